Source: an optimization exercise on an open RTL-to-GDS flow (aim: small area and a short achievable clock period). Production flows keep margins and buffers that such runs may drop.
At most, simulation tests tie the RTL to the original design; equivalence was not proved.
Order is by start time. A run may have started before the one above it ended, and the first run may already hold edits.
Some runs may be left out. An edit can pass the tests and still lose a function that they never use.
Only the layout flow was run in runs 2 to 17, 19 to 21, 23 and 28; the RTL was not checked for function there.
No activity file was given, so power comes from the tool's default toggle rates.

==> flow/design.v <==
module cpreg
#(
    parameter WIDTH = 4
)
(
    input wire i_CLK,
    input wire i_RSTn,
    input wire i_READY, i_VALID,
    output reg o_READY, o_VALID,
    input wire [WIDTH-1 : 0] i_D,
    output reg [WIDTH-1 : 0] o_Q   
);
    reg s_LATCH, s_VALID;
    reg [1:0] s_state;
    localparam [1:0] 
        S0 = 2'b00, 
        S1 = 2'b01,
        S2 = 2'b11;
    always @(posedge i_CLK or negedge i_RSTn)
        if (i_RSTn == 1'b0)
            s_VALID <= 1'b0;
        else
            s_VALID <= i_VALID;
    always @(posedge i_CLK)
        if (s_LATCH == 1'b1)
            o_Q <= i_D;
    always @(posedge i_CLK or negedge i_RSTn)
        if(i_RSTn == 1'b0)
            s_state <= S0;
        else
            case(s_state)
                S0: if(i_VALID == 1'b1)
                        s_state <= S1;
                S1: if(i_READY == 1'b0)
                        s_state <= S2;
                    else
                        if(i_VALID == 1'b0)
                            s_state <= S0;
                S2: if(i_READY == 1'b1)
                        if(s_VALID)
                            s_state <= S1;
                        else
                            s_state <= S0;
                default:
                        s_state <= S0;
            endcase
    always @(*) 
    begin
        s_LATCH = 1'b1;
        o_READY = 1'b1;
        o_VALID = 1'b1;
        case (s_state)
            S0: begin
                    o_VALID = 1'b0;
                end
            S1: begin
                    if (i_READY == 1'b0)
                        s_LATCH = 1'b0;
                end
            S2: begin
                    s_LATCH = 1'b0;
                    o_READY = 1'b0;
                end
        endcase
    end
endmodule
module ALU #(
    parameter WIDTH = 8
)
(
    input wire signed [WIDTH-1:0] i_arg0,
    input wire signed [WIDTH-1:0] i_arg1,
    input wire [1:0] i_oper,
    output wire [WIDTH+2:0] o_Y, 
    input wire i_CLK,
    input wire i_RSTn,
    input wire i_VALID,
    output wire o_READY,
    output wire o_VALID,
    input wire i_READY
);
    reg signed [WIDTH-1:0] o_result;
    reg [2:0] o_flag;  
    reg [WIDTH:0] temp_add_sub;
    reg [2*WIDTH-1:0] temp_vec;
    integer i;
    always @(*) begin
        o_result = {WIDTH{1'b0}};
        o_flag = {3{1'b0}};
        temp_add_sub = {(WIDTH+1){1'b0}};
        case(i_oper)
           2'b00: begin
                temp_add_sub = i_arg0 + i_arg1; 
                o_result = temp_add_sub[WIDTH-1:0];
                o_flag[1] = temp_add_sub[WIDTH];
                o_flag[0] = (i_arg0[WIDTH-1] == i_arg1[WIDTH-1]) && (o_result[WIDTH-1] != i_arg0[WIDTH-1]);
            end
            2'b01: begin
                {o_flag[1], o_result} = $unsigned(i_arg0) - $unsigned(i_arg1);
                o_flag[0] = (i_arg0[WIDTH-1] != i_arg1[WIDTH-1]) && (o_result[WIDTH-1] != i_arg0[WIDTH-1]);
            end
            2'b10: begin
                o_result = i_arg0 & i_arg1;
                o_flag[1] = 1'b0;
                o_flag[0] = 1'b0;
            end
            2'b11: begin
                temp_vec = {i_arg1, i_arg0};
                o_result = 0;
                for(i = 0; i < 2*WIDTH; i = i + 1) begin
                    o_result = o_result + temp_vec[i];
                end
            end
        endcase
        o_flag[2] = (o_result == {WIDTH{1'b0}});
    end
    cpreg #(
        .WIDTH(WIDTH + 3)
    ) u_preg (
        .i_CLK(i_CLK),
        .i_RSTn(i_RSTn),
        .i_VALID(i_VALID),
        .o_READY(o_READY),
        .o_VALID(o_VALID),
        .i_READY(i_READY),
        .i_D({o_result, o_flag}),
        .o_Q(o_Y)
    );
endmodule
module REGS #(
    parameter DATA_WIDTH = 8,
    parameter ADDR_WIDTH = 5,
    parameter REG_COUNT  = 32
)
(
    input wire i_CLK,
    input wire i_RSTn,
    input wire [ADDR_WIDTH-1:0] i_reg0,
    input wire [ADDR_WIDTH-1:0] i_reg1,
    input wire [ADDR_WIDTH-1:0] i_reg2,
    input wire [DATA_WIDTH-1:0] i_data2,
    output reg [DATA_WIDTH-1:0] o_data0,
    output reg [DATA_WIDTH-1:0] o_data1
);
    reg [DATA_WIDTH-1:0] registers [1:REG_COUNT-1];
    integer i;
    always @(*) begin
        if (i_reg0 == 0 || i_reg0 >= REG_COUNT)
            o_data0 = {DATA_WIDTH{1'b0}};
        else
            o_data0 = registers[i_reg0];
        if (i_reg1 == 0 || i_reg1 >= REG_COUNT)
            o_data1 = {DATA_WIDTH{1'b0}};
        else
            o_data1 = registers[i_reg1];
    end
    always @(posedge i_CLK or negedge i_RSTn) begin
        if (!i_RSTn) begin
            for (i = 1; i < REG_COUNT; i = i + 1) begin
                registers[i] <= {DATA_WIDTH{1'b0}};
            end
            registers[1] <= 8'd10;
            registers[2] <= 8'd5;
        end
        else
            if (i_reg2 != 0 && i_reg2 < REG_COUNT)
                registers[i_reg2] <= i_data2;
    end
endmodule
module CONTROL #(
    parameter INSTR_WIDTH = 32,
    parameter ADDR_WIDTH = 5
)
(
    input wire i_CLK,
    input wire i_RSTn,
    input wire [INSTR_WIDTH-1:0] i_instr,
    input wire i_valid,
    output reg o_ready,
    output wire [ADDR_WIDTH-1:0] o_reg0_addr,
    output wire [ADDR_WIDTH-1:0] o_reg1_addr,
    output reg [ADDR_WIDTH-1:0] o_reg2_addr,
    output reg [1:0] o_alu_oper,
    input wire i_alu_ready,
    output reg o_alu_valid
);
    wire [1:0] curr_oper = i_instr[31:30];
    wire [ADDR_WIDTH-1:0] curr_reg2 = i_instr[29:25];
    wire [ADDR_WIDTH-1:0] curr_reg0 = i_instr[24:20];
    wire [ADDR_WIDTH-1:0] curr_reg1 = i_instr[19:15];
    reg [ADDR_WIDTH-1:0] pending_dest_reg;
    reg pending_valid;
    wire hazard_detected;
    assign hazard_detected = pending_valid && (pending_dest_reg != 0) && ((curr_reg0 == pending_dest_reg) || (curr_reg1 == pending_dest_reg));
    assign o_reg0_addr = curr_reg0;
    assign o_reg1_addr = curr_reg1;
    always @(posedge i_CLK or negedge i_RSTn) begin
        if (!i_RSTn) begin
            o_ready <= 0;
            o_alu_valid <= 0;
            o_alu_oper <= 0;
            o_reg2_addr <= 0;
            pending_dest_reg <= 0;
            pending_valid <= 0;
        end
        else begin
            o_ready <= 1; 
            if (i_valid && !hazard_detected && i_alu_ready) begin
                o_alu_oper <= curr_oper;
                o_alu_valid <= 1;
                pending_dest_reg <= curr_reg2; 
                pending_valid <= 1;
                o_reg2_addr <= curr_reg2; 
            end
            else if (hazard_detected) begin
                o_alu_valid <= 0;
                o_ready <= 0; 
                pending_valid <= 0;
            end
            else begin
                o_alu_valid <= 0;
                pending_valid <= 0;
            end
        end
    end
endmodule
module CORE #(
    parameter DATA_WIDTH = 8
)
(
    input wire i_CLK,
    input wire i_RSTn,
    input wire [31:0] i_instr,
    input wire i_valid,
    input wire i_ready1,
    output wire o_ready,
    output wire [DATA_WIDTH-1:0] o_data1,
    output wire o_valid1
);
    wire [4:0] s_reg0_addr, s_reg1_addr, s_reg2_addr;
    wire [1:0] s_alu_oper;
    wire s_alu_start_valid;
    wire [4:0] s_wb_reg_addr;
    wire [DATA_WIDTH-1:0] s_op_a, s_op_b;
    wire s_alu_out_ready;
    wire [DATA_WIDTH+2:0] s_alu_result_packet;
    wire s_alu_done_valid;
    wire [DATA_WIDTH-1:0] s_result_data;
    reg [4:0] r_reg2_addr_delayed;
    assign s_wb_reg_addr = (s_alu_done_valid && i_ready1) ? r_reg2_addr_delayed : 5'd0;
    always @(posedge i_CLK or negedge i_RSTn) begin
        if(!i_RSTn) 
            r_reg2_addr_delayed <= 0;
        else if(s_alu_start_valid && s_alu_out_ready)
            r_reg2_addr_delayed <= s_reg2_addr;
    end
    CONTROL U_CTRL (
        .i_CLK(i_CLK), .i_RSTn(i_RSTn),
        .i_instr(i_instr),
        .i_valid(i_valid),
        .o_ready(o_ready),
        .o_reg0_addr(s_reg0_addr),
        .o_reg1_addr(s_reg1_addr),
        .o_reg2_addr(s_reg2_addr),
        .o_alu_oper(s_alu_oper),
        .i_alu_ready(s_alu_out_ready),
        .o_alu_valid(s_alu_start_valid)
    );
    REGS #(.DATA_WIDTH(DATA_WIDTH)) U_REGS (
        .i_CLK(i_CLK), .i_RSTn(i_RSTn),
        .i_reg0(s_reg0_addr),
        .i_reg1(s_reg1_addr),
        .i_reg2(s_wb_reg_addr), 
        .i_data2(s_result_data),
        .o_data0(s_op_a),
        .o_data1(s_op_b)
    );
    ALU #(.WIDTH(DATA_WIDTH)) U_ALU (
        .i_CLK(i_CLK), .i_RSTn(i_RSTn),
        .i_arg0(s_op_a),
        .i_arg1(s_op_b),
        .i_oper(s_alu_oper),
        .i_VALID(s_alu_start_valid),
        .o_READY(s_alu_out_ready),
        .o_VALID(s_alu_done_valid),
        .i_READY(i_ready1),
        .o_Y(s_alu_result_packet)
    );
    assign s_result_data = s_alu_result_packet[DATA_WIDTH+2 : 3];
    assign o_data1 = s_result_data;
    assign o_valid1 = s_alu_done_valid;
endmodule
==> flow/run.sh <==
#!/bin/bash
# synth_recipe.tcl (not shown) runs the flow's synth.tcl, then flattens the netlist and writes it again
# the make line also repeats each setting of config.mk as NAME=value (left out here)
make -C /OpenROAD-flow-scripts/flow DESIGN_CONFIG=/design/flow/config.mk WORK_HOME=/design/flow/orfs CLKGATE_MAP_FILE= SYNTH_SCRIPT=/design/flow/synth_recipe.tcl finish
==> flow/config.mk <==
export PLATFORM = sky130hd
export DESIGN_NAME = CORE
export DESIGN_NICKNAME = CORE
export VERILOG_FILES = /design/flow/design.v
export SDC_FILE = /design/flow/constraint.sdc
export NUM_CORES = 4
export LEC_CHECK = 0
export CAP_MARGIN = 20
export CORE_MARGIN = 2
export CORE_UTILIZATION = 40
export SETUP_SLACK_MARGIN = 0.3
export SLEW_MARGIN = 20
==> flow/constraint.sdc <==
create_clock -name core_clock -period 7.5 [get_ports {i_CLK}]
set_input_delay 1.5000 -clock core_clock [delete_from_list [all_inputs] [get_ports {i_CLK}]]
set_output_delay 1.5000 -clock core_clock [all_outputs]
set_load 0.01 [all_outputs]
==> impl_metrics.json, run 1 <==
{
  "status": "no timing/DRC/antenna violations",
  "layout-drive-gt1-share_pct": 37.95,
  "die_h_um": 202.9,
  "final_antenna_net_count": 0,
  "drc_errors": 0,
  "synth_area_leader_cell": "dfrtp_1",
  "fin_area_um2": 19690,
  "setup_ws_ns": 0.4806,
  "fin_util_pct": 50.70,
  "wirelength_um": 84250,
  "ir_drop_uv": 193.7,
  "grt_max_degree": 167,
  "fillers": 3582,
  "stdcell_count": 2195,
  "num_rows": 72,
  "min_period_ns": 7.019,
  "worst_skew_pair.late_latency_ns": 0.56,
  "crit_slowest_cell": "fa_1",
  "cap_viol_max_count": 0,
  "numCtsBuffers": 34,
  "worstHoldPathCells": 0,
  "hold_violations": 0,
  "cp_top_family": "adder cells",
  "syn_to_final_growth_pct": 24.36,
  "grt_overflow": 0,
  "maxSlewHeadroom_pct": 20.30,
  "cts_tree": "built",
  "synthTopCellsByArea": "dfrtp_1 41%, mux2_2 20%, a22oi_1 4.3%",
  "start_kind": "primary input",
  "ctsHtreeMaxLevel": 2,
  "die_w_um": 202.9,
  "rsz0062_at_grt": "no",
  "wl_per_cell_um": 38.38,
  "grt_pass1_vias": 14110,
  "dp_cells": 2134,
  "dr.pass1.iters": 6,
  "cp.required_ns": 7.80,
  "synthArstFlopShare_pct": 97.07,
  "crit_buf_inv": 7,
  "pre_cts_ws_ns": -0.4009,
  "pin_count": 46,
  "end_kind": "register",
  "critical_path_class": "primary input to register",
  "worst_slew_pin_slew_ns": 1.194,
  "synthCells": 1445,
  "globalplace.congestion": 1.069,
  "ys_ff_latch": 273,
  "grt_pass1_wl_um": 115300,
  "cp_common_cell": "fa_1",
  "crit_cells": 20,
  "synth_ff_type": "dfrtp_1",
  "clockBufferDepth": 3,
  "layout_common_cells": "276 x mux2_2, 261 x dfrtp_1, 228 x buf_4",
  "skew_ns": 0.01667,
  "drv_slew": 0,
  "dieArea_um2": 41180,
  "synth-seq-area-share_pct": 43.44,
  "powerDensity_nw_per_um2": 333.2,
  "drt_iter0_drc": 1950,
  "leakage_nw": 8.873,
  "slowest_delay_ns": 0.54,
  "critPathArrivalTime_ns": 7.32,
  "hold_path.class": "register to register",
  "synth_warnings": 6,
  "initial_core_util_pct": 40.77,
  "io_buffers": 30,
  "timing.fmax_mhz": 142.5,
  "clkTransAtPathRegs_ns": 0.06,
  "syn-cell-area_um2": 15830,
  "numClockSinks": 273,
  "cts_root_buffer": "clkbuf_16",
  "r2r_cells": 16,
  "coreArea_um2": 38830,
  "regArea_um2": 6877,
  "cp_max_fo": 7,
  "synth_top_area_share_pct": 41.26,
  "ys_types": 73,
  "vias_per_cell": 6.635,
  "setup_viol": 0,
  "track_usage_pct": 41.02,
  "vias": 14560,
  "nNetsFinal": 1723,
  "hpwl_um": 62620,
  "antenna_found_initial": 2,
  "min_period_over_period_pct": 93.59,
  "layout_commonest_cell": "mux2_2",
  "place_area_um2": 18450,
  "multi_input_area_um2": 8568,
  "synth_edf_count": 8,
  "syn_avg_cell_area_um2": 10.96,
  "cp_cell_sequence": "clkdlybuf4s50_1, buf_4, nand2b_1, buf_4, nor4_1, buf_4, nand2_1, nand4_1, a221oi_2, and3_1, fa_1, inv_1, fa_1, inv_1, fa_1, fa_1, fa_2, fa_1, inv_1, mux4_2",
  "total_power_mw": 6.560
}
[Yosys cell counts (13+ instances only)]
| library cell | count |
|---|---|
| ha_1 | 20 |
| a22o_1 | 27 |
| clkbuf_1 | 79 |
| nand3_1 | 50 |
| a22oi_1 | 91 |
| a32oi_1 | 23 |
| inv_1 | 21 |
| dfrtp_1 | 261 |
| nand4_1 | 21 |
| mux2_2 | 276 |
| buf_1 | 13 |
| nor2_1 | 85 |
| nor2b_1 | 30 |
| nor3_1 | 29 |
| mux2i_1 | 32 |
| nand2b_1 | 13 |
| and2_1 | 14 |
| nand2_1 | 59 |
| nand3b_1 | 16 |
| o21ai_0 | 32 |
| a21oi_1 | 28 |
[path summary, 6_finish.rpt]
check                      slack [ns]                      end                     from
max                              0.48      U_ALU.u_preg.o_Q[4]              i_instr[20]
min                              0.41     U_ALU.u_preg.s_VALID     U_CTRL.pending_valid
max reg2reg                      1.78      U_ALU.u_preg.o_Q[4]  U_REGS.registers[13][4]
min reg2reg                      0.41     U_ALU.u_preg.s_VALID     U_CTRL.pending_valid
max in group asynchronous        5.09  U_REGS.registers[18][5]                   i_RSTn
min in group asynchronous        0.95    U_CTRL.o_reg2_addr[2]                   i_RSTn
[what timing repair did]
action	4_1_cts	5_1_grt
hold buffers	0	0
pin swaps	1	6
setup endpoints to repair	3	4
setup buffers	1	0
resized for setup	2	12
[per-layer routing]
layer	vias to the layer above	routed length [µm]	share of wire, %	GRT usage [%]
met5	-	13	0.015	0
met4	2	6370	7.6	25.55
met3	284	8978	11	11.11
met2	950	35090	42	59.99
met1	7410	33810	40	53.90
li1	5917	-	-	-
[kinds of logic after synthesis]
kind of cell	share of synthesized area, %
compound gates	13.86
mux	22.37
buf+inv	3.122
fa+ha+maj	3.098
xor+xnor	0.9405
flops	43.44
simple gates	13.17
[final cells by class]
type / instances / area share, %
sequential: 273 / 34.93
antenna: 1 / 0.01271
clock buffer: 47 / 5.154
multi-input combinational: 1046 / 43.52
tap: 518 / 3.292
timing repair buffer: 278 / 11.99
clock inverter: 10 / 0.6801
inverter: 22 / 0.4195
[report_power, final]
part | switching (mW) | internal [mW]
clock | 0.678 | 1.05
sequential | 0.650 | 2.00
combinational | 1.15 | 1.04
total | 2.47 | 4.09
[state kept, by name, summed over array words and instances (netlist names)]
signal                count
U_REGS.registers        248
U_ALU.u_preg.o_Q          8
U_CTRL.o_reg2_addr        5
r_reg2_addr_delayed       5
U_ALU.u_preg.s_state      2
U_CTRL.o_alu_oper         2
U_ALU.u_preg.s_VALID      1
U_CTRL.o_ready            1
U_CTRL.pending_valid      1
[metrics by stage]
stage                     setup TNS [ns]  hold slack [ns]
after floorplan                        0           0.3729
after global placement           -0.9462           0.3946
after detailed placement          -1.127           0.3947
after CTS                              0           0.4108
after global routing                   0           0.4204
final                                  0           0.4125
==> inputs of run 2 (changes only) <==
==> flow/design.v (replaced) <==
module O22AI (
    input  wire a1, a2, b1, b2,
    output wire y
);
    assign y = ~((a1 | a2) & (b1 | b2));
endmodule
module NOR2 (
    input  wire a, b,
    output wire y
);
    assign y = ~(a | b);
endmodule
module OR16 (
    input  wire [15:0] x,
    output wire        y
);
    assign y = |x;
endmodule
module DEC5N (
    input  wire [4:0]  a,
    output wire [31:1] n
);
    genvar k;
    generate
        for (k = 1; k < 32; k = k + 1) begin : g_dec
            assign n[k] = (a != k);
        end
    endgenerate
endmodule
module ALU (
    input  wire [1:0] i_op,
    input  wire [7:0] i_a,
    input  wire [7:0] i_b,
    output reg  [7:0] o_y
);
    wire [8:0] s = {i_a, 1'b1} + {i_b ^ {8{i_op[0]}}, i_op[0]};
    reg  [4:0] cnt;
    integer i;
    always @(*) begin
        cnt = 5'd0;
        for (i = 0; i < 8; i = i + 1)
            cnt = cnt + i_a[i] + i_b[i];
    end
    always @(*)
        case (i_op)
            2'b10:   o_y = i_a & i_b;
            2'b11:   o_y = {3'd0, cnt};
            default: o_y = s[8:1];
        endcase
endmodule
module RDBIT (
    input  wire [31:1] nsel,
    input  wire [31:1] nd,
    output wire        y
);
    wire [15:0] t;
    genvar k;
    generate
        for (k = 0; k < 15; k = k + 1) begin : g_pair
            O22AI u_p (.a1(nsel[2*k+1]), .a2(nd[2*k+1]),
                       .b1(nsel[2*k+2]), .b2(nd[2*k+2]), .y(t[k]));
        end
    endgenerate
    NOR2 u_last (.a(nsel[31]), .b(nd[31]), .y(t[15]));
    OR16 u_or (.x(t), .y(y));
endmodule
module RDPORT (
    input  wire [4:0]   i_addr,
    input  wire [247:0] i_nd,       
    output wire [7:0]   o_data
);
    wire [31:1] nsel;
    DEC5N u_dec (.a(i_addr), .n(nsel));
    genvar b, k;
    generate
        for (b = 0; b < 8; b = b + 1) begin : g_bit
            wire [31:1] col;
            for (k = 1; k < 32; k = k + 1) begin : g_col
                assign col[k] = i_nd[8*(k-1)+b];
            end
            RDBIT u_bit (.nsel(nsel), .nd(col), .y(o_data[b]));
        end
    endgenerate
endmodule
module CORE #(
    parameter DATA_WIDTH = 8
)
(
    input wire i_CLK,
    input wire i_RSTn,
    input wire [31:0] i_instr,
    input wire i_valid,
    input wire i_ready1,
    output reg o_ready,
    output wire [DATA_WIDTH-1:0] o_data1,
    output wire o_valid1
);
    wire [1:0] op  = i_instr[31:30];
    wire [4:0] rd  = i_instr[29:25];
    wire [4:0] rs0 = i_instr[24:20];
    wire [4:0] rs1 = i_instr[19:15];
    reg       alu_valid;         
    reg [4:0] pend_dest;         
    reg [1:0] alu_oper;
    reg [4:0] wb_dest;
    reg       last_alu_valid;
    reg       st_show;           
    reg       st_hold;           
    wire hazard = alu_valid && (pend_dest != 5'd0) &&
                  ((rs0 == pend_dest) || (rs1 == pend_dest));
    wire alu_ready = !st_hold;
    wire load = !st_show || (!st_hold && i_ready1);
    wire wen  = st_show && i_ready1;
    assign o_valid1 = st_show;
    always @(posedge i_CLK) begin
        pend_dest <= rd;
        alu_oper  <= op;
    end
    always @(posedge i_CLK)
        if (alu_valid && alu_ready)
            wb_dest <= pend_dest;
    always @(posedge i_CLK or negedge i_RSTn)
        if (!i_RSTn) begin
            o_ready        <= 1'b0;
            alu_valid      <= 1'b0;
            last_alu_valid <= 1'b0;
            st_show        <= 1'b0;
            st_hold        <= 1'b0;
        end else begin
            o_ready        <= !hazard;
            alu_valid      <= i_valid && !hazard && alu_ready;
            last_alu_valid <= alu_valid;
            if (!st_show) begin
                st_show <= alu_valid;
            end else if (!st_hold) begin
                if (!i_ready1)
                    st_hold <= 1'b1;
                else if (!alu_valid)
                    st_show <= 1'b0;
            end else if (i_ready1) begin
                st_hold <= 1'b0;
                st_show <= last_alu_valid;
            end
        end
    reg  [247:0] rfn;            
    wire [7:0]   rd0, rd1;
    wire         rst = !i_RSTn;
    genvar k;
    generate
        for (k = 1; k < 32; k = k + 1) begin : g_row
            localparam [7:0] INIT = (k == 1) ? 8'd10 : (k == 2) ? 8'd5 : 8'd0;
            wire we = rst || (wen && wb_dest == k);
            always @(posedge i_CLK)
                if (we)
                    rfn[8*(k-1) +: 8] <= rst ? ~INIT : ~o_data1;
        end
    endgenerate
    RDPORT u_rd0 (.i_addr(rs0), .i_nd(rfn), .o_data(rd0));
    RDPORT u_rd1 (.i_addr(rs1), .i_nd(rfn), .o_data(rd1));
    reg [1:0] res_op;
    reg [7:0] res_a, res_b;
    always @(posedge i_CLK)
        if (load) begin
            res_op <= alu_oper;
            res_a  <= rd0;
            res_b  <= rd1;
        end
    ALU u_alu (.i_op(res_op), .i_a(res_a), .i_b(res_b), .o_y(o_data1));
endmodule
--- a/flow/config.mk
+++ b/flow/config.mk
@@ -10,3 +10,4 @@
 export CORE_UTILIZATION = 40
-export SETUP_SLACK_MARGIN = 0.3
+export SETUP_SLACK_MARGIN = 4.2
 export SLEW_MARGIN = 20
+export SYNTH_HIERARCHICAL = 1
==> impl_metrics.json, run 2 <==
{
  "status": "no timing/DRC/antenna violations",
  "synth_warnings": 8,
  "vias": 9600,
  "largest_reg_flops": 248,
  "synth_top_area_share_pct": 65.09,
  "syn_avg_cell_area_um2": 13.15,
  "setup_ws_ns": 1.753,
  "r2r-start": "res_b[1]",
  "regMostFlops": "rfn",
  "dp_cells": 1368,
  "cp_common_cell": "fa_1",
  "cts_hold_buf": 0,
  "synth_ff_type": "edfxtp_1",
  "ys_ff_latch": 283,
  "worst_slew_pin_slew_ns": 1.114,
  "r2r_cells": 15,
  "syn-cell-area_um2": 12500,
  "synthArstFlopShare_pct": 1.767,
  "wirelength_um": 40960,
  "cp_max_fo": 2,
  "worstReg2RegEnd": "rfn[105]",
  "hold_path.class": "register to register",
  "ir_drop_uv": 505.4,
  "track_usage_pct": 24.10,
  "dieArea_um2": 32690,
  "timing.fmax_mhz": 174.0,
  "hold_violations": 0,
  "setup_viol": 0,
  "yosysMostFrequentCell": "edfxtp_1",
  "critPathArrivalTime_ns": 4.25,
  "drt_iter0_drc": 1116,
  "clkTransAtPathRegs_ns": 0.06,
  "grt_pass1_wl_um": 59270,
  "die_h_um": 180.8,
  "powerDensity_nw_per_um2": 582.6,
  "coreArea_um2": 30670,
  "end_kind": "output port",
  "start_kind": "register",
  "hpwl_um": 26700,
  "synth-seq-area-share_pct": 67.21,
  "min_period_over_period_pct": 76.63,
  "stdcell_count": 1463,
  "final_antenna_net_count": 0,
  "nNetsFinal": 1100,
  "cp_cell_sequence": "inv_2, fa_1, fa_1, fa_2, fa_1, inv_2, ha_4, fa_2, nand2_2, o31ai_4, nand2_1, o21ai_4, buf_6",
  "ctsHtreeMaxLevel": 1,
  "die_w_um": 180.8,
  "numCtsBuffers": 30,
  "initial_core_util_pct": 40.77,
  "pre_cts_ws_ns": 1.696,
  "hold_path_startpoint": "alu_valid",
  "globalplace.congestion": 0.9808,
  "layout-drive-gt1-share_pct": 22.70,
  "layout_common_cells": "271 x edfxtp_1, 241 x o22ai_1, 49 x nand2_1",
  "setup-tns-final_ns": 0,
  "top_regs": "rfn: 248 flops, res_a: 8 flops, res_b: 8 flops",
  "total_power_mw": 9.095,
  "grt_pass1_vias": 9303,
  "cp.required_ns": 6.00,
  "ys_types": 52,
  "crit_buf_inv": 3,
  "drc_errors": 0,
  "num_rows": 64,
  "cts_tree": "built",
  "synth_area_leader_cell": "edfxtp_1",
  "crit_slowest_cell": "fa_1",
  "synthTopCellsByArea": "edfxtp_1 65%, o22ai_1 12%, nor4_1 3.2%",
  "maxSlewHeadroom_pct": 25.70,
  "drv_slew": 0,
  "min_period_ns": 5.747,
  "clockBufferDepth": 3,
  "pin_count": 46,
  "fillers": 2578,
  "synthTopCellsByCount": "271 x edfxtp_1, 241 x o22ai_1, 96 x nand2_1",
  "vias_per_cell": 6.562,
  "slowest_delay_ns": 0.54,
  "syn_to_final_growth_pct": 24.85,
  "fin_area_um2": 15610,
  "critical_path_class": "register to output port",
  "worstHoldPathCells": 0,
  "cp_top_family": "adder cells",
  "dr.pass1.iters": 5,
  "grt_overflow": 0,
  "cap_viol_max_count": 0,
  "synthCells": 951,
  "antenna_found_initial": 0,
  "layout_commonest_cell": "edfxtp_1",
  "reg2reg_slack_ns": 3.19,
  "place_area_um2": 13370,
  "wl_per_cell_um": 28.00,
  "leakage_nw": 4.696,
  "rsz0062_at_grt": "yes",
  "synth_edf_count": 271,
  "cts_root_buffer": "clkbuf_16",
  "numClockSinks": 283,
  "worst_skew_pair.late_latency_ns": 0.55,
  "min_to": "last_alu_valid",
  "skew_ns": 0.008179,
  "io_buffers": 30,
  "grt_max_degree": 67
}
==> run 2: cell types whose count changed in the layout (fill, tap and decap cells not counted), sizes merged, moves of 27 or more <==
cell / delta
mux2: -276
edfxtp: +263
dfrtp: -256
o22ai: +235
buf: -217
a22oi: -91
nor2: -60
nor4: +53
nand2: +51
nand3: -44
mux2i: -31
a22o: -27
==> run 2: metal layers <==
layer	track usage (%)	wire [µm]	vias to the layer above
met5	0	0	-
met4	12.13	2501	0
met3	6.108	4486	144
met2	36.91	18130	669
met1	31.92	15840	4660
li1	-	-	4127
==> run 2: how the worst max path moves through the flow <==
stage	start	to	slack [ns]	depth (start not counted)
2_1_floorplan	res_b[5]	o_data1[1]	2.61	12
3_3_place_gp	res_a[0]	o_data1[2]	1.72	14
3_5_place_dp	res_b[3]	o_data1[2]	1.70	14
4_1_cts	res_b[3]	o_data1[4]	1.73	13
5_1_grt	res_b[1]	o_data1[2]	1.63	14
6_report	res_b[1]	o_data1[1]	1.75	13
==> run 2: worst register-to-register path: cells and delay by family, from the launching register on <==
kind / cells / cell delay (ns)
and+or+nand+nor: 3 / 0.32
buffers and inverters: 4 / 0.44
DFF: 1 / 0.43
adders and majority gates: 6 / 2.59
AOI/OAI and AO/OA: 2 / 0.19
==> run 2: area by class of cell <==
cell class                      count  area, µm²  area share [%]
Antenna cell                        1      2.502         0.01603
Clock buffer                       42      847.1           5.426
Clock inverter                     14      168.9           1.082
Inverter                           30      112.6          0.7214
Multi-Input combinational cell    636       4982           31.92
Sequential cell                   283       8403           53.83
Tap cell                          396      495.5           3.174
Timing Repair Buffer               61      598.1           3.831
==> run 2: power breakdown <==
part	total, mW	internal [mW]	leakage (nW)	switching [mW]
clock network	1.51	0.920	0.498	0.591
logic	4.36	1.73	1.77	2.63
registers	3.22	2.84	2.43	0.378
==> run 2: modules after synthesis, one instance, submodules excluded, excerpt <==
module  flip-flops and latches  area (µm²)
ALU                          0        1013
CORE                       283        8977
DEC5N                        0       225.2
NOR2                         0       3.754
O22AI                        0       6.256
OR16                         0       31.28
==> run 2: repair_timing <==
item,in CTS,in global routing
cloned,10,3
pin swaps,13,10
setup buffers,18,7
resized for setup,138,73
hold endpoints to repair,0,0
endpoints found under the setup margin,237,267
==> run 2: kinds of logic after synthesis <==
| logic type | Yosys count | share of synthesized area [%] |
|---|---|---|
| multiplexers | 1 | 0.1101 |
| AND/OR/NAND/NOR | 263 | 11.33 |
| adder cells (fa/ha/maj) | 22 | 2.802 |
| AO/OA/AOI/OAI | 312 | 15.37 |
| buffers and inverters | 45 | 1.431 |
| XOR/XNOR | 25 | 1.751 |
| flip-flops | 283 | 67.21 |
==> run 2: stage by stage <==
| stage | hold slack, ns | utilization, % |
|---|---|---|
| floorplan | 0.3537 | - |
| global placement | 0.3609 | 43.58 |
| detailed placement | 0.3632 | 43.58 |
| CTS | 0.3761 | 49.46 |
| global route | 0.3916 | 50.89 |
| finish | 0.3743 | 50.90 |
==> inputs of run 3 (changes only) <==
--- a/flow/config.mk
+++ b/flow/config.mk
@@ -10,3 +10,3 @@
 export CORE_UTILIZATION = 40
-export SETUP_SLACK_MARGIN = 4.2
+export SETUP_SLACK_MARGIN = 0.3
 export SLEW_MARGIN = 20
==> impl_metrics.json, run 3 <==
{
  "largest_reg_flops": 248,
  "hpwl_um": 26800,
  "antenna_found_initial": 0,
  "cts_hold_buf": 0,
  "worstReg2RegEnd": "rfn[236]",
  "regMostFlops": "rfn",
  "diodes": 0,
  "maxSlewHeadroom_pct": 22.70,
  "top_regs": "rfn: 248 flops, res_a: 8 flops, res_b: 8 flops",
  "min_period_over_period_pct": 87.24,
  "grt_max_degree": 57,
  "ctsHtreeMaxLevel": 1,
  "status": "no timing/DRC/antenna violations",
  "synthTopCellsByArea": "edfxtp_1 65%, o22ai_1 12%, nor4_1 3.2%",
  "synth_ff_type": "edfxtp_1",
  "cp-startpoint": "res_a[0]",
  "drv_slew": 0,
  "dieArea_um2": 32690,
  "grt_pass1_wl_um": 55770,
  "layout_common_cells": "271 x edfxtp_1, 241 x o22ai_1, 91 x nand2_1",
  "ir_drop_uv": 495.1,
  "worstSetupEndpoint": "o_data1[2]",
  "critPathArrivalTime_ns": 5.04,
  "cts_setup_buffers": 0,
  "synthArstFlopShare_pct": 1.767,
  "cts_tree": "built",
  "vias_per_cell": 6.475,
  "syn-cell-area_um2": 12500,
  "hold_violations": 0,
  "worst_slew_pin_slew_ns": 1.149,
  "r2r-start": "res_a[0]",
  "powerDensity_nw_per_um2": 496.5,
  "clockBufferDepth": 3,
  "die_h_um": 180.8,
  "drt_iter0_drc": 1177,
  "ys_ff_latch": 283,
  "synth_top_area_share_pct": 65.09,
  "vias": 9195,
  "ys_types": 52,
  "io_buffers": 30,
  "syn_avg_cell_area_um2": 13.15,
  "hold_path_startpoint": "alu_valid",
  "skew_ns": 0.01163,
  "globalplace.congestion": 0.9722,
  "yosysMostFrequentCell": "edfxtp_1",
  "layout_commonest_cell": "edfxtp_1",
  "clkTransAtPathRegs_ns": 0.06,
  "synthTopCellsByCount": "271 x edfxtp_1, 241 x o22ai_1, 96 x nand2_1",
  "synthCells": 951,
  "layout-drive-gt1-share_pct": 6.445,
  "num_rows": 64,
  "grt_pass1_vias": 8741,
  "grt_overflow": 0,
  "total_power_mw": 7.052,
  "syn_to_final_growth_pct": 13.60,
  "cts_root_buffer": "clkbuf_16",
  "synth_edf_count": 271,
  "rsz0062_at_grt": "no",
  "cp.required_ns": 6.00,
  "die_w_um": 180.8,
  "cp_max_fo": 4,
  "setup-tns-final_ns": 0,
  "dr.pass1.iters": 6,
  "pin_count": 46,
  "coreArea_um2": 30670,
  "track_usage_pct": 22.66,
  "reg2reg_slack_ns": 2.51,
  "synth_warnings": 8,
  "cap_viol_max_count": 0,
  "worst_skew_pair.late_latency_ns": 0.55,
  "end_kind": "output port",
  "wirelength_um": 37910,
  "timing.fmax_mhz": 152.8,
  "cts_resized": 0,
  "min_period_ns": 6.543,
  "setup_viol": 0,
  "synth-seq-area-share_pct": 67.21,
  "synth_area_leader_cell": "edfxtp_1",
  "numCtsBuffers": 29,
  "numClockSinks": 283,
  "wl_per_cell_um": 26.70,
  "leakage_nw": 4.180,
  "hold_path.class": "register to register",
  "critical_path_class": "register to output port",
  "drc_errors": 0,
  "r2r_cells": 13,
  "initial_core_util_pct": 40.77,
  "nNetsFinal": 1059,
  "final_antenna_net_count": 0,
  "start_kind": "register"
}
-- run 3: cell families (layout without fill, tap and decap cells) --
family / Yosys count / in the layout / share of synthesized area [%]
muxes: 1 / 1 / 0.1101
and+or+nand+nor: 263 / 263 / 11.33
buffers and inverters: 45 / 118 / 1.431
adders and majority gates: 22 / 22 / 2.802
DFF: 283 / 283 / 67.21
AOI/OAI and AO/OA: 312 / 312 / 15.37
xor gates and xnor gates: 25 / 25 / 1.751
-- run 3: area by class of cell --
class	count	area [µm²]
Tap cell	396	495.5
Sequential cell	283	8403
Multi-Input combinational cell	623	3958
Inverter	30	112.6
Clock inverter	21	168.9
Clock buffer	33	740.7
Fill cell	2699	16470
Timing Repair Buffer	34	325.3
-- run 3: worst min-delay path by stage --
stage	endpoint	cells past startpoint
final	last_alu_valid	0
after global routing	last_alu_valid	0
after CTS	last_alu_valid	0
after detailed placement	last_alu_valid	0
after global placement	last_alu_valid	0
after floorplan	last_alu_valid	0
-- run 3: power by group --
group / switching [mW] / internal [mW]
sequential: 0.373 / 2.86
combinational: 1.57 / 0.862
clock: 0.579 / 0.805
-- run 3: Yosys stat by module, one instance, submodules excluded, excerpt --
| module | flip-flops and latches | copies in the design | area [µm²] | cells inside |
|---|---|---|---|---|
| CORE | 283 | 1 | 8977 | 385 |
| ALU | 0 | 1 | 1013 | 138 |
| DEC5N | 0 | 2 | 225.2 | 46 |
| OR16 | 0 | 16 | 31.28 | 5 |
| O22AI | 0 | 240 | 6.256 | 1 |
| NOR2 | 0 | 16 | 3.754 | 1 |
-- run 3: metrics by stage --
step | hold slack (ns) | std cells | instance area, µm² | setup WS [ns] | util [%]
finish | 0.3798 | 1420 | 14200 | 0.9569 | 46.31
global route | 0.3929 | 1420 | 14200 | 0.6346 | 46.31
CTS | 0.3852 | 1420 | 14180 | 0.9313 | 46.25
detailed placement | 0.3724 | 1366 | 13270 | 1.521 | 43.28
global placement | 0.3585 | 1366 | 13260 | 1.551 | 43.24
floorplan | 0.3537 | 951 | 12500 | 2.446 | -
-- run 3: routing by layer --
layer	global-route usage [%]	routed length (µm)	vias up
met5	0	0	-
met4	6.194	1074	0
met3	3.830	3820	82
met2	35.94	17450	556
met1	32.36	15570	4539
li1	-	-	4018
-- run 3: critical path, cell delays in order, from the launching register on --
cell and delay [ns]:
edfxtp_1 0.42, inv_1 0.09, fa_1 0.59, fa_1 0.45
fa_1 0.48, fa_1 0.49, inv_1 0.05, ha_1 0.20
fa_1 0.40, xor2_1 0.15, nand2_1 0.06, o21ai_0 0.11
nand2_1 0.07, o21ai_0 0.28, clkdlybuf4s50_1 0.66
==> inputs of run 4 (changes only) <==
--- a/flow/design.v
+++ b/flow/design.v
@@ -29,3 +29,3 @@
 endmodule
-module ALU (
+module ALU_PRE (
     input  wire [1:0] i_op,
@@ -33,18 +33,67 @@
     input  wire [7:0] i_b,
-    output reg  [7:0] o_y
-);
-    wire [8:0] s = {i_a, 1'b1} + {i_b ^ {8{i_op[0]}}, i_op[0]};
-    reg  [4:0] cnt;
-    integer i;
+    output wire [7:0] o_x,
+    output wire [7:0] o_y
+);
+    wire sub   = (i_op == 2'b01);
+    wire andop = (i_op == 2'b10);
+    wire cntop = (i_op == 2'b11);
+    wire [7:0] bb = i_b ^ {8{sub}};
+    wire [7:0] p  = i_a ^ bb;
+    wire [7:0] g  = i_a & bb;
+    wire [7:0] g0 = {g[7:1], g[0] | (p[0] & sub)};
+    wire [7:0] p0 = p;
+    wire [7:0] g1, p1, g2, p2, g3;
+    genvar i;
+    generate
+        for (i = 0; i < 8; i = i + 1) begin : g_ks
+            if (i >= 1) begin : l1
+                assign g1[i] = g0[i] | (p0[i] & g0[i-1]);
+                assign p1[i] = p0[i] & p0[i-1];
+            end else begin : l1n
+                assign g1[i] = g0[i];
+                assign p1[i] = p0[i];
+            end
+            if (i >= 2) begin : l2
+                assign g2[i] = g1[i] | (p1[i] & g1[i-2]);
+                assign p2[i] = p1[i] & p1[i-2];
+            end else begin : l2n
+                assign g2[i] = g1[i];
+                assign p2[i] = p1[i];
+            end
+            if (i >= 4) begin : l3
+                assign g3[i] = g2[i] | (p2[i] & g2[i-4]);
+            end else begin : l3n
+                assign g3[i] = g2[i];
+            end
+        end
+    endgenerate
+    wire [7:0] c = {g3[6:0], sub};       
+    reg [3:0] ca, cb;
+    integer k;
     always @(*) begin
-        cnt = 5'd0;
-        for (i = 0; i < 8; i = i + 1)
-            cnt = cnt + i_a[i] + i_b[i];
+        ca = 4'd0;
+        cb = 4'd0;
+        for (k = 0; k < 8; k = k + 1) begin
+            ca = ca + i_a[k];
+            cb = cb + i_b[k];
+        end
     end
-    always @(*)
-        case (i_op)
-            2'b10:   o_y = i_a & i_b;
-            2'b11:   o_y = {3'd0, cnt};
-            default: o_y = s[8:1];
-        endcase
+    assign o_x = cntop ? {4'd0, ca} : andop ? g : p;
+    assign o_y = cntop ? {4'd0, cb} : andop ? 8'd0 : c;
+endmodule
+module ALU_POST (
+    input  wire       i_cnt,
+    input  wire [7:0] i_x,
+    input  wire [7:0] i_y,
+    output wire [7:0] o_r
+);
+    wire [4:0] c;
+    assign c[0] = 1'b0;
+    genvar i;
+    generate
+        for (i = 0; i < 4; i = i + 1) begin : g_c
+            assign c[i+1] = (i_x[i] & i_y[i]) | ((i_x[i] | i_y[i]) & c[i]);
+        end
+    endgenerate
+    assign o_r = i_x ^ i_y ^ {3'd0, {5{i_cnt}} & c};
 endmodule
@@ -159,11 +208,13 @@
     RDPORT u_rd1 (.i_addr(rs1), .i_nd(rfn), .o_data(rd1));
-    reg [1:0] res_op;
-    reg [7:0] res_a, res_b;
+    wire [7:0] pre_x, pre_y;
+    ALU_PRE u_pre (.i_op(alu_oper), .i_a(rd0), .i_b(rd1), .o_x(pre_x), .o_y(pre_y));
+    reg       res_cnt;
+    reg [7:0] res_x, res_y;
     always @(posedge i_CLK)
         if (load) begin
-            res_op <= alu_oper;
-            res_a  <= rd0;
-            res_b  <= rd1;
-        end
-    ALU u_alu (.i_op(res_op), .i_a(res_a), .i_b(res_b), .o_y(o_data1));
-endmodule
+            res_cnt <= (alu_oper == 2'b11);
+            res_x   <= pre_x;
+            res_y   <= pre_y;
+        end
+    ALU_POST u_post (.i_cnt(res_cnt), .i_x(res_x), .i_y(res_y), .o_r(o_data1));
+endmodule
--- a/flow/config.mk
+++ b/flow/config.mk
@@ -10,3 +10,3 @@
 export CORE_UTILIZATION = 40
-export SETUP_SLACK_MARGIN = 0.3
+export SETUP_SLACK_MARGIN = 4.0
 export SLEW_MARGIN = 20
==> impl_metrics.json, run 4 <==
{
  "status": "no timing/DRC/antenna violations",
  "synth_area_leader_cell": "edfxtp_1",
  "multi_input_area_um2": 5689,
  "cts_tree": "built",
  "syn_avg_cell_area_um2": 13.26,
  "track_usage_pct": 24.03,
  "hpwl_um": 27200,
  "cts_root_buffer": "clkbuf_16",
  "critPathArrivalTime_ns": 5.47,
  "fillers": 2389,
  "synthCells": 948,
  "drt_iter0_drc": 1242,
  "ctsHtreeMaxLevel": 1,
  "worst_slew_pin_slew_ns": 1.099,
  "reg2reg_slack_ns": 3.40,
  "synth_top_family_by_area": "compound AO/OA/AOI/OAI gates",
  "setup-tns-final_ns": 0,
  "synthArstFlopShare_pct": 1.773,
  "min_period_ns": 5.173,
  "rsz0062_at_grt": "yes",
  "syn-cell-area_um2": 12570,
  "dieArea_um2": 32860,
  "synth_fa_ha_area_share_pct": 3.364,
  "pin_count": 46,
  "synth_edf_count": 270,
  "antenna_found_initial": 0,
  "synthTopCellsByArea": "edfxtp_1 64%, o22ai_1 12%, nor4_1 3.2%",
  "synth_top_area_share_pct": 64.50,
  "drv_slew": 0,
  "synth_mux_area_share_pct": 0.3683,
  "top_regs": "rfn: 248 flops, res_x: 8 flops, res_y: 8 flops",
  "clockBufferDepth": 3,
  "largest_reg_flops": 248,
  "worstReg2RegEnd": "res_x[1]",
  "routed.top_layer": "met4",
  "initial_core_util_pct": 40.88,
  "maxSlewHeadroom_pct": 26.55,
  "worst_skew_pair.late_latency_ns": 0.56,
  "start_kind": "primary input",
  "min_to": "last_alu_valid",
  "layout-drive-gt1-share_pct": 35.98,
  "wl_met2_um": 19830,
  "cp-startpoint": "i_instr[23]",
  "ys_ff_latch": 282,
  "setup_viol": 0,
  "powerDensity_nw_per_um2": 350.1,
  "hold_violations": 0,
  "globalplace.congestion": 0.9466,
  "cp.required_ns": 7.80,
  "numClockSinks": 282,
  "synth-seq-area-share_pct": 66.61,
  "worstHoldPathCells": 0,
  "timing.fmax_mhz": 193.3,
  "clkTransAtPathRegs_ns": 0.06,
  "synth_ff_type": "edfxtp_1",
  "hold_path.class": "register to register",
  "grt_pass1_vias": 9728,
  "wl_per_cell_um": 26.45,
  "die_h_um": 181.3,
  "grt_max_degree": 57,
  "coreArea_um2": 30750,
  "diodes": 0,
  "ir_drop_uv": 206.3,
  "final_antenna_net_count": 0,
  "hold_path_startpoint": "alu_valid",
  "numCtsBuffers": 29,
  "cp_max_fo": 5,
  "wirelength_um": 41120,
  "regArea_um2": 8373,
  "layout_common_cells": "270 x edfxtp_1, 199 x o22ai_1, 96 x buf_4",
  "synth_xor_area_share_pct": 1.951,
  "yosys.area_share.simple_pct": 10.86,
  "layout_commonest_cell": "edfxtp_1",
  "yosysMostFrequentCell": "edfxtp_1",
  "synthTopCellsByCount": "270 x edfxtp_1, 244 x o22ai_1, 91 x nand2_1",
  "vias_per_cell": 6.425,
  "die_w_um": 181.3,
  "hold_slack_ns": 0.3854,
  "end_kind": "register",
  "syn_to_final_growth_pct": 39.10,
  "min_period_over_period_pct": 68.98,
  "r2r-start": "rfn[160]",
  "skew_ns": 0.01244,
  "synth_warnings": 8,
  "leakage_nw": 6.028,
  "drc_errors": 0,
  "grt_pass1_wl_um": 59710,
  "r2r_cells": 14,
  "nNetsFinal": 1201,
  "cap_viol_max_count": 0,
  "ys_types": 52,
  "grt_overflow": 0,
  "dr.pass1.iters": 5,
  "wl_met1_um": 16310,
  "regMostFlops": "rfn",
  "critical_path_class": "primary input to register",
  "vias": 9991,
  "num_rows": 64,
  "io_buffers": 30,
  "wl_met3_um": 3491,
  "synth_compound_area_share_pct": 15.37
}
run 4: changes by cell type in the layout (fill, tap and decap cells not counted), moves of 23 or more:
cell,before,now
buf_12,0,23
buf_4,4,96
buf_6,0,29
nand2_1,91,28
nand2_4,0,40
nor4_1,62,21
o22ai_1,241,199
o22ai_2,0,32
run 4: critical path, cell delays in order:
cell	delay (ns)
buf_12	0.11
and3b_2	0.29
buf_12	0.16
nand2_8	0.09
o22ai_2	0.11
nor4_4	0.35
nand4_1	0.22
fa_1	0.60
inv_2	0.04
fa_1	0.49
fa_1	0.44
inv_2	0.08
ha_4	0.13
inv_1	0.05
fa_1	0.47
a21oi_1	0.06
mux2_4	0.28
run 4: worst max path at each step:
stage | slack, ns | depth (start not counted) | endpoint
after global routing | 2.25 | 18 | res_x[2]
final | 2.33 | 17 | res_x[1]
after CTS | 2.24 | 18 | res_x[1]
after detailed placement | 0.57 | 16 | res_x[1]
after floorplan | 2.35 | 16 | res_x[1]
after global placement | 0.69 | 16 | res_x[1]
run 4: logic make-up (layout without fill, tap and decap cells):
family | count (synthesis) | count (layout)
compound gates | 309 | 309
xor+xnor | 28 | 28
fa+ha+maj | 29 | 29
buf+inv | 45 | 256
flops | 282 | 282
mux | 4 | 4
simple gates | 251 | 251
run 4: power breakdown:
| group | internal [mW] | switching (mW) | leakage (nW) |
|---|---|---|---|
| combinational | 0.753 | 1.00 | 3.01 |
| sequential | 2.52 | 0.320 | 2.53 |
| clock | 0.908 | 0.612 | 0.492 |
| total | 4.19 | 1.94 | 6.03 |
run 4: final cells by class:
class / instances / area share, %
Clock inverter: 12 / 0.8658
Inverter: 31 / 0.6655
Multi-Input combinational cell: 621 / 32.54
Tap cell: 396 / 2.834
Timing Repair Buffer: 171 / 10.25
Sequential cell: 282 / 47.89
Clock buffer: 42 / 4.959
run 4: routing by layer:
layer,global-route usage (%),up-vias
met5,0,-
met4,7.317,0
met3,3.346,112
met2,40.21,557
met1,32.64,5031
li1,-,4291
run 4: metrics by stage:
stage	cell area, µm²	cells	utilization, %	setup slack (ns)	power (mW)
floorplan	13170	948	-	2.354	3.570
detailed placement	13940	1382	45.35	0.5704	4.180
global placement	13940	1382	45.34	0.6852	4.129
finish	17490	1555	56.86	2.327	6.121
global route	17490	1555	56.86	2.251	6.402
CTS	16710	1520	54.34	2.245	5.988
run 4: timing repair:
| action | in CTS | in global routing |
|---|---|---|
| setup buffers | 81 | 34 |
| endpoints found under the hold margin | 0 | 0 |
| endpoints found under the setup margin | 20 | 21 |
| resized for setup | 245 | 69 |
| hold buffers | 0 | 0 |
| cloned | 3 | 1 |
| pin swaps | 68 | 52 |
run 4: modules after synthesis, one instance, submodules excluded, a selection:
module | flip-flops and latches | cells | copies in the design | cell area, µm²
O22AI | 0 | 1 | 240 | 6.256
ALU_PRE | 0 | 106 | 1 | 865.8
ALU_POST | 0 | 29 | 1 | 239.0
NOR2 | 0 | 1 | 16 | 3.754
OR16 | 0 | 5 | 16 | 31.28
CORE | 282 | 385 | 1 | 8954
DEC5N | 0 | 46 | 2 | 225.2
==> inputs of run 5 (changes only) <==
--- a/flow/config.mk
+++ b/flow/config.mk
@@ -10,3 +10,3 @@
 export CORE_UTILIZATION = 40
-export SETUP_SLACK_MARGIN = 4.0
+export SETUP_SLACK_MARGIN = 4.4
 export SLEW_MARGIN = 20
==> impl_metrics.json, run 5 <==
{
  "setup_ws_ns": 2.171,
  "synth_xor_area_share_pct": 1.951,
  "cap_viol_max_count": 0,
  "internal_power_mw": 4.375,
  "wl_per_cell_um": 27.18,
  "syn_avg_cell_area_um2": 13.26,
  "wirelength_um": 43190,
  "synthTopCellsByArea": "edfxtp_1 64%, o22ai_1 12%, nor4_1 3.2%",
  "synth_ff_type": "edfxtp_1",
  "clkTransAtPathRegs_ns": 0.06,
  "grt_overflow": 0,
  "powerDensity_nw_per_um2": 360.4,
  "track_usage_pct": 25.85,
  "synth_warnings": 8,
  "yosysMostFrequentCell": "edfxtp_1",
  "numCtsBuffers": 31,
  "synthTopCellsByCount": "270 x edfxtp_1, 244 x o22ai_1, 91 x nand2_1",
  "vias": 10200,
  "skew_ns": 0.03059,
  "synth_mux_area_share_pct": 0.3683,
  "place_area_um2": 13970,
  "initial_core_util_pct": 40.88,
  "coreArea_um2": 30750,
  "slowest_delay_ns": 0.56,
  "grt_max_degree": 57,
  "worst_skew_pair.late_latency_ns": 0.57,
  "min_period_ns": 5.329,
  "worst_slew_pin_slew_ns": 1.005,
  "ys_ff_latch": 282,
  "cp.required_ns": 7.83,
  "vias_per_cell": 6.419,
  "die_w_um": 181.3,
  "top_regs": "rfn: 248 flops, res_x: 8 flops, res_y: 8 flops",
  "setup_viol": 0,
  "cp_max_fo": 7,
  "synth-seq-area-share_pct": 66.61,
  "hpwl_um": 27300,
  "synth_edf_count": 270,
  "pwr-share-clk_pct": 23.9,
  "syn_to_final_growth_pct": 43.11,
  "rsz0062_at_grt": "yes",
  "fin_util_pct": 58.50,
  "num_rows": 64,
  "maxSlewHeadroom_pct": 32.39,
  "critical_path_class": "primary input to register",
  "pre_cts_ws_ns": 0.6816,
  "synthCells": 948,
  "final_antenna_net_count": 0,
  "antenna_found_initial": 0,
  "start_kind": "primary input",
  "crit_slowest_cell": "fa_1",
  "pwr-share-comb_pct": 31.9,
  "synth_top_area_share_pct": 64.50,
  "setup-tns-final_ns": 0,
  "synth_compound_area_share_pct": 15.37,
  "cts_root_buffer": "clkbuf_16",
  "drv_slew": 0,
  "min_period_over_period_pct": 71.05,
  "drc_errors": 0,
  "cts_tree": "built",
  "synth_area_leader_cell": "edfxtp_1",
  "timing.fmax_mhz": 187.7,
  "p_sw_mw": 2.108,
  "largest_reg_flops": 248,
  "cp_common_cell": "inv_2",
  "cp_top_family": "adder cells",
  "numClockSinks": 282,
  "die_h_um": 181.3,
  "synthArstFlopShare_pct": 1.773,
  "nNetsFinal": 1233,
  "dr.pass1.iters": 5,
  "grt_pass1_wl_um": 63230,
  "syn-cell-area_um2": 12570,
  "layout_commonest_cell": "edfxtp_1",
  "end_kind": "register",
  "ir_drop_uv": 176.5,
  "cp_cell_sequence": "buf_4, and2_4, buf_12, nand2_8, o22ai_1, nor4_1, nand4_1, buf_4, fa_1, inv_2, fa_1, fa_2, inv_2, ha_4, inv_2, fa_2, a21oi_1, mux2_4",
  "critPathArrivalTime_ns": 5.66,
  "yosys.area_share.simple_pct": 10.86,
  "io_buffers": 30,
  "diodes": 0,
  "status": "no timing/DRC/antenna violations",
  "layout-drive-gt1-share_pct": 41.16,
  "crit_buf_inv": 6,
  "ys_types": 52,
  "fillers": 2320,
  "seqPwrFrac_pct": 44.2,
  "fin_area_um2": 17990,
  "leakage_nw": 6.341,
  "synth_top_family_by_area": "compound AO/OA/AOI/OAI gates",
  "pin_count": 46,
  "hold_path.class": "register to register",
  "hold_violations": 0,
  "synth_fa_ha_area_share_pct": 3.364,
  "ctsHtreeMaxLevel": 1,
  "layout_common_cells": "270 x edfxtp_1, 190 x o22ai_1, 115 x buf_4",
  "drt_iter0_drc": 1170,
  "clockBufferDepth": 3,
  "globalplace.congestion": 0.9328,
  "dieArea_um2": 32860,
  "regMostFlops": "rfn",
  "grt_pass1_vias": 10030,
  "swShare_pct": 32.52,
  "total_power_mw": 6.483
}
==> run 5: cell counts after synthesis <==
No cell type changed its count.
==> run 5: routing by layer <==
| metal | up-vias | track usage [%] | part of all wire (%) |
|---|---|---|---|
| li1 | 4362 | - | - |
| met2 | 595 | 40.89 | 46 |
| met3 | 145 | 5.342 | 8.9 |
| met1 | 5097 | 34.26 | 40 |
| met5 | - | 0 | 0 |
| met4 | 0 | 12.16 | 5.5 |
==> run 5: path summary, 6_finish.rpt <==
kind,from,to,slack (ns),cells after the start
min in group asynchronous,i_RSTn,o_ready,1.06,2
max in group asynchronous,i_RSTn,st_show,5.89,2
worst min-delay path,alu_valid,last_alu_valid,0.40,0
worst max-delay path,i_instr[21],res_x[1],2.17,18
worst max register to register,rfn[35],res_x[1],3.22,14
worst min register to register,alu_valid,last_alu_valid,0.40,0
==> run 5: what timing repair did <==
action                                  CTS  global route
pin swaps                                83            57
setup buffers                           126            21
hold buffers                              0             0
resized for setup                       317            79
gates cloned                              3             1
endpoints found under the setup margin  188            86
==> run 5: per-module statistics from Yosys, one instance, submodules excluded, excerpt <==
module	flops+latches	cell area, µm²	times used
NOR2	0	3.754	16
O22AI	0	6.256	240
DEC5N	0	225.2	2
ALU_PRE	0	865.8	1
ALU_POST	0	239.0	1
CORE	282	8954	1
OR16	0	31.28	16
==> run 5: power by group through the flow <==
stage | sequential, mW | combinational [mW] | clock, mW
5_1_grt | 2.92 | 2.21 | 1.64
3_3_place_gp | 2.80 | 1.36 | 0
4_1_cts | 2.84 | 1.81 | 1.57
3_5_place_dp | 2.82 | 1.41 | 0
2_1_floorplan | 2.73 | 0.841 | 0
6_report | 2.86 | 2.07 | 1.55
==> run 5: area by class of cell <==
class | count | area, µm² | area share, %
flip-flops and latches | 282 | 8374 | 46.55
multi-input cells | 621 | 5966 | 33.16
repair buffers | 201 | 1996 | 11.09
clock buffers | 35 | 790.8 | 4.396
well taps | 396 | 495.5 | 2.754
clock inverters | 23 | 251.5 | 1.398
inverters | 31 | 116.4 | 0.6468
==> run 5: cells by family (layout without fill, tap and decap cells) <==
| group | after synthesis | in the layout |
|---|---|---|
| XOR/XNOR | 28 | 28 |
| multiplexers | 4 | 4 |
| flip-flops | 282 | 282 |
| buffers and inverters | 45 | 290 |
| AND/OR/NAND/NOR | 251 | 251 |
| adder cells (fa/ha/maj) | 29 | 29 |
| AO/OA/AOI/OAI | 309 | 309 |
==> run 5: stage by stage <==
| step | hold slack, ns | instances |
|---|---|---|
| global placement | 0.3561 | 1378 |
| floorplan | 0.3537 | 948 |
| finish | 0.4001 | 1589 |
| CTS | 0.4151 | 1566 |
| global route | 0.4217 | 1589 |
| detailed placement | 0.3676 | 1379 |
==> inputs of run 6 (changes only) <==
--- a/flow/design.v
+++ b/flow/design.v
@@ -28,2 +28,72 @@
     endgenerate
+endmodule
+module XOR2 (
+    input  wire a, b,
+    output wire y
+);
+    assign y = a ^ b;
+endmodule
+module PC4 (
+    input  wire [3:0] x,
+    output wire [2:0] c
+);
+    wire h0, k0, h1, k1, hk;
+    XOR2 u_h (.a(x[0]), .b(x[1]), .y(h0));
+    XOR2 u_k (.a(x[2]), .b(x[3]), .y(k0));
+    assign h1 = x[0] & x[1];
+    assign k1 = x[2] & x[3];
+    XOR2 u_c0 (.a(h0), .b(k0), .y(c[0]));
+    XOR2 u_hk (.a(h1), .b(k1), .y(hk));
+    assign c[1] = hk | (h0 & k0);
+    assign c[2] = h1 & k1;
+endmodule
+module PC8 (
+    input  wire [7:0] x,
+    output wire [3:0] c
+);
+    wire [2:0] u, v;
+    PC4 u_lo (.x(x[3:0]), .c(u));
+    PC4 u_hi (.x(x[7:4]), .c(v));
+    wire c1 = u[0] & v[0];
+    wire uv1;
+    XOR2 u_0 (.a(u[0]), .b(v[0]), .y(c[0]));
+    XOR2 u_1 (.a(u[1]), .b(v[1]), .y(uv1));
+    XOR2 u_2 (.a(uv1), .b(c1), .y(c[1]));
+    wire c2 = (u[1] & v[1]) | ((u[1] | v[1]) & c1);
+    assign c[2] = (u[2] ^ v[2]) | c2;
+    assign c[3] = u[2] & v[2];
+endmodule
+module CARRY8 (
+    input  wire [7:0] g,
+    input  wire [7:0] t,
+    input  wire       cin,
+    output wire [7:0] o_c
+);
+    wire [7:0] g0 = {g[7:1], g[0] | (t[0] & cin)};
+    wire [7:0] g1, p1, g2, p2, g3;
+    genvar i;
+    generate
+        for (i = 0; i < 8; i = i + 1) begin : g_ks
+            if (i >= 1) begin : l1
+                assign g1[i] = g0[i] | (t[i] & g0[i-1]);
+                assign p1[i] = t[i] & t[i-1];
+            end else begin : l1n
+                assign g1[i] = g0[i];
+                assign p1[i] = t[i];
+            end
+            if (i >= 2) begin : l2
+                assign g2[i] = g1[i] | (p1[i] & g1[i-2]);
+                assign p2[i] = p1[i] & p1[i-2];
+            end else begin : l2n
+                assign g2[i] = g1[i];
+                assign p2[i] = p1[i];
+            end
+            if (i >= 4) begin : l3
+                assign g3[i] = g2[i] | (p2[i] & g2[i-4]);
+            end else begin : l3n
+                assign g3[i] = g2[i];
+            end
+        end
+    endgenerate
+    assign o_c = {g3[6:0], cin};
 endmodule
@@ -39,45 +109,19 @@
     wire cntop = (i_op == 2'b11);
-    wire [7:0] bb = i_b ^ {8{sub}};
-    wire [7:0] p  = i_a ^ bb;
-    wire [7:0] g  = i_a & bb;
-    wire [7:0] g0 = {g[7:1], g[0] | (p[0] & sub)};
-    wire [7:0] p0 = p;
-    wire [7:0] g1, p1, g2, p2, g3;
+    wire asop  = !i_op[1];
+    wire [7:0] bb, p, c;
+    wire [3:0] ca, cb;
     genvar i;
     generate
-        for (i = 0; i < 8; i = i + 1) begin : g_ks
-            if (i >= 1) begin : l1
-                assign g1[i] = g0[i] | (p0[i] & g0[i-1]);
-                assign p1[i] = p0[i] & p0[i-1];
-            end else begin : l1n
-                assign g1[i] = g0[i];
-                assign p1[i] = p0[i];
-            end
-            if (i >= 2) begin : l2
-                assign g2[i] = g1[i] | (p1[i] & g1[i-2]);
-                assign p2[i] = p1[i] & p1[i-2];
-            end else begin : l2n
-                assign g2[i] = g1[i];
-                assign p2[i] = p1[i];
-            end
-            if (i >= 4) begin : l3
-                assign g3[i] = g2[i] | (p2[i] & g2[i-4]);
-            end else begin : l3n
-                assign g3[i] = g2[i];
-            end
-        end
-    endgenerate
-    wire [7:0] c = {g3[6:0], sub};       
-    reg [3:0] ca, cb;
-    integer k;
-    always @(*) begin
-        ca = 4'd0;
-        cb = 4'd0;
-        for (k = 0; k < 8; k = k + 1) begin
-            ca = ca + i_a[k];
-            cb = cb + i_b[k];
-        end
-    end
-    assign o_x = cntop ? {4'd0, ca} : andop ? g : p;
-    assign o_y = cntop ? {4'd0, cb} : andop ? 8'd0 : c;
+        for (i = 0; i < 8; i = i + 1) begin : g_bit
+            XOR2 u_bb (.a(i_b[i]), .b(sub), .y(bb[i]));
+            XOR2 u_p  (.a(i_a[i]), .b(bb[i]), .y(p[i]));
+        end
+    endgenerate
+    wire [7:0] g = i_a & bb;
+    wire [7:0] t = i_a | bb;
+    CARRY8 u_carry (.g(g), .t(t), .cin(sub), .o_c(c));
+    PC8 u_ca (.x(i_a), .c(ca));
+    PC8 u_cb (.x(i_b), .c(cb));
+    assign o_x = ({8{cntop}} & {4'd0, ca}) | ({8{andop}} & g) | ({8{asop}} & p);
+    assign o_y = ({8{cntop}} & {4'd0, cb}) | ({8{asop}} & c);
 endmodule
@@ -89,11 +133,21 @@
 );
-    wire [4:0] c;
-    assign c[0] = 1'b0;
+    wire [3:0] gg = i_x[3:0] & i_y[3:0];
+    wire [3:0] tt = i_x[3:0] | i_y[3:0];
+    wire [4:1] c;
+    assign c[1] = i_cnt & gg[0];
+    assign c[2] = i_cnt & (gg[1] | (tt[1] & gg[0]));
+    assign c[3] = i_cnt & (gg[2] | (tt[2] & gg[1]) | (tt[2] & tt[1] & gg[0]));
+    assign c[4] = i_cnt & gg[3];
+    wire [7:0] pp;
+    wire [4:1] s;
     genvar i;
     generate
-        for (i = 0; i < 4; i = i + 1) begin : g_c
-            assign c[i+1] = (i_x[i] & i_y[i]) | ((i_x[i] | i_y[i]) & c[i]);
-        end
-    endgenerate
-    assign o_r = i_x ^ i_y ^ {3'd0, {5{i_cnt}} & c};
+        for (i = 0; i < 8; i = i + 1) begin : g_pp
+            XOR2 u_pp (.a(i_x[i]), .b(i_y[i]), .y(pp[i]));
+        end
+        for (i = 1; i < 5; i = i + 1) begin : g_s
+            XOR2 u_s (.a(pp[i]), .b(c[i]), .y(s[i]));
+        end
+    endgenerate
+    assign o_r = {pp[7:5], s[4:1], pp[0]};
 endmodule
--- a/flow/config.mk
+++ b/flow/config.mk
@@ -10,3 +10,3 @@
 export CORE_UTILIZATION = 40
-export SETUP_SLACK_MARGIN = 4.4
+export SETUP_SLACK_MARGIN = 3.8
 export SLEW_MARGIN = 20
==> impl_metrics.json, run 6 <==
{
  "status": "no timing/DRC/antenna violations",
  "die_h_um": 182.0,
  "num_rows": 65,
  "die_w_um": 182.0,
  "diodes": 0,
  "cp_max_fo": 7,
  "grt_max_degree": 57,
  "skew_ns": 0.01401,
  "cts_root_buffer": "clkbuf_16",
  "setup-tns-final_ns": 0,
  "io_buffers": 30,
  "numCtsBuffers": 30,
  "rsz0062_at_grt": "yes",
  "timing.fmax_mhz": 257.3,
  "worst_skew_pair.late_latency_ns": 0.57,
  "syn-cell-area_um2": 12670,
  "cp_cell_sequence": "buf_12, and3b_4, nand2_4, o22ai_4, nor4_4, nand4_1, xor2_2, or2_4, a21o_4, a21o_1, a31o_1, and2b_1",
  "setup_viol": 0,
  "grt_pass1_vias": 9583,
  "regMostFlops": "rfn",
  "hold_violations": 0,
  "cp.required_ns": 7.82,
  "wirelength_um": 42200,
  "layout_common_cells": "270 x edfxtp_1, 194 x o22ai_1, 108 x buf_4",
  "powerDensity_nw_per_um2": 333.5,
  "vias_per_cell": 6.468,
  "grt_overflow": 0,
  "clkTransAtPathRegs_ns": 0.06,
  "worst_slew_pin_slew_ns": 1.083,
  "drt_iter0_drc": 1479,
  "min_period_ns": 3.887,
  "crit_slowest_cell": "nor4_4",
  "maxSlewHeadroom_pct": 27.34,
  "pin_count": 46,
  "layout_commonest_cell": "edfxtp_1",
  "wl_per_cell_um": 26.53,
  "initial_core_util_pct": 40.35,
  "min_period_over_period_pct": 51.82,
  "syn_avg_cell_area_um2": 12.90,
  "critPathArrivalTime_ns": 4.21,
  "fin_util_pct": 56.66,
  "cts_tree": "built",
  "critical_path_class": "primary input to register",
  "dieArea_um2": 33110,
  "numClockSinks": 282,
  "coreArea_um2": 31390,
  "top_regs": "rfn: 248 flops, res_x: 8 flops, res_y: 8 flops",
  "syn_to_final_growth_pct": 40.41,
  "fillers": 2432,
  "ir_drop_uv": 212.6,
  "r2r-start": "alu_oper[1]",
  "end_kind": "register",
  "clockBufferDepth": 3,
  "cp-startpoint": "i_instr[17]",
  "grt_pass1_wl_um": 59860,
  "synthCells": 982,
  "synth_warnings": 7,
  "leakage_nw": 6.080,
  "largest_reg_flops": 248,
  "globalplace.congestion": 0.8886,
  "slowest_delay_ns": 0.53,
  "hold_path_startpoint": "alu_valid",
  "layout-drive-gt1-share_pct": 36.67,
  "hold_path.class": "register to register",
  "vias": 10290,
  "cap_viol_max_count": 0,
  "antenna_found_initial": 0,
  "ctsHtreeMaxLevel": 1,
  "dr.pass1.iters": 5,
  "track_usage_pct": 24.04,
  "final_antenna_net_count": 0,
  "start_kind": "primary input",
  "nNetsFinal": 1205,
  "drc_errors": 0,
  "hpwl_um": 26610,
  "drv_slew": 0
}
[run 6: worst paths after layout]
| check | endpoint | slack (ns) | cells after the start |
|---|---|---|---|
| min in group asynchronous | o_ready | 1.01 | 2 |
| max | res_y[4] | 3.61 | 12 |
| max reg2reg | res_y[4] | 4.49 | 7 |
| max in group asynchronous | last_alu_valid | 6.10 | 2 |
| min | last_alu_valid | 0.39 | 0 |
| min reg2reg | last_alu_valid | 0.39 | 0 |
[run 6: critical path, delay by kind of cell]
family / cells / cell delay [ns]
and+or+nand+nor: 6 / 1.63
AOI/OAI and AO/OA: 4 / 0.72
xor gates and xnor gates: 1 / 0.25
buffers and inverters: 1 / 0.11
[run 6: area by class of cell]
cell class,instances,area (µm²),area share (%)
Tap cell,402,503.0,2.828
Multi-Input combinational cell,666,6190,34.80
Sequential cell,282,8373,47.08
Inverter,15,56.30,0.3166
Clock inverter,22,195.2,1.097
Clock buffer,32,779.5,4.383
Timing Repair Buffer,172,1689,9.497
[run 6: per-layer routing]
layer	vias up	global-route usage, %	wire length (µm)	share of wire (%)
met5	-	0	0	0
met4	0	9.065	1787	4.2
met3	129	5.134	4287	10
met2	633	37.07	19340	46
met1	5132	33.59	16790	40
li1	4396	-	-	-
[run 6: stage by stage]
stage | power, mW | hold slack (ns) | std cells | setup WS [ns] | instance area, µm²
finish | 5.931 | 0.3932 | 1591 | 3.613 | 17790
global route | 6.184 | 0.4051 | 1591 | 3.565 | 17790
CTS | 5.717 | 0.4081 | 1523 | 3.672 | 16250
detailed placement | 4.037 | 0.3714 | 1409 | 1.646 | 13920
global placement | 4.000 | 0.3581 | 1409 | 1.708 | 13920
floorplan | 3.508 | 0.3537 | 982 | 3.631 | 13220
[run 6: timing repair]
action,CTS,global route
endpoints found under the setup margin,19,13
resized for setup,205,156
pin swaps,65,81
hold buffers,0,0
cloned,0,3
buffers inserted,60,65
[run 6: power breakdown]
group / total (mW) / switching, mW / internal [mW]
logic: 1.64 / 0.953 / 0.683
clock network: 1.47 / 0.619 / 0.852
registers: 2.82 / 0.328 / 2.50
total: 5.93 / 1.90 / 4.03
==> inputs of run 7 (changes only) <==
--- a/flow/config.mk
+++ b/flow/config.mk
@@ -10,3 +10,3 @@
 export CORE_UTILIZATION = 40
-export SETUP_SLACK_MARGIN = 3.8
+export SETUP_SLACK_MARGIN = 4.3
 export SLEW_MARGIN = 20
==> impl_metrics.json, run 7 <==
{
  "status": "no timing/DRC/antenna violations",
  "setup_viol": 0,
  "cp.required_ns": 7.80,
  "hold_path.class": "register to register",
  "syn_avg_cell_area_um2": 12.90,
  "fillers": 2374,
  "maxSlewHeadroom_pct": 25.41,
  "vias": 10170,
  "cp_max_fo": 8,
  "grt_max_degree": 57,
  "pin_count": 46,
  "skew_ns": 0.009049,
  "powerDensity_nw_per_um2": 335.6,
  "hold_violations": 0,
  "final_antenna_net_count": 0,
  "rsz0062_at_grt": "yes",
  "ctsHtreeMaxLevel": 1,
  "start_kind": "primary input",
  "r2r_cells": 12,
  "wl_per_cell_um": 26.41,
  "die_w_um": 182.0,
  "timing.fmax_mhz": 254.6,
  "leakage_nw": 6.242,
  "coreArea_um2": 31390,
  "regMostFlops": "rfn",
  "setup-tns-final_ns": 0,
  "layout-drive-gt1-share_pct": 39.53,
  "cts_tree": "built",
  "critPathArrivalTime_ns": 4.22,
  "initial_core_util_pct": 40.35,
  "num_rows": 65,
  "cts_root_buffer": "clkbuf_16",
  "globalplace.congestion": 0.9082,
  "worstReg2RegEnd": "res_y[1]",
  "io_buffers": 30,
  "ir_drop_uv": 202.3,
  "synthCells": 982,
  "worst_skew_pair.late_latency_ns": 0.56,
  "largest_reg_flops": 248,
  "synth_warnings": 7,
  "hold_path_startpoint": "alu_valid",
  "clockBufferDepth": 3,
  "track_usage_pct": 24.54,
  "r2r-start": "rfn[41]",
  "nNetsFinal": 1198,
  "syn_to_final_growth_pct": 42.19,
  "drc_errors": 0,
  "end_kind": "register",
  "min_to": "last_alu_valid",
  "clkTransAtPathRegs_ns": 0.06,
  "reg2reg_slack_ns": 4.63,
  "place_area_um2": 13940,
  "min_period_ns": 3.928,
  "vias_per_cell": 6.414,
  "grt_overflow": 0,
  "hpwl_um": 26470,
  "min_period_over_period_pct": 52.37,
  "grt_pass1_wl_um": 61300,
  "critical_path_class": "primary input to register",
  "worst_slew_pin_slew_ns": 1.116,
  "diodes": 0,
  "drt_iter0_drc": 1226,
  "numClockSinks": 282,
  "die_h_um": 182.0,
  "dr.pass1.iters": 6,
  "numCtsBuffers": 30,
  "syn-cell-area_um2": 12670,
  "grt_pass1_vias": 9766,
  "fin_area_um2": 18010,
  "antenna_found_initial": 0,
  "drv_slew": 0,
  "top_regs": "rfn: 248 flops, res_x: 8 flops, res_y: 8 flops",
  "dieArea_um2": 33110,
  "wirelength_um": 41890,
  "layout_common_cells": "270 x edfxtp_1, 192 x o22ai_1, 88 x buf_4",
  "layout_commonest_cell": "edfxtp_1",
  "worstHoldPathCells": 0,
  "cap_viol_max_count": 0
}
[run 7: cell count changes in the layout (fill, tap and decap cells not counted), sizes merged]
cell,change
dlygate4sd2,+3
buf,-2
inv,-3
clkbuf,+1
clkinvlp,-3
clkinv,+7
bufinv,-1
clkdlybuf4s50,-7
[run 7: area by class of cell]
class,count,area [µm²],area share (%)
Sequential cell,282,8373,46.49
Multi-Input combinational cell,666,6405,35.56
Timing Repair Buffer,165,1729,9.601
Clock buffer,34,787.0,4.370
Tap cell,402,503.0,2.793
Clock inverter,22,157.7,0.8753
Inverter,15,56.30,0.3126
[run 7: per-stage QoR]
step / setup slack [ns] / hold WS [ns] / total power, mW / utilization (%) / instances
global placement: 1.628 / 0.3642 / 3.981 / 44.39 / 1404
global route: 3.535 / 0.3917 / 6.315 / 57.37 / 1586
CTS: 3.688 / 0.3817 / 5.851 / 55.22 / 1557
finish: 3.572 / 0.3780 / 6.045 / 57.37 / 1586
detailed placement: 1.597 / 0.3685 / 4.019 / 44.42 / 1405
floorplan: 3.631 / 0.3537 / 3.512 / - / 982
[run 7: how the worst max path moves through the flow]
stage | endpoint | from | cells past startpoint
after global routing | res_y[1] | i_instr[17] | 15
after floorplan | res_y[4] | i_instr[16] | 12
after detailed placement | res_y[7] | i_instr[18] | 12
after global placement | res_y[7] | i_instr[18] | 12
final | res_y[1] | i_instr[17] | 15
after CTS | res_y[7] | i_instr[17] | 13
[run 7: per-layer routing]
layer / wire length (µm) / vias to the layer above / share of wire, % / global-route usage [%]
met3: 4325 / 153 / 10 / 4.693
met1: 16330 / 5037 / 39 / 33.66
met4: 2096 / 0 / 5.0 / 9.548
met2: 19140 / 622 / 46 / 38.87
li1: - / 4360 / - / -
met5: 0 / - / 0 / 0
[run 7: critical path, cell delays in order]
cell	delay, ns
buf_12	0.11
and3b_2	0.31
nand2_4	0.16
o22ai_4	0.09
nor4_4	0.52
nand4_1	0.14
buf_4	0.18
buf_4	0.14
and2_1	0.15
xor2_1	0.16
a21o_1	0.23
xor2_2	0.22
xor2_1	0.17
nand3_1	0.06
o21ai_1	0.07
[run 7: repair_timing]
| action | 4_1_cts | 5_1_grt |
|---|---|---|
| endpoints found under the setup margin | 80 | 76 |
| setup buffers | 92 | 26 |
| pin swaps | 102 | 40 |
| resized for setup | 347 | 60 |
| hold buffers | 0 | 0 |
| cloned | 4 | 2 |
[run 7: report_power, final]
| group | switching [mW] | internal [mW] |
|---|---|---|
| Combinational | 1.02 | 0.779 |
| Clock | 0.604 | 0.817 |
| Sequential | 0.335 | 2.49 |
| Total | 1.96 | 4.09 |
==> inputs of run 8 (changes only) <==
--- a/flow/config.mk
+++ b/flow/config.mk
@@ -10,3 +10,4 @@
 export CORE_UTILIZATION = 40
-export SETUP_SLACK_MARGIN = 4.3
+export CTS_BUF_LIST = sky130_fd_sc_hd__clkbuf_4 sky130_fd_sc_hd__clkbuf_8
+export SETUP_SLACK_MARGIN = 3.8
 export SLEW_MARGIN = 20
==> impl_metrics.json, run 8 <==
{
  "synthCells": 982,
  "leakage_nw": 6.041,
  "pre_cts_ws_ns": 1.646,
  "wirelength_um": 42300,
  "cp_common_cell": "buf_4",
  "hold_slack_ns": 0.3913,
  "syn-cell-area_um2": 12670,
  "wl_per_cell_um": 26.27,
  "wl_met1_um": 17150,
  "cts_tree": "built",
  "cp.required_ns": 7.84,
  "drt_iter0_drc": 1279,
  "place_area_um2": 13920,
  "globalplace.congestion": 0.8886,
  "reg2reg_slack_ns": 4.48,
  "grt_pass1_wl_um": 60040,
  "die_h_um": 182.0,
  "io_buffers": 30,
  "track_usage_pct": 24.23,
  "fin_area_um2": 17660,
  "setup_ws_ns": 3.644,
  "powerDensity_nw_per_um2": 336.5,
  "grt_overflow": 0,
  "layout_common_cells": "270 x edfxtp_1, 207 x o22ai_1, 96 x buf_4",
  "die_w_um": 182.0,
  "top_regs": "rfn: 248 flops, res_x: 8 flops, res_y: 8 flops",
  "routed.top_layer": "met4",
  "skew_ns": 0.01388,
  "pin_count": 46,
  "min_period_over_period_pct": 51.42,
  "cp_cell_sequence": "buf_12, nor3b_4, buf_4, nand2_8, o22ai_1, nor4_2, nand4_1, buf_4, xor2_2, or2_4, a21o_4, a21o_1, a31o_1, and2b_1",
  "wl_met2_um": 19330,
  "setup_viol": 0,
  "crit_slowest_cell": "nor4_2",
  "diodes": 0,
  "antenna_found_initial": 0,
  "layout-drive-gt1-share_pct": 36.18,
  "hold_path.class": "register to register",
  "synth_warnings": 7,
  "cap_viol_max_count": 0,
  "status": "no timing/DRC/antenna violations",
  "largest_reg_flops": 248,
  "cp_max_fo": 8,
  "regArea_um2": 8373,
  "dieArea_um2": 33110,
  "num_rows": 65,
  "timing.fmax_mhz": 259.3,
  "critPathArrivalTime_ns": 4.19,
  "ir_drop_uv": 173.8,
  "cts_root_buffer": "clkbuf_8",
  "dr.pass1.iters": 6,
  "grt_max_degree": 57,
  "numClockSinks": 282,
  "syn_avg_cell_area_um2": 12.90,
  "drc_errors": 0,
  "final_antenna_net_count": 0,
  "drv_slew": 0,
  "regMostFlops": "rfn",
  "ctsHtreeMaxLevel": 2,
  "worst_skew_pair.late_latency_ns": 0.58,
  "numCtsBuffers": 47,
  "hpwl_um": 26610,
  "slowest_delay_ns": 0.46,
  "hold_violations": 0,
  "multi_input_area_um2": 6102,
  "layout_commonest_cell": "edfxtp_1",
  "syn_to_final_growth_pct": 39.40,
  "maxSlewHeadroom_pct": 24.00,
  "end_kind": "register",
  "coreArea_um2": 31390,
  "rsz0062_at_grt": "yes",
  "start_kind": "primary input",
  "min_period_ns": 3.856,
  "wl_met3_um": 4049,
  "vias_per_cell": 6.443,
  "setup-tns-final_ns": 0,
  "clkTransAtPathRegs_ns": 0.07,
  "initial_core_util_pct": 40.35,
  "vias": 10370,
  "clockBufferDepth": 3,
  "fillers": 2448,
  "cts_hold_buf": 0,
  "grt_pass1_vias": 9689,
  "worst_slew_pin_slew_ns": 1.132,
  "nNetsFinal": 1207,
  "critical_path_class": "primary input to register"
}
-- run 8: final timing paths --
check / startpoint / end / cells after the start
min in group asynchronous: i_RSTn / st_hold / 2
setup reg to reg: alu_oper[1] / res_y[4] / 7
hold reg to reg: alu_valid / last_alu_valid / 0
hold / removal: alu_valid / last_alu_valid / 0
max in group asynchronous: i_RSTn / last_alu_valid / 2
setup / recovery: i_instr[18] / res_y[4] / 14
-- run 8: final cells by class --
type                            instances  area share [%]
Clock buffer                           65           4.499
Timing Repair Buffer                  157           8.992
Inverter                               15          0.3189
Multi-Input combinational cell        666           34.56
Tap cell                              402           2.848
Sequential cell                       282           47.42
Clock inverter                         23           1.368
-- run 8: repair_timing --
item	4_1_cts	5_1_grt
setup buffers	60	48
endpoints found under the setup margin	19	13
pin swaps	63	68
cloned	0	5
gates resized for setup	219	115
-- run 8: power breakdown --
| part | internal [mW] | total (mW) | switching, mW |
|---|---|---|---|
| logic | 0.687 | 1.65 | 0.958 |
| clock network | 0.865 | 1.49 | 0.623 |
| registers | 2.50 | 2.81 | 0.315 |
| total | 4.05 | 5.94 | 1.90 |
-- run 8: stage by stage --
step                      power, mW  cells  util (%)
after floorplan               3.508    982         -
after global placement        4.000   1409     44.35
after detailed placement      4.037   1409     44.35
after CTS                     5.749   1557     52.43
after global routing          6.212   1610     56.25
final                         5.943   1610     56.25
-- run 8: routing by layer --
layer / vias to the layer above / GRT usage (%)
li1: 4411 / -
met1: 5158 / 33.77
met2: 683 / 37.59
met3: 121 / 4.934
met4: 0 / 9.226
met5: - / 0
-- run 8: critical path, delay by kind of cell --
family	cells	cell delay (ns)
XOR/XNOR	1	0.15
buffers and inverters	3	0.49
AND/OR/NAND/NOR	6	1.30
AO/OA/AOI/OAI	4	0.74
==> inputs of run 9 (changes only) <==
--- a/flow/config.mk
+++ b/flow/config.mk
@@ -9,4 +9,3 @@
 export CORE_MARGIN = 2
-export CORE_UTILIZATION = 40
-export CTS_BUF_LIST = sky130_fd_sc_hd__clkbuf_4 sky130_fd_sc_hd__clkbuf_8
+export CORE_UTILIZATION = 60
 export SETUP_SLACK_MARGIN = 3.8
==> impl_metrics.json, run 9 <==
{
  "critPathArrivalTime_ns": 4.45,
  "ctsHtreeMaxLevel": 1,
  "synthCells": 982,
  "layout-drive-gt1-share_pct": 35.14,
  "top_regs": "rfn: 248 flops, res_x: 8 flops, res_y: 8 flops",
  "powerDensity_nw_per_um2": 345.3,
  "worst_skew_pair.late_latency_ns": 0.55,
  "regMostFlops": "rfn",
  "pin_count": 46,
  "skew_ns": 0.01321,
  "worst_slew_pin_slew_ns": 1.159,
  "timing.fmax_mhz": 241.8,
  "clockBufferDepth": 3,
  "hold_slack_ns": 0.3818,
  "numClockSinks": 282,
  "place_area_um2": 13770,
  "dieArea_um2": 22290,
  "critical_path_class": "primary input to register",
  "final_antenna_net_count": 0,
  "track_usage_pct": 39.26,
  "fillers": 1002,
  "io_buffers": 30,
  "start_kind": "primary input",
  "clkTransAtPathRegs_ns": 0.06,
  "min_period_ns": 4.135,
  "hold_violations": 0,
  "diodes": 0,
  "cp.required_ns": 7.81,
  "hold_path_startpoint": "alu_valid",
  "die_h_um": 149.3,
  "end_kind": "register",
  "cp-startpoint": "i_instr[17]",
  "dp_cells": 1282,
  "seqPwrFrac_pct": 46.8,
  "pwr-share-clk_pct": 24.9,
  "p_sw_mw": 1.991,
  "syn-cell-area_um2": 12670,
  "largest_reg_flops": 248,
  "fin_area_um2": 17540,
  "syn_to_final_growth_pct": 38.47,
  "cap_viol_max_count": 0,
  "setup_viol": 0,
  "cp_max_fo": 6,
  "r2r-start": "alu_oper[1]",
  "syn_avg_cell_area_um2": 12.90,
  "synth_warnings": 7,
  "hold_path.class": "register to register",
  "antenna_found_initial": 2,
  "vias_per_cell": 7.516,
  "coreArea_um2": 20890,
  "setup_ws_ns": 3.365,
  "hpwl_um": 27570,
  "cts_root_buffer": "clkbuf_16",
  "drt_iter0_drc": 1638,
  "grt_pass1_wl_um": 63490,
  "swShare_pct": 32.86,
  "layout_commonest_cell": "edfxtp_1",
  "total_power_mw": 6.057,
  "cts_tree": "built",
  "num_rows": 53,
  "wl_per_cell_um": 31.93,
  "pre_cts_ws_ns": 1.603,
  "stdcell_count": 1456,
  "internal_power_mw": 4.067,
  "maxSlewHeadroom_pct": 22.22,
  "drv_slew": 0,
  "ir_drop_uv": 265.7,
  "initial_core_util_pct": 60.64,
  "min_period_over_period_pct": 55.13,
  "numCtsBuffers": 28,
  "vias": 10940,
  "die_w_um": 149.3,
  "globalplace.congestion": 0.9856,
  "dr.pass1.iters": 6,
  "leakage_nw": 6.124,
  "drc_errors": 0,
  "fin_util_pct": 83.97,
  "grt_max_degree": 57,
  "grt_pass1_vias": 10270,
  "nNetsFinal": 1198,
  "wirelength_um": 46480,
  "pwr-share-comb_pct": 28.3,
  "rsz0062_at_grt": "yes",
  "setup-tns-final_ns": 0,
  "status": "no timing/DRC/antenna violations",
  "cts_hold_buf": 0,
  "grt_overflow": 0,
  "layout_common_cells": "270 x edfxtp_1, 213 x o22ai_1, 104 x buf_4"
}
run 9: per-layer routing:
layer	wire length (µm)	share of wire, %	vias to the layer above	global-route usage, %
met2	21150	46	971	61.87
met4	3294	7.1	4	20.38
met1	15690	34	5354	50.93
met5	27	0.058	-	0
met3	6318	14	227	9.725
li1	-	-	4387	-
run 9: power groups by stage:
| stage | Sequential, mW | Clock [mW] | Combinational (mW) |
|---|---|---|---|
| 6_report | 2.83 | 1.51 | 1.72 |
| 5_1_grt | 2.88 | 1.57 | 1.80 |
| 4_1_cts | 2.79 | 1.51 | 1.47 |
| 3_5_place_dp | 2.80 | 0 | 1.24 |
| 3_3_place_gp | 2.76 | 0 | 1.20 |
| 2_1_floorplan | 2.70 | 0 | 0.812 |
run 9: final timing paths:
| kind | depth (start not counted) | slack [ns] | to |
|---|---|---|---|
| max | 15 | 3.37 | res_y[0] |
| min reg2reg | 0 | 0.38 | last_alu_valid |
| min | 0 | 0.38 | last_alu_valid |
| max in group asynchronous | 2 | 6.04 | st_show |
| max reg2reg | 7 | 4.32 | res_y[7] |
| min in group asynchronous | 2 | 1.05 | o_ready |
run 9: critical path: stages:
cell and delay, ns:
buf_12 0.11, and3b_2 0.29, nand2_4 0.16, buf_6 0.13
o22ai_1 0.09, nor4_2 0.46, nand4_1 0.15, buf_4 0.19
buf_4 0.14, xor2_2 0.18, xor2_1 0.25, buf_4 0.16
xor2_1 0.25, nand3_1 0.14, o21ai_0 0.23
run 9: what timing repair did:
action	4_1_cts	5_1_grt
setup endpoints to repair	19	13
resized for setup	262	64
buffers inserted	76	44
endpoints found under the hold margin	0	0
pin swaps	76	58
cloned	1	2
run 9: final cells by class:
class / count / area (µm²) / share of cell area [%]
clock buffer: 30 / 729.5 / 4.159
clock inverter: 21 / 266.5 / 1.519
inverter: 15 / 56.30 / 0.3210
multi-input combinational: 666 / 6071 / 34.61
sequential: 282 / 8373 / 47.74
tap: 275 / 344.1 / 1.962
timing repair buffer: 167 / 1700 / 9.694
==> inputs of run 10 (changes only) <==
--- a/flow/config.mk
+++ b/flow/config.mk
@@ -9,4 +9,4 @@
 export CORE_MARGIN = 2
-export CORE_UTILIZATION = 60
-export SETUP_SLACK_MARGIN = 3.8
+export CORE_UTILIZATION = 40
+export SETUP_SLACK_MARGIN = 0.3
 export SLEW_MARGIN = 20
==> impl_metrics.json, run 10 <==
{
  "worst_slew_pin_slew_ns": 1.083,
  "drv_slew": 0,
  "r2r-start": "rfn[199]",
  "diodes": 0,
  "hold_slack_ns": 0.3847,
  "numClockSinks": 282,
  "min_to": "last_alu_valid",
  "coreArea_um2": 31390,
  "status": "no timing/DRC/antenna violations",
  "antenna_found_initial": 0,
  "start_kind": "primary input",
  "die_w_um": 182.0,
  "drc_errors": 0,
  "cp_max_fo": 9,
  "fin_util_pct": 45.86,
  "dieArea_um2": 33110,
  "cp.required_ns": 7.82,
  "min_period_over_period_pct": 71.63,
  "final_antenna_net_count": 0,
  "dp_cells": 1409,
  "vias_per_cell": 6.413,
  "rsz0062_at_grt": "no",
  "timing.fmax_mhz": 186.1,
  "pin_count": 46,
  "fillers": 2788,
  "grt_overflow": 0,
  "reg2reg_slack_ns": 4.09,
  "ir_drop_uv": 201.9,
  "worstReg2RegEnd": "res_y[2]",
  "setup_viol": 0,
  "clockBufferDepth": 3,
  "track_usage_pct": 22.86,
  "setup_ws_ns": 2.128,
  "powerDensity_nw_per_um2": 375.4,
  "largest_reg_flops": 248,
  "vias": 9389,
  "io_buffers": 30,
  "grt_max_degree": 57,
  "ctsHtreeMaxLevel": 1,
  "die_h_um": 182.0,
  "cap_viol_max_count": 0,
  "hold_path_startpoint": "alu_valid",
  "r2r_cells": 9,
  "hold_path.class": "register to register",
  "synth_warnings": 7,
  "layout-drive-gt1-share_pct": 8.286,
  "wirelength_um": 38280,
  "initial_core_util_pct": 40.35,
  "cts_tree": "built",
  "cts_root_buffer": "clkbuf_16",
  "grt_pass1_wl_um": 56120,
  "clkTransAtPathRegs_ns": 0.06,
  "setup-tns-final_ns": 0,
  "skew_ns": 0.01794,
  "dr.pass1.iters": 5,
  "grt_pass1_vias": 8865,
  "worst_skew_pair.late_latency_ns": 0.57,
  "syn_avg_cell_area_um2": 12.90,
  "regMostFlops": "rfn",
  "leakage_nw": 4.567,
  "num_rows": 65,
  "top_regs": "rfn: 248 flops, res_x: 8 flops, res_y: 8 flops",
  "cts_hold_buf": 0,
  "min_period_ns": 5.372,
  "cts_resized": 0,
  "layout_common_cells": "270 x edfxtp_1, 245 x o22ai_1, 91 x nand2_1",
  "wl_per_cell_um": 26.15,
  "hpwl_um": 27040,
  "synthCells": 982,
  "globalplace.congestion": 0.9462,
  "drt_iter0_drc": 1197,
  "critical_path_class": "primary input to register",
  "worstHoldPathCells": 0,
  "syn_to_final_growth_pct": 13.65,
  "layout_commonest_cell": "edfxtp_1",
  "stdcell_count": 1464,
  "maxSlewHeadroom_pct": 27.12,
  "pre_cts_ws_ns": 1.652,
  "numCtsBuffers": 30,
  "end_kind": "register",
  "cts_setup_buffers": 0,
  "nNetsFinal": 1077,
  "critPathArrivalTime_ns": 5.69,
  "hold_violations": 0,
  "syn-cell-area_um2": 12670,
  "cp-startpoint": "i_instr[24]"
}
-- run 10: power breakdown --
| group | switching, mW | internal [mW] |
|---|---|---|
| logic | 0.831 | 0.413 |
| registers | 0.257 | 2.49 |
| clock network | 0.610 | 0.804 |
-- run 10: cell type report --
cell class | instances | area (µm²) | area share (%)
clock inverters | 19 | 163.9 | 1.139
clock buffers | 36 | 773.2 | 5.371
inverters | 15 | 56.30 | 0.3911
multi-input cells | 666 | 4126 | 28.66
well taps | 402 | 503.0 | 3.494
flip-flops and latches | 282 | 8373 | 58.16
repair buffers | 44 | 400.4 | 2.781
-- run 10: how the worst max path moves through the flow --
stage | end | depth (start not counted) | slack [ns]
floorplan | res_y[4] | 12 | 3.48
global placement | res_y[7] | 11 | 1.71
detailed placement | res_x[1] | 12 | 1.65
CTS | res_x[1] | 12 | 2.22
global route | res_x[2] | 12 | 2.02
finish | res_y[7] | 11 | 2.13
-- run 10: critical path, cell delays in order --
cell and delay (ns):
clkdlybuf4s50_1 0.72, and3b_1 0.40, nand2_1 0.27, o22ai_1 0.15, nor4_1 0.87, nand4_1 0.52, or2_2 0.43, a21o_1 0.21
a31oi_1 0.27, a32oi_1 0.16, and2b_1 0.18
-- run 10: per-stage QoR --
stage	area (µm²)	total power, mW
4_1_cts	14390	5.425
5_1_grt	14400	5.660
2_1_floorplan	12670	3.471
3_3_place_gp	13450	3.980
6_report	14400	5.404
3_5_place_dp	13450	4.018
-- run 10: metal layers --
layer  up-vias  GRT usage (%)  routed length [µm]
met1      4653          30.60               15520
met2       495          38.41               18300
met3        98          3.630                3026
met5         -              0                   0
li1       4143              -                   -
met4         0          7.161                1431
==> inputs of run 11 (changes only) <==
--- a/flow/config.mk
+++ b/flow/config.mk
@@ -10,3 +10,6 @@
 export CORE_UTILIZATION = 40
-export SETUP_SLACK_MARGIN = 0.3
+export CTS_BUF_LIST = sky130_fd_sc_hd__clkbuf_16
+export CTS_CLUSTER_DIAMETER = 100
+export CTS_CLUSTER_SIZE = 30
+export SETUP_SLACK_MARGIN = 3.8
 export SLEW_MARGIN = 20
==> impl_metrics.json, run 11 <==
{
  "antenna_found_initial": 0,
  "pre_cts_ws_ns": 1.646,
  "die_h_um": 182.0,
  "syn_avg_cell_area_um2": 12.90,
  "vias_per_cell": 6.504,
  "regMostFlops": "rfn",
  "hpwl_um": 26610,
  "hold_violations": 0,
  "grt_max_degree": 57,
  "layout_common_cells": "270 x edfxtp_1, 204 x o22ai_1, 78 x buf_4",
  "worstReg2RegEnd": "res_y[4]",
  "wl_per_cell_um": 26.75,
  "fin_area_um2": 17010,
  "slowest_delay_ns": 0.46,
  "rsz0062_at_grt": "yes",
  "vias": 9919,
  "end_kind": "register",
  "critPathArrivalTime_ns": 4.14,
  "final_antenna_net_count": 0,
  "wirelength_um": 40800,
  "synth_warnings": 7,
  "largest_reg_flops": 248,
  "dieArea_um2": 33110,
  "worstSetupEndpoint": "res_y[4]",
  "setup_viol": 0,
  "leakage_nw": 5.656,
  "clkTransAtPathRegs_ns": 0.11,
  "drc_errors": 0,
  "cp_max_fo": 7,
  "place_area_um2": 13920,
  "dr.pass1.iters": 5,
  "worst_slew_pin_slew_ns": 1.184,
  "ctsHtreeMaxLevel": 1,
  "hold_path.class": "register to register",
  "grt_overflow": 0,
  "layout-drive-gt1-share_pct": 32.59,
  "num_rows": 65,
  "hold_slack_ns": 0.4224,
  "cp_cell_sequence": "buf_12, and3b_2, buf_12, nand2_8, o22ai_4, nor4_4, nand4_1, buf_4, xor2_2, or2_4, a21o_4, a21o_1, a31o_1, and2b_1",
  "status": "no timing/DRC/antenna violations",
  "cts_tree": "built",
  "synthCells": 982,
  "cp.required_ns": 7.78,
  "cap_viol_max_count": 0,
  "syn_to_final_growth_pct": 34.29,
  "numCtsBuffers": 14,
  "reg2reg_slack_ns": 4.54,
  "drv_slew": 0,
  "skew_ns": 0.03476,
  "syn-cell-area_um2": 12670,
  "critical_path_class": "primary input to register",
  "maxSlewHeadroom_pct": 20.53,
  "r2r_cells": 7,
  "diodes": 0,
  "cts_hold_buf": 0,
  "io_buffers": 30,
  "top_regs": "rfn: 248 flops, res_x: 8 flops, res_y: 8 flops",
  "drt_iter0_drc": 1326,
  "grt_pass1_vias": 9557,
  "setup-tns-final_ns": 0,
  "min_period_ns": 3.852,
  "cp_common_cell": "buf_12",
  "cp-startpoint": "i_instr[18]",
  "grt_pass1_wl_um": 60050,
  "ir_drop_uv": 251.5,
  "start_kind": "primary input",
  "powerDensity_nw_per_um2": 314.9,
  "globalplace.congestion": 0.8886,
  "pin_count": 46,
  "timing.fmax_mhz": 259.6,
  "worst_skew_pair.late_latency_ns": 0.52,
  "r2r-start": "alu_oper[1]",
  "crit_slowest_cell": "nor4_4",
  "initial_core_util_pct": 40.35,
  "die_w_um": 182.0,
  "nNetsFinal": 1156,
  "numClockSinks": 282,
  "coreArea_um2": 31390,
  "setup_ws_ns": 3.648,
  "cts_root_buffer": "clkbuf_16",
  "min_period_over_period_pct": 51.36,
  "layout_commonest_cell": "edfxtp_1",
  "track_usage_pct": 24.09,
  "clockBufferDepth": 3
}
## run 11: through the flow
stage / power (mW) / utilization [%] / instances
5_1_grt: 5.611 / 54.18 / 1525
2_1_floorplan: 3.508 / - / 982
3_3_place_gp: 4.000 / 44.35 / 1409
6_report: 5.356 / 54.18 / 1525
4_1_cts: 5.185 / 51.49 / 1499
3_5_place_dp: 4.037 / 44.35 / 1409
## run 11: timing repair
| action | 4_1_cts | 5_1_grt |
|---|---|---|
| endpoints found under the setup margin | 19 | 14 |
| pin swaps | 77 | 56 |
| gates resized for setup | 254 | 94 |
| cloned | 1 | 0 |
| setup buffers | 68 | 25 |
| hold endpoints to repair | 0 | 0 |
## run 11: area by class of cell
cell class / instances / area (µm²)
clock buffer: 15 / 375.4
clock inverter: 6 / 82.58
fill: 2503 / 14380
inverter: 15 / 56.30
multi-input combinational: 666 / 6183
sequential: 282 / 8373
tap: 402 / 503.0
timing repair buffer: 139 / 1436
## run 11: metal layers
metal | global-route usage [%] | vias up | share of wire, %
li1 | - | 4273 | -
met1 | 33.89 | 4898 | 40
met2 | 38.13 | 642 | 46
met3 | 4.553 | 106 | 10
met4 | 7.387 | 0 | 3.6
met5 | 0 | - | 0
## run 11: report_power, final
part	internal, mW	switching [mW]
registers	2.49	0.320
logic	0.675	0.952
clock network	0.414	0.509
## run 11: how the worst min path moves through the flow
stage / start / slack, ns / cells after the start / to
final: alu_valid / 0.42 / 0 / last_alu_valid
after CTS: alu_valid / 0.41 / 0 / last_alu_valid
after detailed placement: alu_valid / 0.37 / 0 / last_alu_valid
after floorplan: alu_valid / 0.35 / 0 / last_alu_valid
after global routing: alu_valid / 0.42 / 0 / last_alu_valid
after global placement: alu_valid / 0.36 / 0 / last_alu_valid
## run 11: worst max-delay path: cells and delay by family
kind / cells / cell delay (ns)
buffers and inverters: 3 / 0.46
AO/OA/AOI/OAI: 4 / 0.68
XOR/XNOR: 1 / 0.15
AND/OR/NAND/NOR: 6 / 1.33
==> inputs of run 12 (changes only) <==
--- a/flow/config.mk
+++ b/flow/config.mk
@@ -13,3 +13,3 @@
 export CTS_CLUSTER_SIZE = 30
-export SETUP_SLACK_MARGIN = 3.8
+export SETUP_SLACK_MARGIN = 4.1
 export SLEW_MARGIN = 20
==> impl_metrics.json, run 12 <==
{
  "powerDensity_nw_per_um2": 311.4,
  "coreArea_um2": 31390,
  "numCtsBuffers": 13,
  "fillers": 2537,
  "top_regs": "rfn: 248 flops, res_x: 8 flops, res_y: 8 flops",
  "grt_pass1_vias": 9531,
  "slowest_delay_ns": 0.39,
  "cp_max_fo": 8,
  "num_rows": 65,
  "wl_per_cell_um": 25.56,
  "maxSlewHeadroom_pct": 30.79,
  "layout-drive-gt1-share_pct": 34.21,
  "cts_root_buffer": "clkbuf_16",
  "synth_warnings": 7,
  "fin_util_pct": 53.87,
  "worst_slew_pin_slew_ns": 1.031,
  "worstReg2RegEnd": "res_y[7]",
  "cap_viol_max_count": 0,
  "cp_top_family": "simple AND/OR/NAND/NOR gates",
  "hold_path_startpoint": "alu_valid",
  "drc_errors": 0,
  "syn_to_final_growth_pct": 33.49,
  "r2r-start": "alu_oper[1]",
  "leakage_nw": 5.820,
  "ctsHtreeMaxLevel": 1,
  "regMostFlops": "rfn",
  "die_h_um": 182.0,
  "syn-cell-area_um2": 12670,
  "clockBufferDepth": 3,
  "wirelength_um": 39410,
  "r2r_cells": 7,
  "setup-tns-final_ns": 0,
  "min_period_ns": 3.921,
  "grt_max_degree": 57,
  "min_to": "last_alu_valid",
  "vias_per_cell": 6.377,
  "ir_drop_uv": 307.4,
  "synthCells": 982,
  "crit_buf_inv": 3,
  "critical_path_class": "primary input to register",
  "clkTransAtPathRegs_ns": 0.12,
  "layout_common_cells": "270 x edfxtp_1, 198 x o22ai_1, 96 x buf_4",
  "worst_skew_pair.late_latency_ns": 0.50,
  "dieArea_um2": 33110,
  "place_area_um2": 13970,
  "fin_area_um2": 16910,
  "die_w_um": 182.0,
  "hpwl_um": 26620,
  "antenna_found_initial": 0,
  "cp_common_cell": "buf_12",
  "cts_hold_buf": 0,
  "cp.required_ns": 7.75,
  "hold_slack_ns": 0.4050,
  "critPathArrivalTime_ns": 4.18,
  "drv_slew": 0,
  "largest_reg_flops": 248,
  "diodes": 0,
  "dr.pass1.iters": 5,
  "nNetsFinal": 1172,
  "syn_avg_cell_area_um2": 12.90,
  "reg2reg_slack_ns": 4.42,
  "pin_count": 46,
  "timing.fmax_mhz": 255.0,
  "start_kind": "primary input",
  "setup_viol": 0,
  "skew_ns": 0.02698,
  "io_buffers": 30,
  "layout_commonest_cell": "edfxtp_1",
  "hold_violations": 0,
  "numClockSinks": 282,
  "min_period_over_period_pct": 52.28,
  "vias": 9833,
  "rsz0062_at_grt": "yes",
  "end_kind": "register",
  "final_antenna_net_count": 0,
  "globalplace.congestion": 0.9041,
  "grt_overflow": 0,
  "drt_iter0_drc": 1166,
  "cts_tree": "built",
  "hold_path.class": "register to register",
  "crit_slowest_cell": "nor4_2",
  "cp_cell_sequence": "buf_12, and2_4, buf_12, nand2_4, nor2_1, nor4_2, nand4_1, buf_6, xor2_4, or2_4, a211o_1, o211ai_1, a32oi_1, and2b_1",
  "worstHoldPathCells": 0,
  "grt_pass1_wl_um": 57640,
  "status": "no timing/DRC/antenna violations",
  "initial_core_util_pct": 40.35,
  "track_usage_pct": 22.98
}
[run 12: metrics by stage]
step	instances	worst slack [ns]	power [mW]
after floorplan	982	3.631	3.512
after global placement	1405	1.602	3.985
after detailed placement	1406	1.534	4.046
after CTS	1508	3.613	5.146
after global routing	1542	3.523	5.521
final	1542	3.579	5.266
[run 12: power by group]
group	internal (mW)	switching, mW	leakage, nW
clock network	0.326	0.482	0.201
registers	2.49	0.331	2.53
logic	0.702	0.938	3.09
[run 12: cell type report]
type,instances,area (µm²),area share (%)
Inverter,15,56.30,0.3330
Timing Repair Buffer,156,1544,9.131
Multi-Input combinational cell,666,6068,35.89
Sequential cell,282,8373,49.52
Clock buffer,13,325.3,1.924
Clock inverter,8,40.04,0.2368
Tap cell,402,503.0,2.974
[run 12: worst max-delay path by stage]
stage                 from       end  slack [ns]  cells after the start
5_1_grt        i_instr[18]  res_y[7]        3.52                     13
6_report       i_instr[15]  res_y[7]        3.58                     14
4_1_cts        i_instr[15]  res_y[7]        3.61                     13
2_1_floorplan  i_instr[16]  res_y[4]        3.63                     12
3_3_place_gp   i_instr[18]  res_y[7]        1.60                     12
3_5_place_dp   i_instr[18]  res_y[7]        1.53                     12
[run 12: repair_timing]
item                                   CTS  global route
setup endpoints to repair               21            27
gates cloned                             0             2
gates resized for setup                279            52
buffers inserted                        81            32
pin swaps                               65            35
endpoints found under the hold margin    0             0
[run 12: layer usage]
metal	global-route usage (%)	share of wire [%]	up-vias	wire length (µm)
met3	3.911	9.1	95	3570
met5	0	0	-	0
met4	7.161	3.5	0	1379
li1	-	-	4302	-
met1	31.51	41	4897	16230
met2	37.61	46	539	18230
==> inputs of run 13 (changes only) <==
--- a/flow/config.mk
+++ b/flow/config.mk
@@ -13,4 +13,5 @@
 export CTS_CLUSTER_SIZE = 30
-export SETUP_SLACK_MARGIN = 4.1
+export SETUP_SLACK_MARGIN = 3.8
 export SLEW_MARGIN = 20
 export SYNTH_HIERARCHICAL = 1
+export TNS_END_PERCENT = 20
==> impl_metrics.json, run 13 <==
{
  "syn_to_final_growth_pct": 27.34,
  "routed.top_layer": "met4",
  "cap_viol_max_count": 0,
  "grt_pass1_vias": 9305,
  "setup-tns-final_ns": 0,
  "vias_per_cell": 6.406,
  "die_w_um": 182.0,
  "skew_ns": 0.01992,
  "fin_area_um2": 16130,
  "wl_per_cell_um": 25.99,
  "track_usage_pct": 23.34,
  "vias": 9680,
  "coreArea_um2": 31390,
  "worst_slew_pin_slew_ns": 1.117,
  "place_area_um2": 13690,
  "syn-cell-area_um2": 12670,
  "io_buffers": 30,
  "wirelength_um": 39270,
  "swShare_pct": 32.53,
  "clkTransAtPathRegs_ns": 0.11,
  "pwr-share-clk_pct": 16.3,
  "syn_avg_cell_area_um2": 12.90,
  "dieArea_um2": 33110,
  "rsz0062_at_grt": "yes",
  "largest_reg_flops": 248,
  "final_antenna_net_count": 0,
  "fin_util_pct": 51.38,
  "wl_met1_um": 15990,
  "cp.required_ns": 7.76,
  "grt_pass1_wl_um": 57840,
  "pwr-share-comb_pct": 29.5,
  "synthCells": 982,
  "hpwl_um": 26120,
  "ir_drop_uv": 238.5,
  "pin_count": 46,
  "start_kind": "primary input",
  "critical_path_class": "primary input to register",
  "initial_core_util_pct": 40.35,
  "drt_iter0_drc": 1393,
  "drv_slew": 0,
  "worst_skew_pair.late_latency_ns": 0.50,
  "num_rows": 65,
  "grt_max_degree": 57,
  "critPathArrivalTime_ns": 4.20,
  "setup_viol": 0,
  "total_power_mw": 5.120,
  "regMostFlops": "rfn",
  "status": "no timing/DRC/antenna violations",
  "powerDensity_nw_per_um2": 317.4,
  "numCtsBuffers": 13,
  "hold_path.class": "register to register",
  "clockBufferDepth": 3,
  "numClockSinks": 282,
  "top_regs": "rfn: 248 flops, res_x: 8 flops, res_y: 8 flops",
  "dr.pass1.iters": 6,
  "p_sw_mw": 1.666,
  "layout-drive-gt1-share_pct": 28.58,
  "min_period_over_period_pct": 52.60,
  "hold_violations": 0,
  "internal_power_mw": 3.454,
  "cts_root_buffer": "clkbuf_16",
  "nNetsFinal": 1141,
  "leakage_nw": 5.504,
  "ctsHtreeMaxLevel": 1,
  "cts_tree": "built",
  "synth_warnings": 7,
  "seqPwrFrac_pct": 54.1,
  "cp_max_fo": 8,
  "maxSlewHeadroom_pct": 25.07,
  "timing.fmax_mhz": 253.5,
  "layout_commonest_cell": "edfxtp_1",
  "min_period_ns": 3.945,
  "wl_met2_um": 17830,
  "die_h_um": 182.0,
  "layout_common_cells": "270 x edfxtp_1, 225 x o22ai_1, 74 x buf_4",
  "drc_errors": 0,
  "antenna_found_initial": 0,
  "cts_hold_buf": 0,
  "wl_met3_um": 3634,
  "end_kind": "register",
  "globalplace.congestion": 0.9194,
  "grt_overflow": 0,
  "diodes": 0
}
==> run 13: final timing paths <==
check	start	to	slack (ns)	cells past startpoint
max	i_instr[19]	res_y[7]	3.55	14
min	alu_valid	last_alu_valid	0.40	0
max reg2reg	alu_oper[1]	res_y[3]	4.46	8
min reg2reg	alu_valid	last_alu_valid	0.40	0
max in group asynchronous	i_RSTn	o_ready	6.07	2
min in group asynchronous	i_RSTn	last_alu_valid	1.05	2
==> run 13: repair_timing <==
action | in CTS | in global routing
pin swaps | 72 | 35
cloned | 1 | 0
setup buffers | 63 | 16
resized for setup | 269 | 35
setup endpoints to repair | 19 | 15
==> run 13: area by class of cell <==
cell class,count,area [µm²]
clock buffer,13,325.3
clock inverter,8,70.07
fill,2598,15260
inverter,15,56.30
multi-input combinational,666,5603
sequential,282,8373
tap,402,503.0
timing repair buffer,125,1200
==> run 13: metal layers <==
metal | up-vias | GRT usage (%)
met5 | - | 0
met4 | 0 | 9.677
met3 | 97 | 3.951
met2 | 560 | 36.84
met1 | 4787 | 32.18
li1 | 4236 | -
==> run 13: power groups by stage <==
stage,registers (mW),clock network [mW],logic (mW)
finish,2.77,0.836,1.51
CTS,2.76,0.849,1.43
global placement,2.76,0,1.21
floorplan,2.70,0,0.798
detailed placement,2.78,0,1.23
global route,2.83,0.905,1.65
==> run 13: per-stage QoR <==
| step | hold WS (ns) | setup slack (ns) | std cells |
|---|---|---|---|
| 2_1_floorplan | 0.3537 | 3.631 | 982 |
| 3_3_place_gp | 0.3570 | 1.810 | 1409 |
| 3_5_place_dp | 0.3686 | 1.745 | 1409 |
| 4_1_cts | 0.3945 | 3.587 | 1494 |
| 5_1_grt | 0.4197 | 3.493 | 1511 |
| 6_report | 0.3955 | 3.555 | 1511 |
==> run 13: critical path: stages <==
cell and delay (ns):
buf_12 0.11, and3b_2 0.30, buf_12 0.16, nand2_8 0.09, o22ai_1 0.09, nor4_2 0.47
nand4_1 0.21, buf_6 0.19, xor2_4 0.15, and2_4 0.19, a211o_1 0.28, o211ai_1 0.13
a32oi_1 0.14, and2b_1 0.17
==> inputs of run 14 (changes only) <==
--- a/flow/design.v
+++ b/flow/design.v
@@ -35,31 +35,43 @@
 endmodule
-module PC4 (
-    input  wire [3:0] x,
-    output wire [2:0] c
-);
-    wire h0, k0, h1, k1, hk;
-    XOR2 u_h (.a(x[0]), .b(x[1]), .y(h0));
-    XOR2 u_k (.a(x[2]), .b(x[3]), .y(k0));
-    assign h1 = x[0] & x[1];
-    assign k1 = x[2] & x[3];
-    XOR2 u_c0 (.a(h0), .b(k0), .y(c[0]));
-    XOR2 u_hk (.a(h1), .b(k1), .y(hk));
-    assign c[1] = hk | (h0 & k0);
-    assign c[2] = h1 & k1;
-endmodule
-module PC8 (
+module PAR8 (
     input  wire [7:0] x,
-    output wire [3:0] c
-);
-    wire [2:0] u, v;
-    PC4 u_lo (.x(x[3:0]), .c(u));
-    PC4 u_hi (.x(x[7:4]), .c(v));
-    wire c1 = u[0] & v[0];
-    wire uv1;
-    XOR2 u_0 (.a(u[0]), .b(v[0]), .y(c[0]));
-    XOR2 u_1 (.a(u[1]), .b(v[1]), .y(uv1));
-    XOR2 u_2 (.a(uv1), .b(c1), .y(c[1]));
-    wire c2 = (u[1] & v[1]) | ((u[1] | v[1]) & c1);
-    assign c[2] = (u[2] ^ v[2]) | c2;
-    assign c[3] = u[2] & v[2];
+    output wire       y
+);
+    wire [3:0] l1;
+    wire [1:0] l2;
+    genvar i;
+    generate
+        for (i = 0; i < 4; i = i + 1) begin : g_l1
+            XOR2 u_x (.a(x[2*i]), .b(x[2*i+1]), .y(l1[i]));
+        end
+    endgenerate
+    XOR2 u_x20 (.a(l1[0]), .b(l1[1]), .y(l2[0]));
+    XOR2 u_x21 (.a(l1[2]), .b(l1[3]), .y(l2[1]));
+    XOR2 u_x3  (.a(l2[0]), .b(l2[1]), .y(y));
+endmodule
+module PC8HI (
+    input  wire [7:0] x,
+    output wire [3:1] c
+);
+    wire [3:0] lo = x[3:0];
+    wire [3:0] hi = x[7:4];
+    wire l1 = |lo;
+    wire l2 = (lo[0] & lo[1]) | (lo[0] & lo[2]) | (lo[0] & lo[3]) |
+              (lo[1] & lo[2]) | (lo[1] & lo[3]) | (lo[2] & lo[3]);
+    wire l3 = (lo[0] & lo[1] & lo[2]) | (lo[0] & lo[1] & lo[3]) |
+              (lo[0] & lo[2] & lo[3]) | (lo[1] & lo[2] & lo[3]);
+    wire l4 = &lo;
+    wire h1 = |hi;
+    wire h2 = (hi[0] & hi[1]) | (hi[0] & hi[2]) | (hi[0] & hi[3]) |
+              (hi[1] & hi[2]) | (hi[1] & hi[3]) | (hi[2] & hi[3]);
+    wire h3 = (hi[0] & hi[1] & hi[2]) | (hi[0] & hi[1] & hi[3]) |
+              (hi[0] & hi[2] & hi[3]) | (hi[1] & hi[2] & hi[3]);
+    wire h4 = &hi;
+    wire ge2 = l2 | h2 | (l1 & h1);
+    wire ge4 = l4 | h4 | (l3 & h1) | (l2 & h2) | (l1 & h3);
+    wire ge6 = (l4 & h2) | (l3 & h3) | (l2 & h4);
+    wire ge8 = l4 & h4;
+    assign c[3] = ge8;
+    assign c[2] = ge4 & !ge8;
+    assign c[1] = (ge2 & !ge4) | (ge6 & !ge8);
 endmodule
@@ -106,2 +118,3 @@
 );
+    wire addop = (i_op == 2'b00);
     wire sub   = (i_op == 2'b01);
@@ -109,5 +122,3 @@
     wire cntop = (i_op == 2'b11);
-    wire asop  = !i_op[1];
-    wire [7:0] bb, p, c;
-    wire [3:0] ca, cb;
+    wire [7:0] h;
     genvar i;
@@ -115,13 +126,18 @@
         for (i = 0; i < 8; i = i + 1) begin : g_bit
-            XOR2 u_bb (.a(i_b[i]), .b(sub), .y(bb[i]));
-            XOR2 u_p  (.a(i_a[i]), .b(bb[i]), .y(p[i]));
-        end
-    endgenerate
-    wire [7:0] g = i_a & bb;
-    wire [7:0] t = i_a | bb;
-    CARRY8 u_carry (.g(g), .t(t), .cin(sub), .o_c(c));
-    PC8 u_ca (.x(i_a), .c(ca));
-    PC8 u_cb (.x(i_b), .c(cb));
-    assign o_x = ({8{cntop}} & {4'd0, ca}) | ({8{andop}} & g) | ({8{asop}} & p);
-    assign o_y = ({8{cntop}} & {4'd0, cb}) | ({8{asop}} & c);
+            XOR2 u_h (.a(i_a[i]), .b(i_b[i]), .y(h[i]));
+        end
+    endgenerate
+    wire [7:0] g = i_a & i_b;
+    wire [7:0] ca, cs;
+    CARRY8 u_cadd (.g(g), .t(i_a | i_b), .cin(1'b0), .o_c(ca));
+    CARRY8 u_csub (.g(i_a & ~i_b), .t(i_a | ~i_b), .cin(1'b1), .o_c(cs));
+    wire [3:0] na, nb;
+    PAR8  u_pa (.x(i_a), .y(na[0]));
+    PAR8  u_pb (.x(i_b), .y(nb[0]));
+    PC8HI u_ha (.x(i_a), .c(na[3:1]));
+    PC8HI u_hb (.x(i_b), .c(nb[3:1]));
+    assign o_x = ({8{cntop}} & {4'd0, na}) | ({8{andop}} & g) |
+                 ({8{addop}} & h) | ({8{sub}} & ~h);
+    assign o_y = ({8{cntop}} & {4'd0, nb}) | ({8{addop}} & ca) |
+                 ({8{sub}} & cs);
 endmodule
--- a/flow/config.mk
+++ b/flow/config.mk
@@ -16,2 +16 @@
 export SYNTH_HIERARCHICAL = 1
-export TNS_END_PERCENT = 20
==> impl_metrics.json, run 14 <==
{
  "hpwl_um": 29560,
  "diodes": 0,
  "hold_path.class": "register to register",
  "cap_viol_max_count": 0,
  "place_area_um2": 14670,
  "cts_hold_buf": 0,
  "regMostFlops": "rfn",
  "drt_iter0_drc": 1244,
  "setup_ws_ns": 3.263,
  "maxSlewHeadroom_pct": 25.76,
  "ir_drop_uv": 233.0,
  "skew_ns": 0.02466,
  "fin_area_um2": 18160,
  "total_power_mw": 5.697,
  "wirelength_um": 44890,
  "numClockSinks": 282,
  "die_h_um": 186.4,
  "initial_core_util_pct": 40.82,
  "worst_skew_pair.late_latency_ns": 0.52,
  "min_period_over_period_pct": 56.49,
  "cp_cell_sequence": "buf_6, nor2b_4, buf_4, nand2_4, o22ai_1, nor4_2, nand4_1, buf_6, or4_4, a2111oi_4, nor2_1, a31oi_1, o41ai_1, nand3_1, o21ai_2",
  "status": "no timing/DRC/antenna violations",
  "grt_overflow": 0,
  "numCtsBuffers": 14,
  "track_usage_pct": 24.67,
  "p_sw_mw": 2.008,
  "grt_max_degree": 57,
  "layout_common_cells": "270 x edfxtp_1, 170 x o22ai_1, 109 x buf_4",
  "regArea_um2": 8373,
  "grt_pass1_wl_um": 65020,
  "hold_slack_ns": 0.3842,
  "cts_root_buffer": "clkbuf_16",
  "coreArea_um2": 32620,
  "nNetsFinal": 1281,
  "internal_power_mw": 3.689,
  "num_rows": 66,
  "dp_cells": 1551,
  "drv_slew": 0,
  "pre_cts_ws_ns": 1.288,
  "min_period_ns": 4.237,
  "syn-cell-area_um2": 13310,
  "multi_input_area_um2": 6958,
  "die_w_um": 186.4,
  "cts_tree": "built",
  "largest_reg_flops": 248,
  "final_antenna_net_count": 0,
  "crit_slowest_cell": "or4_4",
  "layout_commonest_cell": "edfxtp_1",
  "end_kind": "register",
  "setup-tns-final_ns": 0,
  "fillers": 2535,
  "leakage_nw": 6.185,
  "cp_max_fo": 8,
  "timing.fmax_mhz": 236.0,
  "stdcell_count": 1692,
  "vias_per_cell": 6.396,
  "dieArea_um2": 34760,
  "setup_viol": 0,
  "antenna_found_initial": 1,
  "vias": 10820,
  "synthCells": 1077,
  "critPathArrivalTime_ns": 4.48,
  "ctsHtreeMaxLevel": 1,
  "critical_path_class": "primary input to register",
  "fin_util_pct": 55.68,
  "dr.pass1.iters": 8,
  "pin_count": 46,
  "worst_slew_pin_slew_ns": 1.102,
  "pwr-share-clk_pct": 15.5,
  "cp.required_ns": 7.74,
  "synth_warnings": 7,
  "top_regs": "rfn: 248 flops, res_x: 8 flops, res_y: 8 flops",
  "hold_violations": 0,
  "rsz0062_at_grt": "yes",
  "seqPwrFrac_pct": 50.4,
  "drc_errors": 0,
  "syn_to_final_growth_pct": 36.41,
  "wl_per_cell_um": 26.53,
  "pwr-share-comb_pct": 34.1,
  "cp_common_cell": "buf_6",
  "swShare_pct": 35.25,
  "globalplace.congestion": 0.9740,
  "crit_buf_inv": 3,
  "cp_top_family": "simple AND/OR/NAND/NOR gates",
  "powerDensity_nw_per_um2": 313.7,
  "io_buffers": 30,
  "grt_pass1_vias": 10320,
  "clockBufferDepth": 3,
  "clkTransAtPathRegs_ns": 0.11,
  "start_kind": "primary input",
  "slowest_delay_ns": 0.55,
  "syn_avg_cell_area_um2": 12.36,
  "layout-drive-gt1-share_pct": 36.24
}
## run 14: worst register-to-register path: stages (launching register included)
cell and delay [ns]:
edfxtp_1 0.43, o22ai_2 0.15, nor4_4 0.39, nand4_1 0.20
buf_6 0.18, or4_4 0.55, a2111oi_4 0.37, nor2_1 0.09
a31oi_1 0.22, o41ai_1 0.10, nand3_1 0.10, o21ai_2 0.08
## run 14: layout make-up
cell class	instances	share of cell area (%)
Clock inverter	6	0.3996
Clock buffer	15	2.067
Tap cell	442	3.045
Inverter	9	0.1860
Sequential cell	282	46.10
Timing Repair Buffer	180	9.886
Multi-Input combinational cell	758	38.31
## run 14: repair_timing
item / 4_1_cts / 5_1_grt
endpoints found under the hold margin: 0 / 0
setup endpoints to repair: 18 / 15
resized for setup: 320 / 78
buffers inserted: 79 / 38
pin swaps: 77 / 35
cloned: 1 / 2
## run 14: layer usage
| layer | vias to the layer above | share of wire (%) | track usage, % |
|---|---|---|---|
| li1 | 4715 | - | - |
| met1 | 5405 | 39 | 32.21 |
| met2 | 564 | 47 | 40.46 |
| met3 | 138 | 8.6 | 4.758 |
| met4 | 0 | 5.1 | 10.22 |
| met5 | - | 0 | 0 |
## run 14: power groups by stage
stage / registers, mW / clock network, mW / logic [mW]
2_1_floorplan: 2.73 / 0 / 0.985
3_3_place_gp: 2.81 / 0 / 1.51
3_5_place_dp: 2.82 / 0 / 1.55
4_1_cts: 2.83 / 0.900 / 1.79
5_1_grt: 2.93 / 0.959 / 2.06
6_report: 2.87 / 0.884 / 1.94
## run 14: final timing paths
| path | endpoint | depth (start not counted) | slack, ns | startpoint |
|---|---|---|---|---|
| worst max-delay path | res_y[1] | 15 | 3.26 | i_instr[15] |
| worst min-delay path | last_alu_valid | 0 | 0.38 | alu_valid |
| worst max register to register | res_y[1] | 11 | 4.35 | rfn[181] |
| worst min register to register | last_alu_valid | 0 | 0.38 | alu_valid |
| max in group asynchronous | st_show | 1 | 5.80 | i_RSTn |
| min in group asynchronous | st_hold | 1 | 1.13 | i_RSTn |
==> inputs of run 15 (changes only) <==
==> flow/design.v: back to that of run 6 <==
--- a/flow/config.mk
+++ b/flow/config.mk
@@ -12,3 +12,3 @@
 export CTS_CLUSTER_DIAMETER = 100
-export CTS_CLUSTER_SIZE = 30
+export CTS_CLUSTER_SIZE = 24
 export SETUP_SLACK_MARGIN = 3.8
@@ -16 +16,2 @@
 export SYNTH_HIERARCHICAL = 1
+export TNS_END_PERCENT = 5
==> impl_metrics.json, run 15 <==
{
  "antenna_found_initial": 0,
  "clkTransAtPathRegs_ns": 0.09,
  "syn_to_final_growth_pct": 26.71,
  "cp_max_fo": 9,
  "cts_root_buffer": "clkbuf_16",
  "maxSlewHeadroom_pct": 17.56,
  "track_usage_pct": 23.03,
  "num_rows": 65,
  "internal_power_mw": 3.429,
  "multi_input_area_um2": 5684,
  "worst_skew_pair.late_latency_ns": 0.52,
  "critical_path_class": "primary input to register",
  "top_regs": "rfn: 248 flops, res_x: 8 flops, res_y: 8 flops",
  "dp_cells": 1409,
  "diodes": 0,
  "vias_per_cell": 6.402,
  "cts_tree": "built",
  "synth_warnings": 7,
  "place_area_um2": 13690,
  "pin_count": 46,
  "syn_avg_cell_area_um2": 12.90,
  "cp.required_ns": 7.78,
  "vias": 9577,
  "setup-tns-final_ns": 0,
  "stdcell_count": 1496,
  "clockBufferDepth": 3,
  "drt_iter0_drc": 1199,
  "initial_core_util_pct": 40.35,
  "dieArea_um2": 33110,
  "r2r_cells": 7,
  "busiest_layer": "met2",
  "start_kind": "primary input",
  "nNetsFinal": 1125,
  "skew_ns": 0.02359,
  "leakage_nw": 5.318,
  "status": "no timing/DRC/antenna violations",
  "io_buffers": 30,
  "pre_cts_ws_ns": 1.745,
  "grtUsageMet1_pct": 31.95,
  "synthCells": 982,
  "regArea_um2": 8373,
  "hold_slack_ns": 0.3902,
  "hold_violations": 0,
  "grt_max_degree": 57,
  "syn-cell-area_um2": 12670,
  "setup_ws_ns": 3.592,
  "fillers": 2621,
  "worstHoldPathCells": 0,
  "crit_cells": 14,
  "p_sw_mw": 1.671,
  "layout_common_cells": "270 x edfxtp_1, 224 x o22ai_1, 60 x buf_4",
  "cap_viol_max_count": 0,
  "die_h_um": 182.0,
  "worst_slew_pin_slew_ns": 1.228,
  "min_period_over_period_pct": 52.11,
  "drv_slew": 0,
  "grt_overflow": 0,
  "numClockSinks": 282,
  "ir_drop_uv": 193.7,
  "use_met3_pct": 4.011,
  "critPathArrivalTime_ns": 4.19,
  "crit_slowest_cell": "nor4_4",
  "wl_per_cell_um": 25.99,
  "reg2reg_slack_ns": 4.51,
  "hold_path.class": "register to register",
  "final_antenna_net_count": 0,
  "cp_cell_sequence": "buf_8, and3b_2, buf_4, nand2_8, o22ai_2, nor4_4, nand4_1, buf_6, xor2_4, or2_4, a21o_4, a21o_1, a31o_1, and2b_1",
  "pwr-share-comb_pct": 28.8,
  "swShare_pct": 32.77,
  "rsz0062_at_grt": "yes",
  "seqPwrFrac_pct": 54.3,
  "dr.pass1.iters": 5,
  "layout_commonest_cell": "edfxtp_1",
  "globalplace.congestion": 0.9194,
  "timing.fmax_mhz": 255.9,
  "hpwl_um": 26120,
  "wirelength_um": 38890,
  "met2_usage_pct": 36.35,
  "min_period_ns": 3.908,
  "total_power_mw": 5.100,
  "powerDensity_nw_per_um2": 317.8,
  "regMostFlops": "rfn",
  "cp_top_family": "simple AND/OR/NAND/NOR gates",
  "setup_viol": 0,
  "layout-drive-gt1-share_pct": 27.61,
  "numCtsBuffers": 15,
  "pwr-share-clk_pct": 16.8,
  "cts_hold_buf": 0,
  "slowest_delay_ns": 0.36,
  "largest_reg_flops": 248,
  "end_kind": "register",
  "grt_pass1_wl_um": 57100,
  "crit_buf_inv": 3,
  "drc_errors": 0,
  "fin_util_pct": 51.13,
  "coreArea_um2": 31390,
  "grt_pass1_vias": 9127,
  "die_w_um": 182.0,
  "fin_area_um2": 16050,
  "ctsHtreeMaxLevel": 1
}
## run 15: layout make-up
| class | count | area share, % |
|---|---|---|
| clock buffers | 15 | 2.339 |
| flip-flops and latches | 282 | 52.17 |
| repair buffers | 107 | 6.346 |
| well taps | 402 | 3.134 |
| multi-input cells | 666 | 35.41 |
| clock inverters | 9 | 0.2495 |
| inverters | 15 | 0.3508 |
## run 15: power groups by stage
| stage | combinational (mW) | sequential [mW] | clock [mW] |
|---|---|---|---|
| after global routing | 1.60 | 2.83 | 0.925 |
| final | 1.47 | 2.77 | 0.859 |
| after detailed placement | 1.23 | 2.78 | 0 |
| after CTS | 1.37 | 2.76 | 0.869 |
| after global placement | 1.21 | 2.76 | 0 |
| after floorplan | 0.798 | 2.70 | 0 |
## run 15: what timing repair did
action | in CTS | in global routing
setup buffers | 41 | 22
endpoints found under the setup margin | 19 | 15
resized for setup | 218 | 89
pin swaps | 59 | 58
## run 15: final timing paths
check,end,from
setup / recovery,res_y[4],i_instr[19]
hold / removal,last_alu_valid,alu_valid
setup reg to reg,res_y[4],alu_oper[1]
hold reg to reg,last_alu_valid,alu_valid
max in group asynchronous,st_hold,i_RSTn
min in group asynchronous,o_ready,i_RSTn
## run 15: per-layer routing
layer  vias to the layer above  part of all wire, %
li1                       4203                    -
met4                         0                  4.6
met1                      4753                   40
met5                         -                    0
met2                       523                   46
met3                        98                  9.5
==> inputs of run 16 (changes only) <==
--- a/flow/design.v
+++ b/flow/design.v
@@ -12,3 +12,9 @@
 endmodule
-module OR16 (
+module NAND4 (
+    input  wire a, b, c, d,
+    output wire y
+);
+    assign y = ~(a & b & c & d);
+endmodule
+module NOR16 (
     input  wire [15:0] x,
@@ -16,3 +22,13 @@
 );
-    assign y = |x;
+    wire [7:0] n;
+    wire [1:0] m;
+    genvar i;
+    generate
+        for (i = 0; i < 8; i = i + 1) begin : g_n
+            NOR2 u_n (.a(x[2*i]), .b(x[2*i+1]), .y(n[i]));
+        end
+    endgenerate
+    NAND4 u_m0 (.a(n[0]), .b(n[1]), .c(n[2]), .d(n[3]), .y(m[0]));
+    NAND4 u_m1 (.a(n[4]), .b(n[5]), .c(n[6]), .d(n[7]), .y(m[1]));
+    NOR2  u_y  (.a(m[0]), .b(m[1]), .y(y));
 endmodule
@@ -167,3 +183,5 @@
     NOR2 u_last (.a(nsel[31]), .b(nd[31]), .y(t[15]));
-    OR16 u_or (.x(t), .y(y));
+    wire yn;
+    NOR16 u_or (.x(t), .y(yn));
+    assign y = ~yn;
 endmodule
==> impl_metrics.json, run 16 <==
{
  "numCtsBuffers": 15,
  "cap_viol_max_count": 0,
  "track_usage_pct": 22.96,
  "pin_count": 46,
  "regMostFlops": "rfn",
  "final_antenna_net_count": 0,
  "timing.fmax_mhz": 252.8,
  "synth_warnings": 7,
  "initial_core_util_pct": 40.88,
  "io_buffers": 30,
  "clkTransAtPathRegs_ns": 0.09,
  "rsz0062_at_grt": "yes",
  "drv_slew": 0,
  "cp_cell_sequence": "buf_6, nor2b_4, buf_12, buf_6, nand2_8, o22ai_1, nor2_1, nand4_1, nor2_2, inv_2, buf_6, and2_1, xor2_1, a21o_1, xor2_1, xor2_1, nand3_1, o21ai_1",
  "clockBufferDepth": 3,
  "syn_to_final_growth_pct": 20.48,
  "hpwl_um": 27500,
  "wirelength_um": 39990,
  "hold_violations": 0,
  "synthCells": 1094,
  "syn-cell-area_um2": 12970,
  "worst_skew_pair.late_latency_ns": 0.51,
  "min_period_over_period_pct": 52.73,
  "end_kind": "register",
  "vias": 9950,
  "die_h_um": 184.1,
  "min_period_ns": 3.955,
  "layout_common_cells": "270 x edfxtp_1, 237 x o22ai_1, 137 x nor2_1",
  "layout-drive-gt1-share_pct": 22.90,
  "ir_drop_uv": 208.3,
  "grt_pass1_wl_um": 57790,
  "setup_viol": 0,
  "grt_pass1_vias": 9305,
  "leakage_nw": 5.466,
  "globalplace.congestion": 0.9304,
  "regArea_um2": 8373,
  "worst_slew_pin_slew_ns": 0.9818,
  "hold_slack_ns": 0.3858,
  "wl_per_cell_um": 25.09,
  "ctsHtreeMaxLevel": 1,
  "antenna_found_initial": 0,
  "cts_tree": "built",
  "nNetsFinal": 1222,
  "dieArea_um2": 33870,
  "drc_errors": 0,
  "setup-tns-final_ns": 0,
  "critPathArrivalTime_ns": 4.19,
  "numClockSinks": 282,
  "status": "no timing/DRC/antenna violations",
  "multi_input_area_um2": 5273,
  "powerDensity_nw_per_um2": 326.6,
  "syn_avg_cell_area_um2": 11.85,
  "largest_reg_flops": 248,
  "layout_commonest_cell": "edfxtp_1",
  "coreArea_um2": 31720,
  "vias_per_cell": 6.242,
  "critical_path_class": "primary input to register",
  "slowest_delay_ns": 0.23,
  "grt_max_degree": 57,
  "top_regs": "rfn: 248 flops, res_x: 8 flops, res_y: 8 flops",
  "crit_slowest_cell": "nor2_1",
  "drt_iter0_drc": 1057,
  "start_kind": "primary input",
  "total_power_mw": 5.102,
  "skew_ns": 0.02260,
  "maxSlewHeadroom_pct": 34.11,
  "cp_max_fo": 8,
  "reg2reg_slack_ns": 4.44,
  "dr.pass1.iters": 6,
  "hold_path.class": "register to register",
  "diodes": 0,
  "num_rows": 65,
  "die_w_um": 184.1,
  "grt_overflow": 0,
  "cp.required_ns": 7.73,
  "fillers": 2779,
  "cts_root_buffer": "clkbuf_16"
}
run 16: worst paths after layout:
check | startpoint | endpoint | depth (start not counted)
worst max-delay path | i_instr[16] | res_y[1] | 18
worst min register to register | alu_valid | last_alu_valid | 0
worst min-delay path | alu_valid | last_alu_valid | 0
max in group asynchronous | i_RSTn | st_show | 2
worst max register to register | alu_oper[1] | res_y[3] | 8
min in group asynchronous | i_RSTn | last_alu_valid | 2
run 16: area by class of cell:
| type | instances | area share (%) |
|---|---|---|
| flip-flops and latches | 282 | 53.59 |
| repair buffers | 92 | 6.046 |
| clock inverters | 10 | 0.2483 |
| clock buffers | 15 | 2.403 |
| multi-input cells | 762 | 33.75 |
| well taps | 402 | 3.219 |
| inverters | 31 | 0.7448 |
run 16: power by group:
group / internal, mW / leakage [nW] / switching, mW / total [mW]
Clock: 0.368 / 0.237 / 0.482 / 0.850
Combinational: 0.562 / 2.70 / 0.942 / 1.50
Sequential: 2.47 / 2.53 / 0.274 / 2.75
run 16: worst max-delay path: cells and delay by family:
kind	cells	cell delay, ns
compound gates	3	0.35
xor+xnor	3	0.50
buf+inv	5	0.66
simple gates	7	1.17
run 16: per-stage QoR:
| stage | utilization [%] | instance area [µm²] | instances | setup WS, ns |
|---|---|---|---|---|
| 3_3_place_gp | 44.25 | 14040 | 1523 | 1.972 |
| 4_1_cts | 47.55 | 15080 | 1576 | 3.637 |
| 2_1_floorplan | - | 13260 | 1094 | 3.797 |
| 3_5_place_dp | 44.27 | 14040 | 1524 | 1.886 |
| 6_report | 49.26 | 15620 | 1594 | 3.545 |
| 5_1_grt | 49.26 | 15620 | 1594 | 3.551 |
run 16: per-layer routing:
layer / part of all wire (%) / GRT usage, % / up-vias / wire [µm]
met5: 0 / 0 / - / 0
met4: 3.3 / 7.808 / 0 / 1304
met3: 8.3 / 2.793 / 65 / 3301
met2: 45 / 35.37 / 510 / 18120
met1: 43 / 33.71 / 4966 / 17260
li1: - / - / 4409 / -
run 16: timing repair:
| action | 4_1_cts | 5_1_grt |
|---|---|---|
| buffers inserted | 27 | 15 |
| pin swaps | 38 | 79 |
| hold buffers | 0 | 0 |
| cloned | 0 | 3 |
| setup endpoints to repair | 18 | 14 |
| resized for setup | 159 | 87 |
==> inputs of run 17 (changes only) <==
--- a/flow/design.v
+++ b/flow/design.v
@@ -12,9 +12,3 @@
 endmodule
-module NAND4 (
-    input  wire a, b, c, d,
-    output wire y
-);
-    assign y = ~(a & b & c & d);
-endmodule
-module NOR16 (
+module OR16 (
     input  wire [15:0] x,
@@ -22,13 +16,3 @@
 );
-    wire [7:0] n;
-    wire [1:0] m;
-    genvar i;
-    generate
-        for (i = 0; i < 8; i = i + 1) begin : g_n
-            NOR2 u_n (.a(x[2*i]), .b(x[2*i+1]), .y(n[i]));
-        end
-    endgenerate
-    NAND4 u_m0 (.a(n[0]), .b(n[1]), .c(n[2]), .d(n[3]), .y(m[0]));
-    NAND4 u_m1 (.a(n[4]), .b(n[5]), .c(n[6]), .d(n[7]), .y(m[1]));
-    NOR2  u_y  (.a(m[0]), .b(m[1]), .y(y));
+    assign y = |x;
 endmodule
@@ -183,5 +167,3 @@
     NOR2 u_last (.a(nsel[31]), .b(nd[31]), .y(t[15]));
-    wire yn;
-    NOR16 u_or (.x(t), .y(yn));
-    assign y = ~yn;
+    OR16 u_or (.x(t), .y(y));
 endmodule
--- a/flow/config.mk
+++ b/flow/config.mk
@@ -9,3 +9,3 @@
 export CORE_MARGIN = 2
-export CORE_UTILIZATION = 40
+export CORE_UTILIZATION = 55
 export CTS_BUF_LIST = sky130_fd_sc_hd__clkbuf_16
@@ -13,2 +13,3 @@
 export CTS_CLUSTER_SIZE = 24
+export PLACE_DENSITY = 0.7
 export SETUP_SLACK_MARGIN = 3.8
==> impl_metrics.json, run 17 <==
{
  "layout_common_cells": "270 x edfxtp_1, 227 x o22ai_1, 54 x buf_4",
  "slowest_delay_ns": 0.43,
  "track_usage_pct": 31.19,
  "layout-drive-gt1-share_pct": 25.37,
  "hold_slack_ns": 0.3862,
  "min_period_ns": 3.957,
  "powerDensity_nw_per_um2": 327.6,
  "crit_slowest_cell": "nor4_4",
  "vias_per_cell": 7.229,
  "fin_area_um2": 15670,
  "setup_viol": 0,
  "final_antenna_net_count": 0,
  "initial_core_util_pct": 55.95,
  "io_buffers": 30,
  "grt_pass1_wl_um": 56190,
  "syn_to_final_growth_pct": 23.69,
  "r2r_cells": 7,
  "globalplace.congestion": 0.9580,
  "cp_top_family": "simple AND/OR/NAND/NOR gates",
  "crit_buf_inv": 3,
  "ctsHtreeMaxLevel": 1,
  "dr.pass1.iters": 6,
  "maxSlewHeadroom_pct": 23.97,
  "swShare_pct": 32.62,
  "worstHoldPathCells": 0,
  "multi_input_area_um2": 5595,
  "pwr-share-clk_pct": 17.3,
  "cap_viol_max_count": 0,
  "hold_violations": 0,
  "cts_hold_buf": 0,
  "skew_ns": 0.01987,
  "syn-cell-area_um2": 12670,
  "cts_root_buffer": "clkbuf_16",
  "grt_max_degree": 57,
  "total_power_mw": 5.132,
  "end_kind": "register",
  "die_w_um": 155.8,
  "hold_path.class": "register to register",
  "die_h_um": 155.8,
  "largest_reg_flops": 248,
  "start_kind": "primary input",
  "status": "no timing/DRC/antenna violations",
  "top_regs": "rfn: 248 flops, res_x: 8 flops, res_y: 8 flops",
  "crit_cells": 14,
  "critical_path_class": "primary input to register",
  "synth_warnings": 7,
  "cp_cell_sequence": "buf_8, nor3b_4, buf_4, nand2_4, o22ai_1, nor4_4, nand4_1, buf_6, xor2_4, or2_4, a211o_1, o211ai_1, a32oi_1, and2b_1",
  "vias": 9868,
  "place_area_um2": 13500,
  "clockBufferDepth": 3,
  "grt_pass1_vias": 9213,
  "wirelength_um": 38570,
  "regMostFlops": "rfn",
  "synthCells": 982,
  "internal_power_mw": 3.458,
  "numClockSinks": 282,
  "num_rows": 55,
  "p_sw_mw": 1.674,
  "syn_avg_cell_area_um2": 12.90,
  "dieArea_um2": 24260,
  "setup-tns-final_ns": 0,
  "rsz0062_at_grt": "yes",
  "clkTransAtPathRegs_ns": 0.09,
  "seqPwrFrac_pct": 54.3,
  "ir_drop_uv": 246.9,
  "wl_per_cell_um": 28.25,
  "diodes": 0,
  "min_period_over_period_pct": 52.76,
  "cp.required_ns": 7.77,
  "worst_skew_pair.late_latency_ns": 0.51,
  "grt_overflow": 0,
  "numCtsBuffers": 15,
  "drt_iter0_drc": 1638,
  "pwr-share-comb_pct": 28.3,
  "pin_count": 46,
  "cts_tree": "built",
  "nNetsFinal": 1110,
  "fillers": 1523,
  "cp_max_fo": 9,
  "coreArea_um2": 22640,
  "hpwl_um": 25590,
  "drc_errors": 0,
  "drv_slew": 0,
  "timing.fmax_mhz": 252.7,
  "worst_slew_pin_slew_ns": 1.133,
  "leakage_nw": 5.304,
  "layout_commonest_cell": "edfxtp_1",
  "critPathArrivalTime_ns": 4.22,
  "regArea_um2": 8373,
  "antenna_found_initial": 0
}
## run 17: worst paths after layout
| check | slack, ns | startpoint | to |
|---|---|---|---|
| setup / recovery | 3.54 | i_instr[17] | res_y[7] |
| hold / removal | 0.39 | alu_valid | last_alu_valid |
| setup reg to reg | 4.47 | alu_oper[1] | res_y[4] |
| hold reg to reg | 0.39 | alu_valid | last_alu_valid |
| max in group asynchronous | 6.05 | i_RSTn | o_ready |
| min in group asynchronous | 1.07 | i_RSTn | st_show |
## run 17: metrics by stage
step | worst slack (ns) | instances | util (%)
after CTS | 3.583 | 1349 | 66.90
final | 3.543 | 1365 | 69.20
after detailed placement | 1.772 | 1286 | 59.64
after global placement | 1.836 | 1286 | 59.64
after floorplan | 3.631 | 982 | -
after global routing | 3.496 | 1365 | 69.20
## run 17: repair_timing
action / in CTS / in global routing
setup buffers: 38 / 15
setup endpoints to repair: 19 / 15
pin swaps: 42 / 35
gates resized for setup: 217 / 72
## run 17: power groups by stage
| stage | combinational [mW] | sequential (mW) | clock, mW |
|---|---|---|---|
| after global routing | 1.57 | 2.84 | 0.945 |
| after CTS | 1.36 | 2.77 | 0.893 |
| after detailed placement | 1.21 | 2.79 | 0 |
| after global placement | 1.18 | 2.77 | 0 |
| final | 1.45 | 2.79 | 0.889 |
| after floorplan | 0.798 | 2.70 | 0 |
## run 17: worst register-to-register path: stages, from the launching register on
cell     delay (ns)
dfxtp_1        0.91
and2b_1        0.55
xor2_4         0.29
or2_4          0.30
a21o_4         0.24
a21o_1         0.20
a31o_1         0.18
and2b_1        0.15
## run 17: layout make-up
| class | count | area share (%) |
|---|---|---|
| clock buffers | 15 | 2.396 |
| clock inverters | 10 | 0.4073 |
| inverters | 15 | 0.3594 |
| multi-input cells | 666 | 35.71 |
| flip-flops and latches | 282 | 53.44 |
| well taps | 285 | 2.276 |
| repair buffers | 92 | 5.406 |
## run 17: layer usage
metal	vias up	wire (µm)	track usage, %
met3	133	4308	6.083
met1	4800	14480	42.78
met5	-	0	0
li1	4173	-	-
met2	762	17930	49.56
met4	0	1852	12.63
==> inputs of run 18 (changes only) <==
--- a/flow/design.v
+++ b/flow/design.v
@@ -12,3 +12,9 @@
 endmodule
-module OR16 (
+module NAND4 (
+    input  wire a, b, c, d,
+    output wire y
+);
+    assign y = ~(a & b & c & d);
+endmodule
+module NOR16 (
     input  wire [15:0] x,
@@ -16,3 +22,13 @@
 );
-    assign y = |x;
+    wire [7:0] n;
+    wire [1:0] m;
+    genvar i;
+    generate
+        for (i = 0; i < 8; i = i + 1) begin : g_n
+            NOR2 u_n (.a(x[2*i]), .b(x[2*i+1]), .y(n[i]));
+        end
+    endgenerate
+    NAND4 u_m0 (.a(n[0]), .b(n[1]), .c(n[2]), .d(n[3]), .y(m[0]));
+    NAND4 u_m1 (.a(n[4]), .b(n[5]), .c(n[6]), .d(n[7]), .y(m[1]));
+    NOR2  u_y  (.a(m[0]), .b(m[1]), .y(y));
 endmodule
@@ -103,2 +119,5 @@
     input  wire [7:0] i_b,
+    input  wire       i_load,       
+    input  wire [7:0] i_xq,
+    input  wire [7:0] i_yq,
     output wire [7:0] o_x,
@@ -124,4 +143,8 @@
     PC8 u_cb (.x(i_b), .c(cb));
-    assign o_x = ({8{cntop}} & {4'd0, ca}) | ({8{andop}} & g) | ({8{asop}} & p);
-    assign o_y = ({8{cntop}} & {4'd0, cb}) | ({8{asop}} & c);
+    wire [7:0] hold = {8{!i_load}};
+    wire [7:0] ld   = {8{i_load}};
+    assign o_x = (hold & i_xq) |
+                 (ld & (({8{cntop}} & {4'd0, ca}) | ({8{andop}} & g) | ({8{asop}} & p)));
+    assign o_y = (hold & i_yq) |
+                 (ld & (({8{cntop}} & {4'd0, cb}) | ({8{asop}} & c)));
 endmodule
@@ -167,3 +190,5 @@
     NOR2 u_last (.a(nsel[31]), .b(nd[31]), .y(t[15]));
-    OR16 u_or (.x(t), .y(y));
+    wire yn;
+    NOR16 u_or (.x(t), .y(yn));
+    assign y = ~yn;
 endmodule
@@ -262,12 +287,13 @@
     RDPORT u_rd1 (.i_addr(rs1), .i_nd(rfn), .o_data(rd1));
+    reg        res_cnt;
+    reg  [7:0] res_x, res_y;
     wire [7:0] pre_x, pre_y;
-    ALU_PRE u_pre (.i_op(alu_oper), .i_a(rd0), .i_b(rd1), .o_x(pre_x), .o_y(pre_y));
-    reg       res_cnt;
-    reg [7:0] res_x, res_y;
-    always @(posedge i_CLK)
-        if (load) begin
+    ALU_PRE u_pre (.i_op(alu_oper), .i_a(rd0), .i_b(rd1), .i_load(load),
+                   .i_xq(res_x), .i_yq(res_y), .o_x(pre_x), .o_y(pre_y));
+    always @(posedge i_CLK) begin
+        res_x <= pre_x;
+        res_y <= pre_y;
+        if (load)
             res_cnt <= (alu_oper == 2'b11);
-            res_x   <= pre_x;
-            res_y   <= pre_y;
-        end
+    end
     ALU_POST u_post (.i_cnt(res_cnt), .i_x(res_x), .i_y(res_y), .o_r(o_data1));
--- a/flow/config.mk
+++ b/flow/config.mk
@@ -9,3 +9,3 @@
 export CORE_MARGIN = 2
-export CORE_UTILIZATION = 55
+export CORE_UTILIZATION = 40
 export CTS_BUF_LIST = sky130_fd_sc_hd__clkbuf_16
@@ -13,3 +13,2 @@
 export CTS_CLUSTER_SIZE = 24
-export PLACE_DENSITY = 0.7
 export SETUP_SLACK_MARGIN = 3.8
==> impl_metrics.json, run 18 <==
{
  "status": "no timing/DRC/antenna violations",
  "min_period_over_period_pct": 51.49,
  "seqPwrFrac_pct": 53.0,
  "regArea_um2": 8214,
  "cap_viol_max_count": 0,
  "cp.required_ns": 7.90,
  "syn-cell-area_um2": 12990,
  "grt_overflow": 0,
  "num_rows": 65,
  "initial_core_util_pct": 40.84,
  "place_area_um2": 14000,
  "layout-drive-gt1-share_pct": 24.63,
  "skew_ns": 0.03360,
  "internal_power_mw": 3.422,
  "leakage_nw": 5.341,
  "die_h_um": 184.2,
  "cts_hold_buf": 0,
  "clkTransAtPathRegs_ns": 0.10,
  "setup-tns-final_ns": 0,
  "die_w_um": 184.2,
  "numClockSinks": 282,
  "grt_max_degree": 57,
  "pwr-share-comb_pct": 30.3,
  "cts_tree": "built",
  "min_period_ns": 3.862,
  "layout_commonest_cell": "edfxtp_1",
  "timing.fmax_mhz": 259.0,
  "fillers": 2821,
  "maxSlewHeadroom_pct": 29.58,
  "worst_skew_pair.late_latency_ns": 0.52,
  "fin_util_pct": 48.92,
  "numCtsBuffers": 15,
  "top_regs": "rfn: 248 flops, res_x: 8 flops, res_y: 8 flops",
  "swShare_pct": 34.00,
  "drc_errors": 0,
  "wl_per_cell_um": 24.70,
  "io_buffers": 30,
  "syn_avg_cell_area_um2": 11.69,
  "layout_common_cells": "254 x edfxtp_1, 221 x o22ai_1, 137 x nor2_1",
  "vias_per_cell": 6.155,
  "total_power_mw": 5.186,
  "start_kind": "primary input",
  "hold_violations": 0,
  "clockBufferDepth": 3,
  "largest_reg_flops": 248,
  "antenna_found_initial": 0,
  "diodes": 0,
  "dieArea_um2": 33920,
  "pwr-share-clk_pct": 16.7,
  "nNetsFinal": 1235,
  "critPathArrivalTime_ns": 4.26,
  "setup_ws_ns": 3.638,
  "final_antenna_net_count": 0,
  "end_kind": "register",
  "syn_to_final_growth_pct": 19.78,
  "powerDensity_nw_per_um2": 333.4,
  "hold_path.class": "register to register",
  "drv_slew": 0,
  "coreArea_um2": 31800,
  "hpwl_um": 27420,
  "setup_viol": 0,
  "synth_warnings": 7,
  "grt_pass1_vias": 9492,
  "ir_drop_uv": 197.7,
  "regMostFlops": "rfn",
  "track_usage_pct": 23.28,
  "drt_iter0_drc": 1473,
  "globalplace.congestion": 0.9199,
  "vias": 10100,
  "synthCells": 1111,
  "pin_count": 46,
  "fin_area_um2": 15550,
  "critical_path_class": "primary input to register",
  "p_sw_mw": 1.763,
  "worst_slew_pin_slew_ns": 1.049,
  "wirelength_um": 40530,
  "pre_cts_ws_ns": 1.790,
  "cp_max_fo": 8,
  "ctsHtreeMaxLevel": 1,
  "multi_input_area_um2": 5434,
  "dr.pass1.iters": 5,
  "cts_root_buffer": "clkbuf_16",
  "rsz0062_at_grt": "yes",
  "grt_pass1_wl_um": 58200
}
## run 18: cell types whose count changed in the layout (fill, tap and decap cells not counted), moves of 13 or more
cell      previous run  this run
nand4_1             16        32
nand2_1             34        21
nand2_8             17         3
nand2_2             15        28
nor4_1              16         0
edfxtp_1           270       254
nor4_2              19         0
nor2_2               0        41
nor4_4              29         0
inv_2                0        14
nor2_1              26       137
dfxtp_1              7        22
## run 18: worst paths after layout
kind / start / slack [ns] / cells after the start / endpoint
max in group asynchronous: i_RSTn / 5.72 / 1 / last_alu_valid
worst max register to register: alu_oper[1] / 4.47 / 7 / res_y[7]
worst max-delay path: i_instr[16] / 3.64 / 15 / res_y[7]
worst min register to register: alu_valid / 0.39 / 0 / last_alu_valid
worst min-delay path: alu_valid / 0.39 / 0 / last_alu_valid
min in group asynchronous: i_RSTn / 1.17 / 1 / st_show
## run 18: stage by stage
| stage | hold WS (ns) | cells |
|---|---|---|
| 6_report | 0.3869 | 1641 |
| 5_1_grt | 0.3954 | 1641 |
| 4_1_cts | 0.3885 | 1614 |
| 3_5_place_dp | 0.3669 | 1565 |
| 3_3_place_gp | 0.3581 | 1564 |
| 2_1_floorplan | 0.3537 | 1111 |
## run 18: area by class of cell
| cell class | count | share of cell area [%] |
|---|---|---|
| tap | 435 | 3.499 |
| inverter | 21 | 0.5228 |
| multi-input combinational | 785 | 34.93 |
| clock inverter | 11 | 0.3218 |
| sequential | 282 | 52.81 |
| timing repair buffer | 92 | 5.502 |
| clock buffer | 15 | 2.413 |
## run 18: worst max-delay path, cell delays in order
cell and delay (ns):
clkbuf_4 0.16, nor2b_4 0.15, buf_12 0.16, nand2_8 0.10
o22ai_1 0.10, nor2_2 0.17, nand4_1 0.34, nor2_2 0.29
inv_2 0.10, buf_4 0.15, xor2_1 0.18, or2_2 0.36
o21ai_0 0.17, a32oi_1 0.09, a22o_1 0.22
## run 18: power groups by stage
| stage | Combinational [mW] | Clock, mW | Sequential, mW |
|---|---|---|---|
| after global routing | 1.69 | 0.932 | 2.81 |
| final | 1.57 | 0.864 | 2.75 |
| after CTS | 1.43 | 0.881 | 2.74 |
| after floorplan | 0.860 | 0 | 2.68 |
| after detailed placement | 1.34 | 0 | 2.77 |
| after global placement | 1.32 | 0 | 2.76 |
## run 18: per-layer routing
layer  up-vias  routed length (µm)  GRT usage (%)
met5         -                   0              0
met4         0                1750          7.648
met3        87                3575          2.727
met2       534               18640          37.84
met1      5018               16560          32.63
li1       4461                   -              -
## run 18: repair_timing
| action | in CTS | in global routing |
|---|---|---|
| buffers inserted | 23 | 26 |
| endpoints found under the setup margin | 19 | 15 |
| hold endpoints to repair | 0 | 0 |
| gates cloned | 0 | 1 |
| pin swaps | 25 | 81 |
| resized for setup | 145 | 108 |
==> inputs of run 19 (changes only) <==
--- a/flow/design.v
+++ b/flow/design.v
@@ -125,2 +125,3 @@
 );
+    wire addop = (i_op == 2'b00);
     wire sub   = (i_op == 2'b01);
@@ -128,5 +129,3 @@
     wire cntop = (i_op == 2'b11);
-    wire asop  = !i_op[1];
-    wire [7:0] bb, p, c;
-    wire [3:0] ca, cb;
+    wire [7:0] h;
     genvar i;
@@ -134,11 +133,12 @@
         for (i = 0; i < 8; i = i + 1) begin : g_bit
-            XOR2 u_bb (.a(i_b[i]), .b(sub), .y(bb[i]));
-            XOR2 u_p  (.a(i_a[i]), .b(bb[i]), .y(p[i]));
+            XOR2 u_h (.a(i_a[i]), .b(i_b[i]), .y(h[i]));
         end
     endgenerate
-    wire [7:0] g = i_a & bb;
-    wire [7:0] t = i_a | bb;
-    CARRY8 u_carry (.g(g), .t(t), .cin(sub), .o_c(c));
-    PC8 u_ca (.x(i_a), .c(ca));
-    PC8 u_cb (.x(i_b), .c(cb));
+    wire [7:0] g = i_a & i_b;
+    wire [7:0] ca, cs;
+    CARRY8 u_cadd (.g(g), .t(i_a | i_b), .cin(1'b0), .o_c(ca));
+    CARRY8 u_csub (.g(i_a & ~i_b), .t(i_a | ~i_b), .cin(1'b1), .o_c(cs));
+    wire [3:0] na, nb;
+    PC8 u_ca (.x(i_a), .c(na));
+    PC8 u_cb (.x(i_b), .c(nb));
     wire [7:0] hold = {8{!i_load}};
@@ -146,5 +146,7 @@
     assign o_x = (hold & i_xq) |
-                 (ld & (({8{cntop}} & {4'd0, ca}) | ({8{andop}} & g) | ({8{asop}} & p)));
+                 (ld & (({8{cntop}} & {4'd0, na}) | ({8{andop}} & g) |
+                        ({8{addop}} & h) | ({8{sub}} & ~h)));
     assign o_y = (hold & i_yq) |
-                 (ld & (({8{cntop}} & {4'd0, cb}) | ({8{asop}} & c)));
+                 (ld & (({8{cntop}} & {4'd0, nb}) | ({8{addop}} & ca) |
+                        ({8{sub}} & cs)));
 endmodule
==> impl_metrics.json, run 19 <==
{
  "critPathArrivalTime_ns": 4.30,
  "dieArea_um2": 34460,
  "min_period_over_period_pct": 51.25,
  "die_h_um": 185.6,
  "status": "no timing/DRC/antenna violations",
  "nNetsFinal": 1290,
  "leakage_nw": 5.434,
  "layout_common_cells": "254 x edfxtp_1, 232 x o22ai_1, 128 x nor2_1",
  "fillers": 2898,
  "num_rows": 66,
  "setup-tns-final_ns": 0,
  "clockBufferDepth": 3,
  "cp_max_fo": 8,
  "hold_violations": 0,
  "largest_reg_flops": 248,
  "synthCells": 1146,
  "coreArea_um2": 32540,
  "syn_to_final_growth_pct": 20.92,
  "synth_warnings": 7,
  "grt_overflow": 0,
  "grt_pass1_wl_um": 60380,
  "setup_viol": 0,
  "antenna_found_initial": 0,
  "cts_hold_buf": 0,
  "cts_tree": "built",
  "critical_path_class": "primary input to register",
  "worst_skew_pair.late_latency_ns": 0.52,
  "syn-cell-area_um2": 13200,
  "total_power_mw": 5.207,
  "layout-drive-gt1-share_pct": 23.39,
  "initial_core_util_pct": 40.56,
  "numCtsBuffers": 15,
  "vias_per_cell": 6.135,
  "dr.pass1.iters": 5,
  "wirelength_um": 41450,
  "hpwl_um": 28350,
  "cp.required_ns": 7.96,
  "drt_iter0_drc": 1459,
  "end_kind": "register",
  "powerDensity_nw_per_um2": 326.3,
  "numClockSinks": 282,
  "layout_commonest_cell": "edfxtp_1",
  "drv_slew": 0,
  "maxSlewHeadroom_pct": 41.31,
  "die_w_um": 185.6,
  "ctsHtreeMaxLevel": 1,
  "pin_count": 46,
  "vias": 10450,
  "start_kind": "primary input",
  "final_antenna_net_count": 0,
  "syn_avg_cell_area_um2": 11.52,
  "track_usage_pct": 23.63,
  "grt_pass1_vias": 9635,
  "io_buffers": 30,
  "multi_input_area_um2": 5569,
  "regArea_um2": 8213,
  "worst_slew_pin_slew_ns": 0.8745,
  "cts_root_buffer": "clkbuf_16",
  "cap_viol_max_count": 0,
  "globalplace.congestion": 0.9552,
  "diodes": 0,
  "wl_per_cell_um": 24.34,
  "ir_drop_uv": 177.7,
  "rsz0062_at_grt": "yes",
  "grt_max_degree": 57,
  "clkTransAtPathRegs_ns": 0.09,
  "drc_errors": 0,
  "skew_ns": 0.01998,
  "top_regs": "rfn: 248 flops, res_x: 8 flops, res_y: 8 flops",
  "regMostFlops": "rfn",
  "hold_path.class": "register to register",
  "min_period_ns": 3.844,
  "timing.fmax_mhz": 260.2
}
## run 19: per-stage QoR
stage | hold WS (ns) | std cells | setup slack, ns | instance area [µm²] | util, %
after global routing | 0.3873 | 1703 | 3.628 | 15960 | 49.05
after global placement | 0.3549 | 1616 | 1.840 | 14050 | 43.19
final | 0.3806 | 1703 | 3.656 | 15960 | 49.05
after detailed placement | 0.3621 | 1617 | 1.788 | 14060 | 43.21
after floorplan | 0.3537 | 1148 | 3.832 | 13210 | -
after CTS | 0.3847 | 1664 | 3.741 | 15220 | 46.79
## run 19: critical path, stage by stage
cell	delay [ns]
buf_12	0.12
and3_2	0.29
nand2_4	0.14
o22ai_1	0.09
nor2_1	0.20
nand4_1	0.31
nor2_4	0.28
inv_4	0.09
and2_4	0.16
xor2_1	0.13
a21o_1	0.19
xor2_1	0.19
xor2_1	0.18
nand3_1	0.09
o211ai_1	0.17
o21a_1	0.15
## run 19: worst paths after layout
| path | from | end | slack (ns) | cells past startpoint |
|---|---|---|---|---|
| max | i_instr[18] | res_y[1] | 3.66 | 16 |
| min | alu_valid | last_alu_valid | 0.38 | 0 |
| max reg2reg | rfn[197] | res_y[1] | 4.78 | 13 |
| min reg2reg | alu_valid | last_alu_valid | 0.38 | 0 |
| max in group asynchronous | i_RSTn | o_ready | 6.04 | 2 |
| min in group asynchronous | i_RSTn | st_show | 1.09 | 2 |
## run 19: final cells by class
| type | count | area share [%] |
|---|---|---|
| Multi-Input combinational cell | 813 | 34.90 |
| Timing Repair Buffer | 111 | 6.805 |
| Inverter | 29 | 0.6978 |
| Tap cell | 442 | 3.465 |
| Clock buffer | 15 | 2.352 |
| Clock inverter | 11 | 0.3214 |
| Sequential cell | 282 | 51.46 |
## run 19: power by group
| group | switching [mW] | internal [mW] |
|---|---|---|
| logic | 0.999 | 0.630 |
| registers | 0.288 | 2.42 |
| clock network | 0.500 | 0.372 |
| total | 1.79 | 3.42 |
## run 19: timing repair
action / 4_1_cts / 5_1_grt
hold endpoints to repair: 0 / 0
cloned: 2 / 0
pin swaps: 60 / 65
setup buffers: 19 / 39
resized for setup: 225 / 94
setup endpoints to repair: 18 / 12
## run 19: routing by layer
metal	track usage (%)	share of wire [%]
met5	0	0
met4	6.835	3.0
met3	3.952	9.3
met2	36.28	45
met1	34.52	43
==> inputs of run 20 (changes only) <==
--- a/flow/design.v
+++ b/flow/design.v
@@ -140,5 +140,7 @@
     CARRY8 u_csub (.g(i_a & ~i_b), .t(i_a | ~i_b), .cin(1'b1), .o_c(cs));
-    wire [3:0] na, nb;
-    PC8 u_ca (.x(i_a), .c(na));
-    PC8 u_cb (.x(i_b), .c(nb));
+    wire [2:0] ua, va, ub, vb;
+    PC4 u_ua (.x(i_a[3:0]), .c(ua));
+    PC4 u_va (.x(i_a[7:4]), .c(va));
+    PC4 u_ub (.x(i_b[3:0]), .c(ub));
+    PC4 u_vb (.x(i_b[7:4]), .c(vb));
     wire [7:0] hold = {8{!i_load}};
@@ -146,6 +148,6 @@
     assign o_x = (hold & i_xq) |
-                 (ld & (({8{cntop}} & {4'd0, na}) | ({8{andop}} & g) |
+                 (ld & (({8{cntop}} & {1'b0, va, 1'b0, ua}) | ({8{andop}} & g) |
                         ({8{addop}} & h) | ({8{sub}} & ~h)));
     assign o_y = (hold & i_yq) |
-                 (ld & (({8{cntop}} & {4'd0, nb}) | ({8{addop}} & ca) |
+                 (ld & (({8{cntop}} & {1'b0, vb, 1'b0, ub}) | ({8{addop}} & ca) |
                         ({8{sub}} & cs)));
@@ -158,11 +160,3 @@
 );
-    wire [3:0] gg = i_x[3:0] & i_y[3:0];
-    wire [3:0] tt = i_x[3:0] | i_y[3:0];
-    wire [4:1] c;
-    assign c[1] = i_cnt & gg[0];
-    assign c[2] = i_cnt & (gg[1] | (tt[1] & gg[0]));
-    assign c[3] = i_cnt & (gg[2] | (tt[2] & gg[1]) | (tt[2] & tt[1] & gg[0]));
-    assign c[4] = i_cnt & gg[3];
     wire [7:0] pp;
-    wire [4:1] s;
     genvar i;
@@ -172,7 +166,28 @@
         end
-        for (i = 1; i < 5; i = i + 1) begin : g_s
-            XOR2 u_s (.a(pp[i]), .b(c[i]), .y(s[i]));
-        end
     endgenerate
-    assign o_r = {pp[7:5], s[4:1], pp[0]};
+    wire [3:0] l, h;
+    wire gl0 = i_x[0] & i_y[0];
+    wire gh0 = i_x[4] & i_y[4];
+    assign l[0] = pp[0];
+    assign h[0] = pp[4];
+    XOR2 u_l1 (.a(pp[1]), .b(gl0), .y(l[1]));
+    XOR2 u_h1 (.a(pp[5]), .b(gh0), .y(h[1]));
+    assign l[2] = pp[2] | (i_x[1] & i_y[1]) | ((i_x[1] | i_y[1]) & gl0);
+    assign h[2] = pp[6] | (i_x[5] & i_y[5]) | ((i_x[5] | i_y[5]) & gh0);
+    assign l[3] = i_x[2] & i_y[2];
+    assign h[3] = i_x[6] & i_y[6];
+    wire [4:0] s;
+    wire k0 = l[0] & h[0];
+    wire k1 = (l[1] & h[1]) | ((l[1] | h[1]) & k0);
+    wire k2 = (l[2] & h[2]) | ((l[2] | h[2]) & k1);
+    wire lh1, lh2, lh3;
+    XOR2 u_s0  (.a(l[0]), .b(h[0]), .y(s[0]));
+    XOR2 u_lh1 (.a(l[1]), .b(h[1]), .y(lh1));
+    XOR2 u_s1  (.a(lh1),  .b(k0),   .y(s[1]));
+    XOR2 u_lh2 (.a(l[2]), .b(h[2]), .y(lh2));
+    XOR2 u_s2  (.a(lh2),  .b(k1),   .y(s[2]));
+    XOR2 u_lh3 (.a(l[3]), .b(h[3]), .y(lh3));
+    XOR2 u_s3  (.a(lh3),  .b(k2),   .y(s[3]));
+    assign s[4] = l[3] & h[3];
+    assign o_r = i_cnt ? {3'd0, s} : pp;
 endmodule
==> flow/flow/run.sh (new file) <==
#!/bin/bash
# The standard layout, except that the input and output port buffers are
# sky130_fd_sc_hd__buf_2 cells (buffer_ports otherwise picks a slow delay cell);
# timing repair resizes them like any other cell.
set -euo pipefail
export BUFFER_PORTS_ARGS="-buffer_cell sky130_fd_sc_hd__buf_2"
bash standard.sh > standard.log 2>&1
==> flow/standard.sh (new file) <==
#!/bin/bash
# synth_recipe.tcl (not shown) runs the flow's synth.tcl, then flattens the netlist and writes it again
# the make line also repeats each setting of config.mk as NAME=value (left out here)
make -C /OpenROAD-flow-scripts/flow DESIGN_CONFIG=/design/flow/config.mk WORK_HOME=/design/flow/orfs CLKGATE_MAP_FILE= SYNTH_SCRIPT=/design/flow/synth_recipe.tcl "${@:-finish}"
removed: flow/run.sh
==> impl_metrics.json, run 20 <==
{
  "worst_slew_pin_slew_ns": 1.094,
  "min_period_over_period_pct": 52.70,
  "layout_commonest_cell": "edfxtp_1",
  "num_rows": 66,
  "initial_core_util_pct": 40.63,
  "status": "no timing/DRC/antenna violations",
  "syn_avg_cell_area_um2": 11.54,
  "vias": 10090,
  "numCtsBuffers": 15,
  "die_h_um": 185.8,
  "r2r_cells": 10,
  "powerDensity_nw_per_um2": 354.1,
  "antenna_found_initial": 0,
  "fin_area_um2": 15260,
  "end_kind": "register",
  "critPathArrivalTime_ns": 4.36,
  "synth_warnings": 7,
  "cts_hold_buf": 0,
  "start_kind": "primary input",
  "place_area_um2": 13960,
  "regArea_um2": 8233,
  "grt_pass1_vias": 9272,
  "layout_common_cells": "254 x edfxtp_1, 243 x o22ai_1, 139 x nor2_1",
  "setup_ws_ns": 3.548,
  "worstReg2RegEnd": "rfn[195]",
  "largest_reg_flops": 248,
  "clockBufferDepth": 3,
  "top_regs": "rfn: 248 flops, res_x: 8 flops, res_y: 8 flops",
  "grt_pass1_wl_um": 57430,
  "maxSlewHeadroom_pct": 26.57,
  "min_to": "last_alu_valid",
  "cp_cell_sequence": "buf_2, and3b_2, nand2_4, o22ai_1, nor2_1, nand4_1, nor2_2, inv_2, and2_1, a21o_1, a21o_1, a31o_1, mux2i_1, o211ai_1, o21a_1",
  "pre_cts_ws_ns": 2.429,
  "reg2reg_slack_ns": 4.66,
  "ir_drop_uv": 222.7,
  "stdcell_count": 1674,
  "cp_top_family": "simple AND/OR/NAND/NOR gates",
  "critical_path_class": "primary input to register",
  "dr.pass1.iters": 5,
  "drc_errors": 0,
  "syn-cell-area_um2": 13220,
  "drv_slew": 0,
  "total_power_mw": 5.406,
  "setup-tns-final_ns": 0,
  "layout-drive-gt1-share_pct": 20.45,
  "hpwl_um": 26920,
  "track_usage_pct": 22.44,
  "crit_slowest_cell": "and3b_2",
  "timing.fmax_mhz": 253.0,
  "cp_max_fo": 9,
  "rsz0062_at_grt": "yes",
  "wirelength_um": 39350,
  "cts_tree": "built",
  "slowest_delay_ns": 0.33,
  "drt_iter0_drc": 1274,
  "cap_viol_max_count": 0,
  "die_w_um": 185.8,
  "multi_input_area_um2": 5339,
  "skew_ns": 0.02015,
  "clkTransAtPathRegs_ns": 0.10,
  "dieArea_um2": 34520,
  "globalplace.congestion": 0.9249,
  "leakage_nw": 5.203,
  "worst_skew_pair.late_latency_ns": 0.51,
  "min_period_ns": 3.952,
  "grt_overflow": 0,
  "numClockSinks": 282,
  "diodes": 0,
  "setup_viol": 0,
  "cp_common_cell": "a21o_1",
  "crit_buf_inv": 2,
  "hold_violations": 0,
  "hold_path_startpoint": "alu_valid",
  "io_buffers": 30,
  "syn_to_final_growth_pct": 15.48,
  "cts_root_buffer": "clkbuf_16",
  "fillers": 3022,
  "vias_per_cell": 6.027,
  "coreArea_um2": 32540,
  "worstHoldPathCells": 0,
  "pin_count": 46,
  "wl_per_cell_um": 23.51,
  "regMostFlops": "rfn",
  "nNetsFinal": 1260,
  "cp.required_ns": 7.91,
  "dp_cells": 1610,
  "final_antenna_net_count": 0,
  "synthCells": 1145,
  "hold_path.class": "register to register",
  "ctsHtreeMaxLevel": 1,
  "grt_max_degree": 57,
  "r2r-start": "res_y[0]"
}
-- run 20: stage by stage --
stage / utilization (%) / hold WS, ns
floorplan: - / 0.3537
global placement: 42.89 / 0.3576
detailed placement: 42.89 / 0.3705
CTS: 45.67 / 0.3911
global route: 46.92 / 0.3993
finish: 46.92 / 0.3890
-- run 20: area by class of cell --
cell class              instances  area share, %
clock buffers                  16          2.623
clock inverters                 9         0.2213
inverters                      25         0.6148
multi-input cells             817          34.98
flip-flops and latches        282          53.93
well taps                     442          3.623
repair buffers                 83          4.008
-- run 20: worst max-delay path by stage --
| stage | cells past startpoint | end | slack, ns | start |
|---|---|---|---|---|
| after floorplan | 15 | res_y[6] | 3.81 | i_instr[21] |
| after global placement | 15 | res_y[6] | 2.50 | i_instr[15] |
| after detailed placement | 15 | res_y[6] | 2.43 | i_instr[15] |
| after CTS | 7 | o_data1[3] | 3.55 | res_y[0] |
| after global routing | 7 | o_data1[3] | 3.50 | res_x[1] |
| final | 15 | res_y[4] | 3.55 | i_instr[24] |
-- run 20: per-layer routing --
metal,part of all wire (%),global-route usage (%),vias to the layer above
met5,0,0,-
met4,3.5,6.488,0
met3,8.7,3.444,67
met2,44,34.44,498
met1,43,32.98,4952
li1,-,-,4572
-- run 20: timing repair --
item,CTS,global route
endpoints found under the setup margin,19,11
pin swaps,13,34
setup buffers,18,20
resized for setup,97,70
-- run 20: report_power, final --
group | internal (mW) | total, mW | leakage [nW] | switching [mW]
clock network | 0.389 | 0.874 | 0.241 | 0.485
registers | 2.53 | 2.83 | 2.43 | 0.303
logic | 0.642 | 1.70 | 2.54 | 1.06
-- run 20: worst register-to-register path, stage by stage, from the launching register on --
cell,delay (ns)
dfxtp_4,0.37
xor2_2,0.19
and2_4,0.17
maj3_2,0.32
maj3_2,0.31
xor2_1,0.17
mux2_4,0.29
buf_4,0.14
buf_4,0.14
nand2_1,0.33
buf_8,0.23
==> inputs of run 21 (changes only) <==
--- a/flow/design.v
+++ b/flow/design.v
@@ -51,65 +51,10 @@
 endmodule
-module PC4 (
+module PC4X (
     input  wire [3:0] x,
-    output wire [2:0] c
+    output wire       c0
 );
-    wire h0, k0, h1, k1, hk;
+    wire h0, k0;
     XOR2 u_h (.a(x[0]), .b(x[1]), .y(h0));
     XOR2 u_k (.a(x[2]), .b(x[3]), .y(k0));
-    assign h1 = x[0] & x[1];
-    assign k1 = x[2] & x[3];
-    XOR2 u_c0 (.a(h0), .b(k0), .y(c[0]));
-    XOR2 u_hk (.a(h1), .b(k1), .y(hk));
-    assign c[1] = hk | (h0 & k0);
-    assign c[2] = h1 & k1;
-endmodule
-module PC8 (
-    input  wire [7:0] x,
-    output wire [3:0] c
-);
-    wire [2:0] u, v;
-    PC4 u_lo (.x(x[3:0]), .c(u));
-    PC4 u_hi (.x(x[7:4]), .c(v));
-    wire c1 = u[0] & v[0];
-    wire uv1;
-    XOR2 u_0 (.a(u[0]), .b(v[0]), .y(c[0]));
-    XOR2 u_1 (.a(u[1]), .b(v[1]), .y(uv1));
-    XOR2 u_2 (.a(uv1), .b(c1), .y(c[1]));
-    wire c2 = (u[1] & v[1]) | ((u[1] | v[1]) & c1);
-    assign c[2] = (u[2] ^ v[2]) | c2;
-    assign c[3] = u[2] & v[2];
-endmodule
-module CARRY8 (
-    input  wire [7:0] g,
-    input  wire [7:0] t,
-    input  wire       cin,
-    output wire [7:0] o_c
-);
-    wire [7:0] g0 = {g[7:1], g[0] | (t[0] & cin)};
-    wire [7:0] g1, p1, g2, p2, g3;
-    genvar i;
-    generate
-        for (i = 0; i < 8; i = i + 1) begin : g_ks
-            if (i >= 1) begin : l1
-                assign g1[i] = g0[i] | (t[i] & g0[i-1]);
-                assign p1[i] = t[i] & t[i-1];
-            end else begin : l1n
-                assign g1[i] = g0[i];
-                assign p1[i] = t[i];
-            end
-            if (i >= 2) begin : l2
-                assign g2[i] = g1[i] | (p1[i] & g1[i-2]);
-                assign p2[i] = p1[i] & p1[i-2];
-            end else begin : l2n
-                assign g2[i] = g1[i];
-                assign p2[i] = p1[i];
-            end
-            if (i >= 4) begin : l3
-                assign g3[i] = g2[i] | (p2[i] & g2[i-4]);
-            end else begin : l3n
-                assign g3[i] = g2[i];
-            end
-        end
-    endgenerate
-    assign o_c = {g3[6:0], cin};
+    XOR2 u_c (.a(h0), .b(k0), .y(c0));
 endmodule
@@ -125,2 +70,20 @@
 );
+    function [7:0] carries(input [7:0] g, input [7:0] t, input cin);
+        reg [7:0] g0, g1, p1, g2, p2, g3;
+        integer i;
+        begin
+            g0 = {g[7:1], g[0] | (t[0] & cin)};
+            for (i = 0; i < 8; i = i + 1) begin
+                g1[i] = (i >= 1) ? (g0[i] | (t[i] & g0[i-1])) : g0[i];
+                p1[i] = (i >= 1) ? (t[i] & t[i-1]) : t[i];
+            end
+            for (i = 0; i < 8; i = i + 1) begin
+                g2[i] = (i >= 2) ? (g1[i] | (p1[i] & g1[i-2])) : g1[i];
+                p2[i] = (i >= 2) ? (p1[i] & p1[i-2]) : p1[i];
+            end
+            for (i = 0; i < 8; i = i + 1)
+                g3[i] = (i >= 4) ? (g2[i] | (p2[i] & g2[i-4])) : g2[i];
+            carries = {g3[6:0], cin};
+        end
+    endfunction
     wire addop = (i_op == 2'b00);
@@ -137,10 +100,17 @@
     wire [7:0] g = i_a & i_b;
-    wire [7:0] ca, cs;
-    CARRY8 u_cadd (.g(g), .t(i_a | i_b), .cin(1'b0), .o_c(ca));
-    CARRY8 u_csub (.g(i_a & ~i_b), .t(i_a | ~i_b), .cin(1'b1), .o_c(cs));
-    wire [2:0] ua, va, ub, vb;
-    PC4 u_ua (.x(i_a[3:0]), .c(ua));
-    PC4 u_va (.x(i_a[7:4]), .c(va));
-    PC4 u_ub (.x(i_b[3:0]), .c(ub));
-    PC4 u_vb (.x(i_b[7:4]), .c(vb));
+    wire [7:0] ca = carries(g, i_a | i_b, 1'b0);
+    wire [7:0] cs = carries(i_a & ~i_b, i_a | ~i_b, 1'b1);
+    wire [15:0] nib = {i_b, i_a};
+    wire [2:0]  nc [0:3];
+    genvar n;
+    generate
+        for (n = 0; n < 4; n = n + 1) begin : g_nib
+            wire [3:0] x = nib[4*n +: 4];
+            PC4X u_x (.x(x), .c0(nc[n][0]));
+            assign nc[n][1] = ((x[0] & x[1]) | (x[0] & x[2]) | (x[0] & x[3]) |
+                               (x[1] & x[2]) | (x[1] & x[3]) | (x[2] & x[3])) & !(&x);
+            assign nc[n][2] = &x;
+        end
+    endgenerate
+    wire [2:0] ua = nc[0], va = nc[1], ub = nc[2], vb = nc[3];
     wire [7:0] hold = {8{!i_load}};
==> impl_metrics.json, run 21 <==
{
  "wl_per_cell_um": 24.62,
  "synth_fa_ha_area_share_pct": 0.7077,
  "r2r_cells": 9,
  "pin_count": 46,
  "powerDensity_nw_per_um2": 373.1,
  "cts_hold_buf": 0,
  "hold_path.class": "register to register",
  "worst_slew_pin_slew_ns": 0.9763,
  "end_kind": "register",
  "yosysMostFrequentCell": "edfxtp_1",
  "initial_core_util_pct": 40.65,
  "critPathArrivalTime_ns": 4.40,
  "critical_path_class": "primary input to register",
  "vias": 10420,
  "io_buffers": 30,
  "cap_viol_max_count": 0,
  "yosys.area_share.simple_pct": 14.00,
  "synth_top_area_share_pct": 57.52,
  "ctsHtreeMaxLevel": 1,
  "nNetsFinal": 1256,
  "hold_slack_ns": 0.3841,
  "cts_tree": "built",
  "grt_max_degree": 57,
  "drc_errors": 0,
  "synth_compound_area_share_pct": 17.07,
  "setup_viol": 0,
  "numClockSinks": 282,
  "cp_max_fo": 12,
  "regMostFlops": "rfn",
  "synthTopCellsByArea": "edfxtp_1 58%, o22ai_1 12%, nor2_1 5.2%",
  "track_usage_pct": 23.50,
  "ys_ff_latch": 282,
  "synth_mux_area_share_pct": 0.6605,
  "rsz0062_at_grt": "yes",
  "numCtsBuffers": 16,
  "synth_ff_type": "edfxtp_1",
  "hold_path_startpoint": "alu_valid",
  "min_period_over_period_pct": 53.45,
  "ys_types": 67,
  "hold_violations": 0,
  "antenna_found_initial": 0,
  "die_h_um": 186.1,
  "min_to": "last_alu_valid",
  "worstHoldPathCells": 0,
  "cp.required_ns": 7.89,
  "drt_iter0_drc": 1511,
  "cts_root_buffer": "clkbuf_16",
  "layout_common_cells": "254 x edfxtp_1, 244 x o22ai_1, 171 x nor2_1",
  "wirelength_um": 41170,
  "synthTopCellsByCount": "254 x edfxtp_1, 244 x o22ai_1, 182 x nor2_1",
  "hpwl_um": 27970,
  "leakage_nw": 4.630,
  "maxSlewHeadroom_pct": 34.47,
  "diodes": 0,
  "synthCells": 1167,
  "r2r-start": "res_x[0]",
  "grt_overflow": 0,
  "synth_edf_count": 254,
  "synth_top_family_by_area": "compound AO/OA/AOI/OAI gates",
  "syn_to_final_growth_pct": 11.97,
  "grt_pass1_vias": 9710,
  "clkTransAtPathRegs_ns": 0.09,
  "die_w_um": 186.1,
  "synth_warnings": 8,
  "layout-drive-gt1-share_pct": 14.55,
  "timing.fmax_mhz": 249.5,
  "setup-tns-final_ns": 0,
  "skew_ns": 0.03139,
  "final_antenna_net_count": 0,
  "synth_xor_area_share_pct": 3.633,
  "worst_skew_pair.late_latency_ns": 0.52,
  "ir_drop_uv": 242.8,
  "clockBufferDepth": 3,
  "grt_pass1_wl_um": 60190,
  "syn_avg_cell_area_um2": 11.36,
  "reg2reg_slack_ns": 4.78,
  "largest_reg_flops": 248,
  "synth_area_leader_cell": "edfxtp_1",
  "vias_per_cell": 6.231,
  "layout_commonest_cell": "edfxtp_1",
  "dr.pass1.iters": 6,
  "worstReg2RegEnd": "rfn[211]",
  "min_period_ns": 4.009,
  "globalplace.congestion": 1.000,
  "drv_slew": 0,
  "status": "no timing/DRC/antenna violations",
  "coreArea_um2": 32620,
  "synth-seq-area-share_pct": 61.94,
  "dieArea_um2": 34620,
  "syn-cell-area_um2": 13260,
  "start_kind": "primary input",
  "top_regs": "rfn: 248 flops, res_x: 8 flops, res_y: 8 flops",
  "synthArstFlopShare_pct": 1.773,
  "num_rows": 66
}
## run 21: area by class of cell
class,count,area (µm²)
fill,2968,17770
sequential,282,8233
multi-input combinational,825,5032
tap,442,553.0
clock buffer,17,425.4
timing repair buffer,64,414.1
inverter,31,123.9
clock inverter,11,66.31
## run 21: logic make-up after synthesis
group | after synthesis
muxes | 8
xor gates and xnor gates | 55
buffers and inverters | 60
and+or+nand+nor | 398
adders and majority gates | 9
DFF | 282
AOI/OAI and AO/OA | 355
## run 21: report_power, final
| group | internal, mW | switching (mW) |
|---|---|---|
| Combinational | 0.612 | 1.14 |
| Clock | 0.423 | 0.515 |
| Sequential | 2.53 | 0.323 |
## run 21: layer usage
| metal | wire (µm) | track usage (%) | part of all wire (%) |
|---|---|---|---|
| met1 | 17590 | 33.96 | 43 |
| met2 | 18580 | 36.49 | 45 |
| met3 | 3549 | 3.052 | 8.6 |
| met4 | 1451 | 8.063 | 3.5 |
| met5 | 0 | 0 | 0 |
## run 21: critical path, stage by stage
cell and delay (ns):
buf_2 0.26, and3b_2 0.32, nand2_2 0.20, o22ai_1 0.11, nor2_1 0.17, nand4_1 0.26
nor2_2 0.27, inv_2 0.16, a31o_1 0.26, a31oi_2 0.30, nor2_1 0.09, o311ai_2 0.34
o221ai_2 0.14
## run 21: how the worst max path moves through the flow
| stage | start | end | slack [ns] |
|---|---|---|---|
| 3_3_place_gp | i_instr[15] | res_y[7] | 2.32 |
| 4_1_cts | res_y[5] | o_data1[3] | 3.52 |
| 2_1_floorplan | i_instr[21] | res_y[7] | 3.85 |
| 5_1_grt | res_x[0] | o_data1[3] | 3.47 |
| 3_5_place_dp | i_instr[15] | res_y[6] | 2.29 |
| 6_report | i_instr[23] | res_y[7] | 3.49 |
## run 21: Yosys stat by module, one instance, submodules excluded, excerpt
module | flops+latches | copies in the design | cells inside
ALU_POST | 0 | 1 | 24
XOR2 | 0 | 37 | 1
CORE | 282 | 1 | 385
O22AI | 0 | 240 | 1
RDBIT | 0 | 16 | 1
NAND4 | 0 | 32 | 1
## run 21: stage by stage
stage | power (mW) | std cells | cell area [µm²] | setup WS [ns] | util, %
floorplan | 3.780 | 1167 | 13260 | 3.847 | -
global placement | 4.399 | 1624 | 13920 | 2.317 | 42.69
detailed placement | 4.441 | 1624 | 13920 | 2.287 | 42.69
CTS | 5.453 | 1658 | 14600 | 3.518 | 44.74
global route | 5.801 | 1672 | 14850 | 3.469 | 45.52
finish | 5.540 | 1672 | 14850 | 3.491 | 45.52
## run 21: repair_timing
item	4_1_cts	5_1_grt
setup endpoints to repair	19	18
gates resized for setup	43	45
setup buffers	6	14
pin swaps	2	5
==> inputs of run 22 (changes only) <==
--- a/flow/design.v
+++ b/flow/design.v
@@ -51,2 +51,38 @@
 endmodule
+module XNOR2 (
+    input  wire a, b,
+    output wire y
+);
+    assign y = ~(a ^ b);
+endmodule
+module NAND2 (
+    input  wire a, b,
+    output wire y
+);
+    assign y = ~(a & b);
+endmodule
+module OAI21 (
+    input  wire a1, a2, b,
+    output wire y
+);
+    assign y = ~((a1 | a2) & b);
+endmodule
+module MUXN (
+    input  wire a, b, s, sn,
+    output wire y
+);
+    wire ta, tb;
+    NAND2 u_a (.a(a), .b(sn), .y(ta));
+    NAND2 u_b (.a(b), .b(s),  .y(tb));
+    NAND2 u_y (.a(ta), .b(tb), .y(y));
+endmodule
+module MAJN (
+    input  wire a, b, c,
+    output wire y
+);
+    wire t, u;
+    NAND2 u_t (.a(a), .b(b), .y(t));
+    OAI21 u_u (.a1(a), .a2(b), .b(c), .y(u));
+    NAND2 u_y (.a(t), .b(u), .y(y));
+endmodule
 module PC4X (
@@ -150,4 +186,5 @@
     wire k0 = l[0] & h[0];
-    wire k1 = (l[1] & h[1]) | ((l[1] | h[1]) & k0);
-    wire k2 = (l[2] & h[2]) | ((l[2] | h[2]) & k1);
+    wire k1, k2;
+    MAJN u_k1 (.a(l[1]), .b(h[1]), .c(k0), .y(k1));
+    MAJN u_k2 (.a(l[2]), .b(h[2]), .c(k1), .y(k2));
     wire lh1, lh2, lh3;
@@ -161,3 +198,10 @@
     assign s[4] = l[3] & h[3];
-    assign o_r = i_cnt ? {3'd0, s} : pp;
+    wire cntn = !i_cnt;
+    genvar j;
+    generate
+        for (j = 0; j < 5; j = j + 1) begin : g_mux
+            MUXN u_m (.a(pp[j]), .b(s[j]), .s(i_cnt), .sn(cntn), .y(o_r[j]));
+        end
+    endgenerate
+    assign o_r[7:5] = pp[7:5] & {3{cntn}};
 endmodule
==> impl_metrics.json, run 22 <==
{
  "wirelength_um": 41610,
  "clkTransAtPathRegs_ns": 0.10,
  "cts_root_buffer": "clkbuf_16",
  "cp.required_ns": 7.88,
  "synth_top_area_share_pct": 57.47,
  "hpwl_um": 28410,
  "dr.pass1.iters": 7,
  "cap_viol_max_count": 0,
  "final_antenna_net_count": 0,
  "drv_slew": 0,
  "die_h_um": 186.2,
  "syn_avg_cell_area_um2": 11.25,
  "layout_common_cells": "254 x edfxtp_1, 242 x o22ai_1, 161 x nor2_1",
  "synthTopCellsByArea": "edfxtp_1 57%, o22ai_1 12%, nor2_1 5.2%",
  "numClockSinks": 282,
  "initial_core_util_pct": 40.69,
  "grt_pass1_wl_um": 60310,
  "syn_to_final_growth_pct": 15.38,
  "cts_hold_buf": 0,
  "numCtsBuffers": 15,
  "ys_ff_latch": 282,
  "coreArea_um2": 32620,
  "synthCells": 1180,
  "synth_warnings": 8,
  "reg2reg_slack_ns": 4.76,
  "regMostFlops": "rfn",
  "ctsHtreeMaxLevel": 1,
  "nNetsFinal": 1286,
  "dieArea_um2": 34650,
  "synthArstFlopShare_pct": 1.773,
  "drc_errors": 0,
  "setup_ws_ns": 3.780,
  "end_kind": "register",
  "synth-seq-area-share_pct": 61.88,
  "skew_ns": 0.03432,
  "layout-drive-gt1-share_pct": 20.02,
  "grt_max_degree": 57,
  "globalplace.congestion": 0.9557,
  "fillers": 2904,
  "powerDensity_nw_per_um2": 347.5,
  "start_kind": "primary input",
  "cts_tree": "built",
  "min_period_ns": 3.720,
  "rsz0062_at_grt": "yes",
  "yosysMostFrequentCell": "edfxtp_1",
  "synth_ff_type": "edfxtp_1",
  "pin_count": 46,
  "ir_drop_uv": 183.2,
  "total_power_mw": 5.322,
  "largest_reg_flops": 248,
  "dp_cells": 1642,
  "vias_per_cell": 6.236,
  "status": "no timing/DRC/antenna violations",
  "hold_violations": 0,
  "setup-tns-final_ns": 0,
  "track_usage_pct": 23.60,
  "layout_commonest_cell": "edfxtp_1",
  "hold_path.class": "register to register",
  "worst_skew_pair.late_latency_ns": 0.53,
  "io_buffers": 30,
  "cp_max_fo": 11,
  "die_w_um": 186.2,
  "critical_path_class": "primary input to register",
  "vias": 10610,
  "leakage_nw": 4.948,
  "synth_area_leader_cell": "edfxtp_1",
  "syn-cell-area_um2": 13270,
  "hold_slack_ns": 0.3887,
  "worst_slew_pin_slew_ns": 1.054,
  "critPathArrivalTime_ns": 4.10,
  "drt_iter0_drc": 1653,
  "stdcell_count": 1702,
  "maxSlewHeadroom_pct": 29.54,
  "antenna_found_initial": 2,
  "min_period_over_period_pct": 49.60,
  "ys_types": 67,
  "grt_pass1_vias": 9863,
  "num_rows": 66,
  "timing.fmax_mhz": 268.8,
  "setup_viol": 0,
  "wl_per_cell_um": 24.45,
  "clockBufferDepth": 3,
  "pre_cts_ws_ns": 2.332,
  "grt_overflow": 0,
  "synthTopCellsByCount": "254 x edfxtp_1, 244 x o22ai_1, 184 x nor2_1",
  "synth_edf_count": 254,
  "top_regs": "rfn: 248 flops, res_x: 8 flops, res_y: 8 flops"
}
-- run 22: routing by layer --
metal | vias up | GRT usage [%] | routed length (µm)
met1 | 5213 | 33.37 | 16860
met4 | 0 | 8.756 | 1709
met2 | 612 | 36.27 | 18650
met3 | 96 | 4.556 | 4388
li1 | 4692 | - | -
met5 | - | 0 | 0
-- run 22: per-stage QoR --
stage                     util (%)  cell area (µm²)
after floorplan                  -            13270
after global placement       42.80            13960
after detailed placement     42.85            13980
after CTS                    45.50            14840
after global routing         46.94            15310
final                        46.94            15310
-- run 22: worst paths after layout --
path	cells after the start	end	start
min in group asynchronous	1	alu_valid	i_RSTn
hold / removal	0	last_alu_valid	alu_valid
max in group asynchronous	1	o_ready	i_RSTn
setup / recovery	13	res_y[7]	i_instr[17]
hold reg to reg	0	last_alu_valid	alu_valid
setup reg to reg	13	rfn[179]	res_y[5]
-- run 22: critical path: stages --
cell and delay [ns]:
buf_8 0.16, and3b_2 0.33, nand2_4 0.16, o22ai_1 0.11
nor2_2 0.19, nand4_1 0.27, nor2_2 0.23, inv_2 0.14
a21o_4 0.23, a2111oi_4 0.36, o221ai_2 0.16, o311ai_2 0.11
o221ai_2 0.13
-- run 22: power breakdown --
group	switching [mW]	internal, mW	total, mW
sequential	0.305	2.48	2.78
clock	0.505	0.372	0.876
combinational	1.08	0.587	1.66
-- run 22: cell families (layout without fill, tap and decap cells) --
group	Yosys count	after routing	synth area share, %
multiplexers	4	4	0.3205
AND/OR/NAND/NOR	419	419	14.63
flip-flops	282	282	61.88
AO/OA/AOI/OAI	354	354	17.04
other	0	1	0
adder cells (fa/ha/maj)	7	7	0.5374
XOR/XNOR	55	55	3.630
buffers and inverters	59	138	1.961
-- run 22: area by class of cell --
type	instances	area (µm²)	area share (%)
clock inverter	11	50.05	0.3269
tap	442	553.0	3.612
sequential	282	8233	53.77
timing repair buffer	81	634.4	4.143
inverter	31	135.1	0.8825
clock buffer	15	375.4	2.451
antenna	1	2.502	0.01634
multi-input combinational	839	5329	34.80
-- run 22: timing repair --
| action | in CTS | in global routing |
|---|---|---|
| resized for setup | 116 | 76 |
| pin swaps | 9 | 32 |
| endpoints found under the setup margin | 19 | 13 |
| buffers inserted | 11 | 22 |
-- run 22: per-module statistics from Yosys, one instance, submodules excluded, excerpt --
module / cell area [µm²] / cells / times used
ALU_POST: 105.1 / 16 / 1
ALU_PRE: 1152 / 181 / 1
CORE: 8796 / 385 / 1
DEC5N: 225.2 / 46 / 2
NAND2: 3.754 / 1 / 19
NAND4: 6.256 / 1 / 32
NOR2: 3.754 / 1 / 160
O22AI: 6.256 / 1 / 240
OAI21: 5.005 / 1 / 2
RDBIT: 3.754 / 1 / 16
XOR2: 8.758 / 1 / 37
==> inputs of run 23 (changes only) <==
--- a/flow/design.v
+++ b/flow/design.v
@@ -20,3 +20,4 @@
     input  wire [15:0] x,
-    output wire        y
+    output wire        y,
+    output wire        yo        
 );
@@ -33,2 +34,9 @@
     NOR2  u_y  (.a(m[0]), .b(m[1]), .y(y));
+    OR2   u_yo (.a(m[0]), .b(m[1]), .y(yo));
+endmodule
+module OR2 (
+    input  wire a, b,
+    output wire y
+);
+    assign y = a | b;
 endmodule
@@ -87,16 +95,91 @@
 endmodule
-module PC4X (
+module NAND3 (
+    input  wire a, b, c,
+    output wire y
+);
+    assign y = ~(a & b & c);
+endmodule
+module INV (
+    input  wire a,
+    output wire y
+);
+    assign y = ~a;
+endmodule
+module AND2 (
+    input  wire a, b,
+    output wire y
+);
+    assign y = a & b;
+endmodule
+module AOI21 (
+    input  wire a1, a2, b,
+    output wire y
+);
+    assign y = ~((a1 & a2) | b);
+endmodule
+module PC4N (
+    input  wire       lc,
     input  wire [3:0] x,
-    output wire       c0
+    output wire       y0n, y1n, y2n
 );
-    wire h0, k0;
-    XOR2 u_h (.a(x[0]), .b(x[1]), .y(h0));
-    XOR2 u_k (.a(x[2]), .b(x[3]), .y(k0));
-    XOR2 u_c (.a(h0), .b(k0), .y(c0));
+    wire h0, k0, par, n1, n2, m, ge2, ne4, all4;
+    XOR2  u_h  (.a(x[0]), .b(x[1]), .y(h0));
+    XOR2  u_k  (.a(x[2]), .b(x[3]), .y(k0));
+    XOR2  u_c  (.a(h0), .b(k0), .y(par));
+    NAND2 u_0  (.a(par), .b(lc), .y(y0n));
+    NAND2 u_n1 (.a(x[0]), .b(x[1]), .y(n1));
+    NAND2 u_n2 (.a(x[2]), .b(x[3]), .y(n2));
+    NAND2 u_m  (.a(h0), .b(k0), .y(m));
+    NAND3 u_g2 (.a(n1), .b(n2), .c(m), .y(ge2));      
+    NAND4 u_n4 (.a(x[0]), .b(x[1]), .c(x[2]), .d(x[3]), .y(ne4));
+    NAND3 u_1  (.a(lc), .b(ge2), .c(ne4), .y(y1n));
+    NOR2  u_a4 (.a(n1), .b(n2), .y(all4));
+    NAND2 u_2  (.a(all4), .b(lc), .y(y2n));
+endmodule
+module CARRYKS (
+    input  wire [7:0] ng,
+    input  wire [7:0] nt,
+    input  wire       c0,
+    output wire [7:0] c
+);
+    wire [7:0] g1, t1, ng2, nt2;
+    INV u_g10 (.a(ng[0]), .y(g1[0]));
+    genvar i;
+    generate
+        for (i = 1; i < 8; i = i + 1) begin : g_l1
+            OAI21 u_g (.a1(nt[i]), .a2(ng[i-1]), .b(ng[i]), .y(g1[i]));
+            NOR2  u_t (.a(nt[i]), .b(nt[i-1]), .y(t1[i]));
+        end
+        for (i = 2; i < 7; i = i + 1) begin : g_l2
+            AOI21 u_g (.a1(t1[i]), .a2(g1[i-2]), .b(g1[i]), .y(ng2[i]));
+        end
+        for (i = 4; i < 7; i = i + 1) begin : g_l2t
+            NAND2 u_t (.a(t1[i]), .b(t1[i-2]), .y(nt2[i]));
+        end
+    endgenerate
+    INV u_g21 (.a(g1[1]), .y(ng2[1]));
+    INV u_g20 (.a(g1[0]), .y(ng2[0]));
+    assign c[0] = c0;
+    assign c[1] = g1[0];
+    assign c[2] = g1[1];
+    INV u_c3 (.a(ng2[2]), .y(c[3]));
+    INV u_c4 (.a(ng2[3]), .y(c[4]));
+    generate
+        for (i = 4; i < 7; i = i + 1) begin : g_l3
+            OAI21 u_g (.a1(nt2[i]), .a2(ng2[i-4]), .b(ng2[i]), .y(c[i+1]));
+        end
+    endgenerate
 endmodule
 module ALU_PRE (
-    input  wire [1:0] i_op,
     input  wire [7:0] i_a,
+    input  wire [7:0] i_a2,         
+    input  wire [7:0] i_an,
     input  wire [7:0] i_b,
-    input  wire       i_load,       
+    input  wire [7:0] i_b2,
+    input  wire [7:0] i_bn,
+    input  wire       i_hold,
+    input  wire       i_la,
+    input  wire       i_ladd,
+    input  wire       i_ls,
+    input  wire       i_lc,
     input  wire [7:0] i_xq,
@@ -106,55 +189,45 @@
 );
-    function [7:0] carries(input [7:0] g, input [7:0] t, input cin);
-        reg [7:0] g0, g1, p1, g2, p2, g3;
-        integer i;
-        begin
-            g0 = {g[7:1], g[0] | (t[0] & cin)};
-            for (i = 0; i < 8; i = i + 1) begin
-                g1[i] = (i >= 1) ? (g0[i] | (t[i] & g0[i-1])) : g0[i];
-                p1[i] = (i >= 1) ? (t[i] & t[i-1]) : t[i];
-            end
-            for (i = 0; i < 8; i = i + 1) begin
-                g2[i] = (i >= 2) ? (g1[i] | (p1[i] & g1[i-2])) : g1[i];
-                p2[i] = (i >= 2) ? (p1[i] & p1[i-2]) : p1[i];
-            end
-            for (i = 0; i < 8; i = i + 1)
-                g3[i] = (i >= 4) ? (g2[i] | (p2[i] & g2[i-4])) : g2[i];
-            carries = {g3[6:0], cin};
-        end
-    endfunction
-    wire addop = (i_op == 2'b00);
-    wire sub   = (i_op == 2'b01);
-    wire andop = (i_op == 2'b10);
-    wire cntop = (i_op == 2'b11);
-    wire [7:0] h;
     genvar i;
+    wire [7:0] ngA, ntA, ngS, ntS;
+    generate
+        for (i = 0; i < 8; i = i + 1) begin : g_l0
+            NAND2 u_nga (.a(i_a[i]),  .b(i_b[i]),  .y(ngA[i]));
+            NOR2  u_nta (.a(i_a[i]), .b(i_b[i]), .y(ntA[i]));
+            NOR2  u_nts (.a(i_a[i]), .b(i_bn[i]), .y(ntS[i]));
+            if (i > 0) begin : g_s
+                NAND2 u_ngs (.a(i_a[i]), .b(i_bn[i]), .y(ngS[i]));
+            end
+        end
+    endgenerate
+    assign ngS[0] = ntS[0];
+    wire [7:0] ca, cs;
+    CARRYKS u_ka (.ng(ngA), .nt(ntA), .c0(1'b0), .c(ca));
+    CARRYKS u_ks (.ng(ngS), .nt(ntS), .c0(1'b1), .c(cs));
+    wire [15:0] nib = {i_b2, i_a2};
+    wire [3:0]  nc0n, nc1n, nc2n;
+    generate
+        for (i = 0; i < 4; i = i + 1) begin : g_nib
+            PC4N u_pc (.lc(i_lc), .x(nib[4*i +: 4]),
+                       .y0n(nc0n[i]), .y1n(nc1n[i]), .y2n(nc2n[i]));
+        end
+    endgenerate
+    wire [7:0] cxn = {1'b1, nc2n[1], nc1n[1], nc0n[1], 1'b1, nc2n[0], nc1n[0], nc0n[0]};
+    wire [7:0] cyn = {1'b1, nc2n[3], nc1n[3], nc0n[3], 1'b1, nc2n[2], nc1n[2], nc0n[2]};
     generate
-        for (i = 0; i < 8; i = i + 1) begin : g_bit
-            XOR2 u_h (.a(i_a[i]), .b(i_b[i]), .y(h[i]));
+        for (i = 0; i < 8; i = i + 1) begin : g_out
+            wire h, hn, n_g, n_h, n_hn, n_e, t, n_ca, n_cs, n_ey;
+            XOR2  u_h   (.a(i_a[i]), .b(i_b[i]), .y(h));
+            XNOR2 u_hn  (.a(i_a[i]), .b(i_b[i]), .y(hn));
+            NAND3 u_ng  (.a(i_la), .b(i_a[i]), .c(i_b[i]), .y(n_g));
+            NAND2 u_nh  (.a(i_ladd), .b(h), .y(n_h));
+            NAND2 u_nhn (.a(i_ls), .b(hn), .y(n_hn));
+            NAND2 u_ne  (.a(i_hold), .b(i_xq[i]), .y(n_e));
+            AND2  u_t   (.a(n_g), .b(n_e), .y(t));
+            NAND4 u_x   (.a(n_h), .b(n_hn), .c(cxn[i]), .d(t), .y(o_x[i]));
+            NAND2 u_nca (.a(i_ladd), .b(ca[i]), .y(n_ca));
+            NAND2 u_ncs (.a(i_ls), .b(cs[i]), .y(n_cs));
+            NAND2 u_ney (.a(i_hold), .b(i_yq[i]), .y(n_ey));
+            NAND4 u_y   (.a(n_ca), .b(n_cs), .c(cyn[i]), .d(n_ey), .y(o_y[i]));
         end
     endgenerate
-    wire [7:0] g = i_a & i_b;
-    wire [7:0] ca = carries(g, i_a | i_b, 1'b0);
-    wire [7:0] cs = carries(i_a & ~i_b, i_a | ~i_b, 1'b1);
-    wire [15:0] nib = {i_b, i_a};
-    wire [2:0]  nc [0:3];
-    genvar n;
-    generate
-        for (n = 0; n < 4; n = n + 1) begin : g_nib
-            wire [3:0] x = nib[4*n +: 4];
-            PC4X u_x (.x(x), .c0(nc[n][0]));
-            assign nc[n][1] = ((x[0] & x[1]) | (x[0] & x[2]) | (x[0] & x[3]) |
-                               (x[1] & x[2]) | (x[1] & x[3]) | (x[2] & x[3])) & !(&x);
-            assign nc[n][2] = &x;
-        end
-    endgenerate
-    wire [2:0] ua = nc[0], va = nc[1], ub = nc[2], vb = nc[3];
-    wire [7:0] hold = {8{!i_load}};
-    wire [7:0] ld   = {8{i_load}};
-    assign o_x = (hold & i_xq) |
-                 (ld & (({8{cntop}} & {1'b0, va, 1'b0, ua}) | ({8{andop}} & g) |
-                        ({8{addop}} & h) | ({8{sub}} & ~h)));
-    assign o_y = (hold & i_yq) |
-                 (ld & (({8{cntop}} & {1'b0, vb, 1'b0, ub}) | ({8{addop}} & ca) |
-                        ({8{sub}} & cs)));
 endmodule
@@ -210,3 +283,5 @@
     input  wire [31:1] nd,
-    output wire        y
+    output wire        y,
+    output wire        y2,       
+    output wire        yn
 );
@@ -221,5 +296,4 @@
     NOR2 u_last (.a(nsel[31]), .b(nd[31]), .y(t[15]));
-    wire yn;
-    NOR16 u_or (.x(t), .y(yn));
-    assign y = ~yn;
+    NOR16 u_or (.x(t), .y(yn), .yo(y2));
+    INV u_inv  (.a(yn), .y(y));
 endmodule
@@ -228,3 +302,5 @@
     input  wire [247:0] i_nd,       
-    output wire [7:0]   o_data
+    output wire [7:0]   o_data,
+    output wire [7:0]   o_data2,
+    output wire [7:0]   o_datan
 );
@@ -239,3 +315,3 @@
             end
-            RDBIT u_bit (.nsel(nsel), .nd(col), .y(o_data[b]));
+            RDBIT u_bit (.nsel(nsel), .nd(col), .y(o_data[b]), .y2(o_data2[b]), .yn(o_datan[b]));
         end
@@ -304,3 +380,3 @@
     reg  [247:0] rfn;            
-    wire [7:0]   rd0, rd1;
+    wire [7:0]   rd0, rd1, rd0n, rd1n, rd0c, rd1c;
     wire         rst = !i_RSTn;
@@ -316,4 +392,4 @@
     endgenerate
-    RDPORT u_rd0 (.i_addr(rs0), .i_nd(rfn), .o_data(rd0));
-    RDPORT u_rd1 (.i_addr(rs1), .i_nd(rfn), .o_data(rd1));
+    RDPORT u_rd0 (.i_addr(rs0), .i_nd(rfn), .o_data(rd0), .o_data2(rd0c), .o_datan(rd0n));
+    RDPORT u_rd1 (.i_addr(rs1), .i_nd(rfn), .o_data(rd1), .o_data2(rd1c), .o_datan(rd1n));
     reg        res_cnt;
@@ -321,3 +397,9 @@
     wire [7:0] pre_x, pre_y;
-    ALU_PRE u_pre (.i_op(alu_oper), .i_a(rd0), .i_b(rd1), .i_load(load),
+    ALU_PRE u_pre (.i_a(rd0), .i_a2(rd0c), .i_an(rd0n),
+                   .i_b(rd1), .i_b2(rd1c), .i_bn(rd1n),
+                   .i_hold(!load),
+                   .i_la(load && alu_oper == 2'b10),
+                   .i_ladd(load && alu_oper == 2'b00),
+                   .i_ls(load && alu_oper == 2'b01),
+                   .i_lc(load && alu_oper == 2'b11),
                    .i_xq(res_x), .i_yq(res_y), .o_x(pre_x), .o_y(pre_y));
==> impl_metrics.json, run 23 <==
{
  "status": "no timing/DRC/antenna violations",
  "worstReg2RegEnd": "rfn[75]",
  "crit_slowest_cell": "buf_2",
  "numClockSinks": 282,
  "syn_avg_cell_area_um2": 10.75,
  "layout_common_cells": "254 x edfxtp_1, 241 x o22ai_1, 179 x nor2_1",
  "nNetsFinal": 1338,
  "synth_warnings": 7,
  "end_kind": "register",
  "rsz0062_at_grt": "yes",
  "grt_overflow": 0,
  "layout_commonest_cell": "edfxtp_1",
  "wl_per_cell_um": 23.20,
  "globalplace.congestion": 0.9458,
  "critPathArrivalTime_ns": 4.10,
  "clockBufferDepth": 3,
  "place_area_um2": 14070,
  "pin_count": 46,
  "min_period_ns": 3.682,
  "hold_path.class": "register to register",
  "r2r_cells": 12,
  "grt_pass1_wl_um": 59150,
  "drc_errors": 0,
  "r2r-start": "res_y[5]",
  "clkTransAtPathRegs_ns": 0.09,
  "start_kind": "primary input",
  "dr.pass1.iters": 6,
  "grt_pass1_vias": 9718,
  "cp_max_fo": 9,
  "hold_violations": 0,
  "ctsHtreeMaxLevel": 1,
  "numCtsBuffers": 16,
  "slowest_delay_ns": 0.31,
  "cp_common_cell": "nor2_1",
  "cts_hold_buf": 0,
  "top_regs": "rfn: 248 flops, res_x: 8 flops, res_y: 8 flops",
  "cts_tree": "built",
  "worstHoldPathCells": 0,
  "diodes": 0,
  "hold_path_startpoint": "alu_valid",
  "timing.fmax_mhz": 271.6,
  "drv_slew": 0,
  "drt_iter0_drc": 1190,
  "worst_skew_pair.late_latency_ns": 0.52,
  "cp_top_family": "simple AND/OR/NAND/NOR gates",
  "hpwl_um": 28500,
  "final_antenna_net_count": 0,
  "critical_path_class": "primary input to register",
  "maxSlewHeadroom_pct": 26.93,
  "wirelength_um": 40690,
  "layout-drive-gt1-share_pct": 14.18,
  "cp_cell_sequence": "buf_2, and3b_2, nand2_2, o22ai_1, nor2_1, nand4_1, nor2_1, inv_1, nor2_1, nor2_1, a21oi_2, o21ai_1, nand2_1, nand4_1",
  "setup_viol": 0,
  "crit_cells": 14,
  "pre_cts_ws_ns": 2.954,
  "min_to": "last_alu_valid",
  "regMostFlops": "rfn",
  "setup_ws_ns": 3.818,
  "die_h_um": 185.8,
  "io_buffers": 30,
  "worst_slew_pin_slew_ns": 1.085,
  "cap_viol_max_count": 0,
  "coreArea_um2": 32540,
  "fin_area_um2": 15000,
  "cts_root_buffer": "clkbuf_16",
  "syn_to_final_growth_pct": 13.54,
  "track_usage_pct": 23.37,
  "largest_reg_flops": 248,
  "reg2reg_slack_ns": 5.04,
  "cp.required_ns": 7.91,
  "dieArea_um2": 34510,
  "min_period_over_period_pct": 49.09,
  "vias_per_cell": 6.038,
  "die_w_um": 185.8,
  "grt_max_degree": 57,
  "num_rows": 66,
  "synthCells": 1229,
  "vias": 10590,
  "crit_buf_inv": 2,
  "setup-tns-final_ns": 0,
  "syn-cell-area_um2": 13220,
  "leakage_nw": 4.735,
  "powerDensity_nw_per_um2": 332.7,
  "ir_drop_uv": 267.9,
  "skew_ns": 0.02972,
  "initial_core_util_pct": 40.62,
  "antenna_found_initial": 0
}
## run 23: how the worst max path moves through the flow
stage | startpoint | to | slack [ns]
6_report | i_instr[23] | res_y[7] | 3.82
2_1_floorplan | i_instr[16] | res_y[7] | 4.21
3_5_place_dp | i_instr[20] | res_y[7] | 2.95
4_1_cts | i_instr[15] | res_y[6] | 3.74
3_3_place_gp | i_instr[20] | res_y[7] | 2.95
5_1_grt | res_y[0] | o_data1[3] | 3.77
## run 23: what timing repair did
item                                    4_1_cts  5_1_grt
endpoints found under the setup margin       15       14
pin swaps                                     5       10
gates resized for setup                      11       80
setup buffers                                 2       12
## run 23: layout make-up
| class | count | area [µm²] |
|---|---|---|
| Fill cell | 3016 | 17530 |
| Sequential cell | 282 | 8227 |
| Multi-Input combinational cell | 905 | 5115 |
| Tap cell | 442 | 553.0 |
| Timing Repair Buffer | 68 | 504.2 |
| Clock buffer | 17 | 425.4 |
| Inverter | 29 | 108.9 |
| Clock inverter | 11 | 71.32 |
## run 23: report_power, final
part	internal (mW)	switching [mW]	total (mW)
registers	2.37	0.255	2.63
logic	0.459	0.956	1.41
clock network	0.423	0.525	0.947
## run 23: stage by stage
step | instances | power (mW) | hold slack (ns) | util, %
2_1_floorplan | 1233 | 3.425 | 0.3883 | -
3_3_place_gp | 1710 | 3.911 | 0.4286 | 43.11
3_5_place_dp | 1711 | 3.974 | 0.4344 | 43.24
4_1_cts | 1741 | 4.930 | 0.4666 | 44.92
5_1_grt | 1754 | 5.241 | 0.4900 | 46.12
6_report | 1754 | 4.992 | 0.4772 | 46.12
## run 23: layer usage
layer	up-vias	global-route usage, %	wire [µm]
met1	5158	33.00	17220
met3	62	5.987	4262
met4	0	7.748	972
met2	608	35.14	18240
li1	4762	-	-
met5	-	0	0
==> inputs of run 24 (changes only) <==
--- a/flow/design.v
+++ b/flow/design.v
@@ -20,4 +20,3 @@
     input  wire [15:0] x,
-    output wire        y,
-    output wire        yo        
+    output wire        y
 );
@@ -34,9 +33,2 @@
     NOR2  u_y  (.a(m[0]), .b(m[1]), .y(y));
-    OR2   u_yo (.a(m[0]), .b(m[1]), .y(yo));
-endmodule
-module OR2 (
-    input  wire a, b,
-    output wire y
-);
-    assign y = a | b;
 endmodule
@@ -119,20 +111,26 @@
 endmodule
-module PC4N (
+module PC4X (
+    input  wire [3:0] x,
+    output wire       c0
+);
+    wire h0, k0;
+    XOR2 u_h (.a(x[0]), .b(x[1]), .y(h0));
+    XOR2 u_k (.a(x[2]), .b(x[3]), .y(k0));
+    XOR2 u_c (.a(h0), .b(k0), .y(c0));
+endmodule
+module NC1N (
+    input  wire       lc,
+    input  wire [3:0] x,
+    output wire       y
+);
+    wire ge2 = (x[0] & x[1]) | (x[0] & x[2]) | (x[0] & x[3]) |
+               (x[1] & x[2]) | (x[1] & x[3]) | (x[2] & x[3]);
+    assign y = !(lc & ge2 & !(&x));
+endmodule
+module NC2N (
     input  wire       lc,
     input  wire [3:0] x,
-    output wire       y0n, y1n, y2n
+    output wire       y
 );
-    wire h0, k0, par, n1, n2, m, ge2, ne4, all4;
-    XOR2  u_h  (.a(x[0]), .b(x[1]), .y(h0));
-    XOR2  u_k  (.a(x[2]), .b(x[3]), .y(k0));
-    XOR2  u_c  (.a(h0), .b(k0), .y(par));
-    NAND2 u_0  (.a(par), .b(lc), .y(y0n));
-    NAND2 u_n1 (.a(x[0]), .b(x[1]), .y(n1));
-    NAND2 u_n2 (.a(x[2]), .b(x[3]), .y(n2));
-    NAND2 u_m  (.a(h0), .b(k0), .y(m));
-    NAND3 u_g2 (.a(n1), .b(n2), .c(m), .y(ge2));      
-    NAND4 u_n4 (.a(x[0]), .b(x[1]), .c(x[2]), .d(x[3]), .y(ne4));
-    NAND3 u_1  (.a(lc), .b(ge2), .c(ne4), .y(y1n));
-    NOR2  u_a4 (.a(n1), .b(n2), .y(all4));
-    NAND2 u_2  (.a(all4), .b(lc), .y(y2n));
+    assign y = !(lc & (&x));
 endmodule
@@ -174,6 +172,4 @@
     input  wire [7:0] i_a,
-    input  wire [7:0] i_a2,         
     input  wire [7:0] i_an,
     input  wire [7:0] i_b,
-    input  wire [7:0] i_b2,
     input  wire [7:0] i_bn,
@@ -205,3 +201,3 @@
     CARRYKS u_ks (.ng(ngS), .nt(ntS), .c0(1'b1), .c(cs));
-    wire [15:0] nib = {i_b2, i_a2};
+    wire [15:0] nib = {i_b, i_a};
     wire [3:0]  nc0n, nc1n, nc2n;
@@ -209,4 +205,8 @@
         for (i = 0; i < 4; i = i + 1) begin : g_nib
-            PC4N u_pc (.lc(i_lc), .x(nib[4*i +: 4]),
-                       .y0n(nc0n[i]), .y1n(nc1n[i]), .y2n(nc2n[i]));
+            wire [3:0] x = nib[4*i +: 4];
+            wire par;
+            PC4X  u_par (.x(x), .c0(par));
+            NAND2 u_n0  (.a(par), .b(i_lc), .y(nc0n[i]));
+            NC1N  u_n1  (.lc(i_lc), .x(x), .y(nc1n[i]));
+            NC2N  u_n2  (.lc(i_lc), .x(x), .y(nc2n[i]));
         end
@@ -284,3 +284,2 @@
     output wire        y,
-    output wire        y2,       
     output wire        yn
@@ -296,4 +295,4 @@
     NOR2 u_last (.a(nsel[31]), .b(nd[31]), .y(t[15]));
-    NOR16 u_or (.x(t), .y(yn), .yo(y2));
-    INV u_inv  (.a(yn), .y(y));
+    NOR16 u_or (.x(t), .y(yn));
+    INV u_inv (.a(yn), .y(y));
 endmodule
@@ -303,3 +302,2 @@
     output wire [7:0]   o_data,
-    output wire [7:0]   o_data2,
     output wire [7:0]   o_datan
@@ -315,3 +313,3 @@
             end
-            RDBIT u_bit (.nsel(nsel), .nd(col), .y(o_data[b]), .y2(o_data2[b]), .yn(o_datan[b]));
+            RDBIT u_bit (.nsel(nsel), .nd(col), .y(o_data[b]), .yn(o_datan[b]));
         end
@@ -380,3 +378,3 @@
     reg  [247:0] rfn;            
-    wire [7:0]   rd0, rd1, rd0n, rd1n, rd0c, rd1c;
+    wire [7:0]   rd0, rd1, rd0n, rd1n;
     wire         rst = !i_RSTn;
@@ -392,4 +390,4 @@
     endgenerate
-    RDPORT u_rd0 (.i_addr(rs0), .i_nd(rfn), .o_data(rd0), .o_data2(rd0c), .o_datan(rd0n));
-    RDPORT u_rd1 (.i_addr(rs1), .i_nd(rfn), .o_data(rd1), .o_data2(rd1c), .o_datan(rd1n));
+    RDPORT u_rd0 (.i_addr(rs0), .i_nd(rfn), .o_data(rd0), .o_datan(rd0n));
+    RDPORT u_rd1 (.i_addr(rs1), .i_nd(rfn), .o_data(rd1), .o_datan(rd1n));
     reg        res_cnt;
@@ -397,4 +395,3 @@
     wire [7:0] pre_x, pre_y;
-    ALU_PRE u_pre (.i_a(rd0), .i_a2(rd0c), .i_an(rd0n),
-                   .i_b(rd1), .i_b2(rd1c), .i_bn(rd1n),
+    ALU_PRE u_pre (.i_a(rd0), .i_an(rd0n), .i_b(rd1), .i_bn(rd1n),
                    .i_hold(!load),
==> impl_metrics.json, run 24 <==
{
  "status": "no timing/DRC/antenna violations",
  "clkTransAtPathRegs_ns": 0.10,
  "cp_max_fo": 8,
  "hpwl_um": 29090,
  "dr.pass1.iters": 8,
  "die_w_um": 185.5,
  "skew_ns": 0.01875,
  "numClockSinks": 282,
  "use_met3_pct": 3.659,
  "powerDensity_nw_per_um2": 335.2,
  "critPathArrivalTime_ns": 4.04,
  "critical_path_class": "primary input to register",
  "syn-cell-area_um2": 13180,
  "synthCells": 1205,
  "timing.fmax_mhz": 273.6,
  "min_period_ns": 3.655,
  "ir_drop_uv": 222.8,
  "regMostFlops": "rfn",
  "maxSlewHeadroom_pct": 25.18,
  "final_antenna_net_count": 0,
  "grt_pass1_wl_um": 61470,
  "grt_overflow": 0,
  "drv_slew": 0,
  "setup-tns-final_ns": 0,
  "cts_tree": "built",
  "num_rows": 66,
  "grt_max_degree": 57,
  "track_usage_pct": 24.30,
  "grtUsageMet1_pct": 34.39,
  "drc_errors": 0,
  "leakage_nw": 4.659,
  "drt_iter0_drc": 1260,
  "vias_per_cell": 6.054,
  "synth_warnings": 7,
  "nNetsFinal": 1313,
  "cap_viol_max_count": 0,
  "crit_slowest_cell": "or3_1",
  "pin_count": 46,
  "end_kind": "register",
  "worst_skew_pair.late_latency_ns": 0.52,
  "largest_reg_flops": 248,
  "met2_usage_pct": 37.96,
  "worst_slew_pin_slew_ns": 1.122,
  "hold_violations": 0,
  "cts_root_buffer": "clkbuf_16",
  "busiest_layer": "met2",
  "setup_viol": 0,
  "slowest_delay_ns": 0.32,
  "clockBufferDepth": 3,
  "rsz0062_at_grt": "yes",
  "numCtsBuffers": 15,
  "grt_pass1_vias": 9868,
  "antenna_found_initial": 1,
  "dieArea_um2": 34400,
  "ctsHtreeMaxLevel": 1,
  "layout-drive-gt1-share_pct": 15.01,
  "syn_avg_cell_area_um2": 10.93,
  "coreArea_um2": 32450,
  "wirelength_um": 41940,
  "cp_cell_sequence": "buf_2, nor2b_4, buf_12, buf_4, nand2_2, o22ai_1, nor2_2, nand4_1, nor2_4, clkinvlp_4, buf_4, or3_1, o2111ai_2, nand4_1",
  "fin_util_pct": 45.94,
  "initial_core_util_pct": 40.60,
  "syn_to_final_growth_pct": 13.15,
  "io_buffers": 30,
  "vias": 10470,
  "globalplace.congestion": 0.9507,
  "cts_hold_buf": 0,
  "cp.required_ns": 7.89,
  "layout_common_cells": "254 x edfxtp_1, 241 x o22ai_1, 177 x nor2_1",
  "min_period_over_period_pct": 48.73,
  "wl_per_cell_um": 24.26,
  "die_h_um": 185.5,
  "hold_path.class": "register to register",
  "top_regs": "rfn: 248 flops, res_x: 8 flops, res_y: 8 flops",
  "layout_commonest_cell": "edfxtp_1",
  "start_kind": "primary input"
}
[run 24: final cells by class]
cell class / count / area [µm²]
diodes: 1 / 2.502
clock buffers: 15 / 375.4
clock inverters: 11 / 47.55
fillers: 2999 / 17550
inverters: 29 / 112.6
multi-input cells: 881 / 5082
flip-flops and latches: 282 / 8233
well taps: 442 / 553.0
repair buffers: 68 / 501.7
[run 24: report_power, final]
| group | total [mW] | internal, mW | switching (mW) |
|---|---|---|---|
| Combinational | 1.46 | 0.484 | 0.975 |
| Clock | 0.874 | 0.371 | 0.503 |
| Sequential | 2.67 | 2.39 | 0.278 |
| Total | 5.00 | 3.24 | 1.76 |
[run 24: per-stage QoR]
stage	area, µm²	power (mW)	hold slack, ns	instances	setup slack [ns]
final	14910	4.998	0.4424	1729	3.845
after global routing	14910	5.251	0.4646	1729	3.781
after CTS	14520	4.894	0.4430	1713	3.787
after detailed placement	13970	4.005	0.4201	1686	2.609
after global placement	13970	3.956	0.4129	1685	2.676
after floorplan	13190	3.447	0.3883	1209	4.162
[run 24: routing by layer]
metal / wire, µm / vias to the layer above
met5: 0 / -
met4: 1606 / 0
met3: 3829 / 85
met2: 18890 / 538
met1: 17620 / 5120
li1: - / 4725
[run 24: critical path: cells and delay by family]
family | cells | cell delay (ns)
AOI/OAI and AO/OA | 2 | 0.20
and+or+nand+nor | 7 | 1.46
buffers and inverters | 5 | 0.86
[run 24: path summary, 6_finish.rpt]
kind / to / slack, ns / depth (start not counted) / start
setup reg to reg: rfn[201] / 4.88 / 10 / res_y[5]
min in group asynchronous: st_hold / 1.19 / 1 / i_RSTn
setup / recovery: res_y[1] / 3.85 / 14 / i_instr[16]
max in group asynchronous: o_ready / 5.65 / 1 / i_RSTn
hold reg to reg: last_alu_valid / 0.44 / 0 / alu_valid
hold / removal: last_alu_valid / 0.44 / 0 / alu_valid
[run 24: repair_timing]
action | CTS | global route
setup buffers | 1 | 15
resized for setup | 37 | 70
endpoints found under the setup margin | 19 | 15
pin swaps | 2 | 8
==> inputs of run 25 (changes only) <==
--- a/flow/config.mk
+++ b/flow/config.mk
@@ -13,3 +13,3 @@
 export CTS_CLUSTER_SIZE = 24
-export SETUP_SLACK_MARGIN = 3.8
+export SETUP_SLACK_MARGIN = 4.0
 export SLEW_MARGIN = 20
==> impl_metrics.json, run 25 <==
{
  "cp-startpoint": "i_instr[16]",
  "powerDensity_nw_per_um2": 336.0,
  "synthCells": 1205,
  "pwr-share-comb_pct": 29.0,
  "antenna_found_initial": 2,
  "worst_skew_pair.late_latency_ns": 0.51,
  "numClockSinks": 282,
  "ir_drop_uv": 221.7,
  "syn_to_final_growth_pct": 12.51,
  "min_period_ns": 3.694,
  "r2r_cells": 10,
  "fin_area_um2": 14820,
  "swShare_pct": 35.03,
  "end_kind": "register",
  "maxSlewHeadroom_pct": 26.14,
  "leakage_nw": 4.585,
  "place_area_um2": 13970,
  "seqPwrFrac_pct": 53.5,
  "layout_commonest_cell": "edfxtp_1",
  "largest_reg_flops": 248,
  "layout_common_cells": "254 x edfxtp_1, 241 x o22ai_1, 180 x nor2_1",
  "p_sw_mw": 1.745,
  "setup_ws_ns": 3.806,
  "track_usage_pct": 24.37,
  "reg2reg_slack_ns": 4.87,
  "timing.fmax_mhz": 270.7,
  "hold_path_startpoint": "alu_valid",
  "globalplace.congestion": 0.9507,
  "r2r-start": "res_y[5]",
  "nNetsFinal": 1309,
  "critical_path_class": "primary input to register",
  "drv_slew": 0,
  "status": "no timing/DRC/antenna violations",
  "grt_overflow": 0,
  "clockBufferDepth": 3,
  "pin_count": 46,
  "initial_core_util_pct": 40.60,
  "layout-drive-gt1-share_pct": 13.96,
  "wl_per_cell_um": 24.29,
  "pwr-share-clk_pct": 17.5,
  "die_h_um": 185.5,
  "worstReg2RegEnd": "rfn[201]",
  "die_w_um": 185.5,
  "synth_warnings": 7,
  "stdcell_count": 1726,
  "syn_avg_cell_area_um2": 10.93,
  "io_buffers": 30,
  "vias_per_cell": 6.022,
  "rsz0062_at_grt": "yes",
  "cts_root_buffer": "clkbuf_16",
  "cp_max_fo": 10,
  "ctsHtreeMaxLevel": 1,
  "vias": 10390,
  "critPathArrivalTime_ns": 4.09,
  "dr.pass1.iters": 12,
  "syn-cell-area_um2": 13180,
  "cts_hold_buf": 0,
  "skew_ns": 0.01404,
  "setup_viol": 0,
  "coreArea_um2": 32450,
  "final_antenna_net_count": 0,
  "worstHoldPathCells": 0,
  "grt_pass1_vias": 9947,
  "internal_power_mw": 3.236,
  "pre_cts_ws_ns": 2.609,
  "drt_iter0_drc": 1297,
  "hold_violations": 0,
  "hold_path.class": "register to register",
  "min_to": "last_alu_valid",
  "top_regs": "rfn: 248 flops, res_x: 8 flops, res_y: 8 flops",
  "clkTransAtPathRegs_ns": 0.09,
  "hpwl_um": 29090,
  "grt_max_degree": 57,
  "wirelength_um": 41930,
  "num_rows": 66,
  "grt_pass1_wl_um": 61690,
  "setup-tns-final_ns": 0,
  "regMostFlops": "rfn",
  "numCtsBuffers": 15,
  "min_period_over_period_pct": 49.25,
  "start_kind": "primary input",
  "worst_slew_pin_slew_ns": 1.108,
  "cts_tree": "built",
  "dieArea_um2": 34400,
  "hold_slack_ns": 0.4403,
  "dp_cells": 1686,
  "cp.required_ns": 7.89,
  "drc_errors": 0,
  "cap_viol_max_count": 0
}
[run 25: cell types whose count changed in the layout (fill, tap and decap cells not counted), sizes merged]
| cell | change |
|---|---|
| clkbuf | -1 |
| clkinvlp | -1 |
| diode | +1 |
| buf | -3 |
| inv | +1 |
[run 25: how the worst max path moves through the flow]
stage                 endpoint  slack (ns)  cells after the start
floorplan             res_y[7]        4.16                     14
global placement      res_y[7]        2.68                     14
detailed placement    res_y[7]        2.61                     14
CTS                 o_data1[3]        3.88                     10
global route          res_y[7]        3.77                     16
finish                res_y[7]        3.81                     16
[run 25: worst max-delay path, stage by stage]
cell and delay (ns):
buf_2 0.17, nor2b_4 0.16, buf_12 0.15, buf_4 0.15, nand2_2 0.16, o22ai_1 0.10, nor2_1 0.26, nand4_1 0.33
nor2_4 0.23, inv_2 0.13, nor2_1 0.21, o21ai_1 0.13, a21oi_2 0.16, o21ai_1 0.10, nand2_1 0.06, nand4_1 0.08
[run 25: area by class of cell]
class,count,area (µm²)
timing repair buffer,64,471.7
antenna,2,5.005
multi-input combinational,881,5029
clock buffer,15,375.4
fill,3015,17630
clock inverter,11,47.55
inverter,29,108.9
sequential,282,8233
tap,442,553.0
[run 25: per-stage QoR]
step | power, mW | utilization, %
final | 4.980 | 45.67
after global routing | 5.234 | 45.67
after CTS | 4.956 | 45.20
after detailed placement | 4.005 | 43.06
after global placement | 3.956 | 43.05
after floorplan | 3.447 | -
[run 25: timing repair]
| action | in CTS | in global routing |
|---|---|---|
| endpoints found under the setup margin | 19 | 15 |
| gates cloned | 0 | 0 |
| setup buffers | 8 | 4 |
| resized for setup | 65 | 27 |
| pin swaps | 10 | 3 |
[run 25: power by group through the flow]
stage	sequential, mW	clock (mW)	combinational [mW]
final	2.66	0.872	1.45
after global placement	2.66	0	1.30
after CTS	2.66	0.888	1.41
after detailed placement	2.68	0	1.33
after global routing	2.72	0.939	1.57
after floorplan	2.59	0	0.854
[run 25: metal layers]
metal  wire length (µm)  up-vias  global-route usage, %
li1                   -     4709                      -
met1              17490     5054                  34.45
met2              19000      554                  38.03
met3               3974       77                  3.561
met4               1462        0                  9.365
met5                  0        -                      0
==> inputs of run 26 (changes only) <==
--- a/flow/config.mk
+++ b/flow/config.mk
@@ -9,3 +9,3 @@
 export CORE_MARGIN = 2
-export CORE_UTILIZATION = 40
+export CORE_UTILIZATION = 55
 export CTS_BUF_LIST = sky130_fd_sc_hd__clkbuf_16
@@ -13,3 +13,4 @@
 export CTS_CLUSTER_SIZE = 24
-export SETUP_SLACK_MARGIN = 4.0
+export PLACE_DENSITY = 0.7
+export SETUP_SLACK_MARGIN = 3.8
 export SLEW_MARGIN = 20
==> impl_metrics.json, run 26 <==
{
  "pwr-share-comb_pct": 28.8,
  "wirelength_um": 39890,
  "dr.pass1.iters": 6,
  "p_sw_mw": 1.716,
  "pin_count": 46,
  "hpwl_um": 28080,
  "drv_slew": 0,
  "numClockSinks": 282,
  "ctsHtreeMaxLevel": 1,
  "worst_slew_pin_slew_ns": 1.082,
  "seqPwrFrac_pct": 53.8,
  "regMostFlops": "rfn",
  "grt_overflow": 0,
  "vias": 10550,
  "io_buffers": 30,
  "cp_cell_sequence": "xor2_2, xor2_1, nand2_1, nand2_2, o21ai_1, nand2_1, xor2_1, nand2_1, nand2_2, buf_2",
  "cts_hold_buf": 0,
  "worstSetupEndpoint": "o_data1[3]",
  "swShare_pct": 34.77,
  "die_h_um": 158.8,
  "r2r_cells": 8,
  "crit_slowest_cell": "dfxtp_4",
  "worstReg2RegEnd": "rfn[202]",
  "layout-drive-gt1-share_pct": 15.19,
  "pwr-share-clk_pct": 17.3,
  "status": "no timing/DRC/antenna violations",
  "cap_viol_max_count": 0,
  "drt_iter0_drc": 1470,
  "num_rows": 56,
  "worst_skew_pair.late_latency_ns": 0.50,
  "fillers": 1905,
  "hold_violations": 0,
  "min_period_ns": 3.658,
  "largest_reg_flops": 248,
  "synthCells": 1205,
  "syn_to_final_growth_pct": 11.60,
  "setup_viol": 0,
  "dieArea_um2": 25210,
  "r2r-start": "res_x[6]",
  "cp_max_fo": 3,
  "wl_per_cell_um": 24.88,
  "final_antenna_net_count": 0,
  "coreArea_um2": 23470,
  "cts_root_buffer": "clkbuf_16",
  "die_w_um": 158.8,
  "maxSlewHeadroom_pct": 27.72,
  "numCtsBuffers": 15,
  "clkTransAtPathRegs_ns": 0.09,
  "min_period_over_period_pct": 48.77,
  "diodes": 0,
  "rsz0062_at_grt": "yes",
  "drc_errors": 0,
  "critical_path_class": "register to output port",
  "powerDensity_nw_per_um2": 335.6,
  "top_regs": "rfn: 248 flops, res_x: 8 flops, res_y: 8 flops",
  "grt_pass1_vias": 9464,
  "cp.required_ns": 6.00,
  "vias_per_cell": 6.581,
  "syn_avg_cell_area_um2": 10.93,
  "fin_util_pct": 62.64,
  "end_kind": "output port",
  "reg2reg_slack_ns": 4.88,
  "antenna_found_initial": 0,
  "skew_ns": 0.01496,
  "timing.fmax_mhz": 273.4,
  "globalplace.congestion": 1.040,
  "ir_drop_uv": 216.6,
  "start_kind": "register",
  "leakage_nw": 4.612,
  "cp-startpoint": "res_x[1]",
  "cp_common_cell": "nand2_1",
  "grt_pass1_wl_um": 58440,
  "slowest_delay_ns": 0.39,
  "hold_path.class": "register to register",
  "clockBufferDepth": 3,
  "layout_common_cells": "254 x edfxtp_1, 241 x o22ai_1, 174 x nor2_1",
  "total_power_mw": 4.934,
  "setup-tns-final_ns": 0,
  "nNetsFinal": 1312,
  "track_usage_pct": 30.81,
  "syn-cell-area_um2": 13180,
  "initial_core_util_pct": 56.13,
  "hold_path_startpoint": "alu_valid",
  "critPathArrivalTime_ns": 2.16,
  "grt_max_degree": 57,
  "internal_power_mw": 3.219,
  "cts_tree": "built",
  "layout_commonest_cell": "edfxtp_1",
  "synth_warnings": 7
}
run 26: what timing repair did:
action	CTS	global route
buffers inserted	2	13
gates resized for setup	28	77
setup endpoints to repair	19	15
pin swaps	3	9
run 26: final cells by class:
| class | instances | area (µm²) | share of cell area [%] |
|---|---|---|---|
| Clock buffer | 15 | 375.4 | 2.553 |
| Clock inverter | 10 | 42.54 | 0.2893 |
| Inverter | 29 | 108.9 | 0.7403 |
| Multi-Input combinational cell | 881 | 5062 | 34.43 |
| Sequential cell | 282 | 8233 | 55.99 |
| Tap cell | 319 | 399.1 | 2.714 |
| Timing Repair Buffer | 67 | 483.0 | 3.285 |
run 26: how the worst min path moves through the flow:
stage                                end  depth (start not counted)
after floorplan           last_alu_valid                          0
after global placement    last_alu_valid                          0
after global routing      last_alu_valid                          0
final                     last_alu_valid                          0
after detailed placement  last_alu_valid                          0
after CTS                 last_alu_valid                          0
run 26: per-layer routing:
metal | vias to the layer above | share of wire [%] | GRT usage (%)
met3 | 88 | 12 | 5.956
met4 | 0 | 3.2 | 7.756
met1 | 5118 | 41 | 47.02
met5 | - | 0 | 0
met2 | 620 | 44 | 45.57
li1 | 4724 | - | -
run 26: critical path, delay by kind of cell, from the launching register on:
| family | cells | cell delay (ns) |
|---|---|---|
| compound gates | 1 | 0.06 |
| xor+xnor | 3 | 0.59 |
| buf+inv | 1 | 0.14 |
| flops | 1 | 0.39 |
| simple gates | 5 | 0.48 |
run 26: power by group through the flow:
stage                     sequential (mW)  combinational [mW]  clock (mW)
after floorplan                      2.59               0.854           0
after detailed placement             2.67                1.31           0
final                                2.66                1.42       0.856
after CTS                            2.64                1.34       0.860
after global placement               2.65                1.26           0
after global routing                 2.71                1.53       0.917
run 26: metrics by stage:
| step | instances | hold slack (ns) | setup WS, ns | cell area [µm²] |
|---|---|---|---|---|
| 2_1_floorplan | 1209 | 0.3883 | 4.162 | 13190 |
| 3_3_place_gp | 1561 | 0.4256 | 2.765 | 13800 |
| 3_5_place_dp | 1563 | 0.4223 | 2.607 | 13830 |
| 4_1_cts | 1590 | 0.4434 | 3.788 | 14350 |
| 5_1_grt | 1603 | 0.4482 | 3.759 | 14700 |
| 6_report | 1603 | 0.4454 | 3.842 | 14700 |
==> inputs of run 27 (changes only) <==
--- a/flow/config.mk
+++ b/flow/config.mk
@@ -9,7 +9,6 @@
 export CORE_MARGIN = 2
-export CORE_UTILIZATION = 55
-export CTS_BUF_LIST = sky130_fd_sc_hd__clkbuf_16
-export CTS_CLUSTER_DIAMETER = 100
-export CTS_CLUSTER_SIZE = 24
-export PLACE_DENSITY = 0.7
+export CORE_UTILIZATION = 40
+export CTS_BUF_LIST = sky130_fd_sc_hd__clkbuf_8
+export CTS_CLUSTER_DIAMETER = 60
+export CTS_CLUSTER_SIZE = 12
 export SETUP_SLACK_MARGIN = 3.8
==> impl_metrics.json, run 27 <==
{
  "status": "no timing/DRC/antenna violations",
  "layout_commonest_cell": "edfxtp_1",
  "reg2reg_slack_ns": 4.87,
  "critical_path_class": "primary input to register",
  "pin_count": 46,
  "grt_pass1_vias": 9987,
  "setup_viol": 0,
  "initial_core_util_pct": 40.60,
  "busiest_layer": "met2",
  "hold_path.class": "register to register",
  "maxSlewHeadroom_pct": 26.19,
  "synthCells": 1205,
  "hpwl_um": 29090,
  "crit_cells": 14,
  "rsz0062_at_grt": "yes",
  "cp_top_family": "simple AND/OR/NAND/NOR gates",
  "fin_area_um2": 14850,
  "min_period_ns": 3.729,
  "numClockSinks": 282,
  "slowest_delay_ns": 0.45,
  "skew_ns": 0.02342,
  "r2r_cells": 10,
  "vias": 10520,
  "cp.required_ns": 8.04,
  "drt_iter0_drc": 1414,
  "use_met3_pct": 3.854,
  "cap_viol_max_count": 0,
  "layout-drive-gt1-share_pct": 13.09,
  "vias_per_cell": 6.012,
  "worstReg2RegEnd": "rfn[193]",
  "cts_root_buffer": "clkbuf_8",
  "critPathArrivalTime_ns": 4.27,
  "cts_tree": "built",
  "hold_slack_ns": 0.4349,
  "place_area_um2": 13970,
  "grt_max_degree": 57,
  "grtUsageMet1_pct": 34.51,
  "worstSetupEndpoint": "res_y[6]",
  "layout_common_cells": "254 x edfxtp_1, 241 x o22ai_1, 185 x nor2_1",
  "cp_cell_sequence": "buf_2, nor2b_4, nand2_1, o22ai_1, nor2_1, nand4_1, nor2_1, inv_1, nor2_1, o21ai_1, inv_1, o21ai_1, nand2_1, nand4_1",
  "timing.fmax_mhz": 268.2,
  "nNetsFinal": 1319,
  "final_antenna_net_count": 0,
  "leakage_nw": 4.658,
  "syn_to_final_growth_pct": 12.68,
  "clockBufferDepth": 3,
  "cts_hold_buf": 0,
  "stdcell_count": 1749,
  "wirelength_um": 42110,
  "globalplace.congestion": 0.9507,
  "largest_reg_flops": 248,
  "numCtsBuffers": 29,
  "dieArea_um2": 34400,
  "ctsHtreeMaxLevel": 1,
  "drv_slew": 0,
  "die_w_um": 185.5,
  "syn-cell-area_um2": 13180,
  "top_regs": "rfn: 248 flops, res_x: 8 flops, res_y: 8 flops",
  "dp_cells": 1686,
  "ir_drop_uv": 195.9,
  "r2r-start": "res_x[5]",
  "wl_per_cell_um": 24.08,
  "min_period_over_period_pct": 49.72,
  "powerDensity_nw_per_um2": 341.4,
  "synth_warnings": 7,
  "met2_usage_pct": 37.88,
  "crit_slowest_cell": "nor2b_4",
  "die_h_um": 185.5,
  "start_kind": "primary input",
  "regMostFlops": "rfn",
  "syn_avg_cell_area_um2": 10.93,
  "track_usage_pct": 24.45,
  "grt_overflow": 0,
  "cp-startpoint": "i_instr[20]",
  "cp_max_fo": 10,
  "worst_skew_pair.late_latency_ns": 0.60,
  "dr.pass1.iters": 6,
  "drc_errors": 0,
  "coreArea_um2": 32450,
  "crit_buf_inv": 3,
  "antenna_found_initial": 1,
  "end_kind": "register",
  "setup-tns-final_ns": 0,
  "io_buffers": 30,
  "cp_common_cell": "nor2_1",
  "num_rows": 66,
  "grt_pass1_wl_um": 61820,
  "clkTransAtPathRegs_ns": 0.08,
  "fillers": 3022,
  "worst_slew_pin_slew_ns": 1.107,
  "hold_violations": 0
}
[run 27: cell types whose count changed in the layout (fill, tap and decap cells not counted), moves of 10 or more]
cell,delta
nor2_2,-10
clkbuf_16,-15
nand2_2,-19
nor2_1,+11
inv_1,+16
clkbuf_8,+32
nand2_1,+19
[run 27: layer usage]
metal / part of all wire [%] / up-vias
met4: 4.1 / 0
met5: 0 / -
met3: 8.6 / 101
li1: - / 4746
met1: 43 / 5099
met2: 44 / 569
[run 27: how the worst min path moves through the flow]
stage | startpoint | endpoint | slack, ns | cells past startpoint
floorplan | alu_valid | last_alu_valid | 0.39 | 0
global placement | alu_valid | last_alu_valid | 0.41 | 0
detailed placement | alu_valid | last_alu_valid | 0.42 | 0
CTS | alu_valid | last_alu_valid | 0.44 | 0
global route | alu_valid | last_alu_valid | 0.46 | 0
finish | alu_valid | last_alu_valid | 0.43 | 0
[run 27: power by group]
part           switching [mW]  total, mW  internal, mW
Sequential              0.275       2.66          2.39
Combinational           0.961       1.43         0.465
Clock                   0.549      0.978         0.430
[run 27: stage by stage]
stage          worst slack, ns  utilization (%)  total power [mW]
2_1_floorplan            4.162                -             3.447
3_3_place_gp             2.676            43.05             3.956
3_5_place_dp             2.609            43.06             4.005
4_1_cts                  3.755            45.18             5.019
5_1_grt                  3.689            45.74             5.331
6_report                 3.771            45.74             5.068
[run 27: cell type report]
class                   count  area [µm²]  area share, %
diodes                      1       2.502        0.01686
clock buffers              32       440.4          2.967
clock inverters            22       123.9         0.8344
inverters                  29       108.9         0.7332
multi-input cells         881        4977          33.53
flip-flops and latches    282        8233          55.46
well taps                 442       553.0          3.725
repair buffers             60       406.6          2.739
[run 27: what timing repair did]
action	in CTS	in global routing
resized for setup	31	29
pin swaps	4	4
setup endpoints to repair	19	13
setup buffers	3	5
endpoints found under the hold margin	0	0
==> inputs of run 28 (changes only) <==
--- a/flow/design.v
+++ b/flow/design.v
@@ -111,2 +111,8 @@
 endmodule
+module NANDB (
+    input  wire a, bn,
+    output wire y
+);
+    assign y = ~(a & ~bn);
+endmodule
 module PC4X (
@@ -137,32 +143,30 @@
 module CARRYKS (
-    input  wire [7:0] ng,
-    input  wire [7:0] nt,
-    input  wire       c0,
-    output wire [7:0] c
+    input  wire [7:0] g,
+    input  wire [7:0] t,
+    output wire [7:1] nc
 );
-    wire [7:0] g1, t1, ng2, nt2;
-    INV u_g10 (.a(ng[0]), .y(g1[0]));
+    wire [7:0] ng1, nt1, g2, t2;
+    INV u_g10 (.a(g[0]), .y(ng1[0]));
     genvar i;
     generate
-        for (i = 1; i < 8; i = i + 1) begin : g_l1
-            OAI21 u_g (.a1(nt[i]), .a2(ng[i-1]), .b(ng[i]), .y(g1[i]));
-            NOR2  u_t (.a(nt[i]), .b(nt[i-1]), .y(t1[i]));
+        for (i = 1; i < 7; i = i + 1) begin : g_l1
+            AOI21 u_g (.a1(t[i]), .a2(g[i-1]), .b(g[i]), .y(ng1[i]));
+            NAND2 u_t (.a(t[i]), .b(t[i-1]), .y(nt1[i]));
         end
         for (i = 2; i < 7; i = i + 1) begin : g_l2
-            AOI21 u_g (.a1(t1[i]), .a2(g1[i-2]), .b(g1[i]), .y(ng2[i]));
+            OAI21 u_g (.a1(nt1[i]), .a2(ng1[i-2]), .b(ng1[i]), .y(g2[i]));
         end
         for (i = 4; i < 7; i = i + 1) begin : g_l2t
-            NAND2 u_t (.a(t1[i]), .b(t1[i-2]), .y(nt2[i]));
+            NOR2 u_t (.a(nt1[i]), .b(nt1[i-2]), .y(t2[i]));
         end
     endgenerate
-    INV u_g21 (.a(g1[1]), .y(ng2[1]));
-    INV u_g20 (.a(g1[0]), .y(ng2[0]));
-    assign c[0] = c0;
-    assign c[1] = g1[0];
-    assign c[2] = g1[1];
-    INV u_c3 (.a(ng2[2]), .y(c[3]));
-    INV u_c4 (.a(ng2[3]), .y(c[4]));
+    INV u_g21 (.a(ng1[1]), .y(g2[1]));
+    assign g2[0] = g[0];
+    assign nc[1] = ng1[0];
+    assign nc[2] = ng1[1];
+    INV u_c3 (.a(g2[2]), .y(nc[3]));
+    INV u_c4 (.a(g2[3]), .y(nc[4]));
     generate
         for (i = 4; i < 7; i = i + 1) begin : g_l3
-            OAI21 u_g (.a1(nt2[i]), .a2(ng2[i-4]), .b(ng2[i]), .y(c[i+1]));
+            AOI21 u_g (.a1(t2[i]), .a2(g2[i-4]), .b(g2[i]), .y(nc[i+1]));
         end
@@ -186,17 +190,14 @@
     genvar i;
-    wire [7:0] ngA, ntA, ngS, ntS;
+    wire [7:0] gA, tA, gS, tS;
     generate
         for (i = 0; i < 8; i = i + 1) begin : g_l0
-            NAND2 u_nga (.a(i_a[i]),  .b(i_b[i]),  .y(ngA[i]));
-            NOR2  u_nta (.a(i_a[i]), .b(i_b[i]), .y(ntA[i]));
-            NOR2  u_nts (.a(i_a[i]), .b(i_bn[i]), .y(ntS[i]));
-            if (i > 0) begin : g_s
-                NAND2 u_ngs (.a(i_a[i]), .b(i_bn[i]), .y(ngS[i]));
-            end
+            NOR2  u_ga (.a(i_an[i]), .b(i_bn[i]), .y(gA[i]));
+            NAND2 u_ta (.a(i_an[i]), .b(i_bn[i]), .y(tA[i]));
+            NOR2  u_gs (.a(i_an[i]), .b(i_b[i]),  .y(gS[i]));
+            NAND2 u_ts (.a(i_an[i]), .b(i_b[i]),  .y(tS[i]));
         end
     endgenerate
-    assign ngS[0] = ntS[0];
-    wire [7:0] ca, cs;
-    CARRYKS u_ka (.ng(ngA), .nt(ntA), .c0(1'b0), .c(ca));
-    CARRYKS u_ks (.ng(ngS), .nt(ntS), .c0(1'b1), .c(cs));
+    wire [7:1] nca, ncs;
+    CARRYKS u_ka (.g(gA), .t(tA), .nc(nca));
+    CARRYKS u_ks (.g({gS[7:1], tS[0]}), .t(tS), .nc(ncs));
     wire [15:0] nib = {i_b, i_a};
@@ -218,5 +219,5 @@
             wire h, hn, n_g, n_h, n_hn, n_e, t, n_ca, n_cs, n_ey;
-            XOR2  u_h   (.a(i_a[i]), .b(i_b[i]), .y(h));
-            XNOR2 u_hn  (.a(i_a[i]), .b(i_b[i]), .y(hn));
-            NAND3 u_ng  (.a(i_la), .b(i_a[i]), .c(i_b[i]), .y(n_g));
+            XOR2  u_h   (.a(i_an[i]), .b(i_bn[i]), .y(h));
+            XNOR2 u_hn  (.a(i_an[i]), .b(i_bn[i]), .y(hn));
+            NAND2 u_ng  (.a(i_la), .b(gA[i]), .y(n_g));
             NAND2 u_nh  (.a(i_ladd), .b(h), .y(n_h));
@@ -226,4 +227,9 @@
             NAND4 u_x   (.a(n_h), .b(n_hn), .c(cxn[i]), .d(t), .y(o_x[i]));
-            NAND2 u_nca (.a(i_ladd), .b(ca[i]), .y(n_ca));
-            NAND2 u_ncs (.a(i_ls), .b(cs[i]), .y(n_cs));
+            if (i == 0) begin : g_c0
+                INV   u_ncs (.a(i_ls), .y(n_cs));
+                assign n_ca = 1'b1;
+            end else begin : g_cn
+                NANDB u_nca (.a(i_ladd), .bn(nca[i]), .y(n_ca));
+                NANDB u_ncs (.a(i_ls), .bn(ncs[i]), .y(n_cs));
+            end
             NAND2 u_ney (.a(i_hold), .b(i_yq[i]), .y(n_ey));
--- a/flow/config.mk
+++ b/flow/config.mk
@@ -10,5 +10,5 @@
 export CORE_UTILIZATION = 40
-export CTS_BUF_LIST = sky130_fd_sc_hd__clkbuf_8
-export CTS_CLUSTER_DIAMETER = 60
-export CTS_CLUSTER_SIZE = 12
+export CTS_BUF_LIST = sky130_fd_sc_hd__clkbuf_16
+export CTS_CLUSTER_DIAMETER = 100
+export CTS_CLUSTER_SIZE = 24
 export SETUP_SLACK_MARGIN = 3.8
==> impl_metrics.json, run 28 <==
{
  "status": "no timing/DRC/antenna violations",
  "cp-startpoint": "i_instr[18]",
  "stdcell_count": 1725,
  "top_regs": "rfn: 248 flops, res_x: 8 flops, res_y: 8 flops",
  "crit_buf_inv": 2,
  "end_kind": "register",
  "clkTransAtPathRegs_ns": 0.10,
  "dr.pass1.iters": 5,
  "layout_commonest_cell": "edfxtp_1",
  "ir_drop_uv": 192.9,
  "syn-cell-area_um2": 13200,
  "cap_viol_max_count": 0,
  "pin_count": 46,
  "hpwl_um": 27960,
  "drc_errors": 0,
  "io_buffers": 30,
  "timing.fmax_mhz": 269.7,
  "die_h_um": 185.7,
  "wl_met1_um": 17420,
  "wl_met2_um": 18090,
  "dieArea_um2": 34480,
  "critPathArrivalTime_ns": 4.12,
  "crit_slowest_cell": "nor2_2",
  "cts_hold_buf": 0,
  "dp_cells": 1688,
  "multi_input_area_um2": 5151,
  "drv_slew": 0,
  "coreArea_um2": 32540,
  "synth_warnings": 7,
  "worstSetupEndpoint": "res_y[5]",
  "ctsHtreeMaxLevel": 1,
  "cp.required_ns": 7.91,
  "routed.top_layer": "met4",
  "fillers": 3035,
  "wl_per_cell_um": 23.42,
  "slowest_delay_ns": 0.35,
  "grt_pass1_vias": 9764,
  "rsz0062_at_grt": "yes",
  "hold_path.class": "register to register",
  "cp_max_fo": 9,
  "grt_max_degree": 57,
  "final_antenna_net_count": 0,
  "globalplace.congestion": 0.8856,
  "cp_top_family": "simple AND/OR/NAND/NOR gates",
  "layout_common_cells": "254 x edfxtp_1, 241 x o22ai_1, 167 x nor2_1",
  "regArea_um2": 8235,
  "numCtsBuffers": 16,
  "skew_ns": 0.02951,
  "r2r-start": "res_y[5]",
  "r2r_cells": 7,
  "start_kind": "primary input",
  "track_usage_pct": 23.04,
  "worst_slew_pin_slew_ns": 1.031,
  "syn_avg_cell_area_um2": 11.00,
  "diodes": 0,
  "cts_tree": "built",
  "critical_path_class": "primary input to register",
  "min_period_ns": 3.708,
  "antenna_found_initial": 0,
  "numClockSinks": 282,
  "powerDensity_nw_per_um2": 339.6,
  "grt_overflow": 0,
  "wl_met3_um": 3473,
  "setup-tns-final_ns": 0,
  "cts_root_buffer": "clkbuf_16",
  "leakage_nw": 4.667,
  "vias_per_cell": 6.078,
  "cp_common_cell": "nand4_1",
  "initial_core_util_pct": 40.58,
  "min_period_over_period_pct": 49.45,
  "synthCells": 1200,
  "largest_reg_flops": 248,
  "wirelength_um": 40400,
  "grt_pass1_wl_um": 58830,
  "worstReg2RegEnd": "rfn[241]",
  "worst_skew_pair.late_latency_ns": 0.52,
  "die_w_um": 185.7,
  "nNetsFinal": 1309,
  "reg2reg_slack_ns": 4.95,
  "layout-drive-gt1-share_pct": 15.28,
  "hold_violations": 0,
  "syn_to_final_growth_pct": 13.32,
  "regMostFlops": "rfn",
  "setup_viol": 0,
  "num_rows": 66,
  "crit_cells": 11,
  "maxSlewHeadroom_pct": 31.10,
  "vias": 10490,
  "clockBufferDepth": 3,
  "cp_cell_sequence": "buf_2, and3_1, nand2_2, o22ai_1, nor2_1, nand4_1, nor2_2, inv_1, maj3_2, o2111ai_2, nand4_1",
  "drt_iter0_drc": 1172
}
==> run 28: cell types whose count changed in the layout (fill, tap and decap cells not counted), moves of 10 or more <==
cell       delta
o21ai_1      -18
nor2_4       +10
clkbuf_8     -32
nand2_2      +15
clkbuf_16    +17
nand2_1      -19
nor2_1       -18
nand2b_1     +14
==> run 28: how the worst min path moves through the flow <==
stage	from	end	slack (ns)	cells after the start
CTS	alu_valid	last_alu_valid	0.45	0
finish	alu_valid	last_alu_valid	0.44	0
detailed placement	alu_valid	last_alu_valid	0.43	0
floorplan	alu_valid	last_alu_valid	0.39	0
global placement	alu_valid	last_alu_valid	0.43	0
global route	alu_valid	last_alu_valid	0.48	0
==> run 28: layout make-up <==
| class | count | share of cell area (%) |
|---|---|---|
| clock buffer | 17 | 2.843 |
| sequential | 282 | 55.04 |
| inverter | 28 | 0.7024 |
| clock inverter | 11 | 0.4432 |
| multi-input combinational | 879 | 34.43 |
| tap | 442 | 3.696 |
| timing repair buffer | 66 | 2.851 |
==> run 28: metrics by stage <==
step	area [µm²]	setup slack (ns)	hold slack [ns]	util (%)	total power, mW
finish	14960	3.792	0.4429	45.99	5.081
CTS	14660	3.741	0.4500	45.05	4.991
global route	14960	3.729	0.4750	45.99	5.342
detailed placement	14060	2.794	0.4281	43.23	4.027
global placement	14060	2.873	0.4264	43.22	3.984
floorplan	13220	4.038	0.3883	-	3.489
==> run 28: metal layers <==
metal / vias to the layer above / GRT usage, %
met5: - / 0
met4: 0 / 8.756
met3: 70 / 4.050
met2: 516 / 35.24
met1: 5190 / 32.75
li1: 4709 / -
==> run 28: where the power goes <==
part           internal, mW  total [mW]  switching (mW)
clock network         0.424       0.948           0.524
logic                 0.488        1.46           0.975
registers              2.40        2.67           0.268
total                  3.31        5.08            1.77
==> run 28: repair_timing <==
item,CTS,global route
endpoints found under the setup margin,18,16
pin swaps,2,14
resized for setup,35,60
buffers inserted,0,9
==> inputs of run 29 (changes only) <==
==> flow/design.v: back to that of run 24 <==
--- a/flow/config.mk
+++ b/flow/config.mk
@@ -16,2 +16,2 @@
 export SYNTH_HIERARCHICAL = 1
-export TNS_END_PERCENT = 5
+export TNS_END_PERCENT = 100
==> impl_metrics.json, run 29 <==
{
  "leakage_nw": 4.609,
  "syn_to_final_growth_pct": 12.94,
  "slowest_delay_ns": 0.32,
  "total_power_mw": 5.011,
  "stdcell_count": 1728,
  "min_period_over_period_pct": 49.62,
  "track_usage_pct": 24.32,
  "setup_viol": 0,
  "antenna_found_initial": 1,
  "clkTransAtPathRegs_ns": 0.10,
  "grt_overflow": 0,
  "cp_cell_sequence": "buf_2, nor2b_4, buf_12, buf_4, nand2_2, o22ai_1, nor2_2, nand4_1, nor2_4, clkinvlp_4, buf_4, or3_1, o2111ai_2, nand4_1",
  "ctsHtreeMaxLevel": 1,
  "layout_common_cells": "254 x edfxtp_1, 241 x o22ai_1, 178 x nor2_1",
  "nNetsFinal": 1312,
  "dp_cells": 1686,
  "vias": 10430,
  "cp_max_fo": 8,
  "vias_per_cell": 6.034,
  "pin_count": 46,
  "cts_root_buffer": "clkbuf_16",
  "start_kind": "primary input",
  "wirelength_um": 41990,
  "dieArea_um2": 34400,
  "num_rows": 66,
  "syn-cell-area_um2": 13180,
  "initial_core_util_pct": 40.60,
  "worst_slew_pin_slew_ns": 1.117,
  "end_kind": "register",
  "rsz0062_at_grt": "yes",
  "globalplace.congestion": 0.9507,
  "cp.required_ns": 7.89,
  "wl_per_cell_um": 24.30,
  "syn_avg_cell_area_um2": 10.93,
  "clockBufferDepth": 3,
  "top_regs": "rfn: 248 flops, res_x: 8 flops, res_y: 8 flops",
  "synthCells": 1205,
  "regMostFlops": "rfn",
  "critPathArrivalTime_ns": 4.11,
  "place_area_um2": 13970,
  "reg2reg_slack_ns": 4.86,
  "largest_reg_flops": 248,
  "layout_commonest_cell": "edfxtp_1",
  "layout-drive-gt1-share_pct": 14.86,
  "die_h_um": 185.5,
  "drt_iter0_drc": 1417,
  "grt_max_degree": 57,
  "drv_slew": 0,
  "fin_area_um2": 14880,
  "maxSlewHeadroom_pct": 25.53,
  "drc_errors": 0,
  "critical_path_class": "primary input to register",
  "cts_hold_buf": 0,
  "ir_drop_uv": 223.9,
  "cts_tree": "built",
  "hold_path.class": "register to register",
  "coreArea_um2": 32450,
  "hpwl_um": 29090,
  "die_w_um": 185.5,
  "grt_pass1_wl_um": 61520,
  "synth_warnings": 7,
  "min_period_ns": 3.721,
  "dr.pass1.iters": 8,
  "final_antenna_net_count": 0,
  "skew_ns": 0.01283,
  "crit_slowest_cell": "or3_1",
  "cap_viol_max_count": 0,
  "timing.fmax_mhz": 268.7,
  "powerDensity_nw_per_um2": 336.8,
  "grt_pass1_vias": 9881,
  "setup-tns-final_ns": 0,
  "io_buffers": 30,
  "status": "no timing/DRC/antenna violations",
  "hold_violations": 0,
  "worst_skew_pair.late_latency_ns": 0.51,
  "fin_util_pct": 45.85,
  "numCtsBuffers": 15,
  "numClockSinks": 282
}
run 29: final timing paths:
kind,startpoint,endpoint,depth (start not counted)
worst max-delay path,i_instr[16],res_y[1],14
worst min-delay path,alu_valid,last_alu_valid,0
worst max register to register,res_y[5],rfn[201],10
worst min register to register,alu_valid,last_alu_valid,0
max in group asynchronous,i_RSTn,o_ready,1
min in group asynchronous,i_RSTn,st_hold,1
run 29: critical path: cells and delay by family:
family          cells  cell delay (ns)
buf+inv             5             0.86
compound gates      2             0.21
simple gates        7             1.49
run 29: what timing repair did:
action | in CTS | in global routing
endpoints found under the hold margin | 0 | 0
setup buffers | 3 | 12
setup endpoints to repair | 19 | 14
pin swaps | 2 | 11
resized for setup | 38 | 62
run 29: area by class of cell:
class | count | area, µm²
multi-input cells | 881 | 5065
diodes | 1 | 2.502
well taps | 442 | 553.0
clock buffers | 15 | 375.4
flip-flops and latches | 282 | 8230
fillers | 3002 | 17570
clock inverters | 11 | 47.55
inverters | 29 | 112.6
repair buffers | 67 | 494.2
run 29: stage by stage:
step | setup slack (ns) | hold WS [ns]
2_1_floorplan | 4.162 | 0.3883
3_3_place_gp | 2.676 | 0.4129
3_5_place_dp | 2.609 | 0.4201
4_1_cts | 3.798 | 0.4430
5_1_grt | 3.731 | 0.4646
6_report | 3.779 | 0.4407
run 29: per-layer routing:
metal	track usage (%)	wire length, µm	vias to the layer above
met3	3.737	3952	89
met4	9.333	1606	0
met2	37.91	18840	555
met5	0	0	-
li1	-	-	4722
met1	34.29	17600	5061
run 29: power by group:
group,internal [mW],leakage (nW),total [mW],switching [mW]
Combinational,0.488,2.00,1.47,0.983
Sequential,2.39,2.37,2.66,0.278
Clock,0.371,0.237,0.875,0.504
==> inputs of run 30 (changes only) <==
--- a/flow/config.mk
+++ b/flow/config.mk
@@ -13,5 +13,5 @@
 export CTS_CLUSTER_SIZE = 24
-export SETUP_SLACK_MARGIN = 3.8
+export SETUP_SLACK_MARGIN = 4.1
 export SLEW_MARGIN = 20
 export SYNTH_HIERARCHICAL = 1
-export TNS_END_PERCENT = 100
+export TNS_END_PERCENT = 50
==> impl_metrics.json, run 30 <==
{
  "numCtsBuffers": 15,
  "worst_slew_pin_slew_ns": 1.132,
  "min_period_over_period_pct": 48.27,
  "coreArea_um2": 32450,
  "critPathArrivalTime_ns": 2.12,
  "numClockSinks": 282,
  "status": "no timing/DRC/antenna violations",
  "layout-drive-gt1-share_pct": 23.74,
  "wirelength_um": 42680,
  "reg2reg_slack_ns": 4.85,
  "crit_slowest_cell": "dfxtp_4",
  "cp_common_cell": "nand2_1",
  "hold_slack_ns": 0.4404,
  "setup-tns-final_ns": 0,
  "grt_pass1_wl_um": 61820,
  "drt_iter0_drc": 1263,
  "synth_warnings": 7,
  "grt_overflow": 0,
  "end_kind": "output port",
  "vias_per_cell": 6.082,
  "vias": 10660,
  "grt_pass1_vias": 9901,
  "cp_max_fo": 4,
  "fillers": 2946,
  "cts_tree": "built",
  "top_regs": "rfn: 248 flops, res_x: 8 flops, res_y: 8 flops",
  "num_rows": 66,
  "powerDensity_nw_per_um2": 330.7,
  "layout_commonest_cell": "edfxtp_1",
  "hold_violations": 0,
  "timing.fmax_mhz": 276.2,
  "skew_ns": 0.02118,
  "diodes": 0,
  "slowest_delay_ns": 0.39,
  "hold_path.class": "register to register",
  "leakage_nw": 5.146,
  "place_area_um2": 13970,
  "synthCells": 1205,
  "min_period_ns": 3.620,
  "die_w_um": 185.5,
  "nNetsFinal": 1337,
  "io_buffers": 30,
  "setup_viol": 0,
  "clkTransAtPathRegs_ns": 0.10,
  "ir_drop_uv": 225.1,
  "start_kind": "register",
  "track_usage_pct": 24.41,
  "rsz0062_at_grt": "yes",
  "die_h_um": 185.5,
  "antenna_found_initial": 0,
  "cp_top_family": "XOR/XNOR gates",
  "ctsHtreeMaxLevel": 1,
  "fin_area_um2": 15630,
  "crit_buf_inv": 1,
  "clockBufferDepth": 3,
  "hpwl_um": 29090,
  "drc_errors": 0,
  "syn-cell-area_um2": 13180,
  "layout_common_cells": "254 x edfxtp_1, 237 x o22ai_1, 141 x nor2_1",
  "cp_cell_sequence": "xor2_4, xor2_2, o21ai_1, nand2_1, o21ai_1, nand2_1, xor2_1, nand2_1, nand2_2, buf_6",
  "critical_path_class": "register to output port",
  "pin_count": 46,
  "cts_root_buffer": "clkbuf_16",
  "grt_max_degree": 57,
  "cap_viol_max_count": 0,
  "cp.required_ns": 6.00,
  "cts_hold_buf": 0,
  "dieArea_um2": 34400,
  "initial_core_util_pct": 40.60,
  "final_antenna_net_count": 0,
  "dr.pass1.iters": 6,
  "regMostFlops": "rfn",
  "worst_skew_pair.late_latency_ns": 0.52,
  "syn_to_final_growth_pct": 18.64,
  "globalplace.congestion": 0.9507,
  "largest_reg_flops": 248,
  "syn_avg_cell_area_um2": 10.93,
  "maxSlewHeadroom_pct": 24.54,
  "wl_per_cell_um": 24.36,
  "drv_slew": 0
}
-- run 30: changes by cell type in the layout (fill, tap and decap cells not counted), sizes merged --
cell | previous run | this run
clkinvlp | 1 | 0
buf | 62 | 90
diode | 1 | 0
clkbuf | 20 | 17
clkinv | 2 | 3
-- run 30: report_power, final --
part,leakage [nW],switching (mW),internal [mW],total (mW)
clock network,0.237,0.501,0.371,0.872
logic,2.54,1.05,0.582,1.63
registers,2.37,0.277,2.39,2.67
total,5.15,1.83,3.34,5.17
-- run 30: path summary, 6_finish.rpt --
check,from,end,cells after the start
min reg2reg,alu_valid,last_alu_valid,0
min,alu_valid,last_alu_valid,0
max in group asynchronous,i_RSTn,o_ready,1
min in group asynchronous,i_RSTn,st_hold,1
max reg2reg,res_y[5],rfn[137],10
max,res_x[5],o_data1[3],10
-- run 30: cell type report --
cell class	count	area [µm²]	area share, %
sequential	282	8233	52.67
multi-input combinational	881	5543	35.46
timing repair buffer	92	755.7	4.835
tap	442	553.0	3.538
clock buffer	15	375.4	2.401
inverter	29	123.9	0.7924
clock inverter	11	47.55	0.3042
-- run 30: repair_timing --
action                     in CTS  in global routing
setup endpoints to repair      19                 15
buffers inserted               13                 27
pin swaps                      15                 48
gates resized for setup       106                153
-- run 30: per-layer routing --
layer / vias to the layer above / share of wire (%) / GRT usage, %
met5: - / 0 / 0
met4: 0 / 3.8 / 8.159
met3: 86 / 8.9 / 3.346
met2: 556 / 45 / 38.85
met1: 5238 / 42 / 34.50
li1: 4776 / - / -
-- run 30: through the flow --
stage	utilization, %	instances	total power, mW	worst slack (ns)
2_1_floorplan	-	1209	3.447	4.162
3_3_place_gp	43.05	1685	3.956	2.676
3_5_place_dp	43.06	1686	4.005	2.609
4_1_cts	45.71	1725	4.969	3.885
5_1_grt	48.16	1752	5.426	3.768
6_report	48.16	1752	5.170	3.880
==> inputs of run 31 (changes only) <==
--- a/flow/design.v
+++ b/flow/design.v
@@ -111,58 +111,56 @@
 endmodule
-module PC4X (
-    input  wire [3:0] x,
-    output wire       c0
+module NANDB (
+    input  wire a, bn,
+    output wire y
 );
-    wire h0, k0;
-    XOR2 u_h (.a(x[0]), .b(x[1]), .y(h0));
-    XOR2 u_k (.a(x[2]), .b(x[3]), .y(k0));
-    XOR2 u_c (.a(h0), .b(k0), .y(c0));
+    assign y = ~(a & ~bn);
 endmodule
-module NC1N (
+module PC4N (
     input  wire       lc,
     input  wire [3:0] x,
-    output wire       y
+    output wire       y0n, y1n, y2n
 );
-    wire ge2 = (x[0] & x[1]) | (x[0] & x[2]) | (x[0] & x[3]) |
-               (x[1] & x[2]) | (x[1] & x[3]) | (x[2] & x[3]);
-    assign y = !(lc & ge2 & !(&x));
-endmodule
-module NC2N (
-    input  wire       lc,
-    input  wire [3:0] x,
-    output wire       y
-);
-    assign y = !(lc & (&x));
+    wire h0, k0, par, n1, n2, m, ge2, ne4, all4;
+    XOR2  u_h  (.a(x[0]), .b(x[1]), .y(h0));
+    XOR2  u_k  (.a(x[2]), .b(x[3]), .y(k0));
+    XOR2  u_c  (.a(h0), .b(k0), .y(par));
+    NAND2 u_0  (.a(par), .b(lc), .y(y0n));
+    NAND2 u_n1 (.a(x[0]), .b(x[1]), .y(n1));
+    NAND2 u_n2 (.a(x[2]), .b(x[3]), .y(n2));
+    NAND2 u_m  (.a(h0), .b(k0), .y(m));
+    NAND3 u_g2 (.a(n1), .b(n2), .c(m), .y(ge2));      
+    NAND4 u_n4 (.a(x[0]), .b(x[1]), .c(x[2]), .d(x[3]), .y(ne4));
+    NAND3 u_1  (.a(lc), .b(ge2), .c(ne4), .y(y1n));
+    NOR2  u_a4 (.a(n1), .b(n2), .y(all4));
+    NAND2 u_2  (.a(all4), .b(lc), .y(y2n));
 endmodule
 module CARRYKS (
-    input  wire [7:0] ng,
-    input  wire [7:0] nt,
-    input  wire       c0,
-    output wire [7:0] c
+    input  wire [7:0] g,
+    input  wire [7:0] t,
+    output wire [7:1] nc
 );
-    wire [7:0] g1, t1, ng2, nt2;
-    INV u_g10 (.a(ng[0]), .y(g1[0]));
+    wire [7:0] ng1, nt1, g2, t2;
+    INV u_g10 (.a(g[0]), .y(ng1[0]));
     genvar i;
     generate
-        for (i = 1; i < 8; i = i + 1) begin : g_l1
-            OAI21 u_g (.a1(nt[i]), .a2(ng[i-1]), .b(ng[i]), .y(g1[i]));
-            NOR2  u_t (.a(nt[i]), .b(nt[i-1]), .y(t1[i]));
+        for (i = 1; i < 7; i = i + 1) begin : g_l1
+            AOI21 u_g (.a1(t[i]), .a2(g[i-1]), .b(g[i]), .y(ng1[i]));
+            NAND2 u_t (.a(t[i]), .b(t[i-1]), .y(nt1[i]));
         end
         for (i = 2; i < 7; i = i + 1) begin : g_l2
-            AOI21 u_g (.a1(t1[i]), .a2(g1[i-2]), .b(g1[i]), .y(ng2[i]));
+            OAI21 u_g (.a1(nt1[i]), .a2(ng1[i-2]), .b(ng1[i]), .y(g2[i]));
         end
         for (i = 4; i < 7; i = i + 1) begin : g_l2t
-            NAND2 u_t (.a(t1[i]), .b(t1[i-2]), .y(nt2[i]));
+            NOR2 u_t (.a(nt1[i]), .b(nt1[i-2]), .y(t2[i]));
         end
     endgenerate
-    INV u_g21 (.a(g1[1]), .y(ng2[1]));
-    INV u_g20 (.a(g1[0]), .y(ng2[0]));
-    assign c[0] = c0;
-    assign c[1] = g1[0];
-    assign c[2] = g1[1];
-    INV u_c3 (.a(ng2[2]), .y(c[3]));
-    INV u_c4 (.a(ng2[3]), .y(c[4]));
+    INV u_g21 (.a(ng1[1]), .y(g2[1]));
+    assign g2[0] = g[0];
+    assign nc[1] = ng1[0];
+    assign nc[2] = ng1[1];
+    INV u_c3 (.a(g2[2]), .y(nc[3]));
+    INV u_c4 (.a(g2[3]), .y(nc[4]));
     generate
         for (i = 4; i < 7; i = i + 1) begin : g_l3
-            OAI21 u_g (.a1(nt2[i]), .a2(ng2[i-4]), .b(ng2[i]), .y(c[i+1]));
+            AOI21 u_g (.a1(t2[i]), .a2(g2[i-4]), .b(g2[i]), .y(nc[i+1]));
         end
@@ -186,17 +184,14 @@
     genvar i;
-    wire [7:0] ngA, ntA, ngS, ntS;
+    wire [7:0] gA, tA, gS, tS;
     generate
         for (i = 0; i < 8; i = i + 1) begin : g_l0
-            NAND2 u_nga (.a(i_a[i]),  .b(i_b[i]),  .y(ngA[i]));
-            NOR2  u_nta (.a(i_a[i]), .b(i_b[i]), .y(ntA[i]));
-            NOR2  u_nts (.a(i_a[i]), .b(i_bn[i]), .y(ntS[i]));
-            if (i > 0) begin : g_s
-                NAND2 u_ngs (.a(i_a[i]), .b(i_bn[i]), .y(ngS[i]));
-            end
+            NOR2  u_ga (.a(i_an[i]), .b(i_bn[i]), .y(gA[i]));
+            NAND2 u_ta (.a(i_an[i]), .b(i_bn[i]), .y(tA[i]));
+            NOR2  u_gs (.a(i_an[i]), .b(i_b[i]),  .y(gS[i]));
+            NAND2 u_ts (.a(i_an[i]), .b(i_b[i]),  .y(tS[i]));
         end
     endgenerate
-    assign ngS[0] = ntS[0];
-    wire [7:0] ca, cs;
-    CARRYKS u_ka (.ng(ngA), .nt(ntA), .c0(1'b0), .c(ca));
-    CARRYKS u_ks (.ng(ngS), .nt(ntS), .c0(1'b1), .c(cs));
+    wire [7:1] nca, ncs;
+    CARRYKS u_ka (.g(gA), .t(tA), .nc(nca));
+    CARRYKS u_ks (.g({gS[7:1], tS[0]}), .t(tS), .nc(ncs));
     wire [15:0] nib = {i_b, i_a};
@@ -205,8 +200,4 @@
         for (i = 0; i < 4; i = i + 1) begin : g_nib
-            wire [3:0] x = nib[4*i +: 4];
-            wire par;
-            PC4X  u_par (.x(x), .c0(par));
-            NAND2 u_n0  (.a(par), .b(i_lc), .y(nc0n[i]));
-            NC1N  u_n1  (.lc(i_lc), .x(x), .y(nc1n[i]));
-            NC2N  u_n2  (.lc(i_lc), .x(x), .y(nc2n[i]));
+            PC4N u_pc (.lc(i_lc), .x(nib[4*i +: 4]),
+                       .y0n(nc0n[i]), .y1n(nc1n[i]), .y2n(nc2n[i]));
         end
@@ -217,8 +208,7 @@
         for (i = 0; i < 8; i = i + 1) begin : g_out
-            wire h, hn, n_g, n_h, n_hn, n_e, t, n_ca, n_cs, n_ey;
-            XOR2  u_h   (.a(i_a[i]), .b(i_b[i]), .y(h));
-            XNOR2 u_hn  (.a(i_a[i]), .b(i_b[i]), .y(hn));
-            NAND3 u_ng  (.a(i_la), .b(i_a[i]), .c(i_b[i]), .y(n_g));
+            wire h, n_g, n_h, n_hn, n_e, t, n_ca, n_cs, n_ey;
+            XOR2  u_h   (.a(i_an[i]), .b(i_bn[i]), .y(h));
+            NAND2 u_ng  (.a(i_la), .b(gA[i]), .y(n_g));
             NAND2 u_nh  (.a(i_ladd), .b(h), .y(n_h));
-            NAND2 u_nhn (.a(i_ls), .b(hn), .y(n_hn));
+            NANDB u_nhn (.a(i_ls), .bn(h), .y(n_hn));
             NAND2 u_ne  (.a(i_hold), .b(i_xq[i]), .y(n_e));
@@ -226,4 +216,9 @@
             NAND4 u_x   (.a(n_h), .b(n_hn), .c(cxn[i]), .d(t), .y(o_x[i]));
-            NAND2 u_nca (.a(i_ladd), .b(ca[i]), .y(n_ca));
-            NAND2 u_ncs (.a(i_ls), .b(cs[i]), .y(n_cs));
+            if (i == 0) begin : g_c0
+                INV   u_ncs (.a(i_ls), .y(n_cs));
+                assign n_ca = 1'b1;
+            end else begin : g_cn
+                NANDB u_nca (.a(i_ladd), .bn(nca[i]), .y(n_ca));
+                NANDB u_ncs (.a(i_ls), .bn(ncs[i]), .y(n_cs));
+            end
             NAND2 u_ney (.a(i_hold), .b(i_yq[i]), .y(n_ey));
--- a/flow/config.mk
+++ b/flow/config.mk
@@ -13,5 +13,5 @@
 export CTS_CLUSTER_SIZE = 24
-export SETUP_SLACK_MARGIN = 4.1
+export SETUP_SLACK_MARGIN = 3.8
 export SLEW_MARGIN = 20
 export SYNTH_HIERARCHICAL = 1
-export TNS_END_PERCENT = 50
+export TNS_END_PERCENT = 5
==> impl_metrics.json, run 31 <==
{
  "crit_buf_inv": 2,
  "drv_slew": 0,
  "drt_iter0_drc": 1267,
  "hold_violations": 0,
  "synthCells": 1200,
  "syn-cell-area_um2": 13090,
  "slowest_delay_ns": 0.41,
  "setup_viol": 0,
  "syn_avg_cell_area_um2": 10.91,
  "antenna_found_initial": 0,
  "synth_warnings": 7,
  "powerDensity_nw_per_um2": 340.5,
  "ir_drop_uv": 206.5,
  "min_period_over_period_pct": 49.53,
  "numCtsBuffers": 16,
  "die_h_um": 184.9,
  "cts_root_buffer": "clkbuf_16",
  "cts_tree": "built",
  "fillers": 3073,
  "initial_core_util_pct": 40.45,
  "grt_pass1_wl_um": 57640,
  "die_w_um": 184.9,
  "rsz0062_at_grt": "yes",
  "worst_slew_pin_slew_ns": 1.110,
  "cp_max_fo": 9,
  "critPathArrivalTime_ns": 4.16,
  "dr.pass1.iters": 6,
  "worst_skew_pair.late_latency_ns": 0.52,
  "leakage_nw": 4.593,
  "skew_ns": 0.02619,
  "r2r_cells": 12,
  "clockBufferDepth": 3,
  "hpwl_um": 28250,
  "hold_path.class": "register to register",
  "syn_to_final_growth_pct": 12.65,
  "wl_per_cell_um": 22.51,
  "r2r-start": "res_y[1]",
  "track_usage_pct": 22.59,
  "regMostFlops": "rfn",
  "coreArea_um2": 32370,
  "dieArea_um2": 34200,
  "hold_slack_ns": 0.4685,
  "worstReg2RegEnd": "rfn[195]",
  "layout_common_cells": "254 x edfxtp_1, 241 x o22ai_1, 174 x nor2_1",
  "largest_reg_flops": 248,
  "hold_path_startpoint": "alu_valid",
  "maxSlewHeadroom_pct": 25.21,
  "num_rows": 66,
  "pin_count": 46,
  "grt_overflow": 0,
  "cp_top_family": "simple AND/OR/NAND/NOR gates",
  "io_buffers": 30,
  "ctsHtreeMaxLevel": 1,
  "reg2reg_slack_ns": 5.01,
  "cp_cell_sequence": "buf_2, and3b_1, nand2_1, o22ai_1, nor2_1, nand4_1, nor2_1, inv_1, xor2_1, xor2_1, nand2_1, nand4_1",
  "timing.fmax_mhz": 269.2,
  "diodes": 0,
  "clkTransAtPathRegs_ns": 0.11,
  "end_kind": "register",
  "wirelength_um": 38690,
  "numClockSinks": 282,
  "vias": 10130,
  "critical_path_class": "primary input to register",
  "cap_viol_max_count": 0,
  "drc_errors": 0,
  "vias_per_cell": 5.895,
  "crit_slowest_cell": "nor2_1",
  "nNetsFinal": 1303,
  "layout_commonest_cell": "edfxtp_1",
  "status": "no timing/DRC/antenna violations",
  "grt_pass1_vias": 9523,
  "setup-tns-final_ns": 0,
  "cp.required_ns": 7.95,
  "final_antenna_net_count": 0,
  "start_kind": "primary input",
  "min_to": "last_alu_valid",
  "globalplace.congestion": 0.9113,
  "top_regs": "rfn: 248 flops, res_x: 8 flops, res_y: 8 flops",
  "layout-drive-gt1-share_pct": 13.23,
  "grt_max_degree": 57,
  "crit_cells": 12,
  "worstHoldPathCells": 0,
  "total_power_mw": 5.022,
  "min_period_ns": 3.715
}
[run 31: how the worst max path moves through the flow]
stage,start,to,slack [ns]
floorplan,i_instr[16],res_y[7],4.15
global route,res_x[5],o_data1[3],3.71
CTS,res_y[1],o_data1[1],3.74
finish,i_instr[18],res_y[4],3.78
detailed placement,i_instr[15],res_y[7],2.94
global placement,i_instr[20],res_y[7],2.97
[run 31: cell type report]
type,instances,area (µm²),share of cell area [%]
inverter,28,105.1,0.7125
multi-input combinational,879,4950,33.56
sequential,282,8225,55.76
tap,442,553.0,3.749
clock inverter,10,58.81,0.3987
clock buffer,18,450.4,3.054
timing repair buffer,60,407.9,2.765
[run 31: power breakdown]
| group | leakage (nW) | switching [mW] | total (mW) | internal (mW) |
|---|---|---|---|---|
| clock | 0.271 | 0.527 | 0.969 | 0.442 |
| combinational | 1.94 | 0.953 | 1.42 | 0.465 |
| sequential | 2.38 | 0.257 | 2.64 | 2.38 |
| total | 4.59 | 1.74 | 5.02 | 3.29 |
[run 31: stage by stage]
stage	utilization (%)	setup WS, ns	cells	area [µm²]
after detailed placement	43.14	2.936	1687	13960
after global routing	45.57	3.713	1719	14750
final	45.57	3.785	1719	14750
after floorplan	-	4.147	1204	13110
after CTS	44.96	3.743	1717	14550
after global placement	43.03	2.972	1685	13930
[run 31: repair_timing]
action,4_1_cts,5_1_grt
endpoints found under the setup margin,16,14
hold buffers,0,0
resized for setup,21,48
endpoints found under the hold margin,0,0
buffers inserted,2,0
pin swaps,5,7
[run 31: layer usage]
layer	track usage (%)	vias up	routed length, µm	part of all wire, %
met5	0	-	0	0
met4	6.730	0	1346	3.5
met3	3.303	66	3288	8.5
met2	35.04	443	17190	44
met1	32.93	4952	16860	44
li1	-	4672	-	-
==> inputs of run 32 (changes only) <==
--- a/flow/config.mk
+++ b/flow/config.mk
@@ -16,2 +16,2 @@
 export SYNTH_HIERARCHICAL = 1
-export TNS_END_PERCENT = 5
+export TNS_END_PERCENT = 100
==> impl_metrics.json, run 32 <==
{
  "status": "no timing/DRC/antenna violations",
  "critical_path_class": "register to output port",
  "track_usage_pct": 22.61,
  "ir_drop_uv": 206.7,
  "grt_pass1_vias": 9530,
  "hold_path.class": "register to register",
  "critPathArrivalTime_ns": 2.15,
  "die_h_um": 184.9,
  "hold_violations": 0,
  "end_kind": "output port",
  "largest_reg_flops": 248,
  "start_kind": "register",
  "globalplace.congestion": 0.9113,
  "cts_root_buffer": "clkbuf_16",
  "hpwl_um": 28250,
  "grt_max_degree": 57,
  "drc_errors": 0,
  "cp_top_family": "XOR/XNOR gates",
  "final_antenna_net_count": 0,
  "dr.pass1.iters": 5,
  "maxSlewHeadroom_pct": 27.51,
  "place_area_um2": 13960,
  "cts_tree": "built",
  "io_buffers": 30,
  "powerDensity_nw_per_um2": 339.6,
  "die_w_um": 184.9,
  "use_met3_pct": 3.303,
  "min_period_ns": 3.652,
  "met2_usage_pct": 35.10,
  "layout_common_cells": "254 x edfxtp_1, 241 x o22ai_1, 171 x nor2_1",
  "timing.fmax_mhz": 273.8,
  "numCtsBuffers": 16,
  "cp.required_ns": 6.00,
  "crit_slowest_cell": "dfxtp_2",
  "drt_iter0_drc": 1359,
  "numClockSinks": 282,
  "cp_cell_sequence": "xor2_2, xor2_1, buf_4, o21ai_2, nand2_1, o21ai_1, nand2_1, xor2_1, nand2_1, nand2_2, buf_6",
  "ctsHtreeMaxLevel": 1,
  "pin_count": 46,
  "regMostFlops": "rfn",
  "cp_common_cell": "nand2_1",
  "leakage_nw": 4.636,
  "setup_viol": 0,
  "fin_area_um2": 14850,
  "cp_max_fo": 4,
  "cap_viol_max_count": 0,
  "total_power_mw": 5.043,
  "fillers": 3067,
  "setup_ws_ns": 3.848,
  "skew_ns": 0.02077,
  "setup-tns-final_ns": 0,
  "crit_buf_inv": 2,
  "initial_core_util_pct": 40.45,
  "dieArea_um2": 34200,
  "multi_input_area_um2": 5040,
  "synth_warnings": 7,
  "clockBufferDepth": 3,
  "syn-cell-area_um2": 13090,
  "cts_hold_buf": 0,
  "grtUsageMet1_pct": 32.93,
  "num_rows": 66,
  "stdcell_count": 1720,
  "layout-drive-gt1-share_pct": 14.32,
  "slowest_delay_ns": 0.36,
  "diodes": 0,
  "wl_per_cell_um": 22.60,
  "drv_slew": 0,
  "hold_slack_ns": 0.4598,
  "vias_per_cell": 5.913,
  "min_period_over_period_pct": 48.69,
  "synthCells": 1200,
  "clkTransAtPathRegs_ns": 0.10,
  "coreArea_um2": 32370,
  "grt_pass1_wl_um": 57680,
  "regArea_um2": 8228,
  "worst_skew_pair.late_latency_ns": 0.52,
  "syn_to_final_growth_pct": 13.42,
  "wirelength_um": 38870,
  "top_regs": "rfn: 248 flops, res_x: 8 flops, res_y: 8 flops",
  "layout_commonest_cell": "edfxtp_1",
  "syn_avg_cell_area_um2": 10.91,
  "fin_util_pct": 45.88,
  "grt_overflow": 0,
  "worst_slew_pin_slew_ns": 1.076,
  "antenna_found_initial": 0,
  "dp_cells": 1687,
  "pre_cts_ws_ns": 2.936,
  "rsz0062_at_grt": "yes",
  "nNetsFinal": 1304,
  "vias": 10170,
  "busiest_layer": "met2"
}
[run 32: per-layer routing]
metal | wire length, µm | share of wire, %
met1 | 16620 | 43
met3 | 3453 | 8.9
met2 | 17470 | 45
met5 | 0 | 0
met4 | 1327 | 3.4
[run 32: cell type report]
class	count	area share, %
Sequential cell	282	55.40
Multi-Input combinational cell	879	33.94
Tap cell	442	3.724
Clock buffer	18	3.033
Timing Repair Buffer	61	2.797
Inverter	28	0.7077
Clock inverter	10	0.3960
[run 32: power by group]
group	internal [mW]	total (mW)	switching [mW]
Sequential	2.38	2.64	0.257
Clock	0.442	0.969	0.526
Combinational	0.477	1.44	0.961
[run 32: repair_timing]
item                                    4_1_cts  5_1_grt
endpoints found under the setup margin       16       14
gates cloned                                  0        0
gates resized for setup                      25       69
pin swaps                                     5       12
setup buffers                                 2        1
[run 32: path summary, 6_finish.rpt]
check                           cells after the start      start  slack, ns              to
worst min register to register                      0  alu_valid       0.46  last_alu_valid
worst max register to register                     12   res_y[1]       5.02        rfn[195]
max in group asynchronous                           2     i_RSTn       6.09         o_ready
min in group asynchronous                           2     i_RSTn       1.03       alu_valid
worst min-delay path                                0  alu_valid       0.46  last_alu_valid
worst max-delay path                               11   res_y[1]       3.85      o_data1[3]
[run 32: worst register-to-register path: stages (launching register included)]
cell	delay, ns
dfxtp_2	0.36
xor2_2	0.18
xor2_1	0.16
buf_4	0.15
o21ai_2	0.10
nand2_1	0.08
o21ai_1	0.09
nand2_1	0.08
xor2_1	0.15
nand2_1	0.08
nand2_2	0.12
buf_4	0.15
nand2_2	0.36
==> inputs of run 33 (changes only) <==
--- a/flow/config.mk
+++ b/flow/config.mk
@@ -13,2 +13,3 @@
 export CTS_CLUSTER_SIZE = 24
+export PLACE_DENSITY = 0.75
 export SETUP_SLACK_MARGIN = 3.8
==> impl_metrics.json, run 33 <==
{
  "status": "no timing/DRC/antenna violations",
  "setup_ws_ns": 3.836,
  "clockBufferDepth": 3,
  "reg2reg_slack_ns": 4.91,
  "top_regs": "rfn: 248 flops, res_x: 8 flops, res_y: 8 flops",
  "grt_pass1_vias": 10010,
  "cp_max_fo": 9,
  "cap_viol_max_count": 0,
  "drc_errors": 0,
  "numClockSinks": 282,
  "drv_slew": 0,
  "syn_avg_cell_area_um2": 10.91,
  "wirelength_um": 39550,
  "syn-cell-area_um2": 13090,
  "grt_pass1_wl_um": 58630,
  "vias": 10540,
  "pre_cts_ws_ns": 2.871,
  "vias_per_cell": 6.122,
  "track_usage_pct": 22.72,
  "initial_core_util_pct": 40.45,
  "min_period_ns": 3.664,
  "clkTransAtPathRegs_ns": 0.09,
  "hold_violations": 0,
  "syn_to_final_growth_pct": 12.95,
  "nNetsFinal": 1307,
  "largest_reg_flops": 248,
  "timing.fmax_mhz": 272.9,
  "wl_per_cell_um": 22.98,
  "die_w_um": 184.9,
  "min_period_over_period_pct": 48.85,
  "cp.required_ns": 7.90,
  "critical_path_class": "primary input to register",
  "hold_slack_ns": 0.4549,
  "die_h_um": 184.9,
  "dieArea_um2": 34200,
  "globalplace.congestion": 0.8907,
  "rsz0062_at_grt": "yes",
  "layout_commonest_cell": "edfxtp_1",
  "layout_common_cells": "254 x edfxtp_1, 241 x o22ai_1, 170 x nor2_1",
  "layout-drive-gt1-share_pct": 14.54,
  "hold_path.class": "register to register",
  "met2_usage_pct": 36.49,
  "regMostFlops": "rfn",
  "antenna_found_initial": 0,
  "ctsHtreeMaxLevel": 1,
  "worst_slew_pin_slew_ns": 1.109,
  "total_power_mw": 4.980,
  "hpwl_um": 27220,
  "powerDensity_nw_per_um2": 336.7,
  "setup_viol": 0,
  "num_rows": 66,
  "grtUsageMet1_pct": 30.53,
  "diodes": 0,
  "ir_drop_uv": 207.9,
  "final_antenna_net_count": 0,
  "skew_ns": 0.02644,
  "cp_cell_sequence": "buf_2, and3b_1, nand2_2, o22ai_1, nor2_1, nand4_1, nor2_4, nand2_1, a21oi_2, o21ai_1, a21oi_2, nand2b_1, nand4_1",
  "synthCells": 1200,
  "dr.pass1.iters": 5,
  "coreArea_um2": 32370,
  "crit_slowest_cell": "nand4_1",
  "fillers": 2985,
  "numCtsBuffers": 15,
  "grt_max_degree": 57,
  "setup-tns-final_ns": 0,
  "cts_root_buffer": "clkbuf_16",
  "grt_overflow": 0,
  "busiest_layer": "met2",
  "cts_tree": "built",
  "end_kind": "register",
  "io_buffers": 30,
  "use_met3_pct": 4.345,
  "synth_warnings": 7,
  "cts_hold_buf": 0,
  "slowest_delay_ns": 0.35,
  "maxSlewHeadroom_pct": 25.72,
  "critPathArrivalTime_ns": 4.06,
  "pin_count": 46,
  "drt_iter0_drc": 1597,
  "start_kind": "primary input",
  "leakage_nw": 4.622,
  "worst_skew_pair.late_latency_ns": 0.51
}
[run 33: critical path: cells and delay by family]
family / cells / cell delay (ns)
buffers and inverters: 1 / 0.25
AOI/OAI and AO/OA: 4 / 0.54
and+or+nand+nor: 8 / 1.77
[run 33: report_power, final]
part | internal (mW) | switching (mW)
clock | 0.403 | 0.489
sequential | 2.38 | 0.265
combinational | 0.476 | 0.963
[run 33: metrics by stage]
step                      cells  instance area [µm²]  utilization, %
after floorplan            1204                13110               -
after global placement     1685                13930           43.03
after detailed placement   1687                13940           43.06
after CTS                  1715                14500           44.79
after global routing       1721                14790           45.69
final                      1721                14790           45.69
[run 33: path summary, 6_finish.rpt]
check / endpoint / from / depth (start not counted)
min in group asynchronous: o_ready / i_RSTn / 1
worst min register to register: last_alu_valid / alu_valid / 0
worst max-delay path: res_y[7] / i_instr[22] / 13
worst min-delay path: last_alu_valid / alu_valid / 0
worst max register to register: rfn[209] / res_y[1] / 8
max in group asynchronous: st_hold / i_RSTn / 1
[run 33: layout make-up]
type | instances | area [µm²] | share of cell area [%]
Clock buffer | 15 | 375.4 | 2.538
Clock inverter | 10 | 63.81 | 0.4315
Inverter | 28 | 105.1 | 0.7107
Multi-Input combinational cell | 879 | 5022 | 33.96
Sequential cell | 282 | 8228 | 55.63
Tap cell | 442 | 553.0 | 3.739
Timing Repair Buffer | 65 | 441.7 | 2.986
[run 33: timing repair]
action	4_1_cts	5_1_grt
buffers inserted	3	4
gates resized for setup	33	63
pin swaps	8	19
setup endpoints to repair	17	15
[run 33: per-layer routing]
metal	up-vias	part of all wire (%)
met5	-	0
li1	4686	-
met2	653	46
met3	105	10
met1	5092	39
met4	0	4.4
==> inputs of run 34 (changes only) <==
--- a/flow/config.mk
+++ b/flow/config.mk
@@ -13,3 +13,3 @@
 export CTS_CLUSTER_SIZE = 24
-export PLACE_DENSITY = 0.75
+export PLACE_DENSITY = 0.85
 export SETUP_SLACK_MARGIN = 3.8
==> impl_metrics.json, run 34 <==
{
  "status": "no timing/DRC/antenna violations",
  "vias_per_cell": 6.141,
  "drt_iter0_drc": 1486,
  "worst_skew_pair.late_latency_ns": 0.51,
  "top_regs": "rfn: 248 flops, res_x: 8 flops, res_y: 8 flops",
  "slowest_delay_ns": 0.29,
  "cts_tree": "built",
  "final_antenna_net_count": 0,
  "pin_count": 46,
  "end_kind": "register",
  "r2r-start": "res_x[0]",
  "grt_pass1_vias": 9942,
  "cp_cell_sequence": "buf_2, and3b_1, nand2_1, o22ai_1, nor2_1, nand4_1, nor2_2, inv_1, nor2_1, a21oi_2, o21ai_1, a21oi_2, nand2b_1, nand4_1",
  "cp.required_ns": 7.95,
  "worstHoldPathCells": 0,
  "grt_max_degree": 57,
  "ctsHtreeMaxLevel": 1,
  "clockBufferDepth": 3,
  "vias": 10480,
  "fin_util_pct": 45.25,
  "grt_pass1_wl_um": 56080,
  "coreArea_um2": 32370,
  "hold_path_startpoint": "alu_valid",
  "cp_top_family": "simple AND/OR/NAND/NOR gates",
  "grt_overflow": 0,
  "leakage_nw": 4.519,
  "diodes": 0,
  "synth_warnings": 7,
  "r2r_cells": 12,
  "setup_viol": 0,
  "io_buffers": 30,
  "setup-tns-final_ns": 0,
  "wl_per_cell_um": 22.31,
  "hpwl_um": 26330,
  "syn_to_final_growth_pct": 11.86,
  "start_kind": "primary input",
  "ir_drop_uv": 230.4,
  "wirelength_um": 38080,
  "fin_area_um2": 14650,
  "regMostFlops": "rfn",
  "rsz0062_at_grt": "yes",
  "num_rows": 66,
  "maxSlewHeadroom_pct": 23.62,
  "initial_core_util_pct": 40.45,
  "min_period_ns": 3.639,
  "layout_common_cells": "254 x edfxtp_1, 241 x o22ai_1, 172 x nor2_1",
  "cts_root_buffer": "clkbuf_16",
  "drc_errors": 0,
  "worstReg2RegEnd": "rfn[203]",
  "min_to": "last_alu_valid",
  "syn-cell-area_um2": 13090,
  "largest_reg_flops": 248,
  "layout-drive-gt1-share_pct": 13.12,
  "syn_avg_cell_area_um2": 10.91,
  "timing.fmax_mhz": 274.8,
  "die_w_um": 184.9,
  "crit_slowest_cell": "and3b_1",
  "antenna_found_initial": 0,
  "synthCells": 1200,
  "hold_path.class": "register to register",
  "critical_path_class": "primary input to register",
  "cap_viol_max_count": 0,
  "dr.pass1.iters": 7,
  "die_h_um": 184.9,
  "critPathArrivalTime_ns": 4.09,
  "clkTransAtPathRegs_ns": 0.09,
  "powerDensity_nw_per_um2": 335.4,
  "cp-startpoint": "i_instr[19]",
  "globalplace.congestion": 0.9419,
  "drv_slew": 0,
  "crit_buf_inv": 2,
  "hold_violations": 0,
  "skew_ns": 0.03107,
  "worst_slew_pin_slew_ns": 1.134,
  "cts_hold_buf": 0,
  "numCtsBuffers": 15,
  "reg2reg_slack_ns": 4.87,
  "place_area_um2": 13860,
  "min_period_over_period_pct": 48.52,
  "dieArea_um2": 34200,
  "numClockSinks": 282,
  "cp_max_fo": 9,
  "track_usage_pct": 21.70,
  "layout_commonest_cell": "edfxtp_1",
  "nNetsFinal": 1293
}
-- run 34: worst reg2reg max path: cells and delay by family (launching register included) --
kind | cells | cell delay [ns]
AOI/OAI and AO/OA | 2 | 0.22
buffers and inverters | 2 | 0.24
and+or+nand+nor | 6 | 0.96
xor gates and xnor gates | 2 | 0.36
DFF | 1 | 0.36
-- run 34: layout make-up --
type                       instances  area (µm²)
inverter                          28       105.1
clock buffer                      15       375.4
sequential                       282        8238
multi-input combinational        879        5014
fill                            2935       17720
tap                              442       553.0
clock inverter                    10       42.54
timing repair buffer              51       319.1
-- run 34: where the power goes --
group / switching (mW) / internal [mW]
sequential: 0.267 / 2.39
combinational: 0.943 / 0.466
clock: 0.475 / 0.369
-- run 34: worst max path at each step --
| stage | cells past startpoint | slack, ns | end |
|---|---|---|---|
| 2_1_floorplan | 14 | 4.15 | res_y[7] |
| 3_3_place_gp | 13 | 2.99 | res_y[7] |
| 3_5_place_dp | 13 | 2.95 | res_y[7] |
| 4_1_cts | 13 | 3.80 | res_y[7] |
| 5_1_grt | 10 | 3.74 | o_data1[3] |
| 6_report | 14 | 3.86 | res_y[6] |
-- run 34: routing by layer --
layer  share of wire, %  track usage [%]  wire, µm
met4                4.8            11.40      1827
met1                 38            28.43     14280
met2                 46            34.91     17690
met5                  0                0         0
met3                 11            3.382      4282
-- run 34: per-stage QoR --
stage,hold WS [ns],instances,worst slack [ns],total power [mW]
after global routing,0.4722,1707,3.743,5.155
after detailed placement,0.4083,1675,2.949,3.929
final,0.4613,1707,3.861,4.913
after global placement,0.4218,1675,2.989,3.852
after CTS,0.4592,1703,3.795,4.799
after floorplan,0.3883,1204,4.147,3.423
-- run 34: what timing repair did --
action | in CTS | in global routing
setup endpoints to repair | 15 | 14
cloned | 0 | 0
pin swaps | 4 | 12
gates resized for setup | 23 | 66
setup buffers | 3 | 4
==> inputs of run 35 (changes only) <==
--- a/flow/config.mk
+++ b/flow/config.mk
@@ -13,3 +13,3 @@
 export CTS_CLUSTER_SIZE = 24
-export PLACE_DENSITY = 0.85
+export PLACE_DENSITY = 0.92
 export SETUP_SLACK_MARGIN = 3.8
==> impl_metrics.json, run 35 <==
{
  "io_buffers": 30,
  "hold_path_startpoint": "alu_valid",
  "grt_pass1_wl_um": 55710,
  "dr.pass1.iters": 6,
  "r2r_cells": 11,
  "setup-tns-final_ns": 0,
  "worst_slew_pin_slew_ns": 1.183,
  "syn_to_final_growth_pct": 12.06,
  "wl_per_cell_um": 21.93,
  "track_usage_pct": 21.35,
  "dp_cells": 1675,
  "grt_pass1_vias": 10050,
  "cts_hold_buf": 0,
  "vias_per_cell": 6.287,
  "num_rows": 66,
  "worst_skew_pair.late_latency_ns": 0.50,
  "fillers": 2949,
  "pin_count": 46,
  "initial_core_util_pct": 40.45,
  "largest_reg_flops": 248,
  "synthCells": 1200,
  "status": "no timing/DRC/antenna violations",
  "stdcell_count": 1709,
  "ir_drop_uv": 213.9,
  "diodes": 0,
  "cp.required_ns": 7.94,
  "place_area_um2": 13850,
  "fin_area_um2": 14670,
  "rsz0062_at_grt": "yes",
  "clkTransAtPathRegs_ns": 0.09,
  "critical_path_class": "primary input to register",
  "layout-drive-gt1-share_pct": 14.05,
  "pre_cts_ws_ns": 2.993,
  "numClockSinks": 282,
  "syn_avg_cell_area_um2": 10.91,
  "die_w_um": 184.9,
  "r2r-start": "res_x[5]",
  "hold_path.class": "register to register",
  "drt_iter0_drc": 1554,
  "fin_util_pct": 45.33,
  "clockBufferDepth": 3,
  "end_kind": "register",
  "drv_slew": 0,
  "top_regs": "rfn: 248 flops, res_x: 8 flops, res_y: 8 flops",
  "start_kind": "primary input",
  "hpwl_um": 25940,
  "grt_overflow": 0,
  "grt_max_degree": 57,
  "vias": 10750,
  "layout_common_cells": "254 x edfxtp_1, 241 x o22ai_1, 172 x nor2_1",
  "setup_ws_ns": 3.793,
  "cap_viol_max_count": 0,
  "wirelength_um": 37480,
  "reg2reg_slack_ns": 4.90,
  "powerDensity_nw_per_um2": 336.2,
  "hold_slack_ns": 0.4427,
  "coreArea_um2": 32370,
  "drc_errors": 0,
  "synth_warnings": 7,
  "timing.fmax_mhz": 269.7,
  "cp_max_fo": 8,
  "min_period_ns": 3.707,
  "ctsHtreeMaxLevel": 1,
  "die_h_um": 184.9,
  "numCtsBuffers": 15,
  "nNetsFinal": 1295,
  "setup_viol": 0,
  "worstHoldPathCells": 0,
  "dieArea_um2": 34200,
  "globalplace.congestion": 0.9493,
  "hold_violations": 0,
  "min_to": "last_alu_valid",
  "antenna_found_initial": 0,
  "final_antenna_net_count": 0,
  "regMostFlops": "rfn",
  "maxSlewHeadroom_pct": 20.28,
  "total_power_mw": 4.934,
  "skew_ns": 0.01123,
  "layout_commonest_cell": "edfxtp_1",
  "syn-cell-area_um2": 13090,
  "cts_tree": "built",
  "leakage_nw": 4.541,
  "cts_root_buffer": "clkbuf_16",
  "min_period_over_period_pct": 49.43,
  "critPathArrivalTime_ns": 4.15,
  "worstReg2RegEnd": "rfn[155]"
}
==> run 35: area by class of cell <==
class	instances	area (µm²)	area share, %
Clock buffer	15	375.4	2.558
Clock inverter	10	41.29	0.2814
Inverter	28	105.1	0.7163
Multi-Input combinational cell	879	5036	34.32
Sequential cell	282	8233	56.11
Tap cell	442	553.0	3.769
Timing Repair Buffer	53	329.1	2.243
==> run 35: power by group <==
part | total (mW) | internal (mW) | leakage, nW | switching (mW)
clock network | 0.844 | 0.368 | 0.233 | 0.475
logic | 1.43 | 0.470 | 1.93 | 0.965
registers | 2.66 | 2.39 | 2.38 | 0.266
==> run 35: how the worst max path moves through the flow <==
stage	to	startpoint	depth (start not counted)	slack (ns)
finish	res_y[7]	i_instr[16]	14	3.79
detailed placement	res_y[7]	i_instr[15]	13	2.99
floorplan	res_y[7]	i_instr[16]	14	4.15
CTS	res_y[7]	i_instr[16]	14	3.80
global route	o_data1[3]	res_y[5]	10	3.74
global placement	res_y[7]	i_instr[15]	14	3.06
==> run 35: routing by layer <==
layer / track usage (%) / up-vias / wire length [µm]
li1: - / 4656 / -
met5: 0 / - / 0
met2: 33.71 / 844 / 16820
met1: 28.54 / 5107 / 13830
met3: 4.424 / 138 / 5032
met4: 9.429 / 0 / 1798
==> run 35: critical path, stage by stage <==
cell	delay, ns
buf_2	0.16
and2_2	0.33
nand2_2	0.27
nor2_1	0.07
nor2_1	0.27
nand4_1	0.37
nor2_4	0.29
inv_1	0.11
nand2_1	0.14
inv_1	0.08
o21ai_1	0.22
a21oi_2	0.09
nand2b_1	0.14
nand4_1	0.10
==> run 35: what timing repair did <==
item | 4_1_cts | 5_1_grt
gates resized for setup | 26 | 69
pin swaps | 5 | 15
setup buffers | 3 | 6
endpoints found under the setup margin | 13 | 16
==> inputs of run 36 (changes only) <==
--- a/flow/config.mk
+++ b/flow/config.mk
@@ -13,4 +13,4 @@
 export CTS_CLUSTER_SIZE = 24
-export PLACE_DENSITY = 0.92
-export SETUP_SLACK_MARGIN = 3.8
+export PLACE_DENSITY = 0.85
+export SETUP_SLACK_MARGIN = 3.95
 export SLEW_MARGIN = 20
==> impl_metrics.json, run 36 <==
{
  "status": "no timing/DRC/antenna violations",
  "diodes": 0,
  "cts_root_buffer": "clkbuf_16",
  "cap_viol_max_count": 0,
  "wirelength_um": 38610,
  "multi_input_area_um2": 5239,
  "end_kind": "output port",
  "grt_max_degree": 57,
  "drt_iter0_drc": 1352,
  "min_period_ns": 3.611,
  "setup_ws_ns": 3.889,
  "layout-drive-gt1-share_pct": 18.04,
  "synthCells": 1200,
  "ir_drop_uv": 227.9,
  "cp_max_fo": 4,
  "top_regs": "rfn: 248 flops, res_x: 8 flops, res_y: 8 flops",
  "leakage_nw": 4.866,
  "numClockSinks": 282,
  "globalplace.congestion": 0.9419,
  "cp_cell_sequence": "xor2_4, xor2_2, o21ai_1, nand2_2, buf_4, xor2_1, nand2_1, nand2_4, buf_2",
  "vias_per_cell": 6.196,
  "numCtsBuffers": 15,
  "dieArea_um2": 34200,
  "r2r-start": "res_y[5]",
  "critPathArrivalTime_ns": 2.11,
  "nNetsFinal": 1314,
  "clkTransAtPathRegs_ns": 0.09,
  "hold_slack_ns": 0.4577,
  "cp-startpoint": "res_y[5]",
  "pin_count": 46,
  "fin_area_um2": 15090,
  "syn-cell-area_um2": 13090,
  "reg2reg_slack_ns": 4.89,
  "dr.pass1.iters": 6,
  "final_antenna_net_count": 0,
  "place_area_um2": 13860,
  "cp_top_family": "XOR/XNOR gates",
  "syn_to_final_growth_pct": 15.23,
  "skew_ns": 0.02986,
  "num_rows": 66,
  "worst_skew_pair.late_latency_ns": 0.51,
  "maxSlewHeadroom_pct": 22.98,
  "cts_tree": "built",
  "cp.required_ns": 6.00,
  "layout_commonest_cell": "edfxtp_1",
  "hold_path.class": "register to register",
  "synth_warnings": 7,
  "crit_buf_inv": 2,
  "crit_cells": 9,
  "vias": 10710,
  "track_usage_pct": 21.77,
  "powerDensity_nw_per_um2": 333.2,
  "start_kind": "register",
  "grt_pass1_vias": 9949,
  "syn_avg_cell_area_um2": 10.91,
  "die_w_um": 184.9,
  "crit_slowest_cell": "dfxtp_4",
  "worstSetupEndpoint": "o_data1[2]",
  "hpwl_um": 26330,
  "timing.fmax_mhz": 276.9,
  "worstReg2RegEnd": "rfn[203]",
  "ctsHtreeMaxLevel": 1,
  "regArea_um2": 8233,
  "r2r_cells": 12,
  "drv_slew": 0,
  "die_h_um": 184.9,
  "antenna_found_initial": 0,
  "initial_core_util_pct": 40.45,
  "rsz0062_at_grt": "yes",
  "clockBufferDepth": 3,
  "pre_cts_ws_ns": 2.949,
  "grt_overflow": 0,
  "critical_path_class": "register to output port",
  "fillers": 2864,
  "wl_per_cell_um": 22.35,
  "fin_util_pct": 46.61,
  "coreArea_um2": 32370,
  "hold_violations": 0,
  "layout_common_cells": "254 x edfxtp_1, 241 x o22ai_1, 166 x nor2_1",
  "drc_errors": 0,
  "regMostFlops": "rfn",
  "slowest_delay_ns": 0.38,
  "setup_viol": 0,
  "min_period_over_period_pct": 48.15,
  "io_buffers": 30,
  "largest_reg_flops": 248,
  "grt_pass1_wl_um": 56340,
  "worst_slew_pin_slew_ns": 1.143,
  "setup-tns-final_ns": 0
}
## run 36: stage by stage
step                power (mW)  cells
CTS                      4.864   1707
floorplan                3.423   1204
global placement         3.852   1675
detailed placement       3.929   1675
finish                   5.027   1728
global route             5.265   1728
## run 36: how the worst min path moves through the flow
stage	startpoint	to	slack, ns	cells after the start
final	alu_valid	last_alu_valid	0.46	0
after detailed placement	alu_valid	last_alu_valid	0.41	0
after floorplan	alu_valid	last_alu_valid	0.39	0
after global placement	alu_valid	last_alu_valid	0.42	0
after global routing	alu_valid	last_alu_valid	0.47	0
after CTS	alu_valid	last_alu_valid	0.46	0
## run 36: cell type report
cell class | instances | area share, %
clock buffers | 15 | 2.488
clock inverters | 10 | 0.2819
inverters | 28 | 0.6966
multi-input cells | 879 | 34.72
flip-flops and latches | 282 | 54.57
well taps | 442 | 3.665
repair buffers | 72 | 3.582
## run 36: per-layer routing
layer,vias up,GRT usage (%),share of wire (%)
met5,-,0,0
met4,0,10.57,5.3
met3,122,3.087,12
met2,772,35.45,46
met1,5118,28.69,37
li1,4694,-,-
## run 36: power by group
part / internal, mW / leakage (nW) / switching, mW / total (mW)
clock network: 0.369 / 0.237 / 0.475 / 0.843
registers: 2.39 / 2.38 / 0.265 / 2.66
logic: 0.538 / 2.25 / 0.990 / 1.53
total: 3.30 / 4.87 / 1.73 / 5.03
## run 36: timing repair
item / 4_1_cts / 5_1_grt
pin swaps: 16 / 31
endpoints found under the setup margin: 17 / 15
hold endpoints to repair: 0 / 0
buffers inserted: 7 / 21
gates cloned: 0 / 0
resized for setup: 61 / 99
hold buffers: 0 / 0
==> inputs of run 37 (changes only) <==
--- a/flow/config.mk
+++ b/flow/config.mk
@@ -14,5 +14,5 @@
 export PLACE_DENSITY = 0.85
-export SETUP_SLACK_MARGIN = 3.95
+export SETUP_SLACK_MARGIN = 3.8
 export SLEW_MARGIN = 20
 export SYNTH_HIERARCHICAL = 1
-export TNS_END_PERCENT = 100
+export TNS_END_PERCENT = 5
==> impl_metrics.json, run 37 <==
{
  "r2r_cells": 12,
  "grt_overflow": 0,
  "seqPwrFrac_pct": 54.5,
  "min_to": "last_alu_valid",
  "cts_hold_buf": 0,
  "multi_input_area_um2": 4965,
  "r2r-start": "res_x[5]",
  "track_usage_pct": 21.70,
  "cts_tree": "built",
  "drt_iter0_drc": 1494,
  "crit_slowest_cell": "nor2_2",
  "io_buffers": 30,
  "final_antenna_net_count": 0,
  "worstHoldPathCells": 0,
  "setup-tns-final_ns": 0,
  "internal_power_mw": 3.203,
  "reg2reg_slack_ns": 4.91,
  "regMostFlops": "rfn",
  "ctsHtreeMaxLevel": 1,
  "hold_violations": 0,
  "initial_core_util_pct": 40.45,
  "numClockSinks": 282,
  "top_regs": "rfn: 248 flops, res_x: 8 flops, res_y: 8 flops",
  "cp_cell_sequence": "buf_2, nor2_2, nand2_1, o22ai_1, nor2_1, nand4_1, nor2_4, nor2_2, inv_1, o21ai_1, a21oi_2, nand2b_1, nand4_1",
  "largest_reg_flops": 248,
  "vias": 10530,
  "layout_commonest_cell": "edfxtp_1",
  "hold_path_startpoint": "alu_valid",
  "clkTransAtPathRegs_ns": 0.09,
  "pwr-share-comb_pct": 28.2,
  "dp_cells": 1675,
  "end_kind": "register",
  "drv_slew": 0,
  "cp.required_ns": 7.95,
  "min_period_ns": 3.689,
  "skew_ns": 0.02683,
  "nNetsFinal": 1291,
  "cts_root_buffer": "clkbuf_16",
  "clockBufferDepth": 3,
  "powerDensity_nw_per_um2": 334.6,
  "syn_to_final_growth_pct": 11.27,
  "globalplace.congestion": 0.9419,
  "diodes": 0,
  "regArea_um2": 8233,
  "cp_top_family": "simple AND/OR/NAND/NOR gates",
  "die_w_um": 184.9,
  "pin_count": 46,
  "fillers": 2946,
  "stdcell_count": 1705,
  "pwr-share-clk_pct": 17.3,
  "grt_pass1_vias": 9942,
  "crit_cells": 13,
  "p_sw_mw": 1.671,
  "wirelength_um": 37860,
  "ir_drop_uv": 228.2,
  "fin_util_pct": 45.01,
  "worst_skew_pair.late_latency_ns": 0.50,
  "hpwl_um": 26330,
  "vias_per_cell": 6.178,
  "synth_warnings": 7,
  "num_rows": 66,
  "slowest_delay_ns": 0.47,
  "drc_errors": 0,
  "setup_viol": 0,
  "coreArea_um2": 32370,
  "dr.pass1.iters": 8,
  "hold_slack_ns": 0.4546,
  "timing.fmax_mhz": 271.1,
  "die_h_um": 184.9,
  "cap_viol_max_count": 0,
  "hold_path.class": "register to register",
  "leakage_nw": 4.492,
  "antenna_found_initial": 0,
  "grt_max_degree": 57,
  "layout_common_cells": "254 x edfxtp_1, 241 x o22ai_1, 174 x nor2_1",
  "worstReg2RegEnd": "rfn[203]",
  "layout-drive-gt1-share_pct": 11.96,
  "syn-cell-area_um2": 13090,
  "crit_buf_inv": 2,
  "wl_per_cell_um": 22.21,
  "worst_slew_pin_slew_ns": 1.128,
  "status": "no timing/DRC/antenna violations",
  "grt_pass1_wl_um": 56080,
  "maxSlewHeadroom_pct": 23.99,
  "syn_avg_cell_area_um2": 10.91,
  "critical_path_class": "primary input to register",
  "critPathArrivalTime_ns": 4.14,
  "swShare_pct": 34.29,
  "start_kind": "primary input",
  "min_period_over_period_pct": 49.19,
  "synthCells": 1200,
  "rsz0062_at_grt": "yes",
  "dieArea_um2": 34200,
  "numCtsBuffers": 15,
  "cp_max_fo": 8
}
==> run 37: layer usage <==
layer,GRT usage [%],share of wire (%),vias to the layer above
met5,0,0,-
met2,34.91,46,788
met3,3.382,12,119
li1,-,-,4650
met4,11.40,5.0,0
met1,28.43,37,4977
==> run 37: stage by stage <==
step                      setup slack [ns]  instance area (µm²)  total power [mW]
after CTS                            3.795                14380             4.799
after detailed placement             2.949                13860             3.929
final                                3.811                14570             4.874
after floorplan                      4.147                13110             3.423
after global routing                 3.731                14570             5.116
after global placement               2.989                13850             3.852
==> run 37: power groups by stage <==
stage / registers [mW] / clock network [mW] / logic [mW]
2_1_floorplan: 2.59 / 0 / 0.837
3_3_place_gp: 2.64 / 0 / 1.21
3_5_place_dp: 2.67 / 0 / 1.26
4_1_cts: 2.65 / 0.848 / 1.30
5_1_grt: 2.71 / 0.903 / 1.50
6_report: 2.66 / 0.844 / 1.37
==> run 37: timing repair <==
item	4_1_cts	5_1_grt
pin swaps	4	6
buffers inserted	3	2
resized for setup	23	47
endpoints found under the setup margin	15	14
==> run 37: area by class of cell <==
type	count	area share, %
clock buffer	15	2.576
sequential	282	56.51
clock inverter	10	0.2920
timing repair buffer	49	2.027
inverter	28	0.7214
tap	442	3.796
multi-input combinational	879	34.08
==> run 37: worst max path at each step <==
stage / start / to / slack, ns
after global placement: i_instr[15] / res_y[7] / 2.99
after detailed placement: i_instr[20] / res_y[7] / 2.95
after global routing: res_x[2] / o_data1[2] / 3.73
after CTS: i_instr[15] / res_y[7] / 3.80
final: i_instr[20] / res_y[7] / 3.81
after floorplan: i_instr[16] / res_y[7] / 4.15
==> inputs of run 38 (changes only) <==
--- a/flow/design.v
+++ b/flow/design.v
@@ -215,6 +215,11 @@
             AND2  u_t   (.a(n_g), .b(n_e), .y(t));
-            NAND4 u_x   (.a(n_h), .b(n_hn), .c(cxn[i]), .d(t), .y(o_x[i]));
+            if (i == 3 || i == 7) begin : g_x3
+                NAND3 u_x (.a(n_h), .b(n_hn), .c(t), .y(o_x[i]));
+            end else begin : g_x4
+                NAND4 u_x (.a(n_h), .b(n_hn), .c(cxn[i]), .d(t), .y(o_x[i]));
+            end
+            NAND2 u_ney (.a(i_hold), .b(i_yq[i]), .y(n_ey));
             if (i == 0) begin : g_c0
                 INV   u_ncs (.a(i_ls), .y(n_cs));
-                assign n_ca = 1'b1;
+                NAND3 u_y   (.a(n_cs), .b(cyn[i]), .c(n_ey), .y(o_y[i]));
             end else begin : g_cn
@@ -222,5 +227,8 @@
                 NANDB u_ncs (.a(i_ls), .bn(ncs[i]), .y(n_cs));
+                if (i == 3 || i == 7) begin : g_y3
+                    NAND3 u_y (.a(n_ca), .b(n_cs), .c(n_ey), .y(o_y[i]));
+                end else begin : g_y4
+                    NAND4 u_y (.a(n_ca), .b(n_cs), .c(cyn[i]), .d(n_ey), .y(o_y[i]));
+                end
             end
-            NAND2 u_ney (.a(i_hold), .b(i_yq[i]), .y(n_ey));
-            NAND4 u_y   (.a(n_ca), .b(n_cs), .c(cyn[i]), .d(n_ey), .y(o_y[i]));
         end
--- a/flow/config.mk
+++ b/flow/config.mk
@@ -17,2 +17,2 @@
 export SYNTH_HIERARCHICAL = 1
-export TNS_END_PERCENT = 5
+export TNS_END_PERCENT = 100
==> impl_metrics.json, run 38 <==
{
  "status": "no timing/DRC/antenna violations",
  "total_power_mw": 4.846,
  "layout_commonest_cell": "edfxtp_1",
  "cp.required_ns": 7.89,
  "final_antenna_net_count": 0,
  "clkTransAtPathRegs_ns": 0.09,
  "ir_drop_uv": 193.8,
  "clockBufferDepth": 3,
  "setup_ws_ns": 3.813,
  "hold_path.class": "register to register",
  "slowest_delay_ns": 0.39,
  "powerDensity_nw_per_um2": 331.9,
  "setup-tns-final_ns": 0,
  "die_w_um": 184.9,
  "grt_max_degree": 57,
  "hold_path_startpoint": "alu_valid",
  "cp_max_fo": 9,
  "crit_slowest_cell": "nor3b_4",
  "maxSlewHeadroom_pct": 21.36,
  "end_kind": "register",
  "antenna_found_initial": 0,
  "ctsHtreeMaxLevel": 1,
  "critPathArrivalTime_ns": 4.08,
  "cts_root_buffer": "clkbuf_16",
  "syn_to_final_growth_pct": 11.61,
  "drc_errors": 0,
  "nNetsFinal": 1288,
  "hpwl_um": 26460,
  "cap_viol_max_count": 0,
  "num_rows": 66,
  "timing.fmax_mhz": 271.2,
  "grt_pass1_wl_um": 55620,
  "setup_viol": 0,
  "coreArea_um2": 32370,
  "pre_cts_ws_ns": 2.916,
  "wirelength_um": 37240,
  "numCtsBuffers": 15,
  "initial_core_util_pct": 40.42,
  "numClockSinks": 282,
  "track_usage_pct": 21.39,
  "worst_slew_pin_slew_ns": 1.177,
  "grt_overflow": 0,
  "worstHoldPathCells": 0,
  "cts_tree": "built",
  "largest_reg_flops": 248,
  "reg2reg_slack_ns": 4.91,
  "die_h_um": 184.9,
  "hold_slack_ns": 0.4416,
  "hold_violations": 0,
  "worstReg2RegEnd": "rfn[211]",
  "min_to": "last_alu_valid",
  "diodes": 0,
  "cp_cell_sequence": "buf_2, nor3b_4, nand2_1, o22ai_1, nor2_1, nand4_1, nor2_4, inv_1, nand2_1, a21oi_2, o21ai_1, a21oi_2, nand2b_1, nand3_1",
  "vias_per_cell": 6.247,
  "skew_ns": 0.01833,
  "r2r-start": "res_y[5]",
  "wl_per_cell_um": 21.88,
  "r2r_cells": 12,
  "layout-drive-gt1-share_pct": 13.33,
  "layout_common_cells": "254 x edfxtp_1, 241 x o22ai_1, 171 x nor2_1",
  "leakage_nw": 4.519,
  "drt_iter0_drc": 1761,
  "grt_pass1_vias": 9858,
  "synth_warnings": 7,
  "critical_path_class": "primary input to register",
  "dieArea_um2": 34170,
  "min_period_over_period_pct": 49.16,
  "synthCells": 1199,
  "syn_avg_cell_area_um2": 10.91,
  "rsz0062_at_grt": "yes",
  "regMostFlops": "rfn",
  "vias": 10630,
  "drv_slew": 0,
  "min_period_ns": 3.687,
  "fillers": 2928,
  "worst_skew_pair.late_latency_ns": 0.50,
  "syn-cell-area_um2": 13080,
  "io_buffers": 30,
  "top_regs": "rfn: 248 flops, res_x: 8 flops, res_y: 8 flops",
  "dr.pass1.iters": 6,
  "start_kind": "primary input",
  "pin_count": 46,
  "globalplace.congestion": 1.006
}
-- run 38: layout make-up --
| class | instances | area (µm²) | share of cell area, % |
|---|---|---|---|
| timing repair buffer | 51 | 316.6 | 2.168 |
| inverter | 28 | 105.1 | 0.7197 |
| tap | 442 | 553.0 | 3.787 |
| clock buffer | 15 | 375.4 | 2.570 |
| clock inverter | 10 | 40.04 | 0.2742 |
| sequential | 282 | 8233 | 56.38 |
| multi-input combinational | 874 | 4980 | 34.10 |
-- run 38: through the flow --
step / util, % / cell area [µm²] / std cells
after global routing: 45.11 / 14600 / 1702
final: 45.11 / 14600 / 1702
after global placement: 42.75 / 13840 / 1671
after detailed placement: 42.76 / 13840 / 1672
after CTS: 44.20 / 14310 / 1699
after floorplan: - / 13080 / 1199
-- run 38: routing by layer --
metal,GRT usage [%],wire (µm),share of wire (%)
met2,34.76,17190,46
met1,28.65,13670,37
met3,4.129,4779,13
met4,7.746,1595,4.3
met5,0,0,0
-- run 38: worst max-delay path, delay by kind of cell --
family                 cells  cell delay (ns)
AND/OR/NAND/NOR            8             1.50
buffers and inverters      2             0.40
AO/OA/AOI/OAI              4             0.67
-- run 38: what timing repair did --
action	in CTS	in global routing
hold buffers	0	0
pin swaps	4	9
resized for setup	16	70
endpoints found under the setup margin	17	14
setup buffers	2	1
-- run 38: worst max-delay path by stage --
stage,from,to,slack (ns),cells after the start
after floorplan,i_instr[16],res_y[5],4.15,14
after global placement,i_instr[20],res_y[7],3.00,13
after detailed placement,i_instr[20],res_y[7],2.92,13
after CTS,i_instr[20],res_y[7],3.78,13
after global routing,res_x[5],o_data1[3],3.72,11
final,i_instr[19],res_y[7],3.81,14
-- run 38: power by group --
group	internal, mW	switching, mW	total, mW
Combinational	0.433	0.920	1.35
Clock	0.369	0.476	0.845
Sequential	2.39	0.261	2.65
Total	3.19	1.66	4.85
==> inputs of run 39 (changes only) <==
--- a/flow/config.mk
+++ b/flow/config.mk
@@ -14,3 +14,3 @@
 export PLACE_DENSITY = 0.85
-export SETUP_SLACK_MARGIN = 3.8
+export SETUP_SLACK_MARGIN = 3.95
 export SLEW_MARGIN = 20
==> impl_metrics.json, run 39 <==
{
  "reg2reg_slack_ns": 4.90,
  "layout-drive-gt1-share_pct": 17.44,
  "cp_common_cell": "xor2_1",
  "stdcell_count": 1721,
  "grt_pass1_vias": 9906,
  "cp_max_fo": 4,
  "synth_warnings": 7,
  "pin_count": 46,
  "track_usage_pct": 21.45,
  "vias_per_cell": 6.266,
  "syn_to_final_growth_pct": 14.23,
  "cp_top_family": "XOR/XNOR gates",
  "maxSlewHeadroom_pct": 24.06,
  "min_to": "last_alu_valid",
  "ir_drop_uv": 175.3,
  "timing.fmax_mhz": 274.0,
  "cp_cell_sequence": "xor2_2, xor2_1, buf_4, buf_4, xor2_1, xor2_1, nand2_1, nand2_2, buf_6",
  "cts_root_buffer": "clkbuf_16",
  "leakage_nw": 4.783,
  "critical_path_class": "register to output port",
  "worst_slew_pin_slew_ns": 1.137,
  "r2r-start": "res_y[5]",
  "min_period_ns": 3.649,
  "wl_met2_um": 17410,
  "die_h_um": 184.9,
  "setup-tns-final_ns": 0,
  "drv_slew": 0,
  "dp_cells": 1672,
  "drc_errors": 0,
  "final_antenna_net_count": 0,
  "crit_cells": 9,
  "synthCells": 1199,
  "syn_avg_cell_area_um2": 10.91,
  "r2r_cells": 12,
  "clockBufferDepth": 3,
  "cts_tree": "built",
  "fin_area_um2": 14950,
  "initial_core_util_pct": 40.42,
  "min_period_over_period_pct": 48.66,
  "vias": 10780,
  "pre_cts_ws_ns": 2.916,
  "diodes": 0,
  "num_rows": 66,
  "clkTransAtPathRegs_ns": 0.10,
  "grt_pass1_wl_um": 55840,
  "hpwl_um": 26460,
  "largest_reg_flops": 248,
  "regMostFlops": "rfn",
  "skew_ns": 0.01573,
  "start_kind": "register",
  "drt_iter0_drc": 1773,
  "end_kind": "output port",
  "status": "no timing/DRC/antenna violations",
  "coreArea_um2": 32370,
  "wl_met1_um": 13930,
  "die_w_um": 184.9,
  "place_area_um2": 13840,
  "hold_path_startpoint": "alu_valid",
  "nNetsFinal": 1307,
  "numCtsBuffers": 15,
  "dieArea_um2": 34170,
  "worstHoldPathCells": 0,
  "setup_ws_ns": 3.851,
  "critPathArrivalTime_ns": 2.15,
  "hold_path.class": "register to register",
  "regArea_um2": 8232,
  "crit_slowest_cell": "dfxtp_4",
  "wl_met3_um": 4579,
  "wirelength_um": 37570,
  "worst_skew_pair.late_latency_ns": 0.49,
  "rsz0062_at_grt": "yes",
  "fillers": 2911,
  "routed.top_layer": "met4",
  "layout_common_cells": "254 x edfxtp_1, 241 x o22ai_1, 162 x nor2_1",
  "setup_viol": 0,
  "cts_hold_buf": 0,
  "dr.pass1.iters": 6,
  "syn-cell-area_um2": 13080,
  "powerDensity_nw_per_um2": 333.3,
  "hold_violations": 0,
  "crit_buf_inv": 3,
  "grt_overflow": 0,
  "ctsHtreeMaxLevel": 1,
  "worstReg2RegEnd": "rfn[211]",
  "slowest_delay_ns": 0.37,
  "io_buffers": 30,
  "globalplace.congestion": 1.006,
  "top_regs": "rfn: 248 flops, res_x: 8 flops, res_y: 8 flops",
  "multi_input_area_um2": 5152,
  "numClockSinks": 282,
  "total_power_mw": 4.981,
  "cap_viol_max_count": 0,
  "layout_commonest_cell": "edfxtp_1",
  "grt_max_degree": 57,
  "antenna_found_initial": 0,
  "cp.required_ns": 6.00,
  "wl_per_cell_um": 21.83
}
-- run 39: stage by stage --
stage | hold slack (ns) | util, %
2_1_floorplan | 0.3883 | -
3_3_place_gp | 0.4242 | 42.75
3_5_place_dp | 0.4224 | 42.76
4_1_cts | 0.4479 | 44.61
5_1_grt | 0.4734 | 46.17
6_report | 0.4429 | 46.17
-- run 39: cell type report --
type / count / share of cell area [%]
well taps: 442 / 3.700
flip-flops and latches: 282 / 55.08
clock inverters: 10 / 0.2679
inverters: 28 / 0.7032
multi-input cells: 874 / 34.47
repair buffers: 70 / 3.265
clock buffers: 15 / 2.512
-- run 39: how the worst max path moves through the flow --
| stage | start | endpoint | slack (ns) |
|---|---|---|---|
| floorplan | i_instr[16] | res_y[5] | 4.15 |
| global placement | i_instr[20] | res_y[7] | 3.00 |
| detailed placement | i_instr[20] | res_y[7] | 2.92 |
| CTS | res_x[5] | o_data1[3] | 3.83 |
| global route | res_y[5] | o_data1[1] | 3.69 |
| finish | res_y[5] | o_data1[1] | 3.85 |
-- run 39: where the power goes --
group | leakage [nW] | switching, mW | internal, mW
Combinational | 2.20 | 0.961 | 0.528
Sequential | 2.35 | 0.258 | 2.39
Clock | 0.235 | 0.477 | 0.369
-- run 39: layer usage --
| layer | vias up | track usage, % |
|---|---|---|
| met5 | - | 0 |
| met4 | 0 | 7.175 |
| met3 | 115 | 3.991 |
| met2 | 782 | 35.21 |
| met1 | 5196 | 28.75 |
| li1 | 4691 | - |
-- run 39: repair_timing --
item / CTS / global route
endpoints found under the setup margin: 17 / 15
gates resized for setup: 44 / 106
endpoints found under the hold margin: 0 / 0
setup buffers: 7 / 15
pin swaps: 11 / 26
==> inputs of run 40 (changes only) <==
--- a/flow/config.mk
+++ b/flow/config.mk
@@ -13,4 +13,5 @@
 export CTS_CLUSTER_SIZE = 24
+export GPL_ROUTABILITY_DRIVEN = 0
 export PLACE_DENSITY = 0.85
-export SETUP_SLACK_MARGIN = 3.95
+export SETUP_SLACK_MARGIN = 3.8
 export SLEW_MARGIN = 20
==> impl_metrics.json, run 40 <==
{
  "status": "no timing/DRC/antenna violations",
  "worstHoldPathCells": 0,
  "syn_to_final_growth_pct": 11.93,
  "layout-drive-gt1-share_pct": 13.31,
  "drc_errors": 0,
  "cts_tree": "built",
  "top_regs": "rfn: 248 flops, res_x: 8 flops, res_y: 8 flops",
  "critical_path_class": "primary input to register",
  "critPathArrivalTime_ns": 4.15,
  "leakage_nw": 4.551,
  "crit_buf_inv": 1,
  "grt_overflow": 0,
  "skew_ns": 0.02114,
  "syn_avg_cell_area_um2": 10.91,
  "grt_pass1_wl_um": 56250,
  "worst_skew_pair.late_latency_ns": 0.51,
  "coreArea_um2": 32370,
  "regMostFlops": "rfn",
  "powerDensity_nw_per_um2": 335.5,
  "clkTransAtPathRegs_ns": 0.09,
  "place_area_um2": 13830,
  "cp-startpoint": "i_instr[23]",
  "cp_cell_sequence": "buf_2, and3b_1, nand2_1, o22ai_1, nor2_1, nand4_1, nor2_4, nor2_1, a21oi_2, o21ai_1, a21oi_2, nand2b_1, nand3_1",
  "fillers": 2886,
  "slowest_delay_ns": 0.42,
  "cts_root_buffer": "clkbuf_16",
  "final_antenna_net_count": 0,
  "numClockSinks": 282,
  "fin_area_um2": 14650,
  "min_period_over_period_pct": 50.12,
  "multi_input_area_um2": 4962,
  "drv_slew": 0,
  "cp_max_fo": 9,
  "vias_per_cell": 6.391,
  "wirelength_um": 38170,
  "layout_commonest_cell": "edfxtp_1",
  "min_period_ns": 3.759,
  "cp.required_ns": 7.90,
  "setup_viol": 0,
  "worstSetupEndpoint": "res_y[7]",
  "numCtsBuffers": 15,
  "ir_drop_uv": 191.0,
  "diodes": 0,
  "cp_top_family": "simple AND/OR/NAND/NOR gates",
  "layout_common_cells": "254 x edfxtp_1, 241 x o22ai_1, 171 x nor2_1",
  "grt_max_degree": 57,
  "crit_cells": 13,
  "hold_path.class": "register to register",
  "worst_slew_pin_slew_ns": 1.143,
  "cap_viol_max_count": 0,
  "ctsHtreeMaxLevel": 1,
  "wl_per_cell_um": 22.40,
  "timing.fmax_mhz": 266.0,
  "drt_iter0_drc": 2194,
  "cts_hold_buf": 0,
  "dr.pass1.iters": 8,
  "hold_slack_ns": 0.4662,
  "dieArea_um2": 34170,
  "r2r-start": "res_x[5]",
  "rsz0062_at_grt": "no",
  "num_rows": 66,
  "antenna_found_initial": 0,
  "hold_violations": 0,
  "hpwl_um": 25970,
  "syn-cell-area_um2": 13080,
  "crit_slowest_cell": "nand4_1",
  "synthCells": 1199,
  "r2r_cells": 9,
  "reg2reg_slack_ns": 4.81,
  "end_kind": "register",
  "io_buffers": 30,
  "largest_reg_flops": 248,
  "nNetsFinal": 1290,
  "initial_core_util_pct": 40.42,
  "worstReg2RegEnd": "rfn[210]",
  "pin_count": 46,
  "synth_warnings": 7,
  "regArea_um2": 8225,
  "setup-tns-final_ns": 0,
  "die_w_um": 184.9,
  "vias": 10890,
  "die_h_um": 184.9,
  "grt_pass1_vias": 9878,
  "start_kind": "primary input",
  "track_usage_pct": 21.61,
  "clockBufferDepth": 3,
  "maxSlewHeadroom_pct": 23.00
}
-- run 40: where the power goes --
group / leakage, nW / internal [mW] / switching [mW]
logic: 1.97 / 0.453 / 0.950
clock network: 0.237 / 0.369 / 0.476
registers: 2.35 / 2.39 / 0.277
total: 4.55 / 3.21 / 1.70
-- run 40: how the worst min path moves through the flow --
stage / start / endpoint / slack, ns
after global placement: alu_valid / last_alu_valid / 0.41
after global routing: alu_valid / last_alu_valid / 0.47
after CTS: alu_valid / last_alu_valid / 0.46
after detailed placement: alu_valid / last_alu_valid / 0.44
final: alu_valid / last_alu_valid / 0.47
after floorplan: alu_valid / last_alu_valid / 0.39
-- run 40: area by class of cell --
class / instances / share of cell area [%]
Clock inverter: 10 / 0.2905
Multi-Input combinational cell: 874 / 33.88
Inverter: 28 / 0.7176
Clock buffer: 15 / 2.563
Timing Repair Buffer: 53 / 2.606
Sequential cell: 282 / 56.16
Tap cell: 442 / 3.776
-- run 40: metrics by stage --
step / utilization (%) / power (mW) / setup slack [ns] / std cells
after floorplan: - / 3.406 / 4.150 / 1199
after global placement: 42.72 / 3.823 / 2.996 / 1670
after detailed placement: 42.72 / 3.911 / 2.895 / 1670
after CTS: 44.18 / 4.756 / 3.757 / 1697
after global routing: 45.24 / 5.108 / 3.706 / 1704
final: 45.24 / 4.913 / 3.741 / 1704
-- run 40: worst register-to-register path, delay by kind of cell (launching register included) --
family          cells  cell delay (ns)
compound gates      1             0.12
buf+inv             1             0.15
flops               1             0.36
xor+xnor            3             0.52
simple gates        4             1.00
-- run 40: routing by layer --
| metal | global-route usage (%) | vias to the layer above | share of wire (%) | routed length, µm |
|---|---|---|---|---|
| met5 | 0 | - | 0 | 0 |
| met4 | 10.83 | 0 | 6.2 | 2351 |
| met3 | 4.562 | 181 | 15 | 5667 |
| met2 | 32.78 | 1005 | 44 | 16640 |
| met1 | 29.47 | 5068 | 35 | 13510 |
| li1 | - | 4636 | - | - |
-- run 40: repair_timing --
item                                    4_1_cts  5_1_grt
endpoints found under the setup margin       15       16
setup buffers                                 2        5
pin swaps                                     3       10
cloned                                        0        0
gates resized for setup                      14       68
==> inputs of run 41 (changes only) <==
--- a/flow/config.mk
+++ b/flow/config.mk
@@ -9,3 +9,3 @@
 export CORE_MARGIN = 2
-export CORE_UTILIZATION = 40
+export CORE_UTILIZATION = 55
 export CTS_BUF_LIST = sky130_fd_sc_hd__clkbuf_16
@@ -13,3 +13,2 @@
 export CTS_CLUSTER_SIZE = 24
-export GPL_ROUTABILITY_DRIVEN = 0
 export PLACE_DENSITY = 0.85
==> impl_metrics.json, run 41 <==
{
  "powerDensity_nw_per_um2": 337.6,
  "end_kind": "register",
  "timing.fmax_mhz": 272.4,
  "vias": 10810,
  "layout-drive-gt1-share_pct": 12.25,
  "numClockSinks": 282,
  "cts_hold_buf": 0,
  "syn-cell-area_um2": 13080,
  "setup_viol": 0,
  "clockBufferDepth": 3,
  "nNetsFinal": 1285,
  "die_w_um": 158.2,
  "pin_count": 46,
  "status": "no timing/DRC/antenna violations",
  "clkTransAtPathRegs_ns": 0.09,
  "worst_slew_pin_slew_ns": 1.163,
  "wirelength_um": 37120,
  "slowest_delay_ns": 0.42,
  "min_period_ns": 3.672,
  "largest_reg_flops": 248,
  "top_regs": "rfn: 248 flops, res_x: 8 flops, res_y: 8 flops",
  "hold_path.class": "register to register",
  "grt_max_degree": 57,
  "cp.required_ns": 7.94,
  "drv_slew": 0,
  "num_rows": 56,
  "critPathArrivalTime_ns": 4.11,
  "setup_ws_ns": 3.828,
  "hpwl_um": 26040,
  "worst_skew_pair.late_latency_ns": 0.50,
  "cp_cell_sequence": "buf_2, nor2b_4, nand2_1, o22ai_1, nor2_1, nand4_1, nor2_2, nor2_1, inv_1, o21ai_1, a21oi_2, nand2b_1, nand3_1",
  "syn_to_final_growth_pct": 10.14,
  "grt_overflow": 0,
  "start_kind": "primary input",
  "cts_root_buffer": "clkbuf_16",
  "final_antenna_net_count": 0,
  "regMostFlops": "rfn",
  "maxSlewHeadroom_pct": 22.30,
  "track_usage_pct": 29.49,
  "die_h_um": 158.2,
  "drc_errors": 0,
  "skew_ns": 0.01677,
  "leakage_nw": 4.465,
  "globalplace.congestion": 0.9639,
  "syn_avg_cell_area_um2": 10.91,
  "cts_tree": "built",
  "pre_cts_ws_ns": 2.910,
  "vias_per_cell": 6.861,
  "synth_warnings": 7,
  "fin_util_pct": 61.58,
  "setup-tns-final_ns": 0,
  "hold_violations": 0,
  "crit_slowest_cell": "nor2b_4",
  "layout_commonest_cell": "edfxtp_1",
  "drt_iter0_drc": 1971,
  "io_buffers": 30,
  "grt_pass1_vias": 9838,
  "synthCells": 1199,
  "coreArea_um2": 23400,
  "antenna_found_initial": 0,
  "critical_path_class": "primary input to register",
  "wl_per_cell_um": 23.55,
  "layout_common_cells": "254 x edfxtp_1, 241 x o22ai_1, 174 x nor2_1",
  "ir_drop_uv": 291.3,
  "cp_max_fo": 8,
  "ctsHtreeMaxLevel": 1,
  "numCtsBuffers": 15,
  "dr.pass1.iters": 7,
  "initial_core_util_pct": 55.91,
  "min_period_over_period_pct": 48.95,
  "dieArea_um2": 25040,
  "cp_common_cell": "nor2_1",
  "grt_pass1_wl_um": 55540,
  "cap_viol_max_count": 0,
  "rsz0062_at_grt": "yes",
  "diodes": 0
}
## run 41: final timing paths
kind,endpoint,slack (ns),from,depth (start not counted)
max,res_y[7],3.83,i_instr[15],13
min,last_alu_valid,0.45,alu_valid,0
max reg2reg,rfn[233],4.63,res_x[5],9
min reg2reg,last_alu_valid,0.45,alu_valid,0
max in group asynchronous,st_show,6.04,i_RSTn,2
min in group asynchronous,o_ready,1.07,i_RSTn,2
## run 41: critical path: cells and delay by family
kind | cells | cell delay, ns
and+or+nand+nor | 8 | 1.72
AOI/OAI and AO/OA | 3 | 0.58
buffers and inverters | 2 | 0.29
## run 41: per-stage QoR
step           instance area (µm²)  instances  hold WS [ns]  power (mW)
4_1_cts                      14180       1574        0.4508       4.758
6_report                     14410       1576        0.4522       4.865
3_5_place_dp                 13670       1547        0.4259       3.887
3_3_place_gp                 13660       1545        0.4209       3.808
2_1_floorplan                13080       1199        0.3883       3.406
5_1_grt                      14410       1576        0.4684       5.079
## run 41: what timing repair did
| action | 4_1_cts | 5_1_grt |
|---|---|---|
| gates resized for setup | 24 | 55 |
| setup endpoints to repair | 17 | 14 |
| pin swaps | 5 | 9 |
| buffers inserted | 2 | 1 |
## run 41: power breakdown
part	leakage (nW)	internal [mW]	switching, mW	total, mW
Clock	0.237	0.369	0.474	0.843
Combinational	1.88	0.438	0.918	1.36
Sequential	2.35	2.39	0.274	2.67
## run 41: layout make-up
type,instances,area [µm²]
Fill cell,1807,8992
Sequential cell,282,8235
Multi-Input combinational cell,874,4959
Tap cell,319,399.1
Clock buffer,15,375.4
Timing Repair Buffer,48,294.0
Inverter,28,105.1
Clock inverter,10,42.54
## run 41: per-layer routing
| layer | share of wire, % | GRT usage [%] | wire length [µm] | vias to the layer above |
|---|---|---|---|---|
| met2 | 45 | 45.42 | 16640 | 906 |
| li1 | - | - | - | 4650 |
| met5 | 0 | 0 | 0 | - |
| met3 | 14 | 6.707 | 5047 | 146 |
| met1 | 37 | 40.93 | 13590 | 5111 |
| met4 | 5.0 | 11.80 | 1849 | 0 |

==> re-timing with driven ports <==
The results above use ideal ports. As a check the final layouts listed here were re-extracted and re-timed, cells and wires unchanged. Step 1, drivers: a clkbuf_16 drives i_CLK and a buf_2 each remaining input, both assumed. Step 2 times the ports against the registers' clock, not the clock port: input delays grow and output delays shrink by t, the midpoint of the rising clock arrivals with the driver on. Slacks: no drivers / after step 1 / after step 2; pairs: no drivers / after step 1.
run | t (ns) | slack for setup (ns) | clock arrival spread, ns
run 1 | 0.609 | 0.481 / 0.491 / -0.119 | 0.017 / 0.017
run 2 | 0.599 | 1.753 / 1.702 / 2.301 | 0.010 / 0.009
run 3 | 0.599 | 0.957 / 0.907 / 1.506 | 0.013 / 0.013
run 4 | 0.599 | 2.327 / 2.213 / 1.614 | 0.013 / 0.013
run 5 | 0.611 | 2.171 / 2.136 / 1.524 | 0.030 / 0.031
run 6 | 0.616 | 3.613 / 3.546 / 2.930 | 0.018 / 0.018
run 7 | 0.605 | 3.572 / 3.480 / 2.875 | 0.009 / 0.009
run 8 | 0.617 | 3.644 / 3.606 / 2.989 | 0.014 / 0.014
run 9 | 0.587 | 3.365 / 3.268 / 2.681 | 0.018 / 0.018
run 10 | 0.608 | 2.128 / 2.153 / 1.545 | 0.018 / 0.018
run 11 | 0.549 | 3.648 / 3.625 / 3.076 | 0.038 / 0.038
run 12 | 0.540 | 3.579 / 3.496 / 2.955 | 0.027 / 0.027
run 13 | 0.535 | 3.555 / 3.537 / 3.002 | 0.022 / 0.022
run 14 | 0.550 | 3.263 / 3.180 / 2.629 | 0.029 / 0.029
run 15 | 0.559 | 3.592 / 3.576 / 3.017 | 0.030 / 0.030
run 16 | 0.548 | 3.545 / 3.505 / 2.957 | 0.024 / 0.024
run 17 | 0.545 | 3.543 / 3.551 / 3.006 | 0.020 / 0.020
run 18 | 0.554 | 3.638 / 3.565 / 3.011 | 0.036 / 0.036
run 19 | 0.563 | 3.656 / 3.587 / 3.024 | 0.025 / 0.024
run 20 | 0.546 | 3.548 / 3.501 / 3.031 | 0.022 / 0.022
run 21 | 0.554 | 3.491 / 3.448 / 2.968 | 0.040 / 0.039
run 22 | 0.561 | 3.780 / 3.782 / 3.221 | 0.038 / 0.038
run 23 | 0.559 | 3.818 / 3.833 / 3.286 | 0.036 / 0.035
run 24 | 0.559 | 3.845 / 3.851 / 3.292 | 0.021 / 0.020
run 25 | 0.558 | 3.806 / 3.836 / 3.278 | 0.014 / 0.014
run 26 | 0.540 | 3.842 / 3.795 / 3.338 | 0.015 / 0.015
run 27 | 0.640 | 3.771 / 3.769 / 3.129 | 0.024 / 0.024
run 28 | 0.558 | 3.792 / 3.821 / 3.265 | 0.030 / 0.029
run 29 | 0.559 | 3.779 / 3.772 / 3.212 | 0.013 / 0.013
run 30 | 0.559 | 3.880 / 3.826 / 3.500 | 0.023 / 0.023
run 31 | 0.558 | 3.785 / 3.789 / 3.243 | 0.027 / 0.027
run 32 | 0.558 | 3.848 / 3.797 / 3.323 | 0.022 / 0.022
run 33 | 0.549 | 3.836 / 3.797 / 3.319 | 0.029 / 0.029
run 34 | 0.540 | 3.861 / 3.843 / 3.346 | 0.031 / 0.031
run 35 | 0.538 | 3.793 / 3.751 / 3.277 | 0.012 / 0.011
run 36 | 0.540 | 3.889 / 3.841 / 3.461 | 0.030 / 0.030
run 37 | 0.536 | 3.811 / 3.826 / 3.301 | 0.027 / 0.027
run 38 | 0.532 | 3.813 / 3.811 / 3.306 | 0.021 / 0.020
run 39 | 0.536 | 3.851 / 3.802 / 3.420 | 0.016 / 0.016
run 40 | 0.548 | 3.741 / 3.766 / 3.218 | 0.025 / 0.026
run 41 | 0.536 | 3.828 / 3.819 / 3.306 | 0.018 / 0.019
Met with ideal ports but missed after step 2: setup timing in run 1. The setup slack of run 4, which loses most, moves by -0.114 ns with the drivers and by -0.713 ns with both steps.
